This design comes from an exercise in tuning for small area, a short achievable clock period and few clock cycles on the open sky130 flow, not from production work. RTL that was checked went through simulation tests only; none was proved equivalent to the original. The runs stand in the order in which they began. Some may have run side by side, so a run need not build on the results above it, and the first need not be the original design. Not every run is shown, and edits may drop behaviour that the tests do not exercise. No functional check of the RTL was part of runs 8 to 10, 13, 14, 19 and 22 to 25. No activity file was given, so power comes from the tool's default toggle rates.

===== flow/design.v =====
module quantize #(
	parameter INPUT_DW = 24,
	parameter INPUT_IT = 17,
	parameter INPUT_PC = 6,
	parameter OUTPUT_DW = 8,
	parameter OUTPUT_IT = 4,
	parameter OUTPUT_PC = 3
)
(
	input  logic signed [INPUT_DW-1:0] ori_data,
	output logic signed [OUTPUT_DW-1:0] quantized_data
);
logic signed [INPUT_IT+OUTPUT_PC:0] round; 
logic signed carry_bit;
assign carry_bit = ori_data[INPUT_DW-1] ? ( ori_data[INPUT_PC-OUTPUT_PC-1] & (|ori_data[INPUT_PC-OUTPUT_PC-2:0]) ) : ori_data[INPUT_PC-OUTPUT_PC-1] ;
assign round = {ori_data[INPUT_DW-1], ori_data[INPUT_DW-1:INPUT_PC-OUTPUT_PC]} + carry_bit;
assign quantized_data = (round[(INPUT_IT+OUTPUT_PC) -: (INPUT_IT-OUTPUT_IT+1)] == {(INPUT_IT-OUTPUT_IT+1){1'b0}} ||
		round[(INPUT_IT+OUTPUT_PC) -: (INPUT_IT-OUTPUT_IT+1)] == {(INPUT_IT-OUTPUT_IT+1){1'b1}})
		? round[OUTPUT_DW-1:0]:  
		{round[INPUT_IT+OUTPUT_PC],{(OUTPUT_DW-1){!round[INPUT_IT+OUTPUT_PC]}}} ;  
endmodule
module shift_register #(
    parameter LEN = 4
)(
    input clk,
    input rst_n,
    input [7:0] din,
    input logic ren_n,
    output logic [7:0] dout
);
    logic [7:0] shift_reg [0:LEN-1];
    always_ff @(posedge clk) begin
        for (int i=0;i<LEN;i++) begin
            if (i==0) begin
                if (!rst_n) begin
                    shift_reg[i] <= 0;
                end
                else begin
                    if (ren_n) begin
                        shift_reg[i] <= 0;
                    end
                    else begin
                        shift_reg[i] <= din;
                    end
                end
            end
            else begin
                if (!rst_n) begin
                    shift_reg[i] <= 0;
                end
                else begin
                    shift_reg[i] <= shift_reg[i-1];
                end
            end
        end
    end
    assign dout = shift_reg[LEN-1];
endmodule
module shift_array #(
    parameter N = 8
) (
    input clk,
    input rst_n,
    input logic [N-1:0] [7:0] data_in,  
    input logic ren_n,
    output logic [N-1:0] [7:0]  data_out
);
    logic ren_n_r;
    always_ff @ (posedge clk) begin
        ren_n_r <= ren_n;
    end
    assign data_out[0] = (ren_n_r) ? 0:data_in[0];
    generate
        for (genvar i=1;i<N;i++) begin
            shift_register #(.LEN(i))
            u_shift_reg (
                .clk(clk),
                .rst_n(rst_n),
                .din(data_in[i]),
                .ren_n(ren_n_r),
                .dout(data_out[i])
            );
        end
    endgenerate
endmodule
module systolic_NxN_cfg
#(
    parameter N = 8
)(
    input clk,
    input rst_n,
    input logic start,
    input logic clear,
    output logic calc_done,
    output logic dout_done,
    input logic [7:0] k_param,  
    input logic out_mode,  
    input logic signed [N-1:0] [7:0] row_in,
    input logic signed [N-1:0] [7:0] col_in,
    output logic [12:0] raddr,
    output logic [12:0] waddr,
    output logic ren_n,  
    output logic wen_n,  
    output logic signed [N-1:0] [23:0] row_out, col_out
);
logic signed [7:0]  pe_a    [0:N-1][0:N-1];
logic signed [7:0]  pe_b    [0:N-1][0:N-1];
logic signed [23:0] pe_psum [0:N-1][0:N-1];
logic [7:0] cnt, shift_cnt, clear_cnt;
logic busy, shift_busy, calc_busy, calc_busy_r, clear_r;
always_ff @(posedge clk or negedge rst_n) begin
    if (!rst_n) begin
        cnt <= 0;
    end 
    else begin
        if (start) begin
            cnt <= 0;
        end
        else if (busy) begin
            cnt <= cnt + 1;
        end
    end
end
always_ff @(posedge clk or negedge rst_n) begin
    if (!rst_n) begin
        shift_cnt <= 0;
    end
    else begin
        shift_cnt <= cnt;
    end
end
always_ff @(posedge clk or negedge rst_n) begin
    if (!rst_n) begin
        busy <= 0;
    end 
    else begin
        if (start) begin
            busy <= 1;
        end
        else if (cnt == 2*N+k_param-3) begin
            busy <= 0;
        end
    end
end
always_ff @(posedge clk or negedge rst_n) begin
    if (!rst_n) begin
        shift_busy <= 0;
        calc_busy <= 0;
        calc_busy_r <= 0;
    end
    else begin
        shift_busy <= busy;
        calc_busy <= shift_busy;
        calc_busy_r <= calc_busy;
    end
end
always_ff @(posedge clk or negedge rst_n) begin
    if (!rst_n) begin
        calc_done <= 0;
    end
    else begin
        if (calc_busy_r && !calc_busy) begin
            calc_done <= 1;
        end
        else begin
            calc_done <= 0;
        end
    end
end
always_ff @(posedge clk or negedge rst_n) begin
    if (!rst_n) begin
        clear_r <= 0;
    end
    else begin
        if (clear) begin
            clear_r <= 1;
        end
        else if (clear_cnt == N-1) begin
            clear_r <= 0;
        end
    end
end
always_ff @(posedge clk or negedge rst_n) begin
    if (!rst_n) begin
        clear_cnt <= 0;
    end
    else begin
        if (clear_cnt == N-1) begin
            clear_cnt <= 0;
        end
        else if (clear_r) begin
            clear_cnt <= clear_cnt + 1;
        end
    end
end
assign dout_done = (clear_cnt == N-1) ? 1:0;
always_ff @(posedge clk or negedge rst_n) begin: shift_reg
    if (!rst_n) begin
        for (int i=0;i<N;i++) begin
            for (int j=0;j<N;j++) begin
                pe_a[i][j] <= 0;
                pe_b[i][j] <= 0;
            end
        end
    end 
    else begin
        if (shift_busy || calc_busy) begin
            for (int i=0;i<N;i++) begin
                pe_a[i][0] <= row_in[i];
            end
            for (int j=0;j<N;j++) begin
                pe_b[0][j] <= col_in[j];
            end
            for (int i=0;i<N;i++) begin
                for (int j=1;j<N;j++) begin
                    pe_a[i][j] <= pe_a[i][j-1];
                end
            end
            for (int j=0;j<N;j++) begin
                for (int i=1;i<N;i++) begin
                    pe_b[i][j] <= pe_b[i-1][j];
                end
            end
        end
    end
end
always_ff @(posedge clk or negedge rst_n) begin: MAC_calc
    if (!rst_n) begin
        for (int i=0;i<N;i++) begin
            for (int j=0;j<N;j++) begin
                pe_psum[i][j] <= 0;
            end
        end
    end
    else begin
        if (calc_busy) begin
            for (int i=0;i<N;i++) begin
                for (int j=0;j<N;j++) begin
                    pe_psum[i][j] <= pe_a[i][j] * pe_b[i][j] + pe_psum[i][j]; 
                end
            end
        end
        else if (clear_r) begin
            if (out_mode == 0) begin
                for (int i=0;i<N;i++) begin
                    pe_psum[i][N-1] <= 0;
                    for (int j=0;j<N-1;j++) begin
                        pe_psum[i][j] <= pe_psum[i][j+1]; 
                    end
                end
            end
            else begin
                for (int j=0;j<N;j++) begin
                    pe_psum[N-1][j] <= 0;
                    for (int i=0;i<N-1;i++) begin
                        pe_psum[i][j] <= pe_psum[i+1][j]; 
                    end
                end
            end
        end
    end
end
assign raddr = (cnt<k_param) ? cnt:0;
assign ren_n = ((busy)&&(cnt<k_param)) ? 0:1;
always_comb begin: data_row_out
    for (int i=0;i<N;i++) begin
        row_out[i] = (out_mode == 0) ? pe_psum[i][0]:0;
    end
end
always_comb begin : data_col_out
    for (int j=0;j<N;j++) begin
        col_out[j] = (out_mode == 0) ? 0:pe_psum[0][j];
    end
end
assign waddr = clear_cnt;
assign wen_n = ! clear_r;
endmodule
module SA_with_shift_cfg #(
    parameter N = 8
) (
    input clk,
    input rst_n,
    input  logic start_all,
    input  logic [7:0] k_param,
    input  logic out_mode,  
    input  logic [7:0] row_shape,  
    input  logic [7:0] col_shape,  
    output logic done_all,
    output logic ren_n,
    output logic [12:0] raddr_row,
    input  logic [N-1:0] [7:0] rdata_row,
    output logic [12:0] raddr_col,
    input  logic [N-1:0] [7:0] rdata_col,
    output logic wen_n,
    output logic [12:0] waddr,
    output logic [N-1:0] [7:0] data_out
);
logic [N-1:0] [7:0] shift_row, shift_col;
logic [12:0] raddr;
logic [N-1:0] [23:0] sytsolic_out;
logic [7:0] a_shape, b_shape;
assign a_shape = out_mode ? col_shape:row_shape;
assign b_shape = out_mode ? row_shape:col_shape;
shift_array #(.N(N))
u_shift_array_row (
    .clk(clk),
    .rst_n(rst_n),
    .data_in(rdata_row),
    .ren_n(ren_n),
    .data_out(shift_row)
);
shift_array #(.N(N))
u_shift_array_col (
    .clk(clk),
    .rst_n(rst_n),
    .data_in(rdata_col),
    .ren_n(ren_n),
    .data_out(shift_col)
);
logic start, clear, calc_done, dout_done;
assign start = (start_all || (dout_done && !done_all)) ? 1:0;
assign clear = calc_done;
logic [7:0] row_cnt, col_cnt;
logic [12:0] wb_base_addr, waddr_out;
always_ff @(posedge clk or negedge rst_n) begin
    if (!rst_n) begin
        row_cnt <= 0;
        col_cnt <= 0;
        wb_base_addr <= 0;
    end
    else begin
        if (dout_done) begin
            wb_base_addr <= wb_base_addr + N;
            if (col_cnt == b_shape-1) begin
                col_cnt <= 0;
                if (row_cnt == a_shape-1) begin
                    row_cnt <= 0;
                    wb_base_addr <= 0;
                end
                else begin
                    row_cnt <= row_cnt + 1;
                end
            end
            else begin
                col_cnt <= col_cnt + 1;
            end
        end
    end
end
assign done_all = ((row_cnt == a_shape-1) && (col_cnt == b_shape-1)) ? dout_done:0;
assign raddr_row = out_mode ? col_cnt * k_param + raddr:row_cnt * k_param + raddr;
assign raddr_col = out_mode ? row_cnt * k_param + raddr:col_cnt * k_param + raddr;
logic [N-1:0] [23:0] temp_out, row_out, col_out;
systolic_NxN_cfg #(.N(N))
u_systolic (
    .clk(clk),
    .rst_n(rst_n),
    .start(start),
    .clear(clear),
    .calc_done(calc_done),
    .dout_done(dout_done),
    .k_param(k_param),
    .out_mode(out_mode),
    .row_in(shift_row),
    .col_in(shift_col),
    .raddr(raddr),
    .ren_n(ren_n),
    .waddr(waddr_out),
    .wen_n(wen_n),
    .row_out(row_out),
    .col_out(col_out)
);
assign temp_out = out_mode? col_out:row_out;
assign waddr = waddr_out + wb_base_addr;
generate
    for (genvar i=0;i<N;i++) begin
        quantize u_quant_row (
            .ori_data(temp_out[i]),
            .quantized_data(data_out[i])
        );
    end
endgenerate
endmodule
module sa_accel (
    input  logic        clk,
    input  logic        rst_n,
    input  logic        start_all,
    input  logic [7:0]  k_param,
    input  logic        out_mode,
    input  logic [7:0]  row_shape,
    input  logic [7:0]  col_shape,
    output logic        done_all,
    output logic        ren_n,
    output logic [12:0] raddr_row,
    input  logic [31:0] rdata_row,
    output logic [12:0] raddr_col,
    input  logic [31:0] rdata_col,
    output logic        wen_n,
    output logic [12:0] waddr,
    output logic [31:0] data_out
);
SA_with_shift_cfg #(.N(4)) u_SA (
    .clk(clk), .rst_n(rst_n),
    .start_all(start_all), .k_param(k_param), .out_mode(out_mode),
    .row_shape(row_shape), .col_shape(col_shape), .done_all(done_all),
    .ren_n(ren_n), .raddr_row(raddr_row), .rdata_row(rdata_row),
    .raddr_col(raddr_col), .rdata_col(rdata_col),
    .wen_n(wen_n), .waddr(waddr), .data_out(data_out)
);
endmodule

===== flow/run.sh =====
#!/bin/bash
# synth_recipe.tcl (not shown) runs the flow's synth.tcl, then flattens the netlist and writes it again
# the make line also repeats each setting of config.mk as NAME=value (left out here)
make -C /OpenROAD-flow-scripts/flow DESIGN_CONFIG=/design/flow/config.mk WORK_HOME=/design/flow/orfs CLKGATE_MAP_FILE= SYNTH_SCRIPT=/design/flow/synth_recipe.tcl finish

===== flow/config.mk =====
export PLATFORM = sky130hd
export DESIGN_NAME = sa_accel
export DESIGN_NICKNAME = sa_accel
export VERILOG_FILES = /design/flow/design.v
export SDC_FILE = /design/flow/constraint.sdc
export NUM_CORES = 4
export LEC_CHECK = 0
export CAP_MARGIN = 20
export CORE_MARGIN = 2
export CORE_UTILIZATION = 40
export SLEW_MARGIN = 20

===== flow/constraint.sdc =====
create_clock -name core_clock -period 11.0 [get_ports {clk}]
set_input_delay 2.2000 -clock core_clock [delete_from_list [all_inputs] [get_ports {clk}]]
set_output_delay 2.2000 -clock core_clock [all_outputs]
set_load 0.01 [all_outputs]

==> results of run 1 <==
-- routing by layer --
layer | wire (um) | up-vias | track usage [%]
li1 | - | 35900 | -
met1 | 131000 | 41200 | 29.9
met2 | 159000 | 1990 | 41.2
met3 | 13800 | 588 | 2.61
met4 | 18000 | 8 | 11.0
met5 | 276 | - | 0
-- power by group --
part / total, mW / leakage (nW) / internal (mW) / switching (mW)
Sequential: 6.35 / 9.20 / 3.90 / 2.44
Clock: 3.67 / 1.79 / 2.10 / 1.58
Combinational: 22.2 / 47.0 / 9.69 / 12.5
Total: 32.2 / 58.0 / 15.7 / 16.5
-- layout make-up --
class,instances,area (um^2)
Fill cell,26000,153000
Multi-Input combinational cell,8171,81100
Sequential cell,786,19200
Inverter,1715,6450
Tap cell,3570,4470
Clock buffer,142,3100
Timing Repair Buffer,279,2620
Clock inverter,54,596
Antenna cell,5,12.5
-- worst max-delay path by stage --
stage               start       endpoint  slack [ps]  depth (start not counted)
3_5_place_dp   k_param[1]  raddr_row[12]          40                         26
3_3_place_gp   k_param[1]  raddr_row[12]           5                         29
5_1_grt        k_param[1]  raddr_col[12]          40                         26
4_1_cts        k_param[1]  raddr_row[11]           3                         28
6_report       k_param[1]  raddr_col[12]         290                         26
2_1_floorplan  k_param[2]  raddr_col[12]        1080                         26
-- kinds of logic after synthesis --
kind of cell	after synthesis	share of synthesized area, %
AND/OR/NAND/NOR	2748	12.4
adder cells (fa/ha/maj)	2692	43.1
buffers and inverters	2197	7.72
AO/OA/AOI/OAI	1692	9.78
flip-flops	786	17.7
multiplexers	543	5.30
XOR/XNOR	496	4.00
-- critical path, stage by stage --
cell                              delay, ps
sky130_fd_sc_hd__clkdlybuf4s50_1        520
sky130_fd_sc_hd__inv_1                  100
sky130_fd_sc_hd__ha_1                   290
sky130_fd_sc_hd__nor2b_1                130
sky130_fd_sc_hd__o21a_1                 170
sky130_fd_sc_hd__o21a_1                 170
sky130_fd_sc_hd__o21a_1                 170
sky130_fd_sc_hd__o21a_1                 160
sky130_fd_sc_hd__o21a_1                 190
sky130_fd_sc_hd__o21ai_2                170
sky130_fd_sc_hd__buf_6                  160
sky130_fd_sc_hd__nand3_2                120
sky130_fd_sc_hd__fa_1                   540
sky130_fd_sc_hd__fa_1                   450
sky130_fd_sc_hd__fa_1                   520
sky130_fd_sc_hd__fa_1                   500
sky130_fd_sc_hd__inv_1                   50
sky130_fd_sc_hd__ha_1                   310
sky130_fd_sc_hd__nor2b_1                150
sky130_fd_sc_hd__o21a_1                 180
sky130_fd_sc_hd__o41a_1                 440
sky130_fd_sc_hd__buf_4                  160
sky130_fd_sc_hd__a31oi_2                200
sky130_fd_sc_hd__xnor2_2                170
sky130_fd_sc_hd__mux2i_1                110
sky130_fd_sc_hd__dlymetal6s2s_1         200
-- cell usage in the layout (no fill, tap or decap), types with 23 or more instances in the layout --
master | netlist | routed
sky130_fd_sc_hd__nand2b_1 | 66 | 66
sky130_fd_sc_hd__nand3b_1 | 23 | 23
sky130_fd_sc_hd__nand2_1 | 901 | 901
sky130_fd_sc_hd__clkdlybuf4s50_1 | 0 | 155
sky130_fd_sc_hd__buf_4 | 5 | 107
sky130_fd_sc_hd__dfxtp_1 | 97 | 96
sky130_fd_sc_hd__a21o_1 | 91 | 91
sky130_fd_sc_hd__clkbuf_16 | 0 | 114
sky130_fd_sc_hd__nor2b_1 | 83 | 82
sky130_fd_sc_hd__and3_1 | 82 | 82
sky130_fd_sc_hd__fa_1 | 1746 | 1746
sky130_fd_sc_hd__o22ai_1 | 23 | 23
sky130_fd_sc_hd__mux2_2 | 255 | 255
sky130_fd_sc_hd__o31ai_1 | 39 | 39
sky130_fd_sc_hd__nor2_1 | 513 | 512
sky130_fd_sc_hd__a21oi_1 | 485 | 479
sky130_fd_sc_hd__nand3_1 | 127 | 121
sky130_fd_sc_hd__xor2_1 | 182 | 180
sky130_fd_sc_hd__mux2i_1 | 288 | 288
sky130_fd_sc_hd__a311oi_1 | 48 | 48
sky130_fd_sc_hd__o21ai_0 | 423 | 423
sky130_fd_sc_hd__ha_1 | 946 | 946
sky130_fd_sc_hd__dfrtp_1 | 689 | 687
sky130_fd_sc_hd__a211oi_1 | 124 | 124
sky130_fd_sc_hd__nor4_1 | 28 | 28
sky130_fd_sc_hd__nand4_1 | 36 | 36
sky130_fd_sc_hd__xnor2_1 | 314 | 313
sky130_fd_sc_hd__inv_1 | 1697 | 1695
sky130_fd_sc_hd__o21bai_1 | 52 | 52
sky130_fd_sc_hd__and2_1 | 665 | 663
sky130_fd_sc_hd__or3_1 | 40 | 40
sky130_fd_sc_hd__nor3_1 | 123 | 123
sky130_fd_sc_hd__o211ai_1 | 98 | 98
sky130_fd_sc_hd__o21a_1 | 57 | 57
sky130_fd_sc_hd__a31oi_1 | 74 | 73
-- repair_timing --
| item | CTS | global route |
|---|---|---|
| pin swaps | 0 | 8 |
| buffers inserted | 0 | 1 |
| hold buffers | 0 | 0 |
| gates resized for setup | 1 | 26 |
| setup endpoints to repair | 1 | 8 |
==> summary.txt, run 1 <==
Status
  • Status: complete, no violations

Clock network
  • CTS sink count: ~790
  • Worst-case clock buffer depth: 3
  • Clk root buf: sky130_fd_sc_hd__clkbuf_16
  • Num CTS Buffers: 104
  • Clock slew at the register clock pins of the worst setup and hold paths: roughly 60 ps
  • H-tree lvl count: 3
  • TritonCTS clock tree: done
  • Source-to-sink clock delay at the later pin of the worst-skew pair: 800 ps

Power and ir drop
  • VDD IR-drop max: a little over 0.3 mV
  • Total power per unit cell area: 274 mW/mm^2
  • Overall power: 32.2 mW
  • Leakage power total: 58.0 nW

Critical path
  • R2R Path End: u_SA.u_systolic.pe_psum[9][19]$_DFFE_PN0P_
  • Type of element capturing the critical path: output port
  • FF-to-FF setup slack: 4300 ps
  • Critical Path Source Type: input port
  • Arrival time reported for the critical path endpoint: between 8000 and 9000 ps
  • Logic depth of the worst register-to-register path: 18
  • Worst path required time: 8800 ps
  • Worst Path Class, Setup: input port to output port
  • Source of the worst register-to-register timing path: u_SA.u_systolic.pe_a[9][7]$_DFFE_PN0P_
  • Max Fanout on Critical Path: 6

Synth
  • Proportion of synthesized chip area in sequential cells: between 10% and 20%
  • Number of cells produced by synthesis: 11200
  • Flip-flop cell with the highest count after synthesis: sky130_fd_sc_hd__dfrtp_1
  • Synthesized area per cell: 9.73 um^2
  • Cells taking the most area after synthesis: sky130_fd_sc_hd__fa_1 32%, sky130_fd_sc_hd__dfrtp_1 16%, sky130_fd_sc_hd__ha_1 11%
  • Synth unique cells: 93
  • Portion of synthesized cell area occupied by the leading cell type: between 30% and 40%
  • Nets in the synthesized netlist: 13900
  • Ranking of synthesized cells by instance count: 1746 x sky130_fd_sc_hd__fa_1, 1697 x sky130_fd_sc_hd__inv_1, 946 x sky130_fd_sc_hd__ha_1, 901 x sky130_fd_sc_hd__nand2_1, 689 x sky130_fd_sc_hd__dfrtp_1
  • Number of synthesized register bits: approximately 790
  • Number of enable flip-flop cells after synthesis: 0
  • Synth warnings: 12
  • Cell taking the most area after synthesis: sky130_fd_sc_hd__fa_1
  • Synth async-reset ratio: roughly 90%
  • Cell with the most instances after synthesis: sky130_fd_sc_hd__fa_1
  • Post-synthesis instance area: ~0.11 mm^2

Finish
  • Area of all placed cells without fillers: 0.118 mm^2
  • Non-filler cells, final: 14700
  • Post-synthesis to final-layout area growth: 8.27%
  • Max FFs per register: 384
  • Final design utilization: 43.5%
  • Layout cells sized above 1: 5.60%
  • Post-layout net count: around 14000
  • Largest reg by FF count: u_SA.u_systolic.pe_psum

Placed design
  • Placed instance area: 0.114 mm^2
  • Place WS: a little over 40 ps
  • Final estimated routing congestion in global placement: 0.927
  • Placed Cells: 14500
  • Count of input and output buffers: 165
  • Detailed-placement wirelength estimate: 258000 um

Job
  • Max Cap Violations: 0

Hold path
  • Hold path cells: 1
  • Worst min-delay path category: register to register

Floorplanning
  • I/O pin count: 166
  • Vertical extent of the die: 525 um
  • Total die area: about 0.28 mm^2
  • Rows: 191
  • Initial core utilization: 40.2%
  • Die W: 525 um
  • Area of the core region: 0.270 mm^2

Timing
  • Setup TNS: 0 ps
  • Hold_ws: 432 ps
  • Worst slew margin relative to its limit: 24.7%
  • Top achievable clock speed: between 0.09 and 0.1 GHz
  • Crit share post-route: 97.4%
  • Time the worst path needs with I/O delays and setup: roughly 11000 ps
  • Final-report hold violation count: 0
  • Final Slew Violations: 0
  • Transition at the pin with the smallest max-transition slack: 1130 ps
  • Worst setup slack after layout: just under 300 ps
  • RSZ-0062 raised after global routing: no
  • # setup viols final: 0
  • Worst Skew: between 80 and 90 ps

Routing
  • Aggregate routed wire length: between 300000 and 400000 um
  • Overall via count from detail_route: about 80000
  • DRC violations left: 0
  • Drt pass-1 iters: 6
  • Count of nets left with antenna violations after detail routing: 0
  • Avg Vias per Cell: 5.42
  • Average wire length per cell after detail routing: 21.9 um
  • Starting DRT DRC Count: between 4000 and 5000

Global routing
  • Pin count of the biggest net entering global routing: 185
  • Global-route wire length before repair: 514000 um
  • Leftover overflow at the end of global routing: 0
  • Via count of the first global-routing pass: 86500
  • Antenna violations before repair: 6
  • Global-route total usage across every layer: 23.9%
Testbench counts, summed over its fixed seeds: cycles 247,968.
==> inputs of run 2 (changes only) <==
==> flow/design.v (replaced) <==
module quantize (
    input  logic signed [23:0] ori_data,
    output logic signed [7:0]  quantized_data
);
    logic        carry_bit;
    logic [20:0] round;
    assign carry_bit = ori_data[23] ? (ori_data[2] & (|ori_data[1:0])) : ori_data[2];
    assign round     = ori_data[23:3] + {20'd0, carry_bit};
    assign quantized_data = (round[20:7] == 14'h0000 || round[20:7] == 14'h3fff)
                          ? round[7:0]
                          : {round[20], {7{~round[20]}}};
endmodule
module shift_register #(
    parameter LEN = 1,
    parameter W   = 8
) (
    input  logic         clk,
    input  logic [W-1:0] din,
    output logic [W-1:0] dout
);
    logic [W-1:0] sr [0:LEN-1];
    always_ff @(posedge clk) begin
        sr[0] <= din;
        for (int i = 1; i < LEN; i++) sr[i] <= sr[i-1];
    end
    assign dout = sr[LEN-1];
endmodule
module shift_array (
    input  logic             clk,
    input  logic [3:0][7:0]  a_in,       
    input  logic [3:0][7:0]  b_in,       
    output logic [3:0][31:0] a_col,      
    output logic [3:0][7:0]  b_col       
);
    assign a_col[0] = a_in;
    assign b_col[0] = b_in[0];
    generate
        for (genvar m = 1; m < 4; m++) begin : g_col
            shift_register #(.LEN(1), .W(32)) u_a (
                .clk(clk), .din(a_col[m-1]), .dout(a_col[m]));
            shift_register #(.LEN(m), .W(8)) u_b (
                .clk(clk), .din(b_in[m]), .dout(b_col[m]));
        end
    endgenerate
endmodule
module systolic_NxN_cfg (
    input  logic             clk,
    input  logic [3:0][31:0] a_col,
    input  logic [3:0][7:0]  b_col,
    input  logic [3:0]       first,     
    output logic [3:0][3:0][22:0] psum  
);
    generate
        for (genvar m = 0; m < 4; m++) begin : g_m
            for (genvar x = 0; x < 4; x++) begin : g_x
                logic signed [7:0]  a, b;
                logic signed [22:0] acc;
                assign a = a_col[m][8*x +: 8];
                assign b = b_col[m];
                always_ff @(posedge clk) begin
                    acc <= (first[m] ? 23'sd0 : acc) + a * b;
                end
                assign psum[m][x] = acc;
            end
        end
    endgenerate
endmodule
module SA_with_shift_cfg (
    input  logic        clk,
    input  logic        rst_n,
    input  logic        start_all,
    input  logic [7:0]  k_param,
    input  logic        out_mode,
    input  logic [7:0]  row_shape,
    input  logic [7:0]  col_shape,
    output logic        done_all,
    output logic        ren_n,
    output logic [12:0] raddr_row,
    input  logic [31:0] rdata_row,
    output logic [12:0] raddr_col,
    input  logic [31:0] rdata_col,
    output logic        wen_n,
    output logic [12:0] waddr,
    output logic [31:0] data_out
);
    logic        busy;
    logic [7:0]  cnt;         
    logic [7:0]  inner;       
    logic [7:0]  outer;       
    logic [12:0] base_a;      
    logic        ren_q;       
    logic        first_q;     
    logic [12:0] ra_row, ra_col;
    logic [7:0]  n_outer, n_inner, slot_m1;
    assign n_outer = out_mode ? col_shape : row_shape;
    assign n_inner = out_mode ? row_shape : col_shape;
    assign slot_m1 = (k_param < 8'd4) ? 8'd3 : k_param - 8'd1;
    logic end_blk, inner_last, last_blk, job_last;
    assign end_blk    = busy && (cnt == 8'd0);
    assign inner_last = (inner == 8'd0);
    assign job_last   = end_blk && inner_last && (outer == 8'd0);
    assign last_blk   = end_blk;
    logic [12:0] ra_a, ra_b, na_a, na_b;
    assign ra_a = out_mode ? ra_col : ra_row;
    assign ra_b = out_mode ? ra_row : ra_col;
    always_comb begin
        na_a = ra_a;
        na_b = ra_b;
        if (ren_q) begin
            na_a = ra_a + 13'd1;
            na_b = ra_b + 13'd1;
            if (end_blk) begin
                if (inner_last) na_b = 13'd0;
                else            na_a = base_a;
            end
        end
    end
    logic       busy_n;
    logic [7:0] cnt_n;
    always_comb begin
        busy_n = busy;
        cnt_n  = cnt - 8'd1;
        if (!busy) begin
            busy_n = start_all;
            cnt_n  = slot_m1;
        end else if (cnt == 8'd0) begin
            busy_n = !job_last;
            cnt_n  = slot_m1;
        end
    end
    always_ff @(posedge clk or negedge rst_n) begin
        if (!rst_n) begin
            busy    <= 1'b0;
            cnt     <= 8'd0;
            inner   <= 8'd0;
            outer   <= 8'd0;
            base_a  <= 13'd0;
            ren_q   <= 1'b0;
            first_q <= 1'b0;
            ra_row  <= 13'd0;
            ra_col  <= 13'd0;
        end else begin
            busy    <= busy_n;
            cnt     <= cnt_n;
            ren_q   <= busy_n && (cnt_n < k_param);
            first_q <= busy_n && (cnt_n == k_param - 8'd1);
            if (!busy) begin
                inner  <= n_inner - 8'd1;
                outer  <= n_outer - 8'd1;
                base_a <= 13'd0;
                ra_row <= 13'd0;
                ra_col <= 13'd0;
            end else begin
                if (end_blk) begin
                    if (inner_last) begin
                        inner  <= n_inner - 8'd1;
                        outer  <= outer - 8'd1;
                        base_a <= ra_a + 13'd1;
                    end else begin
                        inner  <= inner - 8'd1;
                    end
                end
                ra_row <= out_mode ? na_b : na_a;
                ra_col <= out_mode ? na_a : na_b;
            end
        end
    end
    assign ren_n     = !ren_q;
    assign raddr_row = ra_row;
    assign raddr_col = ra_col;
    logic [6:0] p_val, p_first, p_last, p_job;
    always_ff @(posedge clk or negedge rst_n) begin
        if (!rst_n) begin
            p_val   <= '0;
            p_first <= '0;
            p_last  <= '0;
            p_job   <= '0;
        end else begin
            p_val   <= {p_val[5:0],   ren_q};
            p_first <= {p_first[5:0], ren_q && first_q};
            p_last  <= {p_last[5:0],  last_blk};
            p_job   <= {p_job[5:0],   job_last};
        end
    end
    logic [3:0][7:0] a_reg, b_reg;
    always_ff @(posedge clk) begin
        if (p_val[0]) begin
            a_reg <= out_mode ? rdata_col : rdata_row;
            b_reg <= out_mode ? rdata_row : rdata_col;
        end else begin
            a_reg <= '0;
            b_reg <= '0;
        end
    end
    logic [3:0][31:0] a_col;
    logic [3:0][7:0]  b_col;
    shift_array u_skew (
        .clk(clk), .a_in(a_reg), .b_in(b_reg), .a_col(a_col), .b_col(b_col));
    logic [3:0][3:0][22:0] psum;
    systolic_NxN_cfg u_array (
        .clk(clk), .a_col(a_col), .b_col(b_col),
        .first(p_first[4:1]), .psum(psum));
    logic [3:0] wr;
    assign wr = p_last[5:2];
    logic [3:0][23:0] sel;
    always_comb begin
        for (int x = 0; x < 4; x++) begin
            sel[x] = '0;
            for (int m = 0; m < 4; m++)
                if (wr[m]) sel[x] = {psum[m][x][22], psum[m][x]};
        end
    end
    logic [3:0][7:0] q;
    generate
        for (genvar x = 0; x < 4; x++) begin : g_q
            quantize u_q (.ori_data(sel[x]), .quantized_data(q[x]));
        end
    endgenerate
    logic [31:0] dout_q;
    logic        wen_q, done_q;
    logic [12:0] waddr_q;
    always_ff @(posedge clk) begin
        if (|wr) dout_q <= q;
    end
    always_ff @(posedge clk or negedge rst_n) begin
        if (!rst_n) begin
            wen_q   <= 1'b0;
            done_q  <= 1'b0;
            waddr_q <= 13'h1fff;
        end else begin
            wen_q  <= |wr;
            done_q <= p_job[5];
            if (start_all && !busy) waddr_q <= 13'h1fff;
            else if (|wr)           waddr_q <= waddr_q + 13'd1;
        end
    end
    assign data_out = dout_q;
    assign wen_n    = !wen_q;
    assign waddr    = waddr_q;
    assign done_all = done_q;
endmodule
module sa_accel (
    input  logic        clk,
    input  logic        rst_n,
    input  logic        start_all,
    input  logic [7:0]  k_param,
    input  logic        out_mode,
    input  logic [7:0]  row_shape,
    input  logic [7:0]  col_shape,
    output logic        done_all,
    output logic        ren_n,
    output logic [12:0] raddr_row,
    input  logic [31:0] rdata_row,
    output logic [12:0] raddr_col,
    input  logic [31:0] rdata_col,
    output logic        wen_n,
    output logic [12:0] waddr,
    output logic [31:0] data_out
);
SA_with_shift_cfg u_SA (
    .clk(clk), .rst_n(rst_n),
    .start_all(start_all), .k_param(k_param), .out_mode(out_mode),
    .row_shape(row_shape), .col_shape(col_shape), .done_all(done_all),
    .ren_n(ren_n), .raddr_row(raddr_row), .rdata_row(rdata_row),
    .raddr_col(raddr_col), .rdata_col(rdata_col),
    .wen_n(wen_n), .waddr(waddr), .data_out(data_out)
);
endmodule
==> run 2 against run 1 <==
Against the previous run:
- core utilization increased by 0.26 points
- non-clock buffer count down 49
- global-route usage decreased by 3.6 points
- synthesized cell count down 18%
- register-to-register slack worse by 690 ps
==> summary.txt, run 2 <==
Critical path
  • Arrival time reported for the critical path endpoint: 7980 ps
  • Cell repeated most along the worst path: sky130_fd_sc_hd__fa_1
  • Critical Path Source Type: register
  • Logic depth of the worst register-to-register path: 19
  • FF-to-FF setup slack: 3610 ps
  • Sum of buffers and inverters on the critical path: 3
  • Type of element capturing the critical path: register
  • Max incr delay on CP: 860 ps
  • Source of the worst register-to-register timing path: u_SA.u_skew.g_col[1].u_b.sr[0][0]$_DFF_P_
  • Worst Path Class, Setup: register to register
  • Standard cell with the maximum stage delay on the critical path: sky130_fd_sc_hd__and2_1
  • Kind of cell adding the most delay to the critical path: adder cells
  • Worst path required time: between 10000 and 15000 ps
  • Critical path cell sequence: buf_4 > and2_1 > inv_1 > fa_1 > inv_1 > fa_1 > fa_1 > fa_1 > fa_1 > ha_1 > nand3_1 > o211ai_1 > o41ai_1 > o21ai_0 > o41ai_1 > o21ai_0 > nor4_1 > nor3_1 > xor2_1
  • R2R Path End: u_SA.u_array.g_m[1].g_x[1].acc[21]$_DFF_P_
  • Total stage count of the critical path: 19
  • Max Fanout on Critical Path: 19

Synth
  • Synthesized area per cell: 9.92 um^2
  • Number of enable flip-flop cells after synthesis: 32
  • Synth warnings: 10
  • Number of synthesized register bits: 707
  • Number of cells produced by synthesis: slightly above 9000
  • Synth unique cells: ~110
  • Portion of synthesized cell area occupied by the leading cell type: 35.3%
  • Cells taking the most area after synthesis: sky130_fd_sc_hd__fa_1 35%, sky130_fd_sc_hd__dfxtp_1 13%, sky130_fd_sc_hd__ha_1 12%
  • Nets in the synthesized netlist: 11700
  • Ranking of synthesized cells by instance count: 1600 x sky130_fd_sc_hd__fa_1, 1444 x sky130_fd_sc_hd__inv_1, 857 x sky130_fd_sc_hd__ha_1, 672 x sky130_fd_sc_hd__nand2_1, 576 x sky130_fd_sc_hd__dfxtp_1
  • Cell taking the most area after synthesis: sky130_fd_sc_hd__fa_1
  • Cell with the most instances after synthesis: sky130_fd_sc_hd__fa_1
  • Synth async-reset ratio: 14.0%
  • Proportion of synthesized chip area in sequential cells: between 15 and 20%
  • Post-synthesis instance area: ~0.091 mm^2
  • Flip-flop cell with the highest count after synthesis: sky130_fd_sc_hd__dfxtp_1

Floorplanning
  • Rows: 174
  • Initial core utilization: 40.3%
  • Total die area: 0.230 mm^2
  • I/O pin count: 166
  • Vertical extent of the die: ~480 um
  • Area of the core region: ~0.23 mm^2
  • Die W: 480 um

Finish
  • Layout cells sized above 1: 3.60%
  • Post-layout net count: 11700
  • Post-synthesis to final-layout area growth: 8.69%
  • Most frequent cells in the layout: 1600 x sky130_fd_sc_hd__fa_1, 1444 x sky130_fd_sc_hd__inv_1, 857 x sky130_fd_sc_hd__ha_1
  • Max FFs per register: 368
  • Commonest non-fill, non-tap cell in the layout: sky130_fd_sc_hd__fa_1
  • # fillers: 21500
  • Non-filler cells, final: 12300
  • Largest reg by FF count: u_SA.u_array.g_m.g_x.acc
  • Area of all placed cells without fillers: between 0.09 and 0.1 mm^2

Timing
  • Final Slew Violations: 0
  • Transition at the pin with the smallest max-transition slack: between 1000 and 1500 ps
  • Crit share post-route: approximately two thirds
  • Hold_ws: 320 ps
  • Setup TNS: 0 ps
  • Worst slew margin relative to its limit: 21.1%
  • Final-report hold violation count: 0
  • Worst Skew: approximately 22 ps
  • RSZ-0062 raised after global routing: no
  • Top achievable clock speed: approximately 0.14 GHz
  • Time the worst path needs with I/O delays and setup: 7390 ps
  • # setup viols final: 0

Clock network
  • Clock slew at the register clock pins of the worst setup and hold paths: 60 ps
  • H-tree lvl count: 3
  • Cells resized by post-CTS repair: 0
  • Num CTS Buffers: 86
  • TritonCTS clock tree: done
  • CTS sink count: about 710
  • Worst-case clock buffer depth: 3
  • Post-CTS setup buffer count: 0
  • Hold buffers post-CTS: 0
  • Source-to-sink clock delay at the later pin of the worst-skew pair: 720 ps
  • Clk root buf: sky130_fd_sc_hd__clkbuf_16

Global routing
  • Met3 Usage GRT: 2.53%
  • Via count of the first global-routing pass: between 60000 and 70000
  • Pin count of the biggest net entering global routing: 104
  • Leftover overflow at the end of global routing: 0
  • Busiest grt layer: met2
  • Global-route wire length before repair: 373000 um
  • Global-route total usage across every layer: a little over 20%
  • Global routing met2 resource utilization: 31.9%
  • Antenna violations before repair: 5
  • Met1 layer usage reported by global route: 29.7%

Job
  • Max Cap Violations: 0

Placed design
  • Count of input and output buffers: 165
  • Final estimated routing congestion in global placement: 0.900
  • Detailed-placement wirelength estimate: 185000 um
  • Placed instance area: 0.0953 mm^2
  • Placed Cells: between 10000 and 15000

Routing
  • Count of nets left with antenna violations after detail routing: 0
  • Average wire length per cell after detail routing: 18.6 um
  • Drt pass-1 iters: 5
  • Avg Vias per Cell: 5.11
  • Overall via count from detail_route: 62600
  • DRC violations left: 0
  • Aggregate routed wire length: 228000 um
  • Starting DRT DRC Count: ~3900

Status
  • Status: complete, no violations

Hold path
  • Hold endpoint: u_SA.u_skew.g_col[2].u_b.sr[0][2]$_DFF_P_
  • Hold Startpoint: u_SA.b_reg[18]$_SDFF_PN0_
  • Hold path cells: 0
  • Worst min-delay path category: register to register
run 2: changes by cell type after synthesis, sizes merged, moves of 146 or more:
cell    before   now
a21oi      485   255
fa        1746  1600
clkbuf     400   194
mux2i      288   121
mux2       255    27
nor2b       83   476
dfxtp       97   576
nand2      901   672
nor2       513   310
dfrtp      689    86
o21ai      431   155
inv       1697  1446
run 2: cell families after synthesis:
family                     synth area share, %
DFF                                       16.5
adders and majority gates                 47.2
xor gates and xnor gates                  4.47
AOI/OAI and AO/OA                         6.82
and+or+nand+nor                           16.0
buffers and inverters                     7.31
muxes                                     1.67
run 2: worst register-to-register path: cells and delay by family, from the launching register on:
kind	cells	cell delay [ps]
adders and majority gates	6	2810
AOI/OAI and AO/OA	5	1630
and+or+nand+nor	4	1330
DFF	1	750
buffers and inverters	3	630
xor gates and xnor gates	1	150
run 2: area by class of cell:
type	instances	area (um^2)	area share, %
multi-input combinational	6711	69000	70.1
sequential	707	15000	15.2
inverter	1447	5430	5.51
tap	2992	3740	3.80
clock buffer	117	2540	2.58
timing repair buffer	230	2150	2.19
clock inverter	44	553	0.562
antenna	7	17.5	0.0178
run 2: how the worst max path moves through the flow:
stage	start	endpoint	slack, ps
3_5_place_dp	u_SA.u_skew.g_col[1].u_b.sr[0][0]$_DFF_P_	u_SA.u_array.g_m[1].g_x[1].acc[21]$_DFF_P_	3690
6_report	u_SA.u_skew.g_col[1].u_b.sr[0][0]$_DFF_P_	u_SA.u_array.g_m[1].g_x[1].acc[21]$_DFF_P_	3610
4_1_cts	u_SA.u_skew.g_col[1].u_b.sr[0][0]$_DFF_P_	u_SA.u_array.g_m[1].g_x[1].acc[21]$_DFF_P_	3600
5_1_grt	u_SA.u_skew.g_col[1].u_b.sr[0][0]$_DFF_P_	u_SA.u_array.g_m[1].g_x[1].acc[21]$_DFF_P_	2970
3_3_place_gp	u_SA.u_skew.g_col[1].u_b.sr[0][0]$_DFF_P_	u_SA.u_array.g_m[1].g_x[1].acc[21]$_DFF_P_	3780
2_1_floorplan	u_SA.u_skew.g_col[3].u_b.sr[2][0]$_DFF_P_	u_SA.u_array.g_m[3].g_x[0].acc[22]$_DFF_P_	4850
run 2: stage by stage:
stage                     utilization (%)  setup WS (ps)
after floorplan                         -           4850
after global placement               42.4           3780
after detailed placement             42.4           3690
after CTS                            43.7           3600
after global routing                 43.7           2970
final                                43.8           3610
run 2: per-layer routing:
layer  vias up  routed length (um)
li1      29200                   -
met1     31900              109000
met2      1300              103000
met3       237               11600
met4         0                5340
met5         -                   0
Testbench counts for the RTL of run 2, summed over its fixed seeds: cycles 206,458.
Power of run 2 is left out: the tool's default activity adds up to more than one toggle a clock period on the data nets, which glitch-free logic cannot reach.
==> inputs of run 3 (changes only) <==
--- a/flow/config.mk
+++ b/flow/config.mk
@@ -6,6 +6,8 @@
 export NUM_CORES = 4
 export LEC_CHECK = 0
+export ABC_CLOCK_PERIOD_IN_PS = 3000
 export CAP_MARGIN = 20
 export CORE_MARGIN = 2
 export CORE_UTILIZATION = 40
+export SETUP_SLACK_MARGIN = 5
 export SLEW_MARGIN = 20
==> run 3 against run 2 <==
Against the previous run:
- still clean
- synthesized cell count stayed put
- wire length grew 1.5%
- register-to-register slack better by 1600 ps
- highest routed layer is now met5
==> summary.txt, run 3 <==
Routing
  • Drt pass-1 iters: 5
  • Aggregate routed wire length: approximately 230000 um
  • Starting DRT DRC Count: 3574
  • DRC violations left: 0
  • Avg Vias per Cell: 5.10
  • Count of nets left with antenna violations after detail routing: 0
  • Average wire length per cell after detail routing: approximately 19 um
  • Overall via count from detail_route: 62900

Floorplanning
  • Die W: between 400 and 500 um
  • I/O pin count: 166
  • Total die area: 0.230 mm^2
  • Rows: 174
  • Vertical extent of the die: 480 um
  • Initial core utilization: between 40% and 50%
  • Area of the core region: approximately 0.23 mm^2

Synth
  • Flip-flop cell with the highest count after synthesis: sky130_fd_sc_hd__dfxtp_1
  • Post-synthesis instance area: between 0.09 and 0.1 mm^2
  • Number of synthesized register bits: slightly above 700
  • Cell with the most instances after synthesis: sky130_fd_sc_hd__fa_1
  • Number of enable flip-flop cells after synthesis: 32
  • Proportion of synthesized chip area in sequential cells: between 10% and 20%
  • Synth warnings: 10
  • Cells taking the most area after synthesis: sky130_fd_sc_hd__fa_1 35%, sky130_fd_sc_hd__dfxtp_1 13%, sky130_fd_sc_hd__ha_1 12%
  • Nets in the synthesized netlist: 11700
  • Portion of synthesized cell area occupied by the leading cell type: 35.3%
  • Ranking of synthesized cells by instance count: 1600 x sky130_fd_sc_hd__fa_1, 1444 x sky130_fd_sc_hd__inv_1, 857 x sky130_fd_sc_hd__ha_1, 672 x sky130_fd_sc_hd__nand2_1, 576 x sky130_fd_sc_hd__dfxtp_1
  • Cell taking the most area after synthesis: sky130_fd_sc_hd__fa_1
  • Synth unique cells: 105
  • Number of cells produced by synthesis: 9131
  • Synthesized area per cell: 9.92 um^2
  • Synth async-reset ratio: between 10% and 20%

Timing
  • Worst slew margin relative to its limit: 24.2%
  • RSZ-0062 raised after global routing: yes
  • Crit share post-route: about 53%
  • Final Slew Violations: 0
  • Final-report hold violation count: 0
  • Time the worst path needs with I/O delays and setup: 5810 ps
  • Top achievable clock speed: 0.172 GHz
  • # setup viols final: 0
  • Transition at the pin with the smallest max-transition slack: 1130 ps
  • Setup TNS: 0 ps
  • Worst Skew: 43.8 ps

Global routing
  • Antenna violations before repair: 8
  • Global-route total usage across every layer: 20.5%
  • Pin count of the biggest net entering global routing: between 70 and 80
  • Via count of the first global-routing pass: 67300
  • Global-route wire length before repair: roughly 380000 um
  • Leftover overflow at the end of global routing: 0

Critical path
  • Arrival time reported for the critical path endpoint: ~6400 ps
  • Critical Path Source Type: register
  • FF-to-FF setup slack: 5190 ps
  • R2R Path End: u_SA.u_array.g_m[0].g_x[2].acc[22]$_DFF_P_
  • Type of element capturing the critical path: register
  • Source of the worst register-to-register timing path: u_SA.b_reg[0]$_SDFF_PN0_
  • Worst path required time: 11600 ps
  • Worst Path Class, Setup: register to register
  • Max Fanout on Critical Path: 32
  • Logic depth of the worst register-to-register path: 21

Finish
  • Most frequent cells in the layout: 1595 x sky130_fd_sc_hd__fa_1, 1443 x sky130_fd_sc_hd__inv_1, 847 x sky130_fd_sc_hd__ha_1
  • Commonest non-fill, non-tap cell in the layout: sky130_fd_sc_hd__fa_1
  • Largest reg by FF count: u_SA.u_array.g_m.g_x.acc
  • Layout cells sized above 1: 5.35%
  • Post-synthesis to final-layout area growth: 10.0%
  • Max FFs per register: between 300 and 400
  • Post-layout net count: roughly 12000
  • Area of all placed cells without fillers: 0.0997 mm^2

Clock network
  • CTS sink count: 707
  • H-tree lvl count: 3
  • Clock slew at the register clock pins of the worst setup and hold paths: 70 ps
  • Clk root buf: sky130_fd_sc_hd__clkbuf_16
  • Source-to-sink clock delay at the later pin of the worst-skew pair: slightly above 700 ps
  • Hold buffers post-CTS: 0
  • Worst-case clock buffer depth: 3
  • TritonCTS clock tree: done
  • Num CTS Buffers: 85

Placed design
  • Final estimated routing congestion in global placement: 0.892
  • Count of input and output buffers: 165
  • Detailed-placement wirelength estimate: 186000 um
  • Placed instance area: between 0.09 and 0.1 mm^2

Status
  • Status: complete, no violations

Hold path
  • Hold endpoint: u_SA.u_skew.g_col[2].u_b.sr[1][2]$_DFF_P_
  • Hold path cells: 0
  • Hold Startpoint: u_SA.u_skew.g_col[2].u_b.sr[0][2]$_DFF_P_
  • Worst min-delay path category: register to register

Job
  • Max Cap Violations: 0
==> run 3: cell counts after synthesis <==
No cell type changed its count.
==> run 3: layout make-up <==
class                   count  area, um^2
multi-input cells        6711       69700
clock inverters            45         475
clock buffers             115        2520
flip-flops and latches    707       15000
inverters                1447        5430
diodes                      1        2.50
fillers                 21400      125000
well taps                2992        3740
repair buffers            295        2870
==> run 3: worst max-delay path: stages, from the launching register on <==
cell and delay, ps:
sky130_fd_sc_hd__dfxtp_1 330, sky130_fd_sc_hd__buf_6 350, sky130_fd_sc_hd__and2_4 240, sky130_fd_sc_hd__inv_1 70
sky130_fd_sc_hd__fa_1 540, sky130_fd_sc_hd__inv_1 70, sky130_fd_sc_hd__fa_1 500, sky130_fd_sc_hd__inv_1 60
sky130_fd_sc_hd__fa_1 530, sky130_fd_sc_hd__inv_1 50, sky130_fd_sc_hd__fa_1 370, sky130_fd_sc_hd__ha_1 220
sky130_fd_sc_hd__ha_1 360, sky130_fd_sc_hd__a21o_1 200, sky130_fd_sc_hd__a21o_1 190, sky130_fd_sc_hd__a21oi_1 210
sky130_fd_sc_hd__o21ai_0 200, sky130_fd_sc_hd__a211oi_1 290, sky130_fd_sc_hd__nor2_1 100, sky130_fd_sc_hd__and4_1 220
sky130_fd_sc_hd__a2111oi_1 430, sky130_fd_sc_hd__xnor2_1 170
==> run 3: layer usage <==
metal  wire, um  track usage, %
met5         13               0
met3      13200            2.90
met2     104000            32.4
met1     109000            29.8
met4       4910            4.38
==> run 3: timing repair <==
item | CTS | global route
buffers inserted | 24 | 39
hold endpoints to repair | 0 | 0
setup endpoints to repair | 133 | 57
resized for setup | 106 | 102
gates cloned | 2 | 1
pin swaps | 11 | 47
==> run 3: kinds of logic after synthesis <==
logic type | Yosys count | share of synthesized area [%]
simple gates | 2727 | 16.0
fa+ha+maj | 2457 | 47.2
buf+inv | 1713 | 7.31
compound gates | 916 | 6.82
flops | 707 | 16.5
xor+xnor | 463 | 4.47
mux | 148 | 1.67
==> run 3: through the flow <==
step	utilization (%)	setup WS (ps)	instances	hold WS [ps]
final	44.3	5190	12300	318
after global routing	44.3	4840	12300	326
after CTS	44.0	4890	12300	323
after detailed placement	42.4	3730	12100	312
after global placement	42.4	3760	12100	312
after floorplan	-	5040	9131	310
==> run 3: worst max path at each step <==
stage                                                     startpoint                                         end  slack, ps  cells after the start
final                                       u_SA.b_reg[0]$_SDFF_PN0_  u_SA.u_array.g_m[0].g_x[2].acc[22]$_DFF_P_       5190                     21
after global routing                        u_SA.b_reg[0]$_SDFF_PN0_  u_SA.u_array.g_m[0].g_x[2].acc[22]$_DFF_P_       4840                     21
after CTS                 u_SA.u_skew.g_col[2].u_a.sr[0][23]$_DFF_P_  u_SA.u_array.g_m[2].g_x[2].acc[22]$_DFF_P_       4890                     17
after detailed placement   u_SA.u_skew.g_col[2].u_b.sr[1][0]$_DFF_P_  u_SA.u_array.g_m[2].g_x[2].acc[22]$_DFF_P_       3730                     17
after global placement     u_SA.u_skew.g_col[2].u_b.sr[1][0]$_DFF_P_  u_SA.u_array.g_m[2].g_x[2].acc[22]$_DFF_P_       3760                     17
after floorplan                                             out_mode                   u_SA.ra_col[12]$_DFF_PN0_       5040                     16
Power of run 3 is left out for the same reason.
==> inputs of run 4 (changes only) <==
--- a/flow/design.v
+++ b/flow/design.v
@@ -1,13 +1,23 @@
 module quantize (
-    input  logic signed [23:0] ori_data,
-    output logic signed [7:0]  quantized_data
+    input  logic [22:0] acc,
+    input  logic        cp,
+    output logic [7:0]  quantized_data
 );
-    logic        carry_bit;
-    logic [20:0] round;
-    assign carry_bit = ori_data[23] ? (ori_data[2] & (|ori_data[1:0])) : ori_data[2];
-    assign round     = ori_data[23:3] + {20'd0, carry_bit};
-    assign quantized_data = (round[20:7] == 14'h0000 || round[20:7] == 14'h3fff)
-                          ? round[7:0]
-                          : {round[20], {7{~round[20]}}};
+    logic [10:0] hi;
+    logic        allz, allo, s, uni, c;
+    logic [6:0]  w;
+    assign hi   = acc[22:12];
+    assign allz = cp ? (&hi) : ~(|hi);
+    assign allo = cp ? (hi == 11'h7fe) : (&hi);
+    assign s    = hi[10] ^ (cp & (&hi[9:0]));
+    assign uni  = (allz & ~acc[11] & ~acc[10]) | (allo & acc[11] & acc[10]);
+    assign w    = acc[9:3];
+    assign c    = s ? (acc[2] & (acc[1] | acc[0])) : acc[2];
+    always_comb begin
+        if (!uni)         quantized_data = s ? 8'h80 : 8'h7f;
+        else if (s)       quantized_data = {1'b1, w} + {7'd0, c};
+        else if (&w && c) quantized_data = 8'h7f;
+        else              quantized_data = {1'b0, w} + {7'd0, c};
+    end
 endmodule
 module shift_register #(
@@ -28,38 +38,380 @@
 module shift_array (
     input  logic             clk,
-    input  logic [3:0][7:0]  a_in,       
-    input  logic [3:0][7:0]  b_in,       
+    input  logic [31:0]      a_in,       
+    input  logic [7:0]       b0_in,      
+    input  logic [3:1][7:0]  b_in,       
     output logic [3:0][31:0] a_col,      
-    output logic [3:0][7:0]  b_col       
+    output logic [3:0][11:0] bd_col      
 );
+    function automatic logic [11:0] booth_enc(input logic [7:0] b);
+        logic [3:0] one, two, neg;
+        logic bm1, b0, b1;
+        for (int k = 0; k < 4; k++) begin
+            bm1 = (k == 0) ? 1'b0 : b[2*k-1];
+            b0  = b[2*k];
+            b1  = b[2*k+1];
+            one[k] = b0 ^ bm1;
+            two[k] = (b1 & ~b0 & ~bm1) | (~b1 & b0 & bm1);
+            neg[k] = b1;
+        end
+        booth_enc = {neg, two, one};
+    endfunction
     assign a_col[0] = a_in;
-    assign b_col[0] = b_in[0];
+    always_ff @(posedge clk) begin
+        bd_col[0] <= booth_enc(b0_in);
+    end
     generate
         for (genvar m = 1; m < 4; m++) begin : g_col
             shift_register #(.LEN(1), .W(32)) u_a (
                 .clk(clk), .din(a_col[m-1]), .dout(a_col[m]));
-            shift_register #(.LEN(m), .W(8)) u_b (
-                .clk(clk), .din(b_in[m]), .dout(b_col[m]));
+            logic [7:0] b_pre;
+            if (m == 1) begin : g_direct
+                assign b_pre = b_in[m];
+            end else begin : g_delay
+                shift_register #(.LEN(m-1), .W(8)) u_b (
+                    .clk(clk), .din(b_in[m]), .dout(b_pre));
+            end
+            always_ff @(posedge clk) begin
+                bd_col[m] <= booth_enc(b_pre);
+            end
         end
     endgenerate
 endmodule
+module mac_pe (
+    input  logic        clk,
+    input  logic        first,
+    input  logic [7:0]  a,
+    input  logic [3:0]  one, two, neg,   
+    output logic [22:0] acc,
+    output logic        cpend    
+);
+    logic pp1;
+    logic pp2;
+    logic pp3;
+    logic pp4;
+    logic pp5;
+    logic pp6;
+    logic pp7;
+    logic pp8;
+    logic pp9;
+    logic ns10;
+    logic pp11;
+    logic pp12;
+    logic pp13;
+    logic pp14;
+    logic pp15;
+    logic pp16;
+    logic pp17;
+    logic pp18;
+    logic pp19;
+    logic ns20;
+    logic pp21;
+    logic pp22;
+    logic pp23;
+    logic pp24;
+    logic pp25;
+    logic pp26;
+    logic pp27;
+    logic pp28;
+    logic pp29;
+    logic ns30;
+    logic pp31;
+    logic pp32;
+    logic pp33;
+    logic pp34;
+    logic pp35;
+    logic pp36;
+    logic pp37;
+    logic pp38;
+    logic pp39;
+    logic ns40;
+    logic g41;
+    logic g42;
+    logic g43;
+    logic g44;
+    logic g45;
+    logic g46;
+    logic g47;
+    logic g48;
+    logic g49;
+    logic g50;
+    logic g51;
+    logic g52;
+    logic g53;
+    logic g54;
+    logic g55;
+    logic g56;
+    logic g57;
+    logic g58;
+    logic g59;
+    logic g60;
+    logic g61;
+    logic g62;
+    logic g63;
+    logic g64;
+    logic s65;
+    logic c66;
+    logic s67;
+    logic c68;
+    logic s69;
+    logic c70;
+    logic s71;
+    logic c72;
+    logic s73;
+    logic c74;
+    logic s75;
+    logic c76;
+    logic s77;
+    logic c78;
+    logic s79;
+    logic c80;
+    logic s81;
+    logic c82;
+    logic s83;
+    logic c84;
+    logic s85;
+    logic c86;
+    logic s87;
+    logic s88;
+    logic c89;
+    logic s90;
+    logic c91;
+    logic s92;
+    logic c93;
+    logic s94;
+    logic c95;
+    logic s96;
+    logic c97;
+    logic s98;
+    logic c99;
+    logic s100;
+    logic c101;
+    logic s102;
+    logic c103;
+    logic s104;
+    logic c105;
+    logic s106;
+    logic c107;
+    logic s108;
+    logic c109;
+    logic s110;
+    logic c111;
+    logic s112;
+    logic c113;
+    logic s114;
+    logic c115;
+    logic s116;
+    logic c117;
+    logic s118;
+    logic c119;
+    logic s120;
+    logic c121;
+    logic s122;
+    logic c123;
+    logic s124;
+    logic c125;
+    logic s126;
+    logic c127;
+    logic s128;
+    logic c129;
+    logic s130;
+    logic c131;
+    logic s132;
+    logic c133;
+    logic s134;
+    logic c135;
+    logic s136;
+    logic c137;
+    logic s138;
+    logic c139;
+    logic s140;
+    logic c141;
+    logic s142;
+    logic c143;
+    logic s144;
+    logic s145;
+    logic s146;
+    logic s147;
+    logic s148;
+    logic s149;
+    logic s150;
+    logic s151;
+    assign pp1 = ((one[0] & a[0])) ^ neg[0];
+    assign pp2 = ((one[0] & a[1]) | (two[0] & a[0])) ^ neg[0];
+    assign pp3 = ((one[0] & a[2]) | (two[0] & a[1])) ^ neg[0];
+    assign pp4 = ((one[0] & a[3]) | (two[0] & a[2])) ^ neg[0];
+    assign pp5 = ((one[0] & a[4]) | (two[0] & a[3])) ^ neg[0];
+    assign pp6 = ((one[0] & a[5]) | (two[0] & a[4])) ^ neg[0];
+    assign pp7 = ((one[0] & a[6]) | (two[0] & a[5])) ^ neg[0];
+    assign pp8 = ((one[0] & a[7]) | (two[0] & a[6])) ^ neg[0];
+    assign pp9 = ((one[0] & a[7]) | (two[0] & a[7])) ^ neg[0];
+    assign ns10 = ~pp9;
+    assign pp11 = ((one[1] & a[0])) ^ neg[1];
+    assign pp12 = ((one[1] & a[1]) | (two[1] & a[0])) ^ neg[1];
+    assign pp13 = ((one[1] & a[2]) | (two[1] & a[1])) ^ neg[1];
+    assign pp14 = ((one[1] & a[3]) | (two[1] & a[2])) ^ neg[1];
+    assign pp15 = ((one[1] & a[4]) | (two[1] & a[3])) ^ neg[1];
+    assign pp16 = ((one[1] & a[5]) | (two[1] & a[4])) ^ neg[1];
+    assign pp17 = ((one[1] & a[6]) | (two[1] & a[5])) ^ neg[1];
+    assign pp18 = ((one[1] & a[7]) | (two[1] & a[6])) ^ neg[1];
+    assign pp19 = ((one[1] & a[7]) | (two[1] & a[7])) ^ neg[1];
+    assign ns20 = ~pp19;
+    assign pp21 = ((one[2] & a[0])) ^ neg[2];
+    assign pp22 = ((one[2] & a[1]) | (two[2] & a[0])) ^ neg[2];
+    assign pp23 = ((one[2] & a[2]) | (two[2] & a[1])) ^ neg[2];
+    assign pp24 = ((one[2] & a[3]) | (two[2] & a[2])) ^ neg[2];
+    assign pp25 = ((one[2] & a[4]) | (two[2] & a[3])) ^ neg[2];
+    assign pp26 = ((one[2] & a[5]) | (two[2] & a[4])) ^ neg[2];
+    assign pp27 = ((one[2] & a[6]) | (two[2] & a[5])) ^ neg[2];
+    assign pp28 = ((one[2] & a[7]) | (two[2] & a[6])) ^ neg[2];
+    assign pp29 = ((one[2] & a[7]) | (two[2] & a[7])) ^ neg[2];
+    assign ns30 = ~pp29;
+    assign pp31 = ((one[3] & a[0])) ^ neg[3];
+    assign pp32 = ((one[3] & a[1]) | (two[3] & a[0])) ^ neg[3];
+    assign pp33 = ((one[3] & a[2]) | (two[3] & a[1])) ^ neg[3];
+    assign pp34 = ((one[3] & a[3]) | (two[3] & a[2])) ^ neg[3];
+    assign pp35 = ((one[3] & a[4]) | (two[3] & a[3])) ^ neg[3];
+    assign pp36 = ((one[3] & a[5]) | (two[3] & a[4])) ^ neg[3];
+    assign pp37 = ((one[3] & a[6]) | (two[3] & a[5])) ^ neg[3];
+    assign pp38 = ((one[3] & a[7]) | (two[3] & a[6])) ^ neg[3];
+    assign pp39 = ((one[3] & a[7]) | (two[3] & a[7])) ^ neg[3];
+    assign ns40 = ~pp39;
+    assign g41 = acc[0] & ~first;
+    assign g42 = acc[1] & ~first;
+    assign g43 = acc[2] & ~first;
+    assign g44 = acc[3] & ~first;
+    assign g45 = acc[4] & ~first;
+    assign g46 = acc[5] & ~first;
+    assign g47 = acc[6] & ~first;
+    assign g48 = acc[7] & ~first;
+    assign g49 = acc[8] & ~first;
+    assign g50 = acc[9] & ~first;
+    assign g51 = acc[10] & ~first;
+    assign g52 = acc[11] & ~first;
+    assign g53 = acc[12] & ~first;
+    assign g54 = acc[13] & ~first;
+    assign g55 = acc[14] & ~first;
+    assign g56 = acc[15] & ~first;
+    assign g57 = acc[16] & ~first;
+    assign g58 = acc[17] & ~first;
+    assign g59 = acc[18] & ~first;
+    assign g60 = acc[19] & ~first;
+    assign g61 = acc[20] & ~first;
+    assign g62 = acc[21] & ~first;
+    assign g63 = acc[22] & ~first;
+    assign g64 = cpend & ~first;
+    assign s65 = neg[2] ^ g45;
+    assign c66 = neg[2] & g45;
+    assign s67 = g46 ^ pp6;
+    assign c68 = g46 & pp6;
+    assign s69 = neg[3] ^ g47 ^ pp7;
+    assign c70 = (neg[3] & g47) | (neg[3] & pp7) | (g47 & pp7);
+    assign s71 = pp15 ^ pp23;
+    assign c72 = pp15 & pp23;
+    assign s73 = g48 ^ pp8 ^ pp16;
+    assign c74 = (g48 & pp8) | (g48 & pp16) | (pp8 & pp16);
+    assign s75 = pp24 ^ pp32;
+    assign c76 = pp24 & pp32;
+    assign s77 = ~(g49 ^ pp17);
+    assign c78 = g49 | pp17;
+    assign s79 = pp25 ^ pp33 ^ ns10;
+    assign c80 = (pp25 & pp33) | (pp25 & ns10) | (pp33 & ns10);
+    assign s81 = ~(g50 ^ pp18);
+    assign c82 = g50 | pp18;
+    assign s83 = pp26 ^ pp34;
+    assign c84 = pp26 & pp34;
+    assign s85 = g51 ^ pp27 ^ pp35;
+    assign c86 = (g51 & pp27) | (g51 & pp35) | (pp27 & pp35);
+    assign s87 = ~g52;
+    assign s88 = g53 ^ g64;
+    assign c89 = g53 & g64;
+    assign s90 = neg[1] ^ g43;
+    assign c91 = neg[1] & g43;
+    assign s92 = g44 ^ pp4;
+    assign c93 = g44 & pp4;
+    assign s94 = s65 ^ pp5 ^ pp13;
+    assign c95 = (s65 & pp5) | (s65 & pp13) | (pp5 & pp13);
+    assign s96 = c66 ^ pp14 ^ pp22;
+    assign c97 = (c66 & pp14) | (c66 & pp22) | (pp14 & pp22);
+    assign s98 = pp31 ^ c68 ^ s71;
+    assign c99 = (pp31 & c68) | (pp31 & s71) | (c68 & s71);
+    assign s100 = c72 ^ s75 ^ c70;
+    assign c101 = (c72 & s75) | (c72 & c70) | (s75 & c70);
+    assign s102 = c76 ^ c74 ^ s77;
+    assign c103 = (c76 & c74) | (c76 & s77) | (c74 & s77);
+    assign s104 = s83 ^ c78 ^ s81;
+    assign c105 = (s83 & c78) | (s83 & s81) | (c78 & s81);
+    assign s106 = c84 ^ ns20 ^ c82;
+    assign c107 = (c84 & ns20) | (c84 & c82) | (ns20 & c82);
+    assign s108 = s87 ^ pp28 ^ pp36;
+    assign c109 = (s87 & pp28) | (s87 & pp36) | (pp28 & pp36);
+    assign s110 = g52 ^ s88 ^ pp37;
+    assign c111 = (g52 & s88) | (g52 & pp37) | (s88 & pp37);
+    assign s112 = ~(g54 ^ c89);
+    assign c113 = g54 | c89;
+    assign s114 = neg[0] ^ g41;
+    assign c115 = neg[0] & g41;
+    assign s116 = g42 ^ pp2;
+    assign c117 = g42 & pp2;
+    assign s118 = s90 ^ pp3 ^ pp11;
+    assign c119 = (s90 & pp3) | (s90 & pp11) | (pp3 & pp11);
+    assign s120 = c91 ^ pp12 ^ s92;
+    assign c121 = (c91 & pp12) | (c91 & s92) | (pp12 & s92);
+    assign s122 = pp21 ^ c93 ^ s94;
+    assign c123 = (pp21 & c93) | (pp21 & s94) | (c93 & s94);
+    assign s124 = s67 ^ c95 ^ s96;
+    assign c125 = (s67 & c95) | (s67 & s96) | (c95 & s96);
+    assign s126 = c97 ^ s69 ^ s98;
+    assign c127 = (c97 & s69) | (c97 & s98) | (s69 & s98);
+    assign s128 = s73 ^ c99 ^ s100;
+    assign c129 = (s73 & c99) | (s73 & s100) | (c99 & s100);
+    assign s130 = s79 ^ c101 ^ s102;
+    assign c131 = (s79 & c101) | (s79 & s102) | (c101 & s102);
+    assign s132 = c80 ^ c103 ^ s104;
+    assign c133 = (c80 & c103) | (c80 & s104) | (c103 & s104);
+    assign s134 = s85 ^ c105 ^ s106;
+    assign c135 = (s85 & c105) | (s85 & s106) | (c105 & s106);
+    assign s136 = s108 ^ c86 ^ c107;
+    assign c137 = (s108 & c86) | (s108 & c107) | (c86 & c107);
+    assign s138 = ns30 ^ c109 ^ s110;
+    assign c139 = (ns30 & c109) | (ns30 & s110) | (c109 & s110);
+    assign s140 = pp38 ^ c111 ^ s112;
+    assign c141 = (pp38 & c111) | (pp38 & s112) | (c111 & s112);
+    assign s142 = g55 ^ ns40 ^ c113;
+    assign c143 = (g55 & ns40) | (g55 & c113) | (ns40 & c113);
+    assign s144 = ~g56;
+    assign s145 = ~g57;
+    assign s146 = ~g58;
+    assign s147 = ~g59;
+    assign s148 = ~g60;
+    assign s149 = ~g61;
+    assign s150 = ~g62;
+    assign s151 = ~g63;
+    logic [22:0] r0, r1;
+    assign r0 = {g62, g61, g60, g59, g58, g57, g56, c143, c141, c139, c137, c135, c133, c131, c129, c127, c125, c123, c121, c119, c117, c115, s114};
+    assign r1 = {s151, s150, s149, s148, s147, s146, s145, s144, s142, s140, s138, s136, s134, s132, s130, s128, s126, s124, s122, s120, s118, s116, pp1};
+    logic [12:0] lo;
+    assign lo = {1'b0, r0[11:0]} + {1'b0, r1[11:0]};
+    always_ff @(posedge clk) begin
+        acc[11:0] <= lo[11:0];
+        cpend <= lo[12];
+        acc[22:12] <= r0[22:12] + r1[22:12];
+    end
+endmodule
 module systolic_NxN_cfg (
     input  logic             clk,
     input  logic [3:0][31:0] a_col,
-    input  logic [3:0][7:0]  b_col,
+    input  logic [3:0][11:0] bd_col,    
     input  logic [3:0]       first,     
-    output logic [3:0][3:0][22:0] psum  
+    output logic [3:0][3:0][22:0] psum,  
+    output logic [3:0][3:0]       cpend  
 );
     generate
         for (genvar m = 0; m < 4; m++) begin : g_m
             for (genvar x = 0; x < 4; x++) begin : g_x
-                logic signed [7:0]  a, b;
-                logic signed [22:0] acc;
-                assign a = a_col[m][8*x +: 8];
-                assign b = b_col[m];
-                always_ff @(posedge clk) begin
-                    acc <= (first[m] ? 23'sd0 : acc) + a * b;
-                end
-                assign psum[m][x] = acc;
+                mac_pe u_pe (
+                    .clk(clk), .first(first[m]), .a(a_col[m][8*x +: 8]),
+                    .one(bd_col[m][3:0]), .two(bd_col[m][7:4]), .neg(bd_col[m][11:8]),
+                    .acc(psum[m][x]), .cpend(cpend[m][x]));
             end
         end
@@ -92,8 +444,20 @@
     logic        first_q;     
     logic [12:0] ra_row, ra_col;
-    logic [7:0]  n_outer, n_inner, slot_m1;
-    assign n_outer = out_mode ? col_shape : row_shape;
-    assign n_inner = out_mode ? row_shape : col_shape;
-    assign slot_m1 = (k_param < 8'd4) ? 8'd3 : k_param - 8'd1;
+    logic        mode;
+    logic [7:0]  kq, n_outer, n_inner, slot_m1;
+    logic go;    
+    always_ff @(posedge clk or negedge rst_n) begin
+        if (!rst_n) go <= 1'b0;
+        else        go <= start_all && !busy && !go;
+    end
+    always_ff @(posedge clk) begin
+        if (!busy && !go) begin
+            mode    <= out_mode;
+            kq      <= k_param;
+            n_outer <= out_mode ? col_shape : row_shape;
+            n_inner <= out_mode ? row_shape : col_shape;
+            slot_m1 <= (k_param < 8'd4) ? 8'd3 : k_param - 8'd1;
+        end
+    end
     logic end_blk, inner_last, last_blk, job_last;
     assign end_blk    = busy && (cnt == 8'd0);
@@ -102,6 +466,6 @@
     assign last_blk   = end_blk;
     logic [12:0] ra_a, ra_b, na_a, na_b;
-    assign ra_a = out_mode ? ra_col : ra_row;
-    assign ra_b = out_mode ? ra_row : ra_col;
+    assign ra_a = mode ? ra_col : ra_row;
+    assign ra_b = mode ? ra_row : ra_col;
     always_comb begin
         na_a = ra_a;
@@ -122,5 +486,5 @@
         cnt_n  = cnt - 8'd1;
         if (!busy) begin
-            busy_n = start_all;
+            busy_n = go;
             cnt_n  = slot_m1;
         end else if (cnt == 8'd0) begin
@@ -143,6 +507,6 @@
             busy    <= busy_n;
             cnt     <= cnt_n;
-            ren_q   <= busy_n && (cnt_n < k_param);
-            first_q <= busy_n && (cnt_n == k_param - 8'd1);
+            ren_q   <= busy_n && (cnt_n < kq);
+            first_q <= busy_n && (cnt_n == kq - 8'd1);
             if (!busy) begin
                 inner  <= n_inner - 8'd1;
@@ -161,6 +525,6 @@
                     end
                 end
-                ra_row <= out_mode ? na_b : na_a;
-                ra_col <= out_mode ? na_a : na_b;
+                ra_row <= mode ? na_b : na_a;
+                ra_col <= mode ? na_a : na_b;
             end
         end
@@ -183,30 +547,36 @@
         end
     end
-    logic [3:0][7:0] a_reg, b_reg;
+    logic [31:0]     a_word, b_word;
+    logic [31:0]     a_reg;
+    logic [3:1][7:0] b_reg;
+    assign a_word = mode ? rdata_col : rdata_row;
+    assign b_word = mode ? rdata_row : rdata_col;
     always_ff @(posedge clk) begin
-        if (p_val[0]) begin
-            a_reg <= out_mode ? rdata_col : rdata_row;
-            b_reg <= out_mode ? rdata_row : rdata_col;
-        end else begin
-            a_reg <= '0;
-            b_reg <= '0;
-        end
+        a_reg <= p_val[0] ? a_word : 32'd0;
+        b_reg <= b_word[31:8];
     end
     logic [3:0][31:0] a_col;
-    logic [3:0][7:0]  b_col;
+    logic [3:0][11:0] bd_col;
     shift_array u_skew (
-        .clk(clk), .a_in(a_reg), .b_in(b_reg), .a_col(a_col), .b_col(b_col));
+        .clk(clk), .a_in(a_reg), .b0_in(b_word[7:0]), .b_in(b_reg),
+        .a_col(a_col), .bd_col(bd_col));
     logic [3:0][3:0][22:0] psum;
+    logic [3:0][3:0]       cpend;
     systolic_NxN_cfg u_array (
-        .clk(clk), .a_col(a_col), .b_col(b_col),
-        .first(p_first[4:1]), .psum(psum));
+        .clk(clk), .a_col(a_col), .bd_col(bd_col),
+        .first(p_first[4:1]), .psum(psum), .cpend(cpend));
     logic [3:0] wr;
     assign wr = p_last[5:2];
-    logic [3:0][23:0] sel;
+    logic [3:0][22:0] sel_acc;
+    logic [3:0]       sel_cp;
     always_comb begin
         for (int x = 0; x < 4; x++) begin
-            sel[x] = '0;
+            sel_acc[x] = '0;
+            sel_cp[x]  = 1'b0;
             for (int m = 0; m < 4; m++)
-                if (wr[m]) sel[x] = {psum[m][x][22], psum[m][x]};
+                if (wr[m]) begin
+                    sel_acc[x] = psum[m][x];
+                    sel_cp[x]  = cpend[m][x];
+                end
         end
     end
@@ -214,5 +584,5 @@
     generate
         for (genvar x = 0; x < 4; x++) begin : g_q
-            quantize u_q (.ori_data(sel[x]), .quantized_data(q[x]));
+            quantize u_q (.acc(sel_acc[x]), .cp(sel_cp[x]), .quantized_data(q[x]));
         end
     endgenerate
@@ -231,5 +601,5 @@
             wen_q  <= |wr;
             done_q <= p_job[5];
-            if (start_all && !busy) waddr_q <= 13'h1fff;
+            if (go)                 waddr_q <= 13'h1fff;
             else if (|wr)           waddr_q <= waddr_q + 13'd1;
         end
--- a/flow/config.mk
+++ b/flow/config.mk
@@ -6,8 +6,6 @@
 export NUM_CORES = 4
 export LEC_CHECK = 0
-export ABC_CLOCK_PERIOD_IN_PS = 3000
 export CAP_MARGIN = 20
 export CORE_MARGIN = 2
 export CORE_UTILIZATION = 40
-export SETUP_SLACK_MARGIN = 5
 export SLEW_MARGIN = 20
==> run 4 against run 3 <==
Against the previous run:
- setup slack gained 500 ps
- worst hold slack gained 6.2 ps
- via count shrank 20%
- synthesized cell count shrank 22%
- clock-buffer cell count grew 14
- global-route usage grew 1.8 points
- critical path depth shrank 3
- non-clock buffer count shrank 61
- register-to-register slack gained 500 ps
- wire length shrank 18%
- clock skew shrank 9.4 ps
==> summary.txt, run 4 <==
Clock network
  • Hold buffers post-CTS: 0
  • Num CTS Buffers: 97
  • Worst-case clock buffer depth: 3
  • H-tree lvl count: 3
  • CTS sink count: 773
  • Clock slew at the register clock pins of the worst setup and hold paths: 60 ps
  • TritonCTS clock tree: done
  • Cells resized by post-CTS repair: 0
  • Clk root buf: sky130_fd_sc_hd__clkbuf_16
  • Source-to-sink clock delay at the later pin of the worst-skew pair: between 700 and 800 ps
  • Post-CTS setup buffer count: 0

Status
  • Status: complete, no violations

Critical path
  • Worst Path Class, Setup: register to register
  • Max Fanout on Critical Path: 36
  • Arrival time reported for the critical path endpoint: 5980 ps
  • Type of element capturing the critical path: register
  • Critical Path Source Type: register
  • Worst path required time: 11660 ps

Synth
  • Cell taking the most area after synthesis: sky130_fd_sc_hd__dfxtp_1
  • Number of synthesized register bits: 773
  • Number of enable flip-flop cells after synthesis: 65
  • Ranking of synthesized cells by instance count: 765 x sky130_fd_sc_hd__inv_1, 610 x sky130_fd_sc_hd__xnor2_1, 608 x sky130_fd_sc_hd__dfxtp_1, 586 x sky130_fd_sc_hd__ha_1, 477 x sky130_fd_sc_hd__a22oi_1
  • Synthesized area per cell: 9.21 um^2
  • Portion of synthesized cell area occupied by the leading cell type: between 10% and 20%
  • Synth async-reset ratio: between 10% and 20%
  • Flip-flop cell with the highest count after synthesis: sky130_fd_sc_hd__dfxtp_1
  • Nets in the synthesized netlist: 8260
  • Synth unique cells: 96
  • Cell with the most instances after synthesis: sky130_fd_sc_hd__inv_1
  • Proportion of synthesized chip area in sequential cells: 25.3%
  • Number of cells produced by synthesis: 7134
  • Synth warnings: 10
  • Cells taking the most area after synthesis: sky130_fd_sc_hd__dfxtp_1 19%, sky130_fd_sc_hd__fa_1 14%, sky130_fd_sc_hd__ha_1 11%
  • Post-synthesis instance area: between 0.06 and 0.07 mm^2

Routing
  • Count of nets left with antenna violations after detail routing: 0
  • Avg Vias per Cell: 5.43
  • Overall via count from detail_route: 50400
  • Drt pass-1 iters: 6
  • Average wire length per cell after detail routing: between 20 and 25 um
  • Aggregate routed wire length: 189000 um
  • Starting DRT DRC Count: 3939
  • DRC violations left: 0

Job
  • Max Cap Violations: 0

Placed design
  • Final estimated routing congestion in global placement: 0.885
  • Detailed-placement wirelength estimate: 141000 um
  • Count of input and output buffers: ~170

Floorplanning
  • Area of the core region: between 0.15 and 0.2 mm^2
  • Die W: 409 um
  • I/O pin count: 166
  • Vertical extent of the die: 409 um
  • Rows: between 100 and 150
  • Initial core utilization: 40.3%
  • Total die area: around 0.17 mm^2

Global routing
  • Leftover overflow at the end of global routing: 0
  • Via count of the first global-routing pass: 50900
  • Global-route wire length before repair: 294000 um
  • Global-route total usage across every layer: 22.2%
  • Antenna violations before repair: 6
  • Pin count of the biggest net entering global routing: 115

Finish
  • Layout cells sized above 1: 5.51%
  • Post-synthesis to final-layout area growth: 9.83%
  • Post-layout net count: 8153
  • Commonest non-fill, non-tap cell in the layout: sky130_fd_sc_hd__inv_1
  • Max FFs per register: approximately 370
  • Most frequent cells in the layout: 764 x sky130_fd_sc_hd__inv_1, 610 x sky130_fd_sc_hd__xnor2_1, 591 x sky130_fd_sc_hd__dfxtp_1
  • Largest reg by FF count: u_SA.u_array.g_m.g_x.u_pe.acc

Timing
  • RSZ-0062 raised after global routing: no
  • Setup TNS: 0 ps
  • Final Slew Violations: 0
  • Worst slew margin relative to its limit: a little over a quarter
  • Transition at the pin with the smallest max-transition slack: ~1100 ps
  • Time the worst path needs with I/O delays and setup: ~5300 ps
  • # setup viols final: 0
  • Worst Skew: 34.4 ps
  • Top achievable clock speed: 0.188 GHz
  • Final-report hold violation count: 0
  • Crit share post-route: 48.3%

Hold path
  • Worst min-delay path category: register to register
run 4: final timing paths:
kind	slack [ps]	to	startpoint	cells after the start
min in group asynchronous	1410	u_SA.inner[3]$_DFFE_PN0P_	rst_n	1
max	5690	u_SA.u_array.g_m[2].g_x[2].u_pe.acc[22]$_DFF_P_	u_SA.p_first[3]$_DFF_PN0_	18
min reg2reg	320	u_SA.u_skew.g_col[3].g_delay.u_b.sr[0][5]$_DFF_P_	u_SA.b_reg[21]$_DFF_P_	0
min	320	u_SA.u_skew.g_col[3].g_delay.u_b.sr[0][5]$_DFF_P_	u_SA.b_reg[21]$_DFF_P_	0
max in group asynchronous	8440	u_SA.waddr_q[1]$_DFFE_PN1P_	rst_n	3
max reg2reg	5690	u_SA.u_array.g_m[2].g_x[2].u_pe.acc[22]$_DFF_P_	u_SA.p_first[3]$_DFF_PN0_	18
run 4: cells by family (layout without fill, tap and decap cells):
kind of cell / Yosys count / in the layout / synth area share (%)
AOI/OAI and AO/OA: 1493 / 1493 / 15.1
xor gates and xnor gates: 971 / 971 / 12.9
and+or+nand+nor: 1511 / 1511 / 12.2
buffers and inverters: 1211 / 1187 / 7.32
DFF: 773 / 773 / 25.3
adders and majority gates: 1034 / 1034 / 24.8
muxes: 141 / 141 / 2.26
other: 0 / 1 / 0
run 4: cell type report:
| cell class | count | area, um^2 |
|---|---|---|
| clock inverter | 53 | 663 |
| fill | 15800 | 90800 |
| clock buffer | 129 | 2750 |
| multi-input combinational | 5150 | 44300 |
| timing repair buffer | 234 | 2190 |
| sequential | 773 | 16700 |
| antenna | 1 | 2.50 |
| tap | 2175 | 2720 |
| inverter | 771 | 2890 |
run 4: critical path, stage by stage, from the launching register on:
cell	delay [ps]
sky130_fd_sc_hd__dfrtp_2	690
sky130_fd_sc_hd__buf_4	490
sky130_fd_sc_hd__buf_4	470
sky130_fd_sc_hd__nor2b_1	100
sky130_fd_sc_hd__ha_1	310
sky130_fd_sc_hd__inv_1	80
sky130_fd_sc_hd__fa_1	430
sky130_fd_sc_hd__fa_1	510
sky130_fd_sc_hd__inv_1	50
sky130_fd_sc_hd__ha_1	220
sky130_fd_sc_hd__fa_1	420
sky130_fd_sc_hd__a21o_1	180
sky130_fd_sc_hd__a21oi_1	220
sky130_fd_sc_hd__o21bai_1	80
sky130_fd_sc_hd__a21oi_1	220
sky130_fd_sc_hd__o21ai_0	180
sky130_fd_sc_hd__a21o_1	200
sky130_fd_sc_hd__a21oi_1	160
sky130_fd_sc_hd__xor2_1	160
run 4: layer usage:
metal	global-route usage, %	routed length, um	up-vias
met3	4.62	14100	279
met5	0	27	-
li1	-	-	23800
met1	31.3	87100	24900
met2	34.2	81800	1515
met4	6.51	5570	4
run 4: per-stage QoR:
step | util [%] | setup WS [ps] | std cells | instance area (um^2) | hold WS [ps]
floorplan | - | 6720 | 7134 | 65700 | 310
global placement | 42.2 | 5780 | 9102 | 68700 | 310
detailed placement | 42.2 | 5740 | 9102 | 68700 | 312
CTS | 44.3 | 5690 | 9284 | 72200 | 324
global route | 44.3 | 5360 | 9285 | 72200 | 328
finish | 44.3 | 5690 | 9286 | 72200 | 324
Testbench counts for the RTL of run 4, summed over its fixed seeds: cycles 206,490.
Power of run 4 is left out for the same reason.
==> inputs of run 5 (changes only) <==
==> flow/flow/run.sh (new file) <==
#!/bin/bash
set -e
export SETUP_SLACK_MARGIN=${FLOW_SETUP_MARGIN:-7}
bash standard.sh > standard.log 2>&1
==> flow/standard.sh (new file) <==
#!/bin/bash
# synth_recipe.tcl (not shown) runs the flow's synth.tcl, then flattens the netlist and writes it again
# the make line also repeats each setting of config.mk as NAME=value (left out here)
make -C /OpenROAD-flow-scripts/flow DESIGN_CONFIG=/design/flow/config.mk WORK_HOME=/design/flow/orfs CLKGATE_MAP_FILE= SYNTH_SCRIPT=/design/flow/synth_recipe.tcl "${@:-finish}"
removed: flow/run.sh
==> run 5 against run 4 <==
Against the previous run:
- first-iteration DRC count up 11%
- sequential share of layout area is 1.2 points lower
- critical path type unchanged
- still clean on timing, DRC and antenna
- die area did not move
- sequential cell count unchanged
- final area grew 5.7%
- synthesized cell count unchanged
- worst hold slack improved by 0.76 ps
- via count up 3.1%
- critical path depth rose by 1
==> summary.txt, run 5 <==
Status
  • Status: complete, no violations

Floorplanning
  • I/O pin count: 166
  • Total die area: 0.168 mm^2
  • Die W: between 400 and 500 um
  • Initial core utilization: 40.3%
  • Area of the core region: roughly 0.16 mm^2
  • Rows: roughly 150
  • Vertical extent of the die: 409 um

Global routing
  • Met1 layer usage reported by global route: between 30% and 40%
  • Global-route wire length before repair: 302000 um
  • Via count of the first global-routing pass: 51100
  • Pin count of the biggest net entering global routing: 109
  • Leftover overflow at the end of global routing: 0
  • Global routing met2 resource utilization: 36.1%
  • Global-route total usage across every layer: between 20% and 30%
  • Met3 Usage GRT: 4.25%
  • Antenna violations before repair: 3
  • Busiest grt layer: met2

Finish
  • Most frequent cells in the layout: 723 x sky130_fd_sc_hd__inv_1, 603 x sky130_fd_sc_hd__xnor2_1, 581 x sky130_fd_sc_hd__dfxtp_1
  • Max FFs per register: 368
  • Area taken by multi-input logic gates: 0.0461 mm^2
  • Post-synthesis to final-layout area growth: 16.1%
  • Final design utilization: 46.8%
  • # fillers: 15500
  • Non-filler cells, final: 9465
  • Post-layout net count: 8332
  • Largest reg by FF count: u_SA.u_array.g_m.g_x.u_pe.acc
  • Layout cells sized above 1: roughly 12%
  • Commonest non-fill, non-tap cell in the layout: sky130_fd_sc_hd__inv_1
  • Seq. cell area: 0.0168 mm^2

Synth
  • Nets in the synthesized netlist: 8260
  • Cell taking the most area after synthesis: sky130_fd_sc_hd__dfxtp_1
  • Ranking of synthesized cells by instance count: 765 x sky130_fd_sc_hd__inv_1, 610 x sky130_fd_sc_hd__xnor2_1, 608 x sky130_fd_sc_hd__dfxtp_1, 586 x sky130_fd_sc_hd__ha_1, 477 x sky130_fd_sc_hd__a22oi_1
  • Flip-flop cell with the highest count after synthesis: sky130_fd_sc_hd__dfxtp_1
  • Number of enable flip-flop cells after synthesis: 65
  • Post-synthesis instance area: ~0.066 mm^2
  • Cell with the most instances after synthesis: sky130_fd_sc_hd__inv_1
  • Number of synthesized register bits: 773
  • Synth unique cells: 96
  • Proportion of synthesized chip area in sequential cells: 25.3%
  • Synth warnings: 10
  • Number of cells produced by synthesis: 7134
  • Synth async-reset ratio: around an eighth
  • Cells taking the most area after synthesis: sky130_fd_sc_hd__dfxtp_1 19%, sky130_fd_sc_hd__fa_1 14%, sky130_fd_sc_hd__ha_1 11%
  • Portion of synthesized cell area occupied by the leading cell type: 18.5%
  • Synthesized area per cell: between 9 and 10 um^2

Critical path
  • R2R Path End: u_SA.u_array.g_m[3].g_x[1].u_pe.acc[22]$_DFF_P_
  • FF-to-FF setup slack: 6850 ps
  • Total stage count of the critical path: 19
  • Source of the worst register-to-register timing path: u_SA.p_first[4]$_DFF_PN0_
  • Type of element capturing the critical path: register
  • Critical Path Source Type: register
  • Worst path required time: 11590 ps
  • Standard cell with the maximum stage delay on the critical path: sky130_fd_sc_hd__fa_1
  • Kind of cell adding the most delay to the critical path: adder cells
  • Logic depth of the worst register-to-register path: 19
  • Sum of buffers and inverters on the critical path: 5
  • Max Fanout on Critical Path: 8
  • Critical Path Start: u_SA.p_first[4]$_DFF_PN0_
  • Arrival time reported for the critical path endpoint: 4740 ps
  • Worst Path Class, Setup: register to register
  • Max incr delay on CP: 550 ps
  • Critical path cell sequence: buf_6 > buf_16 > nor2b_2 > ha_1 > inv_2 > fa_1 > fa_1 > inv_1 > ha_2 > inv_1 > fa_2 > nor2b_1 > o21ai_1 > a21boi_1 > o21ai_1 > nand2b_1 > a31oi_4 > mux2i_1 > a2111oi_1
  • Critical Path Sink: u_SA.u_array.g_m[3].g_x[1].u_pe.acc[22]$_DFF_P_

Placed design
  • Count of input and output buffers: 165
  • Final estimated routing congestion in global placement: 0.900
  • Detailed-placement wirelength estimate: ~140000 um
  • Place WS: 5780 ps
  • Placed Cells: 9104

Timing
  • Top achievable clock speed: around 0.24 GHz
  • Worst slew margin relative to its limit: between 20% and 30%
  • Worst setup slack after layout: 6850 ps
  • Setup TNS: 0 ps
  • RSZ-0062 raised after global routing: yes
  • Crit share post-route: 37.7%
  • Final-report hold violation count: 0
  • Final Slew Violations: 0
  • Time the worst path needs with I/O delays and setup: 4150 ps
  • # setup viols final: 0
  • Worst Skew: 19.2 ps
  • Transition at the pin with the smallest max-transition slack: approximately 1100 ps

Clock network
  • Clk root buf: sky130_fd_sc_hd__clkbuf_16
  • H-tree lvl count: 3
  • CTS sink count: 773
  • Num CTS Buffers: 94
  • TritonCTS clock tree: done
  • Source-to-sink clock delay at the later pin of the worst-skew pair: between 700 and 800 ps
  • Hold buffers post-CTS: 0
  • Worst-case clock buffer depth: 3
  • Clock slew at the register clock pins of the worst setup and hold paths: 60 ps

Routing
  • Avg Vias per Cell: 5.49
  • Count of nets left with antenna violations after detail routing: 0
  • Starting DRT DRC Count: 4374
  • Aggregate routed wire length: ~200000 um
  • Overall via count from detail_route: 52000
  • Drt pass-1 iters: 6
  • Average wire length per cell after detail routing: between 20 and 25 um
  • DRC violations left: 0

Hold path
  • Worst min-delay path category: register to register

Job
  • Max Cap Violations: 0
[run 5: cell count changes in the layout (fill, tap and decap cells not counted), sizes merged, moves of 5 or more]
cell and delta:
bufbuf +5, clkdlybuf4s50 -26, buf +165, clkinv -12, dlygate4sd2 +26, clkbuf +12
[run 5: worst min-delay path by stage]
stage                     cells past startpoint                                         startpoint  slack, ps                                                 to
after detailed placement                      0                             u_SA.b_reg[12]$_DFF_P_        310  u_SA.u_skew.g_col[2].g_delay.u_b.sr[0][4]$_DFF_P_
after floorplan                               0                              u_SA.b_reg[8]$_DFF_P_        310  u_SA.u_skew.g_col[2].g_delay.u_b.sr[0][0]$_DFF_P_
after global routing                          0                             u_SA.b_reg[17]$_DFF_P_        330  u_SA.u_skew.g_col[3].g_delay.u_b.sr[0][1]$_DFF_P_
after CTS                                     0  u_SA.u_skew.g_col[3].g_delay.u_b.sr[0][1]$_DFF_P_        320  u_SA.u_skew.g_col[3].g_delay.u_b.sr[1][1]$_DFF_P_
final                                         0                             u_SA.b_reg[22]$_DFF_P_        330  u_SA.u_skew.g_col[3].g_delay.u_b.sr[0][6]$_DFF_P_
after global placement                        0                             u_SA.b_reg[20]$_DFF_P_        310  u_SA.u_skew.g_col[3].g_delay.u_b.sr[0][4]$_DFF_P_
[run 5: per-stage QoR]
step                hold slack, ps  instance area, um^2
finish                         325                76300
global route                   329                76300
CTS                            318                73900
detailed placement             312                68800
global placement               312                68800
floorplan                      310                65800
[run 5: layer usage]
metal / wire (um) / share of wire, % / up-vias
met5: 39 / 0.019 / -
met2: 89100 / 44 / 1887
met4: 6690 / 3.3 / 6
li1: - / - / 24200
met3: 15900 / 7.9 / 356
met1: 88800 / 44 / 25600
[run 5: repair_timing]
item / CTS / global route
endpoints found under the setup margin: 263 / 115
pin swaps: 41 / 219
resized for setup: 250 / 408
endpoints found under the hold margin: 0 / 0
setup buffers: 88 / 77
gates cloned: 9 / 7
[run 5: area by class of cell]
class | count | area share, %
sequential | 773 | 21.9
multi-input combinational | 5150 | 60.4
inverter | 771 | 3.82
antenna | 4 | 0.0131
clock inverter | 47 | 0.911
clock buffer | 129 | 3.44
timing repair buffer | 416 | 5.93
tap | 2175 | 3.57
[run 5: kinds of logic after synthesis]
kind of cell,Yosys count,share of synthesized area [%]
buffers and inverters,1211,7.32
xor gates and xnor gates,971,12.9
AOI/OAI and AO/OA,1493,15.1
muxes,141,2.26
adders and majority gates,1034,24.8
and+or+nand+nor,1511,12.2
DFF,773,25.3
[run 5: worst register-to-register path: stages (launching register included)]
cell and delay, ps:
sky130_fd_sc_hd__dfrtp_4 490, sky130_fd_sc_hd__buf_6 140, sky130_fd_sc_hd__buf_16 140, sky130_fd_sc_hd__nor2b_2 50
sky130_fd_sc_hd__ha_1 280, sky130_fd_sc_hd__inv_2 40, sky130_fd_sc_hd__fa_1 550, sky130_fd_sc_hd__fa_1 410
sky130_fd_sc_hd__inv_1 60, sky130_fd_sc_hd__ha_2 170, sky130_fd_sc_hd__inv_1 60, sky130_fd_sc_hd__fa_2 360
sky130_fd_sc_hd__nor2b_1 120, sky130_fd_sc_hd__o21ai_1 90, sky130_fd_sc_hd__a21boi_1 220, sky130_fd_sc_hd__o21ai_1 110
sky130_fd_sc_hd__nand2b_1 150, sky130_fd_sc_hd__a31oi_4 110, sky130_fd_sc_hd__mux2i_1 140, sky130_fd_sc_hd__a2111oi_1 350
Power of run 5 is left out for the same reason.
==> inputs of run 6 (changes only) <==
--- a/flow/design.v
+++ b/flow/design.v
@@ -1,22 +1,30 @@
 module quantize (
+    input  logic        clk,
     input  logic [22:0] acc,
-    input  logic        cp,
+    input  logic [2:0]  cp,
     output logic [7:0]  quantized_data
 );
-    logic [10:0] hi;
-    logic        allz, allo, s, uni, c;
+    logic [22:0] v;
+    logic        s, uni, c;
     logic [6:0]  w;
-    assign hi   = acc[22:12];
-    assign allz = cp ? (&hi) : ~(|hi);
-    assign allo = cp ? (hi == 11'h7fe) : (&hi);
-    assign s    = hi[10] ^ (cp & (&hi[9:0]));
-    assign uni  = (allz & ~acc[11] & ~acc[10]) | (allo & acc[11] & acc[10]);
-    assign w    = acc[9:3];
-    assign c    = s ? (acc[2] & (acc[1] | acc[0])) : acc[2];
+    assign v[6:0]  = acc[6:0];
+    assign v[22:7] = acc[22:7] + {5'd0, cp[2], 4'd0, cp[1], 4'd0, cp[0]};
+    assign s    = v[22];
+    assign uni  = (v[22:10] == 13'h0000) || (v[22:10] == 13'h1fff);
+    assign w    = v[9:3];
+    assign c    = s ? (v[2] & (v[1] | v[0])) : v[2];
+    logic       s_q, uni_q, c_q;
+    logic [6:0] w_q;
+    always_ff @(posedge clk) begin
+        s_q   <= s;
+        uni_q <= uni;
+        c_q   <= c;
+        w_q   <= w;
+    end
     always_comb begin
-        if (!uni)         quantized_data = s ? 8'h80 : 8'h7f;
-        else if (s)       quantized_data = {1'b1, w} + {7'd0, c};
-        else if (&w && c) quantized_data = 8'h7f;
-        else              quantized_data = {1'b0, w} + {7'd0, c};
+        if (!uni_q)           quantized_data = s_q ? 8'h80 : 8'h7f;
+        else if (s_q)         quantized_data = {1'b1, w_q} + {7'd0, c_q};
+        else if (&w_q && c_q) quantized_data = 8'h7f;
+        else                  quantized_data = {1'b0, w_q} + {7'd0, c_q};
     end
 endmodule
@@ -84,5 +92,5 @@
     input  logic [3:0]  one, two, neg,   
     output logic [22:0] acc,
-    output logic        cpend    
+    output logic [2:0]  cpend    
 );
     logic pp1;
@@ -150,6 +158,6 @@
     logic g63;
     logic g64;
-    logic s65;
-    logic c66;
+    logic g65;
+    logic g66;
     logic s67;
     logic c68;
@@ -173,6 +181,6 @@
     logic c86;
     logic s87;
-    logic s88;
-    logic c89;
+    logic c88;
+    logic s89;
     logic s90;
     logic c91;
@@ -230,11 +238,14 @@
     logic c143;
     logic s144;
-    logic s145;
+    logic c145;
     logic s146;
     logic s147;
     logic s148;
-    logic s149;
+    logic c149;
     logic s150;
     logic s151;
+    logic s152;
+    logic s153;
+    logic s154;
     assign pp1 = ((one[0] & a[0])) ^ neg[0];
     assign pp2 = ((one[0] & a[1]) | (two[0] & a[0])) ^ neg[0];
@@ -300,101 +311,103 @@
     assign g62 = acc[21] & ~first;
     assign g63 = acc[22] & ~first;
-    assign g64 = cpend & ~first;
-    assign s65 = neg[2] ^ g45;
-    assign c66 = neg[2] & g45;
-    assign s67 = g46 ^ pp6;
-    assign c68 = g46 & pp6;
-    assign s69 = neg[3] ^ g47 ^ pp7;
-    assign c70 = (neg[3] & g47) | (neg[3] & pp7) | (g47 & pp7);
-    assign s71 = pp15 ^ pp23;
-    assign c72 = pp15 & pp23;
-    assign s73 = g48 ^ pp8 ^ pp16;
-    assign c74 = (g48 & pp8) | (g48 & pp16) | (pp8 & pp16);
-    assign s75 = pp24 ^ pp32;
-    assign c76 = pp24 & pp32;
-    assign s77 = ~(g49 ^ pp17);
-    assign c78 = g49 | pp17;
-    assign s79 = pp25 ^ pp33 ^ ns10;
-    assign c80 = (pp25 & pp33) | (pp25 & ns10) | (pp33 & ns10);
-    assign s81 = ~(g50 ^ pp18);
-    assign c82 = g50 | pp18;
-    assign s83 = pp26 ^ pp34;
-    assign c84 = pp26 & pp34;
-    assign s85 = g51 ^ pp27 ^ pp35;
-    assign c86 = (g51 & pp27) | (g51 & pp35) | (pp27 & pp35);
-    assign s87 = ~g52;
-    assign s88 = g53 ^ g64;
-    assign c89 = g53 & g64;
-    assign s90 = neg[1] ^ g43;
-    assign c91 = neg[1] & g43;
-    assign s92 = g44 ^ pp4;
-    assign c93 = g44 & pp4;
-    assign s94 = s65 ^ pp5 ^ pp13;
-    assign c95 = (s65 & pp5) | (s65 & pp13) | (pp5 & pp13);
-    assign s96 = c66 ^ pp14 ^ pp22;
-    assign c97 = (c66 & pp14) | (c66 & pp22) | (pp14 & pp22);
-    assign s98 = pp31 ^ c68 ^ s71;
-    assign c99 = (pp31 & c68) | (pp31 & s71) | (c68 & s71);
-    assign s100 = c72 ^ s75 ^ c70;
-    assign c101 = (c72 & s75) | (c72 & c70) | (s75 & c70);
-    assign s102 = c76 ^ c74 ^ s77;
-    assign c103 = (c76 & c74) | (c76 & s77) | (c74 & s77);
-    assign s104 = s83 ^ c78 ^ s81;
-    assign c105 = (s83 & c78) | (s83 & s81) | (c78 & s81);
-    assign s106 = c84 ^ ns20 ^ c82;
-    assign c107 = (c84 & ns20) | (c84 & c82) | (ns20 & c82);
-    assign s108 = s87 ^ pp28 ^ pp36;
-    assign c109 = (s87 & pp28) | (s87 & pp36) | (pp28 & pp36);
-    assign s110 = g52 ^ s88 ^ pp37;
-    assign c111 = (g52 & s88) | (g52 & pp37) | (s88 & pp37);
-    assign s112 = ~(g54 ^ c89);
-    assign c113 = g54 | c89;
-    assign s114 = neg[0] ^ g41;
-    assign c115 = neg[0] & g41;
-    assign s116 = g42 ^ pp2;
-    assign c117 = g42 & pp2;
-    assign s118 = s90 ^ pp3 ^ pp11;
-    assign c119 = (s90 & pp3) | (s90 & pp11) | (pp3 & pp11);
-    assign s120 = c91 ^ pp12 ^ s92;
-    assign c121 = (c91 & pp12) | (c91 & s92) | (pp12 & s92);
-    assign s122 = pp21 ^ c93 ^ s94;
-    assign c123 = (pp21 & c93) | (pp21 & s94) | (c93 & s94);
-    assign s124 = s67 ^ c95 ^ s96;
-    assign c125 = (s67 & c95) | (s67 & s96) | (c95 & s96);
-    assign s126 = c97 ^ s69 ^ s98;
-    assign c127 = (c97 & s69) | (c97 & s98) | (s69 & s98);
-    assign s128 = s73 ^ c99 ^ s100;
-    assign c129 = (s73 & c99) | (s73 & s100) | (c99 & s100);
-    assign s130 = s79 ^ c101 ^ s102;
-    assign c131 = (s79 & c101) | (s79 & s102) | (c101 & s102);
-    assign s132 = c80 ^ c103 ^ s104;
-    assign c133 = (c80 & c103) | (c80 & s104) | (c103 & s104);
-    assign s134 = s85 ^ c105 ^ s106;
-    assign c135 = (s85 & c105) | (s85 & s106) | (c105 & s106);
-    assign s136 = s108 ^ c86 ^ c107;
-    assign c137 = (s108 & c86) | (s108 & c107) | (c86 & c107);
-    assign s138 = ns30 ^ c109 ^ s110;
-    assign c139 = (ns30 & c109) | (ns30 & s110) | (c109 & s110);
-    assign s140 = pp38 ^ c111 ^ s112;
-    assign c141 = (pp38 & c111) | (pp38 & s112) | (c111 & s112);
-    assign s142 = g55 ^ ns40 ^ c113;
-    assign c143 = (g55 & ns40) | (g55 & c113) | (ns40 & c113);
-    assign s144 = ~g56;
-    assign s145 = ~g57;
-    assign s146 = ~g58;
-    assign s147 = ~g59;
-    assign s148 = ~g60;
-    assign s149 = ~g61;
-    assign s150 = ~g62;
-    assign s151 = ~g63;
+    assign g64 = cpend[0] & ~first;
+    assign g65 = cpend[1] & ~first;
+    assign g66 = cpend[2] & ~first;
+    assign s67 = neg[2] ^ pp5;
+    assign c68 = neg[2] & pp5;
+    assign s69 = pp6 ^ pp14;
+    assign c70 = pp6 & pp14;
+    assign s71 = neg[3] ^ pp7 ^ pp15;
+    assign c72 = (neg[3] & pp7) | (neg[3] & pp15) | (pp7 & pp15);
+    assign s73 = pp23 ^ pp31;
+    assign c74 = pp23 & pp31;
+    assign s75 = pp8 ^ pp16 ^ pp24;
+    assign c76 = (pp8 & pp16) | (pp8 & pp24) | (pp16 & pp24);
+    assign s77 = pp32 ^ g48 ^ g64;
+    assign c78 = (pp32 & g48) | (pp32 & g64) | (g48 & g64);
+    assign s79 = ~(pp17 ^ pp25);
+    assign c80 = pp17 | pp25;
+    assign s81 = pp33 ^ ns10 ^ g49;
+    assign c82 = (pp33 & ns10) | (pp33 & g49) | (ns10 & g49);
+    assign s83 = ~(pp18 ^ pp26);
+    assign c84 = pp18 | pp26;
+    assign s85 = pp34 ^ g50;
+    assign c86 = pp34 & g50;
+    assign s87 = pp27 ^ pp35 ^ ns20;
+    assign c88 = (pp27 & pp35) | (pp27 & ns20) | (pp35 & ns20);
+    assign s89 = ~pp28;
+    assign s90 = pp37 ^ ns30;
+    assign c91 = pp37 & ns30;
+    assign s92 = neg[1] ^ pp3;
+    assign c93 = neg[1] & pp3;
+    assign s94 = pp4 ^ pp12;
+    assign c95 = pp4 & pp12;
+    assign s96 = pp13 ^ pp21 ^ s67;
+    assign c97 = (pp13 & pp21) | (pp13 & s67) | (pp21 & s67);
+    assign s98 = pp22 ^ c68 ^ s69;
+    assign c99 = (pp22 & c68) | (pp22 & s69) | (c68 & s69);
+    assign s100 = c70 ^ s73 ^ s71;
+    assign c101 = (c70 & s73) | (c70 & s71) | (s73 & s71);
+    assign s102 = c74 ^ c72 ^ s75;
+    assign c103 = (c74 & c72) | (c74 & s75) | (c72 & s75);
+    assign s104 = c76 ^ s79 ^ c78;
+    assign c105 = (c76 & s79) | (c76 & c78) | (s79 & c78);
+    assign s106 = c80 ^ s83 ^ s85;
+    assign c107 = (c80 & s83) | (c80 & s85) | (s83 & s85);
+    assign s108 = c84 ^ g51 ^ c86;
+    assign c109 = (c84 & g51) | (c84 & c86) | (g51 & c86);
+    assign s110 = pp36 ^ s89 ^ g52;
+    assign c111 = (pp36 & s89) | (pp36 & g52) | (s89 & g52);
+    assign s112 = pp28 ^ s90 ^ g53;
+    assign c113 = (pp28 & s90) | (pp28 & g53) | (s90 & g53);
+    assign s114 = ~(pp38 ^ c91);
+    assign c115 = pp38 | c91;
+    assign s116 = neg[0] ^ pp1;
+    assign c117 = neg[0] & pp1;
+    assign s118 = pp2 ^ g42;
+    assign c119 = pp2 & g42;
+    assign s120 = pp11 ^ s92 ^ g43;
+    assign c121 = (pp11 & s92) | (pp11 & g43) | (s92 & g43);
+    assign s122 = c93 ^ s94 ^ g44;
+    assign c123 = (c93 & s94) | (c93 & g44) | (s94 & g44);
+    assign s124 = c95 ^ g45 ^ s96;
+    assign c125 = (c95 & g45) | (c95 & s96) | (g45 & s96);
+    assign s126 = g46 ^ c97 ^ s98;
+    assign c127 = (g46 & c97) | (g46 & s98) | (c97 & s98);
+    assign s128 = g47 ^ c99 ^ s100;
+    assign c129 = (g47 & c99) | (g47 & s100) | (c99 & s100);
+    assign s130 = c101 ^ s102 ^ s77;
+    assign c131 = (c101 & s102) | (c101 & s77) | (s102 & s77);
+    assign s132 = c103 ^ s81 ^ s104;
+    assign c133 = (c103 & s81) | (c103 & s104) | (s81 & s104);
+    assign s134 = c82 ^ s106 ^ c105;
+    assign c135 = (c82 & s106) | (c82 & c105) | (s106 & c105);
+    assign s136 = s87 ^ c107 ^ s108;
+    assign c137 = (s87 & c107) | (s87 & s108) | (c107 & s108);
+    assign s138 = c88 ^ s110 ^ c109;
+    assign c139 = (c88 & s110) | (c88 & c109) | (s110 & c109);
+    assign s140 = g65 ^ c111 ^ s112;
+    assign c141 = (g65 & c111) | (g65 & s112) | (c111 & s112);
+    assign s142 = g54 ^ c113 ^ s114;
+    assign c143 = (g54 & c113) | (g54 & s114) | (c113 & s114);
+    assign s144 = ns40 ^ g55 ^ c115;
+    assign c145 = (ns40 & g55) | (ns40 & c115) | (g55 & c115);
+    assign s146 = ~g56;
+    assign s147 = ~g57;
+    assign s148 = ~(g58 ^ g66);
+    assign c149 = g58 | g66;
+    assign s150 = ~g59;
+    assign s151 = ~g60;
+    assign s152 = ~g61;
+    assign s153 = ~g62;
+    assign s154 = ~g63;
     logic [22:0] r0, r1;
-    assign r0 = {g62, g61, g60, g59, g58, g57, g56, c143, c141, c139, c137, c135, c133, c131, c129, c127, c125, c123, c121, c119, c117, c115, s114};
-    assign r1 = {s151, s150, s149, s148, s147, s146, s145, s144, s142, s140, s138, s136, s134, s132, s130, s128, s126, s124, s122, s120, s118, s116, pp1};
-    logic [12:0] lo;
-    assign lo = {1'b0, r0[11:0]} + {1'b0, r1[11:0]};
+    assign r0 = {g62, g61, g60, g59, c149, g57, g56, c145, c143, c141, c139, c137, c135, c133, c131, c129, c127, c125, c123, c121, c119, c117, s116};
+    assign r1 = {s154, s153, s152, s151, s150, s148, s147, s146, s144, s142, s140, s138, s136, s134, s132, s130, s128, s126, s124, s122, s120, s118, g41};
     always_ff @(posedge clk) begin
-        acc[11:0] <= lo[11:0];
-        cpend <= lo[12];
-        acc[22:12] <= r0[22:12] + r1[22:12];
+        {cpend[0], acc[6:0]} <= {1'b0, r0[6:0]} + {1'b0, r1[6:0]};
+        {cpend[1], acc[11:7]} <= {1'b0, r0[11:7]} + {1'b0, r1[11:7]};
+        {cpend[2], acc[16:12]} <= {1'b0, r0[16:12]} + {1'b0, r1[16:12]};
+        acc[22:17] <= r0[22:17] + r1[22:17];
     end
 endmodule
@@ -405,5 +418,5 @@
     input  logic [3:0]       first,     
     output logic [3:0][3:0][22:0] psum,  
-    output logic [3:0][3:0]       cpend  
+    output logic [3:0][3:0][2:0]  cpend  
 );
     generate
@@ -533,5 +546,5 @@
     assign raddr_row = ra_row;
     assign raddr_col = ra_col;
-    logic [6:0] p_val, p_first, p_last, p_job;
+    logic [7:0] p_val, p_first, p_last, p_job;
     always_ff @(posedge clk or negedge rst_n) begin
         if (!rst_n) begin
@@ -541,8 +554,8 @@
             p_job   <= '0;
         end else begin
-            p_val   <= {p_val[5:0],   ren_q};
-            p_first <= {p_first[5:0], ren_q && first_q};
-            p_last  <= {p_last[5:0],  last_blk};
-            p_job   <= {p_job[5:0],   job_last};
+            p_val   <= {p_val[6:0],   ren_q};
+            p_first <= {p_first[6:0], ren_q && first_q};
+            p_last  <= {p_last[6:0],  last_blk};
+            p_job   <= {p_job[6:0],   job_last};
         end
     end
@@ -562,5 +575,5 @@
         .a_col(a_col), .bd_col(bd_col));
     logic [3:0][3:0][22:0] psum;
-    logic [3:0][3:0]       cpend;
+    logic [3:0][3:0][2:0]  cpend;
     systolic_NxN_cfg u_array (
         .clk(clk), .a_col(a_col), .bd_col(bd_col),
@@ -569,9 +582,9 @@
     assign wr = p_last[5:2];
     logic [3:0][22:0] sel_acc;
-    logic [3:0]       sel_cp;
+    logic [3:0][2:0]  sel_cp;
     always_comb begin
         for (int x = 0; x < 4; x++) begin
             sel_acc[x] = '0;
-            sel_cp[x]  = 1'b0;
+            sel_cp[x]  = 3'd0;
             for (int m = 0; m < 4; m++)
                 if (wr[m]) begin
@@ -584,23 +597,26 @@
     generate
         for (genvar x = 0; x < 4; x++) begin : g_q
-            quantize u_q (.acc(sel_acc[x]), .cp(sel_cp[x]), .quantized_data(q[x]));
+            quantize u_q (.clk(clk), .acc(sel_acc[x]), .cp(sel_cp[x]), .quantized_data(q[x]));
         end
     endgenerate
+    logic        wr_d;
     logic [31:0] dout_q;
     logic        wen_q, done_q;
     logic [12:0] waddr_q;
     always_ff @(posedge clk) begin
-        if (|wr) dout_q <= q;
+        dout_q <= q;
     end
     always_ff @(posedge clk or negedge rst_n) begin
         if (!rst_n) begin
+            wr_d    <= 1'b0;
             wen_q   <= 1'b0;
             done_q  <= 1'b0;
             waddr_q <= 13'h1fff;
         end else begin
-            wen_q  <= |wr;
-            done_q <= p_job[5];
-            if (go)                 waddr_q <= 13'h1fff;
-            else if (|wr)           waddr_q <= waddr_q + 13'd1;
+            wr_d   <= |wr;
+            wen_q  <= wr_d;
+            done_q <= p_job[6];
+            if (go)        waddr_q <= 13'h1fff;
+            else if (wr_d) waddr_q <= waddr_q + 13'd1;
         end
     end
==> flow/flow/run.sh (replaced) <==
#!/bin/bash
set -euo pipefail
bash standard.sh SETUP_SLACK_MARGIN=7.5 "BUFFER_PORTS_ARGS=-buffer_cell sky130_fd_sc_hd__buf_4" finish > standard.log 2>&1
==> run 6 against run 5 <==
Against the previous run:
- still clean
- final cell count rose by 3.9%
- worst hold slack improved by 0.92 ps
- fmax rose by 13%
- core utilization rose by 2.5 points
- critical path type unchanged
- largest cell class unchanged
- highest routed layer unchanged
==> summary.txt, run 6 <==
Synth
  • Synth async-reset ratio: 12.0%
  • Nets in the synthesized netlist: 8407
  • Cell with the most instances after synthesis: sky130_fd_sc_hd__inv_1
  • Flip-flop cell with the highest count after synthesis: sky130_fd_sc_hd__dfxtp_1
  • Number of cells produced by synthesis: 7221
  • Post-synthesis instance area: around 0.067 mm^2
  • Number of synthesized register bits: 847
  • Synth warnings: 10
  • Proportion of synthesized chip area in sequential cells: 26.4%
  • Synthesized area per cell: 9.35 um^2
  • Number of enable flip-flop cells after synthesis: 33
  • Synth unique cells: 103
  • Portion of synthesized cell area occupied by the leading cell type: 21.1%
  • Ranking of synthesized cells by instance count: 1028 x sky130_fd_sc_hd__inv_1, 712 x sky130_fd_sc_hd__dfxtp_1, 639 x sky130_fd_sc_hd__xnor2_1, 598 x sky130_fd_sc_hd__ha_1, 496 x sky130_fd_sc_hd__fa_1
  • Cell taking the most area after synthesis: sky130_fd_sc_hd__dfxtp_1
  • Cells taking the most area after synthesis: sky130_fd_sc_hd__dfxtp_1 21%, sky130_fd_sc_hd__fa_1 15%, sky130_fd_sc_hd__ha_1 11%

Timing
  • Worst slew margin relative to its limit: 25.9%
  • RSZ-0062 raised after global routing: yes
  • Setup TNS: 0 ps
  • Worst Skew: 95.9 ps
  • # setup viols final: 0
  • Crit share post-route: 33.3%
  • Final-report hold violation count: 0
  • Time the worst path needs with I/O delays and setup: between 3000 and 4000 ps
  • Top achievable clock speed: 0.273 GHz
  • Final Slew Violations: 0
  • Transition at the pin with the smallest max-transition slack: 1110 ps

Hold path
  • Worst min-delay path category: register to register
  • Hold path cells: 0
  • Hold Startpoint: u_SA.b_reg[12]$_DFF_P_

Clock network
  • TritonCTS clock tree: done
  • Hold buffers post-CTS: 0
  • H-tree lvl count: 3
  • Clock slew at the register clock pins of the worst setup and hold paths: 70 ps
  • CTS sink count: 847
  • Source-to-sink clock delay at the later pin of the worst-skew pair: 790 ps
  • Clk root buf: sky130_fd_sc_hd__clkbuf_16
  • Worst-case clock buffer depth: 3
  • Num CTS Buffers: 106

Routing
  • Count of nets left with antenna violations after detail routing: 0
  • Drt pass-1 iters: 6
  • DRC violations left: 0
  • Average wire length per cell after detail routing: 23.9 um
  • Avg Vias per Cell: 5.57
  • Overall via count from detail_route: 54800
  • Starting DRT DRC Count: 4983
  • Aggregate routed wire length: 235000 um

Critical path
  • Logic depth of the worst register-to-register path: 15
  • Standard cell with the maximum stage delay on the critical path: sky130_fd_sc_hd__fa_1
  • Critical Path Start: u_SA.u_skew.bd_col[10]$_DFF_P_
  • Arrival time reported for the critical path endpoint: ~4300 ps
  • Sum of buffers and inverters on the critical path: 6
  • Type of element capturing the critical path: register
  • Max Fanout on Critical Path: 20
  • Critical path cell sequence: buf_12 > xor2_1 > fa_1 > inv_1 > fa_1 > inv_2 > fa_1 > inv_1 > ha_2 > inv_2 > fa_2 > inv_2 > a21o_1 > a21oi_2 > xnor2_1
  • Critical Path Source Type: register
  • Worst path required time: 11640 ps
  • Kind of cell adding the most delay to the critical path: adder cells
  • Total stage count of the critical path: 15
  • Worst Path Class, Setup: register to register
  • Max incr delay on CP: about 550 ps
  • Source of the worst register-to-register timing path: u_SA.u_skew.bd_col[10]$_DFF_P_

Finish
  • Layout cells sized above 1: 20.7%
  • Max FFs per register: 368
  • Post-layout net count: ~8700
  • Post-synthesis to final-layout area growth: 22.4%
  • Commonest non-fill, non-tap cell in the layout: sky130_fd_sc_hd__inv_1
  • Largest reg by FF count: u_SA.u_array.g_m.g_x.u_pe.acc
  • Most frequent cells in the layout: 954 x sky130_fd_sc_hd__inv_1, 625 x sky130_fd_sc_hd__xnor2_1, 569 x sky130_fd_sc_hd__dfxtp_1

Placed design
  • Count of input and output buffers: between 150 and 200
  • Final estimated routing congestion in global placement: approximately 0.90
  • Detailed-placement wirelength estimate: 141000 um

Floorplanning
  • Die W: 415 um
  • Rows: 150
  • Area of the core region: approximately 0.17 mm^2
  • Initial core utilization: 40.3%
  • I/O pin count: 166
  • Total die area: 0.172 mm^2
  • Vertical extent of the die: a little over 400 um

Job
  • Max Cap Violations: 0

Global routing
  • Global-route wire length before repair: around 340000 um
  • Global-route total usage across every layer: 25.8%
  • Leftover overflow at the end of global routing: 0
  • Via count of the first global-routing pass: between 50000 and 60000
  • Antenna violations before repair: 18
  • Pin count of the biggest net entering global routing: 139

Status
  • Status: complete, no violations
## run 6: cell count changes after synthesis, moves of 30 or more
cell / before / now
sky130_fd_sc_hd__nor3_1: 86 / 33
sky130_fd_sc_hd__edfxtp_1: 65 / 33
sky130_fd_sc_hd__a21oi_1: 270 / 300
sky130_fd_sc_hd__o21bai_1: 21 / 57
sky130_fd_sc_hd__dfxtp_1: 608 / 712
sky130_fd_sc_hd__nor2_1: 224 / 179
sky130_fd_sc_hd__nand2b_1: 306 / 341
sky130_fd_sc_hd__nand2_1: 325 / 232
sky130_fd_sc_hd__o21ai_0: 305 / 230
sky130_fd_sc_hd__inv_1: 765 / 1028
sky130_fd_sc_hd__fa_1: 448 / 496
sky130_fd_sc_hd__xor2_1: 361 / 308
sky130_fd_sc_hd__or2_2: 35 / 1
## run 6: final timing paths
check,end,slack (ps)
worst max register to register,u_SA.u_array.g_m[0].g_x[3].u_pe.acc[11]$_DFF_P_,7330
worst min-delay path,u_SA.u_skew.g_col[2].g_delay.u_b.sr[0][4]$_DFF_P_,330
max in group asynchronous,u_SA.p_first[2]$_DFF_PN0_,8010
worst min register to register,u_SA.u_skew.g_col[2].g_delay.u_b.sr[0][4]$_DFF_P_,330
worst max-delay path,u_SA.u_array.g_m[0].g_x[3].u_pe.acc[11]$_DFF_P_,7330
min in group asynchronous,u_SA.go$_DFF_PN0_,1430
## run 6: kinds of logic after synthesis
kind of cell	synth area share (%)
fa+ha+maj	25.8
flops	26.4
mux	1.90
compound gates	14.4
simple gates	10.6
xor+xnor	12.3
buf+inv	8.59
## run 6: worst register-to-register path, stage by stage (launching register included)
cell                      delay [ps]
sky130_fd_sc_hd__dfxtp_2         400
sky130_fd_sc_hd__buf_12          260
sky130_fd_sc_hd__xor2_1          150
sky130_fd_sc_hd__fa_1            550
sky130_fd_sc_hd__inv_1            60
sky130_fd_sc_hd__fa_1            500
sky130_fd_sc_hd__inv_2            50
sky130_fd_sc_hd__fa_1            460
sky130_fd_sc_hd__inv_1            70
sky130_fd_sc_hd__ha_2            200
sky130_fd_sc_hd__inv_2            50
sky130_fd_sc_hd__fa_2            370
sky130_fd_sc_hd__inv_2            70
sky130_fd_sc_hd__a21o_1          160
sky130_fd_sc_hd__a21oi_2          80
sky130_fd_sc_hd__xnor2_1         130
## run 6: cell type report
cell class              count  area, um^2
diodes                     17        42.5
clock buffers             132        2900
clock inverters            66         812
fillers                 15100       84800
inverters                1036        3920
multi-input cells        4889       46000
flip-flops and latches    847       18100
well taps                2204        2760
repair buffers            646        8000
## run 6: metal layers
metal / up-vias / share of wire (%) / global-route usage (%)
met3: 682 / 9.0 / 4.46
met5: - / 0.030 / 0
met4: 12 / 6.5 / 13.3
li1: 24400 / - / -
met2: 2640 / 45 / 41.4
met1: 27000 / 39 / 33.2
## run 6: per-stage QoR
| step | cell area, um^2 | hold slack [ps] | worst slack (ps) | util, % | instances |
|---|---|---|---|---|---|
| floorplan | 68000 | 310 | 7340 | - | 7221 |
| global placement | 70300 | 315 | 6400 | 42.0 | 9209 |
| detailed placement | 70300 | 312 | 6300 | 42.0 | 9209 |
| CTS | 79500 | 326 | 7280 | 47.5 | 9679 |
| global route | 82600 | 334 | 7210 | 49.3 | 9833 |
| finish | 82600 | 326 | 7330 | 49.3 | 9837 |
## run 6: timing repair
item / 4_1_cts / 5_1_grt
pin swaps: 114 / 299
setup buffers: 215 / 120
hold endpoints to repair: 0 / 0
setup endpoints to repair: 250 / 170
cloned: 57 / 21
gates resized for setup: 567 / 439
Testbench counts for the RTL of run 6, summed over its fixed seeds: cycles 206,522.
Power of run 6 is not shown: the default activity estimate is doubtful for this run.
==> inputs of run 7 (changes only) <==
==> flow/flow/run.sh (replaced) <==
#!/bin/bash
set -euo pipefail
bash standard.sh SETUP_SLACK_MARGIN=7 "BUFFER_PORTS_ARGS=-buffer_cell sky130_fd_sc_hd__buf_4" finish > standard.log 2>&1
==> run 7 against run 6 <==
Against the previous run:
- core utilization shrank 4.6 points
- still clean
- sequential share of layout area grew 1.9 points
- worst hold slack about the same
- non-clock buffer count shrank 378
- clock-buffer cell count is 8 higher
- register-to-register slack lost 180 ps
- first-iteration DRC count down 24%
- clock skew down 17 ps
==> summary.txt, run 7 <==
Finish
  • Most frequent cells in the layout: 1027 x sky130_fd_sc_hd__inv_1, 682 x sky130_fd_sc_hd__dfxtp_1, 637 x sky130_fd_sc_hd__xnor2_1
  • Layout cells sized above 1: under 10%
  • Post-synthesis to final-layout area growth: 10.9%
  • Max FFs per register: 368
  • # fillers: 16000
  • Post-layout net count: 8331
  • Commonest non-fill, non-tap cell in the layout: sky130_fd_sc_hd__inv_1
  • Largest reg by FF count: u_SA.u_array.g_m.g_x.u_pe.acc

Timing
  • Time the worst path needs with I/O delays and setup: about 3800 ps
  • Crit share post-route: 35.0%
  • Hold_ws: 326 ps
  • Top achievable clock speed: 0.260 GHz
  • Transition at the pin with the smallest max-transition slack: around 1100 ps
  • Final Slew Violations: 0
  • Worst slew margin relative to its limit: between 20% and 30%
  • # setup viols final: 0
  • Setup TNS: 0 ps
  • RSZ-0062 raised after global routing: yes
  • Worst Skew: 78.6 ps
  • Final-report hold violation count: 0

Clock network
  • Clock slew at the register clock pins of the worst setup and hold paths: 60 ps
  • Clk root buf: sky130_fd_sc_hd__clkbuf_16
  • Worst-case clock buffer depth: 3
  • H-tree lvl count: 3
  • TritonCTS clock tree: done
  • CTS sink count: 847
  • Num CTS Buffers: between 100 and 150
  • Source-to-sink clock delay at the later pin of the worst-skew pair: 780 ps
  • Hold buffers post-CTS: 0

Synth
  • Cell with the most instances after synthesis: sky130_fd_sc_hd__inv_1
  • Post-synthesis instance area: 0.0675 mm^2
  • Ranking of synthesized cells by instance count: 1028 x sky130_fd_sc_hd__inv_1, 712 x sky130_fd_sc_hd__dfxtp_1, 639 x sky130_fd_sc_hd__xnor2_1, 598 x sky130_fd_sc_hd__ha_1, 496 x sky130_fd_sc_hd__fa_1
  • Number of synthesized register bits: 847
  • Nets in the synthesized netlist: about 8400
  • Cell taking the most area after synthesis: sky130_fd_sc_hd__dfxtp_1
  • Number of enable flip-flop cells after synthesis: 33
  • Flip-flop cell with the highest count after synthesis: sky130_fd_sc_hd__dfxtp_1
  • Synthesized area per cell: 9.35 um^2
  • Synth unique cells: 103
  • Number of cells produced by synthesis: approximately 7200
  • Portion of synthesized cell area occupied by the leading cell type: 21.1%
  • Cells taking the most area after synthesis: sky130_fd_sc_hd__dfxtp_1 21%, sky130_fd_sc_hd__fa_1 15%, sky130_fd_sc_hd__ha_1 11%
  • Synth async-reset ratio: roughly an eighth
  • Synth warnings: 10
  • Proportion of synthesized chip area in sequential cells: 26.4%

Floorplanning
  • Rows: 150
  • I/O pin count: 166
  • Area of the core region: 0.167 mm^2
  • Initial core utilization: 40.3%
  • Vertical extent of the die: ~410 um
  • Die W: 415 um
  • Total die area: 0.172 mm^2

Routing
  • Starting DRT DRC Count: between 3000 and 4000
  • Drt pass-1 iters: 5
  • Avg Vias per Cell: 5.31
  • Aggregate routed wire length: 194000 um
  • Count of nets left with antenna violations after detail routing: 0
  • Overall via count from detail_route: 50200
  • Average wire length per cell after detail routing: a little over 20 um
  • DRC violations left: 0

Global routing
  • Pin count of the biggest net entering global routing: 139
  • Global-route total usage across every layer: roughly 22%
  • Antenna violations before repair: 7
  • Via count of the first global-routing pass: 51400
  • Leftover overflow at the end of global routing: 0
  • Global-route wire length before repair: 300000 um

Critical path
  • Cell repeated most along the worst path: sky130_fd_sc_hd__a21oi_1
  • Worst path required time: roughly 12000 ps
  • Critical path cell sequence: buf_8 > or2_2 > buf_6 > a221oi_1 > nor2_1 > ha_1 > ha_1 > nand2_2 > a21oi_1 > or3_1 > a21oi_1 > a21oi_1 > or4b_1 > o21ai_1
  • Worst Path Class, Setup: register to register
  • Standard cell with the maximum stage delay on the critical path: sky130_fd_sc_hd__dfrtp_4
  • Max incr delay on CP: approximately 560 ps
  • Arrival time reported for the critical path endpoint: approximately 4500 ps
  • Max Fanout on Critical Path: 45
  • Type of element capturing the critical path: register
  • Critical Path Source Type: register

Status
  • Status: complete, no violations

Placed design
  • Detailed-placement wirelength estimate: 137000 um
  • Count of input and output buffers: 165
  • Final estimated routing congestion in global placement: 0.872

Job
  • Max Cap Violations: 0

Hold path
  • Worst min-delay path category: register to register
## run 7: cell types whose count changed in the layout (fill, tap and decap cells not counted), sizes merged
cell / change
nand3b: -1
clkbuf: +1
nor2b: -1
inv: -1
bufbuf: -43
buf: -328
clkinv: -8
clkinvlp: -2
bufinv: -2
diode: -5
## run 7: cell families after synthesis
family	after synthesis	synth area share, %
AO/OA/AOI/OAI	1435	14.4
XOR/XNOR	947	12.3
adder cells (fa/ha/maj)	1094	25.8
buffers and inverters	1487	8.59
flip-flops	847	26.4
multiplexers	122	1.90
AND/OR/NAND/NOR	1289	10.6
## run 7: critical path, delay by kind of cell (launching register included)
kind / cells / cell delay [ps]
compound gates: 5 / 800
fa+ha+maj: 2 / 480
simple gates: 5 / 1410
flops: 1 / 560
buf+inv: 2 / 490
## run 7: per-layer routing
layer	share of wire, %	track usage (%)	up-vias
met5	0.011	0	-
met4	4.2	8.78	4
met3	6.2	3.55	362
met2	47	36.8	1481
met1	43	28.5	24700
li1	-	-	23600
## run 7: layout make-up
type | count | area, um^2 | area share (%)
Multi-Input combinational cell | 4887 | 44000 | 58.7
Clock buffer | 140 | 3000 | 4.01
Clock inverter | 53 | 624 | 0.834
Tap cell | 2204 | 2760 | 3.68
Antenna cell | 12 | 30.0 | 0.0401
Inverter | 1036 | 3900 | 5.21
Timing Repair Buffer | 268 | 2680 | 3.58
Sequential cell | 847 | 17900 | 23.9
## run 7: through the flow
step           util (%)  worst slack [ps]  instances  area, um^2
3_5_place_dp       42.0              6420       9215       70200
5_1_grt            44.7              6990       9446       74900
3_3_place_gp       42.0              6380       9215       70200
4_1_cts            44.3              6980       9414       74100
6_report           44.7              7150       9447       74900
2_1_floorplan         -              7020       7221       67500
## run 7: final timing paths
path                                                from                                                end  slack (ps)  cells past startpoint
worst max-delay path            u_SA.p_last[5]$_DFF_PN0_                      u_SA.g_q[3].u_q.uni_q$_DFF_P_        7150                     14
worst min-delay path              u_SA.b_reg[19]$_DFF_P_  u_SA.u_skew.g_col[3].g_delay.u_b.sr[0][3]$_DFF_P_         330                      0
worst max register to register  u_SA.p_last[5]$_DFF_PN0_                      u_SA.g_q[3].u_q.uni_q$_DFF_P_        7150                     14
worst min register to register    u_SA.b_reg[19]$_DFF_P_  u_SA.u_skew.g_col[3].g_delay.u_b.sr[0][3]$_DFF_P_         330                      0
max in group asynchronous                          rst_n                           u_SA.p_last[5]$_DFF_PN0_        8090                      2
min in group asynchronous                          rst_n                                  u_SA.go$_DFF_PN0_        1560                      1
## run 7: timing repair
action / in CTS / in global routing
pin swaps: 0 / 2
endpoints found under the setup margin: 44 / 65
gates cloned: 0 / 6
resized for setup: 49 / 139
setup buffers: 6 / 15
Power of run 7 is not shown: the default activity estimate is doubtful for this run.
==> inputs of run 8 (changes only) <==
--- a/flow/design.v
+++ b/flow/design.v
@@ -2,29 +2,27 @@
     input  logic        clk,
     input  logic [22:0] acc,
-    input  logic [2:0]  cp,
+    input  logic [3:0]  cp,
     output logic [7:0]  quantized_data
 );
+    logic [22:0] acc_q;
+    logic [3:0]  cp_q;
+    always_ff @(posedge clk) begin
+        acc_q <= acc;
+        cp_q  <= cp;
+    end
     logic [22:0] v;
     logic        s, uni, c;
     logic [6:0]  w;
-    assign v[6:0]  = acc[6:0];
-    assign v[22:7] = acc[22:7] + {5'd0, cp[2], 4'd0, cp[1], 4'd0, cp[0]};
+    assign v[4:0]  = acc_q[4:0];
+    assign v[22:5] = acc_q[22:5] + {5'd0, cp_q[3], 3'd0, cp_q[2], 3'd0, cp_q[1], 3'd0, cp_q[0]};
     assign s    = v[22];
     assign uni  = (v[22:10] == 13'h0000) || (v[22:10] == 13'h1fff);
     assign w    = v[9:3];
     assign c    = s ? (v[2] & (v[1] | v[0])) : v[2];
-    logic       s_q, uni_q, c_q;
-    logic [6:0] w_q;
-    always_ff @(posedge clk) begin
-        s_q   <= s;
-        uni_q <= uni;
-        c_q   <= c;
-        w_q   <= w;
-    end
     always_comb begin
-        if (!uni_q)           quantized_data = s_q ? 8'h80 : 8'h7f;
-        else if (s_q)         quantized_data = {1'b1, w_q} + {7'd0, c_q};
-        else if (&w_q && c_q) quantized_data = 8'h7f;
-        else                  quantized_data = {1'b0, w_q} + {7'd0, c_q};
+        if (!uni)         quantized_data = s ? 8'h80 : 8'h7f;
+        else if (s)       quantized_data = {1'b1, w} + {7'd0, c};
+        else if (&w && c) quantized_data = 8'h7f;
+        else              quantized_data = {1'b0, w} + {7'd0, c};
     end
 endmodule
@@ -92,5 +90,5 @@
     input  logic [3:0]  one, two, neg,   
     output logic [22:0] acc,
-    output logic [2:0]  cpend    
+    output logic [3:0]  cpend    
 );
     logic pp1;
@@ -160,92 +158,91 @@
     logic g65;
     logic g66;
-    logic s67;
-    logic c68;
-    logic s69;
-    logic c70;
-    logic s71;
-    logic c72;
-    logic s73;
-    logic c74;
-    logic s75;
-    logic c76;
-    logic s77;
-    logic c78;
-    logic s79;
-    logic c80;
-    logic s81;
-    logic c82;
-    logic s83;
-    logic c84;
-    logic s85;
-    logic c86;
-    logic s87;
-    logic c88;
-    logic s89;
+    logic g67;
+    logic s68;
+    logic c69;
+    logic s70;
+    logic c71;
+    logic s72;
+    logic c73;
+    logic s74;
+    logic c75;
+    logic s76;
+    logic c77;
+    logic s78;
+    logic c79;
+    logic s80;
+    logic c81;
+    logic s82;
+    logic c83;
+    logic s84;
+    logic c85;
+    logic s86;
+    logic c87;
+    logic s88;
+    logic c89;
     logic s90;
-    logic c91;
-    logic s92;
-    logic c93;
-    logic s94;
-    logic c95;
-    logic s96;
-    logic c97;
-    logic s98;
-    logic c99;
-    logic s100;
-    logic c101;
-    logic s102;
-    logic c103;
-    logic s104;
-    logic c105;
-    logic s106;
-    logic c107;
-    logic s108;
-    logic c109;
-    logic s110;
-    logic c111;
-    logic s112;
-    logic c113;
-    logic s114;
-    logic c115;
-    logic s116;
-    logic c117;
-    logic s118;
-    logic c119;
-    logic s120;
-    logic c121;
-    logic s122;
-    logic c123;
-    logic s124;
-    logic c125;
-    logic s126;
-    logic c127;
-    logic s128;
-    logic c129;
-    logic s130;
-    logic c131;
-    logic s132;
-    logic c133;
-    logic s134;
-    logic c135;
-    logic s136;
-    logic c137;
-    logic s138;
-    logic c139;
-    logic s140;
-    logic c141;
-    logic s142;
-    logic c143;
-    logic s144;
-    logic c145;
+    logic s91;
+    logic c92;
+    logic s93;
+    logic c94;
+    logic s95;
+    logic c96;
+    logic s97;
+    logic c98;
+    logic s99;
+    logic c100;
+    logic s101;
+    logic c102;
+    logic s103;
+    logic c104;
+    logic s105;
+    logic c106;
+    logic s107;
+    logic c108;
+    logic s109;
+    logic c110;
+    logic s111;
+    logic c112;
+    logic s113;
+    logic c114;
+    logic s115;
+    logic c116;
+    logic s117;
+    logic c118;
+    logic s119;
+    logic c120;
+    logic s121;
+    logic c122;
+    logic s123;
+    logic c124;
+    logic s125;
+    logic c126;
+    logic s127;
+    logic c128;
+    logic s129;
+    logic c130;
+    logic s131;
+    logic c132;
+    logic s133;
+    logic c134;
+    logic s135;
+    logic c136;
+    logic s137;
+    logic c138;
+    logic s139;
+    logic c140;
+    logic s141;
+    logic c142;
+    logic s143;
+    logic c144;
+    logic s145;
     logic s146;
     logic s147;
-    logic s148;
-    logic c149;
+    logic c148;
+    logic s149;
     logic s150;
     logic s151;
     logic s152;
     logic s153;
-    logic s154;
     assign pp1 = ((one[0] & a[0])) ^ neg[0];
     assign pp2 = ((one[0] & a[1]) | (two[0] & a[0])) ^ neg[0];
@@ -314,99 +311,99 @@
     assign g65 = cpend[1] & ~first;
     assign g66 = cpend[2] & ~first;
-    assign s67 = neg[2] ^ pp5;
-    assign c68 = neg[2] & pp5;
-    assign s69 = pp6 ^ pp14;
-    assign c70 = pp6 & pp14;
-    assign s71 = neg[3] ^ pp7 ^ pp15;
-    assign c72 = (neg[3] & pp7) | (neg[3] & pp15) | (pp7 & pp15);
-    assign s73 = pp23 ^ pp31;
-    assign c74 = pp23 & pp31;
-    assign s75 = pp8 ^ pp16 ^ pp24;
-    assign c76 = (pp8 & pp16) | (pp8 & pp24) | (pp16 & pp24);
-    assign s77 = pp32 ^ g48 ^ g64;
-    assign c78 = (pp32 & g48) | (pp32 & g64) | (g48 & g64);
-    assign s79 = ~(pp17 ^ pp25);
-    assign c80 = pp17 | pp25;
-    assign s81 = pp33 ^ ns10 ^ g49;
-    assign c82 = (pp33 & ns10) | (pp33 & g49) | (ns10 & g49);
-    assign s83 = ~(pp18 ^ pp26);
-    assign c84 = pp18 | pp26;
-    assign s85 = pp34 ^ g50;
-    assign c86 = pp34 & g50;
-    assign s87 = pp27 ^ pp35 ^ ns20;
-    assign c88 = (pp27 & pp35) | (pp27 & ns20) | (pp35 & ns20);
-    assign s89 = ~pp28;
-    assign s90 = pp37 ^ ns30;
-    assign c91 = pp37 & ns30;
-    assign s92 = neg[1] ^ pp3;
-    assign c93 = neg[1] & pp3;
-    assign s94 = pp4 ^ pp12;
-    assign c95 = pp4 & pp12;
-    assign s96 = pp13 ^ pp21 ^ s67;
-    assign c97 = (pp13 & pp21) | (pp13 & s67) | (pp21 & s67);
-    assign s98 = pp22 ^ c68 ^ s69;
-    assign c99 = (pp22 & c68) | (pp22 & s69) | (c68 & s69);
-    assign s100 = c70 ^ s73 ^ s71;
-    assign c101 = (c70 & s73) | (c70 & s71) | (s73 & s71);
-    assign s102 = c74 ^ c72 ^ s75;
-    assign c103 = (c74 & c72) | (c74 & s75) | (c72 & s75);
-    assign s104 = c76 ^ s79 ^ c78;
-    assign c105 = (c76 & s79) | (c76 & c78) | (s79 & c78);
-    assign s106 = c80 ^ s83 ^ s85;
-    assign c107 = (c80 & s83) | (c80 & s85) | (s83 & s85);
-    assign s108 = c84 ^ g51 ^ c86;
-    assign c109 = (c84 & g51) | (c84 & c86) | (g51 & c86);
-    assign s110 = pp36 ^ s89 ^ g52;
-    assign c111 = (pp36 & s89) | (pp36 & g52) | (s89 & g52);
-    assign s112 = pp28 ^ s90 ^ g53;
-    assign c113 = (pp28 & s90) | (pp28 & g53) | (s90 & g53);
-    assign s114 = ~(pp38 ^ c91);
-    assign c115 = pp38 | c91;
-    assign s116 = neg[0] ^ pp1;
-    assign c117 = neg[0] & pp1;
-    assign s118 = pp2 ^ g42;
-    assign c119 = pp2 & g42;
-    assign s120 = pp11 ^ s92 ^ g43;
-    assign c121 = (pp11 & s92) | (pp11 & g43) | (s92 & g43);
-    assign s122 = c93 ^ s94 ^ g44;
-    assign c123 = (c93 & s94) | (c93 & g44) | (s94 & g44);
-    assign s124 = c95 ^ g45 ^ s96;
-    assign c125 = (c95 & g45) | (c95 & s96) | (g45 & s96);
-    assign s126 = g46 ^ c97 ^ s98;
-    assign c127 = (g46 & c97) | (g46 & s98) | (c97 & s98);
-    assign s128 = g47 ^ c99 ^ s100;
-    assign c129 = (g47 & c99) | (g47 & s100) | (c99 & s100);
-    assign s130 = c101 ^ s102 ^ s77;
-    assign c131 = (c101 & s102) | (c101 & s77) | (s102 & s77);
-    assign s132 = c103 ^ s81 ^ s104;
-    assign c133 = (c103 & s81) | (c103 & s104) | (s81 & s104);
-    assign s134 = c82 ^ s106 ^ c105;
-    assign c135 = (c82 & s106) | (c82 & c105) | (s106 & c105);
-    assign s136 = s87 ^ c107 ^ s108;
-    assign c137 = (s87 & c107) | (s87 & s108) | (c107 & s108);
-    assign s138 = c88 ^ s110 ^ c109;
-    assign c139 = (c88 & s110) | (c88 & c109) | (s110 & c109);
-    assign s140 = g65 ^ c111 ^ s112;
-    assign c141 = (g65 & c111) | (g65 & s112) | (c111 & s112);
-    assign s142 = g54 ^ c113 ^ s114;
-    assign c143 = (g54 & c113) | (g54 & s114) | (c113 & s114);
-    assign s144 = ns40 ^ g55 ^ c115;
-    assign c145 = (ns40 & g55) | (ns40 & c115) | (g55 & c115);
-    assign s146 = ~g56;
-    assign s147 = ~g57;
-    assign s148 = ~(g58 ^ g66);
-    assign c149 = g58 | g66;
-    assign s150 = ~g59;
-    assign s151 = ~g60;
-    assign s152 = ~g61;
-    assign s153 = ~g62;
-    assign s154 = ~g63;
+    assign g67 = cpend[3] & ~first;
+    assign s68 = neg[2] ^ pp5;
+    assign c69 = neg[2] & pp5;
+    assign s70 = pp6 ^ pp14 ^ pp22;
+    assign c71 = (pp6 & pp14) | (pp6 & pp22) | (pp14 & pp22);
+    assign s72 = neg[3] ^ pp7 ^ pp15;
+    assign c73 = (neg[3] & pp7) | (neg[3] & pp15) | (pp7 & pp15);
+    assign s74 = pp23 ^ pp31;
+    assign c75 = pp23 & pp31;
+    assign s76 = pp8 ^ pp16 ^ pp24;
+    assign c77 = (pp8 & pp16) | (pp8 & pp24) | (pp16 & pp24);
+    assign s78 = pp32 ^ g48;
+    assign c79 = pp32 & g48;
+    assign s80 = ~(pp17 ^ pp25);
+    assign c81 = pp17 | pp25;
+    assign s82 = pp33 ^ ns10 ^ g49;
+    assign c83 = (pp33 & ns10) | (pp33 & g49) | (ns10 & g49);
+    assign s84 = ~(pp18 ^ pp26);
+    assign c85 = pp18 | pp26;
+    assign s86 = pp34 ^ g50 ^ g65;
+    assign c87 = (pp34 & g50) | (pp34 & g65) | (g50 & g65);
+    assign s88 = pp27 ^ pp35 ^ ns20;
+    assign c89 = (pp27 & pp35) | (pp27 & ns20) | (pp35 & ns20);
+    assign s90 = ~pp28;
+    assign s91 = neg[1] ^ pp3;
+    assign c92 = neg[1] & pp3;
+    assign s93 = pp4 ^ pp12;
+    assign c94 = pp4 & pp12;
+    assign s95 = pp13 ^ pp21 ^ s68;
+    assign c96 = (pp13 & pp21) | (pp13 & s68) | (pp21 & s68);
+    assign s97 = c69 ^ s70 ^ g46;
+    assign c98 = (c69 & s70) | (c69 & g46) | (s70 & g46);
+    assign s99 = s74 ^ c71 ^ s72;
+    assign c100 = (s74 & c71) | (s74 & s72) | (c71 & s72);
+    assign s101 = c75 ^ c73 ^ s76;
+    assign c102 = (c75 & c73) | (c75 & s76) | (c73 & s76);
+    assign s103 = c77 ^ s80 ^ c79;
+    assign c104 = (c77 & s80) | (c77 & c79) | (s80 & c79);
+    assign s105 = c81 ^ s84 ^ c83;
+    assign c106 = (c81 & s84) | (c81 & c83) | (s84 & c83);
+    assign s107 = c85 ^ g51 ^ s88;
+    assign c108 = (c85 & g51) | (c85 & s88) | (g51 & s88);
+    assign s109 = pp36 ^ s90 ^ g52;
+    assign c110 = (pp36 & s90) | (pp36 & g52) | (s90 & g52);
+    assign s111 = pp37 ^ pp28 ^ ns30;
+    assign c112 = (pp37 & pp28) | (pp37 & ns30) | (pp28 & ns30);
+    assign s113 = ~(pp38 ^ g54);
+    assign c114 = pp38 | g54;
+    assign s115 = neg[0] ^ pp1;
+    assign c116 = neg[0] & pp1;
+    assign s117 = pp2 ^ g42;
+    assign c118 = pp2 & g42;
+    assign s119 = pp11 ^ s91 ^ g43;
+    assign c120 = (pp11 & s91) | (pp11 & g43) | (s91 & g43);
+    assign s121 = c92 ^ s93 ^ g44;
+    assign c122 = (c92 & s93) | (c92 & g44) | (s93 & g44);
+    assign s123 = c94 ^ g45 ^ s95;
+    assign c124 = (c94 & g45) | (c94 & s95) | (g45 & s95);
+    assign s125 = g64 ^ c96 ^ s97;
+    assign c126 = (g64 & c96) | (g64 & s97) | (c96 & s97);
+    assign s127 = g47 ^ c98 ^ s99;
+    assign c128 = (g47 & c98) | (g47 & s99) | (c98 & s99);
+    assign s129 = s78 ^ c100 ^ s101;
+    assign c130 = (s78 & c100) | (s78 & s101) | (c100 & s101);
+    assign s131 = c102 ^ s82 ^ s103;
+    assign c132 = (c102 & s82) | (c102 & s103) | (s82 & s103);
+    assign s133 = s86 ^ c104 ^ s105;
+    assign c134 = (s86 & c104) | (s86 & s105) | (c104 & s105);
+    assign s135 = c87 ^ s107 ^ c106;
+    assign c136 = (c87 & s107) | (c87 & c106) | (s107 & c106);
+    assign s137 = c89 ^ s109 ^ c108;
+    assign c138 = (c89 & s109) | (c89 & c108) | (s109 & c108);
+    assign s139 = g53 ^ s111 ^ c110;
+    assign c140 = (g53 & s111) | (g53 & c110) | (s111 & c110);
+    assign s141 = g66 ^ c112 ^ s113;
+    assign c142 = (g66 & c112) | (g66 & s113) | (c112 & s113);
+    assign s143 = ns40 ^ g55 ^ c114;
+    assign c144 = (ns40 & g55) | (ns40 & c114) | (g55 & c114);
+    assign s145 = ~g56;
+    assign s146 = ~g57;
+    assign s147 = ~(g58 ^ g67);
+    assign c148 = g58 | g67;
+    assign s149 = ~g59;
+    assign s150 = ~g60;
+    assign s151 = ~g61;
+    assign s152 = ~g62;
+    assign s153 = ~g63;
     logic [22:0] r0, r1;
-    assign r0 = {g62, g61, g60, g59, c149, g57, g56, c145, c143, c141, c139, c137, c135, c133, c131, c129, c127, c125, c123, c121, c119, c117, s116};
-    assign r1 = {s154, s153, s152, s151, s150, s148, s147, s146, s144, s142, s140, s138, s136, s134, s132, s130, s128, s126, s124, s122, s120, s118, g41};
+    assign r0 = {g62, g61, g60, g59, c148, g57, g56, c144, c142, c140, c138, c136, c134, c132, c130, c128, c126, c124, c122, c120, c118, c116, s115};
+    assign r1 = {s153, s152, s151, s150, s149, s147, s146, s145, s143, s141, s139, s137, s135, s133, s131, s129, s127, s125, s123, s121, s119, s117, g41};
     always_ff @(posedge clk) begin
-        {cpend[0], acc[6:0]} <= {1'b0, r0[6:0]} + {1'b0, r1[6:0]};
-        {cpend[1], acc[11:7]} <= {1'b0, r0[11:7]} + {1'b0, r1[11:7]};
-        {cpend[2], acc[16:12]} <= {1'b0, r0[16:12]} + {1'b0, r1[16:12]};
+        {cpend[0], acc[4:0]} <= {1'b0, r0[4:0]} + {1'b0, r1[4:0]};
+        {cpend[1], acc[8:5]} <= {1'b0, r0[8:5]} + {1'b0, r1[8:5]};
+        {cpend[2], acc[12:9]} <= {1'b0, r0[12:9]} + {1'b0, r1[12:9]};
+        {cpend[3], acc[16:13]} <= {1'b0, r0[16:13]} + {1'b0, r1[16:13]};
         acc[22:17] <= r0[22:17] + r1[22:17];
     end
@@ -418,5 +415,5 @@
     input  logic [3:0]       first,     
     output logic [3:0][3:0][22:0] psum,  
-    output logic [3:0][3:0][2:0]  cpend  
+    output logic [3:0][3:0][3:0]  cpend  
 );
     generate
@@ -455,4 +452,5 @@
     logic [12:0] base_a;      
     logic        ren_q;       
+    logic        ren_nq;      
     logic        first_q;     
     logic [12:0] ra_row, ra_col;
@@ -514,4 +512,5 @@
             base_a  <= 13'd0;
             ren_q   <= 1'b0;
+            ren_nq  <= 1'b1;
             first_q <= 1'b0;
             ra_row  <= 13'd0;
@@ -521,4 +520,5 @@
             cnt     <= cnt_n;
             ren_q   <= busy_n && (cnt_n < kq);
+            ren_nq  <= !(busy_n && (cnt_n < kq));
             first_q <= busy_n && (cnt_n == kq - 8'd1);
             if (!busy) begin
@@ -543,5 +543,5 @@
         end
     end
-    assign ren_n     = !ren_q;
+    assign ren_n     = ren_nq;
     assign raddr_row = ra_row;
     assign raddr_col = ra_col;
@@ -575,5 +575,5 @@
         .a_col(a_col), .bd_col(bd_col));
     logic [3:0][3:0][22:0] psum;
-    logic [3:0][3:0][2:0]  cpend;
+    logic [3:0][3:0][3:0]  cpend;
     systolic_NxN_cfg u_array (
         .clk(clk), .a_col(a_col), .bd_col(bd_col),
@@ -582,9 +582,9 @@
     assign wr = p_last[5:2];
     logic [3:0][22:0] sel_acc;
-    logic [3:0][2:0]  sel_cp;
+    logic [3:0][3:0]  sel_cp;
     always_comb begin
         for (int x = 0; x < 4; x++) begin
             sel_acc[x] = '0;
-            sel_cp[x]  = 3'd0;
+            sel_cp[x]  = 4'd0;
             for (int m = 0; m < 4; m++)
                 if (wr[m]) begin
@@ -602,5 +602,5 @@
     logic        wr_d;
     logic [31:0] dout_q;
-    logic        wen_q, done_q;
+    logic        wen_nq, done_q;
     logic [12:0] waddr_q;
     always_ff @(posedge clk) begin
@@ -610,10 +610,10 @@
         if (!rst_n) begin
             wr_d    <= 1'b0;
-            wen_q   <= 1'b0;
+            wen_nq  <= 1'b1;
             done_q  <= 1'b0;
             waddr_q <= 13'h1fff;
         end else begin
             wr_d   <= |wr;
-            wen_q  <= wr_d;
+            wen_nq <= !wr_d;
             done_q <= p_job[6];
             if (go)        waddr_q <= 13'h1fff;
@@ -622,5 +622,5 @@
     end
     assign data_out = dout_q;
-    assign wen_n    = !wen_q;
+    assign wen_n    = wen_nq;
     assign waddr    = waddr_q;
     assign done_all = done_q;
==> run 8 against run 7 <==
Against the previous run:
- fmax increased by 1.4%
- setup slack improved by 52 ps
- clock skew shrank 8.9 ps
- non-clock buffer count fell by 35
- clock-buffer cell count grew 8
- critical path depth fell by 2
- core utilization fell by 0.49 points
- wire length shrank 9.0%
- critical path type unchanged
- largest cell class unchanged
- highest routed layer is now met4
==> summary.txt, run 8 <==
Global routing
  • Via count of the first global-routing pass: 50400
  • Global-route wire length before repair: about 280000 um
  • Leftover overflow at the end of global routing: 0
  • Global-route total usage across every layer: between 20% and 30%
  • Antenna violations before repair: 5
  • Pin count of the biggest net entering global routing: 101

Finish
  • Largest reg by FF count: u_SA.u_array.g_m.g_x.u_pe.acc
  • Seq. cell area: 0.0196 mm^2
  • Post-layout net count: 8556
  • Post-synthesis to final-layout area growth: 9.69%
  • # fillers: 16600
  • Area taken by multi-input logic gates: ~0.044 mm^2
  • Max FFs per register: 368
  • Commonest non-fill, non-tap cell in the layout: sky130_fd_sc_hd__inv_1
  • Area of all placed cells without fillers: between 0.07 and 0.08 mm^2
  • Layout cells sized above 1: 7.15%
  • Most frequent cells in the layout: 908 x sky130_fd_sc_hd__inv_1, 784 x sky130_fd_sc_hd__dfxtp_1, 628 x sky130_fd_sc_hd__xnor2_1

Timing
  • Worst slew margin relative to its limit: between 20% and 30%
  • # setup viols final: 0
  • Transition at the pin with the smallest max-transition slack: 1120 ps
  • Final Slew Violations: 0
  • Top achievable clock speed: 0.263 GHz
  • Time the worst path needs with I/O delays and setup: ~3800 ps
  • Final-report hold violation count: 0
  • RSZ-0062 raised after global routing: no
  • Setup TNS: 0 ps
  • Worst setup slack after layout: between 7000 and 8000 ps
  • Worst Skew: roughly 70 ps
  • Crit share post-route: 34.5%

Synth
  • Flip-flop cell with the highest count after synthesis: sky130_fd_sc_hd__dfxtp_1
  • Synthesized area per cell: between 9 and 10 um^2
  • Ranking of synthesized cells by instance count: 908 x sky130_fd_sc_hd__inv_1, 796 x sky130_fd_sc_hd__dfxtp_1, 629 x sky130_fd_sc_hd__xnor2_1, 569 x sky130_fd_sc_hd__ha_1, 528 x sky130_fd_sc_hd__fa_1
  • Number of synthesized register bits: 932
  • Proportion of synthesized chip area in sequential cells: ~28%
  • Synth warnings: 10
  • Synth unique cells: 89
  • Nets in the synthesized netlist: 8687
  • Number of cells produced by synthesis: 7498
  • Portion of synthesized cell area occupied by the leading cell type: 23.0%
  • Post-synthesis instance area: 0.0693 mm^2
  • Cell taking the most area after synthesis: sky130_fd_sc_hd__dfxtp_1
  • Cells taking the most area after synthesis: sky130_fd_sc_hd__dfxtp_1 23%, sky130_fd_sc_hd__fa_1 15%, sky130_fd_sc_hd__ha_1 10%
  • Synth async-reset ratio: 11.1%
  • Number of enable flip-flop cells after synthesis: 33
  • Cell with the most instances after synthesis: sky130_fd_sc_hd__inv_1

Routing
  • Overall via count from detail_route: between 50000 and 60000
  • Average wire length per cell after detail routing: 18.1 um
  • Starting DRT DRC Count: 3439
  • Drt pass-1 iters: 6
  • Aggregate routed wire length: about 180000 um
  • DRC violations left: 0
  • Avg Vias per Cell: just over 5
  • Count of nets left with antenna violations after detail routing: 0

Job
  • Max Cap Violations: 0

Floorplanning
  • Area of the core region: 0.172 mm^2
  • Die W: roughly 420 um
  • Initial core utilization: 40.3%
  • Rows: 152
  • Vertical extent of the die: 420 um
  • Total die area: ~0.18 mm^2
  • I/O pin count: 166

Clock network
  • Hold buffers post-CTS: 0
  • Worst-case clock buffer depth: 3
  • Post-CTS setup buffer count: 0
  • Source-to-sink clock delay at the later pin of the worst-skew pair: 780 ps
  • Clk root buf: sky130_fd_sc_hd__clkbuf_16
  • CTS sink count: around 930
  • Clock slew at the register clock pins of the worst setup and hold paths: 70 ps
  • Num CTS Buffers: 110
  • H-tree lvl count: 3
  • TritonCTS clock tree: done

Placed design
  • Final estimated routing congestion in global placement: 0.853
  • Detailed-placement wirelength estimate: 131000 um
  • Place WS: 6860 ps
  • Count of input and output buffers: 165
  • Placed instance area: 0.0721 mm^2

Hold path
  • Worst min-delay path category: register to register

Critical path
  • Worst Path Class, Setup: register to register
  • Type of element capturing the critical path: register
  • Worst path required time: 11710 ps
  • Critical Path Source Type: register
  • Arrival time reported for the critical path endpoint: 4500 ps
  • Max Fanout on Critical Path: 21

Status
  • Status: complete, no violations
run 8: path summary, 6_finish.rpt:
check                                                from                                                end  slack, ps  cells after the start
max reg2reg                u_SA.u_skew.bd_col[11]$_DFF_P_     u_SA.u_array.g_m[0].g_x[3].u_pe.acc[8]$_DFF_P_       7200                     12
max in group asynchronous                           rst_n                          u_SA.p_first[2]$_DFF_PN0_       8170                      2
max                        u_SA.u_skew.bd_col[11]$_DFF_P_     u_SA.u_array.g_m[0].g_x[3].u_pe.acc[8]$_DFF_P_       7200                     12
min in group asynchronous                           rst_n                          u_SA.outer[6]$_DFFE_PN0P_       1500                      1
min                                u_SA.b_reg[20]$_DFF_P_  u_SA.u_skew.g_col[3].g_delay.u_b.sr[0][4]$_DFF_P_        330                      0
min reg2reg                        u_SA.b_reg[20]$_DFF_P_  u_SA.u_skew.g_col[3].g_delay.u_b.sr[0][4]$_DFF_P_        330                      0
run 8: critical path: stages (launching register included):
cell	delay, ps
sky130_fd_sc_hd__dfxtp_1	310
sky130_fd_sc_hd__buf_4	400
sky130_fd_sc_hd__inv_2	430
sky130_fd_sc_hd__fa_1	610
sky130_fd_sc_hd__inv_1	50
sky130_fd_sc_hd__fa_1	470
sky130_fd_sc_hd__inv_1	50
sky130_fd_sc_hd__fa_1	530
sky130_fd_sc_hd__inv_1	70
sky130_fd_sc_hd__ha_1	300
sky130_fd_sc_hd__a21o_1	180
sky130_fd_sc_hd__a21oi_1	200
sky130_fd_sc_hd__xnor2_1	140
run 8: repair_timing:
action,in CTS,in global routing
cloned,0,0
resized for setup,2,17
setup endpoints to repair,7,33
run 8: kinds of logic after synthesis:
| family | after synthesis | synth area share [%] |
|---|---|---|
| XOR/XNOR | 925 | 11.7 |
| flip-flops | 932 | 28.2 |
| adder cells (fa/ha/maj) | 1097 | 25.5 |
| AND/OR/NAND/NOR | 1569 | 11.7 |
| multiplexers | 125 | 1.91 |
| buffers and inverters | 1389 | 7.70 |
| AO/OA/AOI/OAI | 1461 | 13.4 |
run 8: metal layers:
metal  vias to the layer above  track usage [%]  share of wire, %
li1                      24200                -                 -
met1                     24700             29.6                49
met2                      1303             30.2                43
met3                       220             3.72               6.3
met4                         0             4.35               2.0
met5                         -                0                 0
run 8: per-stage QoR:
step,instances,hold slack [ps],util [%]
floorplan,7498,310,-
global placement,9565,313,41.9
detailed placement,9565,312,41.9
CTS,9774,326,44.2
global route,9774,333,44.2
finish,9775,325,44.2
run 8: cell type report:
cell class              instances  share of cell area, %
clock buffers                 148                   4.03
multi-input cells            5177                   58.5
flip-flops and latches        932                   25.7
repair buffers                233                   2.35
clock inverters                61                   1.08
inverters                     913                   4.51
diodes                          1                0.00329
well taps                    2310                   3.80
Power of run 8 is not shown: the default activity estimate is doubtful for this run.
==> inputs of run 9 (changes only) <==
==> flow/flow/run.sh (replaced) <==
#!/bin/bash
set -euo pipefail
bash standard.sh SETUP_SLACK_MARGIN=7.5 "BUFFER_PORTS_ARGS=-buffer_cell sky130_fd_sc_hd__buf_4" finish > standard.log 2>&1
==> run 9 against run 8 <==
Against the previous run:
- wire length is 8.2% higher
- final cell count increased by 1.3%
- core utilization rose by 2.1 points
- worst hold slack gained 2.4 ps
- via count grew 2.3%
- synthesized cell count unchanged
- non-clock buffer count increased by 138
- final area grew 4.7%
- sequential cell count unchanged
- fmax up 4.9%
- largest cell class unchanged
==> summary.txt, run 9 <==
Status
  • Status: complete, no violations

Critical path
  • Worst Path Class, Setup: register to output port
  • Sum of buffers and inverters on the critical path: 1
  • Max incr delay on CP: 560 ps
  • Type of element capturing the critical path: output port
  • Critical Path Source Type: register
  • Arrival time reported for the critical path endpoint: 1420 ps
  • Standard cell with the maximum stage delay on the critical path: sky130_fd_sc_hd__dfstp_2
  • Critical path cell sequence: buf_6
  • Worst path required time: 8800 ps
  • Max Fanout on Critical Path: 4
  • Kind of cell adding the most delay to the critical path: flip-flops

Routing
  • Average wire length per cell after detail routing: 19.3 um
  • Overall via count from detail_route: between 50000 and 60000
  • DRC violations left: 0
  • Drt pass-1 iters: 6
  • Avg Vias per Cell: 5.21
  • Count of nets left with antenna violations after detail routing: 0
  • Starting DRT DRC Count: 3889
  • Aggregate routed wire length: 191000 um

Timing
  • Worst setup slack after layout: approximately 7400 ps
  • Final Slew Violations: 0
  • Hold_ws: 328 ps
  • # setup viols final: 0
  • Crit share post-route: 32.9%
  • Worst Skew: 52.6 ps
  • Time the worst path needs with I/O delays and setup: 3620 ps
  • Transition at the pin with the smallest max-transition slack: 1040 ps
  • Setup TNS: 0 ps
  • RSZ-0062 raised after global routing: yes
  • Worst slew margin relative to its limit: a little under a third
  • Final-report hold violation count: 0
  • Top achievable clock speed: 0.276 GHz

Floorplanning
  • Vertical extent of the die: 420 um
  • Rows: 152
  • Total die area: between 0.15 and 0.2 mm^2
  • I/O pin count: 166
  • Initial core utilization: 40.3%
  • Area of the core region: 0.172 mm^2
  • Die W: 420 um

Placed design
  • Detailed-placement wirelength estimate: 131000 um
  • Count of input and output buffers: roughly 170
  • Place WS: 6880 ps
  • Final estimated routing congestion in global placement: 0.858
  • Placed Cells: between 9000 and 10000

Synth
  • Post-synthesis instance area: 0.0693 mm^2
  • Number of synthesized register bits: 932
  • Synth unique cells: 89
  • Flip-flop cell with the highest count after synthesis: sky130_fd_sc_hd__dfxtp_1
  • Cell with the most instances after synthesis: sky130_fd_sc_hd__inv_1
  • Synth async-reset ratio: 11.1%
  • Nets in the synthesized netlist: roughly 8700
  • Ranking of synthesized cells by instance count: 908 x sky130_fd_sc_hd__inv_1, 796 x sky130_fd_sc_hd__dfxtp_1, 629 x sky130_fd_sc_hd__xnor2_1, 569 x sky130_fd_sc_hd__ha_1, 528 x sky130_fd_sc_hd__fa_1
  • Number of enable flip-flop cells after synthesis: 33
  • Number of cells produced by synthesis: 7498
  • Cell taking the most area after synthesis: sky130_fd_sc_hd__dfxtp_1
  • Synthesized area per cell: just over 9 um^2
  • Cells taking the most area after synthesis: sky130_fd_sc_hd__dfxtp_1 23%, sky130_fd_sc_hd__fa_1 15%, sky130_fd_sc_hd__ha_1 10%
  • Synth warnings: 10
  • Proportion of synthesized chip area in sequential cells: 28.2%
  • Portion of synthesized cell area occupied by the leading cell type: a little under a quarter

Clock network
  • TritonCTS clock tree: done
  • Clock slew at the register clock pins of the worst setup and hold paths: 60 ps
  • Clk root buf: sky130_fd_sc_hd__clkbuf_16
  • Worst-case clock buffer depth: 3
  • CTS sink count: a little over 900
  • Source-to-sink clock delay at the later pin of the worst-skew pair: 770 ps
  • Num CTS Buffers: 107
  • H-tree lvl count: 3

Finish
  • Max FFs per register: between 300 and 400
  • Largest reg by FF count: u_SA.u_array.g_m.g_x.u_pe.acc
  • Most frequent cells in the layout: 903 x sky130_fd_sc_hd__inv_1, 655 x sky130_fd_sc_hd__dfxtp_1, 613 x sky130_fd_sc_hd__xnor2_1
  • Commonest non-fill, non-tap cell in the layout: sky130_fd_sc_hd__inv_1
  • Post-synthesis to final-layout area growth: 14.9%
  • Non-filler cells, final: 9903
  • Layout cells sized above 1: between 10% and 20%
  • Post-layout net count: 8691

Hold path
  • Worst min-delay path category: register to register

Job
  • Max Cap Violations: 0

Global routing
  • Pin count of the biggest net entering global routing: 90
  • Via count of the first global-routing pass: 50700
  • Leftover overflow at the end of global routing: 0
  • Global-route wire length before repair: 285000 um
  • Global-route total usage across every layer: 20.3%
  • Antenna violations before repair: 11
-- run 9: what timing repair did --
item	in CTS	in global routing
endpoints found under the hold margin	0	0
hold buffers	0	0
resized for setup	210	417
cloned	3	33
pin swaps	1	71
buffers inserted	39	63
endpoints found under the setup margin	243	180
-- run 9: cell families after synthesis --
family          synth area share [%]
buf+inv                         7.70
mux                             1.91
flops                           28.2
compound gates                  13.4
simple gates                    11.7
xor+xnor                        11.7
fa+ha+maj                       25.5
-- run 9: routing by layer --
metal  share of wire (%)  up-vias  wire length (um)  track usage, %
met5                   0        -                 0               0
met4                 2.2        0              4250            4.22
met3                 6.3      242             12000            3.21
met2                  45     1486             86300            30.7
met1                  46    25400             88500            30.2
li1                    -    24500                 -               -
-- run 9: final timing paths --
path	from	end	slack [ps]	cells after the start
worst min-delay path	u_SA.b_reg[8]$_DFF_P_	u_SA.u_skew.g_col[2].g_delay.u_b.sr[0][0]$_DFF_P_	330	0
worst max register to register	u_SA.u_skew.bd_col[18]$_DFF_P_	u_SA.u_array.g_m[1].g_x[3].u_pe.cpend[1]$_DFF_P_	7520	12
min in group asynchronous	rst_n	u_SA.base_a[1]$_DFFE_PN0P_	1540	1
max in group asynchronous	rst_n	u_SA.p_first[1]$_DFF_PN0_	8190	2
worst max-delay path	u_SA.waddr_q[4]$_DFFE_PN1P_	waddr[4]	7380	1
worst min register to register	u_SA.b_reg[8]$_DFF_P_	u_SA.u_skew.g_col[2].g_delay.u_b.sr[0][0]$_DFF_P_	330	0
-- run 9: final cells by class --
type	count	area (um^2)
Antenna cell	3	7.51
Clock buffer	147	3050
Clock inverter	50	612
Fill cell	16200	92300
Inverter	913	3450
Multi-Input combinational cell	5177	45400
Sequential cell	932	19800
Tap cell	2310	2890
Timing Repair Buffer	371	4400
-- run 9: through the flow --
step / instance area, um^2 / utilization [%]
after floorplan: 69400 / -
after global placement: 72100 / 41.9
after detailed placement: 72100 / 41.9
after CTS: 76900 / 44.7
after global routing: 79600 / 46.3
final: 79600 / 46.3
Power of run 9 is not shown: the default activity estimate is doubtful for this run.
==> inputs of run 10 (changes only) <==
==> flow/flow/run.sh (replaced) <==
#!/bin/bash
set -euo pipefail
bash standard.sh SETUP_SLACK_MARGIN=7 "BUFFER_PORTS_ARGS=-buffer_cell sky130_fd_sc_hd__buf_4" finish > standard.log 2>&1
--- a/flow/config.mk
+++ b/flow/config.mk
@@ -9,3 +9,5 @@
 export CORE_MARGIN = 2
 export CORE_UTILIZATION = 40
+export CTS_CLUSTER_DIAMETER = 100
+export CTS_CLUSTER_SIZE = 24
 export SLEW_MARGIN = 20
==> run 10 against run 9 <==
Against the previous run:
- final area down 7.3%
- critical path type is now register to register
- largest cell class unchanged
- sequential share of layout area up 1.6 points
- highest routed layer unchanged
- core utilization decreased by 3.4 points
- clock-buffer cell count is 81 lower
==> summary.txt, run 10 <==
Finish
  • Most frequent cells in the layout: 908 x sky130_fd_sc_hd__inv_1, 784 x sky130_fd_sc_hd__dfxtp_1, 628 x sky130_fd_sc_hd__xnor2_1
  • # fillers: 16800
  • Commonest non-fill, non-tap cell in the layout: sky130_fd_sc_hd__inv_1
  • Post-layout net count: 8497
  • Max FFs per register: ~370
  • Largest reg by FF count: u_SA.u_array.g_m.g_x.u_pe.acc
  • Post-synthesis to final-layout area growth: 6.52%
  • Layout cells sized above 1: 5.78%

Routing
  • Average wire length per cell after detail routing: 18.1 um
  • DRC violations left: 0
  • Avg Vias per Cell: 5.18
  • Overall via count from detail_route: 50000
  • Count of nets left with antenna violations after detail routing: 0
  • Aggregate routed wire length: roughly 180000 um
  • Starting DRT DRC Count: 3488
  • Drt pass-1 iters: 6

Synth
  • Number of synthesized register bits: between 900 and 1000
  • Synth unique cells: 89
  • Portion of synthesized cell area occupied by the leading cell type: 23.0%
  • Synthesized area per cell: about 9.2 um^2
  • Ranking of synthesized cells by instance count: 908 x sky130_fd_sc_hd__inv_1, 796 x sky130_fd_sc_hd__dfxtp_1, 629 x sky130_fd_sc_hd__xnor2_1, 569 x sky130_fd_sc_hd__ha_1, 528 x sky130_fd_sc_hd__fa_1
  • Cell taking the most area after synthesis: sky130_fd_sc_hd__dfxtp_1
  • Synth async-reset ratio: 11.1%
  • Cell with the most instances after synthesis: sky130_fd_sc_hd__inv_1
  • Flip-flop cell with the highest count after synthesis: sky130_fd_sc_hd__dfxtp_1
  • Synth warnings: 10
  • Proportion of synthesized chip area in sequential cells: 28.2%
  • Nets in the synthesized netlist: just under 9000
  • Cells taking the most area after synthesis: sky130_fd_sc_hd__dfxtp_1 23%, sky130_fd_sc_hd__fa_1 15%, sky130_fd_sc_hd__ha_1 10%
  • Post-synthesis instance area: 0.0693 mm^2
  • Number of cells produced by synthesis: 7498
  • Number of enable flip-flop cells after synthesis: 33

Hold path
  • Worst min-delay path category: register to register

Floorplanning
  • Total die area: between 0.15 and 0.2 mm^2
  • Die W: 420 um
  • Initial core utilization: 40.3%
  • Rows: 152
  • I/O pin count: 166
  • Area of the core region: 0.172 mm^2
  • Vertical extent of the die: 420 um

Clock network
  • Num CTS Buffers: 51
  • Clock slew at the register clock pins of the worst setup and hold paths: 100 ps
  • TritonCTS clock tree: done
  • CTS sink count: 932
  • Post-CTS setup buffer count: 0
  • H-tree lvl count: 2
  • Clk root buf: sky130_fd_sc_hd__clkbuf_16
  • Worst-case clock buffer depth: 3
  • Source-to-sink clock delay at the later pin of the worst-skew pair: 700 ps

Timing
  • Transition at the pin with the smallest max-transition slack: 1110 ps
  • Worst setup slack after layout: 7180 ps
  • Setup TNS: 0 ps
  • Worst slew margin relative to its limit: a little over a quarter
  • Final-report hold violation count: 0
  • Final Slew Violations: 0
  • Worst Skew: around 45 ps
  • Crit share post-route: 34.7%
  • Top achievable clock speed: around 0.26 GHz
  • Time the worst path needs with I/O delays and setup: 3820 ps
  • # setup viols final: 0
  • RSZ-0062 raised after global routing: no

Critical path
  • Type of element capturing the critical path: register
  • Critical Path Source Type: register
  • Worst Path Class, Setup: register to register
  • Max Fanout on Critical Path: 21
  • Worst path required time: 11640 ps
  • Arrival time reported for the critical path endpoint: 4450 ps

Global routing
  • Global-route wire length before repair: 280000 um
  • Global-route total usage across every layer: 19.8%
  • Leftover overflow at the end of global routing: 0
  • Pin count of the biggest net entering global routing: around 100
  • Via count of the first global-routing pass: 49700
  • Antenna violations before repair: 5

Job
  • Max Cap Violations: 0

Placed design
  • Detailed-placement wirelength estimate: 131000 um
  • Place WS: 6860 ps
  • Final estimated routing congestion in global placement: 0.853
  • Count of input and output buffers: ~170

Status
  • Status: complete, no violations
==> run 10: cell types whose count changed in the layout (fill, tap and decap cells not counted), moves of 16 or more <==
cell                        change
sky130_fd_sc_hd__fa_1          +39
sky130_fd_sc_hd__buf_12        -53
sky130_fd_sc_hd__dfxtp_1      +129
sky130_fd_sc_hd__a22oi_2       -81
sky130_fd_sc_hd__clkbuf_8      -17
sky130_fd_sc_hd__clkinv_2      -16
sky130_fd_sc_hd__dfxtp_2      -100
sky130_fd_sc_hd__dfxtp_4       -29
sky130_fd_sc_hd__buf_6         -46
sky130_fd_sc_hd__a22oi_1       +81
sky130_fd_sc_hd__clkbuf_16     -90
sky130_fd_sc_hd__fa_2          -39
==> run 10: final timing paths <==
check | from | slack, ps | cells past startpoint | end
min reg2reg | u_SA.b_reg[20]$_DFF_P_ | 320 | 0 | u_SA.u_skew.g_col[3].g_delay.u_b.sr[0][4]$_DFF_P_
max reg2reg | u_SA.u_skew.bd_col[11]$_DFF_P_ | 7180 | 12 | u_SA.u_array.g_m[0].g_x[3].u_pe.acc[8]$_DFF_P_
max in group asynchronous | rst_n | 8130 | 2 | u_SA.p_first[2]$_DFF_PN0_
max | u_SA.u_skew.bd_col[11]$_DFF_P_ | 7180 | 12 | u_SA.u_array.g_m[0].g_x[3].u_pe.acc[8]$_DFF_P_
min | u_SA.b_reg[20]$_DFF_P_ | 320 | 0 | u_SA.u_skew.g_col[3].g_delay.u_b.sr[0][4]$_DFF_P_
min in group asynchronous | rst_n | 1560 | 1 | u_SA.outer[6]$_DFFE_PN0P_
==> run 10: what timing repair did <==
item	in CTS	in global routing
gates resized for setup	2	20
hold buffers	0	0
setup endpoints to repair	7	35
==> run 10: area by class of cell <==
type / instances / area, um^2 / area share [%]
antenna: 1 / 2.50 / 0.00339
clock buffer: 66 / 1370 / 1.86
clock inverter: 20 / 310 / 0.420
inverter: 913 / 3430 / 4.65
multi-input combinational: 5177 / 44500 / 60.2
sequential: 932 / 19600 / 26.5
tap: 2310 / 2890 / 3.91
timing repair buffer: 233 / 1790 / 2.43
==> run 10: per-layer routing <==
layer	vias up	routed length, um	global-route usage, %
li1	24000	-	-
met1	24600	86700	29.8
met2	1228	75300	30.0
met3	161	10100	2.66
met4	0	3040	3.78
met5	-	0	0
==> run 10: cells by family (layout without fill, tap and decap cells) <==
kind of cell	count (synthesis)	after routing	share of synthesized area (%)
and+or+nand+nor	1569	1569	11.7
other	0	1	0
adders and majority gates	1097	1097	25.5
muxes	125	125	1.91
AOI/OAI and AO/OA	1461	1461	13.4
xor gates and xnor gates	925	925	11.7
DFF	932	932	28.2
buffers and inverters	1389	1232	7.70
==> run 10: per-stage QoR <==
| stage | area (um^2) | hold WS (ps) | util [%] | cells |
|---|---|---|---|---|
| global placement | 72100 | 313 | 41.9 | 9565 |
| global route | 73900 | 337 | 43.0 | 9651 |
| finish | 73900 | 320 | 43.0 | 9652 |
| detailed placement | 72100 | 312 | 41.9 | 9565 |
| CTS | 73800 | 321 | 42.9 | 9651 |
| floorplan | 69300 | 310 | - | 7498 |
==> run 10: worst max-delay path: stages, from the launching register on <==
cell and delay (ps):
sky130_fd_sc_hd__dfxtp_1 320, sky130_fd_sc_hd__buf_4 400, sky130_fd_sc_hd__inv_2 440, sky130_fd_sc_hd__fa_1 610, sky130_fd_sc_hd__inv_1 50, sky130_fd_sc_hd__fa_1 470, sky130_fd_sc_hd__inv_1 50, sky130_fd_sc_hd__fa_1 530
sky130_fd_sc_hd__inv_1 70, sky130_fd_sc_hd__ha_1 300, sky130_fd_sc_hd__a21o_1 180, sky130_fd_sc_hd__a21oi_1 200, sky130_fd_sc_hd__xnor2_1 140
Power of run 10 is not shown: the default activity estimate is doubtful for this run.
==> inputs of run 11 (changes only) <==
--- a/flow/design.v
+++ b/flow/design.v
@@ -507,38 +507,33 @@
         if (!rst_n) begin
             busy    <= 1'b0;
-            cnt     <= 8'd0;
-            inner   <= 8'd0;
-            outer   <= 8'd0;
-            base_a  <= 13'd0;
             ren_q   <= 1'b0;
-            ren_nq  <= 1'b1;
             first_q <= 1'b0;
-            ra_row  <= 13'd0;
-            ra_col  <= 13'd0;
         end else begin
             busy    <= busy_n;
-            cnt     <= cnt_n;
             ren_q   <= busy_n && (cnt_n < kq);
-            ren_nq  <= !(busy_n && (cnt_n < kq));
             first_q <= busy_n && (cnt_n == kq - 8'd1);
-            if (!busy) begin
-                inner  <= n_inner - 8'd1;
-                outer  <= n_outer - 8'd1;
-                base_a <= 13'd0;
-                ra_row <= 13'd0;
-                ra_col <= 13'd0;
-            end else begin
-                if (end_blk) begin
-                    if (inner_last) begin
-                        inner  <= n_inner - 8'd1;
-                        outer  <= outer - 8'd1;
-                        base_a <= ra_a + 13'd1;
-                    end else begin
-                        inner  <= inner - 8'd1;
-                    end
+        end
+    end
+    always_ff @(posedge clk) begin
+        cnt     <= cnt_n;
+        ren_nq  <= !(busy_n && (cnt_n < kq));
+        if (!busy) begin
+            inner  <= n_inner - 8'd1;
+            outer  <= n_outer - 8'd1;
+            base_a <= 13'd0;
+            ra_row <= 13'd0;
+            ra_col <= 13'd0;
+        end else begin
+            if (end_blk) begin
+                if (inner_last) begin
+                    inner  <= n_inner - 8'd1;
+                    outer  <= outer - 8'd1;
+                    base_a <= ra_a + 13'd1;
+                end else begin
+                    inner  <= inner - 8'd1;
                 end
-                ra_row <= mode ? na_b : na_a;
-                ra_col <= mode ? na_a : na_b;
             end
+            ra_row <= mode ? na_b : na_a;
+            ra_col <= mode ? na_a : na_b;
         end
     end
@@ -606,18 +601,12 @@
     always_ff @(posedge clk) begin
         dout_q <= q;
+        wen_nq <= !wr_d;
+        done_q <= p_job[6];
+        if (go)        waddr_q <= 13'h1fff;
+        else if (wr_d) waddr_q <= waddr_q + 13'd1;
     end
     always_ff @(posedge clk or negedge rst_n) begin
-        if (!rst_n) begin
-            wr_d    <= 1'b0;
-            wen_nq  <= 1'b1;
-            done_q  <= 1'b0;
-            waddr_q <= 13'h1fff;
-        end else begin
-            wr_d   <= |wr;
-            wen_nq <= !wr_d;
-            done_q <= p_job[6];
-            if (go)        waddr_q <= 13'h1fff;
-            else if (wr_d) waddr_q <= waddr_q + 13'd1;
-        end
+        if (!rst_n) wr_d <= 1'b0;
+        else        wr_d <= |wr;
     end
     assign data_out = dout_q;
==> flow/flow/run.sh (replaced) <==
#!/bin/bash
set -euo pipefail
bash standard.sh SETUP_SLACK_MARGIN=${MARGIN:-7.8} SYNTH_ARGS=-noabc \
  "BUFFER_PORTS_ARGS=-buffer_cell sky130_fd_sc_hd__buf_4" finish > standard.log 2>&1
==> run 11 against run 10 <==
Against the previous run:
- critical path depth unchanged
- worst hold slack better by 15 ps
- sequential share of layout area is 1.9 points lower
- core utilization is 5.1 points higher
- non-clock buffer count rose by 324
==> summary.txt, run 11 <==
Global routing
  • Met1 layer usage reported by global route: 32.3%
  • Global routing met2 resource utilization: 37.1%
  • Antenna violations before repair: 9
  • Met3 Usage GRT: 3.15%
  • Pin count of the biggest net entering global routing: roughly 110
  • Busiest grt layer: met2
  • Via count of the first global-routing pass: 50000
  • Global-route wire length before repair: 307000 um
  • Global-route total usage across every layer: 23.3%
  • Leftover overflow at the end of global routing: 0

Critical path
  • Worst path required time: 11600 ps
  • Arrival time reported for the critical path endpoint: 4090 ps
  • FF-to-FF setup slack: 7510 ps
  • Critical Path Sink: u_SA.u_array.g_m[0].g_x[3].u_pe.cpend[2]$_DFF_P_
  • Worst Path Class, Setup: register to register
  • Critical path cell sequence: buf_12 > buf_4 > a22oi_2 > xor2_1 > ha_1 > fa_1 > inv_1 > fa_1 > ha_4 > fa_2 > a21o_1 > a21o_1
  • Max Fanout on Critical Path: 8
  • Critical Path Start: u_SA.u_skew.bd_col[5]$_DFF_P_
  • Sum of buffers and inverters on the critical path: 3
  • Type of element capturing the critical path: register
  • Max incr delay on CP: around 520 ps
  • Standard cell with the maximum stage delay on the critical path: sky130_fd_sc_hd__fa_1
  • Kind of cell adding the most delay to the critical path: adder cells
  • Source of the worst register-to-register timing path: u_SA.u_skew.bd_col[5]$_DFF_P_
  • Total stage count of the critical path: 12
  • R2R Path End: u_SA.u_array.g_m[0].g_x[3].u_pe.cpend[2]$_DFF_P_
  • Critical Path Source Type: register
  • Logic depth of the worst register-to-register path: 12

Synth
  • Compound-cell area share of the yosys netlist: 14.7%
  • Portion of synthesized cell area occupied by the leading cell type: 25.7%
  • Proportion of synthesized chip area in sequential cells: 28.8%
  • XOR/XNOR share of the synthesized area: about 12%
  • Adder-cell share of the synthesized area: 26.8%
  • Flip-flop cell with the highest count after synthesis: sky130_fd_sc_hd__dfxtp_1
  • Synth unique cells: 87
  • Ranking of synthesized cells by instance count: 859 x sky130_fd_sc_hd__dfxtp_1, 605 x sky130_fd_sc_hd__xnor2_1, 589 x sky130_fd_sc_hd__ha_1, 565 x sky130_fd_sc_hd__a22oi_1, 528 x sky130_fd_sc_hd__fa_1
  • Synth async-reset ratio: under 10%
  • Cell taking the most area after synthesis: sky130_fd_sc_hd__dfxtp_1
  • Number of enable flip-flop cells after synthesis: 49
  • Cell with the most instances after synthesis: sky130_fd_sc_hd__dfxtp_1
  • Number of cells produced by synthesis: 6811
  • Synth warnings: 10
  • Dominant combinational cell family by area after synthesis: adder cells
  • Multiplexer fraction of the synthesized cell area: under 10%
  • Simple-gate area share of the yosys netlist: around 10%
  • Cells taking the most area after synthesis: sky130_fd_sc_hd__dfxtp_1 26%, sky130_fd_sc_hd__fa_1 16%, sky130_fd_sc_hd__ha_1 11%
  • Number of synthesized register bits: ~930
  • Nets in the synthesized netlist: 8020
  • Post-synthesis instance area: 0.0669 mm^2
  • Synthesized area per cell: 9.82 um^2

Clock network
  • Worst-case clock buffer depth: 3
  • CTS sink count: 932
  • Source-to-sink clock delay at the later pin of the worst-skew pair: about 700 ps
  • Num CTS Buffers: 50
  • TritonCTS clock tree: done
  • H-tree lvl count: 2
  • Clock slew at the register clock pins of the worst setup and hold paths: 110 ps
  • Clk root buf: sky130_fd_sc_hd__clkbuf_16

Finish
  • Post-layout net count: between 8000 and 9000
  • Largest reg by FF count: u_SA.u_array.g_m.g_x.u_pe.acc
  • Seq. cell area: around 0.02 mm^2
  • Area taken by multi-input logic gates: 0.0468 mm^2
  • Max FFs per register: 368
  • Layout cells sized above 1: 22.1%
  • Post-synthesis to final-layout area growth: 19.8%
  • Most frequent cells in the layout: 627 x sky130_fd_sc_hd__dfxtp_1, 551 x sky130_fd_sc_hd__xnor2_1, 523 x sky130_fd_sc_hd__ha_1
  • Non-filler cells, final: 9191
  • # fillers: roughly 15000
  • Commonest non-fill, non-tap cell in the layout: sky130_fd_sc_hd__dfxtp_1
  • Area of all placed cells without fillers: 0.0801 mm^2
  • Final design utilization: 48.1%

Timing
  • Top achievable clock speed: 0.287 GHz
  • Crit share post-route: a little under a third
  • RSZ-0062 raised after global routing: yes
  • Time the worst path needs with I/O delays and setup: roughly 3500 ps
  • Setup TNS: 0 ps
  • Worst Skew: 35.2 ps
  • Transition at the pin with the smallest max-transition slack: a little under 1000 ps
  • # setup viols final: 0
  • Final-report hold violation count: 0
  • Final Slew Violations: 0
  • Worst slew margin relative to its limit: around a third

Routing
  • Average wire length per cell after detail routing: between 20 and 25 um
  • Starting DRT DRC Count: 4185
  • Count of nets left with antenna violations after detail routing: 0
  • Aggregate routed wire length: 212000 um
  • Overall via count from detail_route: between 50000 and 60000
  • Avg Vias per Cell: approximately 5.5
  • Drt pass-1 iters: 6
  • DRC violations left: 0

Status
  • Status: complete, no violations

Floorplanning
  • Vertical extent of the die: 413 um
  • Die W: 413 um
  • Total die area: 0.170 mm^2
  • Area of the core region: 0.167 mm^2
  • Initial core utilization: 40.1%
  • Rows: 150
  • I/O pin count: between 150 and 200

Hold path
  • Worst min-delay path category: register to register

Placed design
  • Count of input and output buffers: 165
  • Final estimated routing congestion in global placement: 0.853
  • Placed instance area: 0.0705 mm^2
  • Placed Cells: 8786
  • Detailed-placement wirelength estimate: 126000 um

Job
  • Max Cap Violations: 0
[run 11: cell types whose count changed after synthesis, sizes merged, moves of 24 or more]
cell / before / now
a21oi: 406 / 295
dfrtp: 88 / 24
dfxtp: 796 / 859
xnor2: 629 / 605
nor2: 328 / 209
nand2: 377 / 281
a22oi: 458 / 565
o21ai: 326 / 265
a21o: 126 / 217
nand2b: 358 / 253
inv: 912 / 523
xor2: 296 / 321
[run 11: repair_timing]
item | 4_1_cts | 5_1_grt
pin swaps | 173 | 369
cloned | 54 | 29
hold endpoints to repair | 0 | 0
setup buffers | 145 | 95
hold buffers | 0 | 0
resized for setup | 627 | 402
endpoints found under the setup margin | 381 | 284
[run 11: how the worst min path moves through the flow]
stage,startpoint,endpoint,slack [ps],cells past startpoint
floorplan,u_SA.b_reg[8]$_DFF_P_,u_SA.u_skew.g_col[2].g_delay.u_b.sr[0][0]$_DFF_P_,310,0
detailed placement,u_SA.b_reg[16]$_DFF_P_,u_SA.u_skew.g_col[3].g_delay.u_b.sr[0][0]$_DFF_P_,310,0
finish,u_SA.u_skew.g_col[3].g_delay.u_b.sr[0][0]$_DFF_P_,u_SA.u_skew.g_col[3].g_delay.u_b.sr[1][0]$_DFF_P_,330,0
global route,u_SA.u_skew.g_col[3].g_delay.u_b.sr[0][5]$_DFF_P_,u_SA.u_skew.g_col[3].g_delay.u_b.sr[1][5]$_DFF_P_,340,0
CTS,u_SA.b_reg[16]$_DFF_P_,u_SA.u_skew.g_col[3].g_delay.u_b.sr[0][0]$_DFF_P_,330,0
global placement,u_SA.u_skew.g_col[3].g_delay.u_b.sr[0][6]$_DFF_P_,u_SA.u_skew.g_col[3].g_delay.u_b.sr[1][6]$_DFF_P_,310,0
[run 11: area by class of cell]
| type | instances | share of cell area (%) |
|---|---|---|
| antenna | 1 | 0.00312 |
| clock buffer | 65 | 1.79 |
| clock inverter | 16 | 0.214 |
| inverter | 524 | 2.46 |
| multi-input combinational | 4892 | 58.4 |
| sequential | 932 | 24.6 |
| tap | 2204 | 3.44 |
| timing repair buffer | 557 | 9.13 |
[run 11: routing by layer]
metal,wire [um],vias up
met5,47,-
met1,91500,25200
met2,95700,1897
li1,-,23200
met4,10700,6
met3,14100,441
[run 11: cell families (layout without fill, tap and decap cells)]
family,Yosys count,count (layout)
flops,932,932
fa+ha+maj,1117,1117
mux,117,117
other cells,0,1
buf+inv,987,1162
xor+xnor,926,926
compound gates,1480,1480
simple gates,1252,1252
[run 11: stage by stage]
| step | hold WS [ps] | setup slack, ps |
|---|---|---|
| CTS | 334 | 7570 |
| global placement | 313 | 6520 |
| finish | 334 | 7510 |
| floorplan | 310 | 7710 |
| global route | 340 | 7460 |
| detailed placement | 312 | 6410 |
Testbench counts for the RTL of run 11, summed over its fixed seeds: cycles 206,522.
Power of run 11 is not shown: the default activity estimate is doubtful for this run.
==> inputs of run 12 (changes only) <==
==> flow/flow/run.sh (replaced) <==
#!/bin/bash
set -euo pipefail
bash standard.sh SETUP_SLACK_MARGIN=${MARGIN:-7.5} SYNTH_ARGS=-noabc \
  "BUFFER_PORTS_ARGS=-buffer_cell sky130_fd_sc_hd__buf_4" finish > standard.log 2>&1
==> run 12 against run 11 <==
Against the previous run:
- sequential cell count is the same
- first-iteration DRC count shrank 3.2%
- critical path type unchanged
- via count shrank 2.4%
- still clean
- synthesized cell count is the same
- clock skew grew 29 ps
==> summary.txt, run 12 <==
Critical path
  • Sum of buffers and inverters on the critical path: 3
  • Kind of cell adding the most delay to the critical path: adder cells
  • Type of element capturing the critical path: register
  • Logic depth of the worst register-to-register path: 12
  • Total stage count of the critical path: 12
  • Max incr delay on CP: 470 ps
  • Arrival time reported for the critical path endpoint: 4090 ps
  • Standard cell with the maximum stage delay on the critical path: sky130_fd_sc_hd__fa_1
  • Critical path cell sequence: buf_12 > buf_16 > buf_4 > a22oi_2 > xnor2_1 > fa_1 > fa_2 > fa_2 > ha_2 > fa_2 > a21o_1 > a21o_1
  • Cell repeated most along the worst path: sky130_fd_sc_hd__fa_2
  • Worst Path Class, Setup: register to register
  • Critical Path Source Type: register
  • Worst path required time: around 12000 ps
  • Max Fanout on Critical Path: 7

Synth
  • Flip-flop cell with the highest count after synthesis: sky130_fd_sc_hd__dfxtp_1
  • Synthesized area per cell: 9.82 um^2
  • Number of synthesized register bits: around 930
  • Cell with the most instances after synthesis: sky130_fd_sc_hd__dfxtp_1
  • Proportion of synthesized chip area in sequential cells: 28.8%
  • Nets in the synthesized netlist: 8020
  • Synth async-reset ratio: under 10%
  • Post-synthesis instance area: between 0.06 and 0.07 mm^2
  • Synth unique cells: 87
  • Cell taking the most area after synthesis: sky130_fd_sc_hd__dfxtp_1
  • Ranking of synthesized cells by instance count: 859 x sky130_fd_sc_hd__dfxtp_1, 605 x sky130_fd_sc_hd__xnor2_1, 589 x sky130_fd_sc_hd__ha_1, 565 x sky130_fd_sc_hd__a22oi_1, 528 x sky130_fd_sc_hd__fa_1
  • Number of cells produced by synthesis: a little under 7000
  • Cells taking the most area after synthesis: sky130_fd_sc_hd__dfxtp_1 26%, sky130_fd_sc_hd__fa_1 16%, sky130_fd_sc_hd__ha_1 11%
  • Number of enable flip-flop cells after synthesis: 49
  • Portion of synthesized cell area occupied by the leading cell type: between 20% and 30%
  • Synth warnings: 10

Clock network
  • TritonCTS clock tree: done
  • Source-to-sink clock delay at the later pin of the worst-skew pair: 710 ps
  • Clk root buf: sky130_fd_sc_hd__clkbuf_16
  • Worst-case clock buffer depth: 3
  • Num CTS Buffers: 48
  • CTS sink count: 932
  • Clock slew at the register clock pins of the worst setup and hold paths: about 100 ps
  • H-tree lvl count: 2
  • Hold buffers post-CTS: 0

Finish
  • Post-synthesis to final-layout area growth: 13.3%
  • # fillers: 15600
  • Seq. cell area: 0.0196 mm^2
  • Layout cells sized above 1: 14.2%
  • Number of diodes: 0
  • Area taken by multi-input logic gates: 0.0450 mm^2
  • Post-layout net count: 7979
  • Commonest non-fill, non-tap cell in the layout: sky130_fd_sc_hd__dfxtp_1
  • Most frequent cells in the layout: 685 x sky130_fd_sc_hd__dfxtp_1, 585 x sky130_fd_sc_hd__xnor2_1, 556 x sky130_fd_sc_hd__ha_1
  • Largest reg by FF count: u_SA.u_array.g_m.g_x.u_pe.acc
  • Max FFs per register: 368

Floorplanning
  • I/O pin count: between 150 and 200
  • Die W: just over 400 um
  • Area of the core region: 0.167 mm^2
  • Total die area: ~0.17 mm^2
  • Rows: 150
  • Initial core utilization: about 40%
  • Vertical extent of the die: 413 um

Routing
  • Overall via count from detail_route: 49500
  • Count of nets left with antenna violations after detail routing: 0
  • Average wire length per cell after detail routing: roughly 22 um
  • DRC violations left: 0
  • Aggregate routed wire length: about 200000 um
  • Starting DRT DRC Count: 4051
  • Avg Vias per Cell: 5.50
  • Drt pass-1 iters: 6

Job
  • Max Cap Violations: 0

Placed design
  • Count of input and output buffers: 165
  • Detailed-placement wirelength estimate: 128000 um
  • Final estimated routing congestion in global placement: about 0.85

Global routing
  • Leftover overflow at the end of global routing: 0
  • Antenna violations before repair: 5
  • Global-route wire length before repair: 297000 um
  • Via count of the first global-routing pass: 49500
  • Global-route total usage across every layer: 22.4%
  • Pin count of the biggest net entering global routing: 175

Timing
  • Final-report hold violation count: 0
  • Worst Skew: 64.3 ps
  • # setup viols final: 0
  • RSZ-0062 raised after global routing: yes
  • Setup TNS: 0 ps
  • Top achievable clock speed: 0.286 GHz
  • Crit share post-route: between 30% and 40%
  • Transition at the pin with the smallest max-transition slack: 986 ps
  • Worst slew margin relative to its limit: 34.3%
  • Time the worst path needs with I/O delays and setup: approximately 3500 ps
  • Final Slew Violations: 0

Hold path
  • Hold path cells: 0
  • Worst min-delay path category: register to register

Status
  • Status: complete, no violations
[run 12: cell counts after synthesis]
Identical to the previous run, type by type.
[run 12: cells by family (layout without fill, tap and decap cells)]
group	after synthesis	after routing	share of synthesized area [%]
AOI/OAI and AO/OA	1480	1480	14.7
buffers and inverters	987	970	5.78
muxes	117	117	1.84
xor gates and xnor gates	926	926	12.1
adders and majority gates	1117	1117	26.8
DFF	932	932	28.8
and+or+nand+nor	1252	1252	9.88
[run 12: metrics by stage]
stage	std cells	hold slack, ps	setup WS [ps]	utilization [%]	instance area (um^2)
3_3_place_gp	8783	313	6930	41.7	69500
4_1_cts	8939	333	7460	44.3	73900
5_1_grt	8998	340	7260	45.5	75800
2_1_floorplan	6811	310	7440	-	67200
3_5_place_dp	8783	312	6880	41.7	69500
6_report	8998	331	7500	45.5	75800
[run 12: cell type report]
| type | instances | share of cell area [%] |
|---|---|---|
| Multi-Input combinational cell | 4892 | 59.4 |
| Inverter | 524 | 2.60 |
| Clock inverter | 15 | 0.311 |
| Timing Repair inverter | 1 | 0.00661 |
| Clock buffer | 59 | 1.72 |
| Sequential cell | 932 | 25.9 |
| Tap cell | 2204 | 3.64 |
| Timing Repair Buffer | 371 | 6.42 |
[run 12: final timing paths]
check | from | endpoint | slack, ps
max in group asynchronous | rst_n | u_SA.p_first[1]$_DFF_PN0_ | 9160
worst max-delay path | u_SA.u_skew.bd_col[18]$_DFF_P_ | u_SA.u_array.g_m[1].g_x[1].u_pe.cpend[2]$_DFF_P_ | 7500
worst max register to register | u_SA.u_skew.bd_col[18]$_DFF_P_ | u_SA.u_array.g_m[1].g_x[1].u_pe.cpend[2]$_DFF_P_ | 7500
min in group asynchronous | rst_n | u_SA.p_first[4]$_DFF_PN0_ | 1440
worst min register to register | u_SA.b_reg[12]$_DFF_P_ | u_SA.u_skew.g_col[2].g_delay.u_b.sr[0][4]$_DFF_P_ | 330
worst min-delay path | u_SA.b_reg[12]$_DFF_P_ | u_SA.u_skew.g_col[2].g_delay.u_b.sr[0][4]$_DFF_P_ | 330
[run 12: routing by layer]
metal  global-route usage [%]  share of wire, %
met1                     30.9                44
met2                     36.3                46
met4                     6.73               3.5
met3                     3.08               6.1
met5                        0                 0
[run 12: what timing repair did]
action	in CTS	in global routing
resized for setup	372	299
gates cloned	37	14
setup endpoints to repair	183	96
pin swaps	38	190
setup buffers	45	45
Power of run 12 is not shown: the default activity estimate is doubtful for this run.
==> inputs of run 13 (changes only) <==
--- a/flow/design.v
+++ b/flow/design.v
@@ -5,15 +5,12 @@
     output logic [7:0]  quantized_data
 );
-    logic [22:0] acc_q;
-    logic [3:0]  cp_q;
-    always_ff @(posedge clk) begin
-        acc_q <= acc;
-        cp_q  <= cp;
-    end
-    logic [22:0] v;
+    logic [22:0] sum, v;
     logic        s, uni, c;
     logic [6:0]  w;
-    assign v[4:0]  = acc_q[4:0];
-    assign v[22:5] = acc_q[22:5] + {5'd0, cp_q[3], 3'd0, cp_q[2], 3'd0, cp_q[1], 3'd0, cp_q[0]};
+    assign sum[4:0]  = acc[4:0];
+    assign sum[22:5] = acc[22:5] + {5'd0, cp[3], 3'd0, cp[2], 3'd0, cp[1], 3'd0, cp[0]};
+    always_ff @(posedge clk) begin
+        v <= sum;
+    end
     assign s    = v[22];
     assign uni  = (v[22:10] == 13'h0000) || (v[22:10] == 13'h1fff);
==> run 13 against run 12 <==
Against the previous run:
- global-route usage grew 1.4 points
- worst hold slack improved by 3.7 ps
- core utilization increased by 1.2 points
- sequential share of layout area decreased by 0.74 points
- register-to-register slack lost 99 ps
==> summary.txt, run 13 <==
Status
  • Status: complete, no violations

Finish
  • Final design utilization: 46.6%
  • # fillers: 15400
  • Post-synthesis to final-layout area growth: 15.8%
  • Post-layout net count: 7921
  • Most frequent cells in the layout: 673 x sky130_fd_sc_hd__dfxtp_1, 585 x sky130_fd_sc_hd__xnor2_1, 556 x sky130_fd_sc_hd__ha_1
  • Layout cells sized above 1: around 17%
  • Largest reg by FF count: u_SA.u_array.g_m.g_x.u_pe.acc
  • Commonest non-fill, non-tap cell in the layout: sky130_fd_sc_hd__dfxtp_1
  • Max FFs per register: 368

Floorplanning
  • Total die area: 0.169 mm^2
  • Die W: 411 um
  • Rows: 149
  • Initial core utilization: 40.3%
  • Vertical extent of the die: 411 um
  • I/O pin count: 166
  • Area of the core region: 0.165 mm^2

Clock network
  • Num CTS Buffers: 49
  • Source-to-sink clock delay at the later pin of the worst-skew pair: between 700 and 800 ps
  • Worst-case clock buffer depth: 3
  • Clock slew at the register clock pins of the worst setup and hold paths: 110 ps
  • H-tree lvl count: 2
  • TritonCTS clock tree: done
  • CTS sink count: 916
  • Clk root buf: sky130_fd_sc_hd__clkbuf_16

Routing
  • Overall via count from detail_route: 50400
  • Drt pass-1 iters: 7
  • DRC violations left: 0
  • Average wire length per cell after detail routing: 24.0 um
  • Count of nets left with antenna violations after detail routing: 0
  • Aggregate routed wire length: 214000 um
  • Avg Vias per Cell: 5.64
  • Starting DRT DRC Count: 4795

Timing
  • Time the worst path needs with I/O delays and setup: approximately 3600 ps
  • Worst Skew: 42.3 ps
  • Final Slew Violations: 0
  • RSZ-0062 raised after global routing: yes
  • Transition at the pin with the smallest max-transition slack: between 900 and 1000 ps
  • Crit share post-route: 32.7%
  • Final-report hold violation count: 0
  • Setup TNS: 0 ps
  • Worst slew margin relative to its limit: roughly a third
  • # setup viols final: 0
  • Top achievable clock speed: around 0.28 GHz

Global routing
  • Via count of the first global-routing pass: approximately 49000
  • Leftover overflow at the end of global routing: 0
  • Pin count of the biggest net entering global routing: between 80 and 90
  • Antenna violations before repair: 5
  • Global-route total usage across every layer: 23.8%
  • Global-route wire length before repair: 308000 um

Synth
  • Proportion of synthesized chip area in sequential cells: 28.6%
  • Synth async-reset ratio: 2.62%
  • Nets in the synthesized netlist: ~7800
  • Number of synthesized register bits: 916
  • Ranking of synthesized cells by instance count: 843 x sky130_fd_sc_hd__dfxtp_1, 608 x sky130_fd_sc_hd__xnor2_1, 589 x sky130_fd_sc_hd__ha_1, 545 x sky130_fd_sc_hd__inv_1, 528 x sky130_fd_sc_hd__fa_1
  • Flip-flop cell with the highest count after synthesis: sky130_fd_sc_hd__dfxtp_1
  • Post-synthesis instance area: 0.0664 mm^2
  • Number of enable flip-flop cells after synthesis: 49
  • Cells taking the most area after synthesis: sky130_fd_sc_hd__dfxtp_1 25%, sky130_fd_sc_hd__fa_1 16%, sky130_fd_sc_hd__ha_1 11%
  • Number of cells produced by synthesis: 6628
  • Synth unique cells: 85
  • Synth warnings: 10
  • Cell with the most instances after synthesis: sky130_fd_sc_hd__dfxtp_1
  • Synthesized area per cell: 10.0 um^2
  • Cell taking the most area after synthesis: sky130_fd_sc_hd__dfxtp_1
  • Portion of synthesized cell area occupied by the leading cell type: 25.4%

Placed design
  • Count of input and output buffers: ~170
  • Final estimated routing congestion in global placement: 0.908
  • Detailed-placement wirelength estimate: ~140000 um

Hold path
  • Hold Startpoint: u_SA.u_skew.g_col[3].g_delay.u_b.sr[0][4]$_DFF_P_
  • Worst min-delay path category: register to register
  • Hold endpoint: u_SA.u_skew.g_col[3].g_delay.u_b.sr[1][4]$_DFF_P_
  • Hold path cells: 0

Critical path
  • Arrival time reported for the critical path endpoint: ~4200 ps
  • Sum of buffers and inverters on the critical path: 0
  • Kind of cell adding the most delay to the critical path: adder cells
  • Max Fanout on Critical Path: 8
  • Logic depth of the worst register-to-register path: 9
  • Worst path required time: 11600 ps
  • Cell repeated most along the worst path: sky130_fd_sc_hd__fa_1
  • Worst Path Class, Setup: register to register
  • Source of the worst register-to-register timing path: u_SA.u_skew.g_col[3].u_a.sr[0][24]$_DFF_P_
  • Critical Path Source Type: register
  • Critical Path Start: u_SA.u_skew.g_col[3].u_a.sr[0][24]$_DFF_P_
  • Critical path cell sequence: a22oi_1 > xnor2_1 > fa_1 > fa_1 > fa_1 > ha_2 > fa_1 > a21o_1 > a21o_1
  • FF-to-FF setup slack: 7400 ps
  • Type of element capturing the critical path: register
  • Standard cell with the maximum stage delay on the critical path: sky130_fd_sc_hd__dfxtp_1
  • R2R Path End: u_SA.u_array.g_m[3].g_x[3].u_pe.cpend[1]$_DFF_P_
  • Max incr delay on CP: between 500 and 600 ps

Job
  • Max Cap Violations: 0
## run 13: cell types whose count changed in the layout (fill, tap and decap cells not counted), sizes merged, moves of 13 or more
cell | previous run | this run
a21oi | 295 | 225
a221o | 0 | 25
a221oi | 2 | 19
a22oi | 565 | 510
a311oi | 0 | 13
and3 | 20 | 35
buf | 329 | 433
dfxtp | 859 | 843
inv | 526 | 551
nand2 | 281 | 183
nor2 | 209 | 142
o211ai | 1 | 18
o21ai | 265 | 203
o22ai | 7 | 38
## run 13: cells by family after synthesis
group	count (synthesis)	share of synthesized area (%)
AO/OA/AOI/OAI	1432	15.0
XOR/XNOR	932	12.3
adder cells (fa/ha/maj)	1117	27.0
buffers and inverters	989	5.86
flip-flops	916	28.6
multiplexers	122	1.93
AND/OR/NAND/NOR	1120	9.35
## run 13: cell type report
type	instances	area (um^2)	area share (%)
multi-input combinational	4724	45100	58.8
timing repair buffer	476	6020	7.83
clock buffer	61	1300	1.69
antenna	3	7.51	0.00977
tap	2189	2740	3.56
clock inverter	21	262	0.340
inverter	545	2050	2.67
sequential	916	19300	25.1
## run 13: worst max path at each step
stage                     cells past startpoint                                                to
after floorplan                              11  u_SA.u_array.g_m[3].g_x[3].u_pe.cpend[1]$_DFF_P_
after global placement                       14                     u_SA.g_q[0].u_q.v[17]$_DFF_P_
after detailed placement                     14                     u_SA.g_q[0].u_q.v[17]$_DFF_P_
after CTS                                     9  u_SA.u_array.g_m[3].g_x[3].u_pe.cpend[1]$_DFF_P_
after global routing                         11  u_SA.u_array.g_m[3].g_x[1].u_pe.cpend[1]$_DFF_P_
final                                         9  u_SA.u_array.g_m[3].g_x[3].u_pe.cpend[1]$_DFF_P_
## run 13: worst register-to-register path: cells and delay by family (launching register included)
family          cells  cell delay [ps]
compound gates      3              530
xor+xnor            1              230
flops               1              590
fa+ha+maj           5             2150
## run 13: what timing repair did
| action | 4_1_cts | 5_1_grt |
|---|---|---|
| setup buffers | 95 | 94 |
| hold buffers | 0 | 0 |
| cloned | 35 | 19 |
| resized for setup | 397 | 360 |
| pin swaps | 55 | 340 |
| setup endpoints to repair | 240 | 124 |
## run 13: through the flow
stage / hold WS (ps) / setup slack, ps / cell area (um^2) / instances
after global placement: 312 / 6390 / 69100 / 8607
after global routing: 340 / 7290 / 76800 / 8932
after floorplan: 310 / 7470 / 66800 / 6628
after detailed placement: 313 / 6380 / 69100 / 8607
final: 334 / 7400 / 76800 / 8935
after CTS: 335 / 7380 / 74100 / 8819
## run 13: metal layers
| metal | up-vias | global-route usage, % | routed length, um |
|---|---|---|---|
| met4 | 2 | 8.99 | 9950 |
| met5 | - | 0 | 12 |
| met3 | 448 | 4.02 | 17500 |
| li1 | 22700 | - | - |
| met2 | 2149 | 38.0 | 97500 |
| met1 | 25100 | 32.3 | 89300 |
Power of run 13 is not shown: the default activity estimate is doubtful for this run.
==> inputs of run 14 (changes only) <==
==> flow/flow/run.sh (replaced) <==
#!/bin/bash
set -euo pipefail
bash standard.sh SETUP_SLACK_MARGIN=${MARGIN:-7.3} SYNTH_ARGS=-noabc \
  "BUFFER_PORTS_ARGS=-buffer_cell sky130_fd_sc_hd__buf_4" finish > standard.log 2>&1
==> run 14 against run 13 <==
Against the previous run:
- final area down 5.1%
- via count down 3.2%
- synthesized cell count unchanged
- die area unchanged
- non-clock buffer count down 174
==> summary.txt, run 14 <==
Synth
  • Number of cells produced by synthesis: about 6600
  • Synth warnings: 10
  • Synth unique cells: 85
  • Cell with the most instances after synthesis: sky130_fd_sc_hd__dfxtp_1
  • XOR/XNOR share of the synthesized area: roughly 12%
  • Ranking of synthesized cells by instance count: 843 x sky130_fd_sc_hd__dfxtp_1, 608 x sky130_fd_sc_hd__xnor2_1, 589 x sky130_fd_sc_hd__ha_1, 545 x sky130_fd_sc_hd__inv_1, 528 x sky130_fd_sc_hd__fa_1
  • Cell taking the most area after synthesis: sky130_fd_sc_hd__dfxtp_1
  • Simple-gate area share of the yosys netlist: 9.35%
  • Compound-cell area share of the yosys netlist: 15.0%
  • Proportion of synthesized chip area in sequential cells: 28.6%
  • Dominant combinational cell family by area after synthesis: adder cells
  • Multiplexer fraction of the synthesized cell area: 1.93%
  • Number of enable flip-flop cells after synthesis: 49
  • Cells taking the most area after synthesis: sky130_fd_sc_hd__dfxtp_1 25%, sky130_fd_sc_hd__fa_1 16%, sky130_fd_sc_hd__ha_1 11%
  • Flip-flop cell with the highest count after synthesis: sky130_fd_sc_hd__dfxtp_1
  • Adder-cell share of the synthesized area: ~27%
  • Number of synthesized register bits: 916
  • Portion of synthesized cell area occupied by the leading cell type: between 20% and 30%
  • Synthesized area per cell: around 10 um^2
  • Synth async-reset ratio: 2.62%
  • Post-synthesis instance area: 0.0664 mm^2
  • Nets in the synthesized netlist: 7837

Clock network
  • Worst-case clock buffer depth: 3
  • H-tree lvl count: 2
  • CTS sink count: 916
  • Num CTS Buffers: 51
  • Source-to-sink clock delay at the later pin of the worst-skew pair: 710 ps
  • Clk root buf: sky130_fd_sc_hd__clkbuf_16
  • TritonCTS clock tree: done
  • Clock slew at the register clock pins of the worst setup and hold paths: 100 ps

Finish
  • Post-synthesis to final-layout area growth: 9.92%
  • Non-filler cells, final: 8763
  • Layout cells sized above 1: under 10%
  • # fillers: 15600
  • Most frequent cells in the layout: 734 x sky130_fd_sc_hd__dfxtp_1, 606 x sky130_fd_sc_hd__xnor2_1, 586 x sky130_fd_sc_hd__ha_1
  • Commonest non-fill, non-tap cell in the layout: sky130_fd_sc_hd__dfxtp_1
  • Post-layout net count: 7748
  • Max FFs per register: around 370
  • Largest reg by FF count: u_SA.u_array.g_m.g_x.u_pe.acc

Global routing
  • Antenna violations before repair: 11
  • Pin count of the biggest net entering global routing: 106
  • Via count of the first global-routing pass: 48400
  • Global-route wire length before repair: 289000 um
  • Global-route total usage across every layer: around 22%
  • Leftover overflow at the end of global routing: 0

Placed design
  • Detailed-placement wirelength estimate: 138000 um
  • Final estimated routing congestion in global placement: 0.909
  • Place WS: 6500 ps
  • Placed Cells: 8605
  • Count of input and output buffers: ~170

Routing
  • Starting DRT DRC Count: 4278
  • Drt pass-1 iters: 8
  • DRC violations left: 0
  • Average wire length per cell after detail routing: 22.8 um
  • Overall via count from detail_route: 48800
  • Count of nets left with antenna violations after detail routing: 0
  • Aggregate routed wire length: approximately 200000 um
  • Avg Vias per Cell: 5.57

Critical path
  • Worst Path Class, Setup: register to register
  • Type of element capturing the critical path: register
  • Worst path required time: 11590 ps
  • Arrival time reported for the critical path endpoint: about 4300 ps
  • Critical Path Source Type: register
  • Max Fanout on Critical Path: 36

Timing
  • Worst Skew: 45.3 ps
  • Setup TNS: 0 ps
  • Final Slew Violations: 0
  • Worst setup slack after layout: between 7000 and 8000 ps
  • RSZ-0062 raised after global routing: yes
  • Time the worst path needs with I/O delays and setup: 3680 ps
  • Final-report hold violation count: 0
  • Transition at the pin with the smallest max-transition slack: 1010 ps
  • Worst slew margin relative to its limit: 33.0%
  • Crit share post-route: 33.4%
  • Top achievable clock speed: 0.272 GHz
  • # setup viols final: 0

Floorplanning
  • Total die area: between 0.15 and 0.2 mm^2
  • Initial core utilization: between 40% and 50%
  • Die W: 411 um
  • I/O pin count: approximately 170
  • Rows: 149
  • Vertical extent of the die: 411 um
  • Area of the core region: 0.165 mm^2

Status
  • Status: complete, no violations

Job
  • Max Cap Violations: 0

Hold path
  • Worst min-delay path category: register to register
-- run 14: repair_timing --
item / 4_1_cts / 5_1_grt
pin swaps: 0 / 16
hold buffers: 0 / 0
buffers inserted: 11 / 35
cloned: 2 / 22
gates resized for setup: 113 / 223
endpoints found under the setup margin: 139 / 85
-- run 14: metal layers --
layer	GRT usage [%]	routed length, um	vias to the layer above
met5	0	47	-
met4	5.30	4720	6
met2	34.8	92200	1765
li1	-	-	22300
met1	31.3	87300	24500
met3	3.17	15200	260
-- run 14: metrics by stage --
stage	hold slack, ps	util (%)	area (um^2)
6_report	328	44.3	72900
5_1_grt	328	44.3	72900
4_1_cts	329	43.3	71400
3_5_place_dp	312	41.9	69100
3_3_place_gp	312	41.9	69100
2_1_floorplan	310	-	66400
-- run 14: logic make-up (layout without fill, tap and decap cells) --
kind of cell | after synthesis | in the layout
DFF | 916 | 916
adders and majority gates | 1117 | 1117
AOI/OAI and AO/OA | 1432 | 1432
and+or+nand+nor | 1120 | 1120
xor gates and xnor gates | 932 | 932
other | 0 | 5
buffers and inverters | 989 | 930
muxes | 122 | 122
-- run 14: critical path: stages, from the launching register on --
cell and delay [ps]:
sky130_fd_sc_hd__dfxtp_1 380, sky130_fd_sc_hd__buf_12 240, sky130_fd_sc_hd__a22oi_1 140, sky130_fd_sc_hd__xnor2_1 220
sky130_fd_sc_hd__fa_1 490, sky130_fd_sc_hd__fa_1 520, sky130_fd_sc_hd__fa_1 500, sky130_fd_sc_hd__ha_1 250
sky130_fd_sc_hd__fa_1 450, sky130_fd_sc_hd__a21o_1 170, sky130_fd_sc_hd__a21o_1 170
-- run 14: layout make-up --
type / count / area [um^2] / area share, %
antenna: 5 / 12.5 / 0.0172
tap: 2189 / 2740 / 3.76
inverter: 545 / 2050 / 2.81
clock buffer: 62 / 1330 / 1.82
multi-input combinational: 4723 / 43700 / 60.0
timing repair buffer: 302 / 3590 / 4.93
clock inverter: 21 / 320 / 0.439
sequential: 916 / 19200 / 26.3
-- run 14: worst paths after layout --
check	slack, ps	from	depth (start not counted)	endpoint
hold / removal	330	u_SA.b_reg[13]$_DFF_P_	0	u_SA.u_skew.g_col[2].g_delay.u_b.sr[0][5]$_DFF_P_
setup / recovery	7320	u_SA.u_skew.bd_col[13]$_DFF_P_	10	u_SA.u_array.g_m[1].g_x[0].u_pe.cpend[1]$_DFF_P_
hold reg to reg	330	u_SA.b_reg[13]$_DFF_P_	0	u_SA.u_skew.g_col[2].g_delay.u_b.sr[0][5]$_DFF_P_
min in group asynchronous	1450	rst_n	1	u_SA.p_job[3]$_DFF_PN0_
max in group asynchronous	9150	rst_n	1	u_SA.p_last[3]$_DFF_PN0_
setup reg to reg	7320	u_SA.u_skew.bd_col[13]$_DFF_P_	10	u_SA.u_array.g_m[1].g_x[0].u_pe.cpend[1]$_DFF_P_
Power of run 14 is not shown: the default activity estimate is doubtful for this run.
==> inputs of run 15 (changes only) <==
--- a/flow/design.v
+++ b/flow/design.v
@@ -2,15 +2,18 @@
     input  logic        clk,
     input  logic [22:0] acc,
-    input  logic [3:0]  cp,
+    input  logic [5:0]  cp,
     output logic [7:0]  quantized_data
 );
-    logic [22:0] sum, v;
-    logic        s, uni, c;
-    logic [6:0]  w;
-    assign sum[4:0]  = acc[4:0];
-    assign sum[22:5] = acc[22:5] + {5'd0, cp[3], 3'd0, cp[2], 3'd0, cp[1], 3'd0, cp[0]};
+    logic [22:0] acc_q;
+    logic [5:0]  cp_q;
     always_ff @(posedge clk) begin
-        v <= sum;
+        acc_q <= acc;
+        cp_q  <= cp;
     end
+    logic [22:0] v;
+    logic        s, uni, c;
+    logic [6:0]  w;
+    assign v[4:0]  = acc_q[4:0];
+    assign v[22:5] = acc_q[22:5] + {5'd0, cp_q[5], 3'd0, cp_q[4], 1'b0, cp_q[3], 1'b0, cp_q[2], 1'b0, cp_q[1], 1'b0, cp_q[0]};
     assign s    = v[22];
     assign uni  = (v[22:10] == 13'h0000) || (v[22:10] == 13'h1fff);
@@ -87,5 +90,5 @@
     input  logic [3:0]  one, two, neg,   
     output logic [22:0] acc,
-    output logic [3:0]  cpend    
+    output logic [5:0]  cpend    
 );
     logic pp1;
@@ -156,6 +159,6 @@
     logic g66;
     logic g67;
-    logic s68;
-    logic c69;
+    logic g68;
+    logic g69;
     logic s70;
     logic c71;
@@ -179,67 +182,70 @@
     logic c89;
     logic s90;
-    logic s91;
-    logic c92;
-    logic s93;
-    logic c94;
-    logic s95;
-    logic c96;
-    logic s97;
-    logic c98;
-    logic s99;
-    logic c100;
-    logic s101;
-    logic c102;
-    logic s103;
-    logic c104;
-    logic s105;
-    logic c106;
-    logic s107;
-    logic c108;
-    logic s109;
-    logic c110;
-    logic s111;
-    logic c112;
-    logic s113;
-    logic c114;
-    logic s115;
-    logic c116;
-    logic s117;
-    logic c118;
-    logic s119;
-    logic c120;
-    logic s121;
-    logic c122;
-    logic s123;
-    logic c124;
-    logic s125;
-    logic c126;
-    logic s127;
-    logic c128;
-    logic s129;
-    logic c130;
-    logic s131;
-    logic c132;
-    logic s133;
-    logic c134;
-    logic s135;
-    logic c136;
-    logic s137;
-    logic c138;
-    logic s139;
-    logic c140;
-    logic s141;
-    logic c142;
-    logic s143;
-    logic c144;
-    logic s145;
+    logic c91;
+    logic s92;
+    logic c93;
+    logic s94;
+    logic c95;
+    logic s96;
+    logic c97;
+    logic s98;
+    logic c99;
+    logic s100;
+    logic c101;
+    logic s102;
+    logic c103;
+    logic s104;
+    logic c105;
+    logic s106;
+    logic c107;
+    logic s108;
+    logic c109;
+    logic s110;
+    logic c111;
+    logic s112;
+    logic c113;
+    logic s114;
+    logic c115;
+    logic s116;
+    logic c117;
+    logic s118;
+    logic c119;
+    logic s120;
+    logic c121;
+    logic s122;
+    logic c123;
+    logic s124;
+    logic c125;
+    logic s126;
+    logic c127;
+    logic s128;
+    logic c129;
+    logic s130;
+    logic c131;
+    logic s132;
+    logic c133;
+    logic s134;
+    logic c135;
+    logic s136;
+    logic c137;
+    logic s138;
+    logic c139;
+    logic s140;
+    logic c141;
+    logic s142;
+    logic c143;
+    logic s144;
+    logic c145;
     logic s146;
-    logic s147;
-    logic c148;
+    logic c147;
+    logic s148;
     logic s149;
     logic s150;
-    logic s151;
+    logic c151;
     logic s152;
     logic s153;
+    logic s154;
+    logic s155;
+    logic s156;
     assign pp1 = ((one[0] & a[0])) ^ neg[0];
     assign pp2 = ((one[0] & a[1]) | (two[0] & a[0])) ^ neg[0];
@@ -309,98 +315,103 @@
     assign g66 = cpend[2] & ~first;
     assign g67 = cpend[3] & ~first;
-    assign s68 = neg[2] ^ pp5;
-    assign c69 = neg[2] & pp5;
-    assign s70 = pp6 ^ pp14 ^ pp22;
-    assign c71 = (pp6 & pp14) | (pp6 & pp22) | (pp14 & pp22);
-    assign s72 = neg[3] ^ pp7 ^ pp15;
-    assign c73 = (neg[3] & pp7) | (neg[3] & pp15) | (pp7 & pp15);
-    assign s74 = pp23 ^ pp31;
-    assign c75 = pp23 & pp31;
-    assign s76 = pp8 ^ pp16 ^ pp24;
-    assign c77 = (pp8 & pp16) | (pp8 & pp24) | (pp16 & pp24);
-    assign s78 = pp32 ^ g48;
-    assign c79 = pp32 & g48;
-    assign s80 = ~(pp17 ^ pp25);
-    assign c81 = pp17 | pp25;
-    assign s82 = pp33 ^ ns10 ^ g49;
-    assign c83 = (pp33 & ns10) | (pp33 & g49) | (ns10 & g49);
-    assign s84 = ~(pp18 ^ pp26);
-    assign c85 = pp18 | pp26;
-    assign s86 = pp34 ^ g50 ^ g65;
-    assign c87 = (pp34 & g50) | (pp34 & g65) | (g50 & g65);
-    assign s88 = pp27 ^ pp35 ^ ns20;
-    assign c89 = (pp27 & pp35) | (pp27 & ns20) | (pp35 & ns20);
-    assign s90 = ~pp28;
-    assign s91 = neg[1] ^ pp3;
-    assign c92 = neg[1] & pp3;
-    assign s93 = pp4 ^ pp12;
-    assign c94 = pp4 & pp12;
-    assign s95 = pp13 ^ pp21 ^ s68;
-    assign c96 = (pp13 & pp21) | (pp13 & s68) | (pp21 & s68);
-    assign s97 = c69 ^ s70 ^ g46;
-    assign c98 = (c69 & s70) | (c69 & g46) | (s70 & g46);
-    assign s99 = s74 ^ c71 ^ s72;
-    assign c100 = (s74 & c71) | (s74 & s72) | (c71 & s72);
-    assign s101 = c75 ^ c73 ^ s76;
-    assign c102 = (c75 & c73) | (c75 & s76) | (c73 & s76);
-    assign s103 = c77 ^ s80 ^ c79;
-    assign c104 = (c77 & s80) | (c77 & c79) | (s80 & c79);
-    assign s105 = c81 ^ s84 ^ c83;
-    assign c106 = (c81 & s84) | (c81 & c83) | (s84 & c83);
-    assign s107 = c85 ^ g51 ^ s88;
-    assign c108 = (c85 & g51) | (c85 & s88) | (g51 & s88);
-    assign s109 = pp36 ^ s90 ^ g52;
-    assign c110 = (pp36 & s90) | (pp36 & g52) | (s90 & g52);
-    assign s111 = pp37 ^ pp28 ^ ns30;
-    assign c112 = (pp37 & pp28) | (pp37 & ns30) | (pp28 & ns30);
-    assign s113 = ~(pp38 ^ g54);
-    assign c114 = pp38 | g54;
-    assign s115 = neg[0] ^ pp1;
-    assign c116 = neg[0] & pp1;
-    assign s117 = pp2 ^ g42;
-    assign c118 = pp2 & g42;
-    assign s119 = pp11 ^ s91 ^ g43;
-    assign c120 = (pp11 & s91) | (pp11 & g43) | (s91 & g43);
-    assign s121 = c92 ^ s93 ^ g44;
-    assign c122 = (c92 & s93) | (c92 & g44) | (s93 & g44);
-    assign s123 = c94 ^ g45 ^ s95;
-    assign c124 = (c94 & g45) | (c94 & s95) | (g45 & s95);
-    assign s125 = g64 ^ c96 ^ s97;
-    assign c126 = (g64 & c96) | (g64 & s97) | (c96 & s97);
-    assign s127 = g47 ^ c98 ^ s99;
-    assign c128 = (g47 & c98) | (g47 & s99) | (c98 & s99);
-    assign s129 = s78 ^ c100 ^ s101;
-    assign c130 = (s78 & c100) | (s78 & s101) | (c100 & s101);
-    assign s131 = c102 ^ s82 ^ s103;
-    assign c132 = (c102 & s82) | (c102 & s103) | (s82 & s103);
-    assign s133 = s86 ^ c104 ^ s105;
-    assign c134 = (s86 & c104) | (s86 & s105) | (c104 & s105);
-    assign s135 = c87 ^ s107 ^ c106;
-    assign c136 = (c87 & s107) | (c87 & c106) | (s107 & c106);
-    assign s137 = c89 ^ s109 ^ c108;
-    assign c138 = (c89 & s109) | (c89 & c108) | (s109 & c108);
-    assign s139 = g53 ^ s111 ^ c110;
-    assign c140 = (g53 & s111) | (g53 & c110) | (s111 & c110);
-    assign s141 = g66 ^ c112 ^ s113;
-    assign c142 = (g66 & c112) | (g66 & s113) | (c112 & s113);
-    assign s143 = ns40 ^ g55 ^ c114;
-    assign c144 = (ns40 & g55) | (ns40 & c114) | (g55 & c114);
-    assign s145 = ~g56;
-    assign s146 = ~g57;
-    assign s147 = ~(g58 ^ g67);
-    assign c148 = g58 | g67;
-    assign s149 = ~g59;
-    assign s150 = ~g60;
-    assign s151 = ~g61;
-    assign s152 = ~g62;
-    assign s153 = ~g63;
+    assign g68 = cpend[4] & ~first;
+    assign g69 = cpend[5] & ~first;
+    assign s70 = neg[2] ^ pp5;
+    assign c71 = neg[2] & pp5;
+    assign s72 = pp6 ^ pp14 ^ pp22;
+    assign c73 = (pp6 & pp14) | (pp6 & pp22) | (pp14 & pp22);
+    assign s74 = neg[3] ^ pp7 ^ pp15;
+    assign c75 = (neg[3] & pp7) | (neg[3] & pp15) | (pp7 & pp15);
+    assign s76 = pp23 ^ pp31;
+    assign c77 = pp23 & pp31;
+    assign s78 = pp8 ^ pp16 ^ pp24;
+    assign c79 = (pp8 & pp16) | (pp8 & pp24) | (pp16 & pp24);
+    assign s80 = pp32 ^ g48 ^ g65;
+    assign c81 = (pp32 & g48) | (pp32 & g65) | (g48 & g65);
+    assign s82 = ~(pp17 ^ pp25);
+    assign c83 = pp17 | pp25;
+    assign s84 = pp33 ^ ns10 ^ g49;
+    assign c85 = (pp33 & ns10) | (pp33 & g49) | (ns10 & g49);
+    assign s86 = ~(pp18 ^ pp26);
+    assign c87 = pp18 | pp26;
+    assign s88 = pp34 ^ g50 ^ g66;
+    assign c89 = (pp34 & g50) | (pp34 & g66) | (g50 & g66);
+    assign s90 = pp27 ^ pp35 ^ ns20;
+    assign c91 = (pp27 & pp35) | (pp27 & ns20) | (pp35 & ns20);
+    assign s92 = ~(pp28 ^ pp36);
+    assign c93 = pp28 | pp36;
+    assign s94 = neg[1] ^ pp3;
+    assign c95 = neg[1] & pp3;
+    assign s96 = pp4 ^ pp12;
+    assign c97 = pp4 & pp12;
+    assign s98 = pp13 ^ pp21 ^ s70;
+    assign c99 = (pp13 & pp21) | (pp13 & s70) | (pp21 & s70);
+    assign s100 = c71 ^ s72 ^ g46;
+    assign c101 = (c71 & s72) | (c71 & g46) | (s72 & g46);
+    assign s102 = s76 ^ c73 ^ s74;
+    assign c103 = (s76 & c73) | (s76 & s74) | (c73 & s74);
+    assign s104 = c77 ^ c75 ^ s78;
+    assign c105 = (c77 & c75) | (c77 & s78) | (c75 & s78);
+    assign s106 = c79 ^ s82 ^ c81;
+    assign c107 = (c79 & s82) | (c79 & c81) | (s82 & c81);
+    assign s108 = c83 ^ s86 ^ c85;
+    assign c109 = (c83 & s86) | (c83 & c85) | (s86 & c85);
+    assign s110 = c87 ^ g51 ^ s90;
+    assign c111 = (c87 & g51) | (c87 & s90) | (g51 & s90);
+    assign s112 = s92 ^ g52 ^ g67;
+    assign c113 = (s92 & g52) | (s92 & g67) | (g52 & g67);
+    assign s114 = pp37 ^ ns30 ^ c93;
+    assign c115 = (pp37 & ns30) | (pp37 & c93) | (ns30 & c93);
+    assign s116 = ~(pp38 ^ g54);
+    assign c117 = pp38 | g54;
+    assign s118 = neg[0] ^ pp1;
+    assign c119 = neg[0] & pp1;
+    assign s120 = pp2 ^ g42;
+    assign c121 = pp2 & g42;
+    assign s122 = pp11 ^ s94 ^ g43;
+    assign c123 = (pp11 & s94) | (pp11 & g43) | (s94 & g43);
+    assign s124 = c95 ^ s96 ^ g44;
+    assign c125 = (c95 & s96) | (c95 & g44) | (s96 & g44);
+    assign s126 = c97 ^ g45 ^ s98;
+    assign c127 = (c97 & g45) | (c97 & s98) | (g45 & s98);
+    assign s128 = g64 ^ c99 ^ s100;
+    assign c129 = (g64 & c99) | (g64 & s100) | (c99 & s100);
+    assign s130 = g47 ^ c101 ^ s102;
+    assign c131 = (g47 & c101) | (g47 & s102) | (c101 & s102);
+    assign s132 = c103 ^ s104 ^ s80;
+    assign c133 = (c103 & s104) | (c103 & s80) | (s104 & s80);
+    assign s134 = c105 ^ s84 ^ s106;
+    assign c135 = (c105 & s84) | (c105 & s106) | (s84 & s106);
+    assign s136 = s88 ^ c107 ^ s108;
+    assign c137 = (s88 & c107) | (s88 & s108) | (c107 & s108);
+    assign s138 = c89 ^ s110 ^ c109;
+    assign c139 = (c89 & s110) | (c89 & c109) | (s110 & c109);
+    assign s140 = c91 ^ s112 ^ c111;
+    assign c141 = (c91 & s112) | (c91 & c111) | (s112 & c111);
+    assign s142 = g53 ^ c113 ^ s114;
+    assign c143 = (g53 & c113) | (g53 & s114) | (c113 & s114);
+    assign s144 = g68 ^ c115 ^ s116;
+    assign c145 = (g68 & c115) | (g68 & s116) | (c115 & s116);
+    assign s146 = ns40 ^ g55 ^ c117;
+    assign c147 = (ns40 & g55) | (ns40 & c117) | (g55 & c117);
+    assign s148 = ~g56;
+    assign s149 = ~g57;
+    assign s150 = ~(g58 ^ g69);
+    assign c151 = g58 | g69;
+    assign s152 = ~g59;
+    assign s153 = ~g60;
+    assign s154 = ~g61;
+    assign s155 = ~g62;
+    assign s156 = ~g63;
     logic [22:0] r0, r1;
-    assign r0 = {g62, g61, g60, g59, c148, g57, g56, c144, c142, c140, c138, c136, c134, c132, c130, c128, c126, c124, c122, c120, c118, c116, s115};
-    assign r1 = {s153, s152, s151, s150, s149, s147, s146, s145, s143, s141, s139, s137, s135, s133, s131, s129, s127, s125, s123, s121, s119, s117, g41};
+    assign r0 = {g62, g61, g60, g59, c151, g57, g56, c147, c145, c143, c141, c139, c137, c135, c133, c131, c129, c127, c125, c123, c121, c119, s118};
+    assign r1 = {s156, s155, s154, s153, s152, s150, s149, s148, s146, s144, s142, s140, s138, s136, s134, s132, s130, s128, s126, s124, s122, s120, g41};
     always_ff @(posedge clk) begin
         {cpend[0], acc[4:0]} <= {1'b0, r0[4:0]} + {1'b0, r1[4:0]};
-        {cpend[1], acc[8:5]} <= {1'b0, r0[8:5]} + {1'b0, r1[8:5]};
-        {cpend[2], acc[12:9]} <= {1'b0, r0[12:9]} + {1'b0, r1[12:9]};
-        {cpend[3], acc[16:13]} <= {1'b0, r0[16:13]} + {1'b0, r1[16:13]};
+        {cpend[1], acc[6:5]} <= {1'b0, r0[6:5]} + {1'b0, r1[6:5]};
+        {cpend[2], acc[8:7]} <= {1'b0, r0[8:7]} + {1'b0, r1[8:7]};
+        {cpend[3], acc[10:9]} <= {1'b0, r0[10:9]} + {1'b0, r1[10:9]};
+        {cpend[4], acc[12:11]} <= {1'b0, r0[12:11]} + {1'b0, r1[12:11]};
+        {cpend[5], acc[16:13]} <= {1'b0, r0[16:13]} + {1'b0, r1[16:13]};
         acc[22:17] <= r0[22:17] + r1[22:17];
     end
@@ -412,5 +423,5 @@
     input  logic [3:0]       first,     
     output logic [3:0][3:0][22:0] psum,  
-    output logic [3:0][3:0][3:0]  cpend  
+    output logic [3:0][3:0][5:0]  cpend  
 );
     generate
@@ -567,5 +578,5 @@
         .a_col(a_col), .bd_col(bd_col));
     logic [3:0][3:0][22:0] psum;
-    logic [3:0][3:0][3:0]  cpend;
+    logic [3:0][3:0][5:0]  cpend;
     systolic_NxN_cfg u_array (
         .clk(clk), .a_col(a_col), .bd_col(bd_col),
@@ -574,9 +585,9 @@
     assign wr = p_last[5:2];
     logic [3:0][22:0] sel_acc;
-    logic [3:0][3:0]  sel_cp;
+    logic [3:0][5:0]  sel_cp;
     always_comb begin
         for (int x = 0; x < 4; x++) begin
             sel_acc[x] = '0;
-            sel_cp[x]  = 4'd0;
+            sel_cp[x]  = 6'd0;
             for (int m = 0; m < 4; m++)
                 if (wr[m]) begin
==> run 15 against run 14 <==
Against the previous run:
- still clean
- worst hold slack lost 1.3 ps
- global-route usage shrank 2.0 points
- non-clock buffer count shrank 63
- sequential cell count grew 56
- clock skew shrank 6.9 ps
- final area shrank 1.6%
- final cell count grew 0.60%
- fmax grew 1.6%
- critical path type is now register to output port
- critical endpoint is now raddr_col[2]
- highest routed layer unchanged
==> summary.txt, run 15 <==
Floorplanning
  • I/O pin count: 166
  • Die W: approximately 410 um
  • Rows: 150
  • Total die area: 0.171 mm^2
  • Initial core utilization: 40.2%
  • Vertical extent of the die: 414 um
  • Area of the core region: ~0.17 mm^2

Critical path
  • Type of element capturing the critical path: output port
  • Kind of cell adding the most delay to the critical path: flip-flops
  • Worst Path Class, Setup: register to output port
  • Worst path required time: 8800 ps
  • Max incr delay on CP: 530 ps
  • Critical path cell sequence: buf_4
  • Standard cell with the maximum stage delay on the critical path: sky130_fd_sc_hd__dfxtp_1
  • Arrival time reported for the critical path endpoint: approximately 1400 ps
  • Critical Path Source Type: register
  • Sum of buffers and inverters on the critical path: 1
  • Max Fanout on Critical Path: 8

Timing
  • Worst Skew: about 38 ps
  • Crit share post-route: 32.9%
  • Setup TNS: 0 ps
  • Final-report hold violation count: 0
  • Top achievable clock speed: 0.276 GHz
  • Transition at the pin with the smallest max-transition slack: 980 ps
  • RSZ-0062 raised after global routing: yes
  • Time the worst path needs with I/O delays and setup: 3620 ps
  • Worst slew margin relative to its limit: 34.5%
  • Final Slew Violations: 0
  • Hold_ws: 327 ps
  • # setup viols final: 0

Finish
  • Max FFs per register: 368
  • Commonest non-fill, non-tap cell in the layout: sky130_fd_sc_hd__dfxtp_1
  • Most frequent cells in the layout: 879 x sky130_fd_sc_hd__dfxtp_1, 576 x sky130_fd_sc_hd__fa_1, 569 x sky130_fd_sc_hd__a22oi_1
  • Post-synthesis to final-layout area growth: 6.79%
  • Final design utilization: 43.0%
  • Post-layout net count: between 7000 and 8000
  • Largest reg by FF count: u_SA.u_array.g_m.g_x.u_pe.acc
  • Layout cells sized above 1: 6.78%

Synth
  • Portion of synthesized cell area occupied by the leading cell type: a little over a quarter
  • Post-synthesis instance area: 0.0672 mm^2
  • Flip-flop cell with the highest count after synthesis: sky130_fd_sc_hd__dfxtp_1
  • Number of synthesized register bits: 972
  • Synth unique cells: 86
  • Number of cells produced by synthesis: 6757
  • Proportion of synthesized chip area in sequential cells: about 30%
  • Ranking of synthesized cells by instance count: 899 x sky130_fd_sc_hd__dfxtp_1, 576 x sky130_fd_sc_hd__fa_1, 569 x sky130_fd_sc_hd__a22oi_1, 563 x sky130_fd_sc_hd__xnor2_1, 533 x sky130_fd_sc_hd__ha_1
  • Cell with the most instances after synthesis: sky130_fd_sc_hd__dfxtp_1
  • Synth async-reset ratio: ~2.5%
  • Cell taking the most area after synthesis: sky130_fd_sc_hd__dfxtp_1
  • Number of enable flip-flop cells after synthesis: 49
  • Nets in the synthesized netlist: ~8000
  • Cells taking the most area after synthesis: sky130_fd_sc_hd__dfxtp_1 27%, sky130_fd_sc_hd__fa_1 17%, sky130_fd_sc_hd__ha_1 9.9%
  • Synthesized area per cell: 9.95 um^2
  • Synth warnings: 10

Clock network
  • Source-to-sink clock delay at the later pin of the worst-skew pair: 700 ps
  • Hold buffers post-CTS: 0
  • Num CTS Buffers: 51
  • TritonCTS clock tree: done
  • Clk root buf: sky130_fd_sc_hd__clkbuf_16
  • Clock slew at the register clock pins of the worst setup and hold paths: around 100 ps
  • H-tree lvl count: 2
  • CTS sink count: a little under 1000
  • Worst-case clock buffer depth: 3

Routing
  • Count of nets left with antenna violations after detail routing: 0
  • Drt pass-1 iters: 6
  • Avg Vias per Cell: 5.34
  • Overall via count from detail_route: ~47000
  • Aggregate routed wire length: 172000 um
  • Average wire length per cell after detail routing: 19.5 um
  • DRC violations left: 0
  • Starting DRT DRC Count: 3854

Hold path
  • Worst min-delay path category: register to register

Placed design
  • Detailed-placement wirelength estimate: 124000 um
  • Final estimated routing congestion in global placement: 0.862
  • Count of input and output buffers: approximately 170

Global routing
  • Antenna violations before repair: 5
  • Global-route wire length before repair: 271000 um
  • Global-route total usage across every layer: 19.9%
  • Leftover overflow at the end of global routing: 0
  • Via count of the first global-routing pass: 47400
  • Pin count of the biggest net entering global routing: 156

Job
  • Max Cap Violations: 0

Status
  • Status: complete, no violations
[run 15: what timing repair did]
item | 4_1_cts | 5_1_grt
gates resized for setup | 16 | 32
endpoints found under the setup margin | 72 | 85
buffers inserted | 4 | 6
pin swaps | 0 | 2
[run 15: area by class of cell]
cell class                      count  area (um^2)
Clock inverter                     19          208
Fill cell                       16000        95300
Inverter                          513         1930
Sequential cell                   972        20100
Multi-Input combinational cell   4805        43400
Tap cell                         2204         2760
Antenna cell                        4         10.0
Timing Repair Buffer              239         1950
Clock buffer                       60         1360
[run 15: kinds of logic after synthesis]
group	share of synthesized area [%]
adders and majority gates	27.1
AOI/OAI and AO/OA	14.1
muxes	2.15
xor gates and xnor gates	11.0
and+or+nand+nor	10.2
DFF	29.9
buffers and inverters	5.69
[run 15: path summary, 6_finish.rpt]
kind | from | endpoint | slack, ps | cells past startpoint
worst max-delay path | u_SA.ra_col[2]$_SDFF_PN0_ | raddr_col[2] | 7380 | 1
worst min-delay path | u_SA.u_skew.g_col[3].g_delay.u_b.sr[0][6]$_DFF_P_ | u_SA.u_skew.g_col[3].g_delay.u_b.sr[1][6]$_DFF_P_ | 330 | 0
worst max register to register | u_SA.u_skew.bd_col[18]$_DFF_P_ | u_SA.u_array.g_m[1].g_x[3].u_pe.cpend[5]$_DFF_P_ | 7420 | 11
worst min register to register | u_SA.u_skew.g_col[3].g_delay.u_b.sr[0][6]$_DFF_P_ | u_SA.u_skew.g_col[3].g_delay.u_b.sr[1][6]$_DFF_P_ | 330 | 0
max in group asynchronous | rst_n | u_SA.p_first[2]$_DFF_PN0_ | 9270 | 1
min in group asynchronous | rst_n | u_SA.go$_DFF_PN0_ | 1410 | 1
[run 15: metrics by stage]
stage	cell area, um^2	worst slack, ps	instances
final	71800	7380	8816
after global routing	71800	7130	8812
after CTS	71500	7310	8806
after detailed placement	69900	6960	8723
after global placement	69900	7010	8723
after floorplan	67200	7310	6757
[run 15: per-layer routing]
layer  vias to the layer above  wire length, um  GRT usage (%)
met4                         2             3390           4.20
met1                     23300            85000           30.4
met2                      1294            72300           29.3
li1                      22300                -              -
met5                         -               13              0
met3                       164            10900           3.15
Testbench counts for the RTL of run 15, summed over its fixed seeds: cycles 206,522.
Power of run 15 is not shown: the default activity estimate is doubtful for this run.
==> inputs of run 16 (changes only) <==
==> flow/design.v: back to that of run 11 <==
==> flow/flow/run.sh (replaced) <==
#!/bin/bash
set -euo pipefail
bash standard.sh SETUP_SLACK_MARGIN=${MARGIN:-7.5} SYNTH_ARGS=-noabc \
  "BUFFER_PORTS_ARGS=-buffer_cell sky130_fd_sc_hd__buf_4" finish > standard.log 2>&1
--- a/flow/config.mk
+++ b/flow/config.mk
@@ -8,6 +8,7 @@
 export CAP_MARGIN = 20
 export CORE_MARGIN = 2
-export CORE_UTILIZATION = 40
+export CORE_UTILIZATION = 60
 export CTS_CLUSTER_DIAMETER = 100
 export CTS_CLUSTER_SIZE = 24
+export PLACE_DENSITY = 0.72
 export SLEW_MARGIN = 20
==> run 16 against run 15 <==
Against the previous run:
- core utilization increased by 24 points
- first-iteration DRC count rose by 29%
- worst hold slack got worse by 30 ps
==> summary.txt, run 16 <==
Status
  • Status: complete, no violations

Synth
  • Proportion of synthesized chip area in sequential cells: 28.8%
  • Cell taking the most area after synthesis: sky130_fd_sc_hd__dfxtp_1
  • Number of cells produced by synthesis: around 6800
  • Cell with the most instances after synthesis: sky130_fd_sc_hd__dfxtp_1
  • Number of synthesized register bits: 932
  • Flip-flop cell with the highest count after synthesis: sky130_fd_sc_hd__dfxtp_1
  • Cells taking the most area after synthesis: sky130_fd_sc_hd__dfxtp_1 26%, sky130_fd_sc_hd__fa_1 16%, sky130_fd_sc_hd__ha_1 11%
  • Post-synthesis instance area: 0.0669 mm^2
  • Synth warnings: 10
  • Nets in the synthesized netlist: 8020
  • Number of enable flip-flop cells after synthesis: 49
  • Synth unique cells: 87
  • Ranking of synthesized cells by instance count: 859 x sky130_fd_sc_hd__dfxtp_1, 605 x sky130_fd_sc_hd__xnor2_1, 589 x sky130_fd_sc_hd__ha_1, 565 x sky130_fd_sc_hd__a22oi_1, 528 x sky130_fd_sc_hd__fa_1
  • Synth async-reset ratio: 2.58%
  • Portion of synthesized cell area occupied by the leading cell type: 25.7%
  • Synthesized area per cell: 9.82 um^2

Floorplanning
  • I/O pin count: 166
  • Die W: roughly 340 um
  • Area of the core region: 0.111 mm^2
  • Rows: between 100 and 150
  • Initial core utilization: 60.4%
  • Vertical extent of the die: 338 um
  • Total die area: 0.114 mm^2

Timing
  • Worst slew margin relative to its limit: 33.4%
  • Crit share post-route: 32.1%
  • Time the worst path needs with I/O delays and setup: 3530 ps
  • RSZ-0062 raised after global routing: yes
  • Transition at the pin with the smallest max-transition slack: 999 ps
  • # setup viols final: 0
  • Final-report hold violation count: 0
  • Worst Skew: just under 50 ps
  • Setup TNS: 0 ps
  • Final Slew Violations: 0
  • Top achievable clock speed: 0.284 GHz

Routing
  • Avg Vias per Cell: 6.07
  • Starting DRT DRC Count: 4981
  • Count of nets left with antenna violations after detail routing: 0
  • Aggregate routed wire length: 186000 um
  • Overall via count from detail_route: 50100
  • DRC violations left: 0
  • Drt pass-1 iters: 6
  • Average wire length per cell after detail routing: 22.6 um

Placed design
  • Final estimated routing congestion in global placement: between 0.8 and 0.9
  • Detailed-placement wirelength estimate: around 120000 um
  • Placed Cells: 8069
  • Count of input and output buffers: 165

Finish
  • Most frequent cells in the layout: 683 x sky130_fd_sc_hd__dfxtp_1, 587 x sky130_fd_sc_hd__xnor2_1, 564 x sky130_fd_sc_hd__ha_1
  • Post-layout net count: 7949
  • Number of diodes: 0
  • Non-filler cells, final: 8249
  • Commonest non-fill, non-tap cell in the layout: sky130_fd_sc_hd__dfxtp_1
  • Layout cells sized above 1: between 10 and 15%
  • Max FFs per register: 368
  • Largest reg by FF count: u_SA.u_array.g_m.g_x.u_pe.acc
  • Post-synthesis to final-layout area growth: 10.5%

Critical path
  • Critical path cell sequence: buf_12 > a22oi_1 > xnor2_1 > fa_1 > fa_1 > fa_1 > ha_2 > fa_1 > a21o_1 > a21o_1
  • Worst path required time: approximately 12000 ps
  • Cell repeated most along the worst path: sky130_fd_sc_hd__fa_1
  • Standard cell with the maximum stage delay on the critical path: sky130_fd_sc_hd__fa_1
  • Critical Path Source Type: register
  • Max Fanout on Critical Path: 16
  • Max incr delay on CP: 570 ps
  • Worst Path Class, Setup: register to register
  • Arrival time reported for the critical path endpoint: 4080 ps
  • Type of element capturing the critical path: register

Global routing
  • Via count of the first global-routing pass: 49500
  • Pin count of the biggest net entering global routing: 182
  • Leftover overflow at the end of global routing: 0
  • Global-route wire length before repair: 279000 um
  • Antenna violations before repair: 0
  • Global-route total usage across every layer: 31.3%

Job
  • Max Cap Violations: 0

Hold path
  • Worst min-delay path category: register to register

Clock network
  • CTS sink count: just over 900
  • Clk root buf: sky130_fd_sc_hd__clkbuf_16
  • Clock slew at the register clock pins of the worst setup and hold paths: 100 ps
  • Source-to-sink clock delay at the later pin of the worst-skew pair: 700 ps
  • H-tree lvl count: 2
  • TritonCTS clock tree: done
  • Num CTS Buffers: 47
  • Hold buffers post-CTS: 0
  • Worst-case clock buffer depth: 3
## run 16: what timing repair did
item / 4_1_cts / 5_1_grt
cloned: 31 / 16
endpoints found under the setup margin: 172 / 85
setup buffers: 30 / 33
resized for setup: 337 / 231
pin swaps: 39 / 129
## run 16: critical path: cells and delay by family, from the launching register on
kind | cells | cell delay [ps]
buffers and inverters | 1 | 160
AOI/OAI and AO/OA | 3 | 580
DFF | 1 | 380
adders and majority gates | 5 | 2180
xor gates and xnor gates | 1 | 120
## run 16: per-stage QoR
stage,utilization (%),worst slack [ps],instance area (um^2),hold slack [ps]
3_5_place_dp,62.0,6530,68700,312
4_1_cts,65.4,7440,72400,302
5_1_grt,66.8,7370,73900,307
3_3_place_gp,62.0,6640,68700,311
6_report,66.8,7470,73900,297
2_1_floorplan,-,7440,67200,310
## run 16: logic make-up (layout without fill, tap and decap cells)
| family | Yosys count | count (layout) | synth area share [%] |
|---|---|---|---|
| fa+ha+maj | 1117 | 1117 | 26.8 |
| simple gates | 1252 | 1252 | 9.88 |
| flops | 932 | 932 | 28.8 |
| buf+inv | 987 | 937 | 5.78 |
| compound gates | 1480 | 1480 | 14.7 |
| mux | 117 | 117 | 1.84 |
| xor+xnor | 926 | 926 | 12.1 |
## run 16: final timing paths
check | from | to | slack (ps) | depth (start not counted)
setup / recovery | u_SA.u_skew.bd_col[6]$_DFF_P_ | u_SA.u_array.g_m[0].g_x[1].u_pe.cpend[1]$_DFF_P_ | 7470 | 10
hold / removal | u_SA.u_skew.g_col[3].g_delay.u_b.sr[0][6]$_DFF_P_ | u_SA.u_skew.g_col[3].g_delay.u_b.sr[1][6]$_DFF_P_ | 300 | 0
setup reg to reg | u_SA.u_skew.bd_col[6]$_DFF_P_ | u_SA.u_array.g_m[0].g_x[1].u_pe.cpend[1]$_DFF_P_ | 7470 | 10
hold reg to reg | u_SA.u_skew.g_col[3].g_delay.u_b.sr[0][6]$_DFF_P_ | u_SA.u_skew.g_col[3].g_delay.u_b.sr[1][6]$_DFF_P_ | 300 | 0
max in group asynchronous | rst_n | u_SA.p_first[3]$_DFF_PN0_ | 9260 | 1
min in group asynchronous | rst_n | u_SA.p_first[4]$_DFF_PN0_ | 1420 | 1
## run 16: final cells by class
type                    count  area, um^2
clock buffers              61        1320
clock inverters             9        82.6
fillers                  8524       36800
inverters                 524        1970
multi-input cells        4892       44600
flip-flops and latches    932       19600
well taps                1488        1860
repair buffers            343        4420
## run 16: layer usage
layer / vias up / GRT usage [%] / part of all wire (%) / routed length, um
li1: 22700 / - / - / -
met1: 24800 / 43.1 / 42 / 77400
met2: 2170 / 49.6 / 46 / 85300
met3: 434 / 5.13 / 8.3 / 15500
met4: 0 / 12.2 / 4.3 / 8020
met5: - / 0 / 0 / 0
Testbench counts for the RTL of run 16, summed over its fixed seeds: cycles 206,522.
Power of run 16 is not shown: the default activity estimate is doubtful for this run.
==> inputs of run 17 (changes only) <==
==> flow/design.v: back to that of run 15 <==
==> run 17 against run 16 <==
Against the previous run:
- sequential share of layout area grew 1.6 points
- sequential cell count grew 40
- first-iteration DRC count shrank 11%
- clock skew shrank 20 ps
- via count shrank 3.6%
- die area grew 0.52%
- register-to-register slack gained 90 ps
- still clean on timing, DRC and antenna
- non-clock buffer count shrank 74
==> summary.txt, run 17 <==
Routing
  • Met3 routed wirelength: about 14000 um
  • Drt pass-1 iters: 6
  • Average wire length per cell after detail routing: 21.2 um
  • Met2 layer wire length in the routed design: roughly 77000 um
  • Detailed-routing wirelength on met1: 76700 um
  • DRC violations left: 0
  • Aggregate routed wire length: between 150000 and 200000 um
  • Top routing layer in use: met4
  • Count of nets left with antenna violations after detail routing: 0
  • Avg Vias per Cell: 5.95
  • Starting DRT DRC Count: between 4000 and 5000
  • Overall via count from detail_route: 48300

Placed design
  • Placed instance area: 0.0690 mm^2
  • Detailed-placement wirelength estimate: about 120000 um
  • Count of input and output buffers: 165
  • Final estimated routing congestion in global placement: 0.886

Clock network
  • Source-to-sink clock delay at the later pin of the worst-skew pair: 710 ps
  • Clk root buf: sky130_fd_sc_hd__clkbuf_16
  • CTS sink count: about 970
  • H-tree lvl count: 2
  • TritonCTS clock tree: done
  • Clock slew at the register clock pins of the worst setup and hold paths: 100 ps
  • Worst-case clock buffer depth: 3
  • Num CTS Buffers: 49
  • Hold buffers post-CTS: 0

Timing
  • Worst slew margin relative to its limit: ~40%
  • Hold_ws: between 300 and 400 ps
  • Final-report hold violation count: 0
  • Time the worst path needs with I/O delays and setup: 3470 ps
  • Top achievable clock speed: 0.288 GHz
  • RSZ-0062 raised after global routing: no
  • Setup TNS: 0 ps
  • Transition at the pin with the smallest max-transition slack: 908 ps
  • Final Slew Violations: 0
  • Crit share post-route: about a third
  • # setup viols final: 0
  • Worst Skew: 27.7 ps

Floorplanning
  • Vertical extent of the die: 339 um
  • Die W: approximately 340 um
  • Area of the core region: 0.111 mm^2
  • I/O pin count: 166
  • Rows: roughly 120
  • Total die area: 0.115 mm^2
  • Initial core utilization: just over 60%

Global routing
  • Leftover overflow at the end of global routing: 0
  • Antenna violations before repair: 2
  • Via count of the first global-routing pass: around 48000
  • Global-route total usage across every layer: between 20% and 30%
  • Global-route wire length before repair: 268000 um
  • Pin count of the biggest net entering global routing: 103

Synth
  • Proportion of synthesized chip area in sequential cells: 29.9%
  • Flip-flop cell with the highest count after synthesis: sky130_fd_sc_hd__dfxtp_1
  • Cells taking the most area after synthesis: sky130_fd_sc_hd__dfxtp_1 27%, sky130_fd_sc_hd__fa_1 17%, sky130_fd_sc_hd__ha_1 9.9%
  • Number of synthesized register bits: between 900 and 1000
  • Synth unique cells: 86
  • Synth async-reset ratio: under 10%
  • Nets in the synthesized netlist: between 7000 and 8000
  • Ranking of synthesized cells by instance count: 899 x sky130_fd_sc_hd__dfxtp_1, 576 x sky130_fd_sc_hd__fa_1, 569 x sky130_fd_sc_hd__a22oi_1, 563 x sky130_fd_sc_hd__xnor2_1, 533 x sky130_fd_sc_hd__ha_1
  • Post-synthesis instance area: 0.0672 mm^2
  • Number of enable flip-flop cells after synthesis: a little under 50
  • Synthesized area per cell: about 9.9 um^2
  • Cell taking the most area after synthesis: sky130_fd_sc_hd__dfxtp_1
  • Portion of synthesized cell area occupied by the leading cell type: a little over a quarter
  • Synth warnings: 10
  • Cell with the most instances after synthesis: sky130_fd_sc_hd__dfxtp_1
  • Number of cells produced by synthesis: just under 7000

Finish
  • Area taken by multi-input logic gates: 0.0436 mm^2
  • Commonest non-fill, non-tap cell in the layout: sky130_fd_sc_hd__dfxtp_1
  • Area of all placed cells without fillers: 0.0716 mm^2
  • # fillers: 8988
  • Layout cells sized above 1: 7.59%
  • Post-layout net count: just under 8000
  • Post-synthesis to final-layout area growth: 6.57%
  • Largest reg by FF count: u_SA.u_array.g_m.g_x.u_pe.acc
  • Seq. cell area: between 0.02 and 0.025 mm^2
  • Most frequent cells in the layout: 859 x sky130_fd_sc_hd__dfxtp_1, 575 x sky130_fd_sc_hd__fa_1, 569 x sky130_fd_sc_hd__a22oi_1
  • Max FFs per register: 368

Status
  • Status: complete, no violations

Critical path
  • Kind of cell adding the most delay to the critical path: flip-flops
  • Sum of buffers and inverters on the critical path: 1
  • Worst path required time: 8800 ps
  • Standard cell with the maximum stage delay on the critical path: sky130_fd_sc_hd__dfxtp_4
  • Critical path cell sequence: buf_4
  • Type of element capturing the critical path: output port
  • Max incr delay on CP: between 400 and 500 ps
  • Critical Path Source Type: register
  • Worst Path Class, Setup: register to output port
  • Arrival time reported for the critical path endpoint: between 1000 and 1500 ps
  • Max Fanout on Critical Path: 8

Job
  • Max Cap Violations: 0

Hold path
  • Worst min-delay path category: register to register
## run 17: cell type report
cell class	instances	share of cell area, %
diodes	2	0.00699
clock buffers	56	1.75
clock inverters	15	0.225
inverters	513	2.69
multi-input cells	4805	60.8
flip-flops and latches	972	28.2
well taps	1488	2.60
repair buffers	269	3.71
## run 17: final timing paths
kind / startpoint / endpoint / slack [ps] / cells after the start
setup / recovery: u_SA.ra_col[2]$_SDFF_PN0_ / raddr_col[2] / 7530 / 1
hold / removal: u_SA.b_reg[15]$_DFF_P_ / u_SA.u_skew.g_col[2].g_delay.u_b.sr[0][7]$_DFF_P_ / 330 / 0
setup reg to reg: u_SA.u_skew.bd_col[35]$_DFF_P_ / u_SA.u_array.g_m[2].g_x[3].u_pe.cpend[5]$_DFF_P_ / 7560 / 10
hold reg to reg: u_SA.b_reg[15]$_DFF_P_ / u_SA.u_skew.g_col[2].g_delay.u_b.sr[0][7]$_DFF_P_ / 330 / 0
max in group asynchronous: rst_n / u_SA.p_last[5]$_DFF_PN0_ / 9240 / 1
min in group asynchronous: rst_n / u_SA.p_job[5]$_DFF_PN0_ / 1430 / 1
## run 17: metal layers
| layer | global-route usage [%] | up-vias |
|---|---|---|
| met5 | 0 | - |
| met4 | 7.63 | 0 |
| met3 | 4.92 | 219 |
| met2 | 44.9 | 1862 |
| met1 | 42.3 | 23900 |
| li1 | - | 22300 |
## run 17: timing repair
| action | in CTS | in global routing |
|---|---|---|
| gates resized for setup | 74 | 126 |
| buffers inserted | 8 | 26 |
| pin swaps | 1 | 14 |
| setup endpoints to repair | 196 | 171 |
| cloned | 0 | 6 |
## run 17: logic make-up after synthesis
family	count (synthesis)	share of synthesized area, %
XOR/XNOR	843	11.0
multiplexers	138	2.15
AND/OR/NAND/NOR	1293	10.2
adder cells (fa/ha/maj)	1109	27.1
buffers and inverters	980	5.69
flip-flops	972	29.9
AO/OA/AOI/OAI	1422	14.1
## run 17: through the flow
stage	util [%]	worst slack [ps]	instances
4_1_cts	63.8	7500	8086
2_1_floorplan	-	7510	6757
5_1_grt	64.6	7480	8118
6_report	64.6	7530	8120
3_5_place_dp	62.2	7010	8007
3_3_place_gp	62.2	7060	8006
Testbench counts for the RTL of run 17, summed over its fixed seeds: cycles 206,522.
Power of run 17 is not shown: the default activity estimate is doubtful for this run.
==> inputs of run 18 (changes only) <==
==> flow/flow/run.sh (replaced) <==
#!/bin/bash
set -euo pipefail
bash standard.sh SETUP_SLACK_MARGIN=${MARGIN:-7.65} SYNTH_ARGS=-noabc \
  "BUFFER_PORTS_ARGS=-buffer_cell sky130_fd_sc_hd__buf_4" finish > standard.log 2>&1
==> run 18 against run 17 <==
Against the previous run:
- largest cell class unchanged
- critical path type unchanged
- global-route usage up 0.86 points
- die area unchanged
- sequential cell count unchanged
==> summary.txt, run 18 <==
Status
  • Status: complete, no violations

Critical path
  • Critical Path Source Type: register
  • R2R Path End: u_SA.u_array.g_m[3].g_x[3].u_pe.cpend[5]$_DFF_P_
  • Max Fanout on Critical Path: 5
  • Total stage count of the critical path: 1
  • FF-to-FF setup slack: about 7600 ps
  • Standard cell with the maximum stage delay on the critical path: sky130_fd_sc_hd__dfxtp_4
  • Critical path cell sequence: buf_6
  • Worst Path Class, Setup: register to output port
  • Max incr delay on CP: 410 ps
  • Arrival time reported for the critical path endpoint: between 1000 and 1500 ps
  • Kind of cell adding the most delay to the critical path: flip-flops
  • Sum of buffers and inverters on the critical path: 1
  • Source of the worst register-to-register timing path: u_SA.u_skew.bd_col[42]$_DFF_P_
  • Type of element capturing the critical path: output port
  • Worst path required time: ~8800 ps
  • Logic depth of the worst register-to-register path: 11

Clock network
  • Clk root buf: sky130_fd_sc_hd__clkbuf_16
  • Worst-case clock buffer depth: 3
  • Clock slew at the register clock pins of the worst setup and hold paths: 100 ps
  • CTS sink count: 972
  • Num CTS Buffers: 48
  • Source-to-sink clock delay at the later pin of the worst-skew pair: 700 ps
  • TritonCTS clock tree: done
  • Hold buffers post-CTS: 0
  • H-tree lvl count: 2

Timing
  • Crit share post-route: roughly 31%
  • # setup viols final: 0
  • Final Slew Violations: 0
  • RSZ-0062 raised after global routing: yes
  • Worst slew margin relative to its limit: 27.8%
  • Top achievable clock speed: 0.292 GHz
  • Worst setup slack after layout: 7580 ps
  • Transition at the pin with the smallest max-transition slack: 1080 ps
  • Time the worst path needs with I/O delays and setup: 3420 ps
  • Final-report hold violation count: 0
  • Worst Skew: 48.7 ps
  • Setup TNS: 0 ps
  • Hold_ws: 335 ps

Synth
  • Proportion of synthesized chip area in sequential cells: 29.9%
  • Cell with the most instances after synthesis: sky130_fd_sc_hd__dfxtp_1
  • Synth unique cells: 86
  • Synth warnings: 10
  • Cell taking the most area after synthesis: sky130_fd_sc_hd__dfxtp_1
  • Synthesized area per cell: 9.95 um^2
  • Synth async-reset ratio: 2.47%
  • Cells taking the most area after synthesis: sky130_fd_sc_hd__dfxtp_1 27%, sky130_fd_sc_hd__fa_1 17%, sky130_fd_sc_hd__ha_1 9.9%
  • Nets in the synthesized netlist: 7958
  • Number of cells produced by synthesis: 6757
  • Flip-flop cell with the highest count after synthesis: sky130_fd_sc_hd__dfxtp_1
  • Number of synthesized register bits: 972
  • Number of enable flip-flop cells after synthesis: between 40 and 50
  • Ranking of synthesized cells by instance count: 899 x sky130_fd_sc_hd__dfxtp_1, 576 x sky130_fd_sc_hd__fa_1, 569 x sky130_fd_sc_hd__a22oi_1, 563 x sky130_fd_sc_hd__xnor2_1, 533 x sky130_fd_sc_hd__ha_1
  • Portion of synthesized cell area occupied by the leading cell type: 26.8%
  • Post-synthesis instance area: 0.0672 mm^2

Finish
  • Post-layout net count: 7922
  • Seq. cell area: 0.0204 mm^2
  • Commonest non-fill, non-tap cell in the layout: sky130_fd_sc_hd__dfxtp_1
  • Area taken by multi-input logic gates: approximately 0.044 mm^2
  • Max FFs per register: between 300 and 400
  • Largest reg by FF count: u_SA.u_array.g_m.g_x.u_pe.acc
  • Post-synthesis to final-layout area growth: 11.1%
  • Final design utilization: between 60% and 70%
  • Layout cells sized above 1: 12.7%
  • # fillers: about 8600
  • Most frequent cells in the layout: 714 x sky130_fd_sc_hd__dfxtp_1, 564 x sky130_fd_sc_hd__fa_1, 554 x sky130_fd_sc_hd__xnor2_1

Routing
  • Overall via count from detail_route: 49900
  • Starting DRT DRC Count: 4568
  • Detailed-routing wirelength on met1: 76800 um
  • Avg Vias per Cell: 6.06
  • Top routing layer in use: met5
  • Met3 routed wirelength: 17700 um
  • DRC violations left: 0
  • Aggregate routed wire length: 187000 um
  • Drt pass-1 iters: 6
  • Average wire length per cell after detail routing: 22.7 um
  • Met2 layer wire length in the routed design: 85100 um
  • Count of nets left with antenna violations after detail routing: 0

Floorplanning
  • Rows: 122
  • Die W: 339 um
  • Area of the core region: 0.111 mm^2
  • Total die area: between 0.1 and 0.15 mm^2
  • Vertical extent of the die: 339 um
  • I/O pin count: 166
  • Initial core utilization: 60.6%

Global routing
  • Pin count of the biggest net entering global routing: 118
  • Via count of the first global-routing pass: 49200
  • Global-route total usage across every layer: 29.9%
  • Leftover overflow at the end of global routing: 0
  • Antenna violations before repair: 6
  • Global-route wire length before repair: 274000 um

Placed design
  • Place WS: 6980 ps
  • Detailed-placement wirelength estimate: 120000 um
  • Count of input and output buffers: between 150 and 200
  • Final estimated routing congestion in global placement: about 0.88

Job
  • Max Cap Violations: 0

Hold path
  • Worst min-delay path category: register to register
  • Hold endpoint: u_SA.u_skew.g_col[3].g_delay.u_b.sr[1][1]$_DFF_P_
  • Hold Startpoint: u_SA.u_skew.g_col[3].g_delay.u_b.sr[0][1]$_DFF_P_
  • Hold path cells: 0
## run 18: cell counts after synthesis
Identical to the previous run, type by type.
## run 18: worst max path at each step
| stage | from | end | slack [ps] |
|---|---|---|---|
| 2_1_floorplan | u_SA.u_skew.bd_col[2]$_DFF_P_ | u_SA.u_array.g_m[0].g_x[0].u_pe.acc[6]$_DFF_P_ | 7650 |
| 3_3_place_gp | u_SA.mode$_DFFE_PP_ | u_SA.ra_row[8]$_SDFF_PN0_ | 7060 |
| 3_5_place_dp | u_SA.mode$_DFFE_PP_ | u_SA.ra_row[8]$_SDFF_PN0_ | 6980 |
| 4_1_cts | u_SA.ra_row[4]$_SDFF_PN0_ | raddr_row[4] | 7560 |
| 5_1_grt | u_SA.g_q[2].u_q.acc_q[7]$_DFF_P_ | u_SA.dout_q[22]$_DFF_P_ | 7500 |
| 6_report | u_SA.ra_row[4]$_SDFF_PN0_ | raddr_row[4] | 7580 |
## run 18: layer usage
layer,up-vias,track usage (%)
met1,24600,41.6
li1,22600,-
met4,4,8.02
met5,-,0
met3,387,6.54
met2,2271,47.3
## run 18: through the flow
stage,cell area (um^2),instances
after detailed placement,69000,8007
after floorplan,67300,6757
final,74600,8233
after CTS,72400,8156
after global placement,69000,8007
after global routing,74600,8230
## run 18: logic make-up after synthesis
logic type | Yosys count | share of synthesized area, %
AO/OA/AOI/OAI | 1422 | 14.1
buffers and inverters | 980 | 5.69
XOR/XNOR | 843 | 11.0
multiplexers | 138 | 2.15
AND/OR/NAND/NOR | 1293 | 10.2
flip-flops | 972 | 29.9
adder cells (fa/ha/maj) | 1109 | 27.1
## run 18: repair_timing
| action | CTS | global route |
|---|---|---|
| gates resized for setup | 302 | 321 |
| gates cloned | 8 | 36 |
| pin swaps | 8 | 60 |
| setup buffers | 70 | 38 |
| endpoints found under the setup margin | 331 | 271 |
## run 18: final cells by class
type / count / share of cell area, %
multi-input cells: 4806 / 59.2
flip-flops and latches: 972 / 27.4
repair buffers: 379 / 6.38
inverters: 513 / 2.59
well taps: 1488 / 2.49
clock buffers: 59 / 1.74
clock inverters: 12 / 0.223
diodes: 3 / 0.0101
repair inverters: 1 / 0.00671
Power of run 18 is not shown: the default activity estimate is doubtful for this run.
==> inputs of run 19 (changes only) <==
--- a/flow/design.v
+++ b/flow/design.v
@@ -462,7 +462,10 @@
     logic        ren_nq;      
     logic        first_q;     
-    logic [12:0] ra_row, ra_col;
+    logic [12:0] ra_a, ra_b;  
+    logic [12:0] ra_row, ra_col;  
     logic        mode;
-    logic [7:0]  kq, n_outer, n_inner, slot_m1;
+    logic [7:0]  n_outer, n_inner, slot_m1;
+    logic        kge4;        
+    logic [1:0]  k_lo, km1_lo;  
     logic go;    
     always_ff @(posedge clk or negedge rst_n) begin
@@ -473,8 +476,10 @@
         if (!busy && !go) begin
             mode    <= out_mode;
-            kq      <= k_param;
             n_outer <= out_mode ? col_shape : row_shape;
             n_inner <= out_mode ? row_shape : col_shape;
             slot_m1 <= (k_param < 8'd4) ? 8'd3 : k_param - 8'd1;
+            kge4    <= (k_param >= 8'd4);
+            k_lo    <= k_param[1:0];
+            km1_lo  <= k_param[1:0] - 2'd1;
         end
     end
@@ -484,7 +489,5 @@
     assign job_last   = end_blk && inner_last && (outer == 8'd0);
     assign last_blk   = end_blk;
-    logic [12:0] ra_a, ra_b, na_a, na_b;
-    assign ra_a = mode ? ra_col : ra_row;
-    assign ra_b = mode ? ra_row : ra_col;
+    logic [12:0] na_a, na_b;
     always_comb begin
         na_a = ra_a;
@@ -499,17 +502,23 @@
         end
     end
-    logic       busy_n;
+    logic       busy_n, slot_start;
     logic [7:0] cnt_n;
     always_comb begin
-        busy_n = busy;
-        cnt_n  = cnt - 8'd1;
+        busy_n     = busy;
+        cnt_n      = cnt - 8'd1;
+        slot_start = 1'b0;
         if (!busy) begin
-            busy_n = go;
-            cnt_n  = slot_m1;
+            busy_n     = go;
+            cnt_n      = slot_m1;
+            slot_start = go;
         end else if (cnt == 8'd0) begin
-            busy_n = !job_last;
-            cnt_n  = slot_m1;
+            busy_n     = !job_last;
+            cnt_n      = slot_m1;
+            slot_start = !job_last;
         end
     end
+    logic rd_n, first_n;
+    assign rd_n    = busy_n && (kge4 || (cnt_n[1:0] < k_lo));
+    assign first_n = kge4 ? slot_start : (busy_n && (cnt_n[1:0] == km1_lo));
     always_ff @(posedge clk or negedge rst_n) begin
         if (!rst_n) begin
@@ -519,15 +528,17 @@
         end else begin
             busy    <= busy_n;
-            ren_q   <= busy_n && (cnt_n < kq);
-            first_q <= busy_n && (cnt_n == kq - 8'd1);
+            ren_q   <= rd_n;
+            first_q <= first_n;
         end
     end
     always_ff @(posedge clk) begin
         cnt     <= cnt_n;
-        ren_nq  <= !(busy_n && (cnt_n < kq));
+        ren_nq  <= !rd_n;
         if (!busy) begin
             inner  <= n_inner - 8'd1;
             outer  <= n_outer - 8'd1;
             base_a <= 13'd0;
+            ra_a   <= 13'd0;
+            ra_b   <= 13'd0;
             ra_row <= 13'd0;
             ra_col <= 13'd0;
@@ -542,4 +553,6 @@
                 end
             end
+            ra_a   <= na_a;
+            ra_b   <= na_b;
             ra_row <= mode ? na_b : na_a;
             ra_col <= mode ? na_a : na_b;
@@ -606,11 +619,16 @@
     logic [31:0] dout_q;
     logic        wen_nq, done_q;
-    logic [12:0] waddr_q;
+    logic [12:0] waddr_q;     
+    logic [12:0] wcnt;        
     always_ff @(posedge clk) begin
         dout_q <= q;
         wen_nq <= !wr_d;
         done_q <= p_job[6];
-        if (go)        waddr_q <= 13'h1fff;
-        else if (wr_d) waddr_q <= waddr_q + 13'd1;
+        if (go) begin
+            wcnt <= 13'd0;
+        end else if (wr_d) begin
+            waddr_q <= wcnt;
+            wcnt    <= wcnt + 13'd1;
+        end
     end
     always_ff @(posedge clk or negedge rst_n) begin
==> flow/flow/run.sh (replaced) <==
#!/bin/bash
set -euo pipefail
bash standard.sh SETUP_SLACK_MARGIN=${MARGIN:-7.5} SYNTH_ARGS=-noabc \
  "BUFFER_PORTS_ARGS=-buffer_cell sky130_fd_sc_hd__buf_4" finish > standard.log 2>&1
==> run 19 against run 18 <==
Against the previous run:
- area after synthesis up 0.26%
- sequential cell count up 36
- die area up 0.26%
- wire length down 9.7%
- setup slack worse by 22 ps
- fmax down 0.64%
- critical endpoint is now u_SA.u_array.g_m[1].g_x[3].u_pe.acc[6]$_DFF_P_
==> summary.txt, run 19 <==
Timing
  • Transition at the pin with the smallest max-transition slack: 1010 ps
  • # setup viols final: 0
  • Setup TNS: 0 ps
  • Worst slew margin relative to its limit: between 30% and 40%
  • Top achievable clock speed: 0.290 GHz
  • Final-report hold violation count: 0
  • Worst setup slack after layout: 7560 ps
  • Time the worst path needs with I/O delays and setup: 3440 ps
  • RSZ-0062 raised after global routing: yes
  • Crit share post-route: 31.3%
  • Final Slew Violations: 0
  • Worst Skew: between 20 and 30 ps

Routing
  • Starting DRT DRC Count: 3807
  • Drt pass-1 iters: 6
  • Average wire length per cell after detail routing: 20.8 um
  • DRC violations left: 0
  • Count of nets left with antenna violations after detail routing: 0
  • Avg Vias per Cell: 5.89
  • Overall via count from detail_route: around 48000
  • Aggregate routed wire length: 169000 um

Synth
  • Cell taking the most area after synthesis: sky130_fd_sc_hd__dfxtp_1
  • Synthesized area per cell: 9.99 um^2
  • Ranking of synthesized cells by instance count: 925 x sky130_fd_sc_hd__dfxtp_1, 576 x sky130_fd_sc_hd__fa_1, 568 x sky130_fd_sc_hd__a22oi_1, 567 x sky130_fd_sc_hd__xnor2_1, 526 x sky130_fd_sc_hd__ha_1
  • Post-synthesis instance area: 0.0674 mm^2
  • Nets in the synthesized netlist: a little under 8000
  • Synth async-reset ratio: 2.38%
  • Cells taking the most area after synthesis: sky130_fd_sc_hd__dfxtp_1 27%, sky130_fd_sc_hd__fa_1 17%, sky130_fd_sc_hd__ha_1 9.8%
  • Cell with the most instances after synthesis: sky130_fd_sc_hd__dfxtp_1
  • Number of synthesized register bits: ~1000
  • Synth unique cells: 92
  • Flip-flop cell with the highest count after synthesis: sky130_fd_sc_hd__dfxtp_1
  • Synth warnings: 10
  • Portion of synthesized cell area occupied by the leading cell type: 27.5%
  • Proportion of synthesized chip area in sequential cells: 31.0%
  • Number of cells produced by synthesis: 6748
  • Number of enable flip-flop cells after synthesis: 59

Clock network
  • TritonCTS clock tree: done
  • Clock slew at the register clock pins of the worst setup and hold paths: 110 ps
  • Worst-case clock buffer depth: 3
  • CTS sink count: 1008
  • Source-to-sink clock delay at the later pin of the worst-skew pair: 690 ps
  • H-tree lvl count: 2
  • Num CTS Buffers: 49
  • Clk root buf: sky130_fd_sc_hd__clkbuf_16

Critical path
  • Worst path required time: 11570 ps
  • Max Fanout on Critical Path: 9
  • Arrival time reported for the critical path endpoint: 4010 ps
  • Critical Path Source Type: register
  • Worst Path Class, Setup: register to register
  • Type of element capturing the critical path: register

Global routing
  • Pin count of the biggest net entering global routing: 121
  • Via count of the first global-routing pass: roughly 48000
  • Leftover overflow at the end of global routing: 0
  • Global-route total usage across every layer: 28.6%
  • Antenna violations before repair: 6
  • Global-route wire length before repair: around 260000 um

Floorplanning
  • Vertical extent of the die: 339 um
  • Die W: around 340 um
  • I/O pin count: between 150 and 200
  • Total die area: 0.115 mm^2
  • Area of the core region: 0.111 mm^2
  • Rows: roughly 120
  • Initial core utilization: 60.7%

Placed design
  • Count of input and output buffers: 165
  • Detailed-placement wirelength estimate: 119000 um
  • Final estimated routing congestion in global placement: 0.867
  • Placed Cells: around 8000
  • Placed instance area: 0.0691 mm^2
  • Place WS: 6990 ps

Finish
  • # fillers: 8833
  • Post-layout net count: 7780
  • Post-synthesis to final-layout area growth: 6.03%
  • Non-filler cells, final: 8097
  • Area of all placed cells without fillers: 0.0714 mm^2
  • Area taken by multi-input logic gates: 0.0428 mm^2
  • Commonest non-fill, non-tap cell in the layout: sky130_fd_sc_hd__dfxtp_1
  • Most frequent cells in the layout: 897 x sky130_fd_sc_hd__dfxtp_1, 576 x sky130_fd_sc_hd__fa_1, 567 x sky130_fd_sc_hd__a22oi_1
  • Layout cells sized above 1: 6.78%
  • Seq. cell area: 0.0210 mm^2
  • Max FFs per register: 368
  • Largest reg by FF count: u_SA.u_array.g_m.g_x.u_pe.acc

Hold path
  • Worst min-delay path category: register to register

Job
  • Max Cap Violations: 0

Status
  • Status: complete, no violations
[run 19: changes by cell type in the layout (fill, tap and decap cells not counted), moves of 34 or more]
cell	change
sky130_fd_sc_hd__dfxtp_4	-35
sky130_fd_sc_hd__a22oi_1	+55
sky130_fd_sc_hd__buf_12	-34
sky130_fd_sc_hd__buf_6	-42
sky130_fd_sc_hd__dfxtp_2	-122
sky130_fd_sc_hd__a22oi_2	-56
sky130_fd_sc_hd__dfxtp_1	+183
[run 19: cells by family (layout without fill, tap and decap cells)]
kind of cell / Yosys count / after routing / synth area share (%)
other: 0 / 3 / 0
buffers and inverters: 990 / 848 / 5.73
xor gates and xnor gates: 847 / 847 / 11.0
DFF: 1008 / 1008 / 31.0
AOI/OAI and AO/OA: 1399 / 1399 / 13.7
and+or+nand+nor: 1301 / 1301 / 10.1
adders and majority gates: 1102 / 1102 / 26.9
muxes: 101 / 101 / 1.58
[run 19: stage by stage]
| step | util, % | hold WS, ps |
|---|---|---|
| final | 64.4 | 334 |
| after global routing | 64.4 | 336 |
| after CTS | 63.8 | 333 |
| after detailed placement | 62.3 | 312 |
| after global placement | 62.3 | 310 |
| after floorplan | - | 310 |
[run 19: layout make-up]
class,instances,share of cell area [%]
antenna,3,0.0105
clock buffer,62,1.87
clock inverter,9,0.0998
inverter,522,2.74
multi-input combinational,4750,59.9
sequential,1008,29.3
tap,1488,2.61
timing repair buffer,255,3.44
[run 19: path summary, 6_finish.rpt]
| check | end | depth (start not counted) | slack (ps) | from |
|---|---|---|---|---|
| max | u_SA.u_array.g_m[1].g_x[3].u_pe.acc[6]$_DFF_P_ | 7 | 7560 | u_SA.u_skew.g_col[1].u_a.sr[0][24]$_DFF_P_ |
| min | u_SA.u_skew.g_col[2].g_delay.u_b.sr[0][3]$_DFF_P_ | 0 | 330 | u_SA.b_reg[11]$_DFF_P_ |
| max reg2reg | u_SA.u_array.g_m[1].g_x[3].u_pe.acc[6]$_DFF_P_ | 7 | 7560 | u_SA.u_skew.g_col[1].u_a.sr[0][24]$_DFF_P_ |
| min reg2reg | u_SA.u_skew.g_col[2].g_delay.u_b.sr[0][3]$_DFF_P_ | 0 | 330 | u_SA.b_reg[11]$_DFF_P_ |
| max in group asynchronous | u_SA.p_first[3]$_DFF_PN0_ | 1 | 9250 | rst_n |
| min in group asynchronous | u_SA.first_q$_DFF_PN0_ | 1 | 1410 | rst_n |
[run 19: worst max-delay path: stages (launching register included)]
cell                      delay (ps)
sky130_fd_sc_hd__dfxtp_1         660
sky130_fd_sc_hd__a22oi_1         200
sky130_fd_sc_hd__xnor2_1         280
sky130_fd_sc_hd__fa_1            480
sky130_fd_sc_hd__fa_1            540
sky130_fd_sc_hd__fa_1            500
sky130_fd_sc_hd__ha_1            230
sky130_fd_sc_hd__fa_1            430
[run 19: timing repair]
item	4_1_cts	5_1_grt
gates cloned	0	3
endpoints found under the setup margin	168	143
resized for setup	39	95
pin swaps	0	3
hold buffers	0	0
setup buffers	9	15
[run 19: routing by layer]
| layer | global-route usage [%] | share of wire (%) | up-vias |
|---|---|---|---|
| li1 | - | - | 22200 |
| met1 | 40.9 | 44 | 23600 |
| met2 | 44.7 | 45 | 1725 |
| met3 | 5.46 | 8.2 | 254 |
| met4 | 7.14 | 2.7 | 4 |
| met5 | 0 | 0.020 | - |
Power of run 19 is not shown: the default activity estimate is doubtful for this run.
==> inputs of run 20 (changes only) <==
==> flow/design.v: back to that of run 15 <==
--- a/flow/config.mk
+++ b/flow/config.mk
@@ -8,7 +8,6 @@
 export CAP_MARGIN = 20
 export CORE_MARGIN = 2
-export CORE_UTILIZATION = 60
+export CORE_UTILIZATION = 40
 export CTS_CLUSTER_DIAMETER = 100
 export CTS_CLUSTER_SIZE = 24
-export PLACE_DENSITY = 0.72
 export SLEW_MARGIN = 20
==> run 20 against run 19 <==
Against the previous run:
- global-route usage decreased by 8.6 points
- fmax decreased by 0.32%
- synthesized cell count increased by 0.13%
- wire length increased by 5.5%
- worst hold slack got worse by 32 ps
- setup slack got worse by 11 ps
- first-iteration DRC count decreased by 2.9%
==> summary.txt, run 20 <==
Timing
  • Final-report hold violation count: 0
  • Worst slew margin relative to its limit: 25.6%
  • # setup viols final: 0
  • Final Slew Violations: 0
  • Worst setup slack after layout: about 7500 ps
  • Transition at the pin with the smallest max-transition slack: 1110 ps
  • Worst Skew: between 40 and 50 ps
  • Top achievable clock speed: 0.289 GHz
  • Setup TNS: 0 ps
  • Time the worst path needs with I/O delays and setup: 3460 ps
  • Crit share post-route: 31.4%
  • RSZ-0062 raised after global routing: yes

Critical path
  • FF-to-FF setup slack: approximately 7600 ps
  • Worst path required time: 8800 ps
  • Logic depth of the worst register-to-register path: 7
  • Arrival time reported for the critical path endpoint: 1260 ps
  • Max Fanout on Critical Path: 5
  • Critical path cell sequence: buf_4
  • Sum of buffers and inverters on the critical path: 1
  • Source of the worst register-to-register timing path: u_SA.u_skew.bd_col[46]$_DFF_P_
  • Max incr delay on CP: 410 ps
  • Critical Path Source Type: register
  • R2R Path End: u_SA.u_array.g_m[3].g_x[0].u_pe.acc[8]$_DFF_P_
  • Worst Path Class, Setup: register to output port
  • Type of element capturing the critical path: output port
  • Kind of cell adding the most delay to the critical path: flip-flops
  • Standard cell with the maximum stage delay on the critical path: sky130_fd_sc_hd__dfxtp_2

Hold path
  • Hold Startpoint: u_SA.b_reg[21]$_DFF_P_
  • Worst min-delay path category: register to register
  • Hold path cells: 0
  • Hold endpoint: u_SA.u_skew.g_col[3].g_delay.u_b.sr[0][5]$_DFF_P_

Finish
  • # fillers: ~16000
  • Most frequent cells in the layout: 845 x sky130_fd_sc_hd__dfxtp_1, 575 x sky130_fd_sc_hd__fa_1, 569 x sky130_fd_sc_hd__a22oi_1
  • Post-synthesis to final-layout area growth: 8.46%
  • Post-layout net count: 7822
  • Layout cells sized above 1: 8.10%
  • Max FFs per register: between 300 and 400
  • Seq. cell area: 0.0202 mm^2
  • Area of all placed cells without fillers: 0.0729 mm^2
  • Commonest non-fill, non-tap cell in the layout: sky130_fd_sc_hd__dfxtp_1
  • Number of diodes: 0
  • Area taken by multi-input logic gates: 0.0437 mm^2
  • Largest reg by FF count: u_SA.u_array.g_m.g_x.u_pe.acc

Placed design
  • Count of input and output buffers: 165
  • Placed instance area: around 0.07 mm^2
  • Detailed-placement wirelength estimate: between 100000 and 150000 um
  • Place WS: 6480 ps
  • Final estimated routing congestion in global placement: 0.865

Floorplanning
  • Rows: 150
  • Vertical extent of the die: 414 um
  • I/O pin count: ~170
  • Total die area: 0.171 mm^2
  • Die W: between 400 and 500 um
  • Initial core utilization: 40.2%
  • Area of the core region: around 0.17 mm^2

Global routing
  • Antenna violations before repair: 4
  • Via count of the first global-routing pass: 47700
  • Leftover overflow at the end of global routing: 0
  • Pin count of the biggest net entering global routing: 190
  • Global-route total usage across every layer: between 20% and 30%
  • Global-route wire length before repair: 273000 um

Status
  • Status: complete, no violations

Synth
  • Proportion of synthesized chip area in sequential cells: 29.9%
  • Portion of synthesized cell area occupied by the leading cell type: 26.8%
  • Ranking of synthesized cells by instance count: 899 x sky130_fd_sc_hd__dfxtp_1, 576 x sky130_fd_sc_hd__fa_1, 569 x sky130_fd_sc_hd__a22oi_1, 563 x sky130_fd_sc_hd__xnor2_1, 533 x sky130_fd_sc_hd__ha_1
  • Synthesized area per cell: between 9 and 10 um^2
  • Flip-flop cell with the highest count after synthesis: sky130_fd_sc_hd__dfxtp_1
  • Synth unique cells: 86
  • Cells taking the most area after synthesis: sky130_fd_sc_hd__dfxtp_1 27%, sky130_fd_sc_hd__fa_1 17%, sky130_fd_sc_hd__ha_1 9.9%
  • Number of cells produced by synthesis: between 6000 and 7000
  • Nets in the synthesized netlist: around 8000
  • Synth async-reset ratio: 2.47%
  • Post-synthesis instance area: 0.0672 mm^2
  • Cell taking the most area after synthesis: sky130_fd_sc_hd__dfxtp_1
  • Synth warnings: 10
  • Cell with the most instances after synthesis: sky130_fd_sc_hd__dfxtp_1
  • Number of synthesized register bits: 972
  • Number of enable flip-flop cells after synthesis: 49

Routing
  • Drt pass-1 iters: 6
  • Aggregate routed wire length: 178000 um
  • Overall via count from detail_route: approximately 48000
  • Starting DRT DRC Count: 3695
  • Average wire length per cell after detail routing: 20.1 um
  • Count of nets left with antenna violations after detail routing: 0
  • Avg Vias per Cell: approximately 5.4
  • DRC violations left: 0

Clock network
  • Clk root buf: sky130_fd_sc_hd__clkbuf_16
  • Source-to-sink clock delay at the later pin of the worst-skew pair: 700 ps
  • Num CTS Buffers: 50
  • Worst-case clock buffer depth: 3
  • H-tree lvl count: 2
  • Clock slew at the register clock pins of the worst setup and hold paths: 100 ps
  • CTS sink count: 972
  • TritonCTS clock tree: done

Job
  • Max Cap Violations: 0
==> run 20: how the worst max path moves through the flow <==
| stage | cells past startpoint | from | end | slack (ps) |
|---|---|---|---|---|
| final | 1 | u_SA.ra_col[4]$_SDFF_PN0_ | raddr_col[4] | 7540 |
| after global routing | 7 | u_SA.busy$_DFF_PN0_ | u_SA.first_q$_DFF_PN0_ | 7410 |
| after CTS | 10 | u_SA.mode$_DFFE_PP_ | u_SA.ra_row[8]$_SDFF_PN0_ | 7420 |
| after detailed placement | 10 | u_SA.mode$_DFFE_PP_ | u_SA.ra_row[8]$_SDFF_PN0_ | 6480 |
| after global placement | 10 | u_SA.mode$_DFFE_PP_ | u_SA.ra_row[8]$_SDFF_PN0_ | 6510 |
| after floorplan | 8 | u_SA.u_skew.bd_col[33]$_DFF_P_ | u_SA.u_array.g_m[2].g_x[3].u_pe.acc[6]$_DFF_P_ | 7510 |
==> run 20: cell type report <==
| type | count | area share [%] |
|---|---|---|
| repair buffers | 279 | 3.88 |
| flip-flops and latches | 972 | 27.7 |
| well taps | 2204 | 3.78 |
| clock buffers | 63 | 1.86 |
| multi-input cells | 4805 | 59.9 |
| inverters | 513 | 2.64 |
| clock inverters | 12 | 0.206 |
==> run 20: kinds of logic after synthesis <==
group                      count (synthesis)  share of synthesized area, %
DFF                                      972                          29.9
muxes                                    138                          2.15
buffers and inverters                    980                          5.69
xor gates and xnor gates                 843                          11.0
adders and majority gates               1109                          27.1
AOI/OAI and AO/OA                       1422                          14.1
and+or+nand+nor                         1293                          10.2
==> run 20: timing repair <==
action / 4_1_cts / 5_1_grt
endpoints found under the hold margin: 0 / 0
buffers inserted: 12 / 29
hold buffers: 0 / 0
pin swaps: 3 / 13
resized for setup: 84 / 165
setup endpoints to repair: 202 / 174
gates cloned: 0 / 9
==> run 20: metal layers <==
layer	vias to the layer above	wire (um)	global-route usage [%]
li1	22400	-	-
met4	2	3210	4.05
met2	1388	76700	29.7
met3	168	12100	3.62
met5	-	13	0
met1	23700	85900	30.2
==> run 20: per-stage QoR <==
step	hold slack, ps	instances	utilization [%]
2_1_floorplan	310	6757	-
3_3_place_gp	311	8723	41.8
3_5_place_dp	312	8723	41.8
4_1_cts	310	8810	43.0
5_1_grt	313	8848	43.6
6_report	302	8848	43.6
Testbench counts for the RTL of run 20, summed over its fixed seeds: cycles 206,522.
Power of run 20 is not shown: the default activity estimate is doubtful for this run.
==> inputs of run 21 (changes only) <==
--- a/flow/config.mk
+++ b/flow/config.mk
@@ -6,4 +6,5 @@
 export NUM_CORES = 4
 export LEC_CHECK = 0
+export ABC_AREA = 1
 export CAP_MARGIN = 20
 export CORE_MARGIN = 2
==> run 21 against run 20 <==
Against the previous run:
- largest cell class unchanged
- final area increased by 0.69%
- register-to-register slack lost 40 ps
- wire length grew 13%
- synthesized cell count grew 15%
- clock skew grew 11 ps
- sequential share of layout area down 0.20 points
- still clean on timing, DRC and antenna
- worst hold slack better by 30 ps
- clock-buffer cell count up 2
==> summary.txt, run 21 <==
Floorplanning
  • I/O pin count: 166
  • Total die area: 0.172 mm^2
  • Vertical extent of the die: 415 um
  • Rows: 150
  • Area of the core region: 0.167 mm^2
  • Die W: 415 um
  • Initial core utilization: 40.4%

Clock network
  • Hold buffers post-CTS: 0
  • TritonCTS clock tree: done
  • Clock slew at the register clock pins of the worst setup and hold paths: 100 ps
  • CTS sink count: between 900 and 1000
  • Worst-case clock buffer depth: 3
  • H-tree lvl count: 2
  • Clk root buf: sky130_fd_sc_hd__clkbuf_16
  • Num CTS Buffers: 53
  • Source-to-sink clock delay at the later pin of the worst-skew pair: 720 ps

Placed design
  • Count of input and output buffers: 165
  • Final estimated routing congestion in global placement: 0.957
  • Detailed-placement wirelength estimate: around 150000 um

Timing
  • Transition at the pin with the smallest max-transition slack: 995 ps
  • Setup TNS: 0 ps
  • Crit share post-route: a little under a third
  • Top achievable clock speed: 0.289 GHz
  • Final-report hold violation count: 0
  • RSZ-0062 raised after global routing: yes
  • Final Slew Violations: 0
  • Time the worst path needs with I/O delays and setup: 3460 ps
  • Worst Skew: just under 60 ps
  • # setup viols final: 0
  • Worst slew margin relative to its limit: 33.7%

Global routing
  • Pin count of the biggest net entering global routing: 110
  • Global-route total usage across every layer: between 20% and 30%
  • Global-route wire length before repair: 302000 um
  • Antenna violations before repair: 10
  • Via count of the first global-routing pass: 51300
  • Leftover overflow at the end of global routing: 0

Routing
  • Count of nets left with antenna violations after detail routing: 0
  • Aggregate routed wire length: approximately 200000 um
  • Overall via count from detail_route: 52400
  • Drt pass-1 iters: 8
  • Starting DRT DRC Count: between 4000 and 5000
  • Average wire length per cell after detail routing: 20.0 um
  • Avg Vias per Cell: 5.22
  • DRC violations left: 0

Synth
  • Flip-flop cell with the highest count after synthesis: sky130_fd_sc_hd__dfxtp_1
  • Synth async-reset ratio: about 2.5%
  • Synth unique cells: between 50 and 60
  • Number of cells produced by synthesis: 7793
  • Cell with the most instances after synthesis: sky130_fd_sc_hd__inv_1
  • Number of synthesized register bits: 972
  • Synthesized area per cell: approximately 8.7 um^2
  • Post-synthesis instance area: 0.0676 mm^2
  • Nets in the synthesized netlist: about 9000
  • Proportion of synthesized chip area in sequential cells: 29.7%
  • Ranking of synthesized cells by instance count: 1207 x sky130_fd_sc_hd__inv_1, 1026 x sky130_fd_sc_hd__nand2_1, 899 x sky130_fd_sc_hd__dfxtp_1, 724 x sky130_fd_sc_hd__xor2_1, 609 x sky130_fd_sc_hd__nor2_1
  • Cell taking the most area after synthesis: sky130_fd_sc_hd__dfxtp_1
  • Synth warnings: 10
  • Number of enable flip-flop cells after synthesis: 49
  • Portion of synthesized cell area occupied by the leading cell type: about a quarter
  • Cells taking the most area after synthesis: sky130_fd_sc_hd__dfxtp_1 27%, sky130_fd_sc_hd__fa_1 17%, sky130_fd_sc_hd__ha_1 9.9%

Finish
  • Layout cells sized above 1: 7.19%
  • Post-synthesis to final-layout area growth: 8.65%
  • Commonest non-fill, non-tap cell in the layout: sky130_fd_sc_hd__inv_1
  • Largest reg by FF count: u_SA.u_array.g_m.g_x.u_pe.acc
  • Most frequent cells in the layout: 1192 x sky130_fd_sc_hd__inv_1, 1025 x sky130_fd_sc_hd__nand2_1, 835 x sky130_fd_sc_hd__dfxtp_1
  • Final design utilization: 43.8%
  • Post-layout net count: 8991
  • Max FFs per register: about 370

Critical path
  • Arrival time reported for the critical path endpoint: just over 4000 ps
  • Worst Path Class, Setup: register to register
  • FF-to-FF setup slack: 7540 ps
  • Max Fanout on Critical Path: 8
  • Source of the worst register-to-register timing path: u_SA.u_skew.g_col[1].u_a.sr[0][23]$_DFF_P_
  • Worst path required time: 11600 ps
  • Critical Path Source Type: register
  • Critical Path Start: u_SA.u_skew.g_col[1].u_a.sr[0][23]$_DFF_P_
  • Type of element capturing the critical path: register

Job
  • Max Cap Violations: 0

Hold path
  • Worst min-delay path category: register to register
  • Hold Startpoint: u_SA.b_reg[18]$_DFF_P_

Status
  • Status: complete, no violations
==> run 21: cell types whose count changed in the layout (fill, tap and decap cells not counted), sizes merged, moves of 439 or more <==
cell,before,now
nand2,270,1048
o22ai,10,449
xnor2,563,68
xor2,280,724
inv,519,1258
a22oi,569,1
==> run 21: per-stage QoR <==
stage          cells  hold WS [ps]  setup WS [ps]  area, um^2
4_1_cts        10000           335           7450       72900
3_3_place_gp    9905           312           7180       70700
6_report       10000           332           7540       73400
2_1_floorplan   7793           310           7450       67600
5_1_grt        10000           337           7490       73400
3_5_place_dp    9905           314           7120       70700
==> run 21: worst paths after layout <==
check                                                                    end  depth (start not counted)
max                           u_SA.u_array.g_m[1].g_x[2].u_pe.acc[8]$_DFF_P_                          8
min                        u_SA.u_skew.g_col[3].g_delay.u_b.sr[0][2]$_DFF_P_                          0
max reg2reg                   u_SA.u_array.g_m[1].g_x[2].u_pe.acc[8]$_DFF_P_                          8
min reg2reg                u_SA.u_skew.g_col[3].g_delay.u_b.sr[0][2]$_DFF_P_                          0
max in group asynchronous                          u_SA.p_first[3]$_DFF_PN0_                          1
min in group asynchronous                           u_SA.p_last[0]$_DFF_PN0_                          1
==> run 21: cell type report <==
| cell class | count | area, um^2 |
|---|---|---|
| fillers | 16300 | 94000 |
| clock inverters | 20 | 287 |
| inverters | 1259 | 4930 |
| flip-flops and latches | 972 | 20200 |
| clock buffers | 65 | 1410 |
| repair buffers | 248 | 2240 |
| well taps | 2204 | 2760 |
| diodes | 1 | 2.50 |
| multi-input cells | 5256 | 41600 |
==> run 21: cells by family (layout without fill, tap and decap cells) <==
| logic type | count (synthesis) | in the layout | share of synthesized area [%] |
|---|---|---|---|
| AO/OA/AOI/OAI | 1310 | 1310 | 11.6 |
| XOR/XNOR | 792 | 792 | 10.3 |
| adder cells (fa/ha/maj) | 1109 | 1109 | 26.9 |
| buffers and inverters | 1565 | 1592 | 8.84 |
| flip-flops | 972 | 972 | 29.7 |
| multiplexers | 13 | 13 | 0.209 |
| other | 0 | 1 | 0 |
| AND/OR/NAND/NOR | 2032 | 2032 | 12.5 |
==> run 21: routing by layer <==
layer	vias to the layer above	global-route usage, %	wire (um)
li1	25000	-	-
met1	25300	31.6	89100
met2	1719	35.7	89700
met3	268	4.50	16100
met4	8	5.42	5360
met5	-	0	60
==> run 21: repair_timing <==
| item | 4_1_cts | 5_1_grt |
|---|---|---|
| gates cloned | 0 | 5 |
| setup endpoints to repair | 213 | 132 |
| buffers inserted | 19 | 10 |
| resized for setup | 123 | 116 |
| pin swaps | 0 | 7 |
==> run 21: critical path, stage by stage (launching register included) <==
cell and delay (ps):
sky130_fd_sc_hd__dfxtp_1 480, sky130_fd_sc_hd__inv_1 210, sky130_fd_sc_hd__o22ai_1 230, sky130_fd_sc_hd__xor2_1 260
sky130_fd_sc_hd__fa_1 500, sky130_fd_sc_hd__fa_1 520, sky130_fd_sc_hd__fa_1 490, sky130_fd_sc_hd__ha_1 220
sky130_fd_sc_hd__fa_1 430
Power of run 21 is not shown: the default activity estimate is doubtful for this run.
==> inputs of run 22 (changes only) <==
--- a/flow/design.v
+++ b/flow/design.v
@@ -1,12 +1,12 @@
 module quantize (
     input  logic        clk,
-    input  logic [22:0] acc,
+    input  logic [22:0] acc_n,    
     input  logic [5:0]  cp,
     output logic [7:0]  quantized_data
 );
-    logic [22:0] acc_q;
+    logic [22:0] acc_nq;
     logic [5:0]  cp_q;
     always_ff @(posedge clk) begin
-        acc_q <= acc;
+        acc_nq <= acc_n;
         cp_q  <= cp;
     end
@@ -14,6 +14,6 @@
     logic        s, uni, c;
     logic [6:0]  w;
-    assign v[4:0]  = acc_q[4:0];
-    assign v[22:5] = acc_q[22:5] + {5'd0, cp_q[5], 3'd0, cp_q[4], 1'b0, cp_q[3], 1'b0, cp_q[2], 1'b0, cp_q[1], 1'b0, cp_q[0]};
+    assign v[4:0]  = ~acc_nq[4:0];
+    assign v[22:5] = ~acc_nq[22:5] + {5'd0, cp_q[5], 3'd0, cp_q[4], 1'b0, cp_q[3], 1'b0, cp_q[2], 1'b0, cp_q[1], 1'b0, cp_q[0]};
     assign s    = v[22];
     assign uni  = (v[22:10] == 13'h0000) || (v[22:10] == 13'h1fff);
@@ -89,5 +89,5 @@
     input  logic [7:0]  a,
     input  logic [3:0]  one, two, neg,   
-    output logic [22:0] acc,
+    output logic [22:0] acc_n,
     output logic [5:0]  cpend    
 );
@@ -288,27 +288,27 @@
     assign pp39 = ((one[3] & a[7]) | (two[3] & a[7])) ^ neg[3];
     assign ns40 = ~pp39;
-    assign g41 = acc[0] & ~first;
-    assign g42 = acc[1] & ~first;
-    assign g43 = acc[2] & ~first;
-    assign g44 = acc[3] & ~first;
-    assign g45 = acc[4] & ~first;
-    assign g46 = acc[5] & ~first;
-    assign g47 = acc[6] & ~first;
-    assign g48 = acc[7] & ~first;
-    assign g49 = acc[8] & ~first;
-    assign g50 = acc[9] & ~first;
-    assign g51 = acc[10] & ~first;
-    assign g52 = acc[11] & ~first;
-    assign g53 = acc[12] & ~first;
-    assign g54 = acc[13] & ~first;
-    assign g55 = acc[14] & ~first;
-    assign g56 = acc[15] & ~first;
-    assign g57 = acc[16] & ~first;
-    assign g58 = acc[17] & ~first;
-    assign g59 = acc[18] & ~first;
-    assign g60 = acc[19] & ~first;
-    assign g61 = acc[20] & ~first;
-    assign g62 = acc[21] & ~first;
-    assign g63 = acc[22] & ~first;
+    assign g41 = ~(acc_n[0] | first);
+    assign g42 = ~(acc_n[1] | first);
+    assign g43 = ~(acc_n[2] | first);
+    assign g44 = ~(acc_n[3] | first);
+    assign g45 = ~(acc_n[4] | first);
+    assign g46 = ~(acc_n[5] | first);
+    assign g47 = ~(acc_n[6] | first);
+    assign g48 = ~(acc_n[7] | first);
+    assign g49 = ~(acc_n[8] | first);
+    assign g50 = ~(acc_n[9] | first);
+    assign g51 = ~(acc_n[10] | first);
+    assign g52 = ~(acc_n[11] | first);
+    assign g53 = ~(acc_n[12] | first);
+    assign g54 = ~(acc_n[13] | first);
+    assign g55 = ~(acc_n[14] | first);
+    assign g56 = ~(acc_n[15] | first);
+    assign g57 = ~(acc_n[16] | first);
+    assign g58 = ~(acc_n[17] | first);
+    assign g59 = ~(acc_n[18] | first);
+    assign g60 = ~(acc_n[19] | first);
+    assign g61 = ~(acc_n[20] | first);
+    assign g62 = ~(acc_n[21] | first);
+    assign g63 = ~(acc_n[22] | first);
     assign g64 = cpend[0] & ~first;
     assign g65 = cpend[1] & ~first;
@@ -407,12 +407,21 @@
     assign r0 = {g62, g61, g60, g59, c151, g57, g56, c147, c145, c143, c141, c139, c137, c135, c133, c131, c129, c127, c125, c123, c121, c119, s118};
     assign r1 = {s156, s155, s154, s153, s152, s150, s149, s148, s146, s144, s142, s140, s138, s136, s134, s132, s130, s128, s126, s124, s122, s120, g41};
+    logic [22:0] sum;
+    logic cout0;
+    assign {cout0, sum[4:0]} = {1'b0, r0[4:0]} + {1'b0, r1[4:0]};
+    logic cout1;
+    assign {cout1, sum[6:5]} = {1'b0, r0[6:5]} + {1'b0, r1[6:5]};
+    logic cout2;
+    assign {cout2, sum[8:7]} = {1'b0, r0[8:7]} + {1'b0, r1[8:7]};
+    logic cout3;
+    assign {cout3, sum[10:9]} = {1'b0, r0[10:9]} + {1'b0, r1[10:9]};
+    logic cout4;
+    assign {cout4, sum[12:11]} = {1'b0, r0[12:11]} + {1'b0, r1[12:11]};
+    logic cout5;
+    assign {cout5, sum[16:13]} = {1'b0, r0[16:13]} + {1'b0, r1[16:13]};
+    assign sum[22:17] = r0[22:17] + r1[22:17];
     always_ff @(posedge clk) begin
-        {cpend[0], acc[4:0]} <= {1'b0, r0[4:0]} + {1'b0, r1[4:0]};
-        {cpend[1], acc[6:5]} <= {1'b0, r0[6:5]} + {1'b0, r1[6:5]};
-        {cpend[2], acc[8:7]} <= {1'b0, r0[8:7]} + {1'b0, r1[8:7]};
-        {cpend[3], acc[10:9]} <= {1'b0, r0[10:9]} + {1'b0, r1[10:9]};
-        {cpend[4], acc[12:11]} <= {1'b0, r0[12:11]} + {1'b0, r1[12:11]};
-        {cpend[5], acc[16:13]} <= {1'b0, r0[16:13]} + {1'b0, r1[16:13]};
-        acc[22:17] <= r0[22:17] + r1[22:17];
+        acc_n <= ~sum;
+        cpend <= {cout5, cout4, cout3, cout2, cout1, cout0};
     end
 endmodule
@@ -422,5 +431,5 @@
     input  logic [3:0][11:0] bd_col,    
     input  logic [3:0]       first,     
-    output logic [3:0][3:0][22:0] psum,  
+    output logic [3:0][3:0][22:0] psum_n,  
     output logic [3:0][3:0][5:0]  cpend  
 );
@@ -431,5 +440,5 @@
                     .clk(clk), .first(first[m]), .a(a_col[m][8*x +: 8]),
                     .one(bd_col[m][3:0]), .two(bd_col[m][7:4]), .neg(bd_col[m][11:8]),
-                    .acc(psum[m][x]), .cpend(cpend[m][x]));
+                    .acc_n(psum_n[m][x]), .cpend(cpend[m][x]));
             end
         end
@@ -462,7 +471,10 @@
     logic        ren_nq;      
     logic        first_q;     
-    logic [12:0] ra_row, ra_col;
+    logic [12:0] ra_a, ra_b;  
+    logic [12:0] ra_row, ra_col;  
     logic        mode;
-    logic [7:0]  kq, n_outer, n_inner, slot_m1;
+    logic [7:0]  n_outer, n_inner, slot_m1;
+    logic        kge4;        
+    logic [1:0]  k_lo, km1_lo;  
     logic go;    
     always_ff @(posedge clk or negedge rst_n) begin
@@ -473,8 +485,10 @@
         if (!busy && !go) begin
             mode    <= out_mode;
-            kq      <= k_param;
             n_outer <= out_mode ? col_shape : row_shape;
             n_inner <= out_mode ? row_shape : col_shape;
             slot_m1 <= (k_param < 8'd4) ? 8'd3 : k_param - 8'd1;
+            kge4    <= (k_param >= 8'd4);
+            k_lo    <= k_param[1:0];
+            km1_lo  <= k_param[1:0] - 2'd1;
         end
     end
@@ -484,7 +498,5 @@
     assign job_last   = end_blk && inner_last && (outer == 8'd0);
     assign last_blk   = end_blk;
-    logic [12:0] ra_a, ra_b, na_a, na_b;
-    assign ra_a = mode ? ra_col : ra_row;
-    assign ra_b = mode ? ra_row : ra_col;
+    logic [12:0] na_a, na_b;
     always_comb begin
         na_a = ra_a;
@@ -499,17 +511,23 @@
         end
     end
-    logic       busy_n;
+    logic       busy_n, slot_start;
     logic [7:0] cnt_n;
     always_comb begin
-        busy_n = busy;
-        cnt_n  = cnt - 8'd1;
+        busy_n     = busy;
+        cnt_n      = cnt - 8'd1;
+        slot_start = 1'b0;
         if (!busy) begin
-            busy_n = go;
-            cnt_n  = slot_m1;
+            busy_n     = go;
+            cnt_n      = slot_m1;
+            slot_start = go;
         end else if (cnt == 8'd0) begin
-            busy_n = !job_last;
-            cnt_n  = slot_m1;
+            busy_n     = !job_last;
+            cnt_n      = slot_m1;
+            slot_start = !job_last;
         end
     end
+    logic rd_n, first_n;
+    assign rd_n    = busy_n && (kge4 || (cnt_n[1:0] < k_lo));
+    assign first_n = kge4 ? slot_start : (busy_n && (cnt_n[1:0] == km1_lo));
     always_ff @(posedge clk or negedge rst_n) begin
         if (!rst_n) begin
@@ -519,15 +537,17 @@
         end else begin
             busy    <= busy_n;
-            ren_q   <= busy_n && (cnt_n < kq);
-            first_q <= busy_n && (cnt_n == kq - 8'd1);
+            ren_q   <= rd_n;
+            first_q <= first_n;
         end
     end
     always_ff @(posedge clk) begin
         cnt     <= cnt_n;
-        ren_nq  <= !(busy_n && (cnt_n < kq));
+        ren_nq  <= !rd_n;
         if (!busy) begin
             inner  <= n_inner - 8'd1;
             outer  <= n_outer - 8'd1;
             base_a <= 13'd0;
+            ra_a   <= 13'd0;
+            ra_b   <= 13'd0;
             ra_row <= 13'd0;
             ra_col <= 13'd0;
@@ -542,4 +562,6 @@
                 end
             end
+            ra_a   <= na_a;
+            ra_b   <= na_b;
             ra_row <= mode ? na_b : na_a;
             ra_col <= mode ? na_a : na_b;
@@ -577,20 +599,20 @@
         .clk(clk), .a_in(a_reg), .b0_in(b_word[7:0]), .b_in(b_reg),
         .a_col(a_col), .bd_col(bd_col));
-    logic [3:0][3:0][22:0] psum;
+    logic [3:0][3:0][22:0] psum_n;
     logic [3:0][3:0][5:0]  cpend;
     systolic_NxN_cfg u_array (
         .clk(clk), .a_col(a_col), .bd_col(bd_col),
-        .first(p_first[4:1]), .psum(psum), .cpend(cpend));
+        .first(p_first[4:1]), .psum_n(psum_n), .cpend(cpend));
     logic [3:0] wr;
     assign wr = p_last[5:2];
-    logic [3:0][22:0] sel_acc;
+    logic [3:0][22:0] sel_acc_n;
     logic [3:0][5:0]  sel_cp;
     always_comb begin
         for (int x = 0; x < 4; x++) begin
-            sel_acc[x] = '0;
+            sel_acc_n[x] = '0;
             sel_cp[x]  = 6'd0;
             for (int m = 0; m < 4; m++)
                 if (wr[m]) begin
-                    sel_acc[x] = psum[m][x];
+                    sel_acc_n[x] = psum_n[m][x];
                     sel_cp[x]  = cpend[m][x];
                 end
@@ -600,5 +622,5 @@
     generate
         for (genvar x = 0; x < 4; x++) begin : g_q
-            quantize u_q (.clk(clk), .acc(sel_acc[x]), .cp(sel_cp[x]), .quantized_data(q[x]));
+            quantize u_q (.clk(clk), .acc_n(sel_acc_n[x]), .cp(sel_cp[x]), .quantized_data(q[x]));
         end
     endgenerate
@@ -606,11 +628,16 @@
     logic [31:0] dout_q;
     logic        wen_nq, done_q;
-    logic [12:0] waddr_q;
+    logic [12:0] waddr_q;     
+    logic [12:0] wcnt;        
     always_ff @(posedge clk) begin
         dout_q <= q;
         wen_nq <= !wr_d;
         done_q <= p_job[6];
-        if (go)        waddr_q <= 13'h1fff;
-        else if (wr_d) waddr_q <= waddr_q + 13'd1;
+        if (go) begin
+            wcnt <= 13'd0;
+        end else if (wr_d) begin
+            waddr_q <= wcnt;
+            wcnt    <= wcnt + 13'd1;
+        end
     end
     always_ff @(posedge clk or negedge rst_n) begin
--- a/flow/config.mk
+++ b/flow/config.mk
@@ -6,9 +6,9 @@
 export NUM_CORES = 4
 export LEC_CHECK = 0
-export ABC_AREA = 1
 export CAP_MARGIN = 20
 export CORE_MARGIN = 2
-export CORE_UTILIZATION = 40
+export CORE_UTILIZATION = 60
 export CTS_CLUSTER_DIAMETER = 100
 export CTS_CLUSTER_SIZE = 24
+export PLACE_DENSITY = 0.72
 export SLEW_MARGIN = 20
==> run 22 against run 21 <==
Against the previous run:
- clock skew fell by 12 ps
- die area shrank 31%
- register-to-register slack about the same
- sequential cell count rose by 36
- fmax fell by 1.1%
- setup slack got worse by 38 ps
- clock-buffer cell count down 1
- core utilization up 22 points
- first-iteration DRC count increased by 3.7%
- area after synthesis increased by 2.6%
==> summary.txt, run 22 <==
Placed design
  • Detailed-placement wirelength estimate: 127000 um
  • Final estimated routing congestion in global placement: 0.941
  • Count of input and output buffers: 165
  • Placed Cells: 8575

Critical path
  • Standard cell with the maximum stage delay on the critical path: sky130_fd_sc_hd__edfxtp_1
  • Worst path required time: 8800 ps
  • Critical path cell sequence: buf_6
  • Worst Path Class, Setup: register to output port
  • FF-to-FF setup slack: 7540 ps
  • Kind of cell adding the most delay to the critical path: flip-flops
  • Max incr delay on CP: between 400 and 500 ps
  • Max Fanout on Critical Path: 1
  • Critical Path Source Type: register
  • Sum of buffers and inverters on the critical path: 1
  • Type of element capturing the critical path: output port
  • Arrival time reported for the critical path endpoint: 1300 ps

Finish
  • Post-layout net count: 8407
  • Area taken by multi-input logic gates: roughly 0.043 mm^2
  • Seq. cell area: 0.0211 mm^2
  • Layout cells sized above 1: 12.6%
  • Largest reg by FF count: u_SA.u_array.g_m.g_x.u_pe.acc_n
  • Post-synthesis to final-layout area growth: 8.52%
  • Max FFs per register: 368
  • Non-filler cells, final: 8751
  • # fillers: 9220
  • Commonest non-fill, non-tap cell in the layout: sky130_fd_sc_hd__inv_1
  • Most frequent cells in the layout: 1038 x sky130_fd_sc_hd__inv_1, 827 x sky130_fd_sc_hd__dfxtp_1, 564 x sky130_fd_sc_hd__fa_1

Synth
  • Post-synthesis instance area: between 0.06 and 0.07 mm^2
  • Proportion of synthesized chip area in sequential cells: 30.1%
  • Synthesized area per cell: 9.49 um^2
  • Number of enable flip-flop cells after synthesis: 59
  • Synth async-reset ratio: 2.38%
  • Ranking of synthesized cells by instance count: 1038 x sky130_fd_sc_hd__inv_1, 925 x sky130_fd_sc_hd__dfxtp_1, 576 x sky130_fd_sc_hd__fa_1, 566 x sky130_fd_sc_hd__a22oi_1, 526 x sky130_fd_sc_hd__ha_1
  • Nets in the synthesized netlist: 8498
  • Portion of synthesized cell area occupied by the leading cell type: 26.7%
  • Number of cells produced by synthesis: roughly 7300
  • Flip-flop cell with the highest count after synthesis: sky130_fd_sc_hd__dfxtp_1
  • Cell taking the most area after synthesis: sky130_fd_sc_hd__dfxtp_1
  • Cells taking the most area after synthesis: sky130_fd_sc_hd__dfxtp_1 27%, sky130_fd_sc_hd__fa_1 17%, sky130_fd_sc_hd__ha_1 9.5%
  • Cell with the most instances after synthesis: sky130_fd_sc_hd__inv_1
  • Synth unique cells: 89
  • Synth warnings: 10
  • Number of synthesized register bits: 1008

Status
  • Status: complete, no violations

Routing
  • Average wire length per cell after detail routing: 21.8 um
  • DRC violations left: 0
  • Avg Vias per Cell: just under 6
  • Met2 layer wire length in the routed design: 87000 um
  • Top routing layer in use: met5
  • Aggregate routed wire length: 191000 um
  • Starting DRT DRC Count: 4697
  • Overall via count from detail_route: 51500
  • Met3 routed wirelength: roughly 19000 um
  • Count of nets left with antenna violations after detail routing: 0
  • Detailed-routing wirelength on met1: ~79000 um
  • Drt pass-1 iters: 6

Timing
  • Worst Skew: 46.8 ps
  • Top achievable clock speed: 0.286 GHz
  • Crit share post-route: 31.8%
  • Final-report hold violation count: 0
  • Final Slew Violations: 0
  • # setup viols final: 0
  • Time the worst path needs with I/O delays and setup: about 3500 ps
  • Worst slew margin relative to its limit: between 30% and 40%
  • Setup TNS: 0 ps
  • RSZ-0062 raised after global routing: yes
  • Transition at the pin with the smallest max-transition slack: 982 ps

Power and ir drop
  • Total power per unit cell area: 315 mW/mm^2
  • VDD IR-drop max: 0.202 mV
  • Leakage power total: 34.3 nW

Floorplanning
  • Initial core utilization: 60.6%
  • Die W: 344 um
  • Area of the core region: between 0.1 and 0.15 mm^2
  • Total die area: roughly 0.12 mm^2
  • I/O pin count: between 150 and 200
  • Vertical extent of the die: about 340 um
  • Rows: 124

Clock network
  • Clk root buf: sky130_fd_sc_hd__clkbuf_16
  • Worst-case clock buffer depth: 3
  • Clock slew at the register clock pins of the worst setup and hold paths: 110 ps
  • CTS sink count: approximately 1000
  • TritonCTS clock tree: done
  • Hold buffers post-CTS: 0
  • H-tree lvl count: 2
  • Num CTS Buffers: 50
  • Source-to-sink clock delay at the later pin of the worst-skew pair: 710 ps

Global routing
  • Global-route wire length before repair: 283000 um
  • Via count of the first global-routing pass: 50900
  • Pin count of the biggest net entering global routing: 86
  • Leftover overflow at the end of global routing: 0
  • Antenna violations before repair: 8
  • Global-route total usage across every layer: 30.5%

Hold path
  • Worst min-delay path category: register to register

Job
  • Max Cap Violations: 0
## run 22: changes by cell type after synthesis, sizes merged, moves of 125 or more
| cell | change |
|---|---|
| clkbuf | +234 |
| inv | -216 |
| xor2 | -375 |
| or2 | +242 |
| o21ai | -125 |
| nor2 | -221 |
| nand3 | -217 |
| o22ai | -418 |
| nand2 | -798 |
| xnor2 | +433 |
| a22oi | +565 |
## run 22: logic make-up after synthesis
kind of cell / share of synthesized area, %
buf+inv: 8.38
compound gates: 13.3
simple gates: 9.73
fa+ha+maj: 26.1
flops: 30.1
xor+xnor: 10.7
mux: 1.61
## run 22: path summary, 6_finish.rpt
path,from,cells past startpoint,endpoint
max,u_SA.waddr_q[10]$_DFFE_PP_,1,waddr[10]
min reg2reg,u_SA.u_skew.g_col[3].g_delay.u_b.sr[0][5]$_DFF_P_,0,u_SA.u_skew.g_col[3].g_delay.u_b.sr[1][5]$_DFF_P_
max reg2reg,u_SA.u_skew.bd_col[37]$_DFF_P_,12,u_SA.u_array.g_m[3].g_x[1].u_pe.acc_n[6]$_DFF_P_
max in group asynchronous,rst_n,1,u_SA.p_first[3]$_DFF_PN0_
min in group asynchronous,rst_n,1,u_SA.p_last[2]$_DFF_PN0_
min,u_SA.u_skew.g_col[3].g_delay.u_b.sr[0][5]$_DFF_P_,0,u_SA.u_skew.g_col[3].g_delay.u_b.sr[1][5]$_DFF_P_
## run 22: per-layer routing
layer	track usage (%)	vias up
li1	-	23500
met1	43.1	25300
met2	47.5	2387
met3	5.54	348
met4	10.0	4
met5	0	-
## run 22: power by group
| part | switching (mW) | internal (mW) | leakage [nW] |
|---|---|---|---|
| combinational | 8.29 | 7.00 | 25.0 |
| sequential | 0.956 | 5.30 | 8.56 |
| clock | 1.28 | 0.903 | 0.715 |
## run 22: layout make-up
type                       instances  area share (%)
antenna                            1         0.00333
inverter                        1039            5.18
timing repair buffer             327            5.01
clock inverter                    13           0.233
sequential                      1008            28.0
tap                             1512            2.51
clock buffer                      64            1.73
multi-input combinational       4787            57.3
## run 22: worst reg2reg max path, stage by stage (launching register included)
cell and delay, ps:
sky130_fd_sc_hd__dfxtp_4 410, sky130_fd_sc_hd__buf_12 160, sky130_fd_sc_hd__buf_4 150, sky130_fd_sc_hd__a22oi_2 150
sky130_fd_sc_hd__xnor2_1 110, sky130_fd_sc_hd__fa_1 510, sky130_fd_sc_hd__inv_1 50, sky130_fd_sc_hd__fa_1 510
sky130_fd_sc_hd__inv_1 60, sky130_fd_sc_hd__fa_1 470, sky130_fd_sc_hd__ha_2 210, sky130_fd_sc_hd__fa_1 530
sky130_fd_sc_hd__inv_1 40
## run 22: per-stage QoR
stage	area, um^2	util, %	hold WS [ps]	setup WS (ps)	power (mW)
6_report	75200	65.7	327	7500	23.7
5_1_grt	75200	65.7	336	7320	26.4
4_1_cts	73500	64.2	331	7440	23.3
3_5_place_dp	71100	62.1	312	6980	21.0
3_3_place_gp	71100	62.1	313	7060	20.1
2_1_floorplan	69400	-	310	7490	17.5
## run 22: repair_timing
| item | in CTS | in global routing |
|---|---|---|
| setup endpoints to repair | 145 | 127 |
| cloned | 4 | 24 |
| pin swaps | 3 | 27 |
| resized for setup | 124 | 259 |
| buffers inserted | 28 | 42 |
==> inputs of run 23 (changes only) <==
==> flow/flow/run.sh (replaced) <==
#!/bin/bash
set -euo pipefail
bash standard.sh SETUP_SLACK_MARGIN=${MARGIN:-7.6} SYNTH_ARGS=-noabc \
  "BUFFER_PORTS_ARGS=-buffer_cell sky130_fd_sc_hd__buf_4" finish > standard.log 2>&1
==> run 23 against run 22 <==
Against the previous run:
- still clean on timing, DRC and antenna
- clock power is 3% higher
- global-route usage is 1.2 points higher
- final cell count is 0.87% higher
- area after synthesis stayed put
- via count is 2.5% higher
- sequential cell count stayed put
- final area is 3.4% higher
- core utilization is 2.2 points higher
- synthesized cell count stayed put
- die area stayed put
- wire length is 6.5% higher
- non-clock buffer count is 74 higher
- critical path type unchanged
==> summary.txt, run 23 <==
Global routing
  • Global-route wire length before repair: 293000 um
  • Via count of the first global-routing pass: roughly 52000
  • Busiest grt layer: met2
  • Global routing met2 resource utilization: 49.5%
  • Pin count of the biggest net entering global routing: 86
  • Global-route total usage across every layer: 31.7%
  • Met1 layer usage reported by global route: 44.6%
  • Met3 Usage GRT: 6.57%
  • Leftover overflow at the end of global routing: 0
  • Antenna violations before repair: 6

Timing
  • Final Slew Violations: 0
  • Final-report hold violation count: 0
  • Crit share post-route: 31.7%
  • Transition at the pin with the smallest max-transition slack: approximately 1000 ps
  • Worst Skew: 29.1 ps
  • Worst slew margin relative to its limit: 29.9%
  • Worst setup slack after layout: roughly 7500 ps
  • # setup viols final: 0
  • RSZ-0062 raised after global routing: yes
  • Setup TNS: 0 ps
  • Top achievable clock speed: ~0.29 GHz
  • Time the worst path needs with I/O delays and setup: 3490 ps
  • Hold_ws: ~330 ps

Critical path
  • Sum of buffers and inverters on the critical path: 1
  • Worst path required time: 8800 ps
  • Critical path cell sequence: buf_6
  • Kind of cell adding the most delay to the critical path: flip-flops
  • Critical Path Source Type: register
  • Standard cell with the maximum stage delay on the critical path: sky130_fd_sc_hd__edfxtp_1
  • Max incr delay on CP: around 430 ps
  • Worst Path Class, Setup: register to output port
  • Max Fanout on Critical Path: 1
  • Arrival time reported for the critical path endpoint: 1290 ps
  • Type of element capturing the critical path: output port

Clock network
  • Source-to-sink clock delay at the later pin of the worst-skew pair: 730 ps
  • CTS sink count: about 1000
  • Clock slew at the register clock pins of the worst setup and hold paths: 100 ps
  • Clk root buf: sky130_fd_sc_hd__clkbuf_16
  • Num CTS Buffers: 50
  • H-tree lvl count: 2
  • TritonCTS clock tree: done
  • Worst-case clock buffer depth: 3

Hold path
  • Worst min-delay path category: register to register

Routing
  • Starting DRT DRC Count: 5609
  • Drt pass-1 iters: 8
  • Avg Vias per Cell: 5.98
  • Count of nets left with antenna violations after detail routing: 0
  • Average wire length per cell after detail routing: roughly 23 um
  • Overall via count from detail_route: 52800
  • DRC violations left: 0
  • Aggregate routed wire length: 203000 um

Placed design
  • Placed Cells: 8575
  • Place WS: 6970 ps
  • Placed instance area: 0.0711 mm^2
  • Detailed-placement wirelength estimate: 126000 um
  • Count of input and output buffers: between 150 and 200
  • Final estimated routing congestion in global placement: 0.903

Finish
  • Final design utilization: between 60% and 70%
  • Post-layout net count: about 8500
  • Layout cells sized above 1: 17.4%
  • Commonest non-fill, non-tap cell in the layout: sky130_fd_sc_hd__inv_1
  • Most frequent cells in the layout: 1032 x sky130_fd_sc_hd__inv_1, 745 x sky130_fd_sc_hd__dfxtp_1, 517 x sky130_fd_sc_hd__fa_1
  • Max FFs per register: 368
  • Area taken by multi-input logic gates: ~0.044 mm^2
  • Seq. cell area: roughly 0.021 mm^2
  • Post-synthesis to final-layout area growth: 12.2%
  • Area of all placed cells without fillers: 0.0778 mm^2
  • Non-filler cells, final: a little under 9000
  • # fillers: between 8000 and 9000
  • Largest reg by FF count: u_SA.u_array.g_m.g_x.u_pe.acc_n
  • Number of diodes: 0

Power and ir drop
  • Leakage power total: 35.2 nW
  • VDD IR-drop max: 0.186 mV
  • Overall power: between 20 and 25 mW
  • Clock Power Share: 9.1%
  • Proportion of power drawn by flip-flops and latches: 25.9%
  • Switching share of total power: 44.7%
  • Total power per unit cell area: 317 mW/mm^2
  • Cell-internal power: between 10 and 15 mW
  • Net Switching: 11.0 mW
  • Fraction of power consumed by combinational cells: 65.0%

Floorplanning
  • Die W: 344 um
  • I/O pin count: 166
  • Rows: roughly 120
  • Vertical extent of the die: roughly 340 um
  • Area of the core region: about 0.11 mm^2
  • Initial core utilization: 60.6%
  • Total die area: 0.118 mm^2

Synth
  • Number of enable flip-flop cells after synthesis: just under 60
  • Number of cells produced by synthesis: between 7000 and 8000
  • Synth warnings: 10
  • Nets in the synthesized netlist: between 8000 and 9000
  • Cell taking the most area after synthesis: sky130_fd_sc_hd__dfxtp_1
  • Number of synthesized register bits: 1008
  • Ranking of synthesized cells by instance count: 1038 x sky130_fd_sc_hd__inv_1, 925 x sky130_fd_sc_hd__dfxtp_1, 576 x sky130_fd_sc_hd__fa_1, 566 x sky130_fd_sc_hd__a22oi_1, 526 x sky130_fd_sc_hd__ha_1
  • Cell with the most instances after synthesis: sky130_fd_sc_hd__inv_1
  • Synth async-reset ratio: 2.38%
  • Synth unique cells: just under 90
  • Cells taking the most area after synthesis: sky130_fd_sc_hd__dfxtp_1 27%, sky130_fd_sc_hd__fa_1 17%, sky130_fd_sc_hd__ha_1 9.5%
  • Portion of synthesized cell area occupied by the leading cell type: 26.7%
  • Proportion of synthesized chip area in sequential cells: 30.1%
  • Post-synthesis instance area: just under 0.07 mm^2
  • Flip-flop cell with the highest count after synthesis: sky130_fd_sc_hd__dfxtp_1
  • Synthesized area per cell: 9.49 um^2

Status
  • Status: complete, no violations

Job
  • Max Cap Violations: 0
run 23: cell type report:
cell class / count / area share [%]
Inverter: 1039 / 5.02
Sequential cell: 1008 / 27.3
Multi-Input combinational cell: 4787 / 56.7
Timing Repair Buffer: 401 / 6.59
Tap cell: 1512 / 2.43
Clock buffer: 65 / 1.68
Clock inverter: 15 / 0.285
run 23: layer usage:
metal	routed length [um]	share of wire [%]
met5	0	0
met4	9690	4.8
met3	21500	11
met2	90500	44
met1	81800	40
run 23: final timing paths:
| path | from | end | slack, ps | cells after the start |
|---|---|---|---|---|
| min in group asynchronous | rst_n | u_SA.ren_q$_DFF_PN0_ | 1450 | 1 |
| min | u_SA.b_reg[15]$_DFF_P_ | u_SA.u_skew.g_col[2].g_delay.u_b.sr[0][7]$_DFF_P_ | 330 | 0 |
| min reg2reg | u_SA.b_reg[15]$_DFF_P_ | u_SA.u_skew.g_col[2].g_delay.u_b.sr[0][7]$_DFF_P_ | 330 | 0 |
| max reg2reg | u_SA.p_first[2]$_DFF_PN0_ | u_SA.u_array.g_m[1].g_x[3].u_pe.acc_n[10]$_DFF_P_ | 7560 | 9 |
| max in group asynchronous | rst_n | u_SA.p_first[4]$_DFF_PN0_ | 9130 | 1 |
| max | u_SA.waddr_q[8]$_DFFE_PP_ | waddr[8] | 7510 | 1 |
run 23: logic make-up (layout without fill, tap and decap cells):
logic type	Yosys count	count (layout)	share of synthesized area [%]
buffers and inverters	1510	1520	8.38
AOI/OAI and AO/OA	1402	1402	13.3
and+or+nand+nor	1326	1327	9.73
adders and majority gates	1102	1102	26.1
DFF	1008	1008	30.1
xor gates and xnor gates	850	850	10.7
muxes	106	106	1.61
run 23: power groups by stage:
stage	clock network (mW)	registers (mW)	logic, mW
after floorplan	0	5.81	11.7
after global placement	0	6.31	13.9
after detailed placement	0	6.32	14.6
after CTS	2.28	6.24	15.1
after global routing	2.40	6.43	18.3
final	2.24	6.37	16.0
run 23: what timing repair did:
action / 4_1_cts / 5_1_grt
gates resized for setup: 288 / 449
gates cloned: 20 / 37
endpoints found under the setup margin: 238 / 193
hold buffers: 0 / 0
setup buffers: 48 / 67
pin swaps: 20 / 191
==> inputs of run 24 (changes only) <==
--- a/flow/design.v
+++ b/flow/design.v
@@ -1,12 +1,12 @@
 module quantize (
     input  logic        clk,
-    input  logic [22:0] acc_n,    
+    input  logic [22:0] acc,
     input  logic [5:0]  cp,
     output logic [7:0]  quantized_data
 );
-    logic [22:0] acc_nq;
+    logic [22:0] acc_q;
     logic [5:0]  cp_q;
     always_ff @(posedge clk) begin
-        acc_nq <= acc_n;
+        acc_q <= acc;
         cp_q  <= cp;
     end
@@ -14,15 +14,23 @@
     logic        s, uni, c;
     logic [6:0]  w;
-    assign v[4:0]  = ~acc_nq[4:0];
-    assign v[22:5] = ~acc_nq[22:5] + {5'd0, cp_q[5], 3'd0, cp_q[4], 1'b0, cp_q[3], 1'b0, cp_q[2], 1'b0, cp_q[1], 1'b0, cp_q[0]};
+    assign v[4:0]  = acc_q[4:0];
+    assign v[22:5] = acc_q[22:5] + {5'd0, cp_q[5], 3'd0, cp_q[4], 1'b0, cp_q[3], 1'b0, cp_q[2], 1'b0, cp_q[1], 1'b0, cp_q[0]};
     assign s    = v[22];
     assign uni  = (v[22:10] == 13'h0000) || (v[22:10] == 13'h1fff);
     assign w    = v[9:3];
     assign c    = s ? (v[2] & (v[1] | v[0])) : v[2];
+    logic       s_q, uni_q, c_q;
+    logic [6:0] w_q;
+    always_ff @(posedge clk) begin
+        s_q   <= s;
+        uni_q <= uni;
+        c_q   <= c;
+        w_q   <= w;
+    end
     always_comb begin
-        if (!uni)         quantized_data = s ? 8'h80 : 8'h7f;
-        else if (s)       quantized_data = {1'b1, w} + {7'd0, c};
-        else if (&w && c) quantized_data = 8'h7f;
-        else              quantized_data = {1'b0, w} + {7'd0, c};
+        if (!uni_q)           quantized_data = s_q ? 8'h80 : 8'h7f;
+        else if (s_q)         quantized_data = {1'b1, w_q} + {7'd0, c_q};
+        else if (&w_q && c_q) quantized_data = 8'h7f;
+        else                  quantized_data = {1'b0, w_q} + {7'd0, c_q};
     end
 endmodule
@@ -89,5 +97,5 @@
     input  logic [7:0]  a,
     input  logic [3:0]  one, two, neg,   
-    output logic [22:0] acc_n,
+    output logic [22:0] acc,
     output logic [5:0]  cpend    
 );
@@ -288,27 +296,27 @@
     assign pp39 = ((one[3] & a[7]) | (two[3] & a[7])) ^ neg[3];
     assign ns40 = ~pp39;
-    assign g41 = ~(acc_n[0] | first);
-    assign g42 = ~(acc_n[1] | first);
-    assign g43 = ~(acc_n[2] | first);
-    assign g44 = ~(acc_n[3] | first);
-    assign g45 = ~(acc_n[4] | first);
-    assign g46 = ~(acc_n[5] | first);
-    assign g47 = ~(acc_n[6] | first);
-    assign g48 = ~(acc_n[7] | first);
-    assign g49 = ~(acc_n[8] | first);
-    assign g50 = ~(acc_n[9] | first);
-    assign g51 = ~(acc_n[10] | first);
-    assign g52 = ~(acc_n[11] | first);
-    assign g53 = ~(acc_n[12] | first);
-    assign g54 = ~(acc_n[13] | first);
-    assign g55 = ~(acc_n[14] | first);
-    assign g56 = ~(acc_n[15] | first);
-    assign g57 = ~(acc_n[16] | first);
-    assign g58 = ~(acc_n[17] | first);
-    assign g59 = ~(acc_n[18] | first);
-    assign g60 = ~(acc_n[19] | first);
-    assign g61 = ~(acc_n[20] | first);
-    assign g62 = ~(acc_n[21] | first);
-    assign g63 = ~(acc_n[22] | first);
+    assign g41 = acc[0] & ~first;
+    assign g42 = acc[1] & ~first;
+    assign g43 = acc[2] & ~first;
+    assign g44 = acc[3] & ~first;
+    assign g45 = acc[4] & ~first;
+    assign g46 = acc[5] & ~first;
+    assign g47 = acc[6] & ~first;
+    assign g48 = acc[7] & ~first;
+    assign g49 = acc[8] & ~first;
+    assign g50 = acc[9] & ~first;
+    assign g51 = acc[10] & ~first;
+    assign g52 = acc[11] & ~first;
+    assign g53 = acc[12] & ~first;
+    assign g54 = acc[13] & ~first;
+    assign g55 = acc[14] & ~first;
+    assign g56 = acc[15] & ~first;
+    assign g57 = acc[16] & ~first;
+    assign g58 = acc[17] & ~first;
+    assign g59 = acc[18] & ~first;
+    assign g60 = acc[19] & ~first;
+    assign g61 = acc[20] & ~first;
+    assign g62 = acc[21] & ~first;
+    assign g63 = acc[22] & ~first;
     assign g64 = cpend[0] & ~first;
     assign g65 = cpend[1] & ~first;
@@ -407,21 +415,12 @@
     assign r0 = {g62, g61, g60, g59, c151, g57, g56, c147, c145, c143, c141, c139, c137, c135, c133, c131, c129, c127, c125, c123, c121, c119, s118};
     assign r1 = {s156, s155, s154, s153, s152, s150, s149, s148, s146, s144, s142, s140, s138, s136, s134, s132, s130, s128, s126, s124, s122, s120, g41};
-    logic [22:0] sum;
-    logic cout0;
-    assign {cout0, sum[4:0]} = {1'b0, r0[4:0]} + {1'b0, r1[4:0]};
-    logic cout1;
-    assign {cout1, sum[6:5]} = {1'b0, r0[6:5]} + {1'b0, r1[6:5]};
-    logic cout2;
-    assign {cout2, sum[8:7]} = {1'b0, r0[8:7]} + {1'b0, r1[8:7]};
-    logic cout3;
-    assign {cout3, sum[10:9]} = {1'b0, r0[10:9]} + {1'b0, r1[10:9]};
-    logic cout4;
-    assign {cout4, sum[12:11]} = {1'b0, r0[12:11]} + {1'b0, r1[12:11]};
-    logic cout5;
-    assign {cout5, sum[16:13]} = {1'b0, r0[16:13]} + {1'b0, r1[16:13]};
-    assign sum[22:17] = r0[22:17] + r1[22:17];
     always_ff @(posedge clk) begin
-        acc_n <= ~sum;
-        cpend <= {cout5, cout4, cout3, cout2, cout1, cout0};
+        {cpend[0], acc[4:0]} <= {1'b0, r0[4:0]} + {1'b0, r1[4:0]};
+        {cpend[1], acc[6:5]} <= {1'b0, r0[6:5]} + {1'b0, r1[6:5]};
+        {cpend[2], acc[8:7]} <= {1'b0, r0[8:7]} + {1'b0, r1[8:7]};
+        {cpend[3], acc[10:9]} <= {1'b0, r0[10:9]} + {1'b0, r1[10:9]};
+        {cpend[4], acc[12:11]} <= {1'b0, r0[12:11]} + {1'b0, r1[12:11]};
+        {cpend[5], acc[16:13]} <= {1'b0, r0[16:13]} + {1'b0, r1[16:13]};
+        acc[22:17] <= r0[22:17] + r1[22:17];
     end
 endmodule
@@ -431,5 +430,5 @@
     input  logic [3:0][11:0] bd_col,    
     input  logic [3:0]       first,     
-    output logic [3:0][3:0][22:0] psum_n,  
+    output logic [3:0][3:0][22:0] psum,  
     output logic [3:0][3:0][5:0]  cpend  
 );
@@ -440,5 +439,5 @@
                     .clk(clk), .first(first[m]), .a(a_col[m][8*x +: 8]),
                     .one(bd_col[m][3:0]), .two(bd_col[m][7:4]), .neg(bd_col[m][11:8]),
-                    .acc_n(psum_n[m][x]), .cpend(cpend[m][x]));
+                    .acc(psum[m][x]), .cpend(cpend[m][x]));
             end
         end
@@ -571,5 +570,5 @@
     assign raddr_row = ra_row;
     assign raddr_col = ra_col;
-    logic [7:0] p_val, p_first, p_last, p_job;
+    logic [8:0] p_val, p_first, p_last, p_job;
     always_ff @(posedge clk or negedge rst_n) begin
         if (!rst_n) begin
@@ -579,8 +578,8 @@
             p_job   <= '0;
         end else begin
-            p_val   <= {p_val[6:0],   ren_q};
-            p_first <= {p_first[6:0], ren_q && first_q};
-            p_last  <= {p_last[6:0],  last_blk};
-            p_job   <= {p_job[6:0],   job_last};
+            p_val   <= {p_val[7:0],   ren_q};
+            p_first <= {p_first[7:0], ren_q && first_q};
+            p_last  <= {p_last[7:0],  last_blk};
+            p_job   <= {p_job[7:0],   job_last};
         end
     end
@@ -599,20 +598,20 @@
         .clk(clk), .a_in(a_reg), .b0_in(b_word[7:0]), .b_in(b_reg),
         .a_col(a_col), .bd_col(bd_col));
-    logic [3:0][3:0][22:0] psum_n;
+    logic [3:0][3:0][22:0] psum;
     logic [3:0][3:0][5:0]  cpend;
     systolic_NxN_cfg u_array (
         .clk(clk), .a_col(a_col), .bd_col(bd_col),
-        .first(p_first[4:1]), .psum_n(psum_n), .cpend(cpend));
+        .first(p_first[4:1]), .psum(psum), .cpend(cpend));
     logic [3:0] wr;
     assign wr = p_last[5:2];
-    logic [3:0][22:0] sel_acc_n;
+    logic [3:0][22:0] sel_acc;
     logic [3:0][5:0]  sel_cp;
     always_comb begin
         for (int x = 0; x < 4; x++) begin
-            sel_acc_n[x] = '0;
+            sel_acc[x] = '0;
             sel_cp[x]  = 6'd0;
             for (int m = 0; m < 4; m++)
                 if (wr[m]) begin
-                    sel_acc_n[x] = psum_n[m][x];
+                    sel_acc[x] = psum[m][x];
                     sel_cp[x]  = cpend[m][x];
                 end
@@ -622,5 +621,5 @@
     generate
         for (genvar x = 0; x < 4; x++) begin : g_q
-            quantize u_q (.clk(clk), .acc_n(sel_acc_n[x]), .cp(sel_cp[x]), .quantized_data(q[x]));
+            quantize u_q (.clk(clk), .acc(sel_acc[x]), .cp(sel_cp[x]), .quantized_data(q[x]));
         end
     endgenerate
@@ -633,5 +632,5 @@
         dout_q <= q;
         wen_nq <= !wr_d;
-        done_q <= p_job[6];
+        done_q <= p_job[7];
         if (go) begin
             wcnt <= 13'd0;
@@ -641,7 +640,13 @@
         end
     end
+    logic wr_d1;
     always_ff @(posedge clk or negedge rst_n) begin
-        if (!rst_n) wr_d <= 1'b0;
-        else        wr_d <= |wr;
+        if (!rst_n) begin
+            wr_d1 <= 1'b0;
+            wr_d  <= 1'b0;
+        end else begin
+            wr_d1 <= |wr;
+            wr_d  <= wr_d1;
+        end
     end
     assign data_out = dout_q;
--- a/flow/config.mk
+++ b/flow/config.mk
@@ -8,7 +8,6 @@
 export CAP_MARGIN = 20
 export CORE_MARGIN = 2
-export CORE_UTILIZATION = 60
+export CORE_UTILIZATION = 40
 export CTS_CLUSTER_DIAMETER = 100
 export CTS_CLUSTER_SIZE = 24
-export PLACE_DENSITY = 0.72
 export SLEW_MARGIN = 20
==> run 24 against run 23 <==
Against the previous run:
- still clean on timing, DRC and antenna
- total power down 2.9%
- core utilization down 24 points
- clock-buffer cell count up 2
- sequential share of layout area up 2.1 points
- clock skew up 19 ps
- synthesized cell count down 7.3%
- global-route usage down 11 points
- final cell count up 0.93%
- sequential cell count up 42
- die area up 47%
- critical path depth unchanged
- sequential power up 7.4%
- critical endpoint is now waddr[6]
- largest cell class unchanged
- highest routed layer is now met5
==> summary.txt, run 24 <==
Clock network
  • TritonCTS clock tree: done
  • Worst-case clock buffer depth: 3
  • Hold buffers post-CTS: 0
  • Clock slew at the register clock pins of the worst setup and hold paths: around 100 ps
  • H-tree lvl count: 2
  • Source-to-sink clock delay at the later pin of the worst-skew pair: 720 ps
  • Num CTS Buffers: 53
  • Clk root buf: sky130_fd_sc_hd__clkbuf_16
  • CTS sink count: approximately 1100

Timing
  • Hold_ws: 316 ps
  • Worst slew margin relative to its limit: between 30% and 40%
  • Crit share post-route: 32.3%
  • Worst setup slack after layout: roughly 7400 ps
  • Transition at the pin with the smallest max-transition slack: 1030 ps
  • RSZ-0062 raised after global routing: yes
  • Setup TNS: 0 ps
  • Final-report hold violation count: 0
  • Worst Skew: roughly 48 ps
  • Top achievable clock speed: 0.282 GHz
  • Time the worst path needs with I/O delays and setup: 3550 ps
  • # setup viols final: 0
  • Final Slew Violations: 0

Power and ir drop
  • VDD IR-drop max: between 0.1 and 0.15 mV
  • Total power per unit cell area: 319 mW/mm^2
  • Overall power: roughly 24 mW
  • Leakage power total: 32.2 nW

Routing
  • Overall via count from detail_route: 48200
  • Count of nets left with antenna violations after detail routing: 0
  • Avg Vias per Cell: 5.41
  • DRC violations left: 0
  • Aggregate routed wire length: 191000 um
  • Drt pass-1 iters: 8
  • Average wire length per cell after detail routing: 21.5 um
  • Starting DRT DRC Count: 4208

Job
  • Max Cap Violations: 0

Global routing
  • Leftover overflow at the end of global routing: 0
  • Global-route wire length before repair: 282000 um
  • Pin count of the biggest net entering global routing: 117
  • Antenna violations before repair: 9
  • Via count of the first global-routing pass: between 40000 and 50000
  • Global-route total usage across every layer: 20.5%

Synth
  • Post-synthesis instance area: 0.0681 mm^2
  • Portion of synthesized cell area occupied by the leading cell type: 28.4%
  • Proportion of synthesized chip area in sequential cells: 31.9%
  • Synthesized area per cell: 10.1 um^2
  • Ranking of synthesized cells by instance count: 965 x sky130_fd_sc_hd__dfxtp_1, 576 x sky130_fd_sc_hd__fa_1, 571 x sky130_fd_sc_hd__a22oi_1, 570 x sky130_fd_sc_hd__xnor2_1, 526 x sky130_fd_sc_hd__ha_1
  • Flip-flop cell with the highest count after synthesis: sky130_fd_sc_hd__dfxtp_1
  • Cell taking the most area after synthesis: sky130_fd_sc_hd__dfxtp_1
  • Nets in the synthesized netlist: 7965
  • Cells taking the most area after synthesis: sky130_fd_sc_hd__dfxtp_1 28%, sky130_fd_sc_hd__fa_1 17%, sky130_fd_sc_hd__ha_1 9.7%
  • Synth unique cells: 75
  • Number of enable flip-flop cells after synthesis: 59
  • Number of synthesized register bits: ~1100
  • Synth warnings: 10
  • Synth async-reset ratio: 2.48%
  • Number of cells produced by synthesis: 6771
  • Cell with the most instances after synthesis: sky130_fd_sc_hd__dfxtp_1

Critical path
  • Kind of cell adding the most delay to the critical path: flip-flops
  • R2R Path End: u_SA.u_array.g_m[3].g_x[0].u_pe.cpend[5]$_DFF_P_
  • Critical Path Source Type: register
  • Arrival time reported for the critical path endpoint: between 1000 and 1500 ps
  • Critical path cell sequence: buf_6
  • Standard cell with the maximum stage delay on the critical path: sky130_fd_sc_hd__edfxtp_1
  • Type of element capturing the critical path: output port
  • Max Fanout on Critical Path: 1
  • Logic depth of the worst register-to-register path: 11
  • Max incr delay on CP: ~470 ps
  • FF-to-FF setup slack: 7650 ps
  • Source of the worst register-to-register timing path: u_SA.u_skew.bd_col[39]$_DFF_P_
  • Worst Path Class, Setup: register to output port
  • Worst path required time: 8800 ps
  • Sum of buffers and inverters on the critical path: 1

Hold path
  • Hold path cells: 0
  • Hold endpoint: u_SA.u_skew.g_col[3].g_delay.u_b.sr[0][6]$_DFF_P_
  • Hold Startpoint: u_SA.b_reg[22]$_DFF_P_
  • Worst min-delay path category: register to register

Placed design
  • Placed instance area: 0.0708 mm^2
  • Final estimated routing congestion in global placement: slightly above 0.8
  • Detailed-placement wirelength estimate: about 130000 um
  • Placed Cells: 8748
  • Place WS: approximately 7000 ps
  • Count of input and output buffers: between 150 and 200

Finish
  • Area of all placed cells without fillers: 0.0749 mm^2
  • Post-layout net count: 7861
  • Layout cells sized above 1: 9.30%
  • Non-filler cells, final: 8909
  • Largest reg by FF count: u_SA.u_array.g_m.g_x.u_pe.acc
  • Most frequent cells in the layout: 830 x sky130_fd_sc_hd__dfxtp_1, 569 x sky130_fd_sc_hd__xnor2_1, 567 x sky130_fd_sc_hd__fa_1
  • Max FFs per register: between 300 and 400
  • Number of diodes: 0
  • Post-synthesis to final-layout area growth: 9.95%
  • Final design utilization: ~44%
  • Commonest non-fill, non-tap cell in the layout: sky130_fd_sc_hd__dfxtp_1

Status
  • Status: complete, no violations

Floorplanning
  • I/O pin count: 166
  • Vertical extent of the die: 417 um
  • Area of the core region: roughly 0.17 mm^2
  • Initial core utilization: 40.3%
  • Total die area: 0.174 mm^2
  • Die W: between 400 and 500 um
  • Rows: 151
[run 24: changes by cell type in the layout (fill, tap and decap cells not counted), moves of 50 or more]
cell,previous run,this run
sky130_fd_sc_hd__dfxtp_1,745,830
sky130_fd_sc_hd__nor2b_1,75,285
sky130_fd_sc_hd__fa_2,59,9
sky130_fd_sc_hd__inv_1,1032,511
sky130_fd_sc_hd__fa_1,517,567
sky130_fd_sc_hd__or2_2,249,3
sky130_fd_sc_hd__nand2b_1,115,255
sky130_fd_sc_hd__a22oi_2,98,18
sky130_fd_sc_hd__xnor2_1,473,569
sky130_fd_sc_hd__a22oi_1,468,553
sky130_fd_sc_hd__nor2_1,393,237
sky130_fd_sc_hd__buf_4,230,173
sky130_fd_sc_hd__xor2_1,344,279
[run 24: worst max path at each step]
| stage | to | cells past startpoint | startpoint |
|---|---|---|---|
| 4_1_cts | waddr[7] | 1 | u_SA.waddr_q[7]$_DFFE_PP_ |
| 3_3_place_gp | u_SA.u_array.g_m[1].g_x[1].u_pe.acc[8]$_DFF_P_ | 9 | u_SA.p_first[2]$_DFF_PN0_ |
| 2_1_floorplan | u_SA.u_array.g_m[3].g_x[1].u_pe.cpend[5]$_DFF_P_ | 12 | u_SA.u_skew.bd_col[39]$_DFF_P_ |
| 6_report | waddr[6] | 1 | u_SA.waddr_q[6]$_DFFE_PP_ |
| 5_1_grt | waddr[7] | 1 | u_SA.waddr_q[7]$_DFFE_PP_ |
| 3_5_place_dp | u_SA.u_array.g_m[1].g_x[1].u_pe.acc[8]$_DFF_P_ | 9 | u_SA.p_first[2]$_DFF_PN0_ |
[run 24: logic make-up after synthesis]
group,synth area share (%)
DFF,31.9
xor gates and xnor gates,10.9
and+or+nand+nor,10.0
muxes,1.63
AOI/OAI and AO/OA,13.3
buffers and inverters,5.61
adders and majority gates,26.6
[run 24: cell type report]
cell class,instances,area [um^2]
Multi-Input combinational cell,4738,42800
Inverter,512,1920
Clock inverter,12,180
Sequential cell,1050,22000
Clock buffer,67,1390
Timing Repair Buffer,312,3890
Fill cell,16000,94400
Tap cell,2218,2780
[run 24: per-layer routing]
layer  track usage [%]  wire length (um)  vias to the layer above
met1              30.2             87800                    24000
met2              31.5             85400                     1638
met5                 0                12                        -
li1                  -                 -                    22300
met4              4.44              4410                        2
met3              3.41             13700                      208
[run 24: power by group]
group / switching [mW] / total, mW / internal [mW]
clock: 1.37 / 2.32 / 0.943
combinational: 7.75 / 14.8 / 7.00
sequential: 1.18 / 6.84 / 5.66
total: 10.3 / 23.9 / 13.6
[run 24: worst reg2reg max path: stages, from the launching register on]
cell                      delay [ps]
sky130_fd_sc_hd__dfxtp_4         410
sky130_fd_sc_hd__buf_12          180
sky130_fd_sc_hd__a22oi_2         130
sky130_fd_sc_hd__xor2_1          160
sky130_fd_sc_hd__ha_1            230
sky130_fd_sc_hd__fa_1            540
sky130_fd_sc_hd__inv_1            60
sky130_fd_sc_hd__fa_1            470
sky130_fd_sc_hd__ha_2            220
sky130_fd_sc_hd__fa_1            460
sky130_fd_sc_hd__a21o_1          200
sky130_fd_sc_hd__a21o_1          170
[run 24: repair_timing]
| item | in CTS | in global routing |
|---|---|---|
| resized for setup | 174 | 213 |
| setup endpoints to repair | 321 | 186 |
| hold endpoints to repair | 0 | 0 |
| setup buffers | 17 | 29 |
| gates cloned | 7 | 29 |
| pin swaps | 0 | 19 |
==> inputs of run 25 (changes only) <==
==> flow/flow/run.sh (replaced) <==
#!/bin/bash
set -euo pipefail
bash standard.sh SETUP_SLACK_MARGIN=${MARGIN:-7.5} SYNTH_ARGS=-noabc \
  "BUFFER_PORTS_ARGS=-buffer_cell sky130_fd_sc_hd__buf_4" finish > standard.log 2>&1
==> run 25 against run 24 <==
Against the previous run:
- final area decreased by 2.7%
- first-iteration DRC count decreased by 19%
- sequential cell count unchanged
- critical path depth unchanged
- global-route usage decreased by 0.89 points
- clock skew decreased by 17 ps
- final cell count decreased by 0.79%
- synthesized cell count unchanged
- sequential share of layout area increased by 0.52 points
- critical path type unchanged
==> summary.txt, run 25 <==
Clock network
  • Num CTS Buffers: 52
  • H-tree lvl count: 2
  • Worst-case clock buffer depth: 3
  • Source-to-sink clock delay at the later pin of the worst-skew pair: ~700 ps
  • CTS sink count: 1050
  • Clock slew at the register clock pins of the worst setup and hold paths: 90 ps
  • Hold buffers post-CTS: 0
  • TritonCTS clock tree: done
  • Clk root buf: sky130_fd_sc_hd__clkbuf_16

Synth
  • Synth unique cells: 75
  • Ranking of synthesized cells by instance count: 965 x sky130_fd_sc_hd__dfxtp_1, 576 x sky130_fd_sc_hd__fa_1, 571 x sky130_fd_sc_hd__a22oi_1, 570 x sky130_fd_sc_hd__xnor2_1, 526 x sky130_fd_sc_hd__ha_1
  • Cell taking the most area after synthesis: sky130_fd_sc_hd__dfxtp_1
  • XOR/XNOR share of the synthesized area: roughly 11%
  • Simple-gate area share of the yosys netlist: roughly 10%
  • Synth warnings: 10
  • Number of cells produced by synthesis: 6771
  • Synth async-reset ratio: 2.48%
  • Adder-cell share of the synthesized area: 26.6%
  • Multiplexer fraction of the synthesized cell area: 1.63%
  • Portion of synthesized cell area occupied by the leading cell type: 28.4%
  • Proportion of synthesized chip area in sequential cells: between 30% and 40%
  • Flip-flop cell with the highest count after synthesis: sky130_fd_sc_hd__dfxtp_1
  • Number of enable flip-flop cells after synthesis: 59
  • Number of synthesized register bits: 1050
  • Post-synthesis instance area: slightly below 0.07 mm^2
  • Cells taking the most area after synthesis: sky130_fd_sc_hd__dfxtp_1 28%, sky130_fd_sc_hd__fa_1 17%, sky130_fd_sc_hd__ha_1 9.7%
  • Dominant combinational cell family by area after synthesis: adder cells
  • Cell with the most instances after synthesis: sky130_fd_sc_hd__dfxtp_1
  • Synthesized area per cell: just over 10 um^2
  • Compound-cell area share of the yosys netlist: 13.3%
  • Nets in the synthesized netlist: ~8000

Routing
  • Drt pass-1 iters: 6
  • DRC violations left: 0
  • Aggregate routed wire length: 173000 um
  • Starting DRT DRC Count: 3394
  • Count of nets left with antenna violations after detail routing: 0
  • Avg Vias per Cell: roughly 5.3
  • Average wire length per cell after detail routing: 19.6 um
  • Overall via count from detail_route: ~47000

Critical path
  • Max Fanout on Critical Path: 1
  • Critical Path Source Type: register
  • Max incr delay on CP: approximately 460 ps
  • Kind of cell adding the most delay to the critical path: flip-flops
  • Arrival time reported for the critical path endpoint: ~1300 ps
  • Worst Path Class, Setup: register to output port
  • Critical path cell sequence: buf_6
  • Standard cell with the maximum stage delay on the critical path: sky130_fd_sc_hd__edfxtp_1
  • Total stage count of the critical path: 1
  • Worst path required time: about 9000 ps
  • Type of element capturing the critical path: output port
  • Logic depth of the worst register-to-register path: 9
  • Sum of buffers and inverters on the critical path: 1

Hold path
  • Worst min-delay path category: register to register
  • Hold path cells: 0

Floorplanning
  • Area of the core region: about 0.17 mm^2
  • Initial core utilization: 40.3%
  • Rows: 151
  • Vertical extent of the die: 417 um
  • Total die area: 0.174 mm^2
  • I/O pin count: 166
  • Die W: 417 um

Job
  • Max Cap Violations: 0

Placed design
  • Placed instance area: 0.0708 mm^2
  • Place WS: 7100 ps
  • Final estimated routing congestion in global placement: 0.831
  • Count of input and output buffers: 165
  • Detailed-placement wirelength estimate: 125000 um

Timing
  • Top achievable clock speed: ~0.29 GHz
  • Time the worst path needs with I/O delays and setup: 3500 ps
  • Worst Skew: 31.2 ps
  • Crit share post-route: 31.8%
  • Setup TNS: 0 ps
  • Transition at the pin with the smallest max-transition slack: between 1000 and 1500 ps
  • Final Slew Violations: 0
  • # setup viols final: 0
  • Final-report hold violation count: 0
  • RSZ-0062 raised after global routing: yes
  • Worst setup slack after layout: roughly 7500 ps
  • Worst slew margin relative to its limit: 30.6%

Finish
  • Largest reg by FF count: u_SA.u_array.g_m.g_x.u_pe.acc
  • Post-synthesis to final-layout area growth: 7.03%
  • Commonest non-fill, non-tap cell in the layout: sky130_fd_sc_hd__dfxtp_1
  • Most frequent cells in the layout: 945 x sky130_fd_sc_hd__dfxtp_1, 575 x sky130_fd_sc_hd__fa_1, 571 x sky130_fd_sc_hd__a22oi_1
  • Post-layout net count: 7794
  • # fillers: 16200
  • Area of all placed cells without fillers: 0.0729 mm^2
  • Max FFs per register: 368
  • Layout cells sized above 1: 6.10%

Global routing
  • Global-route total usage across every layer: 19.6%
  • Leftover overflow at the end of global routing: 0
  • Pin count of the biggest net entering global routing: 183
  • Global-route wire length before repair: 273000 um
  • Via count of the first global-routing pass: between 40000 and 50000
  • Antenna violations before repair: 3

Status
  • Status: complete, no violations
-- run 25: metal layers --
metal | vias to the layer above | part of all wire (%) | track usage [%]
met5 | - | 0 | 0
li1 | 22200 | - | -
met4 | 0 | 1.8 | 4.13
met2 | 1283 | 43 | 30.1
met1 | 23300 | 49 | 29.3
met3 | 174 | 5.7 | 2.66
-- run 25: cell families (layout without fill, tap and decap cells) --
family                   Yosys count  count (layout)
buffers and inverters            984             832
multiplexers                     105             105
adder cells (fa/ha/maj)         1102            1102
AND/OR/NAND/NOR                 1307            1307
AO/OA/AOI/OAI                   1372            1372
flip-flops                      1050            1050
other                              0               2
XOR/XNOR                         851             851
-- run 25: what timing repair did --
action	4_1_cts	5_1_grt
resized for setup	41	73
buffers inserted	6	5
pin swaps	0	0
endpoints found under the setup margin	111	149
cloned	1	2
-- run 25: area by class of cell --
type	count	area, um^2	area share [%]
inverter	512	1930	2.64
multi-input combinational	4737	42600	58.4
clock inverter	10	121	0.166
timing repair buffer	247	2330	3.20
sequential	1050	21800	29.9
tap	2218	2780	3.81
clock buffer	63	1360	1.87
antenna	2	5.00	0.00686
-- run 25: through the flow --
stage / cells / hold slack, ps / utilization (%)
global route: 8837 / 336 / 43.1
floorplan: 6771 / 310 / -
global placement: 8750 / 311 / 41.8
CTS: 8830 / 329 / 42.9
finish: 8839 / 331 / 43.1
detailed placement: 8750 / 313 / 41.8
-- run 25: path summary, 6_finish.rpt --
path	end	slack [ps]	start
max	waddr[10]	7500	u_SA.waddr_q[10]$_DFFE_PP_
min	u_SA.u_skew.g_col[3].g_delay.u_b.sr[1][5]$_DFF_P_	330	u_SA.u_skew.g_col[3].g_delay.u_b.sr[0][5]$_DFF_P_
max reg2reg	u_SA.u_array.g_m[2].g_x[1].u_pe.acc[10]$_DFF_P_	7570	u_SA.p_first[3]$_DFF_PN0_
min reg2reg	u_SA.u_skew.g_col[3].g_delay.u_b.sr[1][5]$_DFF_P_	330	u_SA.u_skew.g_col[3].g_delay.u_b.sr[0][5]$_DFF_P_
max in group asynchronous	u_SA.p_first[4]$_DFF_PN0_	9220	rst_n
min in group asynchronous	u_SA.go$_DFF_PN0_	1420	rst_n
-- run 25: worst reg2reg max path: stages (launching register included) --
cell,delay [ps]
sky130_fd_sc_hd__dfrtp_4,580
sky130_fd_sc_hd__buf_12,190
sky130_fd_sc_hd__buf_12,190
sky130_fd_sc_hd__nand2b_1,200
sky130_fd_sc_hd__fa_1,460
sky130_fd_sc_hd__fa_1,510
sky130_fd_sc_hd__inv_1,50
sky130_fd_sc_hd__fa_1,470
sky130_fd_sc_hd__ha_1,220
sky130_fd_sc_hd__fa_1,430
Power of run 25 is not shown: the default activity estimate is doubtful for this run.

-- re-timing with driven ports --
No port has a modelled driver above. Below, the same layouts with a new extraction and two added sets of constraints. Step 1, drivers: a clkbuf_16 drives clk and a buf_2 each remaining input, both assumed. Step 2 moves the port delays by t, midway between the first and last clock arrival at a register: inputs arrive t later, outputs are due t later. That takes back most of the time a late clock gives input paths. Slacks: ideal / step 1 / step 2; pairs: ideal / step 1.
run | shift t [ns] | setup slack, ns | latest minus earliest clock arrival (ns) | pins driven straight from the clock port
run 1 | 0.850 | 0.291 / 0.265 / 0.265 | 0.084 / 0.084 | 1
run 2 | 0.787 | 3.610 / 3.610 / 3.610 | 0.027 / 0.028 | 1
run 3 | 0.772 | 5.189 / 5.189 / 4.958 | 0.047 / 0.047 | 1
run 4 | 0.807 | 5.686 / 5.686 / 5.686 | 0.041 / 0.040 | 1
run 5 | 0.789 | 6.848 / 6.848 / 6.835 | 0.022 / 0.022 | 1
run 6 | 0.822 | 7.333 / 7.258 / 7.244 | 0.098 / 0.098 | 1
run 7 | 0.825 | 7.151 / 7.095 / 7.151 | 0.083 / 0.083 | 1
run 8 | 0.828 | 7.202 / 7.202 / 7.202 | 0.075 / 0.075 | 1
run 9 | 0.822 | 7.378 / 7.297 / 7.241 | 0.054 / 0.054 | 1
run 10 | 0.768 | 7.184 / 7.184 / 7.184 | 0.050 / 0.050 | 1
run 11 | 0.771 | 7.514 / 7.514 / 7.413 | 0.036 / 0.036 | 1
run 12 | 0.760 | 7.500 / 7.453 / 7.314 | 0.072 / 0.073 | 1
run 13 | 0.769 | 7.401 / 7.401 / 7.401 | 0.049 / 0.048 | 1
run 14 | 0.764 | 7.324 / 7.324 / 7.324 | 0.065 / 0.065 | 1
run 15 | 0.761 | 7.381 / 7.304 / 7.419 | 0.046 / 0.046 | 1
run 16 | 0.746 | 7.474 / 7.462 / 7.388 | 0.051 / 0.051 | 1
run 17 | 0.769 | 7.530 / 7.450 / 7.491 | 0.036 / 0.036 | 1
run 18 | 0.752 | 7.577 / 7.503 / 7.487 | 0.055 / 0.055 | 1
run 19 | 0.752 | 7.555 / 7.491 / 7.373 | 0.031 / 0.032 | 1
run 20 | 0.764 | 7.544 / 7.468 / 7.441 | 0.062 / 0.063 | 1
run 21 | 0.772 | 7.537 / 7.467 / 7.522 | 0.074 / 0.075 | 1
run 22 | 0.766 | 7.500 / 7.422 / 7.254 | 0.049 / 0.049 | 1
run 23 | 0.792 | 7.508 / 7.427 / 7.415 | 0.033 / 0.033 | 1
run 24 | 0.774 | 7.449 / 7.371 / 7.414 | 0.051 / 0.051 | 1
run 25 | 0.766 | 7.500 / 7.425 / 7.426 | 0.037 / 0.038 | 1
After both steps every run listed still meets setup and hold. The setup slack of run 22, which loses most, moves by -0.078 ns with the drivers and by -0.246 ns with both steps. Setup slack includes reset recovery checks.
